What follows belongs to an exercise in optimizing a design on an open flow for small area; a production flow would make more cautious choices.
RTL that was checked went through simulation tests only; none was proved equivalent to the original.
Order is by start time. A run may have started before the one above it ended, and the first run may already hold edits.
Some runs may be left out. An edit can pass the tests and still lose a function that they never use.
Only the layout flow was run in runs 7, 8, 10 to 12 and 19 to 21; the RTL was not checked for function there.
The clock port is modelled as an ideal driver; clocking choices that lean on that would not hold on a real chip.

==> config.mk <==
export PLATFORM = sky130hd
export DESIGN_NAME = maxer
export DESIGN_NICKNAME = maxer
export VERILOG_FILES = /design/flow/design.v
export SDC_FILE = /design/flow/constraint.sdc
export NUM_CORES = 4
export LEC_CHECK = 0
export CAP_MARGIN = 20
export CORE_MARGIN = 2
export CORE_UTILIZATION = 40
export SLEW_MARGIN = 20
==> constraint.sdc <==
create_clock -name core_clock -period 7.0 [get_ports {clk}]
set_input_delay 1.4000 -clock core_clock [delete_from_list [all_inputs] [get_ports {clk}]]
set_output_delay 1.4000 -clock core_clock [all_outputs]
set_load 0.01 [all_outputs]
==> design.v <==
`timescale 1ns/1ps
module div_by_3(
    input clk,
	 input div_enable,
    input  [24-1:0]ip,
    output reg [24-1:0] op
    );
parameter W=24;
reg[24-1:0]    op1,op2,op3,op4,op5;
always@(posedge clk)
begin
	if(div_enable) begin
		op1 = ip/4;
		op2 = ip/16;
		op3 = ip/64;
		op4 = ip/256;
		op5 = ip/512;
		op  = op1+op2+op3+op4+op5;
	end else begin
		op = 0;
	end
end
endmodule
module maxer(
    input clk,
    input rst,
    input maxing,
    input [784-1:0] ips_gen_out,
    output reg start_ips_gen,
    output reg next_ips_gen,
    output reg maxer_valid,
    output [24-1:0]threshold
    );
parameter	M=784, N=8, W=24 , REF = 30,
				D = 9830 , TH = 15018 , PRES = 0, PMIN = -500*4096;
reg[4:0] add_stage1[31:0];
reg[9:0]	add_final;
reg[7:0] ips_counter; 
reg		div_enable;
reg[24-1:0] threshold_sum;
always@(posedge clk, posedge rst)
begin
	if(rst) begin
	start_ips_gen	<= 0;
	next_ips_gen	<= 0;
	maxer_valid		<= 0;
	ips_counter 	<= 0;
	end else begin
		start_ips_gen	<= 0;
		maxer_valid		<= 0;
		div_enable		<= 0;
		if(maxing) begin
			if(ips_counter==0) begin
				start_ips_gen	<= 1;
				threshold_sum	<= 0;
			end
			if(ips_counter <= 200) begin
				next_ips_gen	<= 1;
			end else begin
				next_ips_gen	<= 0;
			end
			if(ips_counter>=4 && ips_counter<=204) begin
				if({14'b00000000000000,add_final}>threshold_sum) begin
				threshold_sum	<= {14'b00000000000000,add_final};
				end
			end
			if(ips_counter==205) begin
				div_enable 	<= 1;
			end
			if(ips_counter==206) begin
				maxer_valid		<= 1; 
			end
			if(ips_counter <= 206) begin
				ips_counter 	<= ips_counter + 1;
			end else begin
				ips_counter		<= 0;
			end
		end
	end
end
reg[1023:0]	adder_input;
always@(posedge clk,posedge rst)
begin
	if(rst) begin
	adder_input	<= 0;
	end else begin
	adder_input[M-1:0] <= ips_gen_out;
	end
end
integer i;
always@(posedge clk, posedge rst)
begin
	if(rst) begin	
		for(i=0;i<32;i=i+1) begin
		add_stage1[i] <= 0;
		end
	end else begin
		for(i=0;i<32;i=i+1) begin
		add_stage1[i] <= adder_input[i*32] + adder_input[i*32 + 1] + adder_input[i*32 + 2] + adder_input[i*32 + 3] + adder_input[i*32 + 4] + adder_input[i*32 + 5] + adder_input[i*32 + 6] + adder_input[i*32 + 7] + adder_input[i*32 + 8] + adder_input[i*32 + 9] + adder_input[i*32 + 10] + adder_input[i*32 + 11] + adder_input[i*32 + 12] + adder_input[i*32 + 13] + adder_input[i*32 + 14] + adder_input[i*32 + 15] + adder_input[i*32 + 16] + adder_input[i*32 + 17] + adder_input[i*32 + 18] + adder_input[i*32 + 19] + adder_input[i*32 + 20] + adder_input[i*32 + 21] + adder_input[i*32 + 22] + adder_input[i*32 + 23] + adder_input[i*32 + 24] + adder_input[i*32 + 25] + adder_input[i*32 + 26] + adder_input[i*32 + 27] + adder_input[i*32 + 28] + adder_input[i*32 + 29] + adder_input[i*32 + 30] + adder_input[i*32 + 31];
		end
		add_final <= add_stage1[0] + add_stage1[1] + add_stage1[2] + add_stage1[3] + add_stage1[4] + add_stage1[5] + add_stage1[6] + add_stage1[7] + add_stage1[8] + add_stage1[9] + add_stage1[10] + add_stage1[11] + add_stage1[12] + add_stage1[13] + add_stage1[14] + add_stage1[15] + add_stage1[16] + add_stage1[17] + add_stage1[18] + add_stage1[19] + add_stage1[20] + add_stage1[21] + add_stage1[22] + add_stage1[23] + add_stage1[24] + add_stage1[25] + add_stage1[26] + add_stage1[27] + add_stage1[28] + add_stage1[29] + add_stage1[30] + add_stage1[31];
	end
end
div_by_3 div1(
	.clk(clk),
	.div_enable(div_enable),
	.ip(threshold_sum),
	.op(threshold)
	);
endmodule
==> run.sh <==
#!/bin/bash
# synth_recipe.tcl (not shown) runs the flow's synth.tcl, then flattens the netlist and writes it again
# the make line also repeats each setting of config.mk as NAME=value (left out here)
make -C /OpenROAD-flow-scripts/flow DESIGN_CONFIG=/design/flow/config.mk WORK_HOME=/design/flow/orfs CLKGATE_MAP_FILE= SYNTH_SCRIPT=/design/flow/synth_recipe.tcl finish
==> qor.txt, run 1 <==
====================================================================================
Wirelength, routed ....................................................   120,000 um
Global route overflow .................................................            0
Initial antenna violation count .......................................           39
IO Count ..............................................................          814
Clock-pin transition on the worst setup and hold timing paths .........      0.06 ns
First drt pass iteration count ........................................            5
MaxCap Viol Count .....................................................            0
Dominant combinational cell family by area after synthesis ............  adder cells
Wire length of the first global-routing pass ..........................   184,000 um
Total CTS buffers .....................................................          110
Tightest slew margin relative to the limit ............................        0.308
Count of different cell masters after synthesis .......................           55
Type of destination of the critical path ..............................    flip-flop
Number of resized instances in the post-cts repair step ...............            0
Area fraction in compound gates after synthesis .......................       0.0328
Number of design rule violations left after detail routing ............            0
CP Data Arrival Time ..................................................      6.09 ns
Cell area after layout ................................................   64,100 um2
Number of placed cells counting well taps .............................        6,003
Slack of the worst reg-to-reg path ....................................      1.38 ns
Port Buf Inserts ......................................................          813
Via count of the first global-routing pass ............................       31,000
Result of the run .....................................................  timing/DRC/antenna clean
Startpoint class of the critical path .................................    flip-flop
Worst Setup Path Type ................................................. flip-flop to flip-flop
Min Tclk post-route ...................................................      5.62 ns
Final RePlAce weighted congestion .....................................        0.837
Clock Tree Buf Depth ..................................................            3
Starting utilization of the core area .................................        0.403
Detailed Route Iter0 Violations .......................................        1,056
Number of cells in the finished layout apart from fillers .............        6,225
DR vias ...............................................................       26,700
Count of nets left with antenna violations after detail routing .......            0
Clock tree sinks ......................................................          979
Count of flip-flops with a built-in enable after synthesis ............           35
Final clock skew ......................................................    0.0623 ns
Worst-margin pin slew .................................................      1.04 ns
Ratio of final minimum period to clock period .........................        0.803
Placed standard-cell area .............................................   60,100 um2
Top fanout value on the critical path .................................            2
Aggregate global-route resource usage .................................        0.197
HP Class .............................................................. flip-flop to flip-flop
Placeable Area ........................................................  124,000 um2
Multiplexer share of the synthesized area .............................      0.00224
Pin count of the biggest net entering global routing ..................          156
Clock Tree Root ....................................................... sky130_fd_sc_hd__clkbuf_16
Simple-gate share of the synthesized area .............................       0.0141
Setup-failing EPs final ...............................................            0
Average routed wire per standard cell .................................      19.3 um
Clock tree from TritonCTS .............................................        built
Via density per instance ..............................................         4.29
Post-synthesis xor/xnor area fraction .................................       0.0199
Top-area cell type share of the netlist area ..........................        0.463
Avg Inst Size Synth ...................................................     14.0 um2
Unrepaired setup endpoints after global routing .......................           no
Data required time of the critical path ...............................      7.47 ns
Yosys warns ...........................................................            3
Filler Cell Count .....................................................       10,600
Final hold vios .......................................................            0
Number of instances in the synthesized netlist ........................        3,547
Biggest area contributors in the synthesized netlist .................. sky130_fd_sc_hd__dfrtp_1 (46%), sky130_fd_sc_hd__fa_1 (29%), sky130_fd_sc_hd__inv_1 (8.0%)
Proportion of synthesized chip area in sequential cells ...............        0.493
Cell type with the highest aggregate area in the netlist .............. sky130_fd_sc_hd__dfrtp_1
Row count .............................................................          129
Fin nets ..............................................................        6,250
Dominant synthesized flop cell ........................................ sky130_fd_sc_hd__dfrtp_1
Clock latency at the later pin of the worst-skew pair .................      0.74 ns
Die area ..............................................................  127,000 um2
Number of buffers inserted for hold repair after clock tree synthesis .            0
Count leader, synth ................................................... sky130_fd_sc_hd__inv_1
Area growth from synthesis to layout ..................................        28.9%
Post-DP HPWL ..........................................................   100,000 um
Maximum level of the CTS H-tree .......................................            3
Post-CTS Setup Repair Bufs ............................................            0
Pins Over Slew Limit ..................................................            0
Fraction of the mapped netlist area in adder cells ....................        0.357
Fraction of final layout cells with drive strength greater than 1 .....       0.0488
Netlist Area Pre-Place ................................................   49,800 um2
Fmax ..................................................................      178 MHz
Post-synthesis sequential element count ...............................          979
Most common library cells after synthesis ............................. sky130_fd_sc_hd__inv_1 (1,056), sky130_fd_sc_hd__dfrtp_1 (920), sky130_fd_sc_hd__fa_1 (728)
Floorplan die width ...................................................       357 um
Share of synthesized flip-flops with an asynchronous set or reset .....        0.940
Floorplan die height ..................................................       357 um
====================================================================================
-- layout make-up --
class	count	area, um2	share of cell area
well taps	1637	2050	0.0319
diodes	17	42.5	0.000663
multi-input cells	1505	21200	0.331
flip-flops and latches	979	24600	0.383
repair buffers	826	8290	0.129
clock inverters	50	722	0.0113
inverters	1056	3970	0.0619
clock buffers	155	3280	0.0511
-- stage by stage --
stage                     hold slack, ns  worst slack [ns]  setup TNS (ns)  utilization
final                              0.477              1.38               0        0.519
after global placement             0.470              1.36               0        0.486
after detailed placement           0.474              1.35               0        0.486
after CTS                          0.487              1.34               0        0.518
after floorplan                    0.456            -10.33        -6740.95            -
after global routing               0.508              1.04               0        0.519
-- cell families after synthesis --
group / after synthesis
fa+ha+maj: 985
buf+inv: 1063
mux: 10
compound gates: 256
flops: 979
other cells: 1
xor+xnor: 113
simple gates: 140
-- critical path, stage by stage, from the launching register on --
cell and delay [ns]:
sky130_fd_sc_hd__dfrtp_1 0.32, sky130_fd_sc_hd__inv_1 0.05, sky130_fd_sc_hd__fa_1 0.53, sky130_fd_sc_hd__inv_1 0.05, sky130_fd_sc_hd__fa_1 0.50, sky130_fd_sc_hd__fa_1 0.54, sky130_fd_sc_hd__fa_1 0.53, sky130_fd_sc_hd__fa_1 0.52
sky130_fd_sc_hd__fa_1 0.52, sky130_fd_sc_hd__fa_1 0.54, sky130_fd_sc_hd__ha_1 0.31, sky130_fd_sc_hd__a21o_1 0.15, sky130_fd_sc_hd__a21oi_1 0.20, sky130_fd_sc_hd__o21bai_1 0.09, sky130_fd_sc_hd__a21oi_1 0.22, sky130_fd_sc_hd__nor2b_1 0.07
sky130_fd_sc_hd__o21ai_0 0.14, sky130_fd_sc_hd__nand2b_1 0.07
-- registers in the layout, summed over array words and instances (netlist names) --
signal,count
start_ips_gen,1
add_final,10
div1.op,24
add_stage1,125
threshold_sum,24
div_enable,1
next_ips_gen,1
maxer_valid,1
ips_counter,8
adder_input,784
-- layout by cell type, fill, tap and decap left out, types with 4 or more instances in the layout --
master,synthesis,routed
sky130_fd_sc_hd__inv_1,1056,1055
sky130_fd_sc_hd__dfrtp_1,920,920
sky130_fd_sc_hd__clkdlybuf4s50_1,0,813
sky130_fd_sc_hd__fa_1,728,728
sky130_fd_sc_hd__ha_1,257,257
sky130_fd_sc_hd__clkbuf_16,0,114
sky130_fd_sc_hd__a21oi_1,104,104
sky130_fd_sc_hd__xnor2_1,100,100
sky130_fd_sc_hd__a21o_1,67,67
sky130_fd_sc_hd__edfxtp_1,35,35
sky130_fd_sc_hd__nor2_1,35,34
sky130_fd_sc_hd__nand2_1,27,27
sky130_fd_sc_hd__clkbuf_8,0,27
sky130_fd_sc_hd__o21ai_0,26,26
sky130_fd_sc_hd__dfxtp_1,24,24
sky130_fd_sc_hd__clkinv_2,0,20
sky130_fd_sc_hd__diode_2,0,17
sky130_fd_sc_hd__nand3_1,17,17
sky130_fd_sc_hd__clkbuf_1,7,14
sky130_fd_sc_hd__bufinv_16,0,14
sky130_fd_sc_hd__xor2_1,13,13
sky130_fd_sc_hd__o21a_1,11,11
sky130_fd_sc_hd__nor3_1,9,9
sky130_fd_sc_hd__o21bai_1,9,9
sky130_fd_sc_hd__mux2_2,9,9
sky130_fd_sc_hd__buf_4,0,9
sky130_fd_sc_hd__nor2b_1,8,8
sky130_fd_sc_hd__and3_1,8,8
sky130_fd_sc_hd__a31oi_1,8,8
sky130_fd_sc_hd__clkinvlp_4,0,8
sky130_fd_sc_hd__nand4_1,7,7
sky130_fd_sc_hd__and2_1,7,7
sky130_fd_sc_hd__nor4_1,6,6
sky130_fd_sc_hd__nand2b_1,6,6
sky130_fd_sc_hd__a211oi_1,4,4
sky130_fd_sc_hd__buf_12,0,4
-- path summary, 6_finish.rpt --
path	to	start	cells after the start
worst min-delay path	add_stage1[21][0]$_DFF_PP0_	adder_input[674]$_DFF_PP0_	1
worst max register to register	add_final[9]$_DFFE_PN_	add_stage1[0][3]$_DFF_PP0_	17
min in group asynchronous	ips_counter[1]$_DFFE_PP0P_	rst	2
worst min register to register	add_stage1[21][0]$_DFF_PP0_	adder_input[674]$_DFF_PP0_	1
worst max-delay path	add_final[9]$_DFFE_PN_	add_stage1[0][3]$_DFF_PP0_	17
max in group asynchronous	adder_input[542]$_DFF_PP0_	rst	4
-- layer usage --
layer,GRT usage,part of all wire,vias up
met4,0.0550,0.026,38
met2,0.346,0.52,557
li1,-,-,12300
met5,0,0.0021,-
met1,0.246,0.40,13600
met3,0.0451,0.052,191
Power of run 1 is left out: the tool's default activity adds up to more than one toggle a clock period on the data nets, which glitch-free logic cannot reach.
==> run 2: too many edits to list; what changed since run 1 <==
design.v: 110 -> 1807 lines; modules unchanged: 0
  div_by_3: edited, 22 -> 7 lines
  maxer: edited, 87 -> 1791 lines, shown in part
  fa: new, 4 lines
  ha: new, 4 lines
==> module div_by_3 as of run 2 <==
module div_by_3(
    input  [7:0] p,
    output [24-1:0] op
    );
  wire [8:0] sum = p + (p >> 2) + (p >> 4) + (p >> 6) + (p >> 7);
  assign op = {{(24-9){1'b0}}, sum};
endmodule
==> module maxer as of run 2, first 43 of 1791 lines <==
module maxer(
    input clk,
    input rst,
    input maxing,
    input [784-1:0] ips_gen_out,
    output reg start_ips_gen,
    output reg next_ips_gen,
    output reg maxer_valid,
    output [24-1:0] threshold
    );
  wire s1, c2;
  fa u_s1 (.a(ips_gen_out[0]), .b(ips_gen_out[1]), .c(ips_gen_out[2]), .s(s1), .co(c2));
  wire s3, c4;
  fa u_s3 (.a(ips_gen_out[3]), .b(ips_gen_out[4]), .c(ips_gen_out[5]), .s(s3), .co(c4));
  wire s5, c6;
  fa u_s5 (.a(ips_gen_out[6]), .b(ips_gen_out[7]), .c(ips_gen_out[8]), .s(s5), .co(c6));
  wire s7, c8;
  fa u_s7 (.a(ips_gen_out[9]), .b(ips_gen_out[10]), .c(ips_gen_out[11]), .s(s7), .co(c8));
  wire s9, c10;
  fa u_s9 (.a(ips_gen_out[12]), .b(ips_gen_out[13]), .c(ips_gen_out[14]), .s(s9), .co(c10));
  wire s11, c12;
  fa u_s11 (.a(ips_gen_out[15]), .b(ips_gen_out[16]), .c(ips_gen_out[17]), .s(s11), .co(c12));
  wire s13, c14;
  fa u_s13 (.a(ips_gen_out[18]), .b(ips_gen_out[19]), .c(ips_gen_out[20]), .s(s13), .co(c14));
  wire s15, c16;
  fa u_s15 (.a(ips_gen_out[21]), .b(ips_gen_out[22]), .c(ips_gen_out[23]), .s(s15), .co(c16));
  wire s17, c18;
  fa u_s17 (.a(ips_gen_out[24]), .b(ips_gen_out[25]), .c(ips_gen_out[26]), .s(s17), .co(c18));
  wire s19, c20;
  fa u_s19 (.a(ips_gen_out[27]), .b(ips_gen_out[28]), .c(ips_gen_out[29]), .s(s19), .co(c20));
  wire s21, c22;
  fa u_s21 (.a(ips_gen_out[30]), .b(ips_gen_out[31]), .c(s1), .s(s21), .co(c22));
  wire s23, c24;
  fa u_s23 (.a(s3), .b(s5), .c(s7), .s(s23), .co(c24));
  wire s25, c26;
  fa u_s25 (.a(s9), .b(s11), .c(s13), .s(s25), .co(c26));
  wire s27, c28;
  fa u_s27 (.a(s15), .b(s17), .c(s19), .s(s27), .co(c28));
  wire s29, c30;
  fa u_s29 (.a(s21), .b(s23), .c(s25), .s(s29), .co(c30));
  wire s31, c32;
  ha u_s31 (.a(s27), .b(s29), .s(s31), .co(c32));
  wire s33, c34;
==> module fa as of run 2 <==
module fa(input a, input b, input c, output s, output co);
  assign s  = a ^ b ^ c;
  assign co = (a & b) | (a & c) | (b & c);
endmodule
==> module ha as of run 2 <==
module ha(input a, input b, output s, output co);
  assign s  = a ^ b;
  assign co = a & b;
endmodule
--- a/config.mk
+++ b/config.mk
@@ -10,2 +10,3 @@
 export CORE_UTILIZATION = 40
 export SLEW_MARGIN = 20
+export SYNTH_HIERARCHICAL = 1
==> qor.txt, run 2 <==
================================================================================
Starting utilization of the core area .............................        0.406
Floorplan die height ..............................................       222 um
Biggest area contributors in the synthesized netlist .............. sky130_fd_sc_hd__fa_1 (80%), sky130_fd_sc_hd__ha_1 (8.0%), sky130_fd_sc_hd__dfxtp_1 (4.1%)
Number of instances in the synthesized netlist ....................        1,098
Row count .........................................................           79
Yosys warns .......................................................            7
Top-area cell type share of the netlist area ......................        0.798
Cell type with the highest aggregate area in the netlist .......... sky130_fd_sc_hd__fa_1
Result of the run ................................................. aborted with a tool error
Stop Error ........................................................ [ERROR PPL-0024] Number of IO pins (814) exceeds maximum number of available positions (796). Increase the die perimeter from 887.60um to 1107.04um.
Netlist Area Pre-Place ............................................   19,000 um2
Count of different cell masters after synthesis ...................           40
Floorplan die width ...............................................       222 um
Dominant synthesized flop cell .................................... sky130_fd_sc_hd__dfxtp_1
Post-synthesis sequential element count ...........................           58
Share of synthesized flip-flops with an asynchronous set or reset .        0.190
Proportion of synthesized chip area in sequential cells ...........       0.0683
Last stage reached ................................................ 3_2_place_iop
Count leader, synth ............................................... sky130_fd_sc_hd__fa_1
Avg Inst Size Synth ...............................................     17.3 um2
Count of flip-flops with a built-in enable after synthesis ........            8
Most common library cells after synthesis ......................... sky130_fd_sc_hd__fa_1 (757), sky130_fd_sc_hd__ha_1 (122), sky130_fd_sc_hd__dfxtp_1 (39)
================================================================================
## run 2: kinds of logic after synthesis
group,synth area share
fa+ha+maj,0.878
flops,0.0683
simple gates,0.0150
xor+xnor,0.0148
mux,0.000527
buf+inv,0.0132
other cells,0.000197
compound gates,0.00968
## run 2: per-module statistics from Yosys (local to each module, per instance)
| module | cells | times used | flip-flops and latches | area (um2) |
|---|---|---|---|---|
| maxer | 170 | 1 | 58 | 2100 |
| div_by_3 | 80 | 1 | 0 | 656 |
| fa | 1 | 750 | 0 | 20.0 |
| ha | 1 | 98 | 0 | 12.5 |
==> run 3: changes to the inputs <==
--- a/config.mk
+++ b/config.mk
@@ -8,5 +8,5 @@
 export CAP_MARGIN = 20
 export CORE_MARGIN = 2
-export CORE_UTILIZATION = 40
+export CORE_UTILIZATION = 22
 export SLEW_MARGIN = 20
 export SYNTH_HIERARCHICAL = 1
==> qor.txt, run 3 <==
=====================================================================================
Result of the run ...................................................... finished with violations
Checks that blocked a clean result ..................................... negative setup slack
Most used cells in the layout excluding fill and tap cells ............. sky130_fd_sc_hd__fa_1 (686), sky130_fd_sc_hd__clkdlybuf4s50_1 (480), sky130_fd_sc_hd__dlymetal6s2s_1 (159)
Clock tree from TritonCTS ..............................................        built
Count of different cell masters after synthesis ........................           40
DR vias ................................................................       11,900
Min Tclk post-route ....................................................      7.04 ns
Avg Inst Size Synth ....................................................     17.3 um2
Reg area ...............................................................     1300 um2
Row count ..............................................................          107
Number of instances in the synthesized netlist .........................        1,098
Clock tree sinks .......................................................           58
Final RePlAce weighted congestion ......................................         1.06
HP Class ............................................................... flip-flop to flip-flop
Max FFs per register ...................................................           23
Total CTS buffers ......................................................            9
Top-area cell type share of the netlist area ...........................        0.798
Cell type with the highest aggregate area in the netlist ............... sky130_fd_sc_hd__fa_1
Wirelength, routed .....................................................    73,000 um
Netlist Area Pre-Place .................................................   19,000 um2
Biggest area contributors in the synthesized netlist ................... sky130_fd_sc_hd__fa_1 (80%), sky130_fd_sc_hd__ha_1 (8.0%), sky130_fd_sc_hd__dfxtp_1 (4.1%)
Tightest slew margin relative to the limit .............................        0.490
CP Data Arrival Time ...................................................      7.24 ns
Yosys warns ............................................................            7
Post-CTS Setup Repair Bufs .............................................            0
Worst-margin pin slew ..................................................     0.765 ns
Via density per instance ...............................................         3.88
Number of cells in the finished layout apart from fillers ..............        3,067
Detailed Route Iter0 Violations ........................................          378
Initial antenna violation count ........................................           14
Clock Tree Root ........................................................ sky130_fd_sc_hd__clkbuf_16
Die area ...............................................................   88,700 um2
Number of placed cells counting well taps ..............................        3,045
Data required time of the critical path ................................      7.21 ns
Fin nets ...............................................................        3,578
Final clock skew .......................................................   0.00730 ns
Placeable Area .........................................................   85,400 um2
Pins Over Slew Limit ...................................................            0
Largest register by flop count .........................................           r1
Dominant synthesized flop cell ......................................... sky130_fd_sc_hd__dfxtp_1
Post-DP HPWL ...........................................................    71,800 um
Count of nets left with antenna violations after detail routing ........            0
Worst Setup Path Type .................................................. input pin to flip-flop
Aggregate global-route resource usage ..................................        0.168
Average routed wire per standard cell ..................................      23.8 um
Setup-failing EPs final ................................................            1
Final worst-path setup slack ...........................................   -0.0379 ns
Pin count of the biggest net entering global routing ...................           15
Number of design rule violations left after detail routing .............            0
Total Negative Setup Slacks ............................................   -0.0379 ns
Type of destination of the critical path ...............................    flip-flop
Most common library cells after synthesis .............................. sky130_fd_sc_hd__fa_1 (757), sky130_fd_sc_hd__ha_1 (122), sky130_fd_sc_hd__dfxtp_1 (39)
Share of synthesized flip-flops with an asynchronous set or reset ......        0.190
Top fanout value on the critical path ..................................            1
Floorplan die width ....................................................       298 um
Number of buffers inserted for hold repair after clock tree synthesis ..            0
Count leader, synth .................................................... sky130_fd_sc_hd__fa_1
Floorplan die height ...................................................       298 um
Proportion of synthesized chip area in sequential cells ................       0.0683
Starting utilization of the core area ..................................        0.222
Unrepaired setup endpoints after global routing ........................          yes
Fraction of final layout cells with drive strength greater than 1 ......       0.0704
Filler Cell Count ......................................................        8,347
Post-synthesis sequential element count ................................           58
Minimum hold slack .....................................................     0.323 ns
Ratio of final minimum period to clock period ..........................         1.01
Count of flip-flops with a built-in enable after synthesis .............            8
IO Count ...............................................................          814
Port Buf Inserts .......................................................          798
Total area of multi-input combinational cells ..........................   18,000 um2
Fmax ...................................................................      142 MHz
Clock-pin transition on the worst setup and hold timing paths ..........      0.05 ns
Global route overflow ..................................................            0
Wire length of the first global-routing pass ...........................   107,000 um
Startpoint class of the critical path ..................................    input pin
Final hold vios ........................................................            0
MaxCap Viol Count ......................................................            0
Clock latency at the later pin of the worst-skew pair ..................      0.33 ns
First drt pass iteration count .........................................            4
Maximum level of the CTS H-tree ........................................            3
Most frequent standard cell in the layout excluding fill and tap cells . sky130_fd_sc_hd__fa_1
Pre-CTS WS .............................................................    -0.902 ns
Clock Tree Buf Depth ...................................................            2
Area growth from synthesis to layout ...................................        55.0%
Via count of the first global-routing pass .............................       16,100
=====================================================================================
==> run 3: final timing paths <==
check	start	cells past startpoint	endpoint	slack, ns
setup / recovery	ips_gen_out[498]	13	r1[5]$_DFF_P_	-0.04
hold / removal	tq2[5]$_DFF_P_	0	tq3[5]$_DFF_P_	0.32
min in group asynchronous	rst	2	next_ips_gen$_DFFE_PP0P_	1.38
max in group asynchronous	rst	2	c[3]$_DFFE_PP0P_	5.30
hold reg to reg	tq2[5]$_DFF_P_	0	tq3[5]$_DFF_P_	0.32
setup reg to reg	r1[0]$_DFF_P_	8	tq2[6]$_DFF_P_	3.99
==> run 3: what timing repair did <==
action,4_1_cts,5_1_grt
resized for setup,254,181
setup endpoints to repair,15,10
gates cloned,0,0
pin swaps,144,139
==> run 3: layer usage <==
| layer | global-route usage | routed length (um) | vias to the layer above |
|---|---|---|---|
| met5 | 0 | 41 | - |
| met4 | 0.0158 | 561 | 6 |
| met3 | 0.0386 | 4580 | 42 |
| met2 | 0.315 | 40000 | 434 |
| met1 | 0.203 | 27800 | 6324 |
| li1 | - | - | 5081 |
==> run 3: final cells by class <==
class                      instances  share of cell area
clock inverter                     5            0.000935
multi-input combinational       1006               0.613
timing repair buffer             807               0.281
antenna                            6            0.000510
sequential                        58              0.0440
clock buffer                      11             0.00825
inverter                          30             0.00383
tap                             1144              0.0486
==> run 3: per-stage QoR <==
| stage | area [um2] | util |
|---|---|---|
| finish | 29400 | 0.345 |
| global route | 29400 | 0.345 |
| CTS | 28900 | 0.339 |
| detailed placement | 28400 | 0.333 |
| global placement | 28400 | 0.333 |
| floorplan | 19000 | - |
==> run 3: cell families (layout without fill, tap and decap cells) <==
kind of cell             count (synthesis)  after routing  share of synthesized area
adder cells (fa/ha/maj)                879            879                      0.878
multiplexers                             1              1                   0.000527
AND/OR/NAND/NOR                         51             51                     0.0150
XOR/XNOR                                32             32                     0.0148
flip-flops                              58             58                     0.0683
other                                    1             21                   0.000197
buffers and inverters                   48            853                     0.0132
AO/OA/AOI/OAI                           28             28                    0.00968
==> run 3: worst max-delay path, cell delays in order <==
cell	delay [ns]
sky130_fd_sc_hd__clkdlybuf4s50_1	0.48
sky130_fd_sc_hd__fa_1	0.45
sky130_fd_sc_hd__fa_1	0.49
sky130_fd_sc_hd__fa_2	0.63
sky130_fd_sc_hd__ha_4	0.21
sky130_fd_sc_hd__fa_2	0.40
sky130_fd_sc_hd__fa_1	0.56
sky130_fd_sc_hd__fa_2	0.37
sky130_fd_sc_hd__fa_1	0.49
sky130_fd_sc_hd__fa_1	0.53
sky130_fd_sc_hd__fa_2	0.45
sky130_fd_sc_hd__fa_2	0.35
sky130_fd_sc_hd__fa_1	0.43
==> run 3: modules after synthesis, one instance, submodules excluded <==
module / times used / flops+latches / cells / area, um2
maxer: 1 / 58 / 170 / 2100
div_by_3: 1 / 0 / 80 / 656
fa: 750 / 0 / 1 / 20.0
ha: 98 / 0 / 1 / 12.5
Power of run 3 is left out for the same reason.
==> run 4: changes to the inputs <==
==> flow/run.sh (new file) <==
#!/bin/bash
# Standard ORFS layout (standard.sh, unchanged synthesis), with the
# port buffers made of the smallest buffer cell instead of the default pick.
set -euo pipefail
export BUFFER_PORTS_ARGS="-buffer_cell sky130_fd_sc_hd__buf_1"
bash standard.sh finish > flow_make.log 2>&1
==> standard.sh (new file) <==
#!/bin/bash
# synth_recipe.tcl (not shown) runs the flow's synth.tcl, then flattens the netlist and writes it again
# the make line also repeats each setting of config.mk as NAME=value (left out here)
make -C /OpenROAD-flow-scripts/flow DESIGN_CONFIG=/design/flow/config.mk WORK_HOME=/design/flow/orfs CLKGATE_MAP_FILE= SYNTH_SCRIPT=/design/flow/synth_recipe.tcl "${@:-finish}"
removed: run.sh
==> qor.txt, run 4 <==
=====================================================================================
Result of the run ......................................................  timing/DRC/antenna clean
Number of buffers and inverters on the critical path ...................            1
Clock tree from TritonCTS ..............................................        built
Number of placed cells counting well taps ..............................        3,042
Top-area cell type share of the netlist area ...........................        0.798
Total Negative Setup Slacks ............................................         0 ns
Count of nets left with antenna violations after detail routing ........            0
Launching point of the worst reg2reg path .............................. r1[2]$_DFF_P_
Count leader, synth .................................................... sky130_fd_sc_hd__fa_1
Aggregate global-route resource usage ..................................        0.152
Row count ..............................................................          107
Share of synthesized flip-flops with an asynchronous set or reset ......        0.190
Fraction of final layout cells with drive strength greater than 1 ......       0.0282
Count of different cell masters after synthesis ........................           40
Data required time of the critical path ................................      7.20 ns
Via density per instance ...............................................         3.90
Proportion of synthesized chip area in sequential cells ................       0.0683
Crit-path leading delay family .........................................  adder cells
Total CTS buffers ......................................................            9
Maximum level of the CTS H-tree ........................................            3
Finished Core Util .....................................................        0.279
Largest register by flop count .........................................           r1
Worst-path cell chain .................................................. buf_1 -> fa_1 -> fa_1 -> fa_1 -> ha_1 -> fa_1 -> ha_1 -> fa_1 -> fa_1 -> fa_1 -> fa_1 -> fa_1 -> fa_1
Starting utilization of the core area ..................................        0.222
Clock-pin transition on the worst setup and hold timing paths ..........      0.05 ns
Wirelength, routed .....................................................    66,500 um
Global route overflow ..................................................            0
MaxCap Viol Count ......................................................            0
Fin nets ...............................................................        3,575
Reg-to-Reg End ......................................................... tq2[6]$_DFF_P_
Port Buf Inserts .......................................................          798
Worst-margin pin slew ..................................................     0.840 ns
DR vias ................................................................       11,900
First drt pass iteration count .........................................            4
Clock tree sinks .......................................................           58
Netlist Area Pre-Place .................................................   19,000 um2
Final clock skew .......................................................   0.00542 ns
Endpoint, Worst Hold ................................................... tq3[0]$_DFF_P_
Detailed Route Iter0 Violations ........................................          411
Post-CTS Setup Repair Bufs .............................................            0
Most frequent standard cell in the layout excluding fill and tap cells . sky130_fd_sc_hd__buf_1
Floorplan die width ....................................................       298 um
Slowest stage cell, crit path .......................................... sky130_fd_sc_hd__fa_1
Clock Tree Root ........................................................ sky130_fd_sc_hd__clkbuf_16
Clock latency at the later pin of the worst-skew pair ..................      0.32 ns
Post-DP HPWL ...........................................................    66,300 um
Tightest slew margin relative to the limit .............................        0.440
Setup-failing EPs final ................................................            0
Via count of the first global-routing pass .............................       15,000
Post-synthesis sequential element count ................................           58
Most common library cells after synthesis .............................. sky130_fd_sc_hd__fa_1 (757), sky130_fd_sc_hd__ha_1 (122), sky130_fd_sc_hd__dfxtp_1 (39)
Floorplan die height ...................................................       298 um
Cell type with the highest aggregate area in the netlist ............... sky130_fd_sc_hd__fa_1
Filler Cell Count ......................................................        8,891
Area growth from synthesis to layout ...................................        25.5%
Startpoint class of the critical path ..................................    input pin
Placed standard-cell area ..............................................   23,400 um2
Placeable Area .........................................................   85,400 um2
Average routed wire per standard cell ..................................      21.7 um
Pin count of the biggest net entering global routing ...................           15
Die area ...............................................................   88,700 um2
HP Class ............................................................... flip-flop to flip-flop
Worst Setup Path Type .................................................. input pin to flip-flop
Final hold vios ........................................................            0
Dominant synthesized flop cell ......................................... sky130_fd_sc_hd__dfxtp_1
Number of cells in the finished layout apart from fillers ..............        3,064
Cell mode on critical path ............................................. sky130_fd_sc_hd__fa_1
Yosys warns ............................................................            7
CP Data Arrival Time ...................................................      7.10 ns
Fmax ...................................................................      145 MHz
Max FFs per register ...................................................           23
Slack of the worst reg-to-reg path .....................................      3.96 ns
Count of flip-flops with a built-in enable after synthesis .............            8
Cell area after layout .................................................   23,800 um2
Wire length of the first global-routing pass ...........................    96,700 um
IO Count ...............................................................          814
Number of design rule violations left after detail routing .............            0
Worst hold start ....................................................... tq2[0]$_DFF_P_
Top fanout value on the critical path ..................................            1
Min Tclk post-route ....................................................      6.89 ns
Initial antenna violation count ........................................            7
Final RePlAce weighted congestion ......................................         1.03
Unrepaired setup endpoints after global routing ........................           no
Cell count of the worst hold path ......................................            0
Ratio of final minimum period to clock period ..........................        0.985
Pins Over Slew Limit ...................................................            0
CP max stage delay .....................................................      0.71 ns
Avg Inst Size Synth ....................................................     17.3 um2
Type of destination of the critical path ...............................    flip-flop
Cells on worst reg2reg path ............................................            8
Biggest area contributors in the synthesized netlist ................... sky130_fd_sc_hd__fa_1 (80%), sky130_fd_sc_hd__ha_1 (8.0%), sky130_fd_sc_hd__dfxtp_1 (4.1%)
Clock Tree Buf Depth ...................................................            2
Most used cells in the layout excluding fill and tap cells ............. sky130_fd_sc_hd__buf_1 (794), sky130_fd_sc_hd__fa_1 (738), sky130_fd_sc_hd__ha_1 (119)
Number of instances in the synthesized netlist .........................        1,098
=====================================================================================
==> run 4: cell counts after synthesis <==
No cell type changed its count.
==> run 4: through the flow <==
stage          hold WS [ns]  setup WS, ns
2_1_floorplan         0.310        0.0920
3_3_place_gp          0.313        -0.494
3_5_place_dp          0.312        -0.504
4_1_cts               0.320        0.0107
5_1_grt               0.345       0.00571
6_report              0.321         0.107
==> run 4: worst register-to-register path: cells and delay by family (launching register included) <==
kind	cells	cell delay, ns
adders and majority gates	7	2.43
DFF	1	0.29
and+or+nand+nor	1	0.20
==> run 4: timing repair <==
| action | 4_1_cts | 5_1_grt |
|---|---|---|
| cloned | 0 | 0 |
| gates resized for setup | 9 | 18 |
| endpoints found under the setup margin | 4 | 4 |
| hold buffers | 0 | 0 |
| pin swaps | 3 | 11 |
| hold endpoints to repair | 0 | 0 |
==> run 4: area by class of cell <==
cell class                 count  area [um2]  share of cell area
multi-input combinational   1006       17600               0.737
inverter                      30         113             0.00473
timing repair buffer         804        3070               0.129
antenna                        6        15.0            0.000630
sequential                    58        1300              0.0544
clock inverter                 4        55.1             0.00231
tap                         1144        1430              0.0601
clock buffer                  12         279              0.0117
==> run 4: logic make-up after synthesis <==
| kind of cell | after synthesis | share of synthesized area |
|---|---|---|
| compound gates | 28 | 0.00968 |
| xor+xnor | 32 | 0.0148 |
| fa+ha+maj | 879 | 0.878 |
| buf+inv | 48 | 0.0132 |
| flops | 58 | 0.0683 |
| mux | 1 | 0.000527 |
| other cells | 1 | 0.000197 |
| simple gates | 51 | 0.0150 |
==> run 4: how the worst max path moves through the flow <==
stage / start / end / slack [ns] / cells after the start
finish: ips_gen_out[332] / r1[5]$_DFF_P_ / 0.11 / 13
global route: ips_gen_out[402] / r1[5]$_DFF_P_ / 0.006 / 13
CTS: ips_gen_out[201] / r1[5]$_DFF_P_ / 0.01 / 13
detailed placement: ips_gen_out[560] / r1[5]$_DFF_P_ / -0.50 / 14
global placement: ips_gen_out[588] / r1[5]$_DFF_P_ / -0.49 / 13
floorplan: ips_gen_out[35] / r1[5]$_DFF_P_ / 0.09 / 12
==> run 4: routing by layer <==
layer / global-route usage / vias to the layer above / share of wire
li1: - / 5069 / -
met3: 0.0194 / 23 / 0.049
met1: 0.198 / 6418 / 0.40
met4: 0.0112 / 2 / 0.0062
met5: 0 / - / 0.00020
met2: 0.281 / 429 / 0.54
==> run 4: per-module statistics from Yosys (local to each module, per instance) <==
module    cells  times used  cell area [um2]  flops+latches
maxer       170           1             2100             58
div_by_3     80           1              656              0
fa            1         750             20.0              0
ha            1          98             12.5              0
Power of run 4 is left out for the same reason.
==> run 5: changes to the inputs <==
--- a/design.v
+++ b/design.v
@@ -4,6 +4,38 @@
     output [24-1:0] op
     );
-  wire [8:0] sum = p + (p >> 2) + (p >> 4) + (p >> 6) + (p >> 7);
-  assign op = {{(24-9){1'b0}}, sum};
+  wire s1748, c1749;
+  fa u_s1748 (.a(p[0]), .b(p[2]), .c(p[4]), .s(s1748), .co(c1749));
+  wire s1750, c1751;
+  fa u_s1750 (.a(p[6]), .b(p[7]), .c(s1748), .s(s1750), .co(c1751));
+  wire s1752, c1753;
+  fa u_s1752 (.a(p[1]), .b(p[3]), .c(p[5]), .s(s1752), .co(c1753));
+  wire s1754, c1755;
+  fa u_s1754 (.a(p[7]), .b(c1749), .c(s1752), .s(s1754), .co(c1755));
+  wire s1756, c1757;
+  ha u_s1756 (.a(c1751), .b(s1754), .s(s1756), .co(c1757));
+  wire s1758, c1759;
+  fa u_s1758 (.a(p[2]), .b(p[4]), .c(p[6]), .s(s1758), .co(c1759));
+  wire s1760, c1761;
+  fa u_s1760 (.a(c1753), .b(s1758), .c(c1755), .s(s1760), .co(c1761));
+  wire s1762, c1763;
+  ha u_s1762 (.a(c1757), .b(s1760), .s(s1762), .co(c1763));
+  wire s1764, c1765;
+  fa u_s1764 (.a(p[3]), .b(p[5]), .c(p[7]), .s(s1764), .co(c1765));
+  wire s1766, c1767;
+  fa u_s1766 (.a(c1759), .b(s1764), .c(c1761), .s(s1766), .co(c1767));
+  wire s1768, c1769;
+  ha u_s1768 (.a(c1763), .b(s1766), .s(s1768), .co(c1769));
+  wire s1770, c1771;
+  fa u_s1770 (.a(p[4]), .b(p[6]), .c(c1765), .s(s1770), .co(c1771));
+  wire s1772, c1773;
+  fa u_s1772 (.a(s1770), .b(c1767), .c(c1769), .s(s1772), .co(c1773));
+  wire s1774, c1775;
+  fa u_s1774 (.a(p[5]), .b(p[7]), .c(c1771), .s(s1774), .co(c1775));
+  wire s1776, c1777;
+  ha u_s1776 (.a(s1774), .b(c1773), .s(s1776), .co(c1777));
+  wire s1778, c1779;
+  fa u_s1778 (.a(p[6]), .b(c1775), .c(c1777), .s(s1778), .co(c1779));
+  wire x1780 = p[7] | c1779;
+  assign op = {{(24-8){1'b0}}, x1780, s1778, s1776, s1772, s1768, s1762, s1756, s1750};
 endmodule
 module maxer(
@@ -1648,152 +1680,157 @@
   fa u_s1629 (.a(s1621), .b(s1623), .c(c1586), .s(s1629), .co(c1630));
   wire s1631, c1632;
-  fa u_s1631 (.a(s1625), .b(s1627), .c(c1588), .s(s1631), .co(c1632));
+  fa u_s1631 (.a(x61), .b(x122), .c(x183), .s(s1631), .co(c1632));
   wire s1633, c1634;
-  fa u_s1633 (.a(x61), .b(x122), .c(x183), .s(s1633), .co(c1634));
+  fa u_s1633 (.a(x244), .b(x305), .c(x366), .s(s1633), .co(c1634));
   wire s1635, c1636;
-  fa u_s1635 (.a(x244), .b(x305), .c(x366), .s(s1635), .co(c1636));
+  fa u_s1635 (.a(x427), .b(x488), .c(x549), .s(s1635), .co(c1636));
   wire s1637, c1638;
-  fa u_s1637 (.a(x427), .b(x488), .c(x549), .s(s1637), .co(c1638));
+  fa u_s1637 (.a(x610), .b(x671), .c(x732), .s(s1637), .co(c1638));
   wire s1639, c1640;
-  fa u_s1639 (.a(x610), .b(x671), .c(x732), .s(s1639), .co(c1640));
+  fa u_s1639 (.a(x793), .b(x854), .c(x915), .s(s1639), .co(c1640));
   wire s1641, c1642;
-  fa u_s1641 (.a(x793), .b(x854), .c(x915), .s(s1641), .co(c1642));
+  fa u_s1641 (.a(x976), .b(x1037), .c(x1098), .s(s1641), .co(c1642));
   wire s1643, c1644;
-  fa u_s1643 (.a(x976), .b(x1037), .c(x1098), .s(s1643), .co(c1644));
+  fa u_s1643 (.a(x1159), .b(x1220), .c(x1281), .s(s1643), .co(c1644));
   wire s1645, c1646;
-  fa u_s1645 (.a(x1159), .b(x1220), .c(x1281), .s(s1645), .co(c1646));
+  fa u_s1645 (.a(x1342), .b(x1403), .c(x1464), .s(s1645), .co(c1646));
   wire s1647, c1648;
-  fa u_s1647 (.a(x1342), .b(x1403), .c(x1464), .s(s1647), .co(c1648));
+  fa u_s1647 (.a(c1590), .b(c1592), .c(c1594), .s(s1647), .co(c1648));
   wire s1649, c1650;
-  fa u_s1649 (.a(c1590), .b(c1592), .c(c1594), .s(s1649), .co(c1650));
+  fa u_s1649 (.a(c1596), .b(c1598), .c(c1600), .s(s1649), .co(c1650));
   wire s1651, c1652;
-  fa u_s1651 (.a(c1596), .b(c1598), .c(c1600), .s(s1651), .co(c1652));
+  fa u_s1651 (.a(c1602), .b(c1604), .c(c1606), .s(s1651), .co(c1652));
   wire s1653, c1654;
-  fa u_s1653 (.a(c1602), .b(c1604), .c(c1606), .s(s1653), .co(c1654));
+  fa u_s1653 (.a(c1608), .b(c1610), .c(c1612), .s(s1653), .co(c1654));
   wire s1655, c1656;
-  fa u_s1655 (.a(c1608), .b(c1610), .c(c1612), .s(s1655), .co(c1656));
+  fa u_s1655 (.a(s1631), .b(s1633), .c(s1635), .s(s1655), .co(c1656));
   wire s1657, c1658;
-  fa u_s1657 (.a(s1633), .b(s1635), .c(s1637), .s(s1657), .co(c1658));
+  fa u_s1657 (.a(s1637), .b(s1639), .c(s1641), .s(s1657), .co(c1658));
   wire s1659, c1660;
-  fa u_s1659 (.a(s1639), .b(s1641), .c(s1643), .s(s1659), .co(c1660));
+  fa u_s1659 (.a(s1643), .b(s1645), .c(c1614), .s(s1659), .co(c1660));
   wire s1661, c1662;
-  fa u_s1661 (.a(s1645), .b(s1647), .c(c1614), .s(s1661), .co(c1662));
+  fa u_s1661 (.a(c1616), .b(c1618), .c(c1620), .s(s1661), .co(c1662));
   wire s1663, c1664;
-  fa u_s1663 (.a(c1616), .b(c1618), .c(c1620), .s(s1663), .co(c1664));
+  fa u_s1663 (.a(c1622), .b(c1624), .c(s1647), .s(s1663), .co(c1664));
   wire s1665, c1666;
-  fa u_s1665 (.a(c1622), .b(c1624), .c(s1649), .s(s1665), .co(c1666));
+  fa u_s1665 (.a(s1649), .b(s1651), .c(s1653), .s(s1665), .co(c1666));
   wire s1667, c1668;
-  fa u_s1667 (.a(s1651), .b(s1653), .c(s1655), .s(s1667), .co(c1668));
+  fa u_s1667 (.a(s1655), .b(s1657), .c(c1626), .s(s1667), .co(c1668));
   wire s1669, c1670;
-  fa u_s1669 (.a(s1657), .b(s1659), .c(c1626), .s(s1669), .co(c1670));
+  fa u_s1669 (.a(c1628), .b(s1659), .c(s1661), .s(s1669), .co(c1670));
   wire s1671, c1672;
-  fa u_s1671 (.a(c1628), .b(s1661), .c(s1663), .s(s1671), .co(c1672));
+  fa u_s1671 (.a(c1632), .b(c1634), .c(c1636), .s(s1671), .co(c1672));
   wire s1673, c1674;
-  fa u_s1673 (.a(s1665), .b(s1667), .c(c1630), .s(s1673), .co(c1674));
+  fa u_s1673 (.a(c1638), .b(c1640), .c(c1642), .s(s1673), .co(c1674));
   wire s1675, c1676;
-  fa u_s1675 (.a(c1634), .b(c1636), .c(c1638), .s(s1675), .co(c1676));
+  fa u_s1675 (.a(c1644), .b(c1646), .c(c1648), .s(s1675), .co(c1676));
   wire s1677, c1678;
-  fa u_s1677 (.a(c1640), .b(c1642), .c(c1644), .s(s1677), .co(c1678));
+  fa u_s1677 (.a(c1650), .b(c1652), .c(c1654), .s(s1677), .co(c1678));
   wire s1679, c1680;
-  fa u_s1679 (.a(c1646), .b(c1648), .c(c1650), .s(s1679), .co(c1680));
+  fa u_s1679 (.a(c1656), .b(c1658), .c(s1671), .s(s1679), .co(c1680));
   wire s1681, c1682;
-  fa u_s1681 (.a(c1652), .b(c1654), .c(c1656), .s(s1681), .co(c1682));
+  fa u_s1681 (.a(s1673), .b(c1660), .c(c1662), .s(s1681), .co(c1682));
   wire s1683, c1684;
-  fa u_s1683 (.a(c1658), .b(c1660), .c(s1675), .s(s1683), .co(c1684));
+  fa u_s1683 (.a(c1664), .b(c1666), .c(s1675), .s(s1683), .co(c1684));
   wire s1685, c1686;
-  fa u_s1685 (.a(s1677), .b(c1662), .c(c1664), .s(s1685), .co(c1686));
-  wire s1687, c1688;
-  fa u_s1687 (.a(c1666), .b(c1668), .c(s1679), .s(s1687), .co(c1688));
-  wire s1689, c1690;
-  fa u_s1689 (.a(c1676), .b(c1678), .c(c1680), .s(s1689), .co(c1690));
-  reg [22:0] r1;
-  wire r1_1691 = r1[0];
-  wire r1_1692 = r1[1];
-  wire r1_1693 = r1[2];
-  wire r1_1694 = r1[3];
-  wire r1_1695 = r1[4];
-  wire r1_1696 = r1[5];
-  wire r1_1697 = r1[6];
-  wire r1_1698 = r1[7];
-  wire r1_1699 = r1[8];
-  wire r1_1700 = r1[9];
-  wire r1_1701 = r1[10];
-  wire r1_1702 = r1[11];
-  wire r1_1703 = r1[12];
-  wire r1_1704 = r1[13];
-  wire r1_1705 = r1[14];
-  wire r1_1706 = r1[15];
-  wire r1_1707 = r1[16];
-  wire r1_1708 = r1[17];
-  wire r1_1709 = r1[18];
-  wire r1_1710 = r1[19];
-  wire r1_1711 = r1[20];
-  wire r1_1712 = r1[21];
-  wire r1_1713 = r1[22];
-  always @(posedge clk) r1 <= {c1690, s1689, c1688, c1686, c1684, c1682, c1674, s1687, s1685, c1672, c1670, s1683, s1681, s1673, c1632, s1671, s1669, s1631, s1629, s1587, s1543, s1501, s1499};
-  wire c1714 = r1_1691 & r1_1692;
-  wire c1715 = r1_1693 & c1714;
+  fa u_s1685 (.a(c1672), .b(c1674), .c(c1676), .s(s1685), .co(c1686));
+  reg [24:0] r1;
+  wire r1_1687 = r1[0];
+  wire r1_1688 = r1[1];
+  wire r1_1689 = r1[2];
+  wire r1_1690 = r1[3];
+  wire r1_1691 = r1[4];
+  wire r1_1692 = r1[5];
+  wire r1_1693 = r1[6];
+  wire r1_1694 = r1[7];
+  wire r1_1695 = r1[8];
+  wire r1_1696 = r1[9];
+  wire r1_1697 = r1[10];
+  wire r1_1698 = r1[11];
+  wire r1_1699 = r1[12];
+  wire r1_1700 = r1[13];
+  wire r1_1701 = r1[14];
+  wire r1_1702 = r1[15];
+  wire r1_1703 = r1[16];
+  wire r1_1704 = r1[17];
+  wire r1_1705 = r1[18];
+  wire r1_1706 = r1[19];
+  wire r1_1707 = r1[20];
+  wire r1_1708 = r1[21];
+  wire r1_1709 = r1[22];
+  wire r1_1710 = r1[23];
+  wire r1_1711 = r1[24];
+  always @(posedge clk) r1 <= {c1686, s1685, c1684, c1682, c1680, c1678, s1683, s1681, c1670, c1668, s1679, s1677, s1669, s1667, c1630, s1665, s1663, s1629, c1588, s1627, s1625, s1587, s1543, s1501, s1499};
+  wire c1712 = r1_1687 & r1_1688;
+  wire c1713 = r1_1689 & c1712;
+  wire s1714, c1715;
+  ha u_s1714 (.a(r1_1690), .b(c1713), .s(s1714), .co(c1715));
   wire s1716, c1717;
-  ha u_s1716 (.a(r1_1694), .b(c1715), .s(s1716), .co(c1717));
+  fa u_s1716 (.a(r1_1691), .b(r1_1692), .c(r1_1693), .s(s1716), .co(c1717));
   wire s1718, c1719;
-  fa u_s1718 (.a(r1_1695), .b(r1_1696), .c(c1717), .s(s1718), .co(c1719));
+  fa u_s1718 (.a(r1_1694), .b(s1716), .c(c1715), .s(s1718), .co(c1719));
   wire s1720, c1721;
-  fa u_s1720 (.a(r1_1697), .b(r1_1698), .c(r1_1699), .s(s1720), .co(c1721));
+  fa u_s1720 (.a(r1_1695), .b(r1_1696), .c(r1_1697), .s(s1720), .co(c1721));
   wire s1722, c1723;
-  fa u_s1722 (.a(r1_1700), .b(s1720), .c(c1719), .s(s1722), .co(c1723));
+  fa u_s1722 (.a(r1_1698), .b(r1_1699), .c(c1717), .s(s1722), .co(c1723));
   wire s1724, c1725;
-  fa u_s1724 (.a(r1_1701), .b(r1_1702), .c(r1_1703), .s(s1724), .co(c1725));
+  fa u_s1724 (.a(s1720), .b(s1722), .c(c1719), .s(s1724), .co(c1725));
   wire s1726, c1727;
-  fa u_s1726 (.a(r1_1704), .b(r1_1705), .c(r1_1706), .s(s1726), .co(c1727));
+  fa u_s1726 (.a(r1_1700), .b(r1_1701), .c(r1_1702), .s(s1726), .co(c1727));
   wire s1728, c1729;
-  fa u_s1728 (.a(r1_1707), .b(c1721), .c(s1724), .s(s1728), .co(c1729));
+  fa u_s1728 (.a(r1_1703), .b(r1_1704), .c(r1_1705), .s(s1728), .co(c1729));
   wire s1730, c1731;
-  fa u_s1730 (.a(s1726), .b(s1728), .c(c1723), .s(s1730), .co(c1731));
+  fa u_s1730 (.a(c1721), .b(s1726), .c(s1728), .s(s1730), .co(c1731));
   wire s1732, c1733;
-  fa u_s1732 (.a(r1_1708), .b(r1_1709), .c(r1_1710), .s(s1732), .co(c1733));
+  fa u_s1732 (.a(c1723), .b(s1730), .c(c1725), .s(s1732), .co(c1733));
   wire s1734, c1735;
-  fa u_s1734 (.a(r1_1711), .b(r1_1712), .c(c1725), .s(s1734), .co(c1735));
+  fa u_s1734 (.a(r1_1706), .b(r1_1707), .c(r1_1708), .s(s1734), .co(c1735));
   wire s1736, c1737;
-  fa u_s1736 (.a(c1727), .b(s1732), .c(c1729), .s(s1736), .co(c1737));
+  fa u_s1736 (.a(r1_1709), .b(r1_1710), .c(c1727), .s(s1736), .co(c1737));
   wire s1738, c1739;
-  fa u_s1738 (.a(s1734), .b(s1736), .c(c1731), .s(s1738), .co(c1739));
+  fa u_s1738 (.a(c1729), .b(s1734), .c(c1731), .s(s1738), .co(c1739));
   wire s1740, c1741;
-  fa u_s1740 (.a(r1_1713), .b(c1733), .c(c1735), .s(s1740), .co(c1741));
+  fa u_s1740 (.a(s1736), .b(s1738), .c(c1733), .s(s1740), .co(c1741));
   wire s1742, c1743;
-  fa u_s1742 (.a(c1737), .b(s1740), .c(c1739), .s(s1742), .co(c1743));
+  fa u_s1742 (.a(r1_1711), .b(c1735), .c(c1737), .s(s1742), .co(c1743));
   wire s1744, c1745;
-  ha u_s1744 (.a(c1741), .b(c1743), .s(s1744), .co(c1745));
+  fa u_s1744 (.a(c1739), .b(s1742), .c(c1741), .s(s1744), .co(c1745));
+  wire s1746, c1747;
+  ha u_s1746 (.a(c1743), .b(c1745), .s(s1746), .co(c1747));
   reg [7:0] tq2, tq3;
   always @(posedge clk) begin
-    tq2 <= {c1745, s1744, s1742, s1738, s1730, s1722, s1718, s1716};
+    tq2 <= {c1747, s1746, s1744, s1740, s1732, s1724, s1718, s1714};
     tq3 <= tq2;
   end
   reg [7:0] c;
-  reg [7:0] peak;    
+  reg       m;
   always @(posedge clk, posedge rst) begin
     if (rst) begin
-      start_ips_gen <= 1'b0;
-      next_ips_gen  <= 1'b0;
-      maxer_valid   <= 1'b0;
-      c             <= 8'd0;
+      c <= 8'd0;
+      m <= 1'b0;
     end else begin
-      start_ips_gen <= maxing && c == 8'd0;
-      maxer_valid   <= maxing && c == 8'd206;
-      if (maxing) begin
-        next_ips_gen <= c <= 8'd200;
-        c            <= (c <= 8'd206) ? c + 8'd1 : 8'd0;
-      end
+      m <= maxing;
+      if (maxing)
+        c <= (c == 8'd207) ? 8'd0 : c + 8'd1;
     end
   end
-  always @(posedge clk) begin
-    if (maxing) begin
-      if (c == 8'd0)
-        peak <= 8'd0;
-      else if (c >= 8'd4 && c <= 8'd204 && tq3 > peak)
-        peak <= tq3;
-    end else if (c == 8'd206) begin
-      peak <= 8'd0;
-    end
+  always @(*) begin
+    start_ips_gen = m && c == 8'd1;
+    maxer_valid   = m && c == 8'd207;
+    next_ips_gen  = c != 8'd0 && c <= 8'd201;
   end
+  reg  [7:0] peak;
+  wire [8:0] gt;     
+  assign gt[0] = 1'b0;
+  genvar i;
+  generate
+    for (i = 0; i < 8; i = i + 1) begin : cmp
+      assign gt[i+1] = (tq3[i] & ~peak[i]) | (tq3[i] & gt[i]) | (~peak[i] & gt[i]);
+    end
+  endgenerate
+  wire load = maxing ? (c >= 8'd4 && c <= 8'd204 && (c == 8'd4 || gt[8])) : c == 8'd206;
+  always @(posedge clk)
+    if (load)
+      peak <= tq3 & {8{maxing}};
   div_by_3 div1(.p(peak), .op(threshold));
 endmodule
==> qor.txt, run 5 <==
=====================================================================================
Wirelength, routed .....................................................    61,900 um
Global route overflow ..................................................            0
Post-CTS Setup Repair Bufs .............................................            0
Worst-margin pin slew ..................................................     0.707 ns
Clock Tree Root ........................................................ sky130_fd_sc_hd__clkbuf_16
Startpoint class of the critical path ..................................    input pin
Count of nets left with antenna violations after detail routing ........            0
Final RePlAce weighted congestion ......................................        0.927
Final worst-path setup slack ...........................................     0.145 ns
Setup crit start ....................................................... ips_gen_out[100]
DR vias ................................................................       11,600
Total CTS buffers ......................................................            9
Dominant synthesized flop cell ......................................... sky130_fd_sc_hd__dfxtp_1
Aggregate global-route resource usage ..................................        0.143
Clock latency at the later pin of the worst-skew pair ..................      0.34 ns
Filler Cell Count ......................................................        8,738
Tightest slew margin relative to the limit .............................        0.529
Pin count of the biggest net entering global routing ...................           18
Post-DP HPWL ...........................................................    61,900 um
Via density per instance ...............................................         3.84
Clock tree sinks .......................................................           58
Port Buf Inserts .......................................................          797
Clock-pin transition on the worst setup and hold timing paths ..........      0.05 ns
Top fanout value on the critical path ..................................            1
Number of design rule violations left after detail routing .............            0
Floorplan die height ...................................................       296 um
Slack of the worst reg-to-reg path .....................................      3.75 ns
Final clock skew .......................................................   0.00673 ns
MaxCap Viol Count ......................................................            0
Minimum hold slack .....................................................     0.324 ns
Number of buffers inserted for hold repair after clock tree synthesis ..            0
Result of the run ......................................................  timing/DRC/antenna clean
Count of different cell masters after synthesis ........................           35
Detailed Route Iter0 Violations ........................................          376
Worst Setup Path Type .................................................. input pin to flip-flop
Finished Core Util .....................................................        0.276
Count of flip-flops with a built-in enable after synthesis .............            8
Top-area cell type share of the netlist area ...........................        0.814
Share of synthesized flip-flops with an asynchronous set or reset ......        0.155
Total Negative Setup Slacks ............................................         0 ns
Area growth from synthesis to layout ...................................        25.0%
Worst setup path end ................................................... r1[12]$_DFF_P_
Min Tclk post-route ....................................................      6.86 ns
Number of resized instances in the post-cts repair step ................            0
Wire length of the first global-routing pass ...........................    88,300 um
Via count of the first global-routing pass .............................       14,300
Count leader, synth .................................................... sky130_fd_sc_hd__fa_1
Initial antenna violation count ........................................            5
Number of instances in the synthesized netlist .........................        1,055
Post-synthesis sequential element count ................................           58
Largest register by flop count .........................................           r1
Ratio of final minimum period to clock period ..........................        0.979
Unrepaired setup endpoints after global routing ........................           no
Fraction of final layout cells with drive strength greater than 1 ......       0.0129
Yosys warns ............................................................            7
Total area of multi-input combinational cells ..........................   17,300 um2
Setup-failing EPs final ................................................            0
Die area ...............................................................   87,500 um2
Data required time of the critical path ................................      7.21 ns
Cells on worst reg2reg path ............................................            7
Clock tree from TritonCTS ..............................................        built
Type of destination of the critical path ...............................    flip-flop
Most used cells in the layout excluding fill and tap cells ............. sky130_fd_sc_hd__buf_1 (796), sky130_fd_sc_hd__fa_1 (761), sky130_fd_sc_hd__ha_1 (106)
IO Count ...............................................................          814
Floorplan die width ....................................................       296 um
Reg-to-Reg End ......................................................... tq2[6]$_DFF_P_
Fin nets ...............................................................        3,513
HP Class ............................................................... flip-flop to flip-flop
Average routed wire per standard cell ..................................      20.6 um
Cell type with the highest aggregate area in the netlist ............... sky130_fd_sc_hd__fa_1
Maximum level of the CTS H-tree ........................................            3
Starting utilization of the core area ..................................        0.221
Launching point of the worst reg2reg path .............................. r1[4]$_DFF_P_
Most common library cells after synthesis .............................. sky130_fd_sc_hd__fa_1 (762), sky130_fd_sc_hd__ha_1 (107), sky130_fd_sc_hd__dfxtp_1 (41)
First drt pass iteration count .........................................            4
Reg area ...............................................................     1290 um2
Pins Over Slew Limit ...................................................            0
Netlist Area Pre-Place .................................................   18,700 um2
Pre-CTS WS .............................................................    -0.252 ns
Row count ..............................................................          107
Max FFs per register ...................................................           25
Placeable Area .........................................................   84,700 um2
Most frequent standard cell in the layout excluding fill and tap cells . sky130_fd_sc_hd__buf_1
Clock Tree Buf Depth ...................................................            2
Proportion of synthesized chip area in sequential cells ................       0.0687
CP Data Arrival Time ...................................................      7.06 ns
Fmax ...................................................................      146 MHz
Avg Inst Size Synth ....................................................     17.8 um2
Biggest area contributors in the synthesized netlist ................... sky130_fd_sc_hd__fa_1 (81%), sky130_fd_sc_hd__ha_1 (7.1%), sky130_fd_sc_hd__dfxtp_1 (4.4%)
Final hold vios ........................................................            0
=====================================================================================
## run 5: changes by cell type in the layout (fill, tap and decap cells not counted), sizes merged, moves of 5 or more
cell,delta
a21oi,-5
clkbuf,-5
fa,+5
ha,-15
inv,-21
nand4,-5
nor2,-6
## run 5: worst max-delay path, stage by stage
cell and delay, ns:
sky130_fd_sc_hd__buf_1 0.20, sky130_fd_sc_hd__fa_1 0.52, sky130_fd_sc_hd__fa_1 0.59, sky130_fd_sc_hd__fa_1 0.42
sky130_fd_sc_hd__ha_1 0.20, sky130_fd_sc_hd__fa_1 0.44, sky130_fd_sc_hd__ha_1 0.34, sky130_fd_sc_hd__fa_1 0.54
sky130_fd_sc_hd__fa_1 0.49, sky130_fd_sc_hd__fa_1 0.45, sky130_fd_sc_hd__fa_1 0.49, sky130_fd_sc_hd__fa_1 0.48
sky130_fd_sc_hd__fa_1 0.49
## run 5: how the worst min path moves through the flow
stage / start / to / slack [ns] / cells past startpoint
floorplan: tq2[0]$_DFF_P_ / tq3[0]$_DFF_P_ / 0.31 / 0
global placement: tq2[5]$_DFF_P_ / tq3[5]$_DFF_P_ / 0.31 / 0
detailed placement: tq2[0]$_DFF_P_ / tq3[0]$_DFF_P_ / 0.31 / 0
CTS: tq2[0]$_DFF_P_ / tq3[0]$_DFF_P_ / 0.32 / 0
global route: tq2[2]$_DFF_P_ / tq3[2]$_DFF_P_ / 0.33 / 0
finish: tq2[0]$_DFF_P_ / tq3[0]$_DFF_P_ / 0.32 / 0
## run 5: kinds of logic (layout without fill, tap and decap cells)
logic type / Yosys count / count (layout) / share of synthesized area
other cells: 1 / 20 / 0.000200
compound gates: 21 / 21 / 0.00675
xor+xnor: 29 / 29 / 0.0136
buf+inv: 34 / 826 / 0.0116
simple gates: 43 / 43 / 0.0134
fa+ha+maj: 869 / 869 / 0.886
flops: 58 / 58 / 0.0687
## run 5: per-module statistics from Yosys, one instance, submodules excluded
module / copies in the design / area, um2
div_by_3: 1 / 190
maxer: 1 / 2010
ha: 102 / 12.5
fa: 762 / 20.0
## run 5: layout make-up
cell class / instances / share of cell area
sequential: 58 / 0.0549
clock inverter: 7 / 0.00460
clock buffer: 9 / 0.00962
timing repair buffer: 801 / 0.129
inverter: 9 / 0.00144
multi-input combinational: 978 / 0.739
antenna: 4 / 0.000428
tap: 1144 / 0.0611
## run 5: through the flow
step                area, um2  cells
floorplan               18800   1070
global placement        23100   2990
detailed placement      23100   2990
CTS                     23400   3006
global route            23400   3008
finish                  23400   3010
## run 5: metal layers
| layer | global-route usage | vias to the layer above | share of wire |
|---|---|---|---|
| met5 | 0 | - | 0.00037 |
| met4 | 0.0220 | 4 | 0.013 |
| met3 | 0.0238 | 30 | 0.057 |
| met2 | 0.254 | 430 | 0.53 |
| met1 | 0.186 | 6215 | 0.40 |
| li1 | - | 4893 | - |
Power of run 5 is left out for the same reason.
==> run 6: changes to the inputs <==
==> flow/run.sh (replaced) <==
#!/bin/bash
# Standard ORFS layout (standard.sh, unchanged synthesis), with
# - the port buffers made of the smallest buffer cell instead of the default pick,
# - a clock tree of small clock buffers and no dummy loads.
set -euo pipefail
export BUFFER_PORTS_ARGS="-buffer_cell sky130_fd_sc_hd__buf_1"
export CTS_ARGS="-sink_clustering_enable -repair_clock_nets -root_buf sky130_fd_sc_hd__clkbuf_4 -buf_list sky130_fd_sc_hd__clkbuf_4 -dont_use_dummy_load"
bash standard.sh finish > flow_make.log 2>&1
==> qor.txt, run 6 <==
=====================================================================================
Endpoint, Worst Hold ................................................... tq3[0]$_DFF_P_
Min Tclk post-route ....................................................      6.80 ns
Worst-margin pin slew ..................................................     0.711 ns
Avg Inst Size Synth ....................................................     17.8 um2
Starting utilization of the core area ..................................        0.221
Clock Tree Root ........................................................ sky130_fd_sc_hd__clkbuf_4
Clock-pin transition on the worst setup and hold timing paths ..........      0.07 ns
Area growth from synthesis to layout ...................................        23.5%
Result of the run ......................................................  timing/DRC/antenna clean
Global route overflow ..................................................            0
Ratio of final minimum period to clock period ..........................        0.971
Clock tree from TritonCTS ..............................................        built
Floorplan die height ...................................................       296 um
CP Data Arrival Time ...................................................      7.07 ns
Launching point of the worst reg2reg path .............................. r1[4]$_DFF_P_
Setup crit start ....................................................... ips_gen_out[8]
Post-DP HPWL ...........................................................    61,900 um
Worst Setup Path Type .................................................. input pin to flip-flop
Most frequent standard cell in the layout excluding fill and tap cells . sky130_fd_sc_hd__buf_1
Largest register by flop count .........................................           r1
Netlist Area Pre-Place .................................................   18,700 um2
Startpoint class of the critical path ..................................    input pin
Dominant synthesized flop cell ......................................... sky130_fd_sc_hd__dfxtp_1
Die area ...............................................................   87,500 um2
Finished Core Util .....................................................        0.273
Tightest slew margin relative to the limit .............................        0.526
Clock latency at the later pin of the worst-skew pair ..................      0.41 ns
Slack of the worst reg-to-reg path .....................................      3.77 ns
Cells on worst reg2reg path ............................................            7
Number of resized instances in the post-cts repair step ................            0
DR vias ................................................................       11,600
Fraction of final layout cells with drive strength greater than 1 ......      0.00863
Average routed wire per standard cell ..................................      20.5 um
Cell type with the highest aggregate area in the netlist ............... sky130_fd_sc_hd__fa_1
Unrepaired setup endpoints after global routing ........................           no
Count of different cell masters after synthesis ........................           35
Wirelength, routed .....................................................    61,700 um
Post-synthesis sequential element count ................................           58
Filler Cell Count ......................................................        8,767
Number of design rule violations left after detail routing .............            0
Reg-to-Reg End ......................................................... tq2[6]$_DFF_P_
Total CTS buffers ......................................................            9
IO Count ...............................................................          814
Final clock skew .......................................................    0.0205 ns
Floorplan die width ....................................................       296 um
First drt pass iteration count .........................................            4
Final RePlAce weighted congestion ......................................        0.927
Biggest area contributors in the synthesized netlist ................... sky130_fd_sc_hd__fa_1 (81%), sky130_fd_sc_hd__ha_1 (7.1%), sky130_fd_sc_hd__dfxtp_1 (4.4%)
Most common library cells after synthesis .............................. sky130_fd_sc_hd__fa_1 (762), sky130_fd_sc_hd__ha_1 (107), sky130_fd_sc_hd__dfxtp_1 (41)
Aggregate global-route resource usage ..................................        0.143
MaxCap Viol Count ......................................................            0
Clock tree sinks .......................................................           58
Row count ..............................................................          107
Share of synthesized flip-flops with an asynchronous set or reset ......        0.155
Clock Tree Buf Depth ...................................................            2
Setup-failing EPs final ................................................            0
Maximum level of the CTS H-tree ........................................            3
Via density per instance ...............................................         3.86
Yosys warns ............................................................            7
Detailed Route Iter0 Violations ........................................          398
Top fanout value on the critical path ..................................            1
Data required time of the critical path ................................      7.27 ns
Proportion of synthesized chip area in sequential cells ................       0.0687
Type of destination of the critical path ...............................    flip-flop
Count of nets left with antenna violations after detail routing ........            0
Fmax ...................................................................      147 MHz
Port Buf Inserts .......................................................          797
Pin count of the biggest net entering global routing ...................           18
Worst hold start ....................................................... tq2[0]$_DFF_P_
Cell count of the worst hold path ......................................            0
Number of instances in the synthesized netlist .........................        1,055
Post-CTS Setup Repair Bufs .............................................            0
Via count of the first global-routing pass .............................       14,300
Most used cells in the layout excluding fill and tap cells ............. sky130_fd_sc_hd__buf_1 (797), sky130_fd_sc_hd__fa_1 (762), sky130_fd_sc_hd__ha_1 (107)
Wire length of the first global-routing pass ...........................    88,100 um
Final hold vios ........................................................            0
Placeable Area .........................................................   84,700 um2
HP Class ............................................................... flip-flop to flip-flop
Count of flip-flops with a built-in enable after synthesis .............            8
Number of buffers inserted for hold repair after clock tree synthesis ..            0
Initial antenna violation count ........................................            6
Max FFs per register ...................................................           25
Fin nets ...............................................................        3,513
Top-area cell type share of the netlist area ...........................        0.814
Count leader, synth .................................................... sky130_fd_sc_hd__fa_1
Pins Over Slew Limit ...................................................            0
Cell area after layout .................................................   23,100 um2
Placed standard-cell area ..............................................   23,100 um2
=====================================================================================
[run 6: through the flow]
step | hold slack (ns) | TNS [ns] | worst slack [ns] | cells
finish | 0.330 | 0 | 0.200 | 3004
global route | 0.337 | 0 | 0.138 | 3002
CTS | 0.331 | 0 | 0.169 | 2999
detailed placement | 0.312 | -1.24 | -0.252 | 2990
global placement | 0.314 | -1.16 | -0.245 | 2990
floorplan | 0.310 | 0 | 0.308 | 1070
[run 6: Yosys stat by module, one instance, submodules excluded]
| module | cell area [um2] | cells inside | copies in the design |
|---|---|---|---|
| div_by_3 | 190 | 26 | 1 |
| maxer | 2010 | 165 | 1 |
| ha | 12.5 | 1 | 102 |
| fa | 20.0 | 1 | 762 |
[run 6: cells by family after synthesis]
kind of cell / count (synthesis) / share of synthesized area
AO/OA/AOI/OAI: 21 / 0.00675
XOR/XNOR: 29 / 0.0136
adder cells (fa/ha/maj): 869 / 0.886
buffers and inverters: 34 / 0.0116
flip-flops: 58 / 0.0687
other: 1 / 0.000200
AND/OR/NAND/NOR: 43 / 0.0134
[run 6: layout make-up]
cell class,instances,area [um2],share of cell area
Sequential cell,58,1290,0.0556
Timing Repair Buffer,801,3020,0.131
Clock buffer,9,67.6,0.00292
Antenna cell,5,12.5,0.000541
Inverter,9,33.8,0.00146
Multi-Input combinational cell,978,17300,0.747
Tap cell,1144,1430,0.0619
[run 6: worst max-delay path by stage]
stage	to	slack [ns]	cells after the start
after floorplan	r1[12]$_DFF_P_	0.31	12
after global placement	r1[12]$_DFF_P_	-0.24	13
after detailed placement	r1[12]$_DFF_P_	-0.25	13
after CTS	r1[12]$_DFF_P_	0.17	13
after global routing	r1[12]$_DFF_P_	0.14	13
final	r1[12]$_DFF_P_	0.20	13
[run 6: per-layer routing]
metal / vias up / GRT usage / share of wire
li1: 4891 / - / -
met1: 6232 / 0.185 / 0.40
met2: 430 / 0.253 / 0.53
met3: 37 / 0.0241 / 0.056
met4: 4 / 0.0219 / 0.014
met5: - / 0 / 0.00045
[run 6: worst max-delay path, cell delays in order]
cell and delay [ns]:
sky130_fd_sc_hd__buf_1 0.26, sky130_fd_sc_hd__fa_1 0.50, sky130_fd_sc_hd__fa_1 0.55, sky130_fd_sc_hd__fa_1 0.45
sky130_fd_sc_hd__ha_1 0.21, sky130_fd_sc_hd__fa_1 0.44, sky130_fd_sc_hd__ha_1 0.40, sky130_fd_sc_hd__fa_1 0.50
sky130_fd_sc_hd__fa_1 0.49, sky130_fd_sc_hd__fa_1 0.44, sky130_fd_sc_hd__fa_1 0.47, sky130_fd_sc_hd__fa_1 0.46
sky130_fd_sc_hd__fa_1 0.49
Power of run 6 is left out for the same reason.
--- run 7: outline of the changes from run 6 ---
design.v: 1844 -> 1753 lines; modules unchanged: 2
  div_by_3: edited, 39 -> 39 lines
  maxer: edited, 1796 -> 1705 lines, shown in part
==> module div_by_3 as of run 7 <==
module div_by_3(
    input  [7:0] p,
    output [24-1:0] op
    );
  wire s1657, c1658;
  fa u_s1657 (.a(p[0]), .b(p[2]), .c(p[4]), .s(s1657), .co(c1658));
  wire s1659, c1660;
  fa u_s1659 (.a(p[6]), .b(p[7]), .c(s1657), .s(s1659), .co(c1660));
  wire s1661, c1662;
  fa u_s1661 (.a(p[1]), .b(p[3]), .c(p[5]), .s(s1661), .co(c1662));
  wire s1663, c1664;
  fa u_s1663 (.a(p[7]), .b(c1658), .c(s1661), .s(s1663), .co(c1664));
  wire s1665, c1666;
  ha u_s1665 (.a(c1660), .b(s1663), .s(s1665), .co(c1666));
  wire s1667, c1668;
  fa u_s1667 (.a(p[2]), .b(p[4]), .c(p[6]), .s(s1667), .co(c1668));
  wire s1669, c1670;
  fa u_s1669 (.a(c1662), .b(s1667), .c(c1664), .s(s1669), .co(c1670));
  wire s1671, c1672;
  ha u_s1671 (.a(c1666), .b(s1669), .s(s1671), .co(c1672));
  wire s1673, c1674;
  fa u_s1673 (.a(p[3]), .b(p[5]), .c(p[7]), .s(s1673), .co(c1674));
  wire s1675, c1676;
  fa u_s1675 (.a(c1668), .b(s1673), .c(c1670), .s(s1675), .co(c1676));
  wire s1677, c1678;
  ha u_s1677 (.a(c1672), .b(s1675), .s(s1677), .co(c1678));
  wire s1679, c1680;
  fa u_s1679 (.a(p[4]), .b(p[6]), .c(c1674), .s(s1679), .co(c1680));
  wire s1681, c1682;
  fa u_s1681 (.a(s1679), .b(c1676), .c(c1678), .s(s1681), .co(c1682));
  wire s1683, c1684;
  fa u_s1683 (.a(p[5]), .b(p[7]), .c(c1680), .s(s1683), .co(c1684));
  wire s1685, c1686;
  ha u_s1685 (.a(s1683), .b(c1682), .s(s1685), .co(c1686));
  wire s1687, c1688;
  fa u_s1687 (.a(p[6]), .b(c1684), .c(c1686), .s(s1687), .co(c1688));
  wire x1689 = p[7] | c1688;
  assign op = {{(24-8){1'b0}}, x1689, s1687, s1685, s1681, s1677, s1671, s1665, s1659};
endmodule
==> module maxer, changes in run 7, first 38 of 2976 lines <==
@@ -30,1735 +30,1644 @@
   fa u_s19 (.a(ips_gen_out[27]), .b(ips_gen_out[28]), .c(ips_gen_out[29]), .s(s19), .co(c20));
   wire s21, c22;
-  fa u_s21 (.a(ips_gen_out[30]), .b(ips_gen_out[31]), .c(s1), .s(s21), .co(c22));
+  fa u_s21 (.a(ips_gen_out[30]), .b(s1), .c(s3), .s(s21), .co(c22));
   wire s23, c24;
-  fa u_s23 (.a(s3), .b(s5), .c(s7), .s(s23), .co(c24));
+  fa u_s23 (.a(s5), .b(s7), .c(s9), .s(s23), .co(c24));
   wire s25, c26;
-  fa u_s25 (.a(s9), .b(s11), .c(s13), .s(s25), .co(c26));
+  fa u_s25 (.a(s11), .b(s13), .c(s15), .s(s25), .co(c26));
   wire s27, c28;
-  fa u_s27 (.a(s15), .b(s17), .c(s19), .s(s27), .co(c28));
+  fa u_s27 (.a(s17), .b(s19), .c(s21), .s(s27), .co(c28));
   wire s29, c30;
-  fa u_s29 (.a(s21), .b(s23), .c(s25), .s(s29), .co(c30));
+  fa u_s29 (.a(s23), .b(s25), .c(s27), .s(s29), .co(c30));
   wire s31, c32;
-  ha u_s31 (.a(s27), .b(s29), .s(s31), .co(c32));
+  fa u_s31 (.a(c2), .b(c4), .c(c6), .s(s31), .co(c32));
   wire s33, c34;
-  fa u_s33 (.a(c2), .b(c4), .c(c6), .s(s33), .co(c34));
+  fa u_s33 (.a(c8), .b(c10), .c(c12), .s(s33), .co(c34));
   wire s35, c36;
-  fa u_s35 (.a(c8), .b(c10), .c(c12), .s(s35), .co(c36));
+  fa u_s35 (.a(c14), .b(c16), .c(c18), .s(s35), .co(c36));
   wire s37, c38;
-  fa u_s37 (.a(c14), .b(c16), .c(c18), .s(s37), .co(c38));
+  fa u_s37 (.a(c20), .b(c22), .c(c24), .s(s37), .co(c38));
   wire s39, c40;
-  fa u_s39 (.a(c20), .b(c22), .c(c24), .s(s39), .co(c40));
+  fa u_s39 (.a(c26), .b(s31), .c(s33), .s(s39), .co(c40));
   wire s41, c42;
-  fa u_s41 (.a(c26), .b(c28), .c(s33), .s(s41), .co(c42));
+  fa u_s41 (.a(s35), .b(c28), .c(s37), .s(s41), .co(c42));
   wire s43, c44;
-  fa u_s43 (.a(s35), .b(s37), .c(c30), .s(s43), .co(c44));
+  fa u_s43 (.a(s39), .b(c30), .c(s41), .s(s43), .co(c44));
==> qor.txt, run 7 <==
=====================================================================================
Proportion of synthesized chip area in sequential cells ................       0.0678
Max FFs per register ...................................................           24
Cell mode on critical path ............................................. sky130_fd_sc_hd__fa_1
Unrepaired setup endpoints after global routing ........................          yes
Post-synthesis sequential element count ................................           57
Clock tree sinks .......................................................           57
Total Negative Setup Slacks ............................................   -0.0255 ns
Cells on worst reg2reg path ............................................            8
Pin count of the biggest net entering global routing ...................           13
Checks that blocked a clean result ..................................... negative setup slack
Slack of the worst reg-to-reg path .....................................      3.71 ns
Tightest slew margin relative to the limit .............................        0.549
Wirelength, routed .....................................................    72,300 um
Result of the run ...................................................... finished with violations
Clock-pin transition on the worst setup and hold timing paths ..........      0.11 ns
Maximum level of the CTS H-tree ........................................            3
Placeable Area .........................................................   83,800 um2
Floorplan die width ....................................................       295 um
Most frequent standard cell in the layout excluding fill and tap cells . sky130_fd_sc_hd__buf_1
Wire length of the first global-routing pass ...........................   102,000 um
Final RePlAce weighted congestion ......................................        0.987
Worst setup path end ................................................... r1[4]$_DFF_P_
Fmax ...................................................................      142 MHz
DR vias ................................................................       12,100
Pins Over Slew Limit ...................................................            0
Data required time of the critical path ................................      7.30 ns
Initial antenna violation count ........................................           30
Ratio of final minimum period to clock period ..........................         1.00
Clock Tree Buf Depth ...................................................            2
Number of instances in the synthesized netlist .........................        1,040
Clock tree from TritonCTS ..............................................        built
Count of different cell masters after synthesis ........................           43
Netlist Area Pre-Place .................................................   18,700 um2
Placed standard-cell area ..............................................   23,300 um2
Setup crit start ....................................................... ips_gen_out[416]
Total CTS buffers ......................................................            9
Cell count along the critical path .....................................           14
CP Data Arrival Time ...................................................      7.32 ns
Global route overflow ..................................................            0
Count of flip-flops with a built-in enable after synthesis .............            8
Most common library cells after synthesis .............................. sky130_fd_sc_hd__fa_1 (808), sky130_fd_sc_hd__dfxtp_1 (40), sky130_fd_sc_hd__nand3_1 (27)
Detailed Route Iter0 Violations ........................................          438
Top fanout value on the critical path ..................................            2
Cell type with the highest aggregate area in the netlist ............... sky130_fd_sc_hd__fa_1
Area growth from synthesis to layout ...................................        26.5%
Cell area after layout .................................................   23,600 um2
Die area ...............................................................   87,300 um2
Worst Setup Path Type .................................................. input pin to flip-flop
Number of design rule violations left after detail routing .............            0
Clock latency at the later pin of the worst-skew pair ..................      0.41 ns
Most used cells in the layout excluding fill and tap cells ............. sky130_fd_sc_hd__buf_1 (793), sky130_fd_sc_hd__fa_1 (682), sky130_fd_sc_hd__fa_2 (126)
Count of nets left with antenna violations after detail routing ........            0
Biggest area contributors in the synthesized netlist ................... sky130_fd_sc_hd__fa_1 (87%), sky130_fd_sc_hd__dfxtp_1 (4.3%), sky130_fd_sc_hd__edfxtp_1 (1.3%)
Yosys warns ............................................................            7
Port Buf Inserts .......................................................          797
Share of synthesized flip-flops with an asynchronous set or reset ......        0.158
Final hold vios ........................................................            0
Launching point of the worst reg2reg path .............................. r1[9]$_DFF_P_
Floorplan die height ...................................................       295 um
Number of buffers inserted for hold repair after clock tree synthesis ..            0
Crit-path leading delay family .........................................  adder cells
Row count ..............................................................          106
Startpoint class of the critical path ..................................    input pin
Top-area cell type share of the netlist area ...........................        0.866
Fraction of final layout cells with drive strength greater than 1 ......       0.0959
Clock Tree Root ........................................................ sky130_fd_sc_hd__clkbuf_4
CP max stage delay .....................................................      0.54 ns
Avg Inst Size Synth ....................................................     18.0 um2
Post-DP HPWL ...........................................................    71,600 um
Aggregate global-route resource usage ..................................        0.167
IO Count ...............................................................          814
Worst-margin pin slew ..................................................     0.675 ns
HP Class ............................................................... flip-flop to flip-flop
MaxCap Viol Count ......................................................            0
Slowest stage cell, crit path .......................................... sky130_fd_sc_hd__fa_1
Finished Core Util .....................................................        0.282
Final clock skew .......................................................    0.0411 ns
Starting utilization of the core area ..................................        0.223
Final worst-path setup slack ...........................................   -0.0255 ns
Reg-to-Reg End ......................................................... tq2[7]$_DFF_P_
Count leader, synth .................................................... sky130_fd_sc_hd__fa_1
Min Tclk post-route ....................................................      7.03 ns
Fin nets ...............................................................        3,478
Worst-path cell chain .................................................. buf_1 -> fa_1 -> fa_1 -> fa_1 -> fa_1 -> fa_1 -> fa_1 -> fa_1 -> buf_4 -> fa_2 -> fa_2 -> fa_1 -> fa_1 -> fa_1
Largest register by flop count .........................................           r1
Dominant synthesized flop cell ......................................... sky130_fd_sc_hd__dfxtp_1
Via density per instance ...............................................         4.01
Average routed wire per standard cell ..................................      24.0 um
Type of destination of the critical path ...............................    flip-flop
First drt pass iteration count .........................................            5
Setup-failing EPs final ................................................            1
Via count of the first global-routing pass .............................       15,100
Number of buffers and inverters on the critical path ...................            2
=====================================================================================
[run 7: cells by family after synthesis]
group | count (synthesis) | synth area share
buffers and inverters | 39 | 0.0129
XOR/XNOR | 8 | 0.00375
other | 1 | 0.000201
adder cells (fa/ha/maj) | 825 | 0.877
AO/OA/AOI/OAI | 17 | 0.00623
multiplexers | 1 | 0.000603
flip-flops | 57 | 0.0678
AND/OR/NAND/NOR | 92 | 0.0316
[run 7: area by class of cell]
type                            count  area [um2]
Clock buffer                        9        67.6
Tap cell                         1134        1420
Inverter                           13        48.8
Multi-Input combinational cell    959       17500
Fill cell                        8667       60200
Antenna cell                       13        32.5
Sequential cell                    57        1270
Timing Repair Buffer              828        3250
[run 7: worst register-to-register path, stage by stage, from the launching register on]
cell                      delay (ns)
sky130_fd_sc_hd__dfxtp_1        0.34
sky130_fd_sc_hd__fa_1           0.49
sky130_fd_sc_hd__fa_1           0.41
sky130_fd_sc_hd__fa_1           0.42
sky130_fd_sc_hd__fa_1           0.39
sky130_fd_sc_hd__fa_1           0.45
sky130_fd_sc_hd__ha_1           0.33
sky130_fd_sc_hd__xnor2_1        0.20
sky130_fd_sc_hd__xnor2_1        0.16
[run 7: modules after synthesis (local to each module, per instance)]
module	cells inside	cell area (um2)	flip-flops and latches
div_by_3	26	190	0
ha	1	12.5	0
maxer	196	2190	57
fa	1	20.0	0
[run 7: how the worst min path moves through the flow]
stage              startpoint              to  slack [ns]  cells after the start
2_1_floorplan  tq2[0]$_DFF_P_  tq3[0]$_DFF_P_        0.31                      0
3_3_place_gp   tq2[4]$_DFF_P_  tq3[4]$_DFF_P_        0.31                      0
3_5_place_dp   tq2[4]$_DFF_P_  tq3[4]$_DFF_P_        0.31                      0
4_1_cts        tq2[4]$_DFF_P_  tq3[4]$_DFF_P_        0.34                      0
5_1_grt        tq2[4]$_DFF_P_  tq3[4]$_DFF_P_        0.34                      0
6_report       tq2[4]$_DFF_P_  tq3[4]$_DFF_P_        0.34                      0
[run 7: metrics by stage]
stage                     hold slack [ns]  worst slack [ns]  cells
after floorplan                     0.310           -0.0537   1055
after global placement              0.312            -0.614   2992
after detailed placement            0.312            -0.657   2992
after CTS                           0.337           -0.0118   3000
after global routing                0.341            -0.111   3009
final                               0.337           -0.0255   3013
[run 7: routing by layer]
layer	GRT usage	wire, um
met1	0.210	28000
met4	0.0261	1230
met5	0	122
met2	0.307	39100
met3	0.0237	3820
[run 7: timing repair]
item,in CTS,in global routing
endpoints found under the setup margin,11,12
endpoints found under the hold margin,0,0
gates resized for setup,50,34
pin swaps,45,18
setup buffers,0,0
Power of run 7 is left out for the same reason.
## Run 8: large edit since run 7, in outline
design.v: 1753 -> 1842 lines; modules unchanged: 2
  div_by_3: edited, 39 -> 39 lines
  maxer: edited, 1705 -> 1794 lines, shown in part
==> module div_by_3 as of run 8 <==
module div_by_3(
    input  [7:0] p,
    output [24-1:0] op
    );
  wire s1746, c1747;
  fa u_s1746 (.a(p[0]), .b(p[2]), .c(p[4]), .s(s1746), .co(c1747));
  wire s1748, c1749;
  fa u_s1748 (.a(p[6]), .b(p[7]), .c(s1746), .s(s1748), .co(c1749));
  wire s1750, c1751;
  fa u_s1750 (.a(p[1]), .b(p[3]), .c(p[5]), .s(s1750), .co(c1751));
  wire s1752, c1753;
  fa u_s1752 (.a(p[7]), .b(c1747), .c(s1750), .s(s1752), .co(c1753));
  wire s1754, c1755;
  ha u_s1754 (.a(c1749), .b(s1752), .s(s1754), .co(c1755));
  wire s1756, c1757;
  fa u_s1756 (.a(p[2]), .b(p[4]), .c(p[6]), .s(s1756), .co(c1757));
  wire s1758, c1759;
  fa u_s1758 (.a(c1751), .b(s1756), .c(c1753), .s(s1758), .co(c1759));
  wire s1760, c1761;
  ha u_s1760 (.a(c1755), .b(s1758), .s(s1760), .co(c1761));
  wire s1762, c1763;
  fa u_s1762 (.a(p[3]), .b(p[5]), .c(p[7]), .s(s1762), .co(c1763));
  wire s1764, c1765;
  fa u_s1764 (.a(c1757), .b(s1762), .c(c1759), .s(s1764), .co(c1765));
  wire s1766, c1767;
  ha u_s1766 (.a(c1761), .b(s1764), .s(s1766), .co(c1767));
  wire s1768, c1769;
  fa u_s1768 (.a(p[4]), .b(p[6]), .c(c1763), .s(s1768), .co(c1769));
  wire s1770, c1771;
  fa u_s1770 (.a(s1768), .b(c1765), .c(c1767), .s(s1770), .co(c1771));
  wire s1772, c1773;
  fa u_s1772 (.a(p[5]), .b(p[7]), .c(c1769), .s(s1772), .co(c1773));
  wire s1774, c1775;
  ha u_s1774 (.a(s1772), .b(c1771), .s(s1774), .co(c1775));
  wire s1776, c1777;
  fa u_s1776 (.a(p[6]), .b(c1773), .c(c1775), .s(s1776), .co(c1777));
  wire x1778 = p[7] | c1777;
  assign op = {{(24-8){1'b0}}, x1778, s1776, s1774, s1770, s1766, s1760, s1754, s1748};
endmodule
==> module maxer, changes in run 8, first 38 of 2974 lines <==
@@ -30,1644 +30,1733 @@
   fa u_s19 (.a(ips_gen_out[27]), .b(ips_gen_out[28]), .c(ips_gen_out[29]), .s(s19), .co(c20));
   wire s21, c22;
-  fa u_s21 (.a(ips_gen_out[30]), .b(s1), .c(s3), .s(s21), .co(c22));
+  fa u_s21 (.a(ips_gen_out[30]), .b(ips_gen_out[31]), .c(s1), .s(s21), .co(c22));
   wire s23, c24;
-  fa u_s23 (.a(s5), .b(s7), .c(s9), .s(s23), .co(c24));
+  fa u_s23 (.a(s3), .b(s5), .c(s7), .s(s23), .co(c24));
   wire s25, c26;
-  fa u_s25 (.a(s11), .b(s13), .c(s15), .s(s25), .co(c26));
+  fa u_s25 (.a(s9), .b(s11), .c(s13), .s(s25), .co(c26));
   wire s27, c28;
-  fa u_s27 (.a(s17), .b(s19), .c(s21), .s(s27), .co(c28));
+  fa u_s27 (.a(s15), .b(s17), .c(s19), .s(s27), .co(c28));
   wire s29, c30;
-  fa u_s29 (.a(s23), .b(s25), .c(s27), .s(s29), .co(c30));
+  fa u_s29 (.a(s21), .b(s23), .c(s25), .s(s29), .co(c30));
   wire s31, c32;
-  fa u_s31 (.a(c2), .b(c4), .c(c6), .s(s31), .co(c32));
+  ha u_s31 (.a(s27), .b(s29), .s(s31), .co(c32));
   wire s33, c34;
-  fa u_s33 (.a(c8), .b(c10), .c(c12), .s(s33), .co(c34));
+  fa u_s33 (.a(c2), .b(c4), .c(c6), .s(s33), .co(c34));
   wire s35, c36;
-  fa u_s35 (.a(c14), .b(c16), .c(c18), .s(s35), .co(c36));
+  fa u_s35 (.a(c8), .b(c10), .c(c12), .s(s35), .co(c36));
   wire s37, c38;
-  fa u_s37 (.a(c20), .b(c22), .c(c24), .s(s37), .co(c38));
+  fa u_s37 (.a(c14), .b(c16), .c(c18), .s(s37), .co(c38));
   wire s39, c40;
-  fa u_s39 (.a(c26), .b(s31), .c(s33), .s(s39), .co(c40));
+  fa u_s39 (.a(c20), .b(c22), .c(c24), .s(s39), .co(c40));
   wire s41, c42;
-  fa u_s41 (.a(s35), .b(c28), .c(s37), .s(s41), .co(c42));
+  fa u_s41 (.a(c26), .b(c28), .c(s33), .s(s41), .co(c42));
   wire s43, c44;
-  fa u_s43 (.a(s39), .b(c30), .c(s41), .s(s43), .co(c44));
+  fa u_s43 (.a(s35), .b(s37), .c(c30), .s(s43), .co(c44));
==> flow/run.sh (replaced) <==
#!/bin/bash
# Standard ORFS layout (standard.sh, unchanged synthesis), with
# - the port buffers made of the smallest buffer cell instead of the default pick,
# - a clock tree of mid-size clock buffers and no dummy loads.
set -euo pipefail
export BUFFER_PORTS_ARGS="-buffer_cell sky130_fd_sc_hd__buf_1"
export CTS_ARGS="-sink_clustering_enable -sink_clustering_size 10 -sink_clustering_max_diameter 60 -repair_clock_nets -root_buf sky130_fd_sc_hd__clkbuf_8 -buf_list sky130_fd_sc_hd__clkbuf_8 -dont_use_dummy_load"
bash standard.sh finish > flow_make.log 2>&1
==> qor.txt, run 8 <==
=====================================================================================
Result of the run ......................................................  timing/DRC/antenna clean
Port Buf Inserts .......................................................          797
Biggest area contributors in the synthesized netlist ................... sky130_fd_sc_hd__fa_1 (81%), sky130_fd_sc_hd__ha_1 (7.1%), sky130_fd_sc_hd__dfxtp_1 (4.2%)
Avg Inst Size Synth ....................................................     17.7 um2
First drt pass iteration count .........................................            5
Post-CTS Setup Repair Bufs .............................................            0
Data required time of the critical path ................................      7.18 ns
Worst Setup Path Type .................................................. input pin to flip-flop
Top-area cell type share of the netlist area ...........................        0.814
Average routed wire per standard cell ..................................      20.0 um
Post-synthesis sequential element count ................................           56
Unrepaired setup endpoints after global routing ........................           no
Number of cells in the finished layout apart from fillers ..............        3,002
Worst-margin pin slew ..................................................     0.749 ns
DR vias ................................................................       11,600
Final clock skew .......................................................    0.0266 ns
Floorplan die width ....................................................       296 um
Clock tree sinks .......................................................           56
Row count ..............................................................          107
Multiplexer share of the synthesized area ..............................      0.00114
Fraction of final layout cells with drive strength greater than 1 ......       0.0222
Maximum level of the CTS H-tree ........................................            2
Starting utilization of the core area ..................................        0.221
Met3 routing resource usage after global routing .......................       0.0246
Largest register by flop count .........................................           r1
Reg-to-Reg End ......................................................... tq2[6]$_DFF_P_
Dominant synthesized flop cell ......................................... sky130_fd_sc_hd__dfxtp_1
Via density per instance ...............................................         3.85
Post-DP HPWL ...........................................................    60,000 um
Count leader, synth .................................................... sky130_fd_sc_hd__fa_1
Via count of the first global-routing pass .............................       14,100
Die area ...............................................................   87,500 um2
Worst hold start ....................................................... tq2[5]$_DFF_P_
CP Data Arrival Time ...................................................      7.06 ns
Wire length of the first global-routing pass ...........................    85,800 um
Top fanout value on the critical path ..................................            1
Type of destination of the critical path ...............................    flip-flop
Global route overflow ..................................................            0
Number of instances in the synthesized netlist .........................        1,056
Yosys warns ............................................................            7
Placeable Area .........................................................   84,700 um2
Met2 layer usage reported by global route ..............................        0.242
Fraction of the mapped netlist area in adder cells .....................        0.887
Met1 GRT Util ..........................................................        0.177
Clock Tree Root ........................................................ sky130_fd_sc_hd__clkbuf_8
Startpoint class of the critical path ..................................    input pin
Clock latency at the later pin of the worst-skew pair ..................      0.32 ns
Dominant combinational cell family by area after synthesis .............  adder cells
Final hold vios ........................................................            0
Final RePlAce weighted congestion ......................................        0.914
Initial antenna violation count ........................................           11
Wirelength, routed .....................................................    60,100 um
Tightest slew margin relative to the limit .............................        0.498
Post-synthesis xor/xnor area fraction ..................................       0.0122
Number of design rule violations left after detail routing .............            0
Ratio of final minimum period to clock period ..........................        0.982
Cell count of the worst hold path ......................................            0
Endpoint, Worst Hold ................................................... tq3[5]$_DFF_P_
Launching point of the worst reg2reg path .............................. r1[0]$_DFF_P_
Setup crit start ....................................................... ips_gen_out[131]
Aggregate global-route resource usage ..................................        0.137
Share of synthesized flip-flops with an asynchronous set or reset ......        0.161
Fmax ...................................................................      145 MHz
Most used cells in the layout excluding fill and tap cells ............. sky130_fd_sc_hd__buf_1 (797), sky130_fd_sc_hd__fa_1 (739), sky130_fd_sc_hd__ha_1 (104)
Max FFs per register ...................................................           23
Cell type with the highest aggregate area in the netlist ............... sky130_fd_sc_hd__fa_1
Slack of the worst reg-to-reg path .....................................      3.96 ns
MaxCap Viol Count ......................................................            0
Cells on worst reg2reg path ............................................            8
Proportion of synthesized chip area in sequential cells ................       0.0665
Count of different cell masters after synthesis ........................           44
Placed standard-cell area ..............................................   23,000 um2
Clock-pin transition on the worst setup and hold timing paths ..........      0.09 ns
Fin nets ...............................................................        3,507
Setup-failing EPs final ................................................            0
Clock tree from TritonCTS ..............................................        built
Total CTS buffers ......................................................            5
Most common library cells after synthesis .............................. sky130_fd_sc_hd__fa_1 (762), sky130_fd_sc_hd__ha_1 (107), sky130_fd_sc_hd__dfxtp_1 (39)
Cell area after layout .................................................   23,200 um2
Number of placed cells counting well taps ..............................        2,988
Floorplan die height ...................................................       296 um
Area growth from synthesis to layout ...................................        24.0%
Detailed Route Iter0 Violations ........................................          413
HP Class ............................................................... flip-flop to flip-flop
Count of nets left with antenna violations after detail routing ........            0
Most used routing layer in global routing ..............................         met2
Pins Over Slew Limit ...................................................            0
Min Tclk post-route ....................................................      6.88 ns
Netlist Area Pre-Place .................................................   18,700 um2
Clock Tree Buf Depth ...................................................            2
Count of flip-flops with a built-in enable after synthesis .............            8
Most frequent standard cell in the layout excluding fill and tap cells . sky130_fd_sc_hd__buf_1
Simple-gate share of the synthesized area ..............................       0.0138
IO Count ...............................................................          814
Area fraction in compound gates after synthesis ........................      0.00708
Pin count of the biggest net entering global routing ...................           20
=====================================================================================
run 8: area by class of cell:
type / count / area (um2)
diodes: 9 / 22.5
clock buffers: 5 / 68.8
fillers: 8692 / 61500
inverters: 11 / 41.3
multi-input cells: 978 / 17400
flip-flops and latches: 56 / 1250
well taps: 1144 / 1430
repair buffers: 799 / 3010
run 8: worst max path at each step:
stage / end / slack (ns) / cells past startpoint
floorplan: r1[5]$_DFF_P_ / 0.09 / 12
global placement: r1[5]$_DFF_P_ / -0.42 / 13
detailed placement: r1[5]$_DFF_P_ / -0.51 / 13
CTS: r1[5]$_DFF_P_ / 0.002 / 13
global route: r1[5]$_DFF_P_ / 0.002 / 13
finish: r1[5]$_DFF_P_ / 0.12 / 13
run 8: worst max-delay path: stages:
cell and delay [ns]:
sky130_fd_sc_hd__buf_1 0.09, sky130_fd_sc_hd__fa_1 0.51, sky130_fd_sc_hd__fa_2 0.63, sky130_fd_sc_hd__fa_1 0.42
sky130_fd_sc_hd__ha_1 0.33, sky130_fd_sc_hd__fa_2 0.46, sky130_fd_sc_hd__fa_2 0.53, sky130_fd_sc_hd__fa_1 0.43
sky130_fd_sc_hd__fa_1 0.49, sky130_fd_sc_hd__fa_1 0.51, sky130_fd_sc_hd__fa_1 0.43, sky130_fd_sc_hd__fa_1 0.39
sky130_fd_sc_hd__fa_1 0.45
run 8: logic make-up after synthesis:
kind of cell	count (synthesis)
adders and majority gates	871
AOI/OAI and AO/OA	20
xor gates and xnor gates	26
muxes	2
DFF	56
other	1
and+or+nand+nor	43
buffers and inverters	37
run 8: what timing repair did:
| item | 4_1_cts | 5_1_grt |
|---|---|---|
| cloned | 0 | 0 |
| hold endpoints to repair | 0 | 0 |
| pin swaps | 0 | 2 |
| hold buffers | 0 | 0 |
| resized for setup | 12 | 15 |
| setup endpoints to repair | 4 | 2 |
run 8: routing by layer:
| layer | routed length, um | share of wire |
|---|---|---|
| met1 | 24000 | 0.40 |
| met2 | 31500 | 0.52 |
| met3 | 3640 | 0.061 |
| met4 | 868 | 0.014 |
| met5 | 23 | 0.00038 |
run 8: modules after synthesis (local to each module, per instance):
module	cells	flip-flops and latches
fa	1	0
div_by_3	26	0
ha	1	0
maxer	166	56
run 8: through the flow:
stage / setup slack (ns) / hold slack [ns] / utilization / TNS (ns)
after floorplan: 0.0920 / 0.310 / - / 0
after global placement: -0.424 / 0.312 / 0.272 / -2.60
after detailed placement: -0.511 / 0.319 / 0.272 / -3.15
after CTS: 0.00189 / 0.340 / 0.273 / 0
after global routing: 0.00246 / 0.343 / 0.274 / 0
final: 0.123 / 0.337 / 0.274 / 0
Power of run 8 is left out for the same reason.
==> run 9: changes to the inputs <==
==> design.v: back to that of run 5 <==
==> flow/run.sh (replaced) <==
#!/bin/bash
# Standard ORFS layout (standard.sh, unchanged synthesis), with
# - the port buffers made of the smallest buffer cell instead of the default pick,
# - a clock tree of small clock buffers and no dummy loads.
set -euo pipefail
export BUFFER_PORTS_ARGS="-buffer_cell sky130_fd_sc_hd__buf_1"
export CTS_ARGS="-sink_clustering_enable -repair_clock_nets -root_buf sky130_fd_sc_hd__clkbuf_4 -buf_list sky130_fd_sc_hd__clkbuf_4 -dont_use_dummy_load"
bash standard.sh finish > flow_make.log 2>&1
--- a/config.mk
+++ b/config.mk
@@ -7,6 +7,6 @@
 export LEC_CHECK = 0
 export CAP_MARGIN = 20
-export CORE_MARGIN = 2
-export CORE_UTILIZATION = 22
+export CORE_AREA = 2 2 418 148
+export DIE_AREA = 0 0 420 150
 export SLEW_MARGIN = 20
 export SYNTH_HIERARCHICAL = 1
==> qor.txt, run 9 <==
=====================================================================================
Result of the run ......................................................  timing/DRC/antenna clean
Slowest stage cell, crit path .......................................... sky130_fd_sc_hd__fa_1
Floorplan die height ...................................................       150 um
Final RePlAce weighted congestion ......................................         1.00
Netlist Area Pre-Place .................................................   18,700 um2
Cell area after layout .................................................   22,800 um2
Number of resized instances in the post-cts repair step ................            0
Crit-path leading delay family .........................................  adder cells
Slack of the worst reg-to-reg path .....................................      3.66 ns
Count of flip-flops with a built-in enable after synthesis .............            8
Filler Cell Count ......................................................        5,821
Clock Tree Root ........................................................ sky130_fd_sc_hd__clkbuf_4
Area growth from synthesis to layout ...................................        21.8%
Clock latency at the later pin of the worst-skew pair ..................      0.47 ns
Aggregate global-route resource usage ..................................        0.200
Worst-margin pin slew ..................................................     0.649 ns
Startpoint class of the critical path ..................................    input pin
Data required time of the critical path ................................      7.34 ns
Cell count of the worst hold path ......................................            0
Detailed Route Iter0 Violations ........................................          496
Starting utilization of the core area ..................................        0.313
Cells on worst reg2reg path ............................................            7
Top-area cell type share of the netlist area ...........................        0.814
Top layer reached by signal wires ......................................         met5
Largest register by flop count .........................................           r1
Final hold vios ........................................................            0
First drt pass iteration count .........................................            5
Count leader, synth .................................................... sky130_fd_sc_hd__fa_1
Wirelength, routed .....................................................    61,000 um
Via density per instance ...............................................         4.32
Number of instances in the synthesized netlist .........................        1,055
Avg Inst Size Synth ....................................................     17.8 um2
Met3 wirelength from detailed routing ..................................      4020 um
Pins Over Slew Limit ...................................................            0
Top fanout value on the critical path ..................................            1
Pin count of the biggest net entering global routing ...................           18
Port Buf Inserts .......................................................          797
Count of different cell masters after synthesis ........................           35
Final clock skew .......................................................    0.0367 ns
Floorplan die width ....................................................       420 um
Wire length of the first global-routing pass ...........................    89,000 um
Placed standard-cell area ..............................................   22,700 um2
CP Data Arrival Time ...................................................      7.16 ns
Fin nets ...............................................................        3,517
Cell count along the critical path .....................................           14
Share of synthesized flip-flops with an asynchronous set or reset ......        0.155
Post-CTS Setup Repair Bufs .............................................            0
Most frequent standard cell in the layout excluding fill and tap cells . sky130_fd_sc_hd__buf_1
Fmax ...................................................................      147 MHz
Total Negative Setup Slacks ............................................         0 ns
DR vias ................................................................       11,600
Average routed wire per standard cell ..................................      22.7 um
Wire length the detailed router placed on met1 .........................    27,300 um
Cell mode on critical path ............................................. sky130_fd_sc_hd__fa_1
Count of nets left with antenna violations after detail routing ........            0
Clock-pin transition on the worst setup and hold timing paths ..........      0.10 ns
Clock Tree Buf Depth ...................................................            2
Fraction of final layout cells with drive strength greater than 1 ......       0.0108
Most used cells in the layout excluding fill and tap cells ............. sky130_fd_sc_hd__buf_1 (797), sky130_fd_sc_hd__fa_1 (762), sky130_fd_sc_hd__ha_1 (107)
Proportion of synthesized chip area in sequential cells ................       0.0687
Tightest slew margin relative to the limit .............................        0.567
Global route overflow ..................................................            0
Via count of the first global-routing pass .............................       14,100
Number of design rule violations left after detail routing .............            0
Setup-failing EPs final ................................................            0
Type of destination of the critical path ...............................    flip-flop
Number of buffers and inverters on the critical path ...................            2
Unrepaired setup endpoints after global routing ........................           no
Post-DP HPWL ...........................................................    60,700 um
Clock tree from TritonCTS ..............................................        built
IO Count ...............................................................          814
Placeable Area .........................................................   59,900 um2
Wire length on met2 ....................................................    29,000 um
Biggest area contributors in the synthesized netlist ................... sky130_fd_sc_hd__fa_1 (81%), sky130_fd_sc_hd__ha_1 (7.1%), sky130_fd_sc_hd__dfxtp_1 (4.4%)
Maximum level of the CTS H-tree ........................................            3
Number of buffers inserted for hold repair after clock tree synthesis ..            0
Yosys warns ............................................................            7
Ratio of final minimum period to clock period ..........................        0.974
MaxCap Viol Count ......................................................            0
Cell type with the highest aggregate area in the netlist ............... sky130_fd_sc_hd__fa_1
Clock tree sinks .......................................................           58
Worst Setup Path Type .................................................. input pin to flip-flop
Total CTS buffers ......................................................            9
Initial antenna violation count ........................................           14
CP max stage delay .....................................................      0.71 ns
Max FFs per register ...................................................           25
Post-synthesis sequential element count ................................           58
Worst-path cell chain .................................................. buf_1 -> fa_1 -> fa_1 -> buf_4 -> fa_1 -> ha_1 -> fa_1 -> fa_1 -> ha_1 -> fa_1 -> fa_1 -> fa_1 -> fa_1 -> fa_1
HP Class ............................................................... flip-flop to flip-flop
Min Tclk post-route ....................................................      6.82 ns
Most common library cells after synthesis .............................. sky130_fd_sc_hd__fa_1 (762), sky130_fd_sc_hd__ha_1 (107), sky130_fd_sc_hd__dfxtp_1 (41)
Die area ...............................................................   63,000 um2
Dominant synthesized flop cell ......................................... sky130_fd_sc_hd__dfxtp_1
Row count ..............................................................           53
=====================================================================================
==> run 9: worst paths after layout <==
| kind | endpoint | from |
|---|---|---|
| max | r1[12]$_DFF_P_ | ips_gen_out[739] |
| min in group asynchronous | c[3]$_DFFE_PP0P_ | rst |
| max reg2reg | tq2[6]$_DFF_P_ | r1[4]$_DFF_P_ |
| max in group asynchronous | m$_DFF_PP0_ | rst |
| min | tq3[7]$_DFF_P_ | tq2[7]$_DFF_P_ |
| min reg2reg | tq3[7]$_DFF_P_ | tq2[7]$_DFF_P_ |
==> run 9: metrics by stage <==
step | util | hold slack (ns) | cells | setup slack [ns]
3_3_place_gp | 0.380 | 0.314 | 2675 | -0.262
4_1_cts | 0.381 | 0.353 | 2684 | 0.202
6_report | 0.381 | 0.356 | 2691 | 0.179
2_1_floorplan | - | 0.310 | 1070 | 0.308
5_1_grt | 0.381 | 0.366 | 2690 | 0.0728
3_5_place_dp | 0.380 | 0.332 | 2675 | -0.286
==> run 9: modules after synthesis (local to each module, per instance) <==
module	flops+latches	copies in the design	area, um2	cells inside
fa	0	762	20.0	1
ha	0	102	12.5	1
div_by_3	0	1	190	26
maxer	58	1	2010	165
==> run 9: per-layer routing <==
layer  global-route usage  up-vias
li1                     -     4902
met5              0.00693        -
met2                0.310      302
met4               0.0227       16
met3               0.0581       51
met1                0.288     6357
==> run 9: logic make-up (layout without fill, tap and decap cells) <==
logic type | count (synthesis) | in the layout | share of synthesized area
xor gates and xnor gates | 29 | 29 | 0.0136
other | 1 | 23 | 0.000200
DFF | 58 | 58 | 0.0687
buffers and inverters | 34 | 823 | 0.0116
AOI/OAI and AO/OA | 21 | 21 | 0.00675
adders and majority gates | 869 | 869 | 0.886
and+or+nand+nor | 43 | 43 | 0.0134
==> run 9: area by class of cell <==
class | count | area, um2 | share of cell area
diodes | 7 | 17.5 | 0.000768
clock buffers | 9 | 67.6 | 0.00296
inverters | 9 | 33.8 | 0.00148
multi-input cells | 978 | 17300 | 0.758
flip-flops and latches | 58 | 1290 | 0.0564
well taps | 825 | 1030 | 0.0452
repair buffers | 805 | 3090 | 0.135
Power of run 9 is left out for the same reason.
==> run 10: changes to the inputs <==
--- a/design.v
+++ b/design.v
@@ -4,38 +4,38 @@
     output [24-1:0] op
     );
-  wire s1748, c1749;
-  fa u_s1748 (.a(p[0]), .b(p[2]), .c(p[4]), .s(s1748), .co(c1749));
-  wire s1750, c1751;
-  fa u_s1750 (.a(p[6]), .b(p[7]), .c(s1748), .s(s1750), .co(c1751));
-  wire s1752, c1753;
-  fa u_s1752 (.a(p[1]), .b(p[3]), .c(p[5]), .s(s1752), .co(c1753));
-  wire s1754, c1755;
-  fa u_s1754 (.a(p[7]), .b(c1749), .c(s1752), .s(s1754), .co(c1755));
-  wire s1756, c1757;
-  ha u_s1756 (.a(c1751), .b(s1754), .s(s1756), .co(c1757));
-  wire s1758, c1759;
-  fa u_s1758 (.a(p[2]), .b(p[4]), .c(p[6]), .s(s1758), .co(c1759));
-  wire s1760, c1761;
-  fa u_s1760 (.a(c1753), .b(s1758), .c(c1755), .s(s1760), .co(c1761));
-  wire s1762, c1763;
-  ha u_s1762 (.a(c1757), .b(s1760), .s(s1762), .co(c1763));
-  wire s1764, c1765;
-  fa u_s1764 (.a(p[3]), .b(p[5]), .c(p[7]), .s(s1764), .co(c1765));
-  wire s1766, c1767;
-  fa u_s1766 (.a(c1759), .b(s1764), .c(c1761), .s(s1766), .co(c1767));
-  wire s1768, c1769;
-  ha u_s1768 (.a(c1763), .b(s1766), .s(s1768), .co(c1769));
-  wire s1770, c1771;
-  fa u_s1770 (.a(p[4]), .b(p[6]), .c(c1765), .s(s1770), .co(c1771));
-  wire s1772, c1773;
-  fa u_s1772 (.a(s1770), .b(c1767), .c(c1769), .s(s1772), .co(c1773));
-  wire s1774, c1775;
-  fa u_s1774 (.a(p[5]), .b(p[7]), .c(c1771), .s(s1774), .co(c1775));
-  wire s1776, c1777;
-  ha u_s1776 (.a(s1774), .b(c1773), .s(s1776), .co(c1777));
-  wire s1778, c1779;
-  fa u_s1778 (.a(p[6]), .b(c1775), .c(c1777), .s(s1778), .co(c1779));
-  wire x1780 = p[7] | c1779;
-  assign op = {{(24-8){1'b0}}, x1780, s1778, s1776, s1772, s1768, s1762, s1756, s1750};
+  wire s1747, c1748;
+  fa u_s1747 (.a(p[0]), .b(p[2]), .c(p[4]), .s(s1747), .co(c1748));
+  wire s1749, c1750;
+  fa u_s1749 (.a(p[6]), .b(p[7]), .c(s1747), .s(s1749), .co(c1750));
+  wire s1751, c1752;
+  fa u_s1751 (.a(p[1]), .b(p[3]), .c(p[5]), .s(s1751), .co(c1752));
+  wire s1753, c1754;
+  fa u_s1753 (.a(p[7]), .b(c1748), .c(s1751), .s(s1753), .co(c1754));
+  wire s1755, c1756;
+  ha u_s1755 (.a(c1750), .b(s1753), .s(s1755), .co(c1756));
+  wire s1757, c1758;
+  fa u_s1757 (.a(p[2]), .b(p[4]), .c(p[6]), .s(s1757), .co(c1758));
+  wire s1759, c1760;
+  fa u_s1759 (.a(c1752), .b(s1757), .c(c1754), .s(s1759), .co(c1760));
+  wire s1761, c1762;
+  ha u_s1761 (.a(c1756), .b(s1759), .s(s1761), .co(c1762));
+  wire s1763, c1764;
+  fa u_s1763 (.a(p[3]), .b(p[5]), .c(p[7]), .s(s1763), .co(c1764));
+  wire s1765, c1766;
+  fa u_s1765 (.a(c1758), .b(s1763), .c(c1760), .s(s1765), .co(c1766));
+  wire s1767, c1768;
+  ha u_s1767 (.a(c1762), .b(s1765), .s(s1767), .co(c1768));
+  wire s1769, c1770;
+  fa u_s1769 (.a(p[4]), .b(p[6]), .c(c1764), .s(s1769), .co(c1770));
+  wire s1771, c1772;
+  fa u_s1771 (.a(s1769), .b(c1766), .c(c1768), .s(s1771), .co(c1772));
+  wire s1773, c1774;
+  fa u_s1773 (.a(p[5]), .b(p[7]), .c(c1770), .s(s1773), .co(c1774));
+  wire s1775, c1776;
+  ha u_s1775 (.a(s1773), .b(c1772), .s(s1775), .co(c1776));
+  wire s1777, c1778;
+  fa u_s1777 (.a(p[6]), .b(c1774), .c(c1776), .s(s1777), .co(c1778));
+  wire x1779 = p[7] | c1778;
+  assign op = {{(24-8){1'b0}}, x1779, s1777, s1775, s1771, s1767, s1761, s1755, s1749};
 endmodule
 module maxer(
@@ -92,7 +92,7 @@
   fa u_s41 (.a(c26), .b(c28), .c(s33), .s(s41), .co(c42));
   wire s43, c44;
-  fa u_s43 (.a(s35), .b(s37), .c(c30), .s(s43), .co(c44));
+  fa u_s43 (.a(s35), .b(s37), .c(s39), .s(s43), .co(c44));
   wire s45, c46;
-  fa u_s45 (.a(s39), .b(s41), .c(c32), .s(s45), .co(c46));
+  fa u_s45 (.a(c30), .b(s41), .c(c32), .s(s45), .co(c46));
   wire s47, c48;
   ha u_s47 (.a(s43), .b(s45), .s(s47), .co(c48));
@@ -153,7 +153,7 @@
   fa u_s102 (.a(c87), .b(c89), .c(s94), .s(s102), .co(c103));
   wire s104, c105;
-  fa u_s104 (.a(s96), .b(s98), .c(c91), .s(s104), .co(c105));
+  fa u_s104 (.a(s96), .b(s98), .c(s100), .s(s104), .co(c105));
   wire s106, c107;
-  fa u_s106 (.a(s100), .b(s102), .c(c93), .s(s106), .co(c107));
+  fa u_s106 (.a(c91), .b(s102), .c(c93), .s(s106), .co(c107));
   wire s108, c109;
   ha u_s108 (.a(s104), .b(s106), .s(s108), .co(c109));
@@ -214,7 +214,7 @@
   fa u_s163 (.a(c148), .b(c150), .c(s155), .s(s163), .co(c164));
   wire s165, c166;
-  fa u_s165 (.a(s157), .b(s159), .c(c152), .s(s165), .co(c166));
+  fa u_s165 (.a(s157), .b(s159), .c(s161), .s(s165), .co(c166));
   wire s167, c168;
-  fa u_s167 (.a(s161), .b(s163), .c(c154), .s(s167), .co(c168));
+  fa u_s167 (.a(c152), .b(s163), .c(c154), .s(s167), .co(c168));
   wire s169, c170;
   ha u_s169 (.a(s165), .b(s167), .s(s169), .co(c170));
@@ -275,7 +275,7 @@
   fa u_s224 (.a(c209), .b(c211), .c(s216), .s(s224), .co(c225));
   wire s226, c227;
-  fa u_s226 (.a(s218), .b(s220), .c(c213), .s(s226), .co(c227));
+  fa u_s226 (.a(s218), .b(s220), .c(s222), .s(s226), .co(c227));
   wire s228, c229;
-  fa u_s228 (.a(s222), .b(s224), .c(c215), .s(s228), .co(c229));
+  fa u_s228 (.a(c213), .b(s224), .c(c215), .s(s228), .co(c229));
   wire s230, c231;
   ha u_s230 (.a(s226), .b(s228), .s(s230), .co(c231));
@@ -336,7 +336,7 @@
   fa u_s285 (.a(c270), .b(c272), .c(s277), .s(s285), .co(c286));
   wire s287, c288;
-  fa u_s287 (.a(s279), .b(s281), .c(c274), .s(s287), .co(c288));
+  fa u_s287 (.a(s279), .b(s281), .c(s283), .s(s287), .co(c288));
   wire s289, c290;
-  fa u_s289 (.a(s283), .b(s285), .c(c276), .s(s289), .co(c290));
+  fa u_s289 (.a(c274), .b(s285), .c(c276), .s(s289), .co(c290));
   wire s291, c292;
   ha u_s291 (.a(s287), .b(s289), .s(s291), .co(c292));
@@ -397,7 +397,7 @@
   fa u_s346 (.a(c331), .b(c333), .c(s338), .s(s346), .co(c347));
   wire s348, c349;
-  fa u_s348 (.a(s340), .b(s342), .c(c335), .s(s348), .co(c349));
+  fa u_s348 (.a(s340), .b(s342), .c(s344), .s(s348), .co(c349));
   wire s350, c351;
-  fa u_s350 (.a(s344), .b(s346), .c(c337), .s(s350), .co(c351));
+  fa u_s350 (.a(c335), .b(s346), .c(c337), .s(s350), .co(c351));
   wire s352, c353;
   ha u_s352 (.a(s348), .b(s350), .s(s352), .co(c353));
@@ -458,7 +458,7 @@
   fa u_s407 (.a(c392), .b(c394), .c(s399), .s(s407), .co(c408));
   wire s409, c410;
-  fa u_s409 (.a(s401), .b(s403), .c(c396), .s(s409), .co(c410));
+  fa u_s409 (.a(s401), .b(s403), .c(s405), .s(s409), .co(c410));
   wire s411, c412;
-  fa u_s411 (.a(s405), .b(s407), .c(c398), .s(s411), .co(c412));
+  fa u_s411 (.a(c396), .b(s407), .c(c398), .s(s411), .co(c412));
   wire s413, c414;
   ha u_s413 (.a(s409), .b(s411), .s(s413), .co(c414));
@@ -519,7 +519,7 @@
   fa u_s468 (.a(c453), .b(c455), .c(s460), .s(s468), .co(c469));
   wire s470, c471;
-  fa u_s470 (.a(s462), .b(s464), .c(c457), .s(s470), .co(c471));
+  fa u_s470 (.a(s462), .b(s464), .c(s466), .s(s470), .co(c471));
   wire s472, c473;
-  fa u_s472 (.a(s466), .b(s468), .c(c459), .s(s472), .co(c473));
+  fa u_s472 (.a(c457), .b(s468), .c(c459), .s(s472), .co(c473));
   wire s474, c475;
   ha u_s474 (.a(s470), .b(s472), .s(s474), .co(c475));
@@ -580,7 +580,7 @@
   fa u_s529 (.a(c514), .b(c516), .c(s521), .s(s529), .co(c530));
   wire s531, c532;
-  fa u_s531 (.a(s523), .b(s525), .c(c518), .s(s531), .co(c532));
+  fa u_s531 (.a(s523), .b(s525), .c(s527), .s(s531), .co(c532));
   wire s533, c534;
-  fa u_s533 (.a(s527), .b(s529), .c(c520), .s(s533), .co(c534));
+  fa u_s533 (.a(c518), .b(s529), .c(c520), .s(s533), .co(c534));
   wire s535, c536;
   ha u_s535 (.a(s531), .b(s533), .s(s535), .co(c536));
@@ -641,7 +641,7 @@
   fa u_s590 (.a(c575), .b(c577), .c(s582), .s(s590), .co(c591));
   wire s592, c593;
-  fa u_s592 (.a(s584), .b(s586), .c(c579), .s(s592), .co(c593));
+  fa u_s592 (.a(s584), .b(s586), .c(s588), .s(s592), .co(c593));
   wire s594, c595;
-  fa u_s594 (.a(s588), .b(s590), .c(c581), .s(s594), .co(c595));
+  fa u_s594 (.a(c579), .b(s590), .c(c581), .s(s594), .co(c595));
   wire s596, c597;
   ha u_s596 (.a(s592), .b(s594), .s(s596), .co(c597));
@@ -702,7 +702,7 @@
   fa u_s651 (.a(c636), .b(c638), .c(s643), .s(s651), .co(c652));
   wire s653, c654;
-  fa u_s653 (.a(s645), .b(s647), .c(c640), .s(s653), .co(c654));
+  fa u_s653 (.a(s645), .b(s647), .c(s649), .s(s653), .co(c654));
   wire s655, c656;
-  fa u_s655 (.a(s649), .b(s651), .c(c642), .s(s655), .co(c656));
+  fa u_s655 (.a(c640), .b(s651), .c(c642), .s(s655), .co(c656));
   wire s657, c658;
   ha u_s657 (.a(s653), .b(s655), .s(s657), .co(c658));
@@ -763,7 +763,7 @@
   fa u_s712 (.a(c697), .b(c699), .c(s704), .s(s712), .co(c713));
   wire s714, c715;
-  fa u_s714 (.a(s706), .b(s708), .c(c701), .s(s714), .co(c715));
+  fa u_s714 (.a(s706), .b(s708), .c(s710), .s(s714), .co(c715));
   wire s716, c717;
-  fa u_s716 (.a(s710), .b(s712), .c(c703), .s(s716), .co(c717));
+  fa u_s716 (.a(c701), .b(s712), .c(c703), .s(s716), .co(c717));
   wire s718, c719;
   ha u_s718 (.a(s714), .b(s716), .s(s718), .co(c719));
@@ -824,7 +824,7 @@
   fa u_s773 (.a(c758), .b(c760), .c(s765), .s(s773), .co(c774));
   wire s775, c776;
-  fa u_s775 (.a(s767), .b(s769), .c(c762), .s(s775), .co(c776));
+  fa u_s775 (.a(s767), .b(s769), .c(s771), .s(s775), .co(c776));
   wire s777, c778;
-  fa u_s777 (.a(s771), .b(s773), .c(c764), .s(s777), .co(c778));
+  fa u_s777 (.a(c762), .b(s773), .c(c764), .s(s777), .co(c778));
   wire s779, c780;
   ha u_s779 (.a(s775), .b(s777), .s(s779), .co(c780));
@@ -885,7 +885,7 @@
   fa u_s834 (.a(c819), .b(c821), .c(s826), .s(s834), .co(c835));
   wire s836, c837;
-  fa u_s836 (.a(s828), .b(s830), .c(c823), .s(s836), .co(c837));
+  fa u_s836 (.a(s828), .b(s830), .c(s832), .s(s836), .co(c837));
   wire s838, c839;
-  fa u_s838 (.a(s832), .b(s834), .c(c825), .s(s838), .co(c839));
+  fa u_s838 (.a(c823), .b(s834), .c(c825), .s(s838), .co(c839));
   wire s840, c841;
   ha u_s840 (.a(s836), .b(s838), .s(s840), .co(c841));
@@ -946,7 +946,7 @@
   fa u_s895 (.a(c880), .b(c882), .c(s887), .s(s895), .co(c896));
   wire s897, c898;
-  fa u_s897 (.a(s889), .b(s891), .c(c884), .s(s897), .co(c898));
+  fa u_s897 (.a(s889), .b(s891), .c(s893), .s(s897), .co(c898));
   wire s899, c900;
-  fa u_s899 (.a(s893), .b(s895), .c(c886), .s(s899), .co(c900));
+  fa u_s899 (.a(c884), .b(s895), .c(c886), .s(s899), .co(c900));
   wire s901, c902;
   ha u_s901 (.a(s897), .b(s899), .s(s901), .co(c902));
@@ -1007,7 +1007,7 @@
   fa u_s956 (.a(c941), .b(c943), .c(s948), .s(s956), .co(c957));
   wire s958, c959;
-  fa u_s958 (.a(s950), .b(s952), .c(c945), .s(s958), .co(c959));
+  fa u_s958 (.a(s950), .b(s952), .c(s954), .s(s958), .co(c959));
   wire s960, c961;
-  fa u_s960 (.a(s954), .b(s956), .c(c947), .s(s960), .co(c961));
+  fa u_s960 (.a(c945), .b(s956), .c(c947), .s(s960), .co(c961));
   wire s962, c963;
   ha u_s962 (.a(s958), .b(s960), .s(s962), .co(c963));
@@ -1068,7 +1068,7 @@
   fa u_s1017 (.a(c1002), .b(c1004), .c(s1009), .s(s1017), .co(c1018));
   wire s1019, c1020;
-  fa u_s1019 (.a(s1011), .b(s1013), .c(c1006), .s(s1019), .co(c1020));
+  fa u_s1019 (.a(s1011), .b(s1013), .c(s1015), .s(s1019), .co(c1020));
   wire s1021, c1022;
-  fa u_s1021 (.a(s1015), .b(s1017), .c(c1008), .s(s1021), .co(c1022));
+  fa u_s1021 (.a(c1006), .b(s1017), .c(c1008), .s(s1021), .co(c1022));
   wire s1023, c1024;
   ha u_s1023 (.a(s1019), .b(s1021), .s(s1023), .co(c1024));
@@ -1129,7 +1129,7 @@
   fa u_s1078 (.a(c1063), .b(c1065), .c(s1070), .s(s1078), .co(c1079));
   wire s1080, c1081;
-  fa u_s1080 (.a(s1072), .b(s1074), .c(c1067), .s(s1080), .co(c1081));
+  fa u_s1080 (.a(s1072), .b(s1074), .c(s1076), .s(s1080), .co(c1081));
   wire s1082, c1083;
-  fa u_s1082 (.a(s1076), .b(s1078), .c(c1069), .s(s1082), .co(c1083));
+  fa u_s1082 (.a(c1067), .b(s1078), .c(c1069), .s(s1082), .co(c1083));
   wire s1084, c1085;
   ha u_s1084 (.a(s1080), .b(s1082), .s(s1084), .co(c1085));
@@ -1190,7 +1190,7 @@
   fa u_s1139 (.a(c1124), .b(c1126), .c(s1131), .s(s1139), .co(c1140));
   wire s1141, c1142;
-  fa u_s1141 (.a(s1133), .b(s1135), .c(c1128), .s(s1141), .co(c1142));
+  fa u_s1141 (.a(s1133), .b(s1135), .c(s1137), .s(s1141), .co(c1142));
   wire s1143, c1144;
-  fa u_s1143 (.a(s1137), .b(s1139), .c(c1130), .s(s1143), .co(c1144));
+  fa u_s1143 (.a(c1128), .b(s1139), .c(c1130), .s(s1143), .co(c1144));
   wire s1145, c1146;
   ha u_s1145 (.a(s1141), .b(s1143), .s(s1145), .co(c1146));
@@ -1251,7 +1251,7 @@
   fa u_s1200 (.a(c1185), .b(c1187), .c(s1192), .s(s1200), .co(c1201));
   wire s1202, c1203;
-  fa u_s1202 (.a(s1194), .b(s1196), .c(c1189), .s(s1202), .co(c1203));
+  fa u_s1202 (.a(s1194), .b(s1196), .c(s1198), .s(s1202), .co(c1203));
   wire s1204, c1205;
-  fa u_s1204 (.a(s1198), .b(s1200), .c(c1191), .s(s1204), .co(c1205));
+  fa u_s1204 (.a(c1189), .b(s1200), .c(c1191), .s(s1204), .co(c1205));
   wire s1206, c1207;
   ha u_s1206 (.a(s1202), .b(s1204), .s(s1206), .co(c1207));
@@ -1312,7 +1312,7 @@
   fa u_s1261 (.a(c1246), .b(c1248), .c(s1253), .s(s1261), .co(c1262));
   wire s1263, c1264;
-  fa u_s1263 (.a(s1255), .b(s1257), .c(c1250), .s(s1263), .co(c1264));
+  fa u_s1263 (.a(s1255), .b(s1257), .c(s1259), .s(s1263), .co(c1264));
   wire s1265, c1266;
-  fa u_s1265 (.a(s1259), .b(s1261), .c(c1252), .s(s1265), .co(c1266));
+  fa u_s1265 (.a(c1250), .b(s1261), .c(c1252), .s(s1265), .co(c1266));
   wire s1267, c1268;
   ha u_s1267 (.a(s1263), .b(s1265), .s(s1267), .co(c1268));
@@ -1373,7 +1373,7 @@
   fa u_s1322 (.a(c1307), .b(c1309), .c(s1314), .s(s1322), .co(c1323));
   wire s1324, c1325;
-  fa u_s1324 (.a(s1316), .b(s1318), .c(c1311), .s(s1324), .co(c1325));
+  fa u_s1324 (.a(s1316), .b(s1318), .c(s1320), .s(s1324), .co(c1325));
   wire s1326, c1327;
-  fa u_s1326 (.a(s1320), .b(s1322), .c(c1313), .s(s1326), .co(c1327));
+  fa u_s1326 (.a(c1311), .b(s1322), .c(c1313), .s(s1326), .co(c1327));
   wire s1328, c1329;
   ha u_s1328 (.a(s1324), .b(s1326), .s(s1328), .co(c1329));
@@ -1434,7 +1434,7 @@
   fa u_s1383 (.a(c1368), .b(c1370), .c(s1375), .s(s1383), .co(c1384));
   wire s1385, c1386;
-  fa u_s1385 (.a(s1377), .b(s1379), .c(c1372), .s(s1385), .co(c1386));
+  fa u_s1385 (.a(s1377), .b(s1379), .c(s1381), .s(s1385), .co(c1386));
   wire s1387, c1388;
-  fa u_s1387 (.a(s1381), .b(s1383), .c(c1374), .s(s1387), .co(c1388));
+  fa u_s1387 (.a(c1372), .b(s1383), .c(c1374), .s(s1387), .co(c1388));
   wire s1389, c1390;
   ha u_s1389 (.a(s1385), .b(s1387), .s(s1389), .co(c1390));
@@ -1495,7 +1495,7 @@
   fa u_s1444 (.a(c1429), .b(c1431), .c(s1436), .s(s1444), .co(c1445));
   wire s1446, c1447;
-  fa u_s1446 (.a(s1438), .b(s1440), .c(c1433), .s(s1446), .co(c1447));
+  fa u_s1446 (.a(s1438), .b(s1440), .c(s1442), .s(s1446), .co(c1447));
   wire s1448, c1449;
-  fa u_s1448 (.a(s1442), .b(s1444), .c(c1435), .s(s1448), .co(c1449));
+  fa u_s1448 (.a(c1433), .b(s1444), .c(c1435), .s(s1448), .co(c1449));
   wire s1450, c1451;
   ha u_s1450 (.a(s1446), .b(s1448), .s(s1450), .co(c1451));
@@ -1580,7 +1580,7 @@
   fa u_s1529 (.a(s1328), .b(s1389), .c(s1450), .s(s1529), .co(c1530));
   wire s1531, c1532;
-  fa u_s1531 (.a(c1496), .b(c1498), .c(c1500), .s(s1531), .co(c1532));
+  fa u_s1531 (.a(c1496), .b(s1509), .c(c1498), .s(s1531), .co(c1532));
   wire s1533, c1534;
-  fa u_s1533 (.a(s1509), .b(s1511), .c(s1513), .s(s1533), .co(c1534));
+  fa u_s1533 (.a(c1500), .b(s1511), .c(s1513), .s(s1533), .co(c1534));
   wire s1535, c1536;
   fa u_s1535 (.a(s1515), .b(s1517), .c(s1519), .s(s1535), .co(c1536));
@@ -1620,19 +1620,19 @@
   fa u_s1569 (.a(c1526), .b(c1528), .c(c1530), .s(s1569), .co(c1570));
   wire s1571, c1572;
-  fa u_s1571 (.a(c1532), .b(c1534), .c(s1547), .s(s1571), .co(c1572));
+  fa u_s1571 (.a(c1532), .b(s1547), .c(c1534), .s(s1571), .co(c1572));
   wire s1573, c1574;
-  fa u_s1573 (.a(c1536), .b(c1538), .c(s1549), .s(s1573), .co(c1574));
+  fa u_s1573 (.a(s1549), .b(s1551), .c(s1553), .s(s1573), .co(c1574));
   wire s1575, c1576;
-  fa u_s1575 (.a(s1551), .b(s1553), .c(s1555), .s(s1575), .co(c1576));
+  fa u_s1575 (.a(s1555), .b(s1557), .c(s1559), .s(s1575), .co(c1576));
   wire s1577, c1578;
-  fa u_s1577 (.a(s1557), .b(s1559), .c(s1561), .s(s1577), .co(c1578));
+  fa u_s1577 (.a(s1561), .b(s1563), .c(s1565), .s(s1577), .co(c1578));
   wire s1579, c1580;
-  fa u_s1579 (.a(s1563), .b(s1565), .c(s1567), .s(s1579), .co(c1580));
+  fa u_s1579 (.a(c1536), .b(c1538), .c(s1567), .s(s1579), .co(c1580));
   wire s1581, c1582;
   fa u_s1581 (.a(s1569), .b(c1540), .c(s1571), .s(s1581), .co(c1582));
   wire s1583, c1584;
-  fa u_s1583 (.a(c1542), .b(s1573), .c(s1575), .s(s1583), .co(c1584));
+  fa u_s1583 (.a(s1573), .b(s1575), .c(s1577), .s(s1583), .co(c1584));
   wire s1585, c1586;
-  fa u_s1585 (.a(s1577), .b(s1579), .c(s1581), .s(s1585), .co(c1586));
+  fa u_s1585 (.a(c1542), .b(s1579), .c(s1581), .s(s1585), .co(c1586));
   wire s1587, c1588;
   fa u_s1587 (.a(c1544), .b(s1583), .c(s1585), .s(s1587), .co(c1588));
@@ -1662,19 +1662,19 @@
   fa u_s1611 (.a(c1564), .b(c1566), .c(c1568), .s(s1611), .co(c1612));
   wire s1613, c1614;
-  fa u_s1613 (.a(c1570), .b(c1572), .c(c1574), .s(s1613), .co(c1614));
+  fa u_s1613 (.a(c1570), .b(c1572), .c(s1589), .s(s1613), .co(c1614));
   wire s1615, c1616;
-  fa u_s1615 (.a(c1576), .b(c1578), .c(c1580), .s(s1615), .co(c1616));
+  fa u_s1615 (.a(s1591), .b(s1593), .c(s1595), .s(s1615), .co(c1616));
   wire s1617, c1618;
-  fa u_s1617 (.a(s1589), .b(s1591), .c(s1593), .s(s1617), .co(c1618));
+  fa u_s1617 (.a(s1597), .b(s1599), .c(s1601), .s(s1617), .co(c1618));
   wire s1619, c1620;
-  fa u_s1619 (.a(s1595), .b(s1597), .c(s1599), .s(s1619), .co(c1620));
+  fa u_s1619 (.a(s1603), .b(s1605), .c(c1574), .s(s1619), .co(c1620));
   wire s1621, c1622;
-  fa u_s1621 (.a(s1601), .b(s1603), .c(s1605), .s(s1621), .co(c1622));
+  fa u_s1621 (.a(c1576), .b(c1578), .c(s1607), .s(s1621), .co(c1622));
   wire s1623, c1624;
-  fa u_s1623 (.a(s1607), .b(s1609), .c(s1611), .s(s1623), .co(c1624));
+  fa u_s1623 (.a(s1609), .b(s1611), .c(c1580), .s(s1623), .co(c1624));
   wire s1625, c1626;
-  fa u_s1625 (.a(c1582), .b(c1584), .c(s1613), .s(s1625), .co(c1626));
+  fa u_s1625 (.a(c1582), .b(s1613), .c(s1615), .s(s1625), .co(c1626));
   wire s1627, c1628;
-  fa u_s1627 (.a(s1615), .b(s1617), .c(s1619), .s(s1627), .co(c1628));
+  fa u_s1627 (.a(s1617), .b(s1619), .c(c1584), .s(s1627), .co(c1628));
   wire s1629, c1630;
   fa u_s1629 (.a(s1621), .b(s1623), .c(c1586), .s(s1629), .co(c1630));
@@ -1710,95 +1710,94 @@
   fa u_s1659 (.a(s1643), .b(s1645), .c(c1614), .s(s1659), .co(c1660));
   wire s1661, c1662;
-  fa u_s1661 (.a(c1616), .b(c1618), .c(c1620), .s(s1661), .co(c1662));
+  fa u_s1661 (.a(s1647), .b(c1616), .c(c1618), .s(s1661), .co(c1662));
   wire s1663, c1664;
-  fa u_s1663 (.a(c1622), .b(c1624), .c(s1647), .s(s1663), .co(c1664));
+  fa u_s1663 (.a(c1620), .b(s1649), .c(s1651), .s(s1663), .co(c1664));
   wire s1665, c1666;
-  fa u_s1665 (.a(s1649), .b(s1651), .c(s1653), .s(s1665), .co(c1666));
+  fa u_s1665 (.a(c1622), .b(s1653), .c(c1624), .s(s1665), .co(c1666));
   wire s1667, c1668;
-  fa u_s1667 (.a(s1655), .b(s1657), .c(c1626), .s(s1667), .co(c1668));
+  fa u_s1667 (.a(s1655), .b(s1657), .c(s1659), .s(s1667), .co(c1668));
   wire s1669, c1670;
-  fa u_s1669 (.a(c1628), .b(s1659), .c(s1661), .s(s1669), .co(c1670));
+  fa u_s1669 (.a(c1626), .b(s1661), .c(c1628), .s(s1669), .co(c1670));
   wire s1671, c1672;
-  fa u_s1671 (.a(c1632), .b(c1634), .c(c1636), .s(s1671), .co(c1672));
+  fa u_s1671 (.a(s1663), .b(s1665), .c(c1630), .s(s1671), .co(c1672));
   wire s1673, c1674;
-  fa u_s1673 (.a(c1638), .b(c1640), .c(c1642), .s(s1673), .co(c1674));
+  fa u_s1673 (.a(c1632), .b(c1634), .c(c1636), .s(s1673), .co(c1674));
   wire s1675, c1676;
-  fa u_s1675 (.a(c1644), .b(c1646), .c(c1648), .s(s1675), .co(c1676));
+  fa u_s1675 (.a(c1638), .b(c1640), .c(c1642), .s(s1675), .co(c1676));
   wire s1677, c1678;
-  fa u_s1677 (.a(c1650), .b(c1652), .c(c1654), .s(s1677), .co(c1678));
+  fa u_s1677 (.a(c1644), .b(c1646), .c(c1648), .s(s1677), .co(c1678));
   wire s1679, c1680;
-  fa u_s1679 (.a(c1656), .b(c1658), .c(s1671), .s(s1679), .co(c1680));
+  fa u_s1679 (.a(c1650), .b(c1652), .c(c1654), .s(s1679), .co(c1680));
   wire s1681, c1682;
-  fa u_s1681 (.a(s1673), .b(c1660), .c(c1662), .s(s1681), .co(c1682));
+  fa u_s1681 (.a(s1673), .b(s1675), .c(c1656), .s(s1681), .co(c1682));
   wire s1683, c1684;
-  fa u_s1683 (.a(c1664), .b(c1666), .c(s1675), .s(s1683), .co(c1684));
+  fa u_s1683 (.a(c1658), .b(c1660), .c(s1677), .s(s1683), .co(c1684));
   wire s1685, c1686;
-  fa u_s1685 (.a(c1672), .b(c1674), .c(c1676), .s(s1685), .co(c1686));
-  reg [24:0] r1;
-  wire r1_1687 = r1[0];
-  wire r1_1688 = r1[1];
-  wire r1_1689 = r1[2];
-  wire r1_1690 = r1[3];
-  wire r1_1691 = r1[4];
-  wire r1_1692 = r1[5];
-  wire r1_1693 = r1[6];
-  wire r1_1694 = r1[7];
-  wire r1_1695 = r1[8];
-  wire r1_1696 = r1[9];
-  wire r1_1697 = r1[10];
-  wire r1_1698 = r1[11];
-  wire r1_1699 = r1[12];
-  wire r1_1700 = r1[13];
-  wire r1_1701 = r1[14];
-  wire r1_1702 = r1[15];
-  wire r1_1703 = r1[16];
-  wire r1_1704 = r1[17];
-  wire r1_1705 = r1[18];
-  wire r1_1706 = r1[19];
-  wire r1_1707 = r1[20];
-  wire r1_1708 = r1[21];
-  wire r1_1709 = r1[22];
-  wire r1_1710 = r1[23];
-  wire r1_1711 = r1[24];
-  always @(posedge clk) r1 <= {c1686, s1685, c1684, c1682, c1680, c1678, s1683, s1681, c1670, c1668, s1679, s1677, s1669, s1667, c1630, s1665, s1663, s1629, c1588, s1627, s1625, s1587, s1543, s1501, s1499};
-  wire c1712 = r1_1687 & r1_1688;
-  wire c1713 = r1_1689 & c1712;
-  wire s1714, c1715;
-  ha u_s1714 (.a(r1_1690), .b(c1713), .s(s1714), .co(c1715));
-  wire s1716, c1717;
-  fa u_s1716 (.a(r1_1691), .b(r1_1692), .c(r1_1693), .s(s1716), .co(c1717));
-  wire s1718, c1719;
-  fa u_s1718 (.a(r1_1694), .b(s1716), .c(c1715), .s(s1718), .co(c1719));
-  wire s1720, c1721;
-  fa u_s1720 (.a(r1_1695), .b(r1_1696), .c(r1_1697), .s(s1720), .co(c1721));
-  wire s1722, c1723;
-  fa u_s1722 (.a(r1_1698), .b(r1_1699), .c(c1717), .s(s1722), .co(c1723));
-  wire s1724, c1725;
-  fa u_s1724 (.a(s1720), .b(s1722), .c(c1719), .s(s1724), .co(c1725));
-  wire s1726, c1727;
-  fa u_s1726 (.a(r1_1700), .b(r1_1701), .c(r1_1702), .s(s1726), .co(c1727));
-  wire s1728, c1729;
-  fa u_s1728 (.a(r1_1703), .b(r1_1704), .c(r1_1705), .s(s1728), .co(c1729));
-  wire s1730, c1731;
-  fa u_s1730 (.a(c1721), .b(s1726), .c(s1728), .s(s1730), .co(c1731));
-  wire s1732, c1733;
-  fa u_s1732 (.a(c1723), .b(s1730), .c(c1725), .s(s1732), .co(c1733));
-  wire s1734, c1735;
-  fa u_s1734 (.a(r1_1706), .b(r1_1707), .c(r1_1708), .s(s1734), .co(c1735));
-  wire s1736, c1737;
-  fa u_s1736 (.a(r1_1709), .b(r1_1710), .c(c1727), .s(s1736), .co(c1737));
-  wire s1738, c1739;
-  fa u_s1738 (.a(c1729), .b(s1734), .c(c1731), .s(s1738), .co(c1739));
-  wire s1740, c1741;
-  fa u_s1740 (.a(s1736), .b(s1738), .c(c1733), .s(s1740), .co(c1741));
-  wire s1742, c1743;
-  fa u_s1742 (.a(r1_1711), .b(c1735), .c(c1737), .s(s1742), .co(c1743));
-  wire s1744, c1745;
-  fa u_s1744 (.a(c1739), .b(s1742), .c(c1741), .s(s1744), .co(c1745));
-  wire s1746, c1747;
-  ha u_s1746 (.a(c1743), .b(c1745), .s(s1746), .co(c1747));
+  fa u_s1685 (.a(c1662), .b(c1664), .c(s1679), .s(s1685), .co(c1686));
+  wire s1687, c1688;
+  fa u_s1687 (.a(c1674), .b(c1676), .c(c1678), .s(s1687), .co(c1688));
+  reg [23:0] r1;
+  wire r1_1689 = r1[0];
+  wire r1_1690 = r1[1];
+  wire r1_1691 = r1[2];
+  wire r1_1692 = r1[3];
+  wire r1_1693 = r1[4];
+  wire r1_1694 = r1[5];
+  wire r1_1695 = r1[6];
+  wire r1_1696 = r1[7];
+  wire r1_1697 = r1[8];
+  wire r1_1698 = r1[9];
+  wire r1_1699 = r1[10];
+  wire r1_1700 = r1[11];
+  wire r1_1701 = r1[12];
+  wire r1_1702 = r1[13];
+  wire r1_1703 = r1[14];
+  wire r1_1704 = r1[15];
+  wire r1_1705 = r1[16];
+  wire r1_1706 = r1[17];
+  wire r1_1707 = r1[18];
+  wire r1_1708 = r1[19];
+  wire r1_1709 = r1[20];
+  wire r1_1710 = r1[21];
+  wire r1_1711 = r1[22];
+  wire r1_1712 = r1[23];
+  always @(posedge clk) r1 <= {c1688, c1686, s1687, c1684, c1682, c1680, c1672, s1685, c1670, s1683, c1668, s1681, c1666, s1671, s1669, s1667, s1629, c1588, s1627, s1625, s1587, s1543, s1501, s1499};
+  wire c1713 = r1_1689 & r1_1690;
+  wire c1714 = r1_1691 & c1713;
+  wire s1715, c1716;
+  ha u_s1715 (.a(r1_1692), .b(c1714), .s(s1715), .co(c1716));
+  wire s1717, c1718;
+  fa u_s1717 (.a(r1_1693), .b(r1_1694), .c(r1_1695), .s(s1717), .co(c1718));
+  wire s1719, c1720;
+  fa u_s1719 (.a(r1_1696), .b(s1717), .c(c1716), .s(s1719), .co(c1720));
+  wire s1721, c1722;
+  fa u_s1721 (.a(r1_1697), .b(r1_1698), .c(r1_1699), .s(s1721), .co(c1722));
+  wire s1723, c1724;
+  fa u_s1723 (.a(c1718), .b(s1721), .c(c1720), .s(s1723), .co(c1724));
+  wire s1725, c1726;
+  fa u_s1725 (.a(r1_1700), .b(r1_1701), .c(r1_1702), .s(s1725), .co(c1726));
+  wire s1727, c1728;
+  fa u_s1727 (.a(r1_1703), .b(r1_1704), .c(r1_1705), .s(s1727), .co(c1728));
+  wire s1729, c1730;
+  fa u_s1729 (.a(r1_1706), .b(c1722), .c(s1725), .s(s1729), .co(c1730));
+  wire s1731, c1732;
+  fa u_s1731 (.a(s1727), .b(s1729), .c(c1724), .s(s1731), .co(c1732));
+  wire s1733, c1734;
+  fa u_s1733 (.a(r1_1707), .b(r1_1708), .c(r1_1709), .s(s1733), .co(c1734));
+  wire s1735, c1736;
+  fa u_s1735 (.a(r1_1710), .b(r1_1711), .c(c1726), .s(s1735), .co(c1736));
+  wire s1737, c1738;
+  fa u_s1737 (.a(c1728), .b(s1733), .c(s1735), .s(s1737), .co(c1738));
+  wire s1739, c1740;
+  fa u_s1739 (.a(c1730), .b(s1737), .c(c1732), .s(s1739), .co(c1740));
+  wire s1741, c1742;
+  fa u_s1741 (.a(r1_1712), .b(c1734), .c(c1736), .s(s1741), .co(c1742));
+  wire s1743, c1744;
+  fa u_s1743 (.a(c1738), .b(s1741), .c(c1740), .s(s1743), .co(c1744));
+  wire s1745, c1746;
+  ha u_s1745 (.a(c1742), .b(c1744), .s(s1745), .co(c1746));
   reg [7:0] tq2, tq3;
   always @(posedge clk) begin
-    tq2 <= {c1747, s1746, s1744, s1740, s1732, s1724, s1718, s1714};
+    tq2 <= {c1746, s1745, s1743, s1739, s1731, s1723, s1719, s1715};
     tq3 <= tq2;
   end
==> flow/run.sh (replaced) <==
#!/bin/bash
# Standard ORFS layout (standard.sh, unchanged synthesis), with
# - the port buffers made of the smallest buffer cell instead of the default pick,
# - a clock tree of mid-size clock buffers and no dummy loads.
set -euo pipefail
export BUFFER_PORTS_ARGS="-buffer_cell sky130_fd_sc_hd__buf_1"
export CTS_ARGS="-sink_clustering_enable -sink_clustering_size 10 -sink_clustering_max_diameter 60 -repair_clock_nets -root_buf sky130_fd_sc_hd__clkbuf_8 -buf_list sky130_fd_sc_hd__clkbuf_8 -dont_use_dummy_load"
bash standard.sh finish > flow_make.log 2>&1
--- a/config.mk
+++ b/config.mk
@@ -7,6 +7,6 @@
 export LEC_CHECK = 0
 export CAP_MARGIN = 20
-export CORE_AREA = 2 2 418 148
-export DIE_AREA = 0 0 420 150
+export CORE_MARGIN = 2
+export CORE_UTILIZATION = 22
 export SLEW_MARGIN = 20
 export SYNTH_HIERARCHICAL = 1
==> qor.txt, run 10 <==
=====================================================================================
Result of the run ......................................................  timing/DRC/antenna clean
Via density per instance ...............................................         3.86
Min Tclk post-route ....................................................      6.85 ns
Total CTS buffers ......................................................            9
Via count of the first global-routing pass .............................       14,500
Filler Cell Count ......................................................        8,816
Wire length of the first global-routing pass ...........................    92,000 um
Area fraction in compound gates after synthesis ........................      0.00534
Clock Tree Root ........................................................ sky130_fd_sc_hd__clkbuf_8
Slowest stage cell, crit path .......................................... sky130_fd_sc_hd__fa_1
Row count ..............................................................          107
Pin count of the biggest net entering global routing ...................           22
Final clock skew .......................................................    0.0182 ns
Count of nets left with antenna violations after detail routing ........            0
CP max stage delay .....................................................      0.58 ns
Clock-pin transition on the worst setup and hold timing paths ..........      0.07 ns
Number of design rule violations left after detail routing .............            0
Dominant combinational cell family by area after synthesis .............  adder cells
Biggest area contributors in the synthesized netlist ................... sky130_fd_sc_hd__fa_1 (81%), sky130_fd_sc_hd__ha_1 (7.1%), sky130_fd_sc_hd__dfxtp_1 (4.3%)
DR vias ................................................................       11,600
Post-CTS Setup Repair Bufs .............................................            0
Cell mode on critical path ............................................. sky130_fd_sc_hd__fa_1
Final hold vios ........................................................            0
Worst Setup Path Type .................................................. input pin to flip-flop
Multiplexer share of the synthesized area ..............................      0.00107
Maximum level of the CTS H-tree ........................................            3
Most common library cells after synthesis .............................. sky130_fd_sc_hd__fa_1 (762), sky130_fd_sc_hd__ha_1 (107), sky130_fd_sc_hd__dfxtp_1 (40)
Number of instances in the synthesized netlist .........................        1,055
Post-synthesis xor/xnor area fraction ..................................       0.0131
Data required time of the critical path ................................      7.21 ns
Dominant synthesized flop cell ......................................... sky130_fd_sc_hd__dfxtp_1
MaxCap Viol Count ......................................................            0
Unrepaired setup endpoints after global routing ........................           no
Floorplan die height ...................................................       296 um
Setup-failing EPs final ................................................            0
Aggregate global-route resource usage ..................................        0.148
Post-synthesis sequential element count ................................           57
Finished Core Util .....................................................        0.274
Top fanout value on the critical path ..................................            1
Clock tree sinks .......................................................           57
Average routed wire per standard cell ..................................      21.4 um
Startpoint class of the critical path ..................................    input pin
Clock Tree Buf Depth ...................................................            2
HP Class ............................................................... flip-flop to flip-flop
Clock latency at the later pin of the worst-skew pair ..................      0.33 ns
Ratio of final minimum period to clock period ..........................        0.979
Netlist Area Pre-Place .................................................   18,700 um2
Largest register by flop count .........................................           r1
Simple-gate share of the synthesized area ..............................       0.0136
Max FFs per register ...................................................           24
Final RePlAce weighted congestion ......................................         1.04
Type of destination of the critical path ...............................    flip-flop
Detailed Route Iter0 Violations ........................................          368
Wirelength, routed .....................................................    64,200 um
Port Buf Inserts .......................................................          797
Cell type with the highest aggregate area in the netlist ............... sky130_fd_sc_hd__fa_1
Die area ...............................................................   87,500 um2
Worst-path cell chain .................................................. buf_1 -> fa_1 -> fa_1 -> fa_1 -> ha_1 -> fa_1 -> fa_1 -> fa_1 -> fa_1 -> fa_1 -> fa_1 -> fa_1 -> fa_1
Fmax ...................................................................      146 MHz
IO Count ...............................................................          814
Count of different cell masters after synthesis ........................           38
Area growth from synthesis to layout ...................................        23.9%
Fin nets ...............................................................        3,509
First drt pass iteration count .........................................            4
Global route overflow ..................................................            0
CP Data Arrival Time ...................................................      7.07 ns
Reg area ...............................................................     1270 um2
Most frequent standard cell in the layout excluding fill and tap cells . sky130_fd_sc_hd__buf_1
Avg Inst Size Synth ....................................................     17.8 um2
Placeable Area .........................................................   84,700 um2
Fraction of final layout cells with drive strength greater than 1 ......       0.0151
Post-DP HPWL ...........................................................    64,000 um
Pins Over Slew Limit ...................................................            0
Total area of multi-input combinational cells ..........................   17,300 um2
Count of flip-flops with a built-in enable after synthesis .............            8
Tightest slew margin relative to the limit .............................        0.423
Most used cells in the layout excluding fill and tap cells ............. sky130_fd_sc_hd__buf_1 (797), sky130_fd_sc_hd__fa_1 (749), sky130_fd_sc_hd__ha_1 (106)
Worst-margin pin slew ..................................................     0.858 ns
Top-area cell type share of the netlist area ...........................        0.814
Starting utilization of the core area ..................................        0.221
Clock tree from TritonCTS ..............................................        built
Fraction of the mapped netlist area in adder cells .....................        0.887
Count leader, synth .................................................... sky130_fd_sc_hd__fa_1
Floorplan die width ....................................................       296 um
Yosys warns ............................................................            7
Initial antenna violation count ........................................           14
Proportion of synthesized chip area in sequential cells ................       0.0676
Share of synthesized flip-flops with an asynchronous set or reset ......        0.158
=====================================================================================
-- run 10: metal layers --
layer,vias up,wire [um],global-route usage
met1,6172,25600,0.187
met2,462,33800,0.265
li1,4882,-,-
met4,14,665,0.0162
met5,-,97,0.00831
met3,55,3970,0.0320
-- run 10: Yosys stat by module, one instance, submodules excluded --
module,cells,area (um2)
maxer,165,2010
div_by_3,26,190
fa,1,20.0
ha,1,12.5
-- run 10: critical path: cells and delay by family --
family / cells / cell delay [ns]
fa+ha+maj: 12 / 5.42
buf+inv: 1 / 0.22
-- run 10: timing repair --
action	CTS	global route
pin swaps	0	1
setup endpoints to repair	2	2
hold buffers	0	0
resized for setup	4	10
-- run 10: logic make-up after synthesis --
family	after synthesis
other cells	1
flops	57
xor+xnor	28
simple gates	44
compound gates	16
buf+inv	35
fa+ha+maj	872
mux	2
-- run 10: through the flow --
stage | setup slack, ns | area [um2] | TNS, ns | hold WS, ns | instances
final | 0.146 | 23200 | 0 | 0.326 | 3005
after global routing | 0.0219 | 23200 | 0 | 0.329 | 3000
after CTS | 0.00276 | 23200 | 0 | 0.328 | 2995
after detailed placement | -0.454 | 23000 | -1.76 | 0.312 | 2986
after floorplan | 0.201 | 18800 | 0 | 0.310 | 1070
after global placement | -0.373 | 23000 | -1.29 | 0.314 | 2986
-- run 10: area by class of cell --
cell class                 instances  share of cell area
antenna                           10             0.00108
clock buffer                       9             0.00534
inverter                           9             0.00146
multi-input combinational        978               0.747
sequential                        57              0.0545
tap                             1144              0.0617
timing repair buffer             798               0.129
-- run 10: final timing paths --
check                               start          endpoint  slack, ns  cells after the start
max                        ips_gen_out[3]    r1[10]$_DFF_P_       0.15                     13
min                        tq2[6]$_DFF_P_    tq3[6]$_DFF_P_       0.33                      0
max reg2reg                 r1[4]$_DFF_P_    tq2[6]$_DFF_P_       3.71                      7
min reg2reg                tq2[6]$_DFF_P_    tq3[6]$_DFF_P_       0.33                      0
max in group asynchronous             rst  c[6]$_DFFE_PP0P_       5.73                      2
min in group asynchronous             rst  c[5]$_DFFE_PP0P_       1.00                      2
Power of run 10 is left out for the same reason.
==> run 11: changes to the inputs <==
--- a/design.v
+++ b/design.v
@@ -4,38 +4,38 @@
     output [24-1:0] op
     );
-  wire s1747, c1748;
-  fa u_s1747 (.a(p[0]), .b(p[2]), .c(p[4]), .s(s1747), .co(c1748));
-  wire s1749, c1750;
-  fa u_s1749 (.a(p[6]), .b(p[7]), .c(s1747), .s(s1749), .co(c1750));
-  wire s1751, c1752;
-  fa u_s1751 (.a(p[1]), .b(p[3]), .c(p[5]), .s(s1751), .co(c1752));
-  wire s1753, c1754;
-  fa u_s1753 (.a(p[7]), .b(c1748), .c(s1751), .s(s1753), .co(c1754));
-  wire s1755, c1756;
-  ha u_s1755 (.a(c1750), .b(s1753), .s(s1755), .co(c1756));
-  wire s1757, c1758;
-  fa u_s1757 (.a(p[2]), .b(p[4]), .c(p[6]), .s(s1757), .co(c1758));
-  wire s1759, c1760;
-  fa u_s1759 (.a(c1752), .b(s1757), .c(c1754), .s(s1759), .co(c1760));
-  wire s1761, c1762;
-  ha u_s1761 (.a(c1756), .b(s1759), .s(s1761), .co(c1762));
-  wire s1763, c1764;
-  fa u_s1763 (.a(p[3]), .b(p[5]), .c(p[7]), .s(s1763), .co(c1764));
-  wire s1765, c1766;
-  fa u_s1765 (.a(c1758), .b(s1763), .c(c1760), .s(s1765), .co(c1766));
-  wire s1767, c1768;
-  ha u_s1767 (.a(c1762), .b(s1765), .s(s1767), .co(c1768));
-  wire s1769, c1770;
-  fa u_s1769 (.a(p[4]), .b(p[6]), .c(c1764), .s(s1769), .co(c1770));
-  wire s1771, c1772;
-  fa u_s1771 (.a(s1769), .b(c1766), .c(c1768), .s(s1771), .co(c1772));
-  wire s1773, c1774;
-  fa u_s1773 (.a(p[5]), .b(p[7]), .c(c1770), .s(s1773), .co(c1774));
-  wire s1775, c1776;
-  ha u_s1775 (.a(s1773), .b(c1772), .s(s1775), .co(c1776));
-  wire s1777, c1778;
-  fa u_s1777 (.a(p[6]), .b(c1774), .c(c1776), .s(s1777), .co(c1778));
-  wire x1779 = p[7] | c1778;
-  assign op = {{(24-8){1'b0}}, x1779, s1777, s1775, s1771, s1767, s1761, s1755, s1749};
+  wire s1748, c1749;
+  fa u_s1748 (.a(p[0]), .b(p[2]), .c(p[4]), .s(s1748), .co(c1749));
+  wire s1750, c1751;
+  fa u_s1750 (.a(p[6]), .b(p[7]), .c(s1748), .s(s1750), .co(c1751));
+  wire s1752, c1753;
+  fa u_s1752 (.a(p[1]), .b(p[3]), .c(p[5]), .s(s1752), .co(c1753));
+  wire s1754, c1755;
+  fa u_s1754 (.a(p[7]), .b(c1749), .c(s1752), .s(s1754), .co(c1755));
+  wire s1756, c1757;
+  ha u_s1756 (.a(c1751), .b(s1754), .s(s1756), .co(c1757));
+  wire s1758, c1759;
+  fa u_s1758 (.a(p[2]), .b(p[4]), .c(p[6]), .s(s1758), .co(c1759));
+  wire s1760, c1761;
+  fa u_s1760 (.a(c1753), .b(s1758), .c(c1755), .s(s1760), .co(c1761));
+  wire s1762, c1763;
+  ha u_s1762 (.a(c1757), .b(s1760), .s(s1762), .co(c1763));
+  wire s1764, c1765;
+  fa u_s1764 (.a(p[3]), .b(p[5]), .c(p[7]), .s(s1764), .co(c1765));
+  wire s1766, c1767;
+  fa u_s1766 (.a(c1759), .b(s1764), .c(c1761), .s(s1766), .co(c1767));
+  wire s1768, c1769;
+  ha u_s1768 (.a(c1763), .b(s1766), .s(s1768), .co(c1769));
+  wire s1770, c1771;
+  fa u_s1770 (.a(p[4]), .b(p[6]), .c(c1765), .s(s1770), .co(c1771));
+  wire s1772, c1773;
+  fa u_s1772 (.a(s1770), .b(c1767), .c(c1769), .s(s1772), .co(c1773));
+  wire s1774, c1775;
+  fa u_s1774 (.a(p[5]), .b(p[7]), .c(c1771), .s(s1774), .co(c1775));
+  wire s1776, c1777;
+  ha u_s1776 (.a(s1774), .b(c1773), .s(s1776), .co(c1777));
+  wire s1778, c1779;
+  fa u_s1778 (.a(p[6]), .b(c1775), .c(c1777), .s(s1778), .co(c1779));
+  wire x1780 = p[7] | c1779;
+  assign op = {{(24-8){1'b0}}, x1780, s1778, s1776, s1772, s1768, s1762, s1756, s1750};
 endmodule
 module maxer(
@@ -1720,84 +1720,85 @@
   fa u_s1669 (.a(c1626), .b(s1661), .c(c1628), .s(s1669), .co(c1670));
   wire s1671, c1672;
-  fa u_s1671 (.a(s1663), .b(s1665), .c(c1630), .s(s1671), .co(c1672));
+  fa u_s1671 (.a(c1632), .b(c1634), .c(c1636), .s(s1671), .co(c1672));
   wire s1673, c1674;
-  fa u_s1673 (.a(c1632), .b(c1634), .c(c1636), .s(s1673), .co(c1674));
+  fa u_s1673 (.a(c1638), .b(c1640), .c(c1642), .s(s1673), .co(c1674));
   wire s1675, c1676;
-  fa u_s1675 (.a(c1638), .b(c1640), .c(c1642), .s(s1675), .co(c1676));
+  fa u_s1675 (.a(c1644), .b(c1646), .c(c1648), .s(s1675), .co(c1676));
   wire s1677, c1678;
-  fa u_s1677 (.a(c1644), .b(c1646), .c(c1648), .s(s1677), .co(c1678));
+  fa u_s1677 (.a(c1650), .b(c1652), .c(c1654), .s(s1677), .co(c1678));
   wire s1679, c1680;
-  fa u_s1679 (.a(c1650), .b(c1652), .c(c1654), .s(s1679), .co(c1680));
+  fa u_s1679 (.a(s1671), .b(s1673), .c(c1656), .s(s1679), .co(c1680));
   wire s1681, c1682;
-  fa u_s1681 (.a(s1673), .b(s1675), .c(c1656), .s(s1681), .co(c1682));
+  fa u_s1681 (.a(c1658), .b(c1660), .c(s1675), .s(s1681), .co(c1682));
   wire s1683, c1684;
-  fa u_s1683 (.a(c1658), .b(c1660), .c(s1677), .s(s1683), .co(c1684));
+  fa u_s1683 (.a(c1662), .b(c1664), .c(s1677), .s(s1683), .co(c1684));
   wire s1685, c1686;
-  fa u_s1685 (.a(c1662), .b(c1664), .c(s1679), .s(s1685), .co(c1686));
-  wire s1687, c1688;
-  fa u_s1687 (.a(c1674), .b(c1676), .c(c1678), .s(s1687), .co(c1688));
-  reg [23:0] r1;
-  wire r1_1689 = r1[0];
-  wire r1_1690 = r1[1];
-  wire r1_1691 = r1[2];
-  wire r1_1692 = r1[3];
-  wire r1_1693 = r1[4];
-  wire r1_1694 = r1[5];
-  wire r1_1695 = r1[6];
-  wire r1_1696 = r1[7];
-  wire r1_1697 = r1[8];
-  wire r1_1698 = r1[9];
-  wire r1_1699 = r1[10];
-  wire r1_1700 = r1[11];
-  wire r1_1701 = r1[12];
-  wire r1_1702 = r1[13];
-  wire r1_1703 = r1[14];
-  wire r1_1704 = r1[15];
-  wire r1_1705 = r1[16];
-  wire r1_1706 = r1[17];
-  wire r1_1707 = r1[18];
-  wire r1_1708 = r1[19];
-  wire r1_1709 = r1[20];
-  wire r1_1710 = r1[21];
-  wire r1_1711 = r1[22];
-  wire r1_1712 = r1[23];
-  always @(posedge clk) r1 <= {c1688, c1686, s1687, c1684, c1682, c1680, c1672, s1685, c1670, s1683, c1668, s1681, c1666, s1671, s1669, s1667, s1629, c1588, s1627, s1625, s1587, s1543, s1501, s1499};
-  wire c1713 = r1_1689 & r1_1690;
-  wire c1714 = r1_1691 & c1713;
-  wire s1715, c1716;
-  ha u_s1715 (.a(r1_1692), .b(c1714), .s(s1715), .co(c1716));
-  wire s1717, c1718;
-  fa u_s1717 (.a(r1_1693), .b(r1_1694), .c(r1_1695), .s(s1717), .co(c1718));
-  wire s1719, c1720;
-  fa u_s1719 (.a(r1_1696), .b(s1717), .c(c1716), .s(s1719), .co(c1720));
-  wire s1721, c1722;
-  fa u_s1721 (.a(r1_1697), .b(r1_1698), .c(r1_1699), .s(s1721), .co(c1722));
-  wire s1723, c1724;
-  fa u_s1723 (.a(c1718), .b(s1721), .c(c1720), .s(s1723), .co(c1724));
-  wire s1725, c1726;
-  fa u_s1725 (.a(r1_1700), .b(r1_1701), .c(r1_1702), .s(s1725), .co(c1726));
-  wire s1727, c1728;
-  fa u_s1727 (.a(r1_1703), .b(r1_1704), .c(r1_1705), .s(s1727), .co(c1728));
-  wire s1729, c1730;
-  fa u_s1729 (.a(r1_1706), .b(c1722), .c(s1725), .s(s1729), .co(c1730));
-  wire s1731, c1732;
-  fa u_s1731 (.a(s1727), .b(s1729), .c(c1724), .s(s1731), .co(c1732));
-  wire s1733, c1734;
-  fa u_s1733 (.a(r1_1707), .b(r1_1708), .c(r1_1709), .s(s1733), .co(c1734));
-  wire s1735, c1736;
-  fa u_s1735 (.a(r1_1710), .b(r1_1711), .c(c1726), .s(s1735), .co(c1736));
-  wire s1737, c1738;
-  fa u_s1737 (.a(c1728), .b(s1733), .c(s1735), .s(s1737), .co(c1738));
-  wire s1739, c1740;
-  fa u_s1739 (.a(c1730), .b(s1737), .c(c1732), .s(s1739), .co(c1740));
-  wire s1741, c1742;
-  fa u_s1741 (.a(r1_1712), .b(c1734), .c(c1736), .s(s1741), .co(c1742));
-  wire s1743, c1744;
-  fa u_s1743 (.a(c1738), .b(s1741), .c(c1740), .s(s1743), .co(c1744));
-  wire s1745, c1746;
-  ha u_s1745 (.a(c1742), .b(c1744), .s(s1745), .co(c1746));
+  fa u_s1685 (.a(c1672), .b(c1674), .c(c1676), .s(s1685), .co(c1686));
+  reg [24:0] r1;
+  wire r1_1687 = r1[0];
+  wire r1_1688 = r1[1];
+  wire r1_1689 = r1[2];
+  wire r1_1690 = r1[3];
+  wire r1_1691 = r1[4];
+  wire r1_1692 = r1[5];
+  wire r1_1693 = r1[6];
+  wire r1_1694 = r1[7];
+  wire r1_1695 = r1[8];
+  wire r1_1696 = r1[9];
+  wire r1_1697 = r1[10];
+  wire r1_1698 = r1[11];
+  wire r1_1699 = r1[12];
+  wire r1_1700 = r1[13];
+  wire r1_1701 = r1[14];
+  wire r1_1702 = r1[15];
+  wire r1_1703 = r1[16];
+  wire r1_1704 = r1[17];
+  wire r1_1705 = r1[18];
+  wire r1_1706 = r1[19];
+  wire r1_1707 = r1[20];
+  wire r1_1708 = r1[21];
+  wire r1_1709 = r1[22];
+  wire r1_1710 = r1[23];
+  wire r1_1711 = r1[24];
+  always @(posedge clk) r1 <= {c1686, c1684, s1685, c1682, c1680, c1678, s1683, c1670, s1681, c1668, s1679, c1666, s1669, s1667, c1630, s1665, s1663, s1629, c1588, s1627, s1625, s1587, s1543, s1501, s1499};
+  wire c1712 = r1_1687 & r1_1688;
+  wire c1713 = r1_1689 & c1712;
+  wire s1714, c1715;
+  ha u_s1714 (.a(r1_1690), .b(c1713), .s(s1714), .co(c1715));
+  wire s1716, c1717;
+  fa u_s1716 (.a(r1_1691), .b(r1_1692), .c(r1_1693), .s(s1716), .co(c1717));
+  wire s1718, c1719;
+  fa u_s1718 (.a(r1_1694), .b(s1716), .c(c1715), .s(s1718), .co(c1719));
+  wire s1720, c1721;
+  fa u_s1720 (.a(r1_1695), .b(r1_1696), .c(r1_1697), .s(s1720), .co(c1721));
+  wire s1722, c1723;
+  fa u_s1722 (.a(r1_1698), .b(r1_1699), .c(c1717), .s(s1722), .co(c1723));
+  wire s1724, c1725;
+  fa u_s1724 (.a(s1720), .b(s1722), .c(c1719), .s(s1724), .co(c1725));
+  wire s1726, c1727;
+  fa u_s1726 (.a(r1_1700), .b(r1_1701), .c(r1_1702), .s(s1726), .co(c1727));
+  wire s1728, c1729;
+  fa u_s1728 (.a(r1_1703), .b(r1_1704), .c(r1_1705), .s(s1728), .co(c1729));
+  wire s1730, c1731;
+  fa u_s1730 (.a(c1721), .b(s1726), .c(s1728), .s(s1730), .co(c1731));
+  wire s1732, c1733;
+  fa u_s1732 (.a(c1723), .b(s1730), .c(c1725), .s(s1732), .co(c1733));
+  wire s1734, c1735;
+  fa u_s1734 (.a(r1_1706), .b(r1_1707), .c(r1_1708), .s(s1734), .co(c1735));
+  wire s1736, c1737;
+  fa u_s1736 (.a(r1_1709), .b(r1_1710), .c(c1727), .s(s1736), .co(c1737));
+  wire s1738, c1739;
+  fa u_s1738 (.a(c1729), .b(s1734), .c(s1736), .s(s1738), .co(c1739));
+  wire s1740, c1741;
+  fa u_s1740 (.a(c1731), .b(s1738), .c(c1733), .s(s1740), .co(c1741));
+  wire s1742, c1743;
+  fa u_s1742 (.a(r1_1711), .b(c1735), .c(c1737), .s(s1742), .co(c1743));
+  wire s1744, c1745;
+  fa u_s1744 (.a(c1739), .b(s1742), .c(c1741), .s(s1744), .co(c1745));
+  wire s1746, c1747;
+  ha u_s1746 (.a(c1743), .b(c1745), .s(s1746), .co(c1747));
   reg [7:0] tq2, tq3;
   always @(posedge clk) begin
-    tq2 <= {c1746, s1745, s1743, s1739, s1731, s1723, s1719, s1715};
+    tq2 <= {c1747, s1746, s1744, s1740, s1732, s1724, s1718, s1714};
     tq3 <= tq2;
   end
==> qor.txt, run 11 <==
=====================================================================================
Result of the run ......................................................  timing/DRC/antenna clean
Post-CTS Setup Repair Bufs .............................................            0
Min Tclk post-route ....................................................      6.73 ns
Pin count of the biggest net entering global routing ...................           18
Fraction of final layout cells with drive strength greater than 1 ......      0.00863
Max FFs per register ...................................................           25
Number of resized instances in the post-cts repair step ................            0
Met1 GRT Util ..........................................................        0.193
Most frequent standard cell in the layout excluding fill and tap cells . sky130_fd_sc_hd__buf_1
Count of flip-flops with a built-in enable after synthesis .............            8
Clock-pin transition on the worst setup and hold timing paths ..........      0.05 ns
Starting utilization of the core area ..................................        0.221
Avg Inst Size Synth ....................................................     17.8 um2
Setup-failing EPs final ................................................            0
Count of different cell masters after synthesis ........................           35
Yosys warns ............................................................            7
Met3 routing resource usage after global routing .......................       0.0214
Dominant combinational cell family by area after synthesis .............  adder cells
Unrepaired setup endpoints after global routing ........................           no
Post-DP HPWL ...........................................................    65,400 um
Aggregate global-route resource usage ..................................        0.151
Via count of the first global-routing pass .............................       14,300
Average routed wire per standard cell ..................................      21.9 um
Largest register by flop count .........................................           r1
Area growth from synthesis to layout ...................................        23.8%
Post-synthesis sequential element count ................................           58
Global route overflow ..................................................            0
Post-synthesis xor/xnor area fraction ..................................       0.0136
Pre-CTS WS .............................................................    -0.131 ns
Worst-margin pin slew ..................................................     0.667 ns
Tightest slew margin relative to the limit .............................        0.556
Multiplexer share of the synthesized area ..............................            0
Most common library cells after synthesis .............................. sky130_fd_sc_hd__fa_1 (762), sky130_fd_sc_hd__ha_1 (107), sky130_fd_sc_hd__dfxtp_1 (41)
Placeable Area .........................................................   84,700 um2
Share of synthesized flip-flops with an asynchronous set or reset ......        0.155
Type of destination of the critical path ...............................    flip-flop
Fin nets ...............................................................        3,513
Total CTS buffers ......................................................            9
Netlist Area Pre-Place .................................................   18,700 um2
DR vias ................................................................       11,700
Final RePlAce weighted congestion ......................................        0.949
Count leader, synth .................................................... sky130_fd_sc_hd__fa_1
Clock tree from TritonCTS ..............................................        built
Area fraction in compound gates after synthesis ........................      0.00675
Startpoint class of the critical path ..................................    input pin
Count of nets left with antenna violations after detail routing ........            0
IO Count ...............................................................          814
Final worst-path setup slack ...........................................     0.266 ns
Via density per instance ...............................................         3.88
Met2 layer usage reported by global route ..............................        0.276
Clock latency at the later pin of the worst-skew pair ..................      0.34 ns
Ratio of final minimum period to clock period ..........................        0.962
Number of buffers inserted for hold repair after clock tree synthesis ..            0
Detailed Route Iter0 Violations ........................................          342
Die area ...............................................................   87,500 um2
Maximum level of the CTS H-tree ........................................            3
Dominant synthesized flop cell ......................................... sky130_fd_sc_hd__dfxtp_1
Worst Setup Path Type .................................................. input pin to flip-flop
CP Data Arrival Time ...................................................      6.94 ns
Floorplan die height ...................................................       296 um
Initial antenna violation count ........................................            5
Filler Cell Count ......................................................        8,812
Row count ..............................................................          107
Data required time of the critical path ................................      7.20 ns
HP Class ............................................................... flip-flop to flip-flop
Final hold vios ........................................................            0
Wire length of the first global-routing pass ...........................    92,500 um
Clock Tree Root ........................................................ sky130_fd_sc_hd__clkbuf_8
Most used routing layer in global routing ..............................         met2
Simple-gate share of the synthesized area ..............................       0.0134
Port Buf Inserts .......................................................          797
First drt pass iteration count .........................................            7
MaxCap Viol Count ......................................................            0
Wirelength, routed .....................................................    65,700 um
Proportion of synthesized chip area in sequential cells ................       0.0687
Fraction of the mapped netlist area in adder cells .....................        0.886
Top fanout value on the critical path ..................................            1
Biggest area contributors in the synthesized netlist ................... sky130_fd_sc_hd__fa_1 (81%), sky130_fd_sc_hd__ha_1 (7.1%), sky130_fd_sc_hd__dfxtp_1 (4.4%)
Fmax ...................................................................      149 MHz
Top-area cell type share of the netlist area ...........................        0.814
Floorplan die width ....................................................       296 um
Clock tree sinks .......................................................           58
Clock Tree Buf Depth ...................................................            2
Most used cells in the layout excluding fill and tap cells ............. sky130_fd_sc_hd__buf_1 (797), sky130_fd_sc_hd__fa_1 (762), sky130_fd_sc_hd__ha_1 (107)
Cell type with the highest aggregate area in the netlist ............... sky130_fd_sc_hd__fa_1
Number of instances in the synthesized netlist .........................        1,055
Pins Over Slew Limit ...................................................            0
Number of design rule violations left after detail routing .............            0
Final clock skew .......................................................    0.0157 ns
=====================================================================================
-- run 11: cell count changes in the layout (fill, tap and decap cells not counted), sizes merged, moves of 3 or more --
cell / before / now
diode: 10 / 5
nand2: 10 / 5
maj3: 3 / 0
nor2b: 5 / 2
buf: 798 / 801
-- run 11: logic make-up after synthesis --
| group | count (synthesis) |
|---|---|
| compound gates | 21 |
| xor+xnor | 29 |
| fa+ha+maj | 869 |
| buf+inv | 34 |
| flops | 58 |
| other cells | 1 |
| simple gates | 43 |
-- run 11: layout make-up --
type | count | area [um2] | area share
Tap cell | 1144 | 1430 | 0.0617
Inverter | 9 | 33.8 | 0.00146
Clock buffer | 9 | 124 | 0.00534
Sequential cell | 58 | 1290 | 0.0554
Multi-Input combinational cell | 978 | 17300 | 0.745
Timing Repair Buffer | 801 | 3020 | 0.130
Antenna cell | 5 | 12.5 | 0.000539
-- run 11: metal layers --
metal	vias to the layer above	wire length [um]
met5	-	0
met4	0	598
met3	27	3450
met2	428	35500
met1	6311	26200
li1	4890	-
-- run 11: modules after synthesis (local to each module, per instance) --
module | times used | flip-flops and latches | cells inside | cell area [um2]
div_by_3 | 1 | 0 | 26 | 190
maxer | 1 | 58 | 165 | 2010
ha | 102 | 0 | 1 | 12.5
fa | 762 | 0 | 1 | 20.0
-- run 11: path summary, 6_finish.rpt --
kind,startpoint,end,slack (ns),cells after the start
max,ips_gen_out[96],r1[12]$_DFF_P_,0.27,13
min,tq2[3]$_DFF_P_,tq3[3]$_DFF_P_,0.33,0
max reg2reg,r1[4]$_DFF_P_,tq2[6]$_DFF_P_,3.78,7
min reg2reg,tq2[3]$_DFF_P_,tq3[3]$_DFF_P_,0.33,0
max in group asynchronous,rst,c[0]$_DFFE_PP0P_,5.66,2
min in group asynchronous,rst,c[5]$_DFFE_PP0P_,1.05,2
-- run 11: worst max-delay path: stages --
cell and delay [ns]:
sky130_fd_sc_hd__buf_1 0.09, sky130_fd_sc_hd__fa_1 0.61, sky130_fd_sc_hd__fa_1 0.48, sky130_fd_sc_hd__fa_1 0.50, sky130_fd_sc_hd__ha_1 0.20, sky130_fd_sc_hd__fa_1 0.38, sky130_fd_sc_hd__fa_1 0.39, sky130_fd_sc_hd__fa_1 0.45
sky130_fd_sc_hd__ha_1 0.35, sky130_fd_sc_hd__fa_1 0.47, sky130_fd_sc_hd__fa_1 0.59, sky130_fd_sc_hd__fa_1 0.60, sky130_fd_sc_hd__fa_1 0.43
-- run 11: through the flow --
stage          area (um2)  instances   util  setup TNS, ns  hold slack, ns
2_1_floorplan       18800       1070      -              0           0.310
3_3_place_gp        23100       2990  0.272        -0.0913           0.313
3_5_place_dp        23100       2990  0.272         -0.383           0.313
4_1_cts             23200       2999  0.274              0           0.325
5_1_grt             23200       3002  0.274              0           0.335
6_report            23200       3004  0.274              0           0.326
Power of run 11 is left out for the same reason.
==> run 12: changes to the inputs <==
==> flow/run.sh (replaced) <==
#!/bin/bash
# Standard ORFS layout (standard.sh, unchanged synthesis), with
# - the port buffers made of the smallest buffer cell instead of the default pick,
set -euo pipefail
export BUFFER_PORTS_ARGS="-buffer_cell sky130_fd_sc_hd__buf_1"
L=orfs/logs/sky130hd/maxer/base

bash standard.sh place > make_place.log 2>&1
for buf in clkbuf_4 clkbuf_8 clkbuf_16; do
  export CTS_ARGS="-sink_clustering_enable -repair_clock_nets -root_buf sky130_fd_sc_hd__$buf -buf_list sky130_fd_sc_hd__$buf -dont_use_dummy_load"
  bash standard.sh cts > make_cts_$buf.log 2>&1
  openroad -no_init -exit flow/clk_slew.tcl > clk_slew_$buf.log 2>&1
  slew=$(awk '/^CLK_SLEW_PS/ {print $2}' clk_slew_$buf.log)
  echo "clock buffers $buf: worst flip-flop clock slew ${slew} ps"
  if awk -v s="$slew" 'BEGIN { exit !(s != "" && s <= 110) }'; then break; fi
  cp $L/4_1_cts.log cts_$buf.log || true
  bash standard.sh clean_cts > make_clean_cts_$buf.log 2>&1
done
bash standard.sh finish > make_finish.log 2>&1
==> flow/clk_slew.tcl (new file) <==
# Worst slew at the flip-flop clock pins of the clock tree just built.
set P $::env(FLOW_HOME)/platforms/sky130hd
read_liberty $P/lib/sky130_fd_sc_hd__tt_025C_1v80.lib
read_db orfs/results/sky130hd/maxer/base/4_cts.odb
read_sdc orfs/results/sky130hd/maxer/base/4_cts.sdc
source $P/setRC.tcl
set_propagated_clock [all_clocks]
estimate_parasitics -placement
set mx 0
foreach p [get_pins -hierarchical */CLK] {
  set s [get_property $p slew_max]
  if { $s > $mx } { set mx $s }
}
puts "CLK_SLEW_PS [expr { $mx * 1000.0 }]"
==> qor.txt, run 12 <==
=====================================================================================
Filler Cell Count ......................................................        8,812
Port Buf Inserts .......................................................          797
Average routed wire per standard cell ..................................      21.9 um
Final clock skew .......................................................    0.0157 ns
Netlist Area Pre-Place .................................................   18,700 um2
Placeable Area .........................................................   84,700 um2
Number of design rule violations left after detail routing .............            0
Minimum hold slack .....................................................     0.326 ns
Clock tree from TritonCTS ..............................................        built
Simple-gate share of the synthesized area ..............................       0.0134
Area fraction in compound gates after synthesis ........................      0.00675
Most common library cells after synthesis .............................. sky130_fd_sc_hd__fa_1 (762), sky130_fd_sc_hd__ha_1 (107), sky130_fd_sc_hd__dfxtp_1 (41)
Floorplan die height ...................................................       296 um
Post-synthesis sequential element count ................................           58
Wirelength, routed .....................................................    65,700 um
Most used cells in the layout excluding fill and tap cells ............. sky130_fd_sc_hd__buf_1 (797), sky130_fd_sc_hd__fa_1 (762), sky130_fd_sc_hd__ha_1 (107)
Count leader, synth .................................................... sky130_fd_sc_hd__fa_1
Cell mode on critical path ............................................. sky130_fd_sc_hd__fa_1
Floorplan die width ....................................................       296 um
Post-DP HPWL ...........................................................    65,400 um
Clock-pin transition on the worst setup and hold timing paths ..........      0.05 ns
Max FFs per register ...................................................           25
Via count of the first global-routing pass .............................       14,300
Multiplexer share of the synthesized area ..............................            0
Fraction of the mapped netlist area in adder cells .....................        0.886
CP Data Arrival Time ...................................................      6.94 ns
Type of destination of the critical path ...............................    flip-flop
Yosys warns ............................................................            7
Data required time of the critical path ................................      7.20 ns
Ratio of final minimum period to clock period ..........................        0.962
Total area of multi-input combinational cells ..........................   17,300 um2
Maximum level of the CTS H-tree ........................................            3
Top layer reached by signal wires ......................................         met4
Tightest slew margin relative to the limit .............................        0.556
Unrepaired setup endpoints after global routing ........................           no
Wire length on met2 ....................................................    35,500 um
Number of resized instances in the post-cts repair step ................            0
Number of buffers and inverters on the critical path ...................            1
Worst-margin pin slew ..................................................     0.667 ns
Die area ...............................................................   87,500 um2
Row count ..............................................................          107
Clock tree sinks .......................................................           58
Via density per instance ...............................................         3.88
Cell area after layout .................................................   23,200 um2
Worst-path cell chain .................................................. buf_1 -> fa_1 -> fa_1 -> fa_1 -> ha_1 -> fa_1 -> fa_1 -> fa_1 -> ha_1 -> fa_1 -> fa_1 -> fa_1 -> fa_1
Wire length the detailed router placed on met1 .........................    26,200 um
CP max stage delay .....................................................      0.61 ns
Startpoint class of the critical path ..................................    input pin
Fin nets ...............................................................        3,513
Avg Inst Size Synth ....................................................     17.8 um2
DR vias ................................................................       11,700
Aggregate global-route resource usage ..................................        0.151
Placed standard-cell area ..............................................   23,100 um2
Post-synthesis xor/xnor area fraction ..................................       0.0136
Post-CTS Setup Repair Bufs .............................................            0
Clock latency at the later pin of the worst-skew pair ..................      0.34 ns
Most frequent standard cell in the layout excluding fill and tap cells . sky130_fd_sc_hd__buf_1
HP Class ............................................................... flip-flop to flip-flop
Top fanout value on the critical path ..................................            1
Top-area cell type share of the netlist area ...........................        0.814
MaxCap Viol Count ......................................................            0
Final RePlAce weighted congestion ......................................        0.949
Pin count of the biggest net entering global routing ...................           18
Proportion of synthesized chip area in sequential cells ................       0.0687
Share of synthesized flip-flops with an asynchronous set or reset ......        0.155
Slowest stage cell, crit path .......................................... sky130_fd_sc_hd__fa_1
Dominant synthesized flop cell ......................................... sky130_fd_sc_hd__dfxtp_1
Number of instances in the synthesized netlist .........................        1,055
Met3 wirelength from detailed routing ..................................      3450 um
Setup-failing EPs final ................................................            0
Number of buffers inserted for hold repair after clock tree synthesis ..            0
Wire length of the first global-routing pass ...........................    92,500 um
Global route overflow ..................................................            0
Initial antenna violation count ........................................            5
Area growth from synthesis to layout ...................................        23.8%
Detailed Route Iter0 Violations ........................................          342
Cell type with the highest aggregate area in the netlist ............... sky130_fd_sc_hd__fa_1
Result of the run ......................................................  timing/DRC/antenna clean
Starting utilization of the core area ..................................        0.221
Clock Tree Root ........................................................ sky130_fd_sc_hd__clkbuf_8
Count of flip-flops with a built-in enable after synthesis .............            8
Largest register by flop count .........................................           r1
Fraction of final layout cells with drive strength greater than 1 ......      0.00863
Clock Tree Buf Depth ...................................................            2
Total CTS buffers ......................................................            9
Reg area ...............................................................     1290 um2
Worst Setup Path Type .................................................. input pin to flip-flop
Count of different cell masters after synthesis ........................           35
Dominant combinational cell family by area after synthesis .............  adder cells
Biggest area contributors in the synthesized netlist ................... sky130_fd_sc_hd__fa_1 (81%), sky130_fd_sc_hd__ha_1 (7.1%), sky130_fd_sc_hd__dfxtp_1 (4.4%)
IO Count ...............................................................          814
Min Tclk post-route ....................................................      6.73 ns
Fmax ...................................................................      149 MHz
Final hold vios ........................................................            0
First drt pass iteration count .........................................            7
Pins Over Slew Limit ...................................................            0
Crit-path leading delay family .........................................  adder cells
Count of nets left with antenna violations after detail routing ........            0
=====================================================================================
[run 12: cell counts after synthesis]
No cell type changed its count.
[run 12: per-module statistics from Yosys, one instance, submodules excluded]
module    times used  cells inside  flops+latches
fa               762             1              0
div_by_3           1            26              0
ha               102             1              0
maxer              1           165             58
[run 12: kinds of logic (layout without fill, tap and decap cells)]
group | Yosys count | after routing
and+or+nand+nor | 43 | 43
adders and majority gates | 869 | 869
xor gates and xnor gates | 29 | 29
buffers and inverters | 34 | 819
AOI/OAI and AO/OA | 21 | 21
DFF | 58 | 58
other | 1 | 21
[run 12: worst paths after layout]
check | end | depth (start not counted) | slack [ns] | startpoint
min reg2reg | tq3[3]$_DFF_P_ | 0 | 0.33 | tq2[3]$_DFF_P_
max in group asynchronous | c[0]$_DFFE_PP0P_ | 2 | 5.66 | rst
max reg2reg | tq2[6]$_DFF_P_ | 7 | 3.78 | r1[4]$_DFF_P_
max | r1[12]$_DFF_P_ | 13 | 0.27 | ips_gen_out[96]
min | tq3[3]$_DFF_P_ | 0 | 0.33 | tq2[3]$_DFF_P_
min in group asynchronous | c[5]$_DFFE_PP0P_ | 2 | 1.05 | rst
[run 12: per-layer routing]
metal	global-route usage	vias up
met5	0	-
met4	0.0156	0
met3	0.0214	27
met2	0.276	428
met1	0.193	6311
li1	-	4890
[run 12: final cells by class]
type | count | share of cell area
Clock buffer | 9 | 0.00534
Inverter | 9 | 0.00146
Timing Repair Buffer | 801 | 0.130
Tap cell | 1144 | 0.0617
Sequential cell | 58 | 0.0554
Antenna cell | 5 | 0.000539
Multi-Input combinational cell | 978 | 0.745
[run 12: per-stage QoR]
stage               TNS [ns]  worst slack [ns]   util  std cells
CTS                        0             0.249  0.274       2999
floorplan                  0             0.412      -       1070
detailed placement    -0.383            -0.131  0.272       2990
finish                     0             0.266  0.274       3004
global route               0             0.152  0.274       3002
global placement     -0.0913           -0.0490  0.272       2990
Power of run 12 is left out for the same reason.
==> run 13: changes to the inputs <==
--- a/design.v
+++ b/design.v
@@ -4,8 +4,9 @@
     output [24-1:0] op
     );
+  wire m67 = p[7] | p[6];
   wire s1748, c1749;
   fa u_s1748 (.a(p[0]), .b(p[2]), .c(p[4]), .s(s1748), .co(c1749));
   wire s1750, c1751;
-  fa u_s1750 (.a(p[6]), .b(p[7]), .c(s1748), .s(s1750), .co(c1751));
+  ha u_s1750 (.a(m67), .b(s1748), .s(s1750), .co(c1751));
   wire s1752, c1753;
   fa u_s1752 (.a(p[1]), .b(p[3]), .c(p[5]), .s(s1752), .co(c1753));
--- a/flow/run.sh
+++ b/flow/run.sh
@@ -13,5 +13,5 @@
   slew=$(awk '/^CLK_SLEW_PS/ {print $2}' clk_slew_$buf.log)
   echo "clock buffers $buf: worst flip-flop clock slew ${slew} ps"
-  if awk -v s="$slew" 'BEGIN { exit !(s != "" && s <= 110) }'; then break; fi
+  if awk -v s="$slew" 'BEGIN { exit !(s != "" && s <= 120) }'; then break; fi
   cp $L/4_1_cts.log cts_$buf.log || true
   bash standard.sh clean_cts > make_clean_cts_$buf.log 2>&1
==> qor.txt, run 13 <==
=====================================================================================
Result of the run ......................................................  timing/DRC/antenna clean
Number of resized instances in the post-cts repair step ................            0
Number of design rule violations left after detail routing .............            0
Count leader, synth .................................................... sky130_fd_sc_hd__fa_1
Slack of the worst reg-to-reg path .....................................      3.84 ns
Post-CTS Setup Repair Bufs .............................................            0
Unrepaired setup endpoints after global routing ........................           no
CP Data Arrival Time ...................................................      6.95 ns
Fin nets ...............................................................        3,511
Count of different cell masters after synthesis ........................           35
Via count of the first global-routing pass .............................       14,300
Clock Tree Root ........................................................ sky130_fd_sc_hd__clkbuf_4
Biggest area contributors in the synthesized netlist ................... sky130_fd_sc_hd__fa_1 (81%), sky130_fd_sc_hd__ha_1 (7.2%), sky130_fd_sc_hd__dfxtp_1 (4.4%)
Number of instances in the synthesized netlist .........................        1,056
Worst-path cell chain .................................................. buf_1 -> fa_1 -> fa_1 -> fa_1 -> ha_1 -> fa_1 -> fa_1 -> fa_1 -> ha_1 -> fa_1 -> fa_1 -> fa_1 -> fa_1
Clock latency at the later pin of the worst-skew pair ..................      0.42 ns
Placeable Area .........................................................   84,700 um2
Die area ...............................................................   87,500 um2
Worst-margin pin slew ..................................................     0.643 ns
Clock tree sinks .......................................................           58
Setup-failing EPs final ................................................            0
Average routed wire per standard cell ..................................      21.8 um
Final RePlAce weighted congestion ......................................         1.01
Maximum level of the CTS H-tree ........................................            3
MaxCap Viol Count ......................................................            0
Number of buffers inserted for hold repair after clock tree synthesis ..            0
Count of nets left with antenna violations after detail routing ........            0
Pins Over Slew Limit ...................................................            0
Clock tree from TritonCTS ..............................................        built
Fmax ...................................................................      150 MHz
Cell mode on critical path ............................................. sky130_fd_sc_hd__fa_1
Cell type with the highest aggregate area in the netlist ............... sky130_fd_sc_hd__fa_1
Filler Cell Count ......................................................        8,869
Port Buf Inserts .......................................................          797
Via density per instance ...............................................         3.86
Yosys warns ............................................................            7
Aggregate global-route resource usage ..................................        0.151
Finished Core Util .....................................................        0.273
Share of synthesized flip-flops with an asynchronous set or reset ......        0.155
Area growth from synthesis to layout ...................................        23.6%
CP max stage delay .....................................................      0.67 ns
Worst Setup Path Type .................................................. input pin to flip-flop
Post-synthesis sequential element count ................................           58
Clock Tree Buf Depth ...................................................            2
DR vias ................................................................       11,600
HP Class ............................................................... flip-flop to flip-flop
Pin count of the biggest net entering global routing ...................           18
Most frequent standard cell in the layout excluding fill and tap cells . sky130_fd_sc_hd__buf_1
Fraction of final layout cells with drive strength greater than 1 ......      0.00702
Startpoint class of the critical path ..................................    input pin
Most used cells in the layout excluding fill and tap cells ............. sky130_fd_sc_hd__buf_1 (797), sky130_fd_sc_hd__fa_1 (761), sky130_fd_sc_hd__ha_1 (108)
Initial antenna violation count ........................................           18
Tightest slew margin relative to the limit .............................        0.571
Minimum hold slack .....................................................     0.327 ns
Ratio of final minimum period to clock period ..........................        0.952
Netlist Area Pre-Place .................................................   18,700 um2
Row count ..............................................................          107
Largest register by flop count .........................................           r1
First drt pass iteration count .........................................            4
Avg Inst Size Synth ....................................................     17.7 um2
Type of destination of the critical path ...............................    flip-flop
Top fanout value on the critical path ..................................            1
Clock-pin transition on the worst setup and hold timing paths ..........      0.09 ns
Most common library cells after synthesis .............................. sky130_fd_sc_hd__fa_1 (761), sky130_fd_sc_hd__ha_1 (108), sky130_fd_sc_hd__dfxtp_1 (41)
Proportion of synthesized chip area in sequential cells ................       0.0687
Count of flip-flops with a built-in enable after synthesis .............            8
Final hold vios ........................................................            0
Total CTS buffers ......................................................            9
Detailed Route Iter0 Violations ........................................          381
Floorplan die height ...................................................       296 um
Floorplan die width ....................................................       296 um
Wirelength, routed .....................................................    65,600 um
Max FFs per register ...................................................           25
Final clock skew .......................................................    0.0393 ns
Global route overflow ..................................................            0
Starting utilization of the core area ..................................        0.221
Dominant synthesized flop cell ......................................... sky130_fd_sc_hd__dfxtp_1
Data required time of the critical path ................................      7.29 ns
IO Count ...............................................................          814
Post-DP HPWL ...........................................................    65,300 um
Min Tclk post-route ....................................................      6.66 ns
Top-area cell type share of the netlist area ...........................        0.813
Slowest stage cell, crit path .......................................... sky130_fd_sc_hd__fa_1
Wire length of the first global-routing pass ...........................    92,900 um
=====================================================================================
-- run 13: layout make-up --
type	count	area, um2	area share
antenna	16	40.0	0.00173
clock buffer	9	67.6	0.00292
inverter	9	33.8	0.00146
multi-input combinational	979	17300	0.747
sequential	58	1290	0.0556
tap	1144	1430	0.0618
timing repair buffer	798	3000	0.130
-- run 13: critical path: cells and delay by family --
family	cells	cell delay, ns
adder cells (fa/ha/maj)	12	5.45
buffers and inverters	1	0.10
-- run 13: per-module statistics from Yosys (local to each module, per instance) --
module | area [um2] | flip-flops and latches | copies in the design
div_by_3 | 196 | 0 | 1
fa | 20.0 | 0 | 761
ha | 12.5 | 0 | 103
maxer | 2010 | 58 | 1
-- run 13: metrics by stage --
| step | worst slack, ns | std cells | setup TNS [ns] | cell area (um2) |
|---|---|---|---|---|
| after floorplan | 0.412 | 1071 | 0 | 18800 |
| after global placement | -0.0690 | 2988 | -0.0973 | 23000 |
| after detailed placement | -0.107 | 2988 | -0.271 | 23000 |
| after CTS | 0.358 | 2997 | 0 | 23100 |
| after global routing | 0.219 | 3005 | 0 | 23100 |
| final | 0.337 | 3013 | 0 | 23100 |
-- run 13: worst paths after layout --
kind / from / to / depth (start not counted)
setup / recovery: ips_gen_out[416] / r1[12]$_DFF_P_ / 13
hold / removal: tq2[1]$_DFF_P_ / tq3[1]$_DFF_P_ / 0
setup reg to reg: r1[4]$_DFF_P_ / tq2[6]$_DFF_P_ / 7
hold reg to reg: tq2[1]$_DFF_P_ / tq3[1]$_DFF_P_ / 0
max in group asynchronous: rst / c[1]$_DFFE_PP0P_ / 2
min in group asynchronous: rst / m$_DFF_PP0_ / 2
-- run 13: layer usage --
layer	track usage	vias up	wire, um
met4	0.0217	8	820
met3	0.0297	41	4190
li1	-	4908	-
met2	0.273	440	34900
met5	0.00831	-	119
met1	0.189	6233	25600
-- run 13: kinds of logic (layout without fill, tap and decap cells) --
group / count (synthesis) / after routing / synth area share
compound gates: 21 / 21 / 0.00675
xor+xnor: 29 / 29 / 0.0136
fa+ha+maj: 869 / 869 / 0.886
buf+inv: 34 / 816 / 0.0116
flops: 58 / 58 / 0.0687
other cells: 1 / 32 / 0.000200
simple gates: 44 / 44 / 0.0137
Power of run 13 is left out for the same reason.
==> run 14: changes to the inputs <==
--- a/design.v
+++ b/design.v
@@ -1806,4 +1806,17 @@
   reg [7:0] c;
   reg       m;
+  wire hi    = c[7] & c[6];
+  wire is207 = hi & c[3] & c[2] & c[1] & c[0];
+  wire is206 = hi & c[3] & c[2] & c[1] & ~c[0];
+  wire is0   = c == 8'd0;
+  wire [7:0] t;      
+  assign t[0] = maxing;
+  genvar j;
+  generate
+    for (j = 1; j < 8; j = j + 1) begin : inc
+      assign t[j] = t[j-1] & c[j-1];
+    end
+  endgenerate
+  wire w = t[4] & hi;    
   always @(posedge clk, posedge rst) begin
     if (rst) begin
@@ -1812,12 +1825,15 @@
     end else begin
       m <= maxing;
-      if (maxing)
-        c <= (c == 8'd207) ? 8'd0 : c + 8'd1;
+      c <= {(c[7:6] ^ t[7:6]) & {2{~w}}, c[5] ^ t[5], c[4] ^ (t[4] & ~hi), c[3:0] ^ t[3:0]};
     end
   end
+  wire le201 = ~hi | ~c[3] | (~c[2] & ~c[1]);
+  wire ge4   = c[7:2] != 6'd0;
+  wire le204 = ~hi | ~(c[3] & c[2]) | (~c[1] & ~c[0]);
+  wire is4   = c[7:3] == 5'd0 && c[2] && !c[1] && !c[0];
   always @(*) begin
-    start_ips_gen = m && c == 8'd1;
-    maxer_valid   = m && c == 8'd207;
-    next_ips_gen  = c != 8'd0 && c <= 8'd201;
+    start_ips_gen = m && c[7:1] == 7'd0 && c[0];
+    maxer_valid   = m && is207;
+    next_ips_gen  = !is0 && le201;
   end
   reg  [7:0] peak;
@@ -1830,5 +1846,5 @@
     end
   endgenerate
-  wire load = maxing ? (c >= 8'd4 && c <= 8'd204 && (c == 8'd4 || gt[8])) : c == 8'd206;
+  wire load = maxing ? (ge4 && le204 && (is4 || gt[8])) : is206;
   always @(posedge clk)
     if (load)
==> qor.txt, run 14 <==
=====================================================================================
DR vias ................................................................       11,500
Cell mode on critical path ............................................. sky130_fd_sc_hd__fa_1
Startpoint class of the critical path ..................................    input pin
Most common library cells after synthesis .............................. sky130_fd_sc_hd__fa_1 (761), sky130_fd_sc_hd__ha_1 (109), sky130_fd_sc_hd__dfxtp_1 (41)
Detailed Route Iter0 Violations ........................................          340
Fin nets ...............................................................        3,499
Clock tree sinks .......................................................           58
Global route overflow ..................................................            0
Dominant synthesized flop cell ......................................... sky130_fd_sc_hd__dfxtp_1
Count of different cell masters after synthesis ........................           36
Post-CTS Setup Repair Bufs .............................................            0
Number of buffers and inverters on the critical path ...................            1
Worst-margin pin slew ..................................................     0.501 ns
Clock Tree Root ........................................................ sky130_fd_sc_hd__clkbuf_8
First drt pass iteration count .........................................            4
Number of instances in the synthesized netlist .........................        1,032
CP max stage delay .....................................................      0.66 ns
Pin count of the biggest net entering global routing ...................           13
Most frequent standard cell in the layout excluding fill and tap cells . sky130_fd_sc_hd__buf_1
Aggregate global-route resource usage ..................................        0.150
Port Buf Inserts .......................................................          797
Setup-failing EPs final ................................................            0
HP Class ............................................................... flip-flop to flip-flop
Via count of the first global-routing pass .............................       14,400
Number of resized instances in the post-cts repair step ................            0
Top-area cell type share of the netlist area ...........................        0.816
Die area ...............................................................   87,200 um2
Final clock skew .......................................................    0.0218 ns
Worst-path cell chain .................................................. buf_1 -> fa_1 -> fa_1 -> fa_1 -> ha_1 -> fa_1 -> fa_1 -> fa_1 -> fa_1 -> fa_1 -> fa_1 -> fa_1
Avg Inst Size Synth ....................................................     18.1 um2
CP Data Arrival Time ...................................................      6.96 ns
Via density per instance ...............................................         3.86
Worst Setup Path Type .................................................. input pin to flip-flop
Unrepaired setup endpoints after global routing ........................           no
Most used cells in the layout excluding fill and tap cells ............. sky130_fd_sc_hd__buf_1 (797), sky130_fd_sc_hd__fa_1 (761), sky130_fd_sc_hd__ha_1 (109)
Wirelength, routed .....................................................    64,800 um
Post-DP HPWL ...........................................................    64,900 um
Starting utilization of the core area ..................................        0.223
Final hold vios ........................................................            0
Clock tree from TritonCTS ..............................................        built
Floorplan die width ....................................................       295 um
Number of design rule violations left after detail routing .............            0
Final RePlAce weighted congestion ......................................        0.959
Post-synthesis sequential element count ................................           58
Wire length of the first global-routing pass ...........................    91,800 um
MaxCap Viol Count ......................................................            0
Worst hold start ....................................................... tq2[2]$_DFF_P_
Total CTS buffers ......................................................            9
Type of destination of the critical path ...............................    flip-flop
Slowest stage cell, crit path .......................................... sky130_fd_sc_hd__fa_1
Average routed wire per standard cell ..................................      21.7 um
Result of the run ......................................................  timing/DRC/antenna clean
Finished Core Util .....................................................        0.277
Count of nets left with antenna violations after detail routing ........            0
IO Count ...............................................................          814
Biggest area contributors in the synthesized netlist ................... sky130_fd_sc_hd__fa_1 (82%), sky130_fd_sc_hd__ha_1 (7.3%), sky130_fd_sc_hd__dfxtp_1 (4.4%)
Clock latency at the later pin of the worst-skew pair ..................      0.34 ns
Floorplan die height ...................................................       295 um
Clock Tree Buf Depth ...................................................            2
Tightest slew margin relative to the limit .............................        0.666
Share of synthesized flip-flops with an asynchronous set or reset ......        0.155
Placeable Area .........................................................   83,800 um2
Data required time of the critical path ................................      7.19 ns
Crit-path leading delay family .........................................  adder cells
Number of buffers inserted for hold repair after clock tree synthesis ..            0
Yosys warns ............................................................            7
Fraction of final layout cells with drive strength greater than 1 ......       0.0152
Count of flip-flops with a built-in enable after synthesis .............            8
Fmax ...................................................................      148 MHz
Count leader, synth .................................................... sky130_fd_sc_hd__fa_1
Setup crit start ....................................................... ips_gen_out[201]
Largest register by flop count .........................................           r1
Maximum level of the CTS H-tree ........................................            3
Min Tclk post-route ....................................................      6.77 ns
Area growth from synthesis to layout ...................................        24.3%
Max FFs per register ...................................................           25
Row count ..............................................................          106
Top fanout value on the critical path ..................................            1
Launching point of the worst reg2reg path .............................. r1[4]$_DFF_P_
Ratio of final minimum period to clock period ..........................        0.967
Initial antenna violation count ........................................            7
Clock-pin transition on the worst setup and hold timing paths ..........      0.06 ns
Cell type with the highest aggregate area in the netlist ............... sky130_fd_sc_hd__fa_1
Netlist Area Pre-Place .................................................   18,700 um2
Pins Over Slew Limit ...................................................            0
Proportion of synthesized chip area in sequential cells ................       0.0689
=====================================================================================
-- run 14: changes by cell type in the layout (fill, tap and decap cells not counted), moves of 3 or more --
cell	before	now
sky130_fd_sc_hd__clkbuf_4	9	0
sky130_fd_sc_hd__o21ai_0	8	0
sky130_fd_sc_hd__a21oi_1	4	0
sky130_fd_sc_hd__buf_4	1	10
sky130_fd_sc_hd__nor2_1	7	2
sky130_fd_sc_hd__diode_2	16	9
sky130_fd_sc_hd__clkbuf_8	0	9
sky130_fd_sc_hd__nand2b_1	0	4
sky130_fd_sc_hd__maj3_1	0	3
-- run 14: final timing paths --
check | slack, ns | endpoint | cells past startpoint
max in group asynchronous | 5.71 | c[1]$_DFF_PP0_ | 2
max reg2reg | 3.75 | tq2[6]$_DFF_P_ | 7
min reg2reg | 0.32 | tq3[2]$_DFF_P_ | 0
min in group asynchronous | 1.02 | c[0]$_DFF_PP0_ | 2
max | 0.23 | r1[3]$_DFF_P_ | 12
min | 0.32 | tq3[2]$_DFF_P_ | 0
-- run 14: cell families after synthesis --
group           synth area share
buf+inv                   0.0115
fa+ha+maj                  0.892
compound gates           0.00449
xor+xnor                  0.0117
simple gates              0.0103
other cells             0.000201
flops                     0.0689
mux                     0.000536
-- run 14: stage by stage --
step | setup TNS, ns | setup WS (ns) | cells | hold slack (ns) | cell area (um2)
after global placement | -0.317 | -0.115 | 2965 | 0.311 | 23000
after floorplan | 0 | 0.412 | 1047 | 0.310 | 18700
after detailed placement | -0.366 | -0.115 | 2965 | 0.313 | 23000
final | 0 | 0.232 | 2983 | 0.316 | 23200
after CTS | 0 | 0.243 | 2974 | 0.316 | 23200
after global routing | 0 | 0.151 | 2978 | 0.332 | 23200
-- run 14: worst reg2reg max path: cells and delay by family, from the launching register on --
| kind | cells | cell delay (ns) |
|---|---|---|
| adder cells (fa/ha/maj) | 7 | 2.83 |
| flip-flops | 1 | 0.31 |
-- run 14: cell type report --
class | count | area [um2]
clock buffers | 9 | 124
repair buffers | 808 | 3090
flip-flops and latches | 58 | 1290
inverters | 9 | 33.8
well taps | 1134 | 1420
multi-input cells | 956 | 17200
fillers | 8731 | 60600
diodes | 9 | 22.5
-- run 14: Yosys stat by module, one instance, submodules excluded --
module | flip-flops and latches | times used
maxer | 58 | 1
div_by_3 | 0 | 1
ha | 0 | 103
fa | 0 | 761
-- run 14: routing by layer --
| layer | routed length, um | vias up | track usage |
|---|---|---|---|
| li1 | - | 4831 | - |
| met1 | 25400 | 6162 | 0.193 |
| met2 | 34400 | 463 | 0.270 |
| met3 | 3820 | 46 | 0.0193 |
| met4 | 1140 | 4 | 0.0260 |
| met5 | 27 | - | 0 |
Power of run 14 is left out for the same reason.
==> run 15: changes to the inputs <==
--- a/flow/run.sh
+++ b/flow/run.sh
@@ -13,5 +13,5 @@
   slew=$(awk '/^CLK_SLEW_PS/ {print $2}' clk_slew_$buf.log)
   echo "clock buffers $buf: worst flip-flop clock slew ${slew} ps"
-  if awk -v s="$slew" 'BEGIN { exit !(s != "" && s <= 120) }'; then break; fi
+  if awk -v s="$slew" 'BEGIN { exit !(s != "" && s <= 125) }'; then break; fi
   cp $L/4_1_cts.log cts_$buf.log || true
   bash standard.sh clean_cts > make_clean_cts_$buf.log 2>&1
==> qor.txt, run 15 <==
=====================================================================================
Result of the run ......................................................  timing/DRC/antenna clean
CP Data Arrival Time ...................................................      6.97 ns
Tightest slew margin relative to the limit .............................        0.663
Number of instances in the synthesized netlist .........................        1,032
Port Buf Inserts .......................................................          797
Cell count of the worst hold path ......................................            0
Average routed wire per standard cell ..................................      21.7 um
Number of buffers inserted for hold repair after clock tree synthesis ..            0
Netlist Area Pre-Place .................................................   18,700 um2
Setup-failing EPs final ................................................            0
Final clock skew .......................................................    0.0356 ns
Ratio of final minimum period to clock period ..........................        0.961
Slack of the worst reg-to-reg path .....................................      3.73 ns
Detailed Route Iter0 Violations ........................................          351
Most common library cells after synthesis .............................. sky130_fd_sc_hd__fa_1 (761), sky130_fd_sc_hd__ha_1 (109), sky130_fd_sc_hd__dfxtp_1 (41)
Data required time of the critical path ................................      7.24 ns
Max FFs per register ...................................................           25
Worst Setup Path Type .................................................. input pin to flip-flop
Post-CTS Setup Repair Bufs .............................................            0
Proportion of synthesized chip area in sequential cells ................       0.0689
Yosys warns ............................................................            7
Share of synthesized flip-flops with an asynchronous set or reset ......        0.155
Initial antenna violation count ........................................            8
Wirelength, routed .....................................................    64,800 um
Number of resized instances in the post-cts repair step ................            0
Clock latency at the later pin of the worst-skew pair ..................      0.40 ns
Number of design rule violations left after detail routing .............            0
Reg area ...............................................................     1290 um2
First drt pass iteration count .........................................            4
Wire length of the first global-routing pass ...........................    92,200 um
Count leader, synth .................................................... sky130_fd_sc_hd__fa_1
Clock tree sinks .......................................................           58
Clock Tree Root ........................................................ sky130_fd_sc_hd__clkbuf_4
Number of cells in the finished layout apart from fillers ..............        2,982
Post-DP HPWL ...........................................................    64,900 um
Worst-margin pin slew ..................................................     0.505 ns
Clock tree from TritonCTS ..............................................        built
Cell type with the highest aggregate area in the netlist ............... sky130_fd_sc_hd__fa_1
Count of flip-flops with a built-in enable after synthesis .............            8
Clock Tree Buf Depth ...................................................            2
Most frequent standard cell in the layout excluding fill and tap cells . sky130_fd_sc_hd__buf_1
Count of different cell masters after synthesis ........................           36
Avg Inst Size Synth ....................................................     18.1 um2
Clock-pin transition on the worst setup and hold timing paths ..........      0.09 ns
Post-synthesis sequential element count ................................           58
MaxCap Viol Count ......................................................            0
Top-area cell type share of the netlist area ...........................        0.816
Largest register by flop count .........................................           r1
Floorplan die width ....................................................       295 um
Fraction of final layout cells with drive strength greater than 1 ......       0.0152
Via count of the first global-routing pass .............................       14,600
Floorplan die height ...................................................       295 um
Total Negative Setup Slacks ............................................         0 ns
Biggest area contributors in the synthesized netlist ................... sky130_fd_sc_hd__fa_1 (82%), sky130_fd_sc_hd__ha_1 (7.3%), sky130_fd_sc_hd__dfxtp_1 (4.4%)
Fin nets ...............................................................        3,499
Row count ..............................................................          106
Startpoint class of the critical path ..................................    input pin
HP Class ............................................................... flip-flop to flip-flop
Minimum hold slack .....................................................     0.316 ns
Pins Over Slew Limit ...................................................            0
Starting utilization of the core area ..................................        0.223
Fmax ...................................................................      149 MHz
Total area of multi-input combinational cells ..........................   17,200 um2
Unrepaired setup endpoints after global routing ........................           no
Maximum level of the CTS H-tree ........................................            3
Global route overflow ..................................................            0
Placeable Area .........................................................   83,800 um2
IO Count ...............................................................          814
Most used cells in the layout excluding fill and tap cells ............. sky130_fd_sc_hd__buf_1 (797), sky130_fd_sc_hd__fa_1 (761), sky130_fd_sc_hd__ha_1 (109)
Count of nets left with antenna violations after detail routing ........            0
Area growth from synthesis to layout ...................................        24.0%
Number of placed cells counting well taps ..............................        2,965
Min Tclk post-route ....................................................      6.72 ns
Type of destination of the critical path ...............................    flip-flop
Dominant synthesized flop cell ......................................... sky130_fd_sc_hd__dfxtp_1
Top fanout value on the critical path ..................................            1
Die area ...............................................................   87,200 um2
Via density per instance ...............................................         3.88
Final hold vios ........................................................            0
Aggregate global-route resource usage ..................................        0.149
Cells on worst reg2reg path ............................................            7
Final RePlAce weighted congestion ......................................        0.959
DR vias ................................................................       11,600
Filler Cell Count ......................................................        8,729
Total CTS buffers ......................................................            9
Pin count of the biggest net entering global routing ...................           13
=====================================================================================
[run 15: cell counts after synthesis]
Identical to the previous run, type by type.
[run 15: layout make-up]
class                   instances  area share
multi-input cells             956       0.744
clock buffers                   9     0.00292
diodes                          8    0.000866
well taps                    1134      0.0613
repair buffers                808       0.133
inverters                       9     0.00146
flip-flops and latches         58      0.0556
[run 15: through the flow]
| step | setup WS, ns | area [um2] | utilization |
|---|---|---|---|
| final | 0.275 | 23100 | 0.276 |
| after global routing | 0.212 | 23100 | 0.276 |
| after detailed placement | -0.115 | 23000 | 0.275 |
| after floorplan | 0.412 | 18700 | - |
| after CTS | 0.304 | 23100 | 0.276 |
| after global placement | -0.115 | 23000 | 0.275 |
[run 15: final timing paths]
path	from	end
setup / recovery	ips_gen_out[201]	r1[12]$_DFF_P_
hold / removal	tq2[2]$_DFF_P_	tq3[2]$_DFF_P_
setup reg to reg	r1[4]$_DFF_P_	tq2[6]$_DFF_P_
hold reg to reg	tq2[2]$_DFF_P_	tq3[2]$_DFF_P_
max in group asynchronous	rst	c[1]$_DFF_PP0_
min in group asynchronous	rst	c[0]$_DFF_PP0_
[run 15: modules after synthesis (local to each module, per instance)]
module    copies in the design  flops+latches
div_by_3                     1              0
fa                         761              0
ha                         103              0
maxer                        1             58
[run 15: worst max-delay path, stage by stage]
cell and delay (ns):
sky130_fd_sc_hd__buf_1 0.18, sky130_fd_sc_hd__fa_1 0.67, sky130_fd_sc_hd__fa_1 0.47, sky130_fd_sc_hd__fa_1 0.50
sky130_fd_sc_hd__ha_1 0.22, sky130_fd_sc_hd__fa_1 0.38, sky130_fd_sc_hd__fa_1 0.44, sky130_fd_sc_hd__ha_1 0.34
sky130_fd_sc_hd__fa_1 0.61, sky130_fd_sc_hd__fa_1 0.47, sky130_fd_sc_hd__fa_1 0.44, sky130_fd_sc_hd__fa_1 0.38
sky130_fd_sc_hd__fa_1 0.44
[run 15: cells by family (layout without fill, tap and decap cells)]
logic type      after synthesis  in the layout  share of synthesized area
fa+ha+maj                   875            875                      0.892
other cells                   1             24                   0.000201
xor+xnor                     25             25                     0.0117
compound gates                9              9                    0.00449
flops                        58             58                     0.0689
simple gates                 30             30                     0.0103
buf+inv                      33            826                     0.0115
mux                           1              1                   0.000536
[run 15: layer usage]
layer / GRT usage / wire (um) / vias to the layer above
met5: 0 / 27 / -
met4: 0.0274 / 1120 / 4
met3: 0.0241 / 3740 / 44
met2: 0.269 / 34400 / 440
met1: 0.190 / 25500 / 6245
li1: - / - / 4830
Power of run 15 is left out for the same reason.
==> run 16: changes to the inputs <==
--- a/config.mk
+++ b/config.mk
@@ -9,4 +9,5 @@
 export CORE_MARGIN = 2
 export CORE_UTILIZATION = 22
+export GPL_TIMING_DRIVEN = 0
 export SLEW_MARGIN = 20
 export SYNTH_HIERARCHICAL = 1
==> qor.txt, run 16 <==
=====================================================================================
MaxCap Viol Count ......................................................            0
Reg area ...............................................................     1290 um2
Clock Tree Buf Depth ...................................................            2
Wire length of the first global-routing pass ...........................    89,200 um
Maximum level of the CTS H-tree ........................................            3
Most used cells in the layout excluding fill and tap cells ............. sky130_fd_sc_hd__buf_1 (797), sky130_fd_sc_hd__fa_1 (760), sky130_fd_sc_hd__ha_1 (109)
Total area of multi-input combinational cells ..........................   17,200 um2
Wire length the detailed router placed on met1 .........................    24,000 um
Largest register by flop count .........................................           r1
Number of design rule violations left after detail routing .............            0
Crit-path leading delay family .........................................  adder cells
Post-synthesis sequential element count ................................           58
IO Count ...............................................................          814
Via count of the first global-routing pass .............................       14,300
Clock tree sinks .......................................................           58
Filler Cell Count ......................................................        8,719
Count leader, synth .................................................... sky130_fd_sc_hd__fa_1
Worst Setup Path Type .................................................. input pin to flip-flop
Count of different cell masters after synthesis ........................           36
Count of flip-flops with a built-in enable after synthesis .............            8
Yosys warns ............................................................            7
Type of destination of the critical path ...............................    flip-flop
Result of the run ......................................................  timing/DRC/antenna clean
Via density per instance ...............................................         3.82
HP Class ............................................................... flip-flop to flip-flop
Fmax ...................................................................      147 MHz
Pins Over Slew Limit ...................................................            0
Die area ...............................................................   87,200 um2
Ratio of final minimum period to clock period ..........................        0.969
Met3 wirelength from detailed routing ..................................      3680 um
Finished Core Util .....................................................        0.277
Number of instances in the synthesized netlist .........................        1,032
Floorplan die height ...................................................       295 um
Total CTS buffers ......................................................            9
Post-DP HPWL ...........................................................    62,900 um
Setup-failing EPs final ................................................            0
Clock tree from TritonCTS ..............................................        built
Startpoint class of the critical path ..................................    input pin
Floorplan die width ....................................................       295 um
Wirelength, routed .....................................................    62,600 um
Fraction of final layout cells with drive strength greater than 1 ......       0.0227
Top layer reached by signal wires ......................................         met5
CP max stage delay .....................................................      0.65 ns
Average routed wire per standard cell ..................................      20.9 um
Detailed Route Iter0 Violations ........................................          263
Aggregate global-route resource usage ..................................        0.145
First drt pass iteration count .........................................            4
CP Data Arrival Time ...................................................      7.03 ns
Top-area cell type share of the netlist area ...........................        0.816
Worst-margin pin slew ..................................................     0.526 ns
Starting utilization of the core area ..................................        0.223
Final clock skew .......................................................    0.0379 ns
Share of synthesized flip-flops with an asynchronous set or reset ......        0.155
Global route overflow ..................................................            0
Avg Inst Size Synth ....................................................     18.1 um2
Final hold vios ........................................................            0
Initial antenna violation count ........................................           12
Clock-pin transition on the worst setup and hold timing paths ..........      0.07 ns
Wire length on met2 ....................................................    33,700 um
Cell area after layout .................................................   23,200 um2
Most common library cells after synthesis .............................. sky130_fd_sc_hd__fa_1 (761), sky130_fd_sc_hd__ha_1 (109), sky130_fd_sc_hd__dfxtp_1 (41)
Most frequent standard cell in the layout excluding fill and tap cells . sky130_fd_sc_hd__buf_1
Row count ..............................................................          106
Max FFs per register ...................................................           25
Clock Tree Root ........................................................ sky130_fd_sc_hd__clkbuf_4
Worst-path cell chain .................................................. buf_1 -> fa_1 -> fa_1 -> fa_1 -> ha_1 -> fa_1 -> fa_1 -> ha_1 -> fa_2 -> fa_1 -> fa_1 -> fa_1 -> fa_1
Number of buffers and inverters on the critical path ...................            1
Cell mode on critical path ............................................. sky130_fd_sc_hd__fa_1
Biggest area contributors in the synthesized netlist ................... sky130_fd_sc_hd__fa_1 (82%), sky130_fd_sc_hd__ha_1 (7.3%), sky130_fd_sc_hd__dfxtp_1 (4.4%)
Area growth from synthesis to layout ...................................        24.5%
Data required time of the critical path ................................      7.25 ns
Tightest slew margin relative to the limit .............................        0.649
Port Buf Inserts .......................................................          797
Top fanout value on the critical path ..................................            1
Proportion of synthesized chip area in sequential cells ................       0.0689
Clock latency at the later pin of the worst-skew pair ..................      0.41 ns
Pin count of the biggest net entering global routing ...................           13
Count of nets left with antenna violations after detail routing ........            0
Fin nets ...............................................................        3,512
Cell type with the highest aggregate area in the netlist ............... sky130_fd_sc_hd__fa_1
Slowest stage cell, crit path .......................................... sky130_fd_sc_hd__fa_2
Final worst-path setup slack ...........................................     0.217 ns
Dominant synthesized flop cell ......................................... sky130_fd_sc_hd__dfxtp_1
Netlist Area Pre-Place .................................................   18,700 um2
Unrepaired setup endpoints after global routing ........................           no
Minimum hold slack .....................................................     0.327 ns
Final RePlAce weighted congestion ......................................        0.936
Pre-CTS WS .............................................................    -0.348 ns
Placeable Area .........................................................   83,800 um2
Placed standard-cell area ..............................................   23,100 um2
Min Tclk post-route ....................................................      6.78 ns
DR vias ................................................................       11,500
=====================================================================================
[run 16: cell counts after synthesis]
Identical to the previous run, type by type.
[run 16: kinds of logic (layout without fill, tap and decap cells)]
logic type | count (synthesis) | after routing | synth area share
flip-flops | 58 | 58 | 0.0689
XOR/XNOR | 25 | 25 | 0.0117
multiplexers | 1 | 1 | 0.000536
buffers and inverters | 33 | 839 | 0.0115
other | 1 | 28 | 0.000201
AO/OA/AOI/OAI | 9 | 9 | 0.00449
adder cells (fa/ha/maj) | 875 | 875 | 0.892
AND/OR/NAND/NOR | 30 | 30 | 0.0103
[run 16: Yosys stat by module, one instance, submodules excluded]
module | cells | cell area (um2) | flip-flops and latches | copies in the design
ha | 1 | 12.5 | 0 | 103
div_by_3 | 27 | 196 | 0 | 1
fa | 1 | 20.0 | 0 | 761
maxer | 141 | 1940 | 58 | 1
[run 16: metrics by stage]
step                instances  TNS (ns)
detailed placement       2978     -1.37
global route             2996         0
CTS                      2987         0
global placement         2978     -1.25
finish                   2999         0
floorplan                1047         0
[run 16: worst paths after layout]
check | startpoint | endpoint | slack, ns | depth (start not counted)
max reg2reg | r1[4]$_DFF_P_ | tq2[6]$_DFF_P_ | 3.72 | 7
min | tq2[6]$_DFF_P_ | tq3[6]$_DFF_P_ | 0.33 | 0
min in group asynchronous | rst | c[6]$_DFF_PP0_ | 0.92 | 2
min reg2reg | tq2[6]$_DFF_P_ | tq3[6]$_DFF_P_ | 0.33 | 0
max in group asynchronous | rst | c[0]$_DFF_PP0_ | 5.79 | 2
max | ips_gen_out[200] | r1[12]$_DFF_P_ | 0.22 | 13
[run 16: routing by layer]
| metal | vias to the layer above | GRT usage |
|---|---|---|
| met3 | 42 | 0.0297 |
| met2 | 438 | 0.267 |
| met5 | - | 0.00776 |
| li1 | 4866 | - |
| met4 | 2 | 0.0272 |
| met1 | 6113 | 0.175 |
[run 16: area by class of cell]
| type | instances | area share |
|---|---|---|
| inverters | 9 | 0.00145 |
| plain buffers | 24 | 0.00776 |
| repair buffers | 797 | 0.129 |
| diodes | 12 | 0.00129 |
| clock buffers | 9 | 0.00291 |
| flip-flops and latches | 58 | 0.0554 |
| multi-input cells | 956 | 0.741 |
| well taps | 1134 | 0.0611 |
[run 16: repair_timing]
action                                  4_1_cts  5_1_grt
gates resized for setup                       0        1
endpoints found under the setup margin        0        1
hold buffers                                  0        0
buffers inserted                              0        0
Power of run 16 is left out for the same reason.
==> run 17: changes to the inputs <==
--- a/flow/run.sh
+++ b/flow/run.sh
@@ -2,6 +2,8 @@
 # Standard ORFS layout (standard.sh, unchanged synthesis), with
 # - the port buffers made of the smallest buffer cell instead of the default pick,
+# - the buffers that synthesis put on submodule outputs removed at floorplan,
 set -euo pipefail
 export BUFFER_PORTS_ARGS="-buffer_cell sky130_fd_sc_hd__buf_1"
+export REMOVE_ABC_BUFFERS=1
 L=orfs/logs/sky130hd/maxer/base
 
--- a/config.mk
+++ b/config.mk
@@ -9,5 +9,4 @@
 export CORE_MARGIN = 2
 export CORE_UTILIZATION = 22
-export GPL_TIMING_DRIVEN = 0
 export SLEW_MARGIN = 20
 export SYNTH_HIERARCHICAL = 1
==> qor.txt, run 17 <==
=====================================================================================
Tightest slew margin relative to the limit .............................        0.651
Avg Inst Size Synth ....................................................     18.1 um2
Startpoint class of the critical path ..................................    input pin
Average routed wire per standard cell ..................................      21.0 um
Slack of the worst reg-to-reg path .....................................      3.76 ns
CP Data Arrival Time ...................................................      6.88 ns
Wire length of the first global-routing pass ...........................    89,600 um
Biggest area contributors in the synthesized netlist ................... sky130_fd_sc_hd__fa_1 (82%), sky130_fd_sc_hd__ha_1 (7.3%), sky130_fd_sc_hd__dfxtp_1 (4.4%)
Maximum level of the CTS H-tree ........................................            3
Pin count of the biggest net entering global routing ...................           13
Cells on worst reg2reg path ............................................            7
Final hold vios ........................................................            0
Unrepaired setup endpoints after global routing ........................           no
Fin nets ...............................................................        3,493
Global route overflow ..................................................            0
Fraction of final layout cells with drive strength greater than 1 ......       0.0120
Simple-gate share of the synthesized area ..............................       0.0103
Detailed Route Iter0 Violations ........................................          314
Via count of the first global-routing pass .............................       14,400
Dominant synthesized flop cell ......................................... sky130_fd_sc_hd__dfxtp_1
Max FFs per register ...................................................           25
Clock latency at the later pin of the worst-skew pair ..................      0.40 ns
Number of resized instances in the post-cts repair step ................            0
Via density per instance ...............................................         3.86
Launching point of the worst reg2reg path .............................. r1[4]$_DFF_P_
Clock-pin transition on the worst setup and hold timing paths ..........      0.07 ns
Pins Over Slew Limit ...................................................            0
Most frequent standard cell in the layout excluding fill and tap cells . sky130_fd_sc_hd__buf_1
DR vias ................................................................       11,500
Proportion of synthesized chip area in sequential cells ................       0.0689
Clock Tree Root ........................................................ sky130_fd_sc_hd__clkbuf_4
Worst Setup Path Type .................................................. input pin to flip-flop
Starting utilization of the core area ..................................        0.223
Clock tree from TritonCTS ..............................................        built
IO Count ...............................................................          814
Final worst-path setup slack ...........................................     0.382 ns
Placeable Area .........................................................   83,800 um2
Floorplan die width ....................................................       295 um
MaxCap Viol Count ......................................................            0
Data required time of the critical path ................................      7.26 ns
Multiplexer share of the synthesized area ..............................     0.000536
Result of the run ......................................................  timing/DRC/antenna clean
Filler Cell Count ......................................................        8,729
Post-synthesis sequential element count ................................           58
Netlist Area Pre-Place .................................................   18,700 um2
Cell area after layout .................................................   23,100 um2
Ratio of final minimum period to clock period ..........................        0.945
Final RePlAce weighted congestion ......................................        0.969
Setup-failing EPs final ................................................            0
Number of instances in the synthesized netlist .........................        1,032
Number of cells in the finished layout apart from fillers ..............        2,976
Port Buf Inserts .......................................................          797
Die area ...............................................................   87,200 um2
Yosys warns ............................................................            7
Most used cells in the layout excluding fill and tap cells ............. sky130_fd_sc_hd__buf_1 (797), sky130_fd_sc_hd__fa_1 (761), sky130_fd_sc_hd__ha_1 (109)
Fraction of the mapped netlist area in adder cells .....................        0.892
Dominant combinational cell family by area after synthesis .............  adder cells
Most common library cells after synthesis .............................. sky130_fd_sc_hd__fa_1 (761), sky130_fd_sc_hd__ha_1 (109), sky130_fd_sc_hd__dfxtp_1 (41)
Initial antenna violation count ........................................           11
Top-area cell type share of the netlist area ...........................        0.816
First drt pass iteration count .........................................            4
Area growth from synthesis to layout ...................................        23.6%
Count of flip-flops with a built-in enable after synthesis .............            8
Number of placed cells counting well taps ..............................        2,959
Area fraction in compound gates after synthesis ........................      0.00449
Clock tree sinks .......................................................           58
Largest register by flop count .........................................           r1
Min Tclk post-route ....................................................      6.62 ns
Post-DP HPWL ...........................................................    62,600 um
HP Class ............................................................... flip-flop to flip-flop
Post-synthesis xor/xnor area fraction ..................................       0.0117
Row count ..............................................................          106
Reg-to-Reg End ......................................................... tq2[6]$_DFF_P_
Type of destination of the critical path ...............................    flip-flop
Final clock skew .......................................................    0.0171 ns
Share of synthesized flip-flops with an asynchronous set or reset ......        0.155
Number of design rule violations left after detail routing .............            0
Post-CTS Setup Repair Bufs .............................................            0
Placed standard-cell area ..............................................   23,000 um2
Clock Tree Buf Depth ...................................................            2
Aggregate global-route resource usage ..................................        0.145
Worst hold start ....................................................... tq2[1]$_DFF_P_
Fmax ...................................................................      151 MHz
Top fanout value on the critical path ..................................            1
Total CTS buffers ......................................................            9
Count of nets left with antenna violations after detail routing ........            0
Worst-margin pin slew ..................................................     0.523 ns
Count leader, synth .................................................... sky130_fd_sc_hd__fa_1
Pre-CTS WS .............................................................   -0.0723 ns
Endpoint, Worst Hold ................................................... tq3[1]$_DFF_P_
Cell type with the highest aggregate area in the netlist ............... sky130_fd_sc_hd__fa_1
Cell count of the worst hold path ......................................            0
Number of buffers inserted for hold repair after clock tree synthesis ..            0
Wirelength, routed .....................................................    62,500 um
Floorplan die height ...................................................       295 um
Count of different cell masters after synthesis ........................           36
=====================================================================================
run 17: cell types whose count changed in the layout (fill, tap and decap cells not counted):
cell / change
sky130_fd_sc_hd__fa_2: -1
sky130_fd_sc_hd__fa_1: +1
sky130_fd_sc_hd__buf_4: -19
sky130_fd_sc_hd__diode_2: -4
run 17: cell type report:
cell class / count / area [um2] / area share
diodes: 8 / 20.0 / 0.000868
clock buffers: 9 / 67.6 / 0.00293
inverters: 9 / 33.8 / 0.00146
multi-input cells: 956 / 17200 / 0.746
flip-flops and latches: 58 / 1290 / 0.0558
well taps: 1134 / 1420 / 0.0615
repair buffers: 802 / 3030 / 0.131
run 17: worst max path at each step:
stage | from | endpoint | slack (ns) | depth (start not counted)
3_5_place_dp | ips_gen_out[268] | r1[12]$_DFF_P_ | -0.07 | 13
3_3_place_gp | ips_gen_out[454] | r1[12]$_DFF_P_ | -0.03 | 13
5_1_grt | ips_gen_out[38] | r1[12]$_DFF_P_ | 0.24 | 13
6_report | ips_gen_out[268] | r1[12]$_DFF_P_ | 0.38 | 13
2_1_floorplan | ips_gen_out[35] | r1[12]$_DFF_P_ | 0.41 | 12
4_1_cts | ips_gen_out[268] | r1[12]$_DFF_P_ | 0.35 | 13
run 17: cells by family after synthesis:
group | Yosys count
buf+inv | 33
simple gates | 30
fa+ha+maj | 875
xor+xnor | 25
other cells | 1
compound gates | 9
flops | 58
mux | 1
run 17: per-stage QoR:
stage	utilization	setup TNS, ns	hold slack (ns)
floorplan	-	0	0.310
global placement	0.274	-0.0386	0.312
detailed placement	0.274	-0.174	0.313
CTS	0.275	0	0.331
global route	0.275	0	0.338
finish	0.275	0	0.329
run 17: worst max-delay path, stage by stage:
cell and delay [ns]:
sky130_fd_sc_hd__buf_1 0.14, sky130_fd_sc_hd__fa_1 0.52, sky130_fd_sc_hd__fa_1 0.58, sky130_fd_sc_hd__fa_1 0.42, sky130_fd_sc_hd__ha_1 0.20, sky130_fd_sc_hd__fa_1 0.39, sky130_fd_sc_hd__fa_1 0.45, sky130_fd_sc_hd__ha_1 0.34
sky130_fd_sc_hd__fa_1 0.57, sky130_fd_sc_hd__fa_1 0.59, sky130_fd_sc_hd__fa_1 0.44, sky130_fd_sc_hd__fa_1 0.39, sky130_fd_sc_hd__fa_1 0.43
run 17: Yosys stat by module, one instance, submodules excluded:
module / times used / cells inside
maxer: 1 / 141
div_by_3: 1 / 27
fa: 761 / 1
ha: 103 / 1
run 17: per-layer routing:
layer	track usage	share of wire	vias up
met4	0.0239	0.016	8
li1	-	-	4818
met1	0.183	0.39	6137
met5	0	0.00082	-
met2	0.264	0.53	475
met3	0.0240	0.060	46
Power of run 17 is left out for the same reason.
==> run 18: changes to the inputs <==
--- a/config.mk
+++ b/config.mk
@@ -9,4 +9,5 @@
 export CORE_MARGIN = 2
 export CORE_UTILIZATION = 22
+export GPL_TIMING_DRIVEN = 0
 export SLEW_MARGIN = 20
 export SYNTH_HIERARCHICAL = 1
==> qor.txt, run 18 <==
=====================================================================================
Wirelength, routed .....................................................    64,100 um
Area growth from synthesis to layout ...................................        23.4%
Ratio of final minimum period to clock period ..........................        0.955
Data required time of the critical path ................................      7.27 ns
HP Class ............................................................... flip-flop to flip-flop
Clock tree sinks .......................................................           58
CP Data Arrival Time ...................................................      6.96 ns
Area fraction in compound gates after synthesis ........................      0.00449
Top fanout value on the critical path ..................................            1
Cell mode on critical path ............................................. sky130_fd_sc_hd__fa_1
Startpoint class of the critical path ..................................    input pin
Total area of multi-input combinational cells ..........................   17,200 um2
Most frequent standard cell in the layout excluding fill and tap cells . sky130_fd_sc_hd__buf_1
Result of the run ......................................................  timing/DRC/antenna clean
Maximum level of the CTS H-tree ........................................            3
Clock Tree Root ........................................................ sky130_fd_sc_hd__clkbuf_4
IO Count ...............................................................          814
Count leader, synth .................................................... sky130_fd_sc_hd__fa_1
Final worst-path setup slack ...........................................     0.314 ns
Final RePlAce weighted congestion ......................................        0.952
Number of instances in the synthesized netlist .........................        1,032
Via density per instance ...............................................         3.84
Unrepaired setup endpoints after global routing ........................           no
Aggregate global-route resource usage ..................................        0.150
CP max stage delay .....................................................      0.59 ns
DR vias ................................................................       11,400
Max FFs per register ...................................................           25
Most used cells in the layout excluding fill and tap cells ............. sky130_fd_sc_hd__buf_1 (797), sky130_fd_sc_hd__fa_1 (761), sky130_fd_sc_hd__ha_1 (109)
Count of nets left with antenna violations after detail routing ........            0
Dominant combinational cell family by area after synthesis .............  adder cells
Count of different cell masters after synthesis ........................           36
Simple-gate share of the synthesized area ..............................       0.0103
Yosys warns ............................................................            7
Initial antenna violation count ........................................            9
Tightest slew margin relative to the limit .............................        0.659
Final clock skew .......................................................    0.0219 ns
Post-synthesis xor/xnor area fraction ..................................       0.0117
Clock Tree Buf Depth ...................................................            2
Avg Inst Size Synth ....................................................     18.1 um2
Worst-margin pin slew ..................................................     0.511 ns
Most common library cells after synthesis .............................. sky130_fd_sc_hd__fa_1 (761), sky130_fd_sc_hd__ha_1 (109), sky130_fd_sc_hd__dfxtp_1 (41)
Worst-path cell chain .................................................. buf_1 -> fa_1 -> fa_1 -> fa_1 -> ha_1 -> fa_1 -> fa_1 -> fa_1 -> fa_1 -> fa_1 -> fa_1 -> fa_1
Fin nets ...............................................................        3,488
Netlist Area Pre-Place .................................................   18,700 um2
Post-DP HPWL ...........................................................    64,300 um
Cell count of the worst hold path ......................................            0
Biggest area contributors in the synthesized netlist ................... sky130_fd_sc_hd__fa_1 (82%), sky130_fd_sc_hd__ha_1 (7.3%), sky130_fd_sc_hd__dfxtp_1 (4.4%)
Number of design rule violations left after detail routing .............            0
Post-CTS Setup Repair Bufs .............................................            0
Clock-pin transition on the worst setup and hold timing paths ..........      0.09 ns
Endpoint, Worst Hold ................................................... tq3[0]$_DFF_P_
MaxCap Viol Count ......................................................            0
Pin count of the biggest net entering global routing ...................           13
Clock latency at the later pin of the worst-skew pair ..................      0.39 ns
Placeable Area .........................................................   83,800 um2
Floorplan die height ...................................................       295 um
Slowest stage cell, crit path .......................................... sky130_fd_sc_hd__fa_1
Number of resized instances in the post-cts repair step ................            0
Floorplan die width ....................................................       295 um
Proportion of synthesized chip area in sequential cells ................       0.0689
Setup-failing EPs final ................................................            0
Fraction of final layout cells with drive strength greater than 1 ......      0.00929
Share of synthesized flip-flops with an asynchronous set or reset ......        0.155
Average routed wire per standard cell ..................................      21.6 um
Slack of the worst reg-to-reg path .....................................      3.75 ns
Detailed Route Iter0 Violations ........................................          379
Die area ...............................................................   87,200 um2
Global route overflow ..................................................            0
Reg-to-Reg End ......................................................... tq2[6]$_DFF_P_
Reg area ...............................................................     1290 um2
First drt pass iteration count .........................................            4
Count of flip-flops with a built-in enable after synthesis .............            8
Number of cells in the finished layout apart from fillers ..............        2,969
Multiplexer share of the synthesized area ..............................     0.000536
Number of buffers inserted for hold repair after clock tree synthesis ..            0
Top-area cell type share of the netlist area ...........................        0.816
Port Buf Inserts .......................................................          797
Clock tree from TritonCTS ..............................................        built
Fmax ...................................................................      150 MHz
Cell type with the highest aggregate area in the netlist ............... sky130_fd_sc_hd__fa_1
Worst hold start ....................................................... tq2[0]$_DFF_P_
Final hold vios ........................................................            0
Dominant synthesized flop cell ......................................... sky130_fd_sc_hd__dfxtp_1
Row count ..............................................................          106
Worst Setup Path Type .................................................. input pin to flip-flop
Cells on worst reg2reg path ............................................            7
Number of placed cells counting well taps ..............................        2,954
Wire length of the first global-routing pass ...........................    91,600 um
Pins Over Slew Limit ...................................................            0
Largest register by flop count .........................................           r1
Pre-CTS WS .............................................................    -0.235 ns
Type of destination of the critical path ...............................    flip-flop
Starting utilization of the core area ..................................        0.223
Fraction of the mapped netlist area in adder cells .....................        0.892
Minimum hold slack .....................................................     0.327 ns
Via count of the first global-routing pass .............................       14,400
Filler Cell Count ......................................................        8,724
Total CTS buffers ......................................................            9
Min Tclk post-route ....................................................      6.69 ns
Launching point of the worst reg2reg path .............................. r1[4]$_DFF_P_
Post-synthesis sequential element count ................................           58
=====================================================================================
## run 18: layer usage
| metal | up-vias | global-route usage | wire length [um] |
|---|---|---|---|
| met4 | 6 | 0.0307 | 1230 |
| met3 | 46 | 0.0268 | 3900 |
| met1 | 6079 | 0.186 | 24500 |
| met2 | 475 | 0.271 | 34400 |
| met5 | - | 0 | 43 |
| li1 | 4808 | - | - |
## run 18: stage by stage
stage / utilization / TNS (ns) / cell area, um2
after detailed placement: 0.274 / -1.06 / 22900
after global placement: 0.274 / -0.579 / 22900
after CTS: 0.275 / 0 / 23000
after floorplan: - / 0 / 18500
after global routing: 0.275 / 0 / 23000
final: 0.275 / 0 / 23000
## run 18: cell families after synthesis
family,count (synthesis)
mux,1
compound gates,9
other cells,1
xor+xnor,25
simple gates,30
buf+inv,33
flops,58
fa+ha+maj,875
## run 18: how the worst max path moves through the flow
stage                     cells after the start  slack [ns]              to              from
after floorplan                              12        0.41  r1[12]$_DFF_P_   ips_gen_out[35]
after global placement                       12       -0.17  r1[12]$_DFF_P_  ips_gen_out[515]
after detailed placement                     12       -0.24  r1[12]$_DFF_P_  ips_gen_out[515]
after CTS                                    12        0.23  r1[12]$_DFF_P_  ips_gen_out[515]
after global routing                         13        0.18  r1[12]$_DFF_P_  ips_gen_out[512]
final                                        12        0.31  r1[12]$_DFF_P_  ips_gen_out[236]
## run 18: area by class of cell
cell class / count / share of cell area
Timing Repair Buffer: 797 / 0.130
Antenna cell: 6 / 0.000652
Tap cell: 1134 / 0.0616
Clock buffer: 9 / 0.00293
Multi-Input combinational cell: 956 / 0.748
Inverter: 9 / 0.00147
Sequential cell: 58 / 0.0559
## run 18: critical path: cells and delay by family
family,cells,cell delay [ns]
fa+ha+maj,11,5.44
buf+inv,1,0.10
## run 18: modules after synthesis, one instance, submodules excluded
module    flip-flops and latches  cell area [um2]
maxer                         58             1940
ha                             0             12.5
fa                             0             20.0
div_by_3                       0              196
Power of run 18 is left out for the same reason.
==> run 19: changes to the inputs <==
--- a/design.v
+++ b/design.v
@@ -5,38 +5,38 @@
     );
   wire m67 = p[7] | p[6];
+  wire s1744, c1745;
+  fa u_s1744 (.a(p[0]), .b(p[2]), .c(p[4]), .s(s1744), .co(c1745));
+  wire s1746, c1747;
+  ha u_s1746 (.a(m67), .b(s1744), .s(s1746), .co(c1747));
   wire s1748, c1749;
-  fa u_s1748 (.a(p[0]), .b(p[2]), .c(p[4]), .s(s1748), .co(c1749));
+  fa u_s1748 (.a(p[1]), .b(p[3]), .c(p[5]), .s(s1748), .co(c1749));
   wire s1750, c1751;
-  ha u_s1750 (.a(m67), .b(s1748), .s(s1750), .co(c1751));
+  fa u_s1750 (.a(p[7]), .b(c1745), .c(s1748), .s(s1750), .co(c1751));
   wire s1752, c1753;
-  fa u_s1752 (.a(p[1]), .b(p[3]), .c(p[5]), .s(s1752), .co(c1753));
+  ha u_s1752 (.a(c1747), .b(s1750), .s(s1752), .co(c1753));
   wire s1754, c1755;
-  fa u_s1754 (.a(p[7]), .b(c1749), .c(s1752), .s(s1754), .co(c1755));
+  fa u_s1754 (.a(p[2]), .b(p[4]), .c(p[6]), .s(s1754), .co(c1755));
   wire s1756, c1757;
-  ha u_s1756 (.a(c1751), .b(s1754), .s(s1756), .co(c1757));
+  fa u_s1756 (.a(c1749), .b(s1754), .c(c1751), .s(s1756), .co(c1757));
   wire s1758, c1759;
-  fa u_s1758 (.a(p[2]), .b(p[4]), .c(p[6]), .s(s1758), .co(c1759));
+  ha u_s1758 (.a(c1753), .b(s1756), .s(s1758), .co(c1759));
   wire s1760, c1761;
-  fa u_s1760 (.a(c1753), .b(s1758), .c(c1755), .s(s1760), .co(c1761));
+  fa u_s1760 (.a(p[3]), .b(p[5]), .c(p[7]), .s(s1760), .co(c1761));
   wire s1762, c1763;
-  ha u_s1762 (.a(c1757), .b(s1760), .s(s1762), .co(c1763));
+  fa u_s1762 (.a(c1755), .b(s1760), .c(c1757), .s(s1762), .co(c1763));
   wire s1764, c1765;
-  fa u_s1764 (.a(p[3]), .b(p[5]), .c(p[7]), .s(s1764), .co(c1765));
+  ha u_s1764 (.a(c1759), .b(s1762), .s(s1764), .co(c1765));
   wire s1766, c1767;
-  fa u_s1766 (.a(c1759), .b(s1764), .c(c1761), .s(s1766), .co(c1767));
+  fa u_s1766 (.a(p[4]), .b(p[6]), .c(c1761), .s(s1766), .co(c1767));
   wire s1768, c1769;
-  ha u_s1768 (.a(c1763), .b(s1766), .s(s1768), .co(c1769));
+  fa u_s1768 (.a(s1766), .b(c1763), .c(c1765), .s(s1768), .co(c1769));
   wire s1770, c1771;
-  fa u_s1770 (.a(p[4]), .b(p[6]), .c(c1765), .s(s1770), .co(c1771));
+  fa u_s1770 (.a(p[5]), .b(p[7]), .c(c1767), .s(s1770), .co(c1771));
   wire s1772, c1773;
-  fa u_s1772 (.a(s1770), .b(c1767), .c(c1769), .s(s1772), .co(c1773));
+  ha u_s1772 (.a(s1770), .b(c1769), .s(s1772), .co(c1773));
   wire s1774, c1775;
-  fa u_s1774 (.a(p[5]), .b(p[7]), .c(c1771), .s(s1774), .co(c1775));
-  wire s1776, c1777;
-  ha u_s1776 (.a(s1774), .b(c1773), .s(s1776), .co(c1777));
-  wire s1778, c1779;
-  fa u_s1778 (.a(p[6]), .b(c1775), .c(c1777), .s(s1778), .co(c1779));
-  wire x1780 = p[7] | c1779;
-  assign op = {{(24-8){1'b0}}, x1780, s1778, s1776, s1772, s1768, s1762, s1756, s1750};
+  fa u_s1774 (.a(p[6]), .b(c1771), .c(c1773), .s(s1774), .co(c1775));
+  wire x1776 = p[7] | c1775;
+  assign op = {{(24-8){1'b0}}, x1776, s1774, s1772, s1768, s1764, s1758, s1752, s1746};
 endmodule
 module maxer(
@@ -1681,125 +1681,121 @@
   fa u_s1629 (.a(s1621), .b(s1623), .c(c1586), .s(s1629), .co(c1630));
   wire s1631, c1632;
-  fa u_s1631 (.a(x61), .b(x122), .c(x183), .s(s1631), .co(c1632));
+  fa u_s1631 (.a(s1625), .b(s1627), .c(c1588), .s(s1631), .co(c1632));
   wire s1633, c1634;
-  fa u_s1633 (.a(x244), .b(x305), .c(x366), .s(s1633), .co(c1634));
+  fa u_s1633 (.a(x61), .b(x122), .c(x183), .s(s1633), .co(c1634));
   wire s1635, c1636;
-  fa u_s1635 (.a(x427), .b(x488), .c(x549), .s(s1635), .co(c1636));
+  fa u_s1635 (.a(x244), .b(x305), .c(x366), .s(s1635), .co(c1636));
   wire s1637, c1638;
-  fa u_s1637 (.a(x610), .b(x671), .c(x732), .s(s1637), .co(c1638));
+  fa u_s1637 (.a(x427), .b(x488), .c(x549), .s(s1637), .co(c1638));
   wire s1639, c1640;
-  fa u_s1639 (.a(x793), .b(x854), .c(x915), .s(s1639), .co(c1640));
+  fa u_s1639 (.a(x610), .b(x671), .c(x732), .s(s1639), .co(c1640));
   wire s1641, c1642;
-  fa u_s1641 (.a(x976), .b(x1037), .c(x1098), .s(s1641), .co(c1642));
+  fa u_s1641 (.a(x793), .b(x854), .c(x915), .s(s1641), .co(c1642));
   wire s1643, c1644;
-  fa u_s1643 (.a(x1159), .b(x1220), .c(x1281), .s(s1643), .co(c1644));
+  fa u_s1643 (.a(x976), .b(x1037), .c(x1098), .s(s1643), .co(c1644));
   wire s1645, c1646;
-  fa u_s1645 (.a(x1342), .b(x1403), .c(x1464), .s(s1645), .co(c1646));
+  fa u_s1645 (.a(x1159), .b(x1220), .c(x1281), .s(s1645), .co(c1646));
   wire s1647, c1648;
-  fa u_s1647 (.a(c1590), .b(c1592), .c(c1594), .s(s1647), .co(c1648));
+  fa u_s1647 (.a(x1342), .b(x1403), .c(x1464), .s(s1647), .co(c1648));
   wire s1649, c1650;
-  fa u_s1649 (.a(c1596), .b(c1598), .c(c1600), .s(s1649), .co(c1650));
+  fa u_s1649 (.a(c1590), .b(c1592), .c(c1594), .s(s1649), .co(c1650));
   wire s1651, c1652;
-  fa u_s1651 (.a(c1602), .b(c1604), .c(c1606), .s(s1651), .co(c1652));
+  fa u_s1651 (.a(c1596), .b(c1598), .c(c1600), .s(s1651), .co(c1652));
   wire s1653, c1654;
-  fa u_s1653 (.a(c1608), .b(c1610), .c(c1612), .s(s1653), .co(c1654));
+  fa u_s1653 (.a(c1602), .b(c1604), .c(c1606), .s(s1653), .co(c1654));
   wire s1655, c1656;
-  fa u_s1655 (.a(s1631), .b(s1633), .c(s1635), .s(s1655), .co(c1656));
+  fa u_s1655 (.a(c1608), .b(c1610), .c(c1612), .s(s1655), .co(c1656));
   wire s1657, c1658;
-  fa u_s1657 (.a(s1637), .b(s1639), .c(s1641), .s(s1657), .co(c1658));
+  fa u_s1657 (.a(s1633), .b(s1635), .c(s1637), .s(s1657), .co(c1658));
   wire s1659, c1660;
-  fa u_s1659 (.a(s1643), .b(s1645), .c(c1614), .s(s1659), .co(c1660));
+  fa u_s1659 (.a(s1639), .b(s1641), .c(s1643), .s(s1659), .co(c1660));
   wire s1661, c1662;
-  fa u_s1661 (.a(s1647), .b(c1616), .c(c1618), .s(s1661), .co(c1662));
+  fa u_s1661 (.a(s1645), .b(s1647), .c(c1614), .s(s1661), .co(c1662));
   wire s1663, c1664;
-  fa u_s1663 (.a(c1620), .b(s1649), .c(s1651), .s(s1663), .co(c1664));
+  fa u_s1663 (.a(s1649), .b(c1616), .c(c1618), .s(s1663), .co(c1664));
   wire s1665, c1666;
-  fa u_s1665 (.a(c1622), .b(s1653), .c(c1624), .s(s1665), .co(c1666));
+  fa u_s1665 (.a(c1620), .b(s1651), .c(s1653), .s(s1665), .co(c1666));
   wire s1667, c1668;
-  fa u_s1667 (.a(s1655), .b(s1657), .c(s1659), .s(s1667), .co(c1668));
+  fa u_s1667 (.a(c1622), .b(s1655), .c(c1624), .s(s1667), .co(c1668));
   wire s1669, c1670;
-  fa u_s1669 (.a(c1626), .b(s1661), .c(c1628), .s(s1669), .co(c1670));
+  fa u_s1669 (.a(s1657), .b(s1659), .c(s1661), .s(s1669), .co(c1670));
   wire s1671, c1672;
-  fa u_s1671 (.a(c1632), .b(c1634), .c(c1636), .s(s1671), .co(c1672));
+  fa u_s1671 (.a(c1626), .b(s1663), .c(c1628), .s(s1671), .co(c1672));
   wire s1673, c1674;
-  fa u_s1673 (.a(c1638), .b(c1640), .c(c1642), .s(s1673), .co(c1674));
+  fa u_s1673 (.a(s1665), .b(s1667), .c(c1630), .s(s1673), .co(c1674));
   wire s1675, c1676;
-  fa u_s1675 (.a(c1644), .b(c1646), .c(c1648), .s(s1675), .co(c1676));
+  fa u_s1675 (.a(c1634), .b(c1636), .c(c1638), .s(s1675), .co(c1676));
   wire s1677, c1678;
-  fa u_s1677 (.a(c1650), .b(c1652), .c(c1654), .s(s1677), .co(c1678));
+  fa u_s1677 (.a(c1640), .b(c1642), .c(c1644), .s(s1677), .co(c1678));
   wire s1679, c1680;
-  fa u_s1679 (.a(s1671), .b(s1673), .c(c1656), .s(s1679), .co(c1680));
+  fa u_s1679 (.a(c1646), .b(c1648), .c(c1650), .s(s1679), .co(c1680));
   wire s1681, c1682;
-  fa u_s1681 (.a(c1658), .b(c1660), .c(s1675), .s(s1681), .co(c1682));
+  fa u_s1681 (.a(c1652), .b(c1654), .c(c1656), .s(s1681), .co(c1682));
   wire s1683, c1684;
-  fa u_s1683 (.a(c1662), .b(c1664), .c(s1677), .s(s1683), .co(c1684));
+  fa u_s1683 (.a(s1675), .b(s1677), .c(c1658), .s(s1683), .co(c1684));
   wire s1685, c1686;
-  fa u_s1685 (.a(c1672), .b(c1674), .c(c1676), .s(s1685), .co(c1686));
-  reg [24:0] r1;
-  wire r1_1687 = r1[0];
-  wire r1_1688 = r1[1];
-  wire r1_1689 = r1[2];
-  wire r1_1690 = r1[3];
-  wire r1_1691 = r1[4];
-  wire r1_1692 = r1[5];
-  wire r1_1693 = r1[6];
-  wire r1_1694 = r1[7];
-  wire r1_1695 = r1[8];
-  wire r1_1696 = r1[9];
-  wire r1_1697 = r1[10];
-  wire r1_1698 = r1[11];
-  wire r1_1699 = r1[12];
-  wire r1_1700 = r1[13];
-  wire r1_1701 = r1[14];
-  wire r1_1702 = r1[15];
-  wire r1_1703 = r1[16];
-  wire r1_1704 = r1[17];
-  wire r1_1705 = r1[18];
-  wire r1_1706 = r1[19];
-  wire r1_1707 = r1[20];
-  wire r1_1708 = r1[21];
-  wire r1_1709 = r1[22];
-  wire r1_1710 = r1[23];
-  wire r1_1711 = r1[24];
-  always @(posedge clk) r1 <= {c1686, c1684, s1685, c1682, c1680, c1678, s1683, c1670, s1681, c1668, s1679, c1666, s1669, s1667, c1630, s1665, s1663, s1629, c1588, s1627, s1625, s1587, s1543, s1501, s1499};
-  wire c1712 = r1_1687 & r1_1688;
-  wire c1713 = r1_1689 & c1712;
-  wire s1714, c1715;
-  ha u_s1714 (.a(r1_1690), .b(c1713), .s(s1714), .co(c1715));
-  wire s1716, c1717;
-  fa u_s1716 (.a(r1_1691), .b(r1_1692), .c(r1_1693), .s(s1716), .co(c1717));
+  fa u_s1685 (.a(c1660), .b(c1662), .c(s1679), .s(s1685), .co(c1686));
+  wire s1687, c1688;
+  fa u_s1687 (.a(c1664), .b(c1666), .c(s1681), .s(s1687), .co(c1688));
+  wire s1689, c1690;
+  fa u_s1689 (.a(c1668), .b(s1683), .c(c1670), .s(s1689), .co(c1690));
+  wire s1691, c1692;
+  fa u_s1691 (.a(c1676), .b(c1678), .c(c1680), .s(s1691), .co(c1692));
+  wire s1693, c1694;
+  fa u_s1693 (.a(c1682), .b(c1684), .c(c1686), .s(s1693), .co(c1694));
+  reg [20:0] r1;
+  wire r1_1695 = r1[0];
+  wire r1_1696 = r1[1];
+  wire r1_1697 = r1[2];
+  wire r1_1698 = r1[3];
+  wire r1_1699 = r1[4];
+  wire r1_1700 = r1[5];
+  wire r1_1701 = r1[6];
+  wire r1_1702 = r1[7];
+  wire r1_1703 = r1[8];
+  wire r1_1704 = r1[9];
+  wire r1_1705 = r1[10];
+  wire r1_1706 = r1[11];
+  wire r1_1707 = r1[12];
+  wire r1_1708 = r1[13];
+  wire r1_1709 = r1[14];
+  wire r1_1710 = r1[15];
+  wire r1_1711 = r1[16];
+  wire r1_1712 = r1[17];
+  wire r1_1713 = r1[18];
+  wire r1_1714 = r1[19];
+  wire r1_1715 = r1[20];
+  always @(posedge clk) r1 <= {c1694, c1692, s1693, c1690, c1688, s1691, s1689, c1674, s1687, c1672, s1685, s1673, c1632, s1671, s1669, s1631, s1629, s1587, s1543, s1501, s1499};
+  wire c1716 = r1_1695 & r1_1696;
+  wire c1717 = r1_1697 & c1716;
   wire s1718, c1719;
-  fa u_s1718 (.a(r1_1694), .b(s1716), .c(c1715), .s(s1718), .co(c1719));
+  ha u_s1718 (.a(r1_1698), .b(c1717), .s(s1718), .co(c1719));
   wire s1720, c1721;
-  fa u_s1720 (.a(r1_1695), .b(r1_1696), .c(r1_1697), .s(s1720), .co(c1721));
+  fa u_s1720 (.a(r1_1699), .b(r1_1700), .c(c1719), .s(s1720), .co(c1721));
   wire s1722, c1723;
-  fa u_s1722 (.a(r1_1698), .b(r1_1699), .c(c1717), .s(s1722), .co(c1723));
+  fa u_s1722 (.a(r1_1701), .b(r1_1702), .c(r1_1703), .s(s1722), .co(c1723));
   wire s1724, c1725;
-  fa u_s1724 (.a(s1720), .b(s1722), .c(c1719), .s(s1724), .co(c1725));
+  fa u_s1724 (.a(r1_1704), .b(s1722), .c(c1721), .s(s1724), .co(c1725));
   wire s1726, c1727;
-  fa u_s1726 (.a(r1_1700), .b(r1_1701), .c(r1_1702), .s(s1726), .co(c1727));
+  fa u_s1726 (.a(r1_1705), .b(r1_1706), .c(r1_1707), .s(s1726), .co(c1727));
   wire s1728, c1729;
-  fa u_s1728 (.a(r1_1703), .b(r1_1704), .c(r1_1705), .s(s1728), .co(c1729));
+  fa u_s1728 (.a(r1_1708), .b(r1_1709), .c(c1723), .s(s1728), .co(c1729));
   wire s1730, c1731;
-  fa u_s1730 (.a(c1721), .b(s1726), .c(s1728), .s(s1730), .co(c1731));
+  fa u_s1730 (.a(s1726), .b(s1728), .c(c1725), .s(s1730), .co(c1731));
   wire s1732, c1733;
-  fa u_s1732 (.a(c1723), .b(s1730), .c(c1725), .s(s1732), .co(c1733));
+  fa u_s1732 (.a(r1_1710), .b(r1_1711), .c(r1_1712), .s(s1732), .co(c1733));
   wire s1734, c1735;
-  fa u_s1734 (.a(r1_1706), .b(r1_1707), .c(r1_1708), .s(s1734), .co(c1735));
+  fa u_s1734 (.a(r1_1713), .b(c1727), .c(s1732), .s(s1734), .co(c1735));
   wire s1736, c1737;
-  fa u_s1736 (.a(r1_1709), .b(r1_1710), .c(c1727), .s(s1736), .co(c1737));
+  fa u_s1736 (.a(c1729), .b(s1734), .c(c1731), .s(s1736), .co(c1737));
   wire s1738, c1739;
-  fa u_s1738 (.a(c1729), .b(s1734), .c(s1736), .s(s1738), .co(c1739));
+  fa u_s1738 (.a(r1_1714), .b(r1_1715), .c(c1733), .s(s1738), .co(c1739));
   wire s1740, c1741;
-  fa u_s1740 (.a(c1731), .b(s1738), .c(c1733), .s(s1740), .co(c1741));
+  fa u_s1740 (.a(s1738), .b(c1735), .c(c1737), .s(s1740), .co(c1741));
   wire s1742, c1743;
-  fa u_s1742 (.a(r1_1711), .b(c1735), .c(c1737), .s(s1742), .co(c1743));
-  wire s1744, c1745;
-  fa u_s1744 (.a(c1739), .b(s1742), .c(c1741), .s(s1744), .co(c1745));
-  wire s1746, c1747;
-  ha u_s1746 (.a(c1743), .b(c1745), .s(s1746), .co(c1747));
+  ha u_s1742 (.a(c1739), .b(c1741), .s(s1742), .co(c1743));
   reg [7:0] tq2, tq3;
   always @(posedge clk) begin
-    tq2 <= {c1747, s1746, s1744, s1740, s1732, s1724, s1718, s1714};
+    tq2 <= {c1743, s1742, s1740, s1736, s1730, s1724, s1720, s1718};
     tq3 <= tq2;
   end
==> qor.txt, run 19 <==
=====================================================================================
Result of the run ......................................................  timing/DRC/antenna clean
MaxCap Viol Count ......................................................            0
Crit-path leading delay family .........................................  adder cells
Area fraction in compound gates after synthesis ........................      0.00451
Clock tree sinks .......................................................           54
Largest register by flop count .........................................           r1
Top-area cell type share of the netlist area ...........................        0.820
Global route overflow ..................................................            0
Max FFs per register ...................................................           21
Clock Tree Buf Depth ...................................................            2
First drt pass iteration count .........................................            4
Final RePlAce weighted congestion ......................................        0.962
Total Negative Setup Slacks ............................................         0 ns
Via density per instance ...............................................         3.82
Min Tclk post-route ....................................................      6.88 ns
Cell type with the highest aggregate area in the netlist ............... sky130_fd_sc_hd__fa_1
Count of flip-flops with a built-in enable after synthesis .............            8
Type of destination of the critical path ...............................    flip-flop
Share of synthesized flip-flops with an asynchronous set or reset ......        0.167
Final hold vios ........................................................            0
Via count of the first global-routing pass .............................       14,500
Total area of multi-input combinational cells ..........................   17,400 um2
Most common library cells after synthesis .............................. sky130_fd_sc_hd__fa_1 (761), sky130_fd_sc_hd__ha_1 (109), sky130_fd_sc_hd__dfxtp_1 (37)
Cell mode on critical path ............................................. sky130_fd_sc_hd__fa_1
Clock tree from TritonCTS ..............................................        built
Initial antenna violation count ........................................           12
Slowest stage cell, crit path .......................................... sky130_fd_sc_hd__fa_1
Most used cells in the layout excluding fill and tap cells ............. sky130_fd_sc_hd__buf_1 (795), sky130_fd_sc_hd__fa_1 (737), sky130_fd_sc_hd__ha_1 (98)
Row count ..............................................................          106
Detailed Route Iter0 Violations ........................................          301
Reg-to-Reg End ......................................................... tq2[6]$_DFF_P_
Total CTS buffers ......................................................            5
Pins Over Slew Limit ...................................................            0
Filler Cell Count ......................................................        8,680
Pin count of the biggest net entering global routing ...................           20
Clock Tree Root ........................................................ sky130_fd_sc_hd__clkbuf_8
DR vias ................................................................       11,300
Ratio of final minimum period to clock period ..........................        0.983
Fraction of the mapped netlist area in adder cells .....................        0.896
Final clock skew .......................................................    0.0327 ns
Netlist Area Pre-Place .................................................   18,600 um2
Worst Setup Path Type .................................................. input pin to flip-flop
CP max stage delay .....................................................      0.58 ns
Minimum hold slack .....................................................     0.341 ns
Number of instances in the synthesized netlist .........................        1,028
Multiplexer share of the synthesized area ..............................     0.000539
Final worst-path setup slack ...........................................     0.118 ns
Aggregate global-route resource usage ..................................        0.146
Avg Inst Size Synth ....................................................     18.1 um2
Number of design rule violations left after detail routing .............            0
Cell count of the worst hold path ......................................            0
Wire length of the first global-routing pass ...........................    90,300 um
Launching point of the worst reg2reg path .............................. r1[2]$_DFF_P_
Count of nets left with antenna violations after detail routing ........            0
Post-synthesis xor/xnor area fraction ..................................       0.0118
Fin nets ...............................................................        3,480
Maximum level of the CTS H-tree ........................................            2
Clock-pin transition on the worst setup and hold timing paths ..........      0.11 ns
Post-synthesis sequential element count ................................           54
Fraction of final layout cells with drive strength greater than 1 ......       0.0280
Most frequent standard cell in the layout excluding fill and tap cells . sky130_fd_sc_hd__buf_1
Yosys warns ............................................................            7
Clock latency at the later pin of the worst-skew pair ..................      0.32 ns
HP Class ............................................................... flip-flop to flip-flop
Post-DP HPWL ...........................................................    62,400 um
Proportion of synthesized chip area in sequential cells ................       0.0649
Port Buf Inserts .......................................................          797
Data required time of the critical path ................................      7.17 ns
Worst-path cell chain .................................................. buf_1 -> fa_1 -> fa_1 -> fa_1 -> ha_2 -> fa_2 -> fa_2 -> fa_1 -> fa_1 -> fa_1 -> fa_1 -> fa_1 -> fa_1
Number of buffers and inverters on the critical path ...................            1
Die area ...............................................................   86,800 um2
Unrepaired setup endpoints after global routing ........................          yes
Dominant combinational cell family by area after synthesis .............  adder cells
Simple-gate share of the synthesized area ..............................       0.0103
CP Data Arrival Time ...................................................      7.05 ns
Count of different cell masters after synthesis ........................           36
Cells on worst reg2reg path ............................................            8
Finished Core Util .....................................................        0.277
Reg area ...............................................................     1210 um2
Startpoint class of the critical path ..................................    input pin
Average routed wire per standard cell ..................................      21.0 um
Count leader, synth .................................................... sky130_fd_sc_hd__fa_1
Placeable Area .........................................................   83,700 um2
Area growth from synthesis to layout ...................................        24.6%
Pre-CTS WS .............................................................    -0.494 ns
Post-CTS Setup Repair Bufs .............................................            0
Endpoint, Worst Hold ................................................... tq3[7]$_DFF_P_
Floorplan die height ...................................................       295 um
Top fanout value on the critical path ..................................            1
Fmax ...................................................................      145 MHz
Starting utilization of the core area ..................................        0.222
Dominant synthesized flop cell ......................................... sky130_fd_sc_hd__dfxtp_1
Biggest area contributors in the synthesized netlist ................... sky130_fd_sc_hd__fa_1 (82%), sky130_fd_sc_hd__ha_1 (7.3%), sky130_fd_sc_hd__dfxtp_1 (4.0%)
Floorplan die width ....................................................       295 um
Number of buffers inserted for hold repair after clock tree synthesis ..            0
Worst hold start ....................................................... tq2[7]$_DFF_P_
Wirelength, routed .....................................................    62,200 um
IO Count ...............................................................          814
Setup-failing EPs final ................................................            0
Slack of the worst reg-to-reg path .....................................      4.01 ns
=====================================================================================
==> run 19: changes by cell type after synthesis <==
cell | previous run | this run
sky130_fd_sc_hd__dfxtp_1 | 41 | 37
==> run 19: worst max-delay path by stage <==
stage                     startpoint            end  slack, ns  cells after the start
floorplan           ips_gen_out[323]  r1[5]$_DFF_P_       0.13                     12
global placement    ips_gen_out[269]  r1[5]$_DFF_P_      -0.50                     13
detailed placement  ips_gen_out[269]  r1[5]$_DFF_P_      -0.49                     13
CTS                 ips_gen_out[355]  r1[5]$_DFF_P_     0.0002                     13
global route        ips_gen_out[164]  r1[5]$_DFF_P_    -0.0008                     13
finish              ips_gen_out[259]  r1[5]$_DFF_P_       0.12                     13
==> run 19: per-module statistics from Yosys, one instance, submodules excluded <==
module / cells inside / copies in the design / area (um2)
fa: 1 / 761 / 20.0
maxer: 137 / 1 / 1860
div_by_3: 27 / 1 / 196
ha: 1 / 103 / 12.5
==> run 19: through the flow <==
step | std cells | instance area [um2]
detailed placement | 2950 | 22900
floorplan | 1019 | 18500
CTS | 2955 | 23000
finish | 2963 | 23100
global route | 2957 | 23100
global placement | 2950 | 22900
==> run 19: cell families (layout without fill, tap and decap cells) <==
| family | after synthesis | count (layout) |
|---|---|---|
| AO/OA/AOI/OAI | 9 | 9 |
| XOR/XNOR | 25 | 25 |
| adder cells (fa/ha/maj) | 875 | 875 |
| buffers and inverters | 33 | 811 |
| flip-flops | 54 | 54 |
| multiplexers | 1 | 1 |
| other | 1 | 24 |
| AND/OR/NAND/NOR | 30 | 30 |
==> run 19: metal layers <==
layer	up-vias	track usage	share of wire
li1	4786	-	-
met1	6063	0.188	0.40
met2	419	0.266	0.53
met3	45	0.0230	0.053
met4	16	0.0178	0.011
met5	-	0	0.0017
==> run 19: final cells by class <==
type | count | area share
repair buffers | 797 | 0.129
inverters | 9 | 0.00146
diodes | 8 | 0.000865
multi-input cells | 956 | 0.752
clock buffers | 5 | 0.00297
well taps | 1134 | 0.0613
flip-flops and latches | 54 | 0.0521
==> run 19: what timing repair did <==
item,4_1_cts,5_1_grt
pin swaps,1,15
resized for setup,11,27
endpoints found under the setup margin,7,6
hold endpoints to repair,0,0
Power of run 19 is left out for the same reason.
==> run 20: changes to the inputs <==
--- a/design.v
+++ b/design.v
@@ -5,38 +5,38 @@
     );
   wire m67 = p[7] | p[6];
-  wire s1744, c1745;
-  fa u_s1744 (.a(p[0]), .b(p[2]), .c(p[4]), .s(s1744), .co(c1745));
   wire s1746, c1747;
-  ha u_s1746 (.a(m67), .b(s1744), .s(s1746), .co(c1747));
+  fa u_s1746 (.a(p[0]), .b(p[2]), .c(p[4]), .s(s1746), .co(c1747));
   wire s1748, c1749;
-  fa u_s1748 (.a(p[1]), .b(p[3]), .c(p[5]), .s(s1748), .co(c1749));
+  ha u_s1748 (.a(m67), .b(s1746), .s(s1748), .co(c1749));
   wire s1750, c1751;
-  fa u_s1750 (.a(p[7]), .b(c1745), .c(s1748), .s(s1750), .co(c1751));
+  fa u_s1750 (.a(p[1]), .b(p[3]), .c(p[5]), .s(s1750), .co(c1751));
   wire s1752, c1753;
-  ha u_s1752 (.a(c1747), .b(s1750), .s(s1752), .co(c1753));
+  fa u_s1752 (.a(p[7]), .b(c1747), .c(s1750), .s(s1752), .co(c1753));
   wire s1754, c1755;
-  fa u_s1754 (.a(p[2]), .b(p[4]), .c(p[6]), .s(s1754), .co(c1755));
+  ha u_s1754 (.a(c1749), .b(s1752), .s(s1754), .co(c1755));
   wire s1756, c1757;
-  fa u_s1756 (.a(c1749), .b(s1754), .c(c1751), .s(s1756), .co(c1757));
+  fa u_s1756 (.a(p[2]), .b(p[4]), .c(p[6]), .s(s1756), .co(c1757));
   wire s1758, c1759;
-  ha u_s1758 (.a(c1753), .b(s1756), .s(s1758), .co(c1759));
+  fa u_s1758 (.a(c1751), .b(s1756), .c(c1753), .s(s1758), .co(c1759));
   wire s1760, c1761;
-  fa u_s1760 (.a(p[3]), .b(p[5]), .c(p[7]), .s(s1760), .co(c1761));
+  ha u_s1760 (.a(c1755), .b(s1758), .s(s1760), .co(c1761));
   wire s1762, c1763;
-  fa u_s1762 (.a(c1755), .b(s1760), .c(c1757), .s(s1762), .co(c1763));
+  fa u_s1762 (.a(p[3]), .b(p[5]), .c(p[7]), .s(s1762), .co(c1763));
   wire s1764, c1765;
-  ha u_s1764 (.a(c1759), .b(s1762), .s(s1764), .co(c1765));
+  fa u_s1764 (.a(c1757), .b(s1762), .c(c1759), .s(s1764), .co(c1765));
   wire s1766, c1767;
-  fa u_s1766 (.a(p[4]), .b(p[6]), .c(c1761), .s(s1766), .co(c1767));
+  ha u_s1766 (.a(c1761), .b(s1764), .s(s1766), .co(c1767));
   wire s1768, c1769;
-  fa u_s1768 (.a(s1766), .b(c1763), .c(c1765), .s(s1768), .co(c1769));
+  fa u_s1768 (.a(p[4]), .b(p[6]), .c(c1763), .s(s1768), .co(c1769));
   wire s1770, c1771;
-  fa u_s1770 (.a(p[5]), .b(p[7]), .c(c1767), .s(s1770), .co(c1771));
+  fa u_s1770 (.a(s1768), .b(c1765), .c(c1767), .s(s1770), .co(c1771));
   wire s1772, c1773;
-  ha u_s1772 (.a(s1770), .b(c1769), .s(s1772), .co(c1773));
+  fa u_s1772 (.a(p[5]), .b(p[7]), .c(c1769), .s(s1772), .co(c1773));
   wire s1774, c1775;
-  fa u_s1774 (.a(p[6]), .b(c1771), .c(c1773), .s(s1774), .co(c1775));
-  wire x1776 = p[7] | c1775;
-  assign op = {{(24-8){1'b0}}, x1776, s1774, s1772, s1768, s1764, s1758, s1752, s1746};
+  ha u_s1774 (.a(s1772), .b(c1771), .s(s1774), .co(c1775));
+  wire s1776, c1777;
+  fa u_s1776 (.a(p[6]), .b(c1773), .c(c1775), .s(s1776), .co(c1777));
+  wire x1778 = p[7] | c1777;
+  assign op = {{(24-8){1'b0}}, x1778, s1776, s1774, s1770, s1766, s1760, s1754, s1748};
 endmodule
 module maxer(
@@ -1681,121 +1681,123 @@
   fa u_s1629 (.a(s1621), .b(s1623), .c(c1586), .s(s1629), .co(c1630));
   wire s1631, c1632;
-  fa u_s1631 (.a(s1625), .b(s1627), .c(c1588), .s(s1631), .co(c1632));
+  fa u_s1631 (.a(x61), .b(x122), .c(x183), .s(s1631), .co(c1632));
   wire s1633, c1634;
-  fa u_s1633 (.a(x61), .b(x122), .c(x183), .s(s1633), .co(c1634));
+  fa u_s1633 (.a(x244), .b(x305), .c(x366), .s(s1633), .co(c1634));
   wire s1635, c1636;
-  fa u_s1635 (.a(x244), .b(x305), .c(x366), .s(s1635), .co(c1636));
+  fa u_s1635 (.a(x427), .b(x488), .c(x549), .s(s1635), .co(c1636));
   wire s1637, c1638;
-  fa u_s1637 (.a(x427), .b(x488), .c(x549), .s(s1637), .co(c1638));
+  fa u_s1637 (.a(x610), .b(x671), .c(x732), .s(s1637), .co(c1638));
   wire s1639, c1640;
-  fa u_s1639 (.a(x610), .b(x671), .c(x732), .s(s1639), .co(c1640));
+  fa u_s1639 (.a(x793), .b(x854), .c(x915), .s(s1639), .co(c1640));
   wire s1641, c1642;
-  fa u_s1641 (.a(x793), .b(x854), .c(x915), .s(s1641), .co(c1642));
+  fa u_s1641 (.a(x976), .b(x1037), .c(x1098), .s(s1641), .co(c1642));
   wire s1643, c1644;
-  fa u_s1643 (.a(x976), .b(x1037), .c(x1098), .s(s1643), .co(c1644));
+  fa u_s1643 (.a(x1159), .b(x1220), .c(x1281), .s(s1643), .co(c1644));
   wire s1645, c1646;
-  fa u_s1645 (.a(x1159), .b(x1220), .c(x1281), .s(s1645), .co(c1646));
+  fa u_s1645 (.a(x1342), .b(x1403), .c(x1464), .s(s1645), .co(c1646));
   wire s1647, c1648;
-  fa u_s1647 (.a(x1342), .b(x1403), .c(x1464), .s(s1647), .co(c1648));
+  fa u_s1647 (.a(c1590), .b(c1592), .c(c1594), .s(s1647), .co(c1648));
   wire s1649, c1650;
-  fa u_s1649 (.a(c1590), .b(c1592), .c(c1594), .s(s1649), .co(c1650));
+  fa u_s1649 (.a(c1596), .b(c1598), .c(c1600), .s(s1649), .co(c1650));
   wire s1651, c1652;
-  fa u_s1651 (.a(c1596), .b(c1598), .c(c1600), .s(s1651), .co(c1652));
+  fa u_s1651 (.a(c1602), .b(c1604), .c(c1606), .s(s1651), .co(c1652));
   wire s1653, c1654;
-  fa u_s1653 (.a(c1602), .b(c1604), .c(c1606), .s(s1653), .co(c1654));
+  fa u_s1653 (.a(c1608), .b(c1610), .c(c1612), .s(s1653), .co(c1654));
   wire s1655, c1656;
-  fa u_s1655 (.a(c1608), .b(c1610), .c(c1612), .s(s1655), .co(c1656));
+  fa u_s1655 (.a(s1631), .b(s1633), .c(s1635), .s(s1655), .co(c1656));
   wire s1657, c1658;
-  fa u_s1657 (.a(s1633), .b(s1635), .c(s1637), .s(s1657), .co(c1658));
+  fa u_s1657 (.a(s1637), .b(s1639), .c(s1641), .s(s1657), .co(c1658));
   wire s1659, c1660;
-  fa u_s1659 (.a(s1639), .b(s1641), .c(s1643), .s(s1659), .co(c1660));
+  fa u_s1659 (.a(s1643), .b(s1645), .c(c1614), .s(s1659), .co(c1660));
   wire s1661, c1662;
-  fa u_s1661 (.a(s1645), .b(s1647), .c(c1614), .s(s1661), .co(c1662));
+  fa u_s1661 (.a(s1647), .b(c1616), .c(c1618), .s(s1661), .co(c1662));
   wire s1663, c1664;
-  fa u_s1663 (.a(s1649), .b(c1616), .c(c1618), .s(s1663), .co(c1664));
+  fa u_s1663 (.a(c1620), .b(s1649), .c(s1651), .s(s1663), .co(c1664));
   wire s1665, c1666;
-  fa u_s1665 (.a(c1620), .b(s1651), .c(s1653), .s(s1665), .co(c1666));
+  fa u_s1665 (.a(c1622), .b(s1653), .c(c1624), .s(s1665), .co(c1666));
   wire s1667, c1668;
-  fa u_s1667 (.a(c1622), .b(s1655), .c(c1624), .s(s1667), .co(c1668));
+  fa u_s1667 (.a(s1655), .b(s1657), .c(s1659), .s(s1667), .co(c1668));
   wire s1669, c1670;
-  fa u_s1669 (.a(s1657), .b(s1659), .c(s1661), .s(s1669), .co(c1670));
+  fa u_s1669 (.a(c1626), .b(s1661), .c(c1628), .s(s1669), .co(c1670));
   wire s1671, c1672;
-  fa u_s1671 (.a(c1626), .b(s1663), .c(c1628), .s(s1671), .co(c1672));
+  fa u_s1671 (.a(s1663), .b(s1665), .c(c1630), .s(s1671), .co(c1672));
   wire s1673, c1674;
-  fa u_s1673 (.a(s1665), .b(s1667), .c(c1630), .s(s1673), .co(c1674));
+  fa u_s1673 (.a(c1632), .b(c1634), .c(c1636), .s(s1673), .co(c1674));
   wire s1675, c1676;
-  fa u_s1675 (.a(c1634), .b(c1636), .c(c1638), .s(s1675), .co(c1676));
+  fa u_s1675 (.a(c1638), .b(c1640), .c(c1642), .s(s1675), .co(c1676));
   wire s1677, c1678;
-  fa u_s1677 (.a(c1640), .b(c1642), .c(c1644), .s(s1677), .co(c1678));
+  fa u_s1677 (.a(c1644), .b(c1646), .c(c1648), .s(s1677), .co(c1678));
   wire s1679, c1680;
-  fa u_s1679 (.a(c1646), .b(c1648), .c(c1650), .s(s1679), .co(c1680));
+  fa u_s1679 (.a(c1650), .b(c1652), .c(c1654), .s(s1679), .co(c1680));
   wire s1681, c1682;
-  fa u_s1681 (.a(c1652), .b(c1654), .c(c1656), .s(s1681), .co(c1682));
+  fa u_s1681 (.a(s1673), .b(s1675), .c(c1656), .s(s1681), .co(c1682));
   wire s1683, c1684;
-  fa u_s1683 (.a(s1675), .b(s1677), .c(c1658), .s(s1683), .co(c1684));
+  fa u_s1683 (.a(c1658), .b(c1660), .c(s1677), .s(s1683), .co(c1684));
   wire s1685, c1686;
-  fa u_s1685 (.a(c1660), .b(c1662), .c(s1679), .s(s1685), .co(c1686));
+  fa u_s1685 (.a(c1662), .b(c1664), .c(s1679), .s(s1685), .co(c1686));
   wire s1687, c1688;
-  fa u_s1687 (.a(c1664), .b(c1666), .c(s1681), .s(s1687), .co(c1688));
+  fa u_s1687 (.a(c1674), .b(c1676), .c(c1678), .s(s1687), .co(c1688));
   wire s1689, c1690;
-  fa u_s1689 (.a(c1668), .b(s1683), .c(c1670), .s(s1689), .co(c1690));
-  wire s1691, c1692;
-  fa u_s1691 (.a(c1676), .b(c1678), .c(c1680), .s(s1691), .co(c1692));
-  wire s1693, c1694;
-  fa u_s1693 (.a(c1682), .b(c1684), .c(c1686), .s(s1693), .co(c1694));
-  reg [20:0] r1;
-  wire r1_1695 = r1[0];
-  wire r1_1696 = r1[1];
-  wire r1_1697 = r1[2];
-  wire r1_1698 = r1[3];
-  wire r1_1699 = r1[4];
-  wire r1_1700 = r1[5];
-  wire r1_1701 = r1[6];
-  wire r1_1702 = r1[7];
-  wire r1_1703 = r1[8];
-  wire r1_1704 = r1[9];
-  wire r1_1705 = r1[10];
-  wire r1_1706 = r1[11];
-  wire r1_1707 = r1[12];
-  wire r1_1708 = r1[13];
-  wire r1_1709 = r1[14];
-  wire r1_1710 = r1[15];
-  wire r1_1711 = r1[16];
-  wire r1_1712 = r1[17];
-  wire r1_1713 = r1[18];
-  wire r1_1714 = r1[19];
-  wire r1_1715 = r1[20];
-  always @(posedge clk) r1 <= {c1694, c1692, s1693, c1690, c1688, s1691, s1689, c1674, s1687, c1672, s1685, s1673, c1632, s1671, s1669, s1631, s1629, s1587, s1543, s1501, s1499};
-  wire c1716 = r1_1695 & r1_1696;
-  wire c1717 = r1_1697 & c1716;
+  fa u_s1689 (.a(c1680), .b(c1682), .c(c1684), .s(s1689), .co(c1690));
+  reg [22:0] r1;
+  wire r1_1691 = r1[0];
+  wire r1_1692 = r1[1];
+  wire r1_1693 = r1[2];
+  wire r1_1694 = r1[3];
+  wire r1_1695 = r1[4];
+  wire r1_1696 = r1[5];
+  wire r1_1697 = r1[6];
+  wire r1_1698 = r1[7];
+  wire r1_1699 = r1[8];
+  wire r1_1700 = r1[9];
+  wire r1_1701 = r1[10];
+  wire r1_1702 = r1[11];
+  wire r1_1703 = r1[12];
+  wire r1_1704 = r1[13];
+  wire r1_1705 = r1[14];
+  wire r1_1706 = r1[15];
+  wire r1_1707 = r1[16];
+  wire r1_1708 = r1[17];
+  wire r1_1709 = r1[18];
+  wire r1_1710 = r1[19];
+  wire r1_1711 = r1[20];
+  wire r1_1712 = r1[21];
+  wire r1_1713 = r1[22];
+  always @(posedge clk) r1 <= {c1690, c1688, s1689, c1686, s1687, c1672, s1685, c1670, s1683, c1668, s1681, c1666, s1671, s1669, s1667, s1629, c1588, s1627, s1625, s1587, s1543, s1501, s1499};
+  wire c1714 = r1_1691 & r1_1692;
+  wire c1715 = r1_1693 & c1714;
+  wire s1716, c1717;
+  ha u_s1716 (.a(r1_1694), .b(c1715), .s(s1716), .co(c1717));
   wire s1718, c1719;
-  ha u_s1718 (.a(r1_1698), .b(c1717), .s(s1718), .co(c1719));
+  fa u_s1718 (.a(r1_1695), .b(r1_1696), .c(r1_1697), .s(s1718), .co(c1719));
   wire s1720, c1721;
-  fa u_s1720 (.a(r1_1699), .b(r1_1700), .c(c1719), .s(s1720), .co(c1721));
+  fa u_s1720 (.a(r1_1698), .b(s1718), .c(c1717), .s(s1720), .co(c1721));
   wire s1722, c1723;
-  fa u_s1722 (.a(r1_1701), .b(r1_1702), .c(r1_1703), .s(s1722), .co(c1723));
+  fa u_s1722 (.a(r1_1699), .b(r1_1700), .c(r1_1701), .s(s1722), .co(c1723));
   wire s1724, c1725;
-  fa u_s1724 (.a(r1_1704), .b(s1722), .c(c1721), .s(s1724), .co(c1725));
+  fa u_s1724 (.a(c1719), .b(s1722), .c(c1721), .s(s1724), .co(c1725));
   wire s1726, c1727;
-  fa u_s1726 (.a(r1_1705), .b(r1_1706), .c(r1_1707), .s(s1726), .co(c1727));
+  fa u_s1726 (.a(r1_1702), .b(r1_1703), .c(r1_1704), .s(s1726), .co(c1727));
   wire s1728, c1729;
-  fa u_s1728 (.a(r1_1708), .b(r1_1709), .c(c1723), .s(s1728), .co(c1729));
+  fa u_s1728 (.a(r1_1705), .b(r1_1706), .c(r1_1707), .s(s1728), .co(c1729));
   wire s1730, c1731;
-  fa u_s1730 (.a(s1726), .b(s1728), .c(c1725), .s(s1730), .co(c1731));
+  fa u_s1730 (.a(r1_1708), .b(c1723), .c(s1726), .s(s1730), .co(c1731));
   wire s1732, c1733;
-  fa u_s1732 (.a(r1_1710), .b(r1_1711), .c(r1_1712), .s(s1732), .co(c1733));
+  fa u_s1732 (.a(s1728), .b(s1730), .c(c1725), .s(s1732), .co(c1733));
   wire s1734, c1735;
-  fa u_s1734 (.a(r1_1713), .b(c1727), .c(s1732), .s(s1734), .co(c1735));
+  fa u_s1734 (.a(r1_1709), .b(r1_1710), .c(r1_1711), .s(s1734), .co(c1735));
   wire s1736, c1737;
-  fa u_s1736 (.a(c1729), .b(s1734), .c(c1731), .s(s1736), .co(c1737));
+  fa u_s1736 (.a(c1727), .b(c1729), .c(s1734), .s(s1736), .co(c1737));
   wire s1738, c1739;
-  fa u_s1738 (.a(r1_1714), .b(r1_1715), .c(c1733), .s(s1738), .co(c1739));
+  fa u_s1738 (.a(c1731), .b(s1736), .c(c1733), .s(s1738), .co(c1739));
   wire s1740, c1741;
-  fa u_s1740 (.a(s1738), .b(c1735), .c(c1737), .s(s1740), .co(c1741));
+  fa u_s1740 (.a(r1_1712), .b(r1_1713), .c(c1735), .s(s1740), .co(c1741));
   wire s1742, c1743;
-  ha u_s1742 (.a(c1739), .b(c1741), .s(s1742), .co(c1743));
+  fa u_s1742 (.a(s1740), .b(c1737), .c(c1739), .s(s1742), .co(c1743));
+  wire s1744, c1745;
+  ha u_s1744 (.a(c1741), .b(c1743), .s(s1744), .co(c1745));
   reg [7:0] tq2, tq3;
   always @(posedge clk) begin
-    tq2 <= {c1743, s1742, s1740, s1736, s1730, s1724, s1720, s1718};
+    tq2 <= {c1745, s1744, s1742, s1738, s1732, s1724, s1720, s1716};
     tq3 <= tq2;
   end
==> qor.txt, run 20 <==
=====================================================================================
Post-synthesis sequential element count ................................           56
Total CTS buffers ......................................................            5
Row count ..............................................................          106
Cell type with the highest aggregate area in the netlist ............... sky130_fd_sc_hd__fa_1
Pin count of the biggest net entering global routing ...................           19
Cell area after layout .................................................   23,000 um2
Unrepaired setup endpoints after global routing ........................           no
Number of placed cells counting well taps ..............................        2,952
Fin nets ...............................................................        3,482
Floorplan die width ....................................................       295 um
Clock latency at the later pin of the worst-skew pair ..................      0.33 ns
Count of different cell masters after synthesis ........................           36
Wire length of the first global-routing pass ...........................    89,600 um
Initial antenna violation count ........................................            8
Wire length on met2 ....................................................    33,000 um
Global route overflow ..................................................            0
Data required time of the critical path ................................      7.22 ns
Number of instances in the synthesized netlist .........................        1,030
Ratio of final minimum period to clock period ..........................        0.983
Number of design rule violations left after detail routing .............            0
Average routed wire per standard cell ..................................      20.9 um
Setup-failing EPs final ................................................            0
Count of flip-flops with a built-in enable after synthesis .............            8
Most frequent standard cell in the layout excluding fill and tap cells . sky130_fd_sc_hd__buf_1
Proportion of synthesized chip area in sequential cells ................       0.0669
MaxCap Viol Count ......................................................            0
Avg Inst Size Synth ....................................................     18.1 um2
Biggest area contributors in the synthesized netlist ................... sky130_fd_sc_hd__fa_1 (82%), sky130_fd_sc_hd__ha_1 (7.3%), sky130_fd_sc_hd__dfxtp_1 (4.2%)
Worst-margin pin slew ..................................................     0.516 ns
Slowest stage cell, crit path .......................................... sky130_fd_sc_hd__fa_1
Maximum level of the CTS H-tree ........................................            2
Count leader, synth .................................................... sky130_fd_sc_hd__fa_1
Worst Setup Path Type .................................................. input pin to flip-flop
Max FFs per register ...................................................           23
HP Class ............................................................... flip-flop to flip-flop
Final RePlAce weighted congestion ......................................        0.961
Min Tclk post-route ....................................................      6.88 ns
Clock tree sinks .......................................................           56
Largest register by flop count .........................................           r1
Number of buffers inserted for hold repair after clock tree synthesis ..            0
Result of the run ......................................................  timing/DRC/antenna clean
Clock Tree Buf Depth ...................................................            2
Startpoint class of the critical path ..................................    input pin
IO Count ...............................................................          814
Via density per instance ...............................................         3.82
Cell mode on critical path ............................................. sky130_fd_sc_hd__fa_1
Netlist Area Pre-Place .................................................   18,600 um2
Count of nets left with antenna violations after detail routing ........            0
Wire length the detailed router placed on met1 .........................    25,000 um
First drt pass iteration count .........................................            4
Clock Tree Root ........................................................ sky130_fd_sc_hd__clkbuf_8
Dominant synthesized flop cell ......................................... sky130_fd_sc_hd__dfxtp_1
Pins Over Slew Limit ...................................................            0
Top fanout value on the critical path ..................................            1
Final hold vios ........................................................            0
Finished Core Util .....................................................        0.275
Met3 wirelength from detailed routing ..................................      3130 um
Clock-pin transition on the worst setup and hold timing paths ..........      0.11 ns
Top layer reached by signal wires ......................................         met5
Top-area cell type share of the netlist area ...........................        0.818
Floorplan die height ...................................................       295 um
Wirelength, routed .....................................................    62,000 um
Most common library cells after synthesis .............................. sky130_fd_sc_hd__fa_1 (761), sky130_fd_sc_hd__ha_1 (109), sky130_fd_sc_hd__dfxtp_1 (39)
Port Buf Inserts .......................................................          797
Number of cells in the finished layout apart from fillers ..............        2,962
Yosys warns ............................................................            7
Starting utilization of the core area ..................................        0.222
Placed standard-cell area ..............................................   22,900 um2
CP max stage delay .....................................................      0.62 ns
Final clock skew .......................................................    0.0318 ns
Detailed Route Iter0 Violations ........................................          323
Die area ...............................................................   87,000 um2
Clock tree from TritonCTS ..............................................        built
Worst-path cell chain .................................................. buf_1 -> fa_1 -> fa_1 -> fa_1 -> ha_1 -> fa_1 -> fa_1 -> fa_1 -> fa_1 -> fa_1 -> fa_1 -> fa_1 -> fa_1
Fmax ...................................................................      145 MHz
Via count of the first global-routing pass .............................       14,300
Area growth from synthesis to layout ...................................        23.7%
CP Data Arrival Time ...................................................      7.10 ns
Aggregate global-route resource usage ..................................        0.145
Post-DP HPWL ...........................................................    62,200 um
Fraction of final layout cells with drive strength greater than 1 ......       0.0159
Tightest slew margin relative to the limit .............................        0.656
DR vias ................................................................       11,300
Most used cells in the layout excluding fill and tap cells ............. sky130_fd_sc_hd__buf_1 (797), sky130_fd_sc_hd__fa_1 (746), sky130_fd_sc_hd__ha_1 (109)
Placeable Area .........................................................   83,700 um2
Post-CTS Setup Repair Bufs .............................................            0
Type of destination of the critical path ...............................    flip-flop
Share of synthesized flip-flops with an asynchronous set or reset ......        0.161
=====================================================================================
==> run 20: cell count changes after synthesis, sizes merged <==
cell / delta
dfxtp: +2
==> run 20: modules after synthesis, one instance, submodules excluded <==
module | cells inside | copies in the design | area [um2]
fa | 1 | 761 | 20.0
ha | 1 | 103 | 12.5
div_by_3 | 27 | 1 | 196
maxer | 139 | 1 | 1900
==> run 20: logic make-up (layout without fill, tap and decap cells) <==
family,after synthesis,after routing,share of synthesized area
AO/OA/AOI/OAI,9,9,0.00450
XOR/XNOR,25,25,0.0118
adder cells (fa/ha/maj),875,875,0.894
buffers and inverters,33,811,0.0115
flip-flops,56,56,0.0669
multiplexers,1,1,0.000538
other,1,21,0.000201
AND/OR/NAND/NOR,30,30,0.0103
==> run 20: area by class of cell <==
type	count	area (um2)
flip-flops and latches	56	1250
repair buffers	797	2990
inverters	9	33.8
multi-input cells	956	17300
fillers	8682	60700
diodes	5	12.5
clock buffers	5	68.8
well taps	1134	1420
==> run 20: through the flow <==
step	setup TNS [ns]	setup slack (ns)	hold slack, ns
3_3_place_gp	-2.34	-0.442	0.313
5_1_grt	0	0.00763	0.335
3_5_place_dp	-2.90	-0.491	0.315
6_report	0	0.121	0.323
4_1_cts	0	0.0121	0.327
2_1_floorplan	0	0.201	0.310
==> run 20: critical path: cells and delay by family <==
kind                     cells  cell delay [ns]
adder cells (fa/ha/maj)     12             5.61
buffers and inverters        1             0.09
==> run 20: path summary, 6_finish.rpt <==
path	start	endpoint	slack, ns	cells past startpoint
max in group asynchronous	rst	c[0]$_DFF_PP0_	5.73	2
setup reg to reg	r1[4]$_DFF_P_	tq2[6]$_DFF_P_	3.82	7
hold / removal	tq2[0]$_DFF_P_	tq3[0]$_DFF_P_	0.32	0
hold reg to reg	tq2[0]$_DFF_P_	tq3[0]$_DFF_P_	0.32	0
setup / recovery	ips_gen_out[12]	r1[10]$_DFF_P_	0.12	13
min in group asynchronous	rst	c[7]$_DFF_PP0_	1.02	2
==> run 20: repair_timing <==
| item | 4_1_cts | 5_1_grt |
|---|---|---|
| endpoints found under the hold margin | 0 | 0 |
| resized for setup | 6 | 10 |
| endpoints found under the setup margin | 3 | 3 |
| pin swaps | 0 | 0 |
==> run 20: per-layer routing <==
layer / vias up / global-route usage
met2: 409 / 0.262
met3: 40 / 0.0195
li1: 4788 / -
met1: 6079 / 0.188
met4: 6 / 0.0208
met5: - / 0
Power of run 20 is left out for the same reason.
--- run 21: outline of the changes from run 20 ---
design.v: 1859 -> 1859 lines; modules unchanged: 3
  maxer: edited, 1810 -> 1810 lines, shown in part
==> module maxer, changes in run 21, first 28 of 2440 lines <==
@@ -10,1466 +10,1466 @@
     );
   wire s1, c2;
-  fa u_s1 (.a(ips_gen_out[0]), .b(ips_gen_out[1]), .c(ips_gen_out[2]), .s(s1), .co(c2));
+  ha u_s1 (.a(ips_gen_out[0]), .b(ips_gen_out[1]), .s(s1), .co(c2));
   wire s3, c4;
-  fa u_s3 (.a(ips_gen_out[3]), .b(ips_gen_out[4]), .c(ips_gen_out[5]), .s(s3), .co(c4));
+  fa u_s3 (.a(ips_gen_out[2]), .b(ips_gen_out[3]), .c(ips_gen_out[4]), .s(s3), .co(c4));
   wire s5, c6;
-  fa u_s5 (.a(ips_gen_out[6]), .b(ips_gen_out[7]), .c(ips_gen_out[8]), .s(s5), .co(c6));
+  fa u_s5 (.a(ips_gen_out[5]), .b(ips_gen_out[6]), .c(ips_gen_out[7]), .s(s5), .co(c6));
   wire s7, c8;
-  fa u_s7 (.a(ips_gen_out[9]), .b(ips_gen_out[10]), .c(ips_gen_out[11]), .s(s7), .co(c8));
+  fa u_s7 (.a(ips_gen_out[8]), .b(ips_gen_out[9]), .c(ips_gen_out[10]), .s(s7), .co(c8));
   wire s9, c10;
-  fa u_s9 (.a(ips_gen_out[12]), .b(ips_gen_out[13]), .c(ips_gen_out[14]), .s(s9), .co(c10));
+  fa u_s9 (.a(ips_gen_out[11]), .b(ips_gen_out[12]), .c(ips_gen_out[13]), .s(s9), .co(c10));
   wire s11, c12;
-  fa u_s11 (.a(ips_gen_out[15]), .b(ips_gen_out[16]), .c(ips_gen_out[17]), .s(s11), .co(c12));
+  fa u_s11 (.a(ips_gen_out[14]), .b(ips_gen_out[15]), .c(ips_gen_out[16]), .s(s11), .co(c12));
   wire s13, c14;
-  fa u_s13 (.a(ips_gen_out[18]), .b(ips_gen_out[19]), .c(ips_gen_out[20]), .s(s13), .co(c14));
+  fa u_s13 (.a(ips_gen_out[17]), .b(ips_gen_out[18]), .c(ips_gen_out[19]), .s(s13), .co(c14));
   wire s15, c16;
-  fa u_s15 (.a(ips_gen_out[21]), .b(ips_gen_out[22]), .c(ips_gen_out[23]), .s(s15), .co(c16));
+  fa u_s15 (.a(ips_gen_out[20]), .b(ips_gen_out[21]), .c(ips_gen_out[22]), .s(s15), .co(c16));
   wire s17, c18;
-  fa u_s17 (.a(ips_gen_out[24]), .b(ips_gen_out[25]), .c(ips_gen_out[26]), .s(s17), .co(c18));
==> qor.txt, run 21 <==
=====================================================================================
Via count of the first global-routing pass .............................       14,300
HP Class ............................................................... flip-flop to flip-flop
Final RePlAce weighted congestion ......................................        0.946
Min Tclk post-route ....................................................      6.85 ns
MaxCap Viol Count ......................................................            0
Number of design rule violations left after detail routing .............            0
Cell count of the worst hold path ......................................            0
Result of the run ......................................................  timing/DRC/antenna clean
Setup-failing EPs final ................................................            0
Worst hold start ....................................................... tq2[4]$_DFF_P_
Number of placed cells counting well taps ..............................        2,952
Proportion of synthesized chip area in sequential cells ................       0.0669
Wire length of the first global-routing pass ...........................    88,400 um
Launching point of the worst reg2reg path .............................. r1[4]$_DFF_P_
Wirelength, routed .....................................................    62,100 um
Number of buffers inserted for hold repair after clock tree synthesis ..            0
Dominant synthesized flop cell ......................................... sky130_fd_sc_hd__dfxtp_1
Simple-gate share of the synthesized area ..............................       0.0103
Aggregate global-route resource usage ..................................        0.144
Clock tree from TritonCTS ..............................................        built
DR vias ................................................................       11,400
Floorplan die width ....................................................       295 um
Share of synthesized flip-flops with an asynchronous set or reset ......        0.161
Port Buf Inserts .......................................................          797
Clock-pin transition on the worst setup and hold timing paths ..........      0.09 ns
Clock latency at the later pin of the worst-skew pair ..................      0.31 ns
Largest register by flop count .........................................           r1
Endpoint, Worst Hold ................................................... tq3[4]$_DFF_P_
Average routed wire per standard cell ..................................      20.9 um
Detailed Route Iter0 Violations ........................................          299
Post-synthesis sequential element count ................................           56
Global route overflow ..................................................            0
First drt pass iteration count .........................................            4
Top fanout value on the critical path ..................................            1
Post-DP HPWL ...........................................................    62,300 um
Clock tree sinks .......................................................           56
Number of instances in the synthesized netlist .........................        1,030
Fraction of the mapped netlist area in adder cells .....................        0.894
Count of flip-flops with a built-in enable after synthesis .............            8
Post-synthesis xor/xnor area fraction ..................................       0.0118
Area growth from synthesis to layout ...................................        23.8%
Startpoint class of the critical path ..................................    input pin
Avg Inst Size Synth ....................................................     18.1 um2
Fraction of final layout cells with drive strength greater than 1 ......       0.0132
Finished Core Util .....................................................        0.275
Clock Tree Root ........................................................ sky130_fd_sc_hd__clkbuf_8
Cells on worst reg2reg path ............................................            7
Count of nets left with antenna violations after detail routing ........            0
Floorplan die height ...................................................       295 um
Unrepaired setup endpoints after global routing ........................           no
Count leader, synth .................................................... sky130_fd_sc_hd__fa_1
Ratio of final minimum period to clock period ..........................        0.979
Pin count of the biggest net entering global routing ...................           19
Reg-to-Reg End ......................................................... tq2[6]$_DFF_P_
Data required time of the critical path ................................      7.19 ns
Setup crit start ....................................................... ips_gen_out[741]
Netlist Area Pre-Place .................................................   18,600 um2
Most used cells in the layout excluding fill and tap cells ............. sky130_fd_sc_hd__buf_1 (797), sky130_fd_sc_hd__fa_1 (753), sky130_fd_sc_hd__ha_1 (109)
Most common library cells after synthesis .............................. sky130_fd_sc_hd__fa_1 (761), sky130_fd_sc_hd__ha_1 (109), sky130_fd_sc_hd__dfxtp_1 (39)
IO Count ...............................................................          814
Top-area cell type share of the netlist area ...........................        0.818
Row count ..............................................................          106
Fin nets ...............................................................        3,482
Total CTS buffers ......................................................            5
Die area ...............................................................   87,000 um2
Cell type with the highest aggregate area in the netlist ............... sky130_fd_sc_hd__fa_1
Total Negative Setup Slacks ............................................         0 ns
Initial antenna violation count ........................................           12
Count of different cell masters after synthesis ........................           36
Clock Tree Buf Depth ...................................................            2
Multiplexer share of the synthesized area ..............................     0.000538
Final hold vios ........................................................            0
Dominant combinational cell family by area after synthesis .............  adder cells
Worst-margin pin slew ..................................................     0.501 ns
Maximum level of the CTS H-tree ........................................            2
CP Data Arrival Time ...................................................      7.04 ns
Area fraction in compound gates after synthesis ........................      0.00450
Most frequent standard cell in the layout excluding fill and tap cells . sky130_fd_sc_hd__buf_1
Yosys warns ............................................................            7
Slack of the worst reg-to-reg path .....................................      3.74 ns
Starting utilization of the core area ..................................        0.222
Max FFs per register ...................................................           23
Type of destination of the critical path ...............................    flip-flop
Tightest slew margin relative to the limit .............................        0.666
Biggest area contributors in the synthesized netlist ................... sky130_fd_sc_hd__fa_1 (82%), sky130_fd_sc_hd__ha_1 (7.3%), sky130_fd_sc_hd__dfxtp_1 (4.2%)
Number of cells in the finished layout apart from fillers ..............        2,967
Fmax ...................................................................      146 MHz
Placeable Area .........................................................   83,700 um2
Post-CTS Setup Repair Bufs .............................................            0
Worst Setup Path Type .................................................. input pin to flip-flop
Final clock skew .......................................................    0.0170 ns
Pins Over Slew Limit ...................................................            0
Via density per instance ...............................................         3.83
=====================================================================================
run 21: metal layers:
layer | up-vias | GRT usage | part of all wire
met5 | - | 0 | 0.00043
li1 | 4793 | - | -
met1 | 6066 | 0.180 | 0.39
met3 | 42 | 0.0220 | 0.057
met4 | 4 | 0.0320 | 0.020
met2 | 448 | 0.262 | 0.53
run 21: stage by stage:
step | cell area, um2 | setup WS [ns] | hold slack [ns]
global route | 23000 | 0.00288 | 0.343
CTS | 23000 | 0.0111 | 0.338
global placement | 22900 | -0.401 | 0.313
finish | 23000 | 0.149 | 0.337
detailed placement | 22900 | -0.422 | 0.312
floorplan | 18500 | 0.254 | 0.310
run 21: cell families after synthesis:
| kind of cell | Yosys count |
|---|---|
| adders and majority gates | 875 |
| DFF | 56 |
| buffers and inverters | 33 |
| and+or+nand+nor | 30 |
| xor gates and xnor gates | 25 |
| AOI/OAI and AO/OA | 9 |
| other | 1 |
| muxes | 1 |
run 21: how the worst max path moves through the flow:
stage                     slack [ns]             end  depth (start not counted)
final                           0.15  r1[16]$_DFF_P_                         12
after global routing           0.003  r1[16]$_DFF_P_                         12
after CTS                       0.01  r1[16]$_DFF_P_                         13
after detailed placement       -0.42  r1[16]$_DFF_P_                         13
after global placement         -0.40  r1[16]$_DFF_P_                         13
after floorplan                 0.25  r1[16]$_DFF_P_                         12
run 21: timing repair:
item / CTS / global route
resized for setup: 1 / 10
pin swaps: 0 / 5
hold endpoints to repair: 0 / 0
setup endpoints to repair: 3 / 5
run 21: layout make-up:
cell class	count	area, um2
fillers	8672	60600
multi-input cells	956	17300
repair buffers	797	2990
well taps	1134	1420
flip-flops and latches	56	1250
clock buffers	5	68.8
inverters	9	33.8
diodes	10	25.0
run 21: worst max-delay path, stage by stage:
cell and delay [ns]:
sky130_fd_sc_hd__buf_1 0.09, sky130_fd_sc_hd__fa_1 0.71, sky130_fd_sc_hd__fa_1 0.48, sky130_fd_sc_hd__fa_1 0.47, sky130_fd_sc_hd__fa_1 0.41, sky130_fd_sc_hd__fa_1 0.41
sky130_fd_sc_hd__fa_1 0.58, sky130_fd_sc_hd__fa_1 0.61, sky130_fd_sc_hd__fa_1 0.48, sky130_fd_sc_hd__fa_1 0.44, sky130_fd_sc_hd__fa_1 0.44, sky130_fd_sc_hd__fa_1 0.50
run 21: per-module statistics from Yosys (local to each module, per instance):
module    flip-flops and latches  times used  cells inside  area [um2]
div_by_3                       0           1            27         196
fa                             0         761             1        20.0
ha                             0         103             1        12.5
maxer                         56           1           139        1900
Power of run 21 is left out for the same reason.
==> run 22: changes to the inputs <==
--- a/design.v
+++ b/design.v
@@ -5,38 +5,38 @@
     );
   wire m67 = p[7] | p[6];
-  wire s1746, c1747;
-  fa u_s1746 (.a(p[0]), .b(p[2]), .c(p[4]), .s(s1746), .co(c1747));
-  wire s1748, c1749;
-  ha u_s1748 (.a(m67), .b(s1746), .s(s1748), .co(c1749));
-  wire s1750, c1751;
-  fa u_s1750 (.a(p[1]), .b(p[3]), .c(p[5]), .s(s1750), .co(c1751));
-  wire s1752, c1753;
-  fa u_s1752 (.a(p[7]), .b(c1747), .c(s1750), .s(s1752), .co(c1753));
-  wire s1754, c1755;
-  ha u_s1754 (.a(c1749), .b(s1752), .s(s1754), .co(c1755));
-  wire s1756, c1757;
-  fa u_s1756 (.a(p[2]), .b(p[4]), .c(p[6]), .s(s1756), .co(c1757));
-  wire s1758, c1759;
-  fa u_s1758 (.a(c1751), .b(s1756), .c(c1753), .s(s1758), .co(c1759));
-  wire s1760, c1761;
-  ha u_s1760 (.a(c1755), .b(s1758), .s(s1760), .co(c1761));
-  wire s1762, c1763;
-  fa u_s1762 (.a(p[3]), .b(p[5]), .c(p[7]), .s(s1762), .co(c1763));
-  wire s1764, c1765;
-  fa u_s1764 (.a(c1757), .b(s1762), .c(c1759), .s(s1764), .co(c1765));
-  wire s1766, c1767;
-  ha u_s1766 (.a(c1761), .b(s1764), .s(s1766), .co(c1767));
-  wire s1768, c1769;
-  fa u_s1768 (.a(p[4]), .b(p[6]), .c(c1763), .s(s1768), .co(c1769));
-  wire s1770, c1771;
-  fa u_s1770 (.a(s1768), .b(c1765), .c(c1767), .s(s1770), .co(c1771));
-  wire s1772, c1773;
-  fa u_s1772 (.a(p[5]), .b(p[7]), .c(c1769), .s(s1772), .co(c1773));
-  wire s1774, c1775;
-  ha u_s1774 (.a(s1772), .b(c1771), .s(s1774), .co(c1775));
-  wire s1776, c1777;
-  fa u_s1776 (.a(p[6]), .b(c1773), .c(c1775), .s(s1776), .co(c1777));
-  wire x1778 = p[7] | c1777;
-  assign op = {{(24-8){1'b0}}, x1778, s1776, s1774, s1770, s1766, s1760, s1754, s1748};
+  wire s1747, c1748;
+  fa u_s1747 (.a(p[0]), .b(p[2]), .c(p[4]), .s(s1747), .co(c1748));
+  wire s1749, c1750;
+  ha u_s1749 (.a(m67), .b(s1747), .s(s1749), .co(c1750));
+  wire s1751, c1752;
+  fa u_s1751 (.a(p[1]), .b(p[3]), .c(p[5]), .s(s1751), .co(c1752));
+  wire s1753, c1754;
+  fa u_s1753 (.a(p[7]), .b(c1748), .c(s1751), .s(s1753), .co(c1754));
+  wire s1755, c1756;
+  ha u_s1755 (.a(c1750), .b(s1753), .s(s1755), .co(c1756));
+  wire s1757, c1758;
+  fa u_s1757 (.a(p[2]), .b(p[4]), .c(p[6]), .s(s1757), .co(c1758));
+  wire s1759, c1760;
+  fa u_s1759 (.a(c1752), .b(s1757), .c(c1754), .s(s1759), .co(c1760));
+  wire s1761, c1762;
+  ha u_s1761 (.a(c1756), .b(s1759), .s(s1761), .co(c1762));
+  wire s1763, c1764;
+  fa u_s1763 (.a(p[3]), .b(p[5]), .c(p[7]), .s(s1763), .co(c1764));
+  wire s1765, c1766;
+  fa u_s1765 (.a(c1758), .b(s1763), .c(c1760), .s(s1765), .co(c1766));
+  wire s1767, c1768;
+  ha u_s1767 (.a(c1762), .b(s1765), .s(s1767), .co(c1768));
+  wire s1769, c1770;
+  fa u_s1769 (.a(p[4]), .b(p[6]), .c(c1764), .s(s1769), .co(c1770));
+  wire s1771, c1772;
+  fa u_s1771 (.a(s1769), .b(c1766), .c(c1768), .s(s1771), .co(c1772));
+  wire s1773, c1774;
+  fa u_s1773 (.a(p[5]), .b(p[7]), .c(c1770), .s(s1773), .co(c1774));
+  wire s1775, c1776;
+  ha u_s1775 (.a(s1773), .b(c1772), .s(s1775), .co(c1776));
+  wire s1777, c1778;
+  fa u_s1777 (.a(p[6]), .b(c1774), .c(c1776), .s(s1777), .co(c1778));
+  wire x1779 = p[7] | c1778;
+  assign op = {{(24-8){1'b0}}, x1779, s1777, s1775, s1771, s1767, s1761, s1755, s1749};
 endmodule
 module maxer(
@@ -1735,69 +1735,70 @@
   fa u_s1683 (.a(c1662), .b(c1664), .c(s1677), .s(s1683), .co(c1684));
   wire s1685, c1686;
-  fa u_s1685 (.a(c1666), .b(s1679), .c(c1668), .s(s1685), .co(c1686));
+  fa u_s1685 (.a(c1672), .b(c1674), .c(c1676), .s(s1685), .co(c1686));
   wire s1687, c1688;
-  fa u_s1687 (.a(c1672), .b(c1674), .c(c1676), .s(s1687), .co(c1688));
-  wire s1689, c1690;
-  fa u_s1689 (.a(c1678), .b(c1680), .c(c1682), .s(s1689), .co(c1690));
-  reg [22:0] r1;
-  wire r1_1691 = r1[0];
-  wire r1_1692 = r1[1];
-  wire r1_1693 = r1[2];
-  wire r1_1694 = r1[3];
-  wire r1_1695 = r1[4];
-  wire r1_1696 = r1[5];
-  wire r1_1697 = r1[6];
-  wire r1_1698 = r1[7];
-  wire r1_1699 = r1[8];
-  wire r1_1700 = r1[9];
-  wire r1_1701 = r1[10];
-  wire r1_1702 = r1[11];
-  wire r1_1703 = r1[12];
-  wire r1_1704 = r1[13];
-  wire r1_1705 = r1[14];
-  wire r1_1706 = r1[15];
-  wire r1_1707 = r1[16];
-  wire r1_1708 = r1[17];
-  wire r1_1709 = r1[18];
-  wire r1_1710 = r1[19];
-  wire r1_1711 = r1[20];
-  wire r1_1712 = r1[21];
-  wire r1_1713 = r1[22];
-  always @(posedge clk) r1 <= {c1690, c1688, s1689, c1686, c1684, s1687, s1685, s1683, c1670, s1681, s1669, c1630, s1667, s1665, c1628, s1629, c1588, s1627, s1625, s1587, s1543, s1501, s1499};
-  wire c1714 = r1_1691 & r1_1692;
-  wire c1715 = r1_1693 & c1714;
-  wire s1716, c1717;
-  ha u_s1716 (.a(r1_1694), .b(c1715), .s(s1716), .co(c1717));
-  wire s1718, c1719;
-  fa u_s1718 (.a(r1_1695), .b(r1_1696), .c(r1_1697), .s(s1718), .co(c1719));
-  wire s1720, c1721;
-  fa u_s1720 (.a(r1_1698), .b(s1718), .c(c1717), .s(s1720), .co(c1721));
-  wire s1722, c1723;
-  fa u_s1722 (.a(r1_1699), .b(r1_1700), .c(r1_1701), .s(s1722), .co(c1723));
-  wire s1724, c1725;
-  fa u_s1724 (.a(r1_1702), .b(r1_1703), .c(c1719), .s(s1724), .co(c1725));
-  wire s1726, c1727;
-  fa u_s1726 (.a(s1722), .b(s1724), .c(c1721), .s(s1726), .co(c1727));
-  wire s1728, c1729;
-  fa u_s1728 (.a(r1_1704), .b(r1_1705), .c(r1_1706), .s(s1728), .co(c1729));
-  wire s1730, c1731;
-  fa u_s1730 (.a(r1_1707), .b(c1723), .c(s1728), .s(s1730), .co(c1731));
-  wire s1732, c1733;
-  fa u_s1732 (.a(c1725), .b(s1730), .c(c1727), .s(s1732), .co(c1733));
-  wire s1734, c1735;
-  fa u_s1734 (.a(r1_1708), .b(r1_1709), .c(r1_1710), .s(s1734), .co(c1735));
-  wire s1736, c1737;
-  fa u_s1736 (.a(r1_1711), .b(c1729), .c(s1734), .s(s1736), .co(c1737));
-  wire s1738, c1739;
-  fa u_s1738 (.a(c1731), .b(s1736), .c(c1733), .s(s1738), .co(c1739));
-  wire s1740, c1741;
-  fa u_s1740 (.a(r1_1712), .b(r1_1713), .c(c1735), .s(s1740), .co(c1741));
-  wire s1742, c1743;
-  fa u_s1742 (.a(s1740), .b(c1737), .c(c1739), .s(s1742), .co(c1743));
-  wire s1744, c1745;
-  ha u_s1744 (.a(c1741), .b(c1743), .s(s1744), .co(c1745));
+  fa u_s1687 (.a(c1678), .b(c1680), .c(c1682), .s(s1687), .co(c1688));
+  reg [23:0] r1;
+  wire r1_1689 = r1[0];
+  wire r1_1690 = r1[1];
+  wire r1_1691 = r1[2];
+  wire r1_1692 = r1[3];
+  wire r1_1693 = r1[4];
+  wire r1_1694 = r1[5];
+  wire r1_1695 = r1[6];
+  wire r1_1696 = r1[7];
+  wire r1_1697 = r1[8];
+  wire r1_1698 = r1[9];
+  wire r1_1699 = r1[10];
+  wire r1_1700 = r1[11];
+  wire r1_1701 = r1[12];
+  wire r1_1702 = r1[13];
+  wire r1_1703 = r1[14];
+  wire r1_1704 = r1[15];
+  wire r1_1705 = r1[16];
+  wire r1_1706 = r1[17];
+  wire r1_1707 = r1[18];
+  wire r1_1708 = r1[19];
+  wire r1_1709 = r1[20];
+  wire r1_1710 = r1[21];
+  wire r1_1711 = r1[22];
+  wire r1_1712 = r1[23];
+  always @(posedge clk) r1 <= {c1688, c1686, s1687, c1684, s1685, s1683, c1670, s1681, c1668, s1679, c1666, s1669, c1630, s1667, s1665, c1628, s1629, c1588, s1627, s1625, s1587, s1543, s1501, s1499};
+  wire c1713 = r1_1689 & r1_1690;
+  wire c1714 = r1_1691 & c1713;
+  wire s1715, c1716;
+  ha u_s1715 (.a(r1_1692), .b(c1714), .s(s1715), .co(c1716));
+  wire s1717, c1718;
+  fa u_s1717 (.a(r1_1693), .b(r1_1694), .c(r1_1695), .s(s1717), .co(c1718));
+  wire s1719, c1720;
+  fa u_s1719 (.a(r1_1696), .b(s1717), .c(c1716), .s(s1719), .co(c1720));
+  wire s1721, c1722;
+  fa u_s1721 (.a(r1_1697), .b(r1_1698), .c(r1_1699), .s(s1721), .co(c1722));
+  wire s1723, c1724;
+  fa u_s1723 (.a(r1_1700), .b(r1_1701), .c(c1718), .s(s1723), .co(c1724));
+  wire s1725, c1726;
+  fa u_s1725 (.a(s1721), .b(s1723), .c(c1720), .s(s1725), .co(c1726));
+  wire s1727, c1728;
+  fa u_s1727 (.a(r1_1702), .b(r1_1703), .c(r1_1704), .s(s1727), .co(c1728));
+  wire s1729, c1730;
+  fa u_s1729 (.a(r1_1705), .b(r1_1706), .c(r1_1707), .s(s1729), .co(c1730));
+  wire s1731, c1732;
+  fa u_s1731 (.a(c1722), .b(s1727), .c(s1729), .s(s1731), .co(c1732));
+  wire s1733, c1734;
+  fa u_s1733 (.a(c1724), .b(s1731), .c(c1726), .s(s1733), .co(c1734));
+  wire s1735, c1736;
+  fa u_s1735 (.a(r1_1708), .b(r1_1709), .c(r1_1710), .s(s1735), .co(c1736));
+  wire s1737, c1738;
+  fa u_s1737 (.a(c1728), .b(c1730), .c(s1735), .s(s1737), .co(c1738));
+  wire s1739, c1740;
+  fa u_s1739 (.a(c1732), .b(s1737), .c(c1734), .s(s1739), .co(c1740));
+  wire s1741, c1742;
+  fa u_s1741 (.a(r1_1711), .b(r1_1712), .c(c1736), .s(s1741), .co(c1742));
+  wire s1743, c1744;
+  fa u_s1743 (.a(s1741), .b(c1738), .c(c1740), .s(s1743), .co(c1744));
+  wire s1745, c1746;
+  ha u_s1745 (.a(c1742), .b(c1744), .s(s1745), .co(c1746));
   reg [7:0] tq2, tq3;
   always @(posedge clk) begin
-    tq2 <= {c1745, s1744, s1742, s1738, s1732, s1726, s1720, s1716};
+    tq2 <= {c1746, s1745, s1743, s1739, s1733, s1725, s1719, s1715};
     tq3 <= tq2;
   end
==> qor.txt, run 22 <==
=====================================================================================
Ratio of final minimum period to clock period ..........................        0.976
Final clock skew .......................................................    0.0184 ns
Post-CTS Setup Repair Bufs .............................................            0
Largest register by flop count .........................................           r1
Filler Cell Count ......................................................        8,750
Post-synthesis sequential element count ................................           57
Dominant synthesized flop cell ......................................... sky130_fd_sc_hd__dfxtp_1
Die area ...............................................................   87,100 um2
Clock latency at the later pin of the worst-skew pair ..................      0.39 ns
Pins Over Slew Limit ...................................................            0
Unrepaired setup endpoints after global routing ........................           no
Yosys warns ............................................................            7
Netlist Area Pre-Place .................................................   18,600 um2
HP Class ............................................................... flip-flop to flip-flop
IO Count ...............................................................          814
Count of different cell masters after synthesis ........................           36
Count leader, synth .................................................... sky130_fd_sc_hd__fa_1
Biggest area contributors in the synthesized netlist ................... sky130_fd_sc_hd__fa_1 (82%), sky130_fd_sc_hd__ha_1 (7.3%), sky130_fd_sc_hd__dfxtp_1 (4.3%)
Most frequent standard cell in the layout excluding fill and tap cells . sky130_fd_sc_hd__buf_1
Top fanout value on the critical path ..................................            1
Detailed Route Iter0 Violations ........................................          354
Clock tree from TritonCTS ..............................................        built
MaxCap Viol Count ......................................................            0
Fraction of final layout cells with drive strength greater than 1 ......       0.0104
Most common library cells after synthesis .............................. sky130_fd_sc_hd__fa_1 (761), sky130_fd_sc_hd__ha_1 (109), sky130_fd_sc_hd__dfxtp_1 (40)
Maximum level of the CTS H-tree ........................................            3
Post-DP HPWL ...........................................................    62,700 um
CP Data Arrival Time ...................................................      7.11 ns
Count of nets left with antenna violations after detail routing ........            0
Clock-pin transition on the worst setup and hold timing paths ..........      0.09 ns
Number of design rule violations left after detail routing .............            0
Total CTS buffers ......................................................            9
Cell type with the highest aggregate area in the netlist ............... sky130_fd_sc_hd__fa_1
Type of destination of the critical path ...............................    flip-flop
Via count of the first global-routing pass .............................       14,000
Port Buf Inserts .......................................................          797
Min Tclk post-route ....................................................      6.84 ns
Setup-failing EPs final ................................................            0
Via density per instance ...............................................         3.84
Final RePlAce weighted congestion ......................................        0.969
Cell area after layout .................................................   23,000 um2
Number of instances in the synthesized netlist .........................        1,031
Proportion of synthesized chip area in sequential cells ................       0.0679
Average routed wire per standard cell ..................................      21.0 um
Worst Setup Path Type .................................................. input pin to flip-flop
Clock Tree Buf Depth ...................................................            2
First drt pass iteration count .........................................            4
Tightest slew margin relative to the limit .............................        0.644
DR vias ................................................................       11,400
Result of the run ......................................................  timing/DRC/antenna clean
Clock Tree Root ........................................................ sky130_fd_sc_hd__clkbuf_4
Reg area ...............................................................     1270 um2
Total area of multi-input combinational cells ..........................   17,200 um2
Final hold vios ........................................................            0
Avg Inst Size Synth ....................................................     18.1 um2
Wirelength, routed .....................................................    62,500 um
Count of flip-flops with a built-in enable after synthesis .............            8
Wire length of the first global-routing pass ...........................    88,800 um
Fmax ...................................................................      146 MHz
Pin count of the biggest net entering global routing ...................           13
Row count ..............................................................          106
Fin nets ...............................................................        3,487
Share of synthesized flip-flops with an asynchronous set or reset ......        0.158
Global route overflow ..................................................            0
Top-area cell type share of the netlist area ...........................        0.817
Floorplan die width ....................................................       295 um
Clock tree sinks .......................................................           57
Floorplan die height ...................................................       295 um
Most used cells in the layout excluding fill and tap cells ............. sky130_fd_sc_hd__buf_1 (797), sky130_fd_sc_hd__fa_1 (759), sky130_fd_sc_hd__ha_1 (109)
Max FFs per register ...................................................           24
Worst-margin pin slew ..................................................     0.535 ns
Total Negative Setup Slacks ............................................         0 ns
Finished Core Util .....................................................        0.275
Placed standard-cell area ..............................................   22,900 um2
Aggregate global-route resource usage ..................................        0.144
Placeable Area .........................................................   83,800 um2
Data required time of the critical path ................................      7.28 ns
Area growth from synthesis to layout ...................................        23.5%
Starting utilization of the core area ..................................        0.222
Startpoint class of the critical path ..................................    input pin
Initial antenna violation count ........................................           17
=====================================================================================
## run 22: cell types whose count changed in the layout (fill, tap and decap cells not counted)
cell                       delta
sky130_fd_sc_hd__clkbuf_4     +9
sky130_fd_sc_hd__clkbuf_8     -5
sky130_fd_sc_hd__dfxtp_1      +1
sky130_fd_sc_hd__diode_2      -1
sky130_fd_sc_hd__fa_1         +6
sky130_fd_sc_hd__fa_2         -6
sky130_fd_sc_hd__xor2_1       +3
sky130_fd_sc_hd__xor2_2       -3
## run 22: worst paths after layout
path | startpoint | endpoint | slack (ns) | cells after the start
max | ips_gen_out[102] | r1[3]$_DFF_P_ | 0.16 | 12
min | tq2[4]$_DFF_P_ | tq3[4]$_DFF_P_ | 0.33 | 0
max reg2reg | r1[4]$_DFF_P_ | tq2[6]$_DFF_P_ | 3.80 | 7
min reg2reg | tq2[4]$_DFF_P_ | tq3[4]$_DFF_P_ | 0.33 | 0
max in group asynchronous | rst | c[0]$_DFF_PP0_ | 5.82 | 2
min in group asynchronous | rst | c[5]$_DFF_PP0_ | 0.94 | 2
## run 22: repair_timing
action                                  in CTS  in global routing
endpoints found under the hold margin        0                  0
hold buffers                                 0                  0
endpoints found under the setup margin       0                  1
resized for setup                            0                  2
## run 22: metrics by stage
stage | worst slack, ns | cells | hold slack (ns)
2_1_floorplan | 0.285 | 1022 | 0.310
3_5_place_dp | -0.344 | 2953 | 0.316
4_1_cts | 0.107 | 2962 | 0.334
3_3_place_gp | -0.299 | 2953 | 0.313
6_report | 0.165 | 2971 | 0.333
5_1_grt | 0.00198 | 2970 | 0.345
## run 22: layout make-up
cell class / instances / area share
Tap cell: 1134 / 0.0616
Timing Repair Buffer: 797 / 0.130
Sequential cell: 57 / 0.0550
Antenna cell: 9 / 0.000978
Clock buffer: 9 / 0.00293
Inverter: 9 / 0.00147
Multi-Input combinational cell: 956 / 0.748
## run 22: worst max-delay path, cell delays in order
cell and delay (ns):
sky130_fd_sc_hd__buf_1 0.21, sky130_fd_sc_hd__fa_1 0.50, sky130_fd_sc_hd__fa_1 0.52, sky130_fd_sc_hd__fa_1 0.45, sky130_fd_sc_hd__fa_1 0.42, sky130_fd_sc_hd__fa_1 0.67, sky130_fd_sc_hd__fa_1 0.51, sky130_fd_sc_hd__fa_1 0.41
sky130_fd_sc_hd__fa_1 0.63, sky130_fd_sc_hd__fa_1 0.47, sky130_fd_sc_hd__fa_1 0.52, sky130_fd_sc_hd__fa_1 0.40
## run 22: cells by family (layout without fill, tap and decap cells)
group / after synthesis / after routing / share of synthesized area
fa+ha+maj: 875 / 875 / 0.893
flops: 57 / 57 / 0.0679
buf+inv: 33 / 815 / 0.0115
simple gates: 30 / 30 / 0.0103
xor+xnor: 25 / 25 / 0.0117
compound gates: 9 / 9 / 0.00450
other cells: 1 / 25 / 0.000201
mux: 1 / 1 / 0.000537
## run 22: per-module statistics from Yosys (local to each module, per instance)
module    times used  flip-flops and latches
div_by_3           1                       0
fa               761                       0
ha               103                       0
maxer              1                      57
## run 22: per-layer routing
layer	share of wire	vias up	track usage
met5	0.0013	-	0
met4	0.016	16	0.0259
met3	0.068	55	0.0329
met2	0.52	461	0.253
li1	-	4807	-
met1	0.39	6073	0.184
Power of run 22 is left out for the same reason.
==> run 23: changes to the inputs <==
==> design.v: back to that of run 14 <==
--- a/flow/run.sh
+++ b/flow/run.sh
@@ -3,7 +3,9 @@
 # - the port buffers made of the smallest buffer cell instead of the default pick,
 # - the buffers that synthesis put on submodule outputs removed at floorplan,
+# - one tie cell for all the constant outputs instead of one per output,
 set -euo pipefail
 export BUFFER_PORTS_ARGS="-buffer_cell sky130_fd_sc_hd__buf_1"
 export REMOVE_ABC_BUFFERS=1
+export SKIP_REPAIR_TIE_FANOUT=1
 L=orfs/logs/sky130hd/maxer/base
 
==> qor.txt, run 23 <==
=====================================================================================
Worst-margin pin slew ..................................................     0.530 ns
Reg area ...............................................................     1290 um2
Biggest area contributors in the synthesized netlist ................... sky130_fd_sc_hd__fa_1 (82%), sky130_fd_sc_hd__ha_1 (7.3%), sky130_fd_sc_hd__dfxtp_1 (4.4%)
Top-area cell type share of the netlist area ...........................        0.816
Max FFs per register ...................................................           25
Cell area after layout .................................................   23,000 um2
Clock-pin transition on the worst setup and hold timing paths ..........      0.08 ns
Area growth from synthesis to layout ...................................        23.1%
Clock Tree Buf Depth ...................................................            2
Netlist Area Pre-Place .................................................   18,700 um2
Number of buffers inserted for hold repair after clock tree synthesis ..            0
Dominant synthesized flop cell ......................................... sky130_fd_sc_hd__dfxtp_1
Pin count of the biggest net entering global routing ...................           17
Number of resized instances in the post-cts repair step ................            0
Port Buf Inserts .......................................................          797
Unrepaired setup endpoints after global routing ........................           no
Wirelength, routed .....................................................    63,600 um
Tightest slew margin relative to the limit .............................        0.647
Pins Over Slew Limit ...................................................            0
Post-CTS Setup Repair Bufs .............................................            0
Fin nets ...............................................................        3,473
Top fanout value on the critical path ..................................            1
Global route overflow ..................................................            0
Clock Tree Root ........................................................ sky130_fd_sc_hd__clkbuf_4
Share of synthesized flip-flops with an asynchronous set or reset ......        0.155
Worst Setup Path Type .................................................. input pin to flip-flop
Min Tclk post-route ....................................................      6.75 ns
Ratio of final minimum period to clock period ..........................        0.965
Maximum level of the CTS H-tree ........................................            3
Worst-path cell chain .................................................. buf_1 -> fa_1 -> fa_1 -> fa_1 -> ha_1 -> fa_1 -> fa_1 -> fa_1 -> ha_1 -> fa_1 -> fa_1 -> fa_1 -> fa_1
Starting utilization of the core area ..................................        0.223
Detailed Route Iter0 Violations ........................................          250
Placed standard-cell area ..............................................   22,900 um2
Final RePlAce weighted congestion ......................................        0.978
Post-DP HPWL ...........................................................    63,800 um
Most frequent standard cell in the layout excluding fill and tap cells . sky130_fd_sc_hd__buf_1
Floorplan die width ....................................................       295 um
Final clock skew .......................................................    0.0184 ns
Cell type with the highest aggregate area in the netlist ............... sky130_fd_sc_hd__fa_1
Yosys warns ............................................................            7
Placeable Area .........................................................   83,800 um2
Avg Inst Size Synth ....................................................     18.1 um2
Most common library cells after synthesis .............................. sky130_fd_sc_hd__fa_1 (761), sky130_fd_sc_hd__ha_1 (109), sky130_fd_sc_hd__dfxtp_1 (41)
Most used cells in the layout excluding fill and tap cells ............. sky130_fd_sc_hd__buf_1 (797), sky130_fd_sc_hd__fa_1 (761), sky130_fd_sc_hd__ha_1 (109)
Filler Cell Count ......................................................        8,753
Count of nets left with antenna violations after detail routing ........            0
Row count ..............................................................          106
Number of design rule violations left after detail routing .............            0
Final worst-path setup slack ...........................................     0.248 ns
Cell mode on critical path ............................................. sky130_fd_sc_hd__fa_1
Clock tree sinks .......................................................           58
Count of flip-flops with a built-in enable after synthesis .............            8
Result of the run ......................................................  timing/DRC/antenna clean
Aggregate global-route resource usage ..................................        0.148
Via density per instance ...............................................         3.86
Proportion of synthesized chip area in sequential cells ................       0.0689
Via count of the first global-routing pass .............................       14,200
Slowest stage cell, crit path .......................................... sky130_fd_sc_hd__fa_1
Total area of multi-input combinational cells ..........................   17,200 um2
Die area ...............................................................   87,200 um2
Setup-failing EPs final ................................................            0
Wire length of the first global-routing pass ...........................    90,600 um
Type of destination of the critical path ...............................    flip-flop
CP Data Arrival Time ...................................................      7.03 ns
MaxCap Viol Count ......................................................            0
Count leader, synth .................................................... sky130_fd_sc_hd__fa_1
Clock latency at the later pin of the worst-skew pair ..................      0.41 ns
CP max stage delay .....................................................      0.68 ns
DR vias ................................................................       11,400
Count of different cell masters after synthesis ........................           36
Initial antenna violation count ........................................            7
Final hold vios ........................................................            0
Total CTS buffers ......................................................            9
Cells on worst reg2reg path ............................................            7
Average routed wire per standard cell ..................................      21.5 um
Post-synthesis sequential element count ................................           58
Floorplan die height ...................................................       295 um
Largest register by flop count .........................................           r1
Fraction of final layout cells with drive strength greater than 1 ......      0.00937
Data required time of the critical path ................................      7.28 ns
HP Class ............................................................... flip-flop to flip-flop
IO Count ...............................................................          814
Pre-CTS WS .............................................................    -0.217 ns
Finished Core Util .....................................................        0.274
Clock tree from TritonCTS ..............................................        built
Cell count of the worst hold path ......................................            0
Fmax ...................................................................      148 MHz
Startpoint class of the critical path ..................................    input pin
First drt pass iteration count .........................................            4
Number of instances in the synthesized netlist .........................        1,032
=====================================================================================
[run 23: changes by cell type in the layout (fill, tap and decap cells not counted)]
cell,before,now
sky130_fd_sc_hd__dfxtp_1,40,41
sky130_fd_sc_hd__diode_2,9,3
sky130_fd_sc_hd__fa_1,759,761
sky130_fd_sc_hd__fa_2,2,0
sky130_fd_sc_hd__conb_1,16,1
[run 23: metal layers]
layer,share of wire,track usage,up-vias
met5,0.00080,0,-
met4,0.014,0.0220,8
met3,0.054,0.0260,47
met2,0.54,0.271,427
met1,0.39,0.185,6128
li1,-,-,4789
[run 23: stage by stage]
stage / TNS [ns] / hold slack [ns] / std cells
after floorplan: 0 / 0.310 / 1008
after global placement: -0.773 / 0.315 / 2939
after detailed placement: -1.06 / 0.316 / 2939
after CTS: 0 / 0.325 / 2948
after global routing: 0 / 0.328 / 2950
final: 0 / 0.318 / 2951
[run 23: path summary, 6_finish.rpt]
| kind | start | to | slack, ns |
|---|---|---|---|
| max in group asynchronous | rst | c[0]$_DFF_PP0_ | 5.84 |
| max | ips_gen_out[1] | r1[12]$_DFF_P_ | 0.25 |
| max reg2reg | r1[4]$_DFF_P_ | tq2[6]$_DFF_P_ | 3.74 |
| min | tq2[0]$_DFF_P_ | tq3[0]$_DFF_P_ | 0.32 |
| min in group asynchronous | rst | c[6]$_DFF_PP0_ | 0.91 |
| min reg2reg | tq2[0]$_DFF_P_ | tq3[0]$_DFF_P_ | 0.32 |
[run 23: logic make-up (layout without fill, tap and decap cells)]
family / Yosys count / after routing / share of synthesized area
adder cells (fa/ha/maj): 875 / 875 / 0.892
buffers and inverters: 33 / 815 / 0.0115
AND/OR/NAND/NOR: 30 / 30 / 0.0103
multiplexers: 1 / 1 / 0.000536
other: 1 / 4 / 0.000201
AO/OA/AOI/OAI: 9 / 9 / 0.00449
XOR/XNOR: 25 / 25 / 0.0117
flip-flops: 58 / 58 / 0.0689
[run 23: layout make-up]
| class | instances | share of cell area |
|---|---|---|
| multi-input cells | 941 | 0.747 |
| repair buffers | 797 | 0.130 |
| well taps | 1134 | 0.0618 |
| flip-flops and latches | 58 | 0.0560 |
| clock buffers | 9 | 0.00294 |
| inverters | 9 | 0.00147 |
| diodes | 3 | 0.000327 |
[run 23: modules after synthesis (local to each module, per instance)]
| module | times used | flops+latches |
|---|---|---|
| maxer | 1 | 58 |
| fa | 761 | 0 |
| div_by_3 | 1 | 0 |
| ha | 103 | 0 |
[run 23: worst max-delay path, delay by kind of cell]
kind       cells  cell delay [ns]
fa+ha+maj     12             5.36
buf+inv        1             0.26
Power of run 23 is left out for the same reason.
==> run 24: changes to the inputs <==
==> design.v: back to that of run 22 <==
==> qor.txt, run 24 <==
=====================================================================================
Result of the run ......................................................  timing/DRC/antenna clean
Fraction of the mapped netlist area in adder cells .....................        0.893
Clock-pin transition on the worst setup and hold timing paths ..........      0.09 ns
Avg Inst Size Synth ....................................................     18.1 um2
Multiplexer share of the synthesized area ..............................     0.000537
Worst-path cell chain .................................................. buf_1 -> fa_1 -> fa_1 -> fa_1 -> fa_1 -> fa_1 -> fa_1 -> fa_2 -> fa_1 -> fa_1 -> fa_1 -> fa_1 -> fa_1
Simple-gate share of the synthesized area ..............................       0.0103
Final clock skew .......................................................    0.0219 ns
Global route overflow ..................................................            0
Slowest stage cell, crit path .......................................... sky130_fd_sc_hd__fa_2
Proportion of synthesized chip area in sequential cells ................       0.0679
Ratio of final minimum period to clock period ..........................        0.974
Clock tree sinks .......................................................           57
Total Negative Setup Slacks ............................................         0 ns
Share of synthesized flip-flops with an asynchronous set or reset ......        0.158
Count of flip-flops with a built-in enable after synthesis .............            8
Die area ...............................................................   87,100 um2
First drt pass iteration count .........................................            4
Clock latency at the later pin of the worst-skew pair ..................      0.39 ns
Setup-failing EPs final ................................................            0
Area growth from synthesis to layout ...................................        23.3%
Wirelength, routed .....................................................    64,000 um
Netlist Area Pre-Place .................................................   18,600 um2
Top-area cell type share of the netlist area ...........................        0.817
Placeable Area .........................................................   83,800 um2
Dominant combinational cell family by area after synthesis .............  adder cells
Crit-path leading delay family .........................................  adder cells
Type of destination of the critical path ...............................    flip-flop
Aggregate global-route resource usage ..................................        0.148
Pin count of the biggest net entering global routing ...................           17
CP Data Arrival Time ...................................................      7.10 ns
Post-synthesis xor/xnor area fraction ..................................       0.0117
Max FFs per register ...................................................           24
Finished Core Util .....................................................        0.274
Largest register by flop count .........................................           r1
Fmax ...................................................................      147 MHz
Clock Tree Buf Depth ...................................................            2
Average routed wire per standard cell ..................................      21.6 um
Tightest slew margin relative to the limit .............................        0.667
Most frequent standard cell in the layout excluding fill and tap cells . sky130_fd_sc_hd__buf_1
Floorplan die width ....................................................       295 um
Detailed Route Iter0 Violations ........................................          304
Cell mode on critical path ............................................. sky130_fd_sc_hd__fa_1
Yosys warns ............................................................            7
Port Buf Inserts .......................................................          797
Worst-margin pin slew ..................................................     0.497 ns
MaxCap Viol Count ......................................................            0
Number of design rule violations left after detail routing .............            0
Number of buffers inserted for hold repair after clock tree synthesis ..            0
Min Tclk post-route ....................................................      6.82 ns
Starting utilization of the core area ..................................        0.222
Clock tree from TritonCTS ..............................................        built
Final RePlAce weighted congestion ......................................        0.949
Fraction of final layout cells with drive strength greater than 1 ......       0.0116
Via count of the first global-routing pass .............................       14,200
Top fanout value on the critical path ..................................            1
Maximum level of the CTS H-tree ........................................            3
Pins Over Slew Limit ...................................................            0
Count of nets left with antenna violations after detail routing ........            0
Most used cells in the layout excluding fill and tap cells ............. sky130_fd_sc_hd__buf_1 (794), sky130_fd_sc_hd__fa_1 (760), sky130_fd_sc_hd__ha_1 (109)
CP max stage delay .....................................................      0.62 ns
Post-synthesis sequential element count ................................           57
IO Count ...............................................................          814
Count leader, synth .................................................... sky130_fd_sc_hd__fa_1
Wire length of the first global-routing pass ...........................    91,100 um
HP Class ............................................................... flip-flop to flip-flop
Number of buffers and inverters on the critical path ...................            1
Data required time of the critical path ................................      7.28 ns
Total CTS buffers ......................................................            9
Dominant synthesized flop cell ......................................... sky130_fd_sc_hd__dfxtp_1
DR vias ................................................................       11,500
Row count ..............................................................          106
Number of instances in the synthesized netlist .........................        1,031
Fin nets ...............................................................        3,472
Floorplan die height ...................................................       295 um
Most common library cells after synthesis .............................. sky130_fd_sc_hd__fa_1 (761), sky130_fd_sc_hd__ha_1 (109), sky130_fd_sc_hd__dfxtp_1 (40)
Post-DP HPWL ...........................................................    64,000 um
Area fraction in compound gates after synthesis ........................      0.00450
Clock Tree Root ........................................................ sky130_fd_sc_hd__clkbuf_4
Biggest area contributors in the synthesized netlist ................... sky130_fd_sc_hd__fa_1 (82%), sky130_fd_sc_hd__ha_1 (7.3%), sky130_fd_sc_hd__dfxtp_1 (4.3%)
Pre-CTS WS .............................................................    -0.366 ns
Count of different cell masters after synthesis ........................           36
Unrepaired setup endpoints after global routing ........................           no
Startpoint class of the critical path ..................................    input pin
Worst Setup Path Type .................................................. input pin to flip-flop
Via density per instance ...............................................         3.87
Initial antenna violation count ........................................           17
Final worst-path setup slack ...........................................     0.181 ns
Final hold vios ........................................................            0
Cell type with the highest aggregate area in the netlist ............... sky130_fd_sc_hd__fa_1
=====================================================================================
## run 24: changes by cell type after synthesis
cell | before | now
sky130_fd_sc_hd__dfxtp_1 | 41 | 40
## run 24: through the flow
stage	cells	hold slack, ns	cell area (um2)
2_1_floorplan	1007	0.310	18500
3_3_place_gp	2938	0.312	22900
3_5_place_dp	2938	0.312	22900
4_1_cts	2947	0.337	22900
5_1_grt	2957	0.347	23000
6_report	2959	0.333	23000
## run 24: area by class of cell
class | instances | area, um2
diodes | 12 | 30.0
inverters | 9 | 33.8
multi-input cells | 941 | 17200
repair buffers | 797 | 3000
fillers | 8755 | 60800
well taps | 1134 | 1420
clock buffers | 9 | 67.6
flip-flops and latches | 57 | 1270
## run 24: worst paths after layout
path | endpoint | startpoint | slack (ns) | depth (start not counted)
max | r1[21]$_DFF_P_ | ips_gen_out[47] | 0.18 | 13
min | tq3[5]$_DFF_P_ | tq2[5]$_DFF_P_ | 0.33 | 0
max reg2reg | tq2[6]$_DFF_P_ | r1[4]$_DFF_P_ | 3.76 | 7
min reg2reg | tq3[5]$_DFF_P_ | tq2[5]$_DFF_P_ | 0.33 | 0
max in group asynchronous | c[0]$_DFF_PP0_ | rst | 5.79 | 2
min in group asynchronous | c[7]$_DFF_PP0_ | rst | 0.94 | 2
## run 24: worst reg2reg max path: stages (launching register included)
cell and delay, ns:
sky130_fd_sc_hd__dfxtp_1 0.32, sky130_fd_sc_hd__fa_1 0.44, sky130_fd_sc_hd__fa_1 0.47, sky130_fd_sc_hd__fa_1 0.41, sky130_fd_sc_hd__fa_1 0.38, sky130_fd_sc_hd__fa_1 0.39, sky130_fd_sc_hd__fa_1 0.43, sky130_fd_sc_hd__ha_1 0.29
## run 24: logic make-up (layout without fill, tap and decap cells)
family / Yosys count / count (layout)
other: 1 / 13
flip-flops: 57 / 57
buffers and inverters: 33 / 815
XOR/XNOR: 25 / 25
multiplexers: 1 / 1
adder cells (fa/ha/maj): 875 / 875
AND/OR/NAND/NOR: 30 / 30
AO/OA/AOI/OAI: 9 / 9
## run 24: per-layer routing
layer / global-route usage / vias to the layer above / wire length [um]
met5: 0 / - / 53
met2: 0.266 / 435 / 34000
met3: 0.0290 / 55 / 4030
met1: 0.184 / 6156 / 24700
met4: 0.0318 / 10 / 1300
li1: - / 4794 / -
## run 24: modules after synthesis (local to each module, per instance)
module	cell area, um2	flip-flops and latches	copies in the design
fa	20.0	0	761
ha	12.5	0	103
div_by_3	196	0	1
maxer	1920	57	1
## run 24: timing repair
action                     4_1_cts  5_1_grt
resized for setup                0        4
setup endpoints to repair        0        2
setup buffers                    0        0
Power of run 24 is left out for the same reason.

==> port drivers added, routing unchanged <==
In the flow no input, the clock included, has a driving cell. The finished layouts below were timed again as built, in two steps. Step 1, drivers: a clkbuf_16 drives clk and a buf_2 each remaining input, both assumed. Step 2 adds t to the input delays and takes it off the output delays; t is the mean of the earliest and latest rising clock arrival at the registers after step 1. Input paths then give back, and output paths get back, about the clock's delay inside the block. Slacks: no drivers / after step 1 / after step 2; pairs: no drivers / after step 1.
run	shift t [ns]	slack for setup (ns)	worst register clock-pin slew, ns
run 1	0.786	1.377 / 1.377 / 1.377	0.07 / 0.07
run 3	0.372	-0.038 / -0.039 / -0.412	0.05 / 0.05
run 4	0.360	0.107 / 0.123 / -0.237	0.05 / 0.05
run 5	0.383	0.145 / 0.171 / -0.212	0.06 / 0.06
run 6	0.444	0.200 / 0.218 / -0.226	0.10 / 0.10
run 7	0.428	-0.026 / -0.015 / -0.443	0.11 / 0.11
run 8	0.352	0.123 / 0.101 / -0.251	0.12 / 0.12
run 9	0.499	0.179 / 0.200 / -0.299	0.12 / 0.12
run 10	0.362	0.146 / 0.152 / -0.210	0.07 / 0.07
run 11	0.371	0.266 / 0.279 / -0.092	0.07 / 0.07
run 12	0.371	0.266 / 0.279 / -0.092	0.07 / 0.07
run 13	0.442	0.337 / 0.355 / -0.087	0.12 / 0.12
run 14	0.379	0.232 / 0.260 / -0.118	0.08 / 0.08
run 15	0.426	0.275 / 0.303 / -0.123	0.12 / 0.12
run 16	0.437	0.217 / 0.232 / -0.205	0.11 / 0.11
run 17	0.432	0.382 / 0.403 / -0.029	0.09 / 0.09
run 18	0.435	0.314 / 0.341 / -0.095	0.10 / 0.10
run 19	0.347	0.118 / 0.134 / -0.212	0.11 / 0.11
run 20	0.358	0.121 / 0.129 / -0.229	0.11 / 0.11
run 21	0.357	0.149 / 0.169 / -0.188	0.10 / 0.10
run 22	0.428	0.165 / 0.179 / -0.250	0.09 / 0.09
run 23	0.440	0.248 / 0.262 / -0.178	0.10 / 0.10
run 24	0.426	0.181 / 0.197 / -0.229	0.10 / 0.10
With both steps, setup timing fails in 20 of these runs, where it was met with ideal ports. For run 9, which loses most, drivers alone change the setup slack by +0.021 ns; drivers and shift together by -0.478 ns.
